Context: an optimization exercise on an open-source flow, tuned for small area, a short achievable clock period and few clock cycles. The choices shown serve that exercise and are no tape-out recipe.
RTL that was checked went through simulation tests only; none was proved equivalent to the original.
Order is by start time. A run may have started before the one above it ended, and the first run may already hold edits.
The series may have gaps, and a smaller design here may also do less where the tests do not look.
Only the layout flow was run in runs 6 to 8, 10 and 12 to 18; the RTL was not checked for function there.
The clock cells of runs 30 and 31 come from the design's own scripts or RTL, not from TritonCTS.
The clock port is modelled as an ideal driver, which makes a skipped or thinned clock tree look cheaper than it is; a real chip needs a root buffer or a tree.
No activity file was given, so power comes from the tool's default toggle rates.

===== flow/design.v =====
module circle1(input logic clk, input logic rst_n, input logic [2:0] colour,
              input logic [7:0] centre_x, input logic [6:0] centre_y, input logic [7:0] radius,
              input logic start, 
              input logic [7:0] c_x2, input logic [7:0] c_x3,
              output logic done,
              output logic [7:0] vga_x, output logic [6:0] vga_y,
              output logic [2:0] vga_colour, output logic vga_plot);
logic [6:0] offset_y, next_offset_y;
logic [7:0] offset_x, next_offset_x;
logic signed [8:0] crit, next_crit;
logic [2:0] octant, next_octant;
logic [1:0] state;
logic [1:0] next_state;
logic [6:0] pixel_y;
logic [7:0] pixel_x;
logic signed [9:0] temp_x, temp_y;
logic onscreen;
always_ff @(posedge clk) begin
    if(!rst_n) begin
        state <= 2'b00;
    end
    else begin
        state <= next_state;
    end
end
always_ff @(posedge clk)begin
     if(!rst_n)begin
          offset_y <= 7'd0;
          offset_x <= 8'd0;
          crit <= 8'd0;
          octant <= 3'd0;
     end
     else begin
          offset_y <= next_offset_y;
          offset_x <= next_offset_x;
          crit <= next_crit;
          octant <= next_octant;
     end
end
always_comb begin
     next_state = state;
     vga_plot = 1'b0;
     done = 1'b0;
     next_offset_y = offset_y;
     next_offset_x = offset_x;
     next_crit = crit;
     vga_x = 8'd0;
     vga_y = 7'd0;
     vga_colour = 3'd0;
     next_octant = octant;
     temp_x = 10'd0;
     temp_y = 10'd0;
     onscreen = 1'b0;
     case(state)
     2'b00: begin
          if(start) begin
          next_offset_y = 7'd0;
          next_offset_x = radius;
          next_crit = 9'sd1 - radius;
          next_state = 2'b01;
          next_octant = 3'd0;
     end
     end
     2'b01: begin
          vga_colour = colour;
          case(octant)
          3'd0:  begin temp_x = centre_x + offset_x; temp_y = centre_y + offset_y;end
          3'd1:  begin temp_x = centre_x + offset_y; temp_y = centre_y + offset_x;end
          3'd2:  begin temp_x = centre_x - offset_x; temp_y = centre_y + offset_y;end
          3'd3:  begin temp_x = centre_x - offset_y; temp_y = centre_y + offset_x;end
          3'd4:  begin temp_x = centre_x - offset_x; temp_y = centre_y - offset_y;end
          3'd5:  begin temp_x = centre_x - offset_y; temp_y = centre_y - offset_x;end
          3'd6:  begin temp_x = centre_x + offset_x; temp_y = centre_y - offset_y;end
          3'd7:  begin temp_x = centre_x + offset_y; temp_y = centre_y - offset_x;end
          default: begin vga_x = 8'd0; vga_y = 7'd0; temp_x = 9'd0; temp_y = 9'd0; end
          endcase
          if ((temp_x >= 0) && (temp_x < 160) && (temp_y >= 0) && (temp_y < 120)) begin
               vga_x = temp_x[7:0];
               vga_y = temp_y[6:0];
               vga_plot  = 1'b1;
               onscreen = 1'b1;
             end
          else begin
               vga_plot  = 1'b0;
          end
          if(onscreen &&((c_x2<=vga_x)&&(c_x3>=vga_x)&&(vga_y<=centre_y)))begin
               vga_plot = 1'b1;
          end
          else begin 
               vga_plot = 1'b0;
          end
          if(octant == 3'd7)begin
               next_octant = 3'd0;
               next_state = 2'b10;
          end
          else begin
               next_octant = octant + 3'd1;
               next_state = 2'b01;
          end
     end
          2'b10: begin
               next_offset_y = offset_y + 7'd1;
               if(crit <= 9'sd0)begin
                    next_crit = crit + ((offset_y << 1) + 9'd1);
               end
               else begin
                    next_offset_x = offset_x - 9'd1;
                    next_crit = crit + ((offset_y - offset_x)<<1) + 9'd1;
               end
               if(next_offset_y >= next_offset_x)begin
                    next_state = 2'b11;
               end
               else begin
                    next_state = 2'b01;
               end
          end
          2'b11: begin
               done = 1'd1;
               vga_plot = 1'd0;
               if(!start)begin
                    next_state = 2'b00;
               end
          end
          default: next_state = 2'b00;
     endcase
end     
endmodule
module circle2(input logic clk, input logic rst_n, input logic [2:0] colour,
              input logic [7:0] centre_x, input logic [6:0] centre_y, input logic [7:0] radius,
              input logic start, 
              input logic [7:0] c_x1, input logic [7:0]c_x3,
              output logic done,
              output logic [7:0] vga_x, output logic [6:0] vga_y,
              output logic [2:0] vga_colour, output logic vga_plot);
logic [6:0] offset_y, next_offset_y;
logic [7:0] offset_x, next_offset_x;
logic signed [8:0] crit, next_crit;
logic [2:0] octant, next_octant;
logic [1:0] state;
logic [1:0] next_state;
logic [6:0] pixel_y;
logic [7:0] pixel_x;
logic signed [9:0] temp_x, temp_y;
logic onscreen;
always_ff @(posedge clk) begin
    if(!rst_n) begin
        state <= 2'b00;
    end
    else begin
        state <= next_state;
    end
end
always_ff @(posedge clk)begin
     if(!rst_n)begin
          offset_y <= 7'd0;
          offset_x <= 8'd0;
          crit <= 8'd0;
          octant <= 3'd0;
     end
     else begin
          offset_y <= next_offset_y;
          offset_x <= next_offset_x;
          crit <= next_crit;
          octant <= next_octant;
     end
end
always_comb begin
     next_state = state;
     vga_plot = 1'b0;
     done = 1'b0;
     next_offset_y = offset_y;
     next_offset_x = offset_x;
     next_crit = crit;
     vga_x = 8'd0;
     vga_y = 7'd0;
     vga_colour = 3'd0;
     next_octant = octant;
     temp_x = 10'd0;
     temp_y = 10'd0;
     onscreen = 1'b0;
     case(state)
     2'b00: begin
          if(start) begin
          next_offset_y = 7'd0;
          next_offset_x = radius;
          next_crit = 9'sd1 - radius;
          next_state = 2'b01;
          next_octant = 3'd0;
     end
     end
     2'b01: begin
          vga_colour = colour;
          case(octant)
          3'd0:  begin temp_x = centre_x + offset_x; temp_y = centre_y + offset_y;end
          3'd1:  begin temp_x = centre_x + offset_y; temp_y = centre_y + offset_x;end
          3'd2:  begin temp_x = centre_x - offset_x; temp_y = centre_y + offset_y;end
          3'd3:  begin temp_x = centre_x - offset_y; temp_y = centre_y + offset_x;end
          3'd4:  begin temp_x = centre_x - offset_x; temp_y = centre_y - offset_y;end
          3'd5:  begin temp_x = centre_x - offset_y; temp_y = centre_y - offset_x;end
          3'd6:  begin temp_x = centre_x + offset_x; temp_y = centre_y - offset_y;end
          3'd7:  begin temp_x = centre_x + offset_y; temp_y = centre_y - offset_x;end
          default: begin vga_x = 8'd0; vga_y = 7'd0; temp_x = 9'd0; temp_y = 9'd0; end
          endcase
          if ((temp_x >= 0) && (temp_x < 160) && (temp_y >= 0) && (temp_y < 120)) begin
               vga_x = temp_x[7:0];
               vga_y = temp_y[6:0];
               vga_plot  = 1'b1;
               onscreen = 1'b1;
             end
          else begin
               vga_plot  = 1'b0;
          end
          if(onscreen &&((c_x1>=vga_x)&&(c_x3<=vga_x)&&(vga_y<=centre_y)))begin
               vga_plot = 1'b1;
          end
          else begin 
               vga_plot = 1'b0;
          end
          if(octant == 3'd7)begin
               next_octant = 3'd0;
               next_state = 2'b10;
          end
          else begin
               next_octant = octant + 3'd1;
               next_state = 2'b01;
          end
     end
          2'b10: begin
               next_offset_y = offset_y + 7'd1;
               if(crit <= 9'sd0)begin
                    next_crit = crit + ((offset_y << 1) + 9'd1);
               end
               else begin
                    next_offset_x = offset_x - 9'd1;
                    next_crit = crit + ((offset_y - offset_x)<<1) + 9'd1;
               end
               if(next_offset_y >= next_offset_x)begin
                    next_state = 2'b11;
               end
               else begin
                    next_state = 2'b01;
               end
          end
          2'b11: begin
               done = 1'd1;
               vga_plot = 1'd0;
               if(!start)begin
                    next_state = 2'b00;
               end
          end
          default: next_state = 2'b00;
     endcase
end     
endmodule
module circle3(input logic clk, input logic rst_n, input logic [2:0] colour,
              input logic [7:0] centre_x, input logic [6:0] centre_y, input logic [7:0] radius,
              input logic start, 
              input logic [6:0] c_y1,
              input logic [7:0] c_x1, input logic [7:0] c_x2,
              output logic done,
              output logic [7:0] vga_x, output logic [6:0] vga_y,
              output logic [2:0] vga_colour, output logic vga_plot);
logic [6:0] offset_y, next_offset_y;
logic [7:0] offset_x, next_offset_x;
logic signed [8:0] crit, next_crit;
logic [2:0] octant, next_octant;
logic [1:0] state;
logic [1:0] next_state;
logic [6:0] pixel_y;
logic [7:0] pixel_x;
logic signed [9:0] temp_x, temp_y;
logic onscreen;
always_ff @(posedge clk) begin
    if(!rst_n) begin
        state <= 2'b00;
    end
    else begin
        state <= next_state;
    end
end
always_ff @(posedge clk)begin
     if(!rst_n)begin
          offset_y <= 7'd0;
          offset_x <= 8'd0;
          crit <= 8'd0;
          octant <= 3'd0;
     end
     else begin
          offset_y <= next_offset_y;
          offset_x <= next_offset_x;
          crit <= next_crit;
          octant <= next_octant;
     end
end
always_comb begin
     next_state = state;
     vga_plot = 1'b0;
     done = 1'b0;
     next_offset_y = offset_y;
     next_offset_x = offset_x;
     next_crit = crit;
     vga_x = 8'd0;
     vga_y = 7'd0;
     vga_colour = 3'd0;
     next_octant = octant;
     temp_x = 10'd0;
     temp_y = 10'd0;
     onscreen = 1'b0;
     case(state)
     2'b00: begin
          if(start) begin
          next_offset_y = 7'd0;
          next_offset_x = radius;
          next_crit = 9'sd1 - radius;
          next_state = 2'b01;
          next_octant = 3'd0;
     end
     end
     2'b01: begin
          vga_colour = colour;
          case(octant)
          3'd0:  begin temp_x = centre_x + offset_x; temp_y = centre_y + offset_y;end
          3'd1:  begin temp_x = centre_x + offset_y; temp_y = centre_y + offset_x;end
          3'd2:  begin temp_x = centre_x - offset_x; temp_y = centre_y + offset_y;end
          3'd3:  begin temp_x = centre_x - offset_y; temp_y = centre_y + offset_x;end
          3'd4:  begin temp_x = centre_x - offset_x; temp_y = centre_y - offset_y;end
          3'd5:  begin temp_x = centre_x - offset_y; temp_y = centre_y - offset_x;end
          3'd6:  begin temp_x = centre_x + offset_x; temp_y = centre_y - offset_y;end
          3'd7:  begin temp_x = centre_x + offset_y; temp_y = centre_y - offset_x;end
          default: begin vga_x = 8'd0; vga_y = 7'd0; temp_x = 9'd0; temp_y = 9'd0; end
          endcase
          if ((temp_x >= 0) && (temp_x < 160) && (temp_y >= 0) && (temp_y < 120)) begin
               vga_x = temp_x[7:0];
               vga_y = temp_y[6:0];
               vga_plot  = 1'b1;
               onscreen = 1'b1;
             end
          else begin
               vga_plot  = 1'b0;
          end
          if(onscreen &&((vga_y>=c_y1)&&(vga_x>=c_x2)&&(vga_x<=c_x1)))begin
               vga_plot = 1'b1;
          end
          else begin 
               vga_plot = 1'b0;
          end
          if(octant == 3'd7)begin
               next_octant = 3'd0;
               next_state = 2'b10;
          end
          else begin
               next_octant = octant + 3'd1;
               next_state = 2'b01;
          end
     end
          2'b10: begin
               next_offset_y = offset_y + 7'd1;
               if(crit <= 9'sd0)begin
                    next_crit = crit + ((offset_y << 1) + 9'd1);
               end
               else begin
                    next_offset_x = offset_x - 9'd1;
                    next_crit = crit + ((offset_y - offset_x)<<1) + 9'd1;
               end
               if(next_offset_y >= next_offset_x)begin
                    next_state = 2'b11;
               end
               else begin
                    next_state = 2'b01;
               end
          end
          2'b11: begin
               done = 1'd1;
               vga_plot = 1'd0;
               if(!start)begin
                    next_state = 2'b00;
               end
          end
          default: next_state = 2'b00;
     endcase
end     
endmodule
module reuleaux(input logic clk, input logic rst_n, input logic [2:0] colour,
                input logic [7:0] centre_x, input logic [6:0] centre_y, input logic [7:0] diameter,
                input logic start, output logic done,
                output logic [7:0] vga_x, output logic [6:0] vga_y,
                output logic [2:0] vga_colour, output logic vga_plot);
logic signed [7:0] c_x, c_x1, c_x2, c_x3;
logic signed [6:0] c_y, c_y1, c_y2, c_y3;
logic [7:0] c1_vga_x;
logic [6:0] c1_vga_y;
logic c1_vga_plot;
logic [7:0] c2_vga_x;
logic [6:0] c2_vga_y;
logic c2_vga_plot;
logic [7:0] c3_vga_x;
logic [6:0] c3_vga_y;
logic c3_vga_plot;
logic [15:0] temp_y1;
logic [15:0] temp_y2;
logic [15:0] temp_y3; 
logic[2:0] c1_vga_colour, c2_vga_colour, c3_vga_colour;
assign c_y1 = temp_y1[6:0];
assign c_y2 = temp_y2[6:0];
assign c_y3 = temp_y3[6:0];
always_comb begin
c_x = centre_x;
c_y = centre_y;
c_x1 = c_x + (diameter>>1);
temp_y1 = c_y + ((diameter * 10'd288)/ 10'd1000);
c_x2 = c_x - (diameter>>1);
temp_y2 = c_y + ((diameter * 10'd288)/ 10'd1000); 
c_x3 = c_x;
temp_y3 = c_y - ((diameter * 10'd577)/ 10'd1000); 
end
logic [1:0] state, next_state;
logic start1, start2, start3;
logic done1, done2, done3;
always_ff @(posedge clk) begin
    if(!rst_n) begin
        state <= 2'b00;
    end
    else begin
        state <= next_state;
    end
end
always_comb begin
     next_state = state;
     start1 = 1'b0;
     start2 = 1'b0;
     start3 = 1'b0;
     done = 1'b0;
case(state)
     2'b00: begin
          if(start)begin
               next_state = 2'b01; 
          end
     end
     2'b01: begin 
          start1 = 1'b1;
          if(done1)begin
               next_state = 2'b10;
               end
          end
     2'b10: begin
          start2 = 1'b1;
          if(done2)begin
               next_state = 2'b11;
          end
     end
     2'b11: begin
          start3 = 1'b1;
          if(done3) begin
               done = 1'b1;
               if(!start) begin
               next_state = 2'b00;
               end
          end     
     end
     default: next_state = 2'b00; 
endcase
end
assign vga_x = (state == 2'b01)? c1_vga_x: (state == 2'b10)? c2_vga_x: c3_vga_x;
assign vga_y = (state == 2'b01)? c1_vga_y: (state == 2'b10)? c2_vga_y: c3_vga_y;
assign vga_plot = (state == 2'b01)? c1_vga_plot: (state == 2'b10)? c2_vga_plot: c3_vga_plot;
assign vga_colour = (state == 2'b01) ? c1_vga_colour :(state == 2'b10) ? c2_vga_colour : c3_vga_colour;
circle1 cir1(
        .clk(clk), 
        .rst_n(rst_n), 
        .colour(colour),
        .centre_x(c_x1),
        .centre_y(c_y1), 
        .radius(diameter),
        .start(start1),
        .c_x2(c_x2),
        .c_x3(c_x3),
        .done(done1),
        .vga_x(c1_vga_x),
        .vga_y(c1_vga_y),
        .vga_colour(c1_vga_colour),
        .vga_plot(c1_vga_plot));
circle2 cir2(
        .clk(clk), 
        .rst_n(rst_n), 
        .colour(colour),
        .centre_x(c_x2),
        .centre_y(c_y2), 
        .radius(diameter),
        .start(start2),
        .c_x1(c_x1),
        .c_x3(c_x3),
        .done(done2),
        .vga_x(c2_vga_x),
        .vga_y(c2_vga_y),
        .vga_colour(c2_vga_colour),
        .vga_plot(c2_vga_plot));
circle3 cir3(
        .clk(clk), 
        .rst_n(rst_n), 
        .colour(colour),
        .centre_x(c_x3),
        .centre_y(c_y3), 
        .radius(diameter),
        .start(start3),
        .c_y1(c_y1),
        .c_x1(c_x1),
        .c_x2(c_x2),
        .done(done3),
        .vga_x(c3_vga_x),
        .vga_y(c3_vga_y),
        .vga_colour(c3_vga_colour),
        .vga_plot(c3_vga_plot));
endmodule

===== flow/run.sh =====
#!/bin/bash
# synth_recipe.tcl (not shown) runs the flow's synth.tcl, then flattens the netlist and writes it again
# the make line also repeats each setting of config.mk as NAME=value (left out here)
make -C /OpenROAD-flow-scripts/flow DESIGN_CONFIG=/design/flow/config.mk WORK_HOME=/design/flow/orfs CLKGATE_MAP_FILE= SYNTH_SCRIPT=/design/flow/synth_recipe.tcl finish

===== flow/config.mk =====
export PLATFORM = sky130hd
export DESIGN_NAME = reuleaux
export DESIGN_NICKNAME = reuleaux
export VERILOG_FILES = /design/flow/design.v
export SDC_FILE = /design/flow/constraint.sdc
export NUM_CORES = 4
export LEC_CHECK = 0
export CAP_MARGIN = 20
export CORE_MARGIN = 2
export CORE_UTILIZATION = 40
export SLEW_MARGIN = 20

===== flow/constraint.sdc =====
create_clock -name core_clock -period 20.0 [get_ports {clk}]
set_input_delay 4.0000 -clock core_clock [delete_from_list [all_inputs] [get_ports {clk}]]
set_output_delay 4.0000 -clock core_clock [all_outputs]
set_load 0.01 [all_outputs]

==> key figures, run 1 <==
Status
  – Status: complete, no violations

Clock network
  – Clock Tree Buf Depth: 2
  – TritonCTS clock tree: yes
  – Clock root cell: clkbuf_16
  – # H-tree levels: 3
  – TritonCTS Sinks: 89
  – Worst skew pair latency: 400 ps
  – Cts bufs inserted: 9
  – Clk slew on worst S/H paths: 70 ps

Timing
  – Final cycle utilization of the critical path: 0.971
  – Least-Margin Pin Slew: 1150 ps
  – Final setup viols: 0
  – Rel. slew slack: 0.228
  – Hold_ws: 513 ps
  – Clock Skews: 19.6 ps
  – Final hold vios: 0
  – Fmax: 51.5 MHz
  – Max-slew violations: 0
  – Min Tclk post-route: 19,410 ps
  – Final TNS setup: 0 ps

Route
  – Antenna Nets Post-Route: 0
  – DRT Pass-1 Iters: 7
  – Via count: 21,906
  – Iter 0 DRT Violations: 1,717
  – Routed wire length: 77.7 mm
  – Residual DRC: 0
  – DR vias/cell: 5.90
  – Avg WL per Cell: 20.9 µm

Worst setup path
  – CP endpoint kind: primary output
  – CP dominant cell by count: buf_4
  – Worst Path Arrival: 15,410 ps
  – Critical path peak fanout: 7
  – Crit path max-delay cell type: or4_1
  – CP required: 16,000 ps
  – Crit Path Category: in -> out
  – Slowest cell delay on critical path: 520 ps
  – Critical Path Start Type: input port

Pwr
  – Leak Pwr: 11.0 nW
  – VDD IR max: 0.0000729 V
  – Power per Cell Area: 156 mW/mm²

Yosys
  – Ys flop type: dfxtp_1
  – Synth async-reset ratio: 0
  – Cells after synthesis: 2,846
  – Ys Warns: 4
  – Number of synthesized flops with an enable pin: 0
  – Syn Area/Cell: 7.46 µm²
  – Flops & latches, synth: 89
  – Mapped cell area: 0.0212 mm²
  – Register area share after synthesis: 0.0839
  – Syn Nets: 3,303
  – Distinct cells, synth: 107

GRT
  – Vias in the first global route: 20,811
  – Largest net degree at the start of global routing: 75
  – Initial antenna violation count: 4
  – GR Overflow Total: 0
  – First-pass GRT wire length: 119 mm
  – GRT Total Usage: 0.278

Cells and area
  – Post-route cell area: 0.0247 mm²
  – Most common cell after layout, fill and taps aside: ha_1
  – Final net count: 3,478
  – Finished Layout Cells: 3,714
  – Number of fill cells: 5,201
  – Diode count: 0
  – Most frequent cells in the layout: ha_1, nor2_1, a21oi_1
  – Area Overhead vs Synth: 16.4%
  – Fin util: 0.470
  – Layout cells sized above 1: 0.126

Floorplan
  – Core area: 0.0526 mm²
  – Die H: 234 µm
  – I/O pin total: 49
  – Die W: 234 µm
  – Row cnt: 84
  – Initial Util: 0.404
  – Die ar.: 0.0550 mm²

Place
  – Placed insts: 3,683
  – HPWL Detailed: 61.8 mm
  – RePlAce Congestion: 0.959
  – DP Area: 0.0238 mm²
  – IO buf count: 48

Hold path
  – Hold WC Path Type: reg -> reg

Flow run
  – Max Cap Viol: 0
-- synthesized netlist by cell type, drive strengths merged (9+ instances only) --
cell type	number	area share
and2	21	0.0062
nor2b	66	0.019
xnor2	166	0.070
a31oi	17	0.0067
nand4	24	0.0071
o21ai	170	0.040
a21oi	229	0.054
nand3	47	0.011
mux2i	22	0.010
o22ai	29	0.0085
inv	196	0.035
nor2	301	0.053
nor3	65	0.015
and3	12	0.0035
a211o	10	0.0041
nand2b	53	0.016
a221oi	15	0.0062
buf	23	0.0063
o31ai	14	0.0062
o21bai	46	0.016
nand2	175	0.031
or3	10	0.0029
fa	37	0.035
or2	22	0.0065
ha	391	0.23
xor2	70	0.030
o21a	30	0.011
o221ai	17	0.0070
a21boi	23	0.0085
a21o	127	0.045
o211ai	37	0.014
o221a	9	0.0048
nor4	16	0.0047
a211oi	33	0.012
a22oi	25	0.0088
dfxtp	89	0.084
clkbuf	89	0.016
-- cells by family (layout without fill, tap and decap cells) --
family | count (synthesis) | after routing | share of synthesized area
flops | 89 | 89 | 0.0839
fa+ha+maj | 431 | 431 | 0.267
compound gates | 914 | 914 | 0.290
xor+xnor | 237 | 237 | 0.101
mux | 30 | 30 | 0.0153
buf+inv | 309 | 489 | 0.0569
simple gates | 836 | 836 | 0.186
-- routing by layer --
metal	wire, µm	global-route usage
met4	3920	0.141
met3	4660	0.0374
met2	34800	0.446
met1	34300	0.364
met5	49	0
-- stage by stage --
step | setup WS [ps] | total power, W
after global placement | -242 | 0.00340
after global routing | -55.0 | 0.00421
after detailed placement | -363 | 0.00348
final | 589 | 0.00386
after floorplan | 1440 | 0.00240
after CTS | 34.7 | 0.00372
-- area by class of cell --
cell class | instances | area, µm² | area share
multi-input cells | 2448 | 18800 | 0.759
clock buffers | 9 | 225 | 0.00911
well taps | 688 | 861 | 0.0348
repair buffers | 276 | 2260 | 0.0915
flip-flops and latches | 89 | 1780 | 0.0721
clock inverters | 7 | 96.3 | 0.00390
inverters | 197 | 739 | 0.0299
-- where the power goes --
part	total (W)	internal, W	switching (W)
clock network	0.000204	0.000101	0.000103
logic	0.00340	0.00153	0.00187
registers	0.000258	0.000205	0.0000530
-- flip-flops by register name, summed over array words and instances (netlist names), 3 cells and up --
register and cells:
cir3.octant 3, cir1.offset_x 8, cir1.octant 3, cir3.crit 9, cir2.offset_y 7, cir2.crit 9
cir2.offset_x 8, cir1.crit 9, cir1.offset_y 7, cir3.offset_y 7, cir3.offset_x 8, cir2.octant 3
-- critical path, delay by kind of cell --
family                     cells  cell delay (ps)
AOI/OAI and AO/OA             20             3380
and+or+nand+nor               18             2910
adders and majority gates      7             2080
buffers and inverters         11             1940
xor gates and xnor gates       4              660
muxes                          1              470
-- timing repair --
action / 4_1_cts / 5_1_grt
hold buffers: 0 / 0
cloned: 1 / 0
pin swaps: 5 / 34
gates resized for setup: 26 / 80
setup endpoints to repair: 1 / 1
setup buffers: 3 / 11
-- final timing paths --
kind / startpoint / end / slack (ps) / cells past startpoint
max: diameter[6] / vga_plot / 590 / 61
min: cir1.crit[8] / cir1.crit[8] / 510 / 2
max reg2reg: cir2.offset_y[0] / cir2.crit[8] / 15770 / 18
min reg2reg: cir1.crit[8] / cir1.crit[8] / 510 / 2
Testbench counts, summed over its fixed seeds: cycles 190,336.
==> run 2, diff against run 1 <==
==> flow/design.v (replaced) <==
module reuleaux(input logic clk, input logic rst_n, input logic [2:0] colour,
                input logic [7:0] centre_x, input logic [6:0] centre_y, input logic [7:0] diameter,
                input logic start, output logic done,
                output logic [7:0] vga_x, output logic [6:0] vga_y,
                output logic [2:0] vga_colour, output logic vga_plot);
function automatic logic [6:0] q1f(input logic [7:0] d);
  case (d)
    8'd0: q1f = 7'd0;
    8'd1: q1f = 7'd0;
    8'd2: q1f = 7'd0;
    8'd3: q1f = 7'd0;
    8'd4: q1f = 7'd1;
    8'd5: q1f = 7'd1;
    8'd6: q1f = 7'd1;
    8'd7: q1f = 7'd2;
    8'd8: q1f = 7'd2;
    8'd9: q1f = 7'd2;
    8'd10: q1f = 7'd2;
    8'd11: q1f = 7'd3;
    8'd12: q1f = 7'd3;
    8'd13: q1f = 7'd3;
    8'd14: q1f = 7'd4;
    8'd15: q1f = 7'd4;
    8'd16: q1f = 7'd4;
    8'd17: q1f = 7'd4;
    8'd18: q1f = 7'd5;
    8'd19: q1f = 7'd5;
    8'd20: q1f = 7'd5;
    8'd21: q1f = 7'd6;
    8'd22: q1f = 7'd6;
    8'd23: q1f = 7'd6;
    8'd24: q1f = 7'd6;
    8'd25: q1f = 7'd7;
    8'd26: q1f = 7'd7;
    8'd27: q1f = 7'd7;
    8'd28: q1f = 7'd8;
    8'd29: q1f = 7'd8;
    8'd30: q1f = 7'd8;
    8'd31: q1f = 7'd8;
    8'd32: q1f = 7'd9;
    8'd33: q1f = 7'd9;
    8'd34: q1f = 7'd9;
    8'd35: q1f = 7'd10;
    8'd36: q1f = 7'd10;
    8'd37: q1f = 7'd10;
    8'd38: q1f = 7'd10;
    8'd39: q1f = 7'd11;
    8'd40: q1f = 7'd11;
    8'd41: q1f = 7'd11;
    8'd42: q1f = 7'd12;
    8'd43: q1f = 7'd12;
    8'd44: q1f = 7'd12;
    8'd45: q1f = 7'd12;
    8'd46: q1f = 7'd13;
    8'd47: q1f = 7'd13;
    8'd48: q1f = 7'd13;
    8'd49: q1f = 7'd14;
    8'd50: q1f = 7'd14;
    8'd51: q1f = 7'd14;
    8'd52: q1f = 7'd14;
    8'd53: q1f = 7'd15;
    8'd54: q1f = 7'd15;
    8'd55: q1f = 7'd15;
    8'd56: q1f = 7'd16;
    8'd57: q1f = 7'd16;
    8'd58: q1f = 7'd16;
    8'd59: q1f = 7'd16;
    8'd60: q1f = 7'd17;
    8'd61: q1f = 7'd17;
    8'd62: q1f = 7'd17;
    8'd63: q1f = 7'd18;
    8'd64: q1f = 7'd18;
    8'd65: q1f = 7'd18;
    8'd66: q1f = 7'd19;
    8'd67: q1f = 7'd19;
    8'd68: q1f = 7'd19;
    8'd69: q1f = 7'd19;
    8'd70: q1f = 7'd20;
    8'd71: q1f = 7'd20;
    8'd72: q1f = 7'd20;
    8'd73: q1f = 7'd21;
    8'd74: q1f = 7'd21;
    8'd75: q1f = 7'd21;
    8'd76: q1f = 7'd21;
    8'd77: q1f = 7'd22;
    8'd78: q1f = 7'd22;
    8'd79: q1f = 7'd22;
    8'd80: q1f = 7'd23;
    8'd81: q1f = 7'd23;
    8'd82: q1f = 7'd23;
    8'd83: q1f = 7'd23;
    8'd84: q1f = 7'd24;
    8'd85: q1f = 7'd24;
    8'd86: q1f = 7'd24;
    8'd87: q1f = 7'd25;
    8'd88: q1f = 7'd25;
    8'd89: q1f = 7'd25;
    8'd90: q1f = 7'd25;
    8'd91: q1f = 7'd26;
    8'd92: q1f = 7'd26;
    8'd93: q1f = 7'd26;
    8'd94: q1f = 7'd27;
    8'd95: q1f = 7'd27;
    8'd96: q1f = 7'd27;
    8'd97: q1f = 7'd27;
    8'd98: q1f = 7'd28;
    8'd99: q1f = 7'd28;
    8'd100: q1f = 7'd28;
    8'd101: q1f = 7'd29;
    8'd102: q1f = 7'd29;
    8'd103: q1f = 7'd29;
    8'd104: q1f = 7'd29;
    8'd105: q1f = 7'd30;
    8'd106: q1f = 7'd30;
    8'd107: q1f = 7'd30;
    8'd108: q1f = 7'd31;
    8'd109: q1f = 7'd31;
    8'd110: q1f = 7'd31;
    8'd111: q1f = 7'd31;
    8'd112: q1f = 7'd32;
    8'd113: q1f = 7'd32;
    8'd114: q1f = 7'd32;
    8'd115: q1f = 7'd33;
    8'd116: q1f = 7'd33;
    8'd117: q1f = 7'd33;
    8'd118: q1f = 7'd33;
    8'd119: q1f = 7'd34;
    8'd120: q1f = 7'd34;
    8'd121: q1f = 7'd34;
    8'd122: q1f = 7'd35;
    8'd123: q1f = 7'd35;
    8'd124: q1f = 7'd35;
    8'd125: q1f = 7'd36;
    8'd126: q1f = 7'd36;
    8'd127: q1f = 7'd36;
    8'd128: q1f = 7'd36;
    8'd129: q1f = 7'd37;
    8'd130: q1f = 7'd37;
    8'd131: q1f = 7'd37;
    8'd132: q1f = 7'd38;
    8'd133: q1f = 7'd38;
    8'd134: q1f = 7'd38;
    8'd135: q1f = 7'd38;
    8'd136: q1f = 7'd39;
    8'd137: q1f = 7'd39;
    8'd138: q1f = 7'd39;
    8'd139: q1f = 7'd40;
    8'd140: q1f = 7'd40;
    8'd141: q1f = 7'd40;
    8'd142: q1f = 7'd40;
    8'd143: q1f = 7'd41;
    8'd144: q1f = 7'd41;
    8'd145: q1f = 7'd41;
    8'd146: q1f = 7'd42;
    8'd147: q1f = 7'd42;
    8'd148: q1f = 7'd42;
    8'd149: q1f = 7'd42;
    8'd150: q1f = 7'd43;
    8'd151: q1f = 7'd43;
    8'd152: q1f = 7'd43;
    8'd153: q1f = 7'd44;
    8'd154: q1f = 7'd44;
    8'd155: q1f = 7'd44;
    8'd156: q1f = 7'd44;
    8'd157: q1f = 7'd45;
    8'd158: q1f = 7'd45;
    8'd159: q1f = 7'd45;
    8'd160: q1f = 7'd46;
    8'd161: q1f = 7'd46;
    8'd162: q1f = 7'd46;
    8'd163: q1f = 7'd46;
    8'd164: q1f = 7'd47;
    8'd165: q1f = 7'd47;
    8'd166: q1f = 7'd47;
    8'd167: q1f = 7'd48;
    8'd168: q1f = 7'd48;
    8'd169: q1f = 7'd48;
    8'd170: q1f = 7'd48;
    8'd171: q1f = 7'd49;
    8'd172: q1f = 7'd49;
    8'd173: q1f = 7'd49;
    8'd174: q1f = 7'd50;
    8'd175: q1f = 7'd50;
    8'd176: q1f = 7'd50;
    8'd177: q1f = 7'd50;
    8'd178: q1f = 7'd51;
    8'd179: q1f = 7'd51;
    8'd180: q1f = 7'd51;
    8'd181: q1f = 7'd52;
    8'd182: q1f = 7'd52;
    8'd183: q1f = 7'd52;
    8'd184: q1f = 7'd52;
    8'd185: q1f = 7'd53;
    8'd186: q1f = 7'd53;
    8'd187: q1f = 7'd53;
    8'd188: q1f = 7'd54;
    8'd189: q1f = 7'd54;
    8'd190: q1f = 7'd54;
    8'd191: q1f = 7'd55;
    8'd192: q1f = 7'd55;
    8'd193: q1f = 7'd55;
    8'd194: q1f = 7'd55;
    8'd195: q1f = 7'd56;
    8'd196: q1f = 7'd56;
    8'd197: q1f = 7'd56;
    8'd198: q1f = 7'd57;
    8'd199: q1f = 7'd57;
    8'd200: q1f = 7'd57;
    8'd201: q1f = 7'd57;
    8'd202: q1f = 7'd58;
    8'd203: q1f = 7'd58;
    8'd204: q1f = 7'd58;
    8'd205: q1f = 7'd59;
    8'd206: q1f = 7'd59;
    8'd207: q1f = 7'd59;
    8'd208: q1f = 7'd59;
    8'd209: q1f = 7'd60;
    8'd210: q1f = 7'd60;
    8'd211: q1f = 7'd60;
    8'd212: q1f = 7'd61;
    8'd213: q1f = 7'd61;
    8'd214: q1f = 7'd61;
    8'd215: q1f = 7'd61;
    8'd216: q1f = 7'd62;
    8'd217: q1f = 7'd62;
    8'd218: q1f = 7'd62;
    8'd219: q1f = 7'd63;
    8'd220: q1f = 7'd63;
    8'd221: q1f = 7'd63;
    8'd222: q1f = 7'd63;
    8'd223: q1f = 7'd64;
    8'd224: q1f = 7'd64;
    8'd225: q1f = 7'd64;
    8'd226: q1f = 7'd65;
    8'd227: q1f = 7'd65;
    8'd228: q1f = 7'd0;
    8'd229: q1f = 7'd0;
    8'd230: q1f = 7'd0;
    8'd231: q1f = 7'd0;
    8'd232: q1f = 7'd1;
    8'd233: q1f = 7'd1;
    8'd234: q1f = 7'd1;
    8'd235: q1f = 7'd2;
    8'd236: q1f = 7'd2;
    8'd237: q1f = 7'd2;
    8'd238: q1f = 7'd3;
    8'd239: q1f = 7'd3;
    8'd240: q1f = 7'd3;
    8'd241: q1f = 7'd3;
    8'd242: q1f = 7'd4;
    8'd243: q1f = 7'd4;
    8'd244: q1f = 7'd4;
    8'd245: q1f = 7'd5;
    8'd246: q1f = 7'd5;
    8'd247: q1f = 7'd5;
    8'd248: q1f = 7'd5;
    8'd249: q1f = 7'd6;
    8'd250: q1f = 7'd6;
    8'd251: q1f = 7'd6;
    8'd252: q1f = 7'd7;
    8'd253: q1f = 7'd7;
    8'd254: q1f = 7'd7;
    8'd255: q1f = 7'd7;
    default: q1f = 7'd0;
  endcase
endfunction
function automatic logic [6:0] q3f(input logic [7:0] d);
  case (d)
    8'd0: q3f = 7'd0;
    8'd1: q3f = 7'd0;
    8'd2: q3f = 7'd1;
    8'd3: q3f = 7'd1;
    8'd4: q3f = 7'd2;
    8'd5: q3f = 7'd2;
    8'd6: q3f = 7'd3;
    8'd7: q3f = 7'd4;
    8'd8: q3f = 7'd4;
    8'd9: q3f = 7'd5;
    8'd10: q3f = 7'd5;
    8'd11: q3f = 7'd6;
    8'd12: q3f = 7'd6;
    8'd13: q3f = 7'd7;
    8'd14: q3f = 7'd8;
    8'd15: q3f = 7'd8;
    8'd16: q3f = 7'd9;
    8'd17: q3f = 7'd9;
    8'd18: q3f = 7'd10;
    8'd19: q3f = 7'd10;
    8'd20: q3f = 7'd11;
    8'd21: q3f = 7'd12;
    8'd22: q3f = 7'd12;
    8'd23: q3f = 7'd13;
    8'd24: q3f = 7'd13;
    8'd25: q3f = 7'd14;
    8'd26: q3f = 7'd15;
    8'd27: q3f = 7'd15;
    8'd28: q3f = 7'd16;
    8'd29: q3f = 7'd16;
    8'd30: q3f = 7'd17;
    8'd31: q3f = 7'd17;
    8'd32: q3f = 7'd18;
    8'd33: q3f = 7'd19;
    8'd34: q3f = 7'd19;
    8'd35: q3f = 7'd20;
    8'd36: q3f = 7'd20;
    8'd37: q3f = 7'd21;
    8'd38: q3f = 7'd21;
    8'd39: q3f = 7'd22;
    8'd40: q3f = 7'd23;
    8'd41: q3f = 7'd23;
    8'd42: q3f = 7'd24;
    8'd43: q3f = 7'd24;
    8'd44: q3f = 7'd25;
    8'd45: q3f = 7'd25;
    8'd46: q3f = 7'd26;
    8'd47: q3f = 7'd27;
    8'd48: q3f = 7'd27;
    8'd49: q3f = 7'd28;
    8'd50: q3f = 7'd28;
    8'd51: q3f = 7'd29;
    8'd52: q3f = 7'd30;
    8'd53: q3f = 7'd30;
    8'd54: q3f = 7'd31;
    8'd55: q3f = 7'd31;
    8'd56: q3f = 7'd32;
    8'd57: q3f = 7'd32;
    8'd58: q3f = 7'd33;
    8'd59: q3f = 7'd34;
    8'd60: q3f = 7'd34;
    8'd61: q3f = 7'd35;
    8'd62: q3f = 7'd35;
    8'd63: q3f = 7'd36;
    8'd64: q3f = 7'd36;
    8'd65: q3f = 7'd37;
    8'd66: q3f = 7'd38;
    8'd67: q3f = 7'd38;
    8'd68: q3f = 7'd39;
    8'd69: q3f = 7'd39;
    8'd70: q3f = 7'd40;
    8'd71: q3f = 7'd40;
    8'd72: q3f = 7'd41;
    8'd73: q3f = 7'd42;
    8'd74: q3f = 7'd42;
    8'd75: q3f = 7'd43;
    8'd76: q3f = 7'd43;
    8'd77: q3f = 7'd44;
    8'd78: q3f = 7'd45;
    8'd79: q3f = 7'd45;
    8'd80: q3f = 7'd46;
    8'd81: q3f = 7'd46;
    8'd82: q3f = 7'd47;
    8'd83: q3f = 7'd47;
    8'd84: q3f = 7'd48;
    8'd85: q3f = 7'd49;
    8'd86: q3f = 7'd49;
    8'd87: q3f = 7'd50;
    8'd88: q3f = 7'd50;
    8'd89: q3f = 7'd51;
    8'd90: q3f = 7'd51;
    8'd91: q3f = 7'd52;
    8'd92: q3f = 7'd53;
    8'd93: q3f = 7'd53;
    8'd94: q3f = 7'd54;
    8'd95: q3f = 7'd54;
    8'd96: q3f = 7'd55;
    8'd97: q3f = 7'd55;
    8'd98: q3f = 7'd56;
    8'd99: q3f = 7'd57;
    8'd100: q3f = 7'd57;
    8'd101: q3f = 7'd58;
    8'd102: q3f = 7'd58;
    8'd103: q3f = 7'd59;
    8'd104: q3f = 7'd60;
    8'd105: q3f = 7'd60;
    8'd106: q3f = 7'd61;
    8'd107: q3f = 7'd61;
    8'd108: q3f = 7'd62;
    8'd109: q3f = 7'd62;
    8'd110: q3f = 7'd63;
    8'd111: q3f = 7'd64;
    8'd112: q3f = 7'd64;
    8'd113: q3f = 7'd65;
    8'd114: q3f = 7'd0;
    8'd115: q3f = 7'd0;
    8'd116: q3f = 7'd1;
    8'd117: q3f = 7'd1;
    8'd118: q3f = 7'd2;
    8'd119: q3f = 7'd3;
    8'd120: q3f = 7'd3;
    8'd121: q3f = 7'd4;
    8'd122: q3f = 7'd4;
    8'd123: q3f = 7'd5;
    8'd124: q3f = 7'd6;
    8'd125: q3f = 7'd6;
    8'd126: q3f = 7'd7;
    8'd127: q3f = 7'd7;
    8'd128: q3f = 7'd8;
    8'd129: q3f = 7'd8;
    8'd130: q3f = 7'd9;
    8'd131: q3f = 7'd10;
    8'd132: q3f = 7'd10;
    8'd133: q3f = 7'd11;
    8'd134: q3f = 7'd11;
    8'd135: q3f = 7'd12;
    8'd136: q3f = 7'd12;
    8'd137: q3f = 7'd13;
    8'd138: q3f = 7'd14;
    8'd139: q3f = 7'd14;
    8'd140: q3f = 7'd15;
    8'd141: q3f = 7'd15;
    8'd142: q3f = 7'd16;
    8'd143: q3f = 7'd16;
    8'd144: q3f = 7'd17;
    8'd145: q3f = 7'd18;
    8'd146: q3f = 7'd18;
    8'd147: q3f = 7'd19;
    8'd148: q3f = 7'd19;
    8'd149: q3f = 7'd20;
    8'd150: q3f = 7'd21;
    8'd151: q3f = 7'd21;
    8'd152: q3f = 7'd22;
    8'd153: q3f = 7'd22;
    8'd154: q3f = 7'd23;
    8'd155: q3f = 7'd23;
    8'd156: q3f = 7'd24;
    8'd157: q3f = 7'd25;
    8'd158: q3f = 7'd25;
    8'd159: q3f = 7'd26;
    8'd160: q3f = 7'd26;
    8'd161: q3f = 7'd27;
    8'd162: q3f = 7'd27;
    8'd163: q3f = 7'd28;
    8'd164: q3f = 7'd29;
    8'd165: q3f = 7'd29;
    8'd166: q3f = 7'd30;
    8'd167: q3f = 7'd30;
    8'd168: q3f = 7'd31;
    8'd169: q3f = 7'd31;
    8'd170: q3f = 7'd32;
    8'd171: q3f = 7'd33;
    8'd172: q3f = 7'd33;
    8'd173: q3f = 7'd34;
    8'd174: q3f = 7'd34;
    8'd175: q3f = 7'd35;
    8'd176: q3f = 7'd36;
    8'd177: q3f = 7'd36;
    8'd178: q3f = 7'd37;
    8'd179: q3f = 7'd37;
    8'd180: q3f = 7'd38;
    8'd181: q3f = 7'd38;
    8'd182: q3f = 7'd39;
    8'd183: q3f = 7'd40;
    8'd184: q3f = 7'd40;
    8'd185: q3f = 7'd41;
    8'd186: q3f = 7'd41;
    8'd187: q3f = 7'd42;
    8'd188: q3f = 7'd42;
    8'd189: q3f = 7'd43;
    8'd190: q3f = 7'd44;
    8'd191: q3f = 7'd44;
    8'd192: q3f = 7'd45;
    8'd193: q3f = 7'd45;
    8'd194: q3f = 7'd46;
    8'd195: q3f = 7'd46;
    8'd196: q3f = 7'd47;
    8'd197: q3f = 7'd48;
    8'd198: q3f = 7'd48;
    8'd199: q3f = 7'd49;
    8'd200: q3f = 7'd49;
    8'd201: q3f = 7'd50;
    8'd202: q3f = 7'd51;
    8'd203: q3f = 7'd51;
    8'd204: q3f = 7'd52;
    8'd205: q3f = 7'd52;
    8'd206: q3f = 7'd53;
    8'd207: q3f = 7'd53;
    8'd208: q3f = 7'd54;
    8'd209: q3f = 7'd55;
    8'd210: q3f = 7'd55;
    8'd211: q3f = 7'd56;
    8'd212: q3f = 7'd56;
    8'd213: q3f = 7'd57;
    8'd214: q3f = 7'd57;
    8'd215: q3f = 7'd58;
    8'd216: q3f = 7'd59;
    8'd217: q3f = 7'd59;
    8'd218: q3f = 7'd60;
    8'd219: q3f = 7'd60;
    8'd220: q3f = 7'd61;
    8'd221: q3f = 7'd61;
    8'd222: q3f = 7'd62;
    8'd223: q3f = 7'd63;
    8'd224: q3f = 7'd63;
    8'd225: q3f = 7'd64;
    8'd226: q3f = 7'd64;
    8'd227: q3f = 7'd65;
    8'd228: q3f = 7'd0;
    8'd229: q3f = 7'd1;
    8'd230: q3f = 7'd1;
    8'd231: q3f = 7'd2;
    8'd232: q3f = 7'd2;
    8'd233: q3f = 7'd3;
    8'd234: q3f = 7'd3;
    8'd235: q3f = 7'd4;
    8'd236: q3f = 7'd5;
    8'd237: q3f = 7'd5;
    8'd238: q3f = 7'd6;
    8'd239: q3f = 7'd6;
    8'd240: q3f = 7'd7;
    8'd241: q3f = 7'd7;
    8'd242: q3f = 7'd8;
    8'd243: q3f = 7'd9;
    8'd244: q3f = 7'd9;
    8'd245: q3f = 7'd10;
    8'd246: q3f = 7'd10;
    8'd247: q3f = 7'd11;
    8'd248: q3f = 7'd12;
    8'd249: q3f = 7'd12;
    8'd250: q3f = 7'd13;
    8'd251: q3f = 7'd13;
    8'd252: q3f = 7'd14;
    8'd253: q3f = 7'd14;
    8'd254: q3f = 7'd15;
    8'd255: q3f = 7'd16;
    default: q3f = 7'd0;
  endcase
endfunction
function automatic logic [8:0] add8(input logic [7:0] a, input logic [7:0] b, input logic cin);
    logic c;
    logic [8:0] s;
    c = cin;
    for (int i = 0; i < 8; i++) begin
        s[i] = a[i] ^ b[i] ^ c;
        c    = (a[i] & b[i]) | (a[i] & c) | (b[i] & c);
    end
    s[8] = c;
    add8 = s;
endfunction
function automatic logic [8:0] sub8(input logic [7:0] a, input logic [7:0] b);
    sub8 = add8(a, ~b, 1'b1);
endfunction
function automatic logic ge8(input logic [7:0] a, input logic [7:0] b);
    logic c;
    c = 1'b1;
    for (int i = 0; i < 8; i++) c = (a[i] & ~b[i]) | (a[i] & c) | (~b[i] & c);
    ge8 = c;
endfunction
function automatic logic lt160(input logic [7:0] x);
    lt160 = !(x[7] && (x[6] || x[5]));
endfunction
localparam logic [1:0] S_IDLE = 2'd0, S_SETUP = 2'd1, S_RUN = 2'd2, S_DONE = 2'd3;
logic [1:0] st;
logic [7:0] cx_r, d_r;
logic [6:0] cy_r;
logic [7:0] x1r, x2r;             
logic       f1, f2;               
logic [6:0] y1r, y3r;             
logic [6:0] h;
logic [8:0] x1w, x2w;
assign h   = d_r[7:1];
assign x1w = add8(cx_r, {1'b0, h}, 1'b0);
assign x2w = sub8(cx_r, {1'b0, h});
logic f1_now;
assign f1_now = x2w[8];
always_ff @(posedge clk) begin
    cx_r       <= centre_x;
    cy_r       <= centre_y;
    d_r        <= diameter;
    vga_colour <= colour;
    x1r        <= x1w[7:0];
    x2r        <= x2w[7:0];
    f1         <= x2w[8];
    f2         <= !x1w[8];
    y1r        <= cy_r + q1f(d_r);
    y3r        <= cy_r - q3f(d_r);
end
logic [7:0] ox;
logic [6:0] oy;
logic [8:0] crit;
logic       wfin;                 
logic       dec;                  
logic [6:0] noy;
logic [7:0] nox;
logic [8:0] ncrit;
logic       ndec, nstop;
always_comb begin
    noy  = oy + 7'd1;
    ndec = !(crit[8] || crit == 9'd0);
    nox  = ndec ? ox - 8'd1 : ox;
    ncrit = crit + {1'b0, oy, 1'b1} - (ndec ? {ox, 1'b0} : 9'd0);
    nstop = {1'b0, noy} >= nox;
end
logic [7:0] oyx;
assign oyx = {1'b0, oy};
logic [7:0] h2;
assign h2 = {h, 1'b0};
function automatic logic [2:0] win(input logic [7:0] o, input logic [6:0] hh);
    logic ge_h, le_h, le_2h, wa, wb;
    logic [8:0] t1, t2;
    ge_h  = ge8(o, {1'b0, hh});
    le_h  = ge8({1'b0, hh}, o);
    le_2h = ge8({hh, 1'b0}, o);
    t1    = add8(o, {hh, 1'b0}, 1'b0);       
    t2    = add8(o, {1'b0, hh}, 1'b0);       
    wa    = ge_h & le_2h;
    wb    = t1[8] & (!t2[8] || t2[7:0] == 8'd0);
    win = {le_h, wb, wa};
endfunction
logic [10:0] ev;
always_comb begin
    logic [2:0] wx, wy;
    logic [8:0] s;
    logic a1x, a1y, a2x, a2y, a3px, a3py, a3mx, a3my;
    logic u_x, u_y, t_px, t_py, t_mx, t_my;
    wx = win(ox, h);
    wy = win(oyx, h);
    s   = f2 ? sub8(x1r, ox)  : add8(x1r, ox, 1'b0);
    a1x = f1 & (f2 ? wx[0] : wx[1]) & lt160(s[7:0]);
    s   = f2 ? sub8(x1r, oyx) : add8(x1r, oyx, 1'b0);
    a1y = f1 & (f2 ? wy[0] : wy[1]) & lt160(s[7:0]);
    s   = f1 ? add8(x2r, ox, 1'b0)  : sub8(x2r, ox);
    a2x = f2 & (f1 ? wx[0] : wx[1]) & lt160(s[7:0]);
    s   = f1 ? add8(x2r, oyx, 1'b0) : sub8(x2r, oyx);
    a2y = f2 & (f1 ? wy[0] : wy[1]) & lt160(s[7:0]);
    s    = add8(cx_r, ox, 1'b0);  a3px = f1 & f2 & wx[2] & lt160(s[7:0]);
    s    = add8(cx_r, oyx, 1'b0); a3py = f1 & f2 & wy[2] & lt160(s[7:0]);
    s    = sub8(cx_r, ox);        a3mx = f1 & f2 & wx[2] & lt160(s[7:0]);
    s    = sub8(cx_r, oyx);       a3my = f1 & f2 & wy[2] & lt160(s[7:0]);
    s   = sub8({1'b0, y1r}, oyx); u_y = s[8] & (s[6:0] < 7'd120);
    s   = sub8({1'b0, y1r}, ox);  u_x = s[8] & (s[6:0] < 7'd120);
    s    = add8({1'b0, y3r}, ox, 1'b0);  t_px = !s[8] & !s[7] & (s[6:0] < 7'd120) & ge8({1'b0, s[6:0]}, {1'b0, y1r});
    s    = add8({1'b0, y3r}, oyx, 1'b0); t_py = !s[8] & !s[7] & (s[6:0] < 7'd120) & ge8({1'b0, s[6:0]}, {1'b0, y1r});
    s    = sub8({1'b0, y3r}, ox);        t_mx = s[8] & (s[6:0] < 7'd120) & ge8({1'b0, s[6:0]}, {1'b0, y1r});
    s    = sub8({1'b0, y3r}, oyx);       t_my = s[8] & (s[6:0] < 7'd120) & ge8({1'b0, s[6:0]}, {1'b0, y1r});
    ev[0]  = a1x & u_y;     
    ev[1]  = a1y & u_x;     
    ev[2]  = a2x & u_y;     
    ev[3]  = a2y & u_x;     
    ev[4]  = a3py & t_px;   
    ev[5]  = a3mx & t_py;   
    ev[6]  = a3my & t_px;   
    ev[7]  = a3mx & t_my;   
    ev[8]  = a3my & t_mx;   
    ev[9]  = a3px & t_my;   
    ev[10] = a3py & t_mx;   
end
logic [10:0] mask, pick, rem;
assign pick = mask & (~mask + 11'd1);
assign rem  = mask & ~pick;
logic [7:0] pox;
logic [6:0] poy;
assign pox = ox + {7'd0, dec};
assign poy = oy - 7'd1;
logic selx1, selx2, xsub, swp, sely3, ysub;
assign selx1 = |pick[1:0];
assign selx2 = |pick[3:2];
assign xsub  = (selx1 & f2) | (selx2 & !f1) | pick[5] | pick[6] | pick[7] | pick[8];
assign swp   = pick[1] | pick[3] | pick[4] | pick[6] | pick[8] | pick[10];
assign sely3 = |pick[10:4];
assign ysub  = ~sely3 | pick[7] | pick[8] | pick[9] | pick[10];
logic [7:0] px_c, px_o;
logic [6:0] py_c, py_o;
logic [8:0] pxs, pys;
always_comb begin
    px_c = selx1 ? x1r : selx2 ? x2r : cx_r;
    px_o = swp ? {1'b0, poy} : pox;
    py_c = sely3 ? y3r : y1r;
    py_o = swp ? pox[6:0] : poy;
    pxs  = xsub ? sub8(px_c, px_o) : add8(px_c, px_o, 1'b0);
    pys  = ysub ? sub8({1'b0, py_c}, {1'b0, py_o}) : add8({1'b0, py_c}, {1'b0, py_o}, 1'b0);
end
logic load;
assign load = (rem == 11'd0) && !wfin;
always_ff @(posedge clk) begin
    vga_x <= pxs[7:0];
    vga_y <= pys[6:0];
    if (!rst_n) begin
        st       <= S_IDLE;
        done     <= 1'b0;
        vga_plot <= 1'b0;
        mask     <= 11'd0;
        wfin     <= 1'b1;
    end else begin
        case (st)
        S_IDLE: begin
            vga_plot <= 1'b0;
            mask     <= 11'd0;
            wfin     <= 1'b1;
            if (start) st <= S_SETUP;
        end
        S_SETUP: begin
            if (!f1_now && !d_r[7]) begin
                st   <= S_DONE;
                done <= 1'b1;
            end else begin
                st   <= S_RUN;
                wfin <= 1'b0;
            end
        end
        S_RUN: begin
            vga_plot <= |mask;
            if (load) begin
                mask <= ev;
                wfin <= nstop;
            end else begin
                mask <= rem;
            end
            if (wfin && mask == 11'd0) begin
                st   <= S_DONE;
                done <= 1'b1;
            end
        end
        S_DONE: begin
            vga_plot <= 1'b0;
            if (!start) begin
                st   <= S_IDLE;
                done <= 1'b0;
            end
        end
        endcase
    end
end
always_ff @(posedge clk) begin
    if (st == S_SETUP) begin
        ox   <= d_r;
        oy   <= 7'd0;
        crit <= 9'd1 - {1'b0, d_r};
    end else if (load) begin
        ox   <= nox;
        oy   <= noy;
        crit <= ncrit;
        dec  <= ndec;
    end
end
endmodule
==> key figures, run 2 <==
Status
  – Status: complete, no violations

Worst setup path
  – Worst Setup SP: diameter[1]
  – Critical Path Start Type: input port
  – Reg2reg path depth: 14 (-4)
  – Terminus of the critical flop-to-flop path: mask[0]
  – Top delay family on crit path: buffers and inverters
  – Worst Path Buf+Inv: 3 (-8)
  – CP endpoint kind: flip-flop
  – Stages on worst setup path: 10 (-84%)
  – Crit Path Category: in -> reg
  – Critical path peak fanout: 17 (+10)
  – CP required: 20,280 ps (+4280 ps)
  – Worst R2R Start: ox[0]
  – Worst Path Arrival: 7180 ps (-8230 ps)
  – Slowest cell delay on critical path: 720 ps (+200 ps)
  – Crit path max-delay cell type: clkdlybuf4s50_1
  – Worst path cell trace: clkdlybuf4s50_1 -> inv_1 -> ha_1 -> inv_1 -> ha_1 -> or2_2 -> mux4_2 -> mux4_2 -> nor2_1 -> a21oi_1
  – Reg2Reg Setup Slack: 14,560 ps (-1210 ps)

Yosys
  – Ys Warns: 1 (-3)
  – Flops & latches, synth: 127 (+43%)
  – Ys flop type: dfxtp_1
  – Top cell type's share of synthesized area: 0.167 (-0.0635)
  – Largest cells by area after synthesis: dfxtp_1, fa_1, ha_1, inv_1, edfxtp_1
  – Syn Area/Cell: 8.74 µm² (+17%)
  – Mapped cell area: 0.0131 mm² (-38%)
  – Top-count cell post-synth: inv_1
  – Post-synth top cells: inv_1, dfxtp_1, fa_1
  – Synth area leader: dfxtp_1
  – Synth async-reset ratio: 0 (unchanged)
  – Register area share after synthesis: 0.208 (+0.124)
  – Syn Nets: 1,721 (-48%)
  – Cells after synthesis: 1,496 (-47%)
  – Distinct cells, synth: 86 (-20%)
  – Number of synthesized flops with an enable pin: 18 (+18)

Route
  – Avg WL per Cell: 19.4 µm (-7.5%)
  – Iter 0 DRT Violations: 1,004 (-42%)
  – Residual DRC: 0 (unchanged)
  – DRT Pass-1 Iters: 5 (-2)
  – Routed wire length: 37.7 mm (-51%)
  – Antenna Nets Post-Route: 0 (unchanged)
  – DR vias/cell: 5.60 (-5.1%)
  – Via count: 10,909 (-50%)

Place
  – IO buf count: 48 (unchanged)
  – DP Worst Slack: 12,660 ps (+13,020 ps)
  – DP Area: 0.0139 mm² (-42%)
  – RePlAce Congestion: 0.895 (-6.7%)
  – HPWL Detailed: 27.9 mm (-55%)

Timing
  – Max-slew violations: 0 (unchanged)
  – Worst Setup Slack, final: 13,100 ps (+12,510 ps)
  – Clock Skews: 14.2 ps (-5.34 ps)
  – Final cycle utilization of the critical path: 0.345 (-0.626)
  – Least-Margin Pin Slew: 1040 ps (-107 ps)
  – Fmax: 145 MHz (+180%)
  – Rel. slew slack: 0.304 (+0.0758)
  – Final setup viols: 0 (unchanged)
  – Final hold vios: 0 (unchanged)
  – Unrepaired setup endpoints after global routing: no
  – Min Tclk post-route: 6900 ps (-12,510 ps)
  – Final TNS setup: 0 ps (unchanged)

Floorplan
  – I/O pin total: 49 (unchanged)
  – Die H: 185 µm (-21%)
  – Core area: 0.0324 mm² (-38%)
  – Die W: 185 µm (-21%)
  – Row cnt: 66 (-21%)
  – Initial Util: 0.404 (about the same)
  – Die ar.: 0.0342 mm² (-38%)

Pwr
  – VDD IR max: 0.0000624 V (-14%)
  – Leak Pwr: 5.96 nW (-46%)
  – Power per Cell Area: 136 mW/mm² (-13%)

Cells and area
  – Layout cells sized above 1: 0.0683 (-0.0579)
  – Area Overhead vs Synth: 11.3%
  – Final net count: 1,719 (-51%)
  – Post-route cell area: 0.0146 mm² (-41%)
  – Most frequent cells in the layout: inv_1, dfxtp_1, fa_1
  – Number of fill cells: 3,201 (-38%)
  – Sequential Area: 0.00272 mm² (+53%)
  – Diode count: 0 (unchanged)
  – Most common cell after layout, fill and taps aside: inv_1
  – Area taken by multi-input logic gates: 0.00932 mm² (-50%)

Clock network
  – Worst skew pair latency: 440 ps (+40 ps)
  – TritonCTS clock tree: yes
  – # H-tree levels: 4 (+1)
  – Hold_buf cts: 0 (unchanged)
  – TritonCTS Sinks: 127 (+43%)
  – Post-CTS Setup Bufs: 0 (-3)
  – PostCTS Resize Cnt: 0 (-100%)
  – Clock root cell: clkbuf_16
  – Cts bufs inserted: 17 (+8)
  – Clock Tree Buf Depth: 2 (unchanged)
  – Clk slew on worst S/H paths: 70 ps (about the same)

GRT
  – Largest net degree at the start of global routing: 70 (-6.7%)
  – GR Overflow Total: 0 (unchanged)
  – First-pass GRT wire length: 61.2 mm (-48%)
  – Vias in the first global route: 10,895 (-48%)
  – Initial antenna violation count: 0 (-4)
  – GRT Total Usage: 0.232 (-0.0455)

Flow run
  – Max Cap Viol: 0 (unchanged)

Hold path
  – Hold Startpoint: done
  – Hold WC Path Type: reg -> reg
## run 2: cell types whose count changed after synthesis, sizes merged, moves of 57 or more
cell / delta
a21o: -114
a21oi: -126
fa: +68
ha: -300
nand2: -86
nor2: -215
o21ai: -92
xnor2: -117
xor2: -57
## run 2: metal layers
layer | GRT usage | part of all wire | vias to the layer above
met4 | 0.0883 | 0.032 | 0
met2 | 0.378 | 0.46 | 370
li1 | - | - | 5215
met3 | 0.0309 | 0.056 | 74
met5 | 0 | 0 | -
met1 | 0.315 | 0.45 | 5250
## run 2: worst register-to-register path: cells and delay by family, from the launching register on
kind | cells | cell delay (ps)
adders and majority gates | 8 | 2960
AOI/OAI and AO/OA | 4 | 1180
DFF | 1 | 640
and+or+nand+nor | 2 | 580
## run 2: metrics by stage
step / hold WS (ps) / util / total power, W / instances
5_1_grt: 531 / 0.450 / 0.00217 / 1949
2_1_floorplan: 420 / - / 0.00129 / 1496
3_5_place_dp: 481 / 0.429 / 0.00161 / 1916
4_1_cts: 487 / 0.450 / 0.00198 / 1948
6_report: 479 / 0.450 / 0.00197 / 1949
3_3_place_gp: 463 / 0.429 / 0.00158 / 1916
## run 2: logic make-up after synthesis
kind of cell / after synthesis / share of synthesized area
buf+inv: 273 / 0.0796
compound gates: 370 / 0.185
flops: 127 / 0.208
simple gates: 354 / 0.134
xor+xnor: 63 / 0.0432
fa+ha+maj: 244 / 0.284
mux: 65 / 0.0656
## run 2: layout make-up
| type | instances | area share |
|---|---|---|
| multi-input cells | 1096 | 0.640 |
| inverters | 184 | 0.0474 |
| repair buffers | 68 | 0.0425 |
| well taps | 442 | 0.0380 |
| flip-flops and latches | 127 | 0.187 |
| clock inverters | 14 | 0.0157 |
| clock buffers | 18 | 0.0295 |
## run 2: worst min-delay path by stage
| stage | cells past startpoint | endpoint |
|---|---|---|
| final | 2 | done |
| after global routing | 2 | done |
| after CTS | 2 | done |
| after detailed placement | 2 | done |
| after global placement | 2 | done |
| after floorplan | 1 | y1r[0] |
## run 2: power by group
part,internal (W),leakage (nW),switching [W]
combinational,0.000506,4.56,0.000664
clock,0.000224,0.314,0.000134
sequential,0.000350,1.08,0.0000967
total,0.00108,5.96,0.000894
Testbench counts for the RTL of run 2, summed over its fixed seeds: cycles 14,870.
==> run 3, diff against run 2 <==
==> flow/design.v (replaced) <==
module reuleaux(input logic clk, input logic rst_n, input logic [2:0] colour,
                input logic [7:0] centre_x, input logic [6:0] centre_y, input logic [7:0] diameter,
                input logic start, output logic done,
                output logic [7:0] vga_x, output logic [6:0] vga_y,
                output logic [2:0] vga_colour, output logic vga_plot);
function automatic logic [6:0] q1f(input logic [7:0] d);
    q1f[0] = 256'hf1e3c70c78f1e3c78e1c3870e1c3870e1c78f1e3c78f1e3c70e1c3870e1c3870 >> d;
    q1f[1] = 256'hfe03f8007f01fc07f01fc07f01fc07f01f80fe03f80fe03f80fe03f80fe03f80 >> d;
    q1f[2] = 256'hfffc00007ffe0007ffe0007ffe0007ffe000fffc000fffc000fffc000fffc000 >> d;
    q1f[3] = 256'h000000007ffffff80000007ffffff8000000fffffff0000000fffffff0000000 >> d;
    q1f[4] = 256'h000000007fffffffffffff80000000000000ffffffffffffff00000000000000 >> d;
    q1f[5] = 256'h000000007fffffffffffffffffffffffffff0000000000000000000000000000 >> d;
    q1f[6] = 256'h0000000f80000000000000000000000000000000000000000000000000000000 >> d;
endfunction
function automatic logic [6:0] q3f(input logic [7:0] d);
    q3f[0] = 256'h4c9b3669b366cd93264c9b366cd93264c9b24c9b366cd93264c9b366cd93264c >> d;
    q3f[1] = 256'h70e3c781c3870e1c3870e3c78f1e3c78f1c070e3c78f1e3c78f1c3870e1c3870 >> d;
    q3f[2] = 256'h7f03f801fc07f01fc07f03f80fe03f80fe007f03f80fe03f80fe03f80fe03f80 >> d;
    q3f[3] = 256'h7ffc0001fff8001fff8003fff0003fff00007ffc000fffc000fffc000fffc000 >> d;
    q3f[4] = 256'h80000001ffffffe0000003ffffffc00000007ffffff0000000fffffff0000000 >> d;
    q3f[5] = 256'h00000001fffffffffffffc000000000000007fffffffffffff00000000000000 >> d;
    q3f[6] = 256'h0000000e00000000000000000000000000038000000000000000000000000000 >> d;
endfunction
function automatic logic [8:0] add8(input logic [7:0] a, input logic [7:0] b, input logic cin);
    logic c;
    logic [8:0] s;
    c = cin;
    for (int i = 0; i < 8; i++) begin
        s[i] = a[i] ^ b[i] ^ c;
        c    = (a[i] & b[i]) | (a[i] & c) | (b[i] & c);
    end
    s[8] = c;
    add8 = s;
endfunction
function automatic logic [8:0] sub8(input logic [7:0] a, input logic [7:0] b);
    sub8 = add8(a, ~b, 1'b1);
endfunction
function automatic logic ge8(input logic [7:0] a, input logic [7:0] b);
    logic c;
    c = 1'b1;
    for (int i = 0; i < 8; i++) c = (a[i] & ~b[i]) | (a[i] & c) | (~b[i] & c);
    ge8 = c;
endfunction
function automatic logic lt160(input logic [7:0] x);
    lt160 = !(x[7] && (x[6] || x[5]));
endfunction
localparam logic [1:0] S_IDLE = 2'd0, S_SETUP = 2'd1, S_RUN = 2'd2, S_DONE = 2'd3;
logic [1:0] st;
logic [7:0] cx_r, d_r;
logic [6:0] cy_r;
logic [7:0] x1r, x2r;             
logic       f1, f2;               
logic [6:0] y1r, y3r;             
logic [6:0] h;
logic [8:0] x1w, x2w;
assign h   = d_r[7:1];
assign x1w = add8(cx_r, {1'b0, h}, 1'b0);
assign x2w = sub8(cx_r, {1'b0, h});
logic f1_now;
assign f1_now = x2w[8];
always_ff @(posedge clk) begin
    cx_r       <= centre_x;
    cy_r       <= centre_y;
    d_r        <= diameter;
    vga_colour <= colour;
    x1r        <= x1w[7:0];
    x2r        <= x2w[7:0];
    f1         <= x2w[8];
    f2         <= !x1w[8];
    y1r        <= cy_r + q1f(d_r);
    y3r        <= cy_r - q3f(d_r);
end
logic [7:0] ox;
logic [6:0] oy;
logic [8:0] crit;
logic       ph;                   
logic       wfin;                 
logic       dec;                  
logic [6:0] noy;
logic [7:0] nox;
logic [8:0] ncrit;
logic       ndec, nstop;
always_comb begin
    noy  = oy + 7'd1;
    ndec = !(crit[8] || crit == 9'd0);
    nox  = ndec ? ox - 8'd1 : ox;
    ncrit = crit + {1'b0, oy, 1'b1} - (ndec ? {ox, 1'b0} : 9'd0);
    nstop = {1'b0, noy} >= nox;
end
logic [7:0] p, q;
assign p = ph ? {1'b0, oy} : ox;
assign q = ph ? ox : {1'b0, oy};
logic [5:0] ev;
logic       swp_need;             
always_comb begin
    logic [8:0] s, r;
    logic p_ge_h, p_le_h, p_le_2h, wa, wb, q_ge_h, q_le_h;
    logic a1, a2, a3p, a3m, u, tp, tm;
    r       = sub8(p, {1'b0, h});
    p_ge_h  = r[8];
    p_le_h  = !r[8] || r[7:0] == 8'd0;
    p_le_2h = ge8({h, 1'b0}, p);
    wa      = p_ge_h & p_le_2h;
    s       = add8(p, {h, 1'b0}, 1'b0);       
    r       = add8(p, {1'b0, h}, 1'b0);       
    wb      = s[8] & (!r[8] || r[7:0] == 8'd0);
    r       = sub8(q, {1'b0, h});
    q_ge_h  = r[8];
    q_le_h  = !r[8] || r[7:0] == 8'd0;
    s   = f2 ? sub8(x1r, p) : add8(x1r, p, 1'b0);
    a1  = f1 & (f2 ? wa : wb) & lt160(s[7:0]);
    s   = f1 ? add8(x2r, p, 1'b0) : sub8(x2r, p);
    a2  = f2 & (f1 ? wa : wb) & lt160(s[7:0]);
    s   = add8(cx_r, q, 1'b0); a3p = f1 & f2 & q_le_h & lt160(s[7:0]);
    s   = sub8(cx_r, q);       a3m = f1 & f2 & q_le_h & lt160(s[7:0]);
    s   = sub8({1'b0, y1r}, q); u = s[8] & (s[6:0] < 7'd120);
    s   = add8({1'b0, y3r}, p, 1'b0); tp = !s[8] & !s[7] & (s[6:0] < 7'd120) & ge8({1'b0, s[6:0]}, {1'b0, y1r});
    s   = sub8({1'b0, y3r}, p);       tm = s[8] & (s[6:0] < 7'd120) & ge8({1'b0, s[6:0]}, {1'b0, y1r});
    ev[0] = a1 & u;      
    ev[1] = a2 & u;      
    ev[2] = a3p & tp;    
    ev[3] = a3m & tp;    
    ev[4] = a3m & tm;    
    ev[5] = a3p & tm;    
    swp_need = q_ge_h | d_r[7] | p_le_h;
end
logic [5:0] mask, pick, rem;
logic       mph, madv;            
assign pick = mask & (~mask + 6'd1);
assign rem  = mask & ~pick;
logic [7:0] pox, pp, pq;
logic [6:0] poy;
assign pox = ox + {7'd0, madv & dec};
assign poy = oy - {6'd0, madv};
assign pp  = mph ? {1'b0, poy} : pox;
assign pq  = mph ? pox : {1'b0, poy};
logic a12, selx1, xsub, sely3, ysub;
assign a12   = |pick[1:0];
assign selx1 = pick[0];
assign xsub  = (pick[0] & f2) | (pick[1] & !f1) | pick[3] | pick[4];
assign sely3 = ~a12;
assign ysub  = a12 | pick[4] | pick[5];
logic [7:0] px_c, px_o, py_o;
logic [6:0] py_c;
logic [8:0] pxs, pys;
always_comb begin
    px_c = selx1 ? x1r : pick[1] ? x2r : cx_r;
    px_o = a12 ? pp : pq;
    py_c = sely3 ? y3r : y1r;
    py_o = a12 ? pq : pp;
    pxs  = xsub ? sub8(px_c, px_o) : add8(px_c, px_o, 1'b0);
    pys  = ysub ? sub8({1'b0, py_c}, py_o) : add8({1'b0, py_c}, py_o, 1'b0);
end
logic load, adv;
assign load = (rem == 6'd0) && !wfin;
assign adv  = ph || !swp_need;
always_ff @(posedge clk) begin
    vga_x <= pxs[7:0];
    vga_y <= pys[6:0];
    if (!rst_n) begin
        st       <= S_IDLE;
        done     <= 1'b0;
        vga_plot <= 1'b0;
        mask     <= 6'd0;
        wfin     <= 1'b1;
    end else begin
        case (st)
        S_IDLE: begin
            vga_plot <= 1'b0;
            mask     <= 6'd0;
            wfin     <= 1'b1;
            if (start) st <= S_SETUP;
        end
        S_SETUP: begin
            if (!f1_now && !d_r[7]) begin
                st   <= S_DONE;
                done <= 1'b1;
            end else begin
                st   <= S_RUN;
                wfin <= 1'b0;
            end
        end
        S_RUN: begin
            vga_plot <= |mask;
            if (load) begin
                mask <= ev;
                if (adv) wfin <= nstop;
            end else begin
                mask <= rem;
            end
            if (wfin && mask == 6'd0) begin
                st   <= S_DONE;
                done <= 1'b1;
            end
        end
        S_DONE: begin
            vga_plot <= 1'b0;
            if (!start) begin
                st   <= S_IDLE;
                done <= 1'b0;
            end
        end
        endcase
    end
end
always_ff @(posedge clk) begin
    if (st == S_SETUP) begin
        ox   <= d_r;
        oy   <= 7'd0;
        crit <= 9'd1 - {1'b0, d_r};
        ph   <= 1'b0;
    end else if (load) begin
        mph  <= ph;
        madv <= adv;
        if (adv) begin
            ox   <= nox;
            oy   <= noy;
            crit <= ncrit;
            dec  <= ndec;
            ph   <= 1'b0;
        end else begin
            ph   <= 1'b1;
        end
    end
end
endmodule
==> key figures, run 3 <==
Floorplan
  – Initial Util: 0.407 (+0.00285)
  – Core area: 0.0278 mm² (-14%)
  – Die ar.: 0.0296 mm² (-13%)
  – Row cnt: 61 (-7.6%)
  – Die H: 172 µm (-6.9%)
  – I/O pin total: 49 (unchanged)
  – Die W: 172 µm (-6.9%)

Worst setup path
  – Critical Path Start Type: flip-flop
  – Worst Path Arrival: 5940 ps (-1240 ps)
  – CP endpoint kind: flip-flop
  – Worst path cell trace: buf_4 -> clkinv_1 -> fa_1 -> fa_1 -> fa_1 -> fa_1 -> or4_1 -> o211a_1 -> o221ai_2 -> nand2_1
  – Slowest cell delay on critical path: 840 ps (+120 ps)
  – Crit path max-delay cell type: clkinv_1
  – CP dominant cell by count: fa_1
  – CP required: 19,940 ps (-340 ps)
  – Critical path peak fanout: 72 (+55)
  – Crit Path Category: reg -> reg
  – Worst Path Buf+Inv: 2 (-1)
  – Top delay family on crit path: adder cells

Yosys
  – Mapped cell area: 0.0113 mm² (-14%)
  – Syn Nets: 1,485 (-14%)
  – Flops & latches, synth: 111 (-13%)
  – Top cell type's share of synthesized area: 0.161 (-0.00568)
  – Post-synth top cells: inv_1, nand2_1, dfxtp_1
  – Top-count cell post-synth: inv_1
  – Register area share after synthesis: 0.214 (+0.00612)
  – Synth area leader: dfxtp_1
  – Number of synthesized flops with an enable pin: 20 (+2)
  – Largest cells by area after synthesis: dfxtp_1, fa_1, ha_1, edfxtp_1, inv_1
  – Syn Area/Cell: 8.81 µm² (+0.70%)
  – Cells after synthesis: 1,284 (-14%)
  – Synth async-reset ratio: 0 (unchanged)
  – Ys flop type: dfxtp_1
  – Distinct cells, synth: 86 (unchanged)
  – Ys Warns: 1 (unchanged)

Route
  – DR vias/cell: 5.61 (+0.15%)
  – Avg WL per Cell: 18.9 µm (-2.5%)
  – DRT Pass-1 Iters: 5 (unchanged)
  – Antenna Nets Post-Route: 0 (unchanged)
  – Iter 0 DRT Violations: 674 (-33%)
  – Residual DRC: 0 (unchanged)
  – Routed wire length: 31.5 mm (-17%)
  – Via count: 9,356 (-14%)

GRT
  – First-pass GRT wire length: 49.8 mm (-19%)
  – Initial antenna violation count: 0 (unchanged)
  – GR Overflow Total: 0 (unchanged)
  – Vias in the first global route: 8,859 (-19%)
  – GRT Total Usage: 0.219 (-0.0136)
  – Largest net degree at the start of global routing: 76 (+8.6%)

Timing
  – Clock Skews: 8.15 ps (-6.08 ps)
  – Least-Margin Pin Slew: 919 ps (-124 ps)
  – Max-slew violations: 0 (unchanged)
  – Unrepaired setup endpoints after global routing: no
  – Final setup viols: 0 (unchanged)
  – Fmax: 167 MHz (+15%)
  – Final hold vios: 0 (unchanged)
  – Final TNS setup: 0 ps (unchanged)
  – Rel. slew slack: 0.372 (+0.0676)
  – Final cycle utilization of the critical path: 0.300 (-0.0447)
  – Min Tclk post-route: 6000 ps (-894 ps)
  – Hold_ws: 496 ps (+16.8 ps)

Flow run
  – Max Cap Viol: 0 (unchanged)

Clock network
  – Cts bufs inserted: 9 (-8)
  – TritonCTS clock tree: yes
  – TritonCTS Sinks: 111 (-13%)
  – Worst skew pair latency: 370 ps (-70 ps)
  – Post-CTS Setup Bufs: 0 (unchanged)
  – Clk slew on worst S/H paths: 80 ps (about the same)
  – Hold_buf cts: 0 (unchanged)
  – Clock Tree Buf Depth: 2 (unchanged)
  – PostCTS Resize Cnt: 0 (unchanged)
  – Clock root cell: clkbuf_16
  – # H-tree levels: 3 (-1)

Place
  – HPWL Detailed: 23.7 mm (-15%)
  – Placed insts: 1,653 (-14%)
  – DP Area: 0.0120 mm² (-14%)
  – IO buf count: 48 (unchanged)
  – RePlAce Congestion: 0.939 (+5.0%)

Pwr
  – Power per Cell Area: 141 mW/mm² (+4.2%)
  – VDD IR max: 0.0000509 V (-18%)
  – Leak Pwr: 5.13 nW (-14%)

Cells and area
  – Largest register FFs: 9
  – Top reg by flops: crit
  – Final net count: 1,487 (-13%)
  – Post-route cell area: 0.0123 mm² (-15%)
  – Layout cells sized above 1: 0.0604 (-0.00793)
  – Finished Layout Cells: 1,669 (-14%)
  – Area Overhead vs Synth: 9.05%
  – Most common cell after layout, fill and taps aside: inv_1
  – Diode count: 0 (unchanged)
  – Most frequent cells in the layout: inv_1, nand2_1, fa_1

Hold path
  – Hold WC Path Type: reg -> reg

Status
  – Status: complete, no violations
-- run 3: cell types whose count changed in the layout (fill, tap and decap cells not counted), sizes merged, moves of 16 or more --
cell and delta:
dfxtp -18, a21oi -20, maj3 -37, fa -16, inv -40, o211ai -17
-- run 3: routing by layer --
metal	up-vias	global-route usage	wire length, µm
met1	4502	0.307	14400
met5	-	0	0
met4	0	0.0793	960
met2	350	0.343	14200
li1	4447	-	-
met3	57	0.0327	2010
-- run 3: worst register-to-register path, stage by stage (launching register included) --
cell,delay (ps)
dfxtp_2,320
buf_4,590
clkinv_1,860
fa_1,680
fa_1,390
fa_1,400
fa_1,440
or4_1,410
o211a_1,280
o221ai_2,540
nand2_1,650
-- run 3: worst paths after layout --
kind / slack (ps) / start / endpoint / depth (start not counted)
worst max register to register: 14000 / d_r[4] / ox[1] / 10
worst min register to register: 500 / cy_r[0] / y1r[0] / 1
worst min-delay path: 500 / cy_r[0] / y1r[0] / 1
worst max-delay path: 14000 / d_r[4] / ox[1] / 10
-- run 3: power by group --
group / leakage (nW) / total [W] / internal (W) / switching [W]
Combinational: 4.03 / 0.00116 / 0.000506 / 0.000659
Sequential: 0.950 / 0.000390 / 0.000315 / 0.0000749
Clock: 0.148 / 0.000188 / 0.0000950 / 0.0000930
-- run 3: layout make-up --
type / count / area, µm²
Clock inverter: 5 / 46.3
Clock buffer: 11 / 254
Tap cell: 378 / 473
Multi-Input combinational cell: 957 / 7990
Sequential cell: 111 / 2430
Inverter: 143 / 544
Timing Repair Buffer: 64 / 601
Fill cell: 2779 / 15500
-- run 3: logic make-up (layout without fill, tap and decap cells) --
logic type               after synthesis  after routing  share of synthesized area
AO/OA/AOI/OAI                        310            310                      0.178
XOR/XNOR                              65             65                     0.0552
adder cells (fa/ha/maj)              183            183                      0.260
buffers and inverters                216            223                     0.0807
flip-flops                           111            111                      0.214
multiplexers                          62             62                     0.0688
AND/OR/NAND/NOR                      337            337                      0.144
-- run 3: per-stage QoR --
| stage | util | worst slack, ps | power (W) |
|---|---|---|---|
| floorplan | - | 14950 | 0.00124 |
| global placement | 0.432 | 13790 | 0.00153 |
| detailed placement | 0.432 | 13640 | 0.00154 |
| CTS | 0.443 | 13620 | 0.00174 |
| global route | 0.444 | 13640 | 0.00192 |
| finish | 0.444 | 14000 | 0.00174 |
Testbench counts for the RTL of run 3, summed over its fixed seeds: cycles 15,574.
==> run 4, diff against run 3 <==
--- a/flow/config.mk
+++ b/flow/config.mk
@@ -5,6 +5,7 @@
 export SDC_FILE = /design/flow/constraint.sdc
 export NUM_CORES = 4
 export LEC_CHECK = 0
+export ABC_CLOCK_PERIOD_IN_PS = 4000
 export CAP_MARGIN = 20
 export CORE_MARGIN = 2
 export CORE_UTILIZATION = 40
==> key figures, run 4 <==
Floorplan
  – Die H: 172 µm (unchanged)
  – I/O pin total: 49 (unchanged)
  – Row cnt: 61 (unchanged)
  – Die ar.: 0.0296 mm² (unchanged)
  – Initial Util: 0.407 (unchanged)
  – Core area: 0.0278 mm² (unchanged)
  – Die W: 172 µm (unchanged)

Yosys
  – Syn Area/Cell: 8.81 µm² (unchanged)
  – Largest cells by area after synthesis: dfxtp_1, fa_1, ha_1, edfxtp_1, inv_1
  – Syn Nets: 1,485 (unchanged)
  – Register area share after synthesis: 0.214 (unchanged)
  – Flops & latches, synth: 111 (unchanged)
  – Post-synth top cells: inv_1, nand2_1, dfxtp_1
  – Number of synthesized flops with an enable pin: 20 (unchanged)
  – Top-count cell post-synth: inv_1
  – Top cell type's share of synthesized area: 0.161 (unchanged)
  – Synth area leader: dfxtp_1
  – Cells after synthesis: 1,284 (unchanged)
  – Synth async-reset ratio: 0 (unchanged)
  – Ys flop type: dfxtp_1
  – Ys Warns: 1 (unchanged)
  – Distinct cells, synth: 86 (unchanged)
  – Mapped cell area: 0.0113 mm² (unchanged)

Cells and area
  – Layout cells sized above 1: 0.0604 (unchanged)
  – Number of fill cells: 2,779 (unchanged)
  – Most common cell after layout, fill and taps aside: inv_1
  – Post-route cell area: 0.0123 mm² (unchanged)
  – Area Overhead vs Synth: 9.05% (unchanged)
  – Final net count: 1,487 (unchanged)
  – Finished Layout Cells: 1,669 (unchanged)
  – Top reg by flops: crit
  – Diode count: 0 (unchanged)
  – Most frequent cells in the layout: inv_1, nand2_1, fa_1
  – Largest register FFs: 9 (unchanged)

Timing
  – Hold_ws: 496 ps (unchanged)
  – Worst Setup Slack, final: 14,000 ps (unchanged)
  – Rel. slew slack: 0.372 (unchanged)
  – Least-Margin Pin Slew: 919 ps (unchanged)
  – Fmax: 167 MHz (unchanged)
  – Unrepaired setup endpoints after global routing: no
  – Final TNS setup: 0 ps (unchanged)
  – Final cycle utilization of the critical path: 0.300 (unchanged)
  – Final hold vios: 0 (unchanged)
  – Final setup viols: 0 (unchanged)
  – Min Tclk post-route: 6000 ps (unchanged)
  – Clock Skews: 8.15 ps (unchanged)
  – Max-slew violations: 0 (unchanged)

Route
  – DRT Pass-1 Iters: 5 (unchanged)
  – Met3 routed WL: 2.01 mm (unchanged)
  – Top Metal Used: met4
  – Residual DRC: 0 (unchanged)
  – Via count: 9,356 (unchanged)
  – Met2 routed WL: 14.2 mm (unchanged)
  – Iter 0 DRT Violations: 674 (unchanged)
  – DR vias/cell: 5.61 (unchanged)
  – Antenna Nets Post-Route: 0 (unchanged)
  – Avg WL per Cell: 18.9 µm (unchanged)
  – Metal-1 WL: 14.4 mm (unchanged)
  – Routed wire length: 31.5 mm (unchanged)

Clock network
  – Post-CTS Setup Bufs: 0 (unchanged)
  – # H-tree levels: 3 (unchanged)
  – Clk slew on worst S/H paths: 80 ps (about the same)
  – Clock root cell: clkbuf_16
  – TritonCTS clock tree: yes
  – Hold_buf cts: 0 (unchanged)
  – PostCTS Resize Cnt: 0 (unchanged)
  – Worst skew pair latency: 370 ps (about the same)
  – Cts bufs inserted: 9 (unchanged)
  – TritonCTS Sinks: 111 (unchanged)
  – Clock Tree Buf Depth: 2 (unchanged)

Hold path
  – Hold WC Path Type: reg -> reg

Worst setup path
  – Critical path peak fanout: 72 (unchanged)
  – Slowest cell delay on critical path: 840 ps (about the same)
  – CP endpoint kind: flip-flop
  – Crit Path Category: reg -> reg
  – Worst path cell trace: buf_4 -> clkinv_1 -> fa_1 -> fa_1 -> fa_1 -> fa_1 -> or4_1 -> o211a_1 -> o221ai_2 -> nand2_1
  – Critical Path Start Type: flip-flop
  – CP dominant cell by count: fa_1
  – Worst Path Arrival: 5940 ps (about the same)
  – CP required: 19,940 ps (about the same)
  – Crit path max-delay cell type: clkinv_1

Place
  – DP Worst Slack: 13,640 ps (unchanged)
  – HPWL Detailed: 23.7 mm (unchanged)
  – Placed insts: 1,653 (unchanged)
  – DP Area: 0.0120 mm² (unchanged)
  – RePlAce Congestion: 0.939 (unchanged)
  – IO buf count: 48 (unchanged)

Pwr
  – VDD IR max: 0.0000509 V (unchanged)
  – Leak Pwr: 5.13 nW (unchanged)
  – Power per Cell Area: 141 mW/mm² (unchanged)

GRT
  – GRT Total Usage: 0.219 (unchanged)
  – Initial antenna violation count: 0 (unchanged)
  – First-pass GRT wire length: 49.8 mm (unchanged)
  – GR Overflow Total: 0 (unchanged)
  – Largest net degree at the start of global routing: 76 (unchanged)
  – Vias in the first global route: 8,859 (unchanged)

Flow run
  – Max Cap Viol: 0 (unchanged)

Status
  – Status: complete, no violations
-- run 4: cell counts after synthesis --
No cell type changed its count.
-- run 4: path summary, 6_finish.rpt --
| check | start | to | slack, ps | depth (start not counted) |
|---|---|---|---|---|
| hold / removal | cy_r[0] | y1r[0] | 500 | 1 |
| hold reg to reg | cy_r[0] | y1r[0] | 500 | 1 |
| setup / recovery | d_r[4] | ox[1] | 14000 | 10 |
| setup reg to reg | d_r[4] | ox[1] | 14000 | 10 |
-- run 4: metal layers --
layer | vias up | track usage
met3 | 57 | 0.0327
met4 | 0 | 0.0793
met2 | 350 | 0.343
li1 | 4447 | -
met1 | 4502 | 0.307
met5 | - | 0
-- run 4: power by group --
part | switching (W) | internal (W) | total, W
Sequential | 0.0000749 | 0.000315 | 0.000390
Combinational | 0.000659 | 0.000506 | 0.00116
Clock | 0.0000930 | 0.0000950 | 0.000188
-- run 4: cells by family after synthesis --
group	after synthesis	synth area share
mux	62	0.0688
compound gates	310	0.178
flops	111	0.214
fa+ha+maj	183	0.260
simple gates	337	0.144
buf+inv	216	0.0807
xor+xnor	65	0.0552
-- run 4: cell type report --
type | instances | area [µm²] | area share
Inverter | 143 | 544 | 0.0441
Sequential cell | 111 | 2430 | 0.197
Clock buffer | 11 | 254 | 0.0206
Clock inverter | 5 | 46.3 | 0.00375
Timing Repair Buffer | 64 | 601 | 0.0487
Multi-Input combinational cell | 957 | 7990 | 0.648
Tap cell | 378 | 473 | 0.0384
-- run 4: per-stage QoR --
stage	total power, W	utilization
after floorplan	0.00124	-
after CTS	0.00174	0.443
after global placement	0.00153	0.432
final	0.00174	0.444
after detailed placement	0.00154	0.432
after global routing	0.00192	0.444
-- run 4: critical path, delay by kind of cell (launching register included) --
family	cells	cell delay (ps)
fa+ha+maj	4	1910
simple gates	2	1050
buf+inv	2	1430
compound gates	2	820
flops	1	320
==> run 5, diff against run 4 <==
==> flow/config.mk (replaced) <==
export PLATFORM = sky130hd
export DESIGN_NAME = reuleaux
export DESIGN_NICKNAME = reuleaux
export VERILOG_FILES = /design/flow/design.v
export SDC_FILE = /design/flow/constraint.sdc
export NUM_CORES = 4
export LEC_CHECK = 0
export CAP_MARGIN = 50
export CORE_MARGIN = 2
export CORE_UTILIZATION = 40
export SLEW_MARGIN = 70
==> key figures, run 5 <==
Yosys
  – Top cell type's share of synthesized area: 0.161 (unchanged)
  – Register area share after synthesis: 0.214 (unchanged)
  – Post-synth top cells: inv_1, nand2_1, dfxtp_1
  – Ys Warns: 1 (unchanged)
  – Synth async-reset ratio: 0 (unchanged)
  – Ys flop type: dfxtp_1
  – Cells after synthesis: 1,284 (unchanged)
  – Syn Nets: 1,485 (unchanged)
  – Number of synthesized flops with an enable pin: 20 (unchanged)
  – Top-count cell post-synth: inv_1
  – Mapped cell area: 0.0113 mm² (unchanged)
  – Distinct cells, synth: 86 (unchanged)
  – Syn Area/Cell: 8.81 µm² (unchanged)
  – Largest cells by area after synthesis: dfxtp_1, fa_1, ha_1, edfxtp_1, inv_1
  – Flops & latches, synth: 111 (unchanged)
  – Synth area leader: dfxtp_1

Clock network
  – Clock root cell: clkbuf_16
  – Hold_buf cts: 0 (unchanged)
  – PostCTS Resize Cnt: 0 (unchanged)
  – Clk slew on worst S/H paths: 80 ps (about the same)
  – Clock Tree Buf Depth: 2 (unchanged)
  – TritonCTS clock tree: yes
  – Worst skew pair latency: 360 ps (about the same)
  – TritonCTS Sinks: 111 (unchanged)
  – Post-CTS Setup Bufs: 0 (unchanged)
  – Cts bufs inserted: 9 (unchanged)
  – # H-tree levels: 3 (unchanged)

Floorplan
  – Die ar.: 0.0296 mm² (unchanged)
  – Initial Util: 0.407 (unchanged)
  – I/O pin total: 49 (unchanged)
  – Core area: 0.0278 mm² (unchanged)
  – Die W: 172 µm (unchanged)
  – Die H: 172 µm (unchanged)
  – Row cnt: 61 (unchanged)

Route
  – Residual DRC: 0 (unchanged)
  – DRT Pass-1 Iters: 7 (+2)
  – DR vias/cell: 5.60 (-0.15%)
  – Routed wire length: 31.5 mm (about the same)
  – Antenna Nets Post-Route: 0 (unchanged)
  – Avg WL per Cell: 18.7 µm (-0.77%)
  – Via count: 9,420 (+0.68%)
  – Iter 0 DRT Violations: 641 (-4.9%)

Worst setup path
  – Critical path peak fanout: 2 (-97%)
  – Worst path cell trace: clkdlybuf4s50_1
  – Top delay family on crit path: buffers and inverters
  – Critical Path Start Type: flip-flop
  – Slowest cell delay on critical path: 530 ps (-310 ps)
  – CP endpoint kind: primary output
  – Worst Path Buf+Inv: 1 (-1)
  – Crit path max-delay cell type: clkdlybuf4s50_1
  – Crit Path Category: reg -> out
  – Worst Path Arrival: 1230 ps (-4710 ps)
  – CP required: 16,000 ps (-3940 ps)

Timing
  – Max-slew violations: 0 (unchanged)
  – Final hold vios: 0 (unchanged)
  – Fmax: 191 MHz (+15%)
  – Final cycle utilization of the critical path: 0.261 (-0.0387)
  – Final TNS setup: 0 ps (unchanged)
  – Unrepaired setup endpoints after global routing: no
  – Final setup viols: 0 (unchanged)
  – Least-Margin Pin Slew: 434 ps (-485 ps)
  – Hold_ws: 502 ps (+6.27 ps)
  – Clock Skews: 12.0 ps (+3.80 ps)
  – Min Tclk post-route: 5230 ps (-775 ps)
  – Rel. slew slack: 0.709 (+0.337)

Cells and area
  – Most frequent cells in the layout: inv_1, nand2_1, fa_1
  – Post-route cell area: 0.0126 mm² (+2.5%)
  – Layout cells sized above 1: 0.100 (+0.0400)
  – Final net count: 1,501 (+0.94%)
  – Top reg by flops: crit
  – Most common cell after layout, fill and taps aside: inv_1
  – Diode count: 0 (unchanged)
  – Number of fill cells: 2,741 (-1.4%)
  – Largest register FFs: 9 (unchanged)
  – Area Overhead vs Synth: 11.8%

GRT
  – Largest net degree at the start of global routing: 76 (unchanged)
  – GR Overflow Total: 0 (unchanged)
  – Vias in the first global route: 9,125 (+3.0%)
  – Initial antenna violation count: 0 (unchanged)
  – First-pass GRT wire length: 50.1 mm (+0.66%)
  – GRT Total Usage: 0.219 (+0.000481)

Flow run
  – Max Cap Viol: 0 (unchanged)

Status
  – Status: complete, no violations

Pwr
  – Power per Cell Area: 141 mW/mm² (-0.21%)
  – VDD IR max: 0.0000603 V (+18%)
  – Leak Pwr: 5.22 nW (+1.8%)

Place
  – RePlAce Congestion: 0.939 (unchanged)
  – DP Area: 0.0123 mm² (+2.0%)
  – HPWL Detailed: 23.9 mm (+1.1%)
  – IO buf count: 48 (unchanged)

Hold path
  – Hold WC Path Type: reg -> reg
==> run 5: cell type report <==
type                            count  area (µm²)  share of cell area
Clock inverter                      6        53.8             0.00426
Inverter                          143         548              0.0433
Sequential cell                   111        2430               0.192
Clock buffer                       10         229              0.0181
Multi-Input combinational cell    957        8180               0.647
Tap cell                          378         473              0.0374
Timing Repair Buffer               78         733              0.0580
==> run 5: power breakdown <==
part | leakage (nW) | switching [W] | total (W) | internal (W)
Combinational | 4.13 | 0.000687 | 0.00122 | 0.000532
Clock | 0.141 | 0.0000924 | 0.000180 | 0.0000873
Sequential | 0.952 | 0.0000695 | 0.000384 | 0.000314
==> run 5: final timing paths <==
path / slack (ps) / end / startpoint / cells after the start
min reg2reg: 500 / y1r[0] / cy_r[0] / 1
max reg2reg: 15050 / ox[1] / ph / 15
max: 14770 / vga_plot / vga_plot / 1
min: 500 / y1r[0] / cy_r[0] / 1
==> run 5: stage by stage <==
stage / setup WS (ps) / power, W / cells / utilization
after floorplan: 14950 / 0.00124 / 1284 / -
after global placement: 13790 / 0.00153 / 1653 / 0.432
after CTS: 14690 / 0.00177 / 1680 / 0.451
after global routing: 14710 / 0.00196 / 1683 / 0.455
final: 14770 / 0.00178 / 1683 / 0.455
after detailed placement: 14310 / 0.00158 / 1664 / 0.441
==> run 5: logic make-up after synthesis <==
logic type / Yosys count / synth area share
simple gates: 337 / 0.144
mux: 62 / 0.0688
fa+ha+maj: 183 / 0.260
xor+xnor: 65 / 0.0552
compound gates: 310 / 0.178
buf+inv: 216 / 0.0807
flops: 111 / 0.214
==> run 5: layer usage <==
metal  vias up  routed length (µm)  GRT usage
li1       4498                   -          -
met1      4572               14400      0.306
met2       316               14500      0.353
met3        34                1860     0.0293
met4         0                 727     0.0694
met5         -                   0          0
==> run 6, diff against run 5 <==
--- a/flow/design.v
+++ b/flow/design.v
@@ -40,6 +40,16 @@
     c = 1'b1;
     for (int i = 0; i < 8; i++) c = (a[i] & ~b[i]) | (a[i] & c) | (~b[i] & c);
     ge8 = c;
+endfunction
+function automatic logic ge_sum(input logic [8:0] a, input logic [8:0] b, input logic [8:0] c,
+                                input logic cin);
+    logic [8:0] t, k;
+    logic cy;
+    t  = a ^ b ^ c;
+    k  = (a & b) | (a & c) | (b & c);
+    cy = (t[0] & cin);
+    for (int i = 1; i < 9; i++) cy = (t[i] & k[i-1]) | (t[i] & cy) | (k[i-1] & cy);
+    ge_sum = k[8] | cy;
 endfunction
 function automatic logic lt160(input logic [7:0] x);
     lt160 = !(x[7] && (x[6] || x[5]));
@@ -74,55 +84,62 @@
 logic [6:0] oy;
 logic [8:0] crit;
 logic       ph;                   
+logic       swp;                  
 logic       wfin;                 
 logic       dec;                  
 logic [6:0] noy;
 logic [7:0] nox;
 logic [8:0] ncrit;
-logic       ndec, nstop;
+logic       ndec, nstop, nswp;
 always_comb begin
+    logic [8:0] ca, cb;
+    logic sa, sb;
     noy  = oy + 7'd1;
     ndec = !(crit[8] || crit == 9'd0);
     nox  = ndec ? ox - 8'd1 : ox;
-    ncrit = crit + {1'b0, oy, 1'b1} - (ndec ? {ox, 1'b0} : 9'd0);
-    nstop = {1'b0, noy} >= nox;
+    ca   = crit + {1'b0, oy, 1'b1};
+    cb   = crit + {1'b0, oy, 1'b1} - {ox, 1'b0};
+    ncrit = ndec ? cb : ca;
+    sa   = ge8({1'b0, noy}, ox);
+    sb   = (ox != 8'd0) && ge_sum({2'b0, noy}, 9'd1, {1'b1, ~ox}, 1'b1);    
+    nstop = ndec ? sb : sa;
+    nswp = swp | d_r[7] | ge_sum({2'b0, oy}, 9'd1, {2'b11, ~h}, 1'b1)     
+               | ge_sum({2'b0, h}, 9'd1, {1'b1, ~ox}, 1'b1);               
 end
 logic [7:0] p, q;
 assign p = ph ? {1'b0, oy} : ox;
 assign q = ph ? ox : {1'b0, oy};
 logic [5:0] ev;
-logic       swp_need;             
 always_comb begin
-    logic [8:0] s, r;
-    logic p_ge_h, p_le_h, p_le_2h, wa, wb, q_ge_h, q_le_h;
+    logic [8:0] p9, q9, x1s, x2s, cxn, y1n, y3n;
+    logic wa, wb, win, q_le_h;
     logic a1, a2, a3p, a3m, u, tp, tm;
-    r       = sub8(p, {1'b0, h});
-    p_ge_h  = r[8];
-    p_le_h  = !r[8] || r[7:0] == 8'd0;
-    p_le_2h = ge8({h, 1'b0}, p);
-    wa      = p_ge_h & p_le_2h;
-    s       = add8(p, {h, 1'b0}, 1'b0);       
-    r       = add8(p, {1'b0, h}, 1'b0);       
-    wb      = s[8] & (!r[8] || r[7:0] == 8'd0);
-    r       = sub8(q, {1'b0, h});
-    q_ge_h  = r[8];
-    q_le_h  = !r[8] || r[7:0] == 8'd0;
-    s   = f2 ? sub8(x1r, p) : add8(x1r, p, 1'b0);
-    a1  = f1 & (f2 ? wa : wb) & lt160(s[7:0]);
-    s   = f1 ? add8(x2r, p, 1'b0) : sub8(x2r, p);
-    a2  = f2 & (f1 ? wa : wb) & lt160(s[7:0]);
-    s   = add8(cx_r, q, 1'b0); a3p = f1 & f2 & q_le_h & lt160(s[7:0]);
-    s   = sub8(cx_r, q);       a3m = f1 & f2 & q_le_h & lt160(s[7:0]);
-    s   = sub8({1'b0, y1r}, q); u = s[8] & (s[6:0] < 7'd120);
-    s   = add8({1'b0, y3r}, p, 1'b0); tp = !s[8] & !s[7] & (s[6:0] < 7'd120) & ge8({1'b0, s[6:0]}, {1'b0, y1r});
-    s   = sub8({1'b0, y3r}, p);       tm = s[8] & (s[6:0] < 7'd120) & ge8({1'b0, s[6:0]}, {1'b0, y1r});
+    p9  = {1'b0, p};
+    q9  = {1'b0, q};
+    wa  = ge8(p, {1'b0, h}) & ge8({h, 1'b0}, p);
+    wb  = ge_sum(p9, {1'b0, h, 1'b0}, 9'd256, 1'b0)                     
+        & !ge_sum(p9, {2'b0, h}, 9'd255, 1'b0);                         
+    q_le_h = ge8({1'b0, h}, q);
+    x1s = {f2, x1r ^ {8{f2}}};
+    a1  = f1 & (f2 ? wa : wb) & (f2 ^ !ge_sum(p9, x1s, f2 ? 9'd160 : 9'd352, 1'b0));
+    x2s = {!f1, x2r ^ {8{!f1}}};
+    a2  = f2 & (f1 ? wa : wb) & (!f1 ^ !ge_sum(p9, x2s, f1 ? 9'd352 : 9'd160, 1'b0));
+    cxn = {1'b1, ~cx_r};
+    a3p = f1 & f2 & q_le_h & !ge_sum(q9, {1'b0, cx_r}, 9'd352, 1'b0);
+    a3m = f1 & f2 & q_le_h &  ge_sum(q9, cxn, 9'd160, 1'b0);
+    y1n = {2'b11, ~y1r};
+    y3n = {2'b11, ~y3r};
+    u   = ge8({1'b0, y1r}, q) & ge_sum(q9, y1n, 9'd120, 1'b0);         
+    tp  = ge_sum(p9, {2'b0, y3r}, y1n, 1'b1)                            
+        & !ge_sum(p9, {2'b0, y3r}, 9'd392, 1'b0);                       
+    tm  = !ge_sum(p9, {2'b0, y1r}, y3n, 1'b0)                           
+        & ge_sum(p9, y3n, 9'd120, 1'b0);                                
     ev[0] = a1 & u;      
     ev[1] = a2 & u;      
     ev[2] = a3p & tp;    
     ev[3] = a3m & tp;    
     ev[4] = a3m & tm;    
     ev[5] = a3p & tm;    
-    swp_need = q_ge_h | d_r[7] | p_le_h;
 end
 logic [5:0] mask, pick, rem;
 logic       mph, madv;            
@@ -153,7 +170,7 @@
 end
 logic load, adv;
 assign load = (rem == 6'd0) && !wfin;
-assign adv  = ph || !swp_need;
+assign adv  = ph || !swp;
 always_ff @(posedge clk) begin
     vga_x <= pxs[7:0];
     vga_y <= pys[6:0];
@@ -209,6 +226,7 @@
         oy   <= 7'd0;
         crit <= 9'd1 - {1'b0, d_r};
         ph   <= 1'b0;
+        swp  <= d_r[7] || d_r[7:1] == 7'd0;
     end else if (load) begin
         mph  <= ph;
         madv <= adv;
@@ -217,6 +235,7 @@
             oy   <= noy;
             crit <= ncrit;
             dec  <= ndec;
+            swp  <= nswp;
             ph   <= 1'b0;
         end else begin
             ph   <= 1'b1;
--- a/flow/config.mk
+++ b/flow/config.mk
@@ -5,7 +5,7 @@
 export SDC_FILE = /design/flow/constraint.sdc
 export NUM_CORES = 4
 export LEC_CHECK = 0
-export CAP_MARGIN = 50
+export CAP_MARGIN = 20
 export CORE_MARGIN = 2
 export CORE_UTILIZATION = 40
-export SLEW_MARGIN = 70
+export SLEW_MARGIN = 20
==> key figures, run 6 <==
Status
  – Status: complete, no violations

Flow run
  – Max Cap Viol: 0 (unchanged)

Worst setup path
  – Worst path cell trace: clkdlybuf4s50_1 -> nand2_1 -> nor2_1 -> o311ai_0 -> a211oi_1 -> o311ai_0 -> nor2_1 -> a2bb2oi_1
  – Critical Path Start Type: input port
  – Terminus of the critical flop-to-flop path: vga_x[7]
  – Slowest cell delay on critical path: 660 ps (+130 ps)
  – Reg2Reg Setup Slack: 14,950 ps (-100 ps)
  – CP required: 20,310 ps (+4310 ps)
  – Reg2reg path depth: 14 (-1)
  – Worst R2R Start: mask[0]
  – Crit path max-delay cell type: clkdlybuf4s50_1
  – Critical path peak fanout: 8 (+6)
  – Worst Path Arrival: 5800 ps (+4570 ps)
  – CP endpoint kind: flip-flop
  – Crit Path Category: in -> reg

Yosys
  – Mapped cell area: 0.0119 mm² (+5.4%)
  – Largest cells by area after synthesis: ha_1, dfxtp_1, fa_1, edfxtp_1, o21ai_0
  – Ys flop type: dfxtp_1
  – Post-synth top cells: ha_1, nand2_1, inv_1
  – Top-count cell post-synth: ha_1
  – Distinct cells, synth: 75 (-13%)
  – Number of synthesized flops with an enable pin: 21 (+5.0%)
  – Cells after synthesis: 1,414 (+10%)
  – Flops & latches, synth: 112 (+0.90%)
  – Syn Area/Cell: 8.43 µm² (-4.3%)
  – Ys Warns: 1 (unchanged)
  – Register area share after synthesis: 0.206 (-0.00844)
  – Synth async-reset ratio: 0 (unchanged)
  – Synth area leader: ha_1
  – Top cell type's share of synthesized area: 0.177 (+0.0163)
  – Syn Nets: 1,664 (+12%)

Clock network
  – Hold_buf cts: 0 (unchanged)
  – PostCTS Resize Cnt: 0 (unchanged)
  – # H-tree levels: 3 (unchanged)
  – TritonCTS Sinks: 112 (+0.90%)
  – Clock root cell: clkbuf_16
  – Worst skew pair latency: 370 ps (about the same)
  – TritonCTS clock tree: yes
  – Clk slew on worst S/H paths: 90 ps (about the same)
  – Post-CTS Setup Bufs: 0 (unchanged)
  – Cts bufs inserted: 9 (unchanged)
  – Clock Tree Buf Depth: 2 (unchanged)

Route
  – Iter 0 DRT Violations: 686 (+7.0%)
  – Antenna Nets Post-Route: 0 (unchanged)
  – DRT Pass-1 Iters: 5 (-2)
  – Via count: 10,268 (+9.0%)
  – Routed wire length: 33.5 mm (+6.2%)
  – Avg WL per Cell: 18.4 µm (-1.6%)
  – DR vias/cell: 5.65 (+0.96%)
  – Residual DRC: 0 (unchanged)

Hold path
  – Hold Startpoint: cy_r[0]
  – Hold path cells: 1 (unchanged)
  – Hold WC Path Type: reg -> reg
  – Hold EP: y1r[0]

Timing
  – Clock Skews: 12.3 ps (+0.301 ps)
  – Final cycle utilization of the critical path: 0.275 (+0.0133)
  – Unrepaired setup endpoints after global routing: no
  – Least-Margin Pin Slew: 977 ps (+543 ps)
  – Max-slew violations: 0 (unchanged)
  – Final TNS setup: 0 ps (unchanged)
  – Final hold vios: 0 (unchanged)
  – Final setup viols: 0 (unchanged)
  – Fmax: 182 MHz (-4.8%)
  – Rel. slew slack: 0.348 (-0.361)
  – Min Tclk post-route: 5490 ps (+266 ps)

Cells and area
  – Final net count: 1,672 (+11%)
  – Post-route cell area: 0.0131 mm² (+3.7%)
  – Top reg by flops: crit
  – Layout cells sized above 1: 0.0441 (-0.0562)
  – Largest register FFs: 9 (unchanged)
  – Area Overhead vs Synth: 9.99%
  – Area taken by multi-input logic gates: 0.00872 mm² (+6.7%)
  – Sequential Area: 0.00246 mm² (+1.1%)
  – Diode count: 0 (unchanged)
  – Fin util: 0.445 (-0.0106)
  – Most frequent cells in the layout: ha_1, nand2_1, inv_1
  – Most common cell after layout, fill and taps aside: ha_1
  – Number of fill cells: 2,941 (+7.3%)

Floorplan
  – Row cnt: 63 (+3.3%)
  – Core area: 0.0295 mm² (+6.1%)
  – Die W: 177 µm (+2.6%)
  – Die H: 177 µm (+2.6%)
  – Initial Util: 0.404 (-0.00279)
  – Die ar.: 0.0312 mm² (+5.3%)
  – I/O pin total: 49 (unchanged)

GRT
  – First-pass GRT wire length: 53.6 mm (+7.0%)
  – GR Overflow Total: 0 (unchanged)
  – Initial antenna violation count: 0 (unchanged)
  – Largest net degree at the start of global routing: 82 (+7.9%)
  – Vias in the first global route: 9,878 (+8.3%)
  – GRT Total Usage: 0.220 (+0.000379)

Pwr
  – Power per Cell Area: 127 mW/mm² (-9.6%)
  – Leak Pwr: 5.60 nW (+7.3%)
  – VDD IR max: 0.0000598 V (-0.93%)
  – Total chip power: 0.00167 W (-6.3%)

Place
  – RePlAce Congestion: 0.928 (-1.2%)
  – HPWL Detailed: 24.8 mm (+3.7%)
  – DP Area: 0.0128 mm² (+4.2%)
  – IO buf count: 48 (unchanged)
-- run 6: through the flow --
stage / hold WS (ps) / setup slack (ps) / std cells
2_1_floorplan: 455 / 15060 / 1414
3_3_place_gp: 495 / 14170 / 1801
6_report: 531 / 14510 / 1817
3_5_place_dp: 510 / 14100 / 1801
4_1_cts: 525 / 14490 / 1817
5_1_grt: 560 / 14350 / 1817
-- run 6: worst max path at each step --
stage / start / endpoint / slack, ps / cells after the start
5_1_grt: rst_n / mask[1] / 14350 / 8
3_3_place_gp: rst_n / mask[1] / 14170 / 8
3_5_place_dp: rst_n / mask[1] / 14100 / 8
6_report: rst_n / mask[1] / 14510 / 8
4_1_cts: rst_n / mask[1] / 14490 / 8
2_1_floorplan: rst_n / mask[1] / 15060 / 7
-- run 6: power by group --
group	internal, W	total, W	switching (W)	leakage (nW)
registers	0.000312	0.000382	0.0000699	0.958
clock network	0.000103	0.000207	0.000104	0.157
logic	0.000463	0.00108	0.000619	4.49
total	0.000878	0.00167	0.000792	5.60
-- run 6: critical path: cells and delay by family --
family          cells  cell delay (ps)
compound gates      4              720
simple gates        3              410
buf+inv             1              660
-- run 6: final cells by class --
| type | instances | share of cell area |
|---|---|---|
| well taps | 390 | 0.0372 |
| flip-flops and latches | 112 | 0.188 |
| repair buffers | 70 | 0.0493 |
| clock buffers | 9 | 0.0172 |
| multi-input cells | 1107 | 0.666 |
| inverters | 122 | 0.0349 |
| clock inverters | 7 | 0.00812 |
-- run 6: layer usage --
layer  global-route usage  vias to the layer above  share of wire
met1                0.295                     4891           0.46
met2                0.365                      314           0.46
li1                     -                     5019              -
met4               0.0716                        0          0.027
met3               0.0282                       44          0.054
met5                    0                        -              0
-- run 6: logic make-up after synthesis --
kind of cell    after synthesis  synth area share
compound gates              389             0.208
mux                          55            0.0508
xor+xnor                     77            0.0566
buf+inv                     195            0.0620
fa+ha+maj                   253             0.292
simple gates                333             0.125
flops                       112             0.206
==> run 7, diff against run 6 <==
--- a/flow/config.mk
+++ b/flow/config.mk
@@ -5,6 +5,7 @@
 export SDC_FILE = /design/flow/constraint.sdc
 export NUM_CORES = 4
 export LEC_CHECK = 0
+export ABC_AREA = 1
 export CAP_MARGIN = 20
 export CORE_MARGIN = 2
 export CORE_UTILIZATION = 40
==> key figures, run 7 <==
Place
  – RePlAce Congestion: 0.934 (+0.64%)
  – HPWL Detailed: 27.3 mm (+9.8%)
  – IO buf count: 48 (unchanged)
  – DP Worst Slack: 14,690 ps (+587 ps)
  – Placed insts: 2,007 (+11%)

Route
  – Antenna Nets Post-Route: 0 (unchanged)
  – Avg WL per Cell: 17.7 µm (-3.7%)
  – Iter 0 DRT Violations: 1,032 (+50%)
  – Via count: 10,956 (+6.7%)
  – Residual DRC: 0 (unchanged)
  – DRT Pass-1 Iters: 6 (+1)
  – DR vias/cell: 5.41 (-4.2%)
  – Routed wire length: 35.9 mm (+7.2%)

Pwr
  – Reg power frac: 0.221 (-0.008)
  – Power share of the clock group: 0.115 (-0.009)
  – Sw Share: 0.503 (+0.0287)
  – VDD IR max: 0.0000562 V (-5.9%)
  – Leak Pwr: 6.23 nW (+11%)
  – Logic gate share of total power: 0.664 (+0.017)
  – NetSw: 0.000873 W (+10%)
  – Power per Cell Area: 134 mW/mm² (+5.1%)
  – Internal power: 0.000864 W (-1.7%)
  – Total chip power: 0.00174 W (+4.0%)

Hold path
  – Hold WC Path Type: reg -> reg
  – Hold EP: done
  – Hold path cells: 2 (+1)
  – Hold Startpoint: done

Cells and area
  – Layout cells sized above 1: 0.0390 (-0.00512)
  – Most common cell after layout, fill and taps aside: nand2_1
  – Finished Layout Cells: 2,024 (+11%)
  – Largest register FFs: 9 (unchanged)
  – Top reg by flops: crit
  – Area Overhead vs Synth: 10.2%
  – Most frequent cells in the layout: nand2_1, inv_1, ha_1
  – Diode count: 0 (unchanged)
  – Final net count: 1,885 (+13%)

GRT
  – Vias in the first global route: 10,703 (+8.4%)
  – GRT Total Usage: 0.240 (+0.0204)
  – GR Overflow Total: 0 (unchanged)
  – Initial antenna violation count: 0 (unchanged)
  – Largest net degree at the start of global routing: 38 (-54%)
  – First-pass GRT wire length: 57.8 mm (+7.8%)

Worst setup path
  – Worst R2R Start: mask[0]
  – Critical Path Start Type: flip-flop
  – CP required: 20,270 ps (-40 ps)
  – Critical path peak fanout: 37 (+29)
  – CP endpoint kind: flip-flop
  – Reg2Reg Setup Slack: 14,650 ps (-300 ps)
  – Terminus of the critical flop-to-flop path: vga_x[7]
  – Worst Path Arrival: 5620 ps (-180 ps)
  – Reg2reg path depth: 15 (+1)
  – Crit Path Category: reg -> reg

Timing
  – Max-slew violations: 0 (unchanged)
  – Final cycle utilization of the critical path: 0.267 (-0.00724)
  – Rel. slew slack: 0.333 (-0.0155)
  – Unrepaired setup endpoints after global routing: no
  – Final setup viols: 0 (unchanged)
  – Min Tclk post-route: 5350 ps (-145 ps)
  – Hold_ws: 444 ps (-87.1 ps)
  – Clock Skews: 15.4 ps (+3.13 ps)
  – Worst Setup Slack, final: 14,650 ps (+145 ps)
  – Final TNS setup: 0 ps (unchanged)
  – Fmax: 187 MHz (+2.7%)
  – Final hold vios: 0 (unchanged)
  – Least-Margin Pin Slew: 1000 ps (+22.9 ps)

Yosys
  – Ys flop type: dfxtp_1
  – Synth Area in XOR/XNOR: 0.0387 (-0.0179)
  – Number of synthesized flops with an enable pin: 21 (unchanged)
  – Register area share after synthesis: 0.208 (+0.00260)
  – Synth Area in Simple Gates: 0.192 (+0.0666)
  – Top cell type's share of synthesized area: 0.180 (+0.00225)
  – Post-synth top cells: nand2_1, inv_1, ha_1
  – Cells after synthesis: 1,603 (+13%)
  – Largest cells by area after synthesis: ha_1, dfxtp_1, nand2_1, fa_1, inv_1
  – Flops & latches, synth: 112 (unchanged)
  – Main combinational cell family by area after synthesis: adder cells
  – Synth area leader: ha_1
  – Synth async-reset ratio: 0 (unchanged)
  – Mux contribution to synthesized area: 0.00191 (-0.0489)
  – Top-count cell post-synth: nand2_1
  – Synth Area in Compound Gates: 0.198 (-0.0100)
  – Ys Warns: 1 (unchanged)
  – Distinct cells, synth: 63 (-16%)
  – Post-Synth Adder-Cell Area: 0.268 (-0.0240)
  – Mapped cell area: 0.0118 mm² (-1.2%)
  – Syn Nets: 1,853 (+11%)
  – Syn Area/Cell: 7.34 µm² (-13%)

Clock network
  – Clock Tree Buf Depth: 2 (unchanged)
  – Hold_buf cts: 0 (unchanged)
  – TritonCTS Sinks: 112 (unchanged)
  – Clk slew on worst S/H paths: 80 ps (about the same)
  – Post-CTS Setup Bufs: 0 (unchanged)
  – Clock root cell: clkbuf_16
  – PostCTS Resize Cnt: 0 (unchanged)
  – Worst skew pair latency: 380 ps (about the same)
  – # H-tree levels: 3 (unchanged)
  – Cts bufs inserted: 9 (unchanged)
  – TritonCTS clock tree: yes

Status
  – Status: complete, no violations

Floorplan
  – Die H: 176 µm (-0.61%)
  – Initial Util: 0.408 (+0.00357)
  – Die ar.: 0.0308 mm² (-1.2%)
  – Core area: 0.0289 mm² (-2.1%)
  – Die W: 176 µm (-0.61%)
  – Row cnt: 62 (-1.6%)
  – I/O pin total: 49 (unchanged)

Flow run
  – Max Cap Viol: 0 (unchanged)
==> run 7: changes by cell type in the layout (fill, tap and decap cells not counted), sizes merged, moves of 24 or more <==
cell   delta
inv     +115
nand3    +24
mux2i    -47
nand2   +234
maj3     -32
xnor2    -41
o21ai    +42
a21oi    -30
==> run 7: cells by family after synthesis <==
kind of cell | count (synthesis)
adder cells (fa/ha/maj) | 221
AND/OR/NAND/NOR | 555
XOR/XNOR | 52
multiplexers | 2
flip-flops | 112
buffers and inverters | 284
AO/OA/AOI/OAI | 377
==> run 7: worst max-delay path: stages, from the launching register on <==
cell      delay [ps]
dfxtp_1          570
clkinv_4         110
nand2_4          210
clkinv_1         690
o21ai_0          530
ha_1             210
inv_1             50
fa_1             380
fa_1             390
fa_1             410
fa_1             390
fa_1             390
fa_1             360
mux2_2           270
xor2_1           150
xnor2_1          130
==> run 7: power by group through the flow <==
stage	clock, W	combinational (W)	sequential, W
2_1_floorplan	0	0.000836	0.000368
3_3_place_gp	0	0.00112	0.000387
3_5_place_dp	0	0.00114	0.000388
4_1_cts	0.000203	0.00115	0.000383
5_1_grt	0.000213	0.00133	0.000393
6_report	0.000199	0.00115	0.000384
==> run 7: area by class of cell <==
cell class	instances	area (µm²)
fill	2954	15900
clock inverter	7	86.3
sequential	112	2450
clock buffer	9	225
inverter	240	906
tap	384	480
multi-input combinational	1207	8210
timing repair buffer	65	608
==> run 7: metal layers <==
layer  vias to the layer above  track usage  share of wire
li1                       5402            -              -
met1                      5086        0.306           0.43
met2                       390        0.409           0.47
met3                        78       0.0307          0.056
met4                         0        0.103          0.040
met5                         -            0              0
==> run 7: worst max path at each step <==
stage	start	end	slack, ps	depth (start not counted)
final	mask[0]	vga_x[7]	14650	15
after CTS	mask[0]	vga_x[7]	14670	15
after global placement	mask[0]	vga_x[7]	14770	15
after global routing	mask[0]	vga_x[7]	14260	15
after floorplan	start	done	15260	5
after detailed placement	mask[0]	vga_x[7]	14690	15
==> run 7: stage by stage <==
stage / utilization / cell area (µm²)
after global routing: 0.449 / 13000
final: 0.449 / 13000
after detailed placement: 0.438 / 12700
after CTS: 0.449 / 13000
after global placement: 0.438 / 12700
after floorplan: - / 11800
==> run 8, diff against run 7 <==
==> flow/flow/run.sh (new file) <==
#!/bin/bash
# The standard layout (standard.sh: standard synthesis, then ORFS to
# finish), with one change: the buffers that ORFS puts on every input and
# output port are sky130_fd_sc_hd__buf_2 instead of the resizer's default pick.
set -euo pipefail
export BUFFER_PORTS_ARGS="-buffer_cell sky130_fd_sc_hd__buf_2"
bash standard.sh > standard.log 2>&1
==> flow/standard.sh (new file) <==
#!/bin/bash
# synth_recipe.tcl (not shown) runs the flow's synth.tcl, then flattens the netlist and writes it again
# the make line also repeats each setting of config.mk as NAME=value (left out here)
make -C /OpenROAD-flow-scripts/flow DESIGN_CONFIG=/design/flow/config.mk WORK_HOME=/design/flow/orfs CLKGATE_MAP_FILE= SYNTH_SCRIPT=/design/flow/synth_recipe.tcl "${@:-finish}"
removed: flow/run.sh
==> key figures, run 8 <==
Worst setup path
  – Critical Path Start Type: flip-flop
  – Worst R2R Start: mask[0]
  – CP endpoint kind: flip-flop
  – Critical path peak fanout: 37 (unchanged)
  – Worst Path Arrival: 5570 ps (-50 ps)
  – Crit Path Category: reg -> reg
  – Worst Setup SP: mask[0]
  – CP required: 20,290 ps (+20 ps)

Yosys
  – Syn Area/Cell: 7.34 µm² (unchanged)
  – Synth async-reset ratio: 0 (unchanged)
  – Number of synthesized flops with an enable pin: 21 (unchanged)
  – Ys flop type: dfxtp_1
  – Syn Nets: 1,853 (unchanged)
  – Top cell type's share of synthesized area: 0.180 (unchanged)
  – Top-count cell post-synth: nand2_1
  – Mapped cell area: 0.0118 mm² (unchanged)
  – Ys Warns: 1 (unchanged)
  – Largest cells by area after synthesis: ha_1, dfxtp_1, nand2_1, fa_1, inv_1
  – Flops & latches, synth: 112 (unchanged)
  – Distinct cells, synth: 63 (unchanged)
  – Synth area leader: ha_1
  – Register area share after synthesis: 0.208 (unchanged)
  – Cells after synthesis: 1,603 (unchanged)
  – Post-synth top cells: nand2_1, inv_1, ha_1

Place
  – IO buf count: 48 (unchanged)
  – Placed insts: 2,004 (-0.15%)
  – RePlAce Congestion: 0.967 (+3.6%)
  – HPWL Detailed: 27.4 mm (+0.69%)

Timing
  – Final setup viols: 0 (unchanged)
  – Unrepaired setup endpoints after global routing: no
  – Min Tclk post-route: 5280 ps (-64.3 ps)
  – Final TNS setup: 0 ps (unchanged)
  – Fmax: 189 MHz (+1.2%)
  – Final cycle utilization of the critical path: 0.264 (-0.00321)
  – Rel. slew slack: 0.247 (-0.0853)
  – Final hold vios: 0 (unchanged)
  – Hold_ws: 444 ps (+0.223 ps)
  – Max-slew violations: 0 (unchanged)
  – Least-Margin Pin Slew: 1120 ps (+117 ps)
  – Clock Skews: 17.7 ps (+2.33 ps)

Floorplan
  – Die W: 176 µm (unchanged)
  – Row cnt: 62 (unchanged)
  – Core area: 0.0289 mm² (unchanged)
  – Die ar.: 0.0308 mm² (unchanged)
  – Die H: 176 µm (unchanged)
  – I/O pin total: 49 (unchanged)
  – Initial Util: 0.408 (unchanged)

Cells and area
  – Final net count: 1,881 (-0.21%)
  – Most common cell after layout, fill and taps aside: nand2_1
  – Area Overhead vs Synth: 8.09%
  – Fin util: 0.441 (-0.00876)
  – Top reg by flops: crit
  – Most frequent cells in the layout: nand2_1, inv_1, ha_1
  – Diode count: 0 (unchanged)
  – Largest register FFs: 9 (unchanged)
  – Finished Layout Cells: 2,020 (-0.20%)
  – Layout cells sized above 1: 0.0660 (+0.0270)

Route
  – Via count: 10,870 (-0.78%)
  – Residual DRC: 0 (unchanged)
  – Avg WL per Cell: 17.8 µm (+0.29%)
  – Iter 0 DRT Violations: 776 (-25%)
  – DR vias/cell: 5.38 (-0.59%)
  – Antenna Nets Post-Route: 0 (unchanged)
  – DRT Pass-1 Iters: 5 (-1)
  – Routed wire length: 35.9 mm (about the same)

Flow run
  – Max Cap Viol: 0 (unchanged)

GRT
  – First-pass GRT wire length: 56.8 mm (-1.7%)
  – Largest net degree at the start of global routing: 38 (unchanged)
  – Vias in the first global route: 10,466 (-2.2%)
  – GRT Total Usage: 0.239 (-0.000751)
  – Initial antenna violation count: 0 (unchanged)
  – GR Overflow Total: 0 (unchanged)

Clock network
  – Cts bufs inserted: 9 (unchanged)
  – PostCTS Resize Cnt: 0 (unchanged)
  – TritonCTS clock tree: yes
  – # H-tree levels: 3 (unchanged)
  – Hold_buf cts: 0 (unchanged)
  – Clock root cell: clkbuf_16
  – Clk slew on worst S/H paths: 90 ps (about the same)
  – TritonCTS Sinks: 112 (unchanged)
  – Clock Tree Buf Depth: 2 (unchanged)
  – Worst skew pair latency: 400 ps (+20 ps)
  – Post-CTS Setup Bufs: 0 (unchanged)

Pwr
  – Leak Pwr: 6.22 nW (-0.21%)
  – VDD IR max: 0.0000525 V (-6.6%)
  – Power per Cell Area: 135 mW/mm² (+1.1%)

Hold path
  – Hold Startpoint: done
  – Hold WC Path Type: reg -> reg

Status
  – Status: complete, no violations
[run 8: kinds of logic (layout without fill, tap and decap cells)]
kind of cell	after synthesis	count (layout)	synth area share
DFF	112	112	0.208
adders and majority gates	221	221	0.268
AOI/OAI and AO/OA	377	377	0.198
xor gates and xnor gates	52	52	0.0387
and+or+nand+nor	555	555	0.192
muxes	2	2	0.00191
buffers and inverters	284	317	0.0936
[run 8: through the flow]
stage	area [µm²]	power (W)	setup slack, ps
final	12700	0.00172	14720
after global routing	12700	0.00192	14330
after detailed placement	12400	0.00151	14720
after floorplan	11800	0.00120	15260
after global placement	12400	0.00149	14820
after CTS	12700	0.00173	14710
[run 8: where the power goes]
group / switching, W / internal, W / leakage (nW)
combinational: 0.000705 / 0.000425 / 5.11
clock: 0.000100 / 0.000108 / 0.156
sequential: 0.0000691 / 0.000314 / 0.957
total: 0.000874 / 0.000847 / 6.22
[run 8: area by class of cell]
class / count / area (µm²)
Timing Repair Buffer: 61 / 338
Inverter: 240 / 906
Sequential cell: 112 / 2450
Clock inverter: 6 / 78.8
Fill cell: 2994 / 16100
Multi-Input combinational cell: 1207 / 8210
Tap cell: 384 / 480
Clock buffer: 10 / 250
[run 8: final timing paths]
kind                            cells past startpoint  slack [ps]        to
worst max-delay path                               15       14720  vga_x[7]
worst min-delay path                                2         440      done
worst max register to register                     15       14720  vga_x[7]
worst min register to register                      2         440      done
[run 8: routing by layer]
metal,global-route usage,share of wire,vias to the layer above
li1,-,-,5395
met1,0.299,0.43,5002
met2,0.404,0.47,370
met3,0.0355,0.055,103
met4,0.117,0.047,0
met5,0,0,-
[run 8: worst max-delay path, stage by stage (launching register included)]
cell and delay, ps:
dfxtp_1 560, clkinv_4 110, nand2_4 200, clkinv_1 670, o21ai_0 510, ha_1 200, inv_1 50, fa_1 370
fa_1 400, fa_1 400, fa_1 400, fa_1 390, fa_1 360, mux2_2 270, xor2_1 150, xnor2_1 140
==> run 9, diff against run 8 <==
==> flow/design.v: back to that of run 3 <==
==> flow/run.sh (new file) <==
#!/bin/bash
# synth_recipe.tcl (not shown) runs the flow's synth.tcl, then flattens the netlist and writes it again
# the make line also repeats each setting of config.mk as NAME=value (left out here)
make -C /OpenROAD-flow-scripts/flow DESIGN_CONFIG=/design/flow/config.mk WORK_HOME=/design/flow/orfs CLKGATE_MAP_FILE= SYNTH_SCRIPT=/design/flow/synth_recipe.tcl finish
removed: flow/flow/run.sh
removed: flow/standard.sh
==> key figures, run 9 <==
Timing
  – Hold_ws: 448 ps (+3.78 ps)
  – Rel. slew slack: 0.235 (-0.0119)
  – Worst Setup Slack, final: 14,750 ps (+34.1 ps)
  – Max-slew violations: 0 (unchanged)
  – Fmax: 190 MHz (+0.65%)
  – Final TNS setup: 0 ps (unchanged)
  – Final hold vios: 0 (unchanged)
  – Least-Margin Pin Slew: 1130 ps (+17.6 ps)
  – Final cycle utilization of the critical path: 0.263 (-0.00171)
  – Final setup viols: 0 (unchanged)
  – Clock Skews: 18.6 ps (+0.867 ps)
  – Min Tclk post-route: 5250 ps (-34.1 ps)
  – Unrepaired setup endpoints after global routing: no

Pwr
  – VDD IR max: 0.0000606 V (+15%)
  – Reg power frac: 0.197 (-0.026)
  – Internal power: 0.000952 W (+12%)
  – NetSw: 0.00104 W (+19%)
  – Sw Share: 0.522 (+0.0142)
  – Total chip power: 0.00199 W (+16%)
  – Power per Cell Area: 168 mW/mm² (+24%)
  – Leak Pwr: 5.59 nW (-10%)
  – Power share of the clock group: 0.098 (-0.023)
  – Logic gate share of total power: 0.705 (+0.048)

Worst setup path
  – CP required: 16,000 ps (-4290 ps)
  – Critical Path Start Type: flip-flop
  – Crit Path Category: reg -> out
  – Worst Setup SP: vga_plot
  – CP endpoint kind: primary output
  – Slowest cell delay on critical path: 540 ps (-130 ps)
  – Critical path peak fanout: 2 (-95%)
  – Top delay family on crit path: buffers and inverters
  – Worst R2R Start: ph
  – Worst path cell trace: clkdlybuf4s50_1
  – Worst Path Buf+Inv: 1 (-2)
  – Worst Path Arrival: 1250 ps (-4320 ps)
  – Crit path max-delay cell type: clkdlybuf4s50_1

Cells and area
  – Area taken by multi-input logic gates: 0.00720 mm² (-12%)
  – Top reg by flops: crit
  – Layout cells sized above 1: 0.0398 (-0.0262)
  – Number of fill cells: 2,710 (-9.5%)
  – Area Overhead vs Synth: 9.97%
  – Sequential Area: 0.00242 mm² (-1.2%)
  – Final net count: 1,677 (-11%)
  – Largest register FFs: 9 (unchanged)
  – Most common cell after layout, fill and taps aside: nand2_1
  – Diode count: 0 (unchanged)
  – Most frequent cells in the layout: nand2_1, inv_1, o21ai_0

Clock network
  – TritonCTS Sinks: 111 (-0.89%)
  – PostCTS Resize Cnt: 0 (unchanged)
  – Post-CTS Setup Bufs: 0 (unchanged)
  – # H-tree levels: 3 (unchanged)
  – Hold_buf cts: 0 (unchanged)
  – Worst skew pair latency: 370 ps (-30 ps)
  – Clock root cell: clkbuf_16
  – Clk slew on worst S/H paths: 90 ps (about the same)
  – TritonCTS clock tree: yes
  – Clock Tree Buf Depth: 2 (unchanged)
  – Cts bufs inserted: 9 (unchanged)

Yosys
  – Synth area leader: dfxtp_1
  – Mapped cell area: 0.0108 mm² (-8.6%)
  – Top-count cell post-synth: nand2_1
  – Synth Area in XOR/XNOR: 0.0383 (-0.000447)
  – Flops & latches, synth: 111 (-0.89%)
  – Largest cells by area after synthesis: dfxtp_1, fa_1, nand2_1, ha_1, inv_1
  – Synth Area in Simple Gates: 0.194 (+0.00293)
  – Ys Warns: 1 (unchanged)
  – Syn Nets: 1,651 (-11%)
  – Synth async-reset ratio: 0 (unchanged)
  – Cells after synthesis: 1,450 (-9.5%)
  – Main combinational cell family by area after synthesis: adder cells
  – Mux contribution to synthesized area: 0.00105 (-0.000867)
  – Synth Area in Compound Gates: 0.174 (-0.0239)
  – Top cell type's share of synthesized area: 0.169 (-0.0104)
  – Register area share after synthesis: 0.225 (+0.0167)
  – Ys flop type: dfxtp_1
  – Distinct cells, synth: 55 (-13%)
  – Syn Area/Cell: 7.42 µm² (+1.1%)
  – Number of synthesized flops with an enable pin: 20 (-4.8%)
  – Post-synth top cells: nand2_1, inv_1, o21ai_0
  – Post-Synth Adder-Cell Area: 0.262 (-0.00606)

GRT
  – First-pass GRT wire length: 50.2 mm (-12%)
  – GR met3 Demand/Resource: 0.0226 (-0.0129)
  – Vias in the first global route: 9,405 (-10%)
  – Gr busiest metal: met2
  – Largest net degree at the start of global routing: 44 (+16%)
  – Initial antenna violation count: 0 (unchanged)
  – GR Overflow Total: 0 (unchanged)
  – GR Util met1: 0.300 (+0.000472)
  – GRT Total Usage: 0.227 (-0.0127)
  – Met2 Track Usage GR: 0.389 (-0.0147)

Route
  – DR vias/cell: 5.30 (-1.4%)
  – Via count: 9,664 (-11%)
  – DRT Pass-1 Iters: 6 (+1)
  – Avg WL per Cell: 17.3 µm (-2.7%)
  – Iter 0 DRT Violations: 955 (+23%)
  – Antenna Nets Post-Route: 0 (unchanged)
  – Routed wire length: 31.5 mm (-12%)
  – Residual DRC: 0 (unchanged)

Floorplan
  – Core area: 0.0267 mm² (-7.6%)
  – Die ar.: 0.0282 mm² (-8.4%)
  – Die W: 168 µm (-4.3%)
  – Die H: 168 µm (-4.3%)
  – Initial Util: 0.404 (-0.00403)
  – Row cnt: 60 (-3.2%)
  – I/O pin total: 49 (unchanged)

Status
  – Status: complete, no violations

Hold path
  – Hold WC Path Type: reg -> reg
  – Hold Startpoint: done

Place
  – RePlAce Congestion: 0.888 (-8.2%)
  – DP Worst Slack: 14,810 ps (+94.4 ps)
  – IO buf count: 48 (unchanged)
  – HPWL Detailed: 24.6 mm (-10%)

Flow run
  – Max Cap Viol: 0 (unchanged)
[run 9: path summary, 6_finish.rpt]
path	endpoint	slack [ps]	depth (start not counted)
worst max register to register	crit[6]	14820	18
worst max-delay path	vga_plot	14750	1
worst min register to register	done	450	2
worst min-delay path	done	450	2
[run 9: layout make-up]
cell class              instances  share of cell area
inverters                     240              0.0764
well taps                     341              0.0361
multi-input cells            1056               0.609
clock inverters                 7             0.00793
flip-flops and latches        111               0.205
repair buffers                 58              0.0470
clock buffers                   9              0.0190
[run 9: power groups by stage]
stage                     logic, W  registers [W]  clock network (W)
final                      0.00140       0.000392           0.000196
after detailed placement   0.00140       0.000396                  0
after global placement     0.00136       0.000394                  0
after CTS                  0.00141       0.000392           0.000199
after floorplan            0.00102       0.000382                  0
after global routing       0.00163       0.000400           0.000208
[run 9: kinds of logic (layout without fill, tap and decap cells)]
logic type	after synthesis	count (layout)
buf+inv	283	314
fa+ha+maj	172	172
mux	1	1
xor+xnor	47	47
simple gates	513	513
compound gates	323	323
flops	111	111
[run 9: metal layers]
layer	vias up	wire length (µm)
met1	4561	14000
met2	315	15200
met4	0	907
met3	53	1500
met5	-	0
li1	4735	-
[run 9: stage by stage]
| step | util | std cells | cell area, µm² |
|---|---|---|---|
| CTS | 0.444 | 1822 | 11800 |
| global placement | 0.432 | 1806 | 11500 |
| global route | 0.444 | 1822 | 11800 |
| floorplan | - | 1450 | 10800 |
| detailed placement | 0.432 | 1806 | 11500 |
| finish | 0.444 | 1822 | 11800 |
Testbench counts for the RTL of run 9, summed over its fixed seeds: cycles 15,574.
==> run 10, diff against run 9 <==
--- a/flow/design.v
+++ b/flow/design.v
@@ -40,6 +40,16 @@
     c = 1'b1;
     for (int i = 0; i < 8; i++) c = (a[i] & ~b[i]) | (a[i] & c) | (~b[i] & c);
     ge8 = c;
+endfunction
+function automatic logic ge_sum(input logic [8:0] a, input logic [8:0] b, input logic [8:0] c,
+                                input logic cin);
+    logic [8:0] t, k;
+    logic cy;
+    t  = a ^ b ^ c;
+    k  = (a & b) | (a & c) | (b & c);
+    cy = (t[0] & cin);
+    for (int i = 1; i < 9; i++) cy = (t[i] & k[i-1]) | (t[i] & cy) | (k[i-1] & cy);
+    ge_sum = k[8] | cy;
 endfunction
 function automatic logic lt160(input logic [7:0] x);
     lt160 = !(x[7] && (x[6] || x[5]));
@@ -74,38 +84,44 @@
 logic [6:0] oy;
 logic [8:0] crit;
 logic       ph;                   
+logic       swp;                  
 logic       wfin;                 
 logic       dec;                  
 logic [6:0] noy;
 logic [7:0] nox;
 logic [8:0] ncrit;
-logic       ndec, nstop;
+logic       ndec, nstop, nswp;
 always_comb begin
+    logic [8:0] ca, cb;
+    logic sa, sb;
     noy  = oy + 7'd1;
     ndec = !(crit[8] || crit == 9'd0);
     nox  = ndec ? ox - 8'd1 : ox;
-    ncrit = crit + {1'b0, oy, 1'b1} - (ndec ? {ox, 1'b0} : 9'd0);
-    nstop = {1'b0, noy} >= nox;
+    ca   = crit + {1'b0, oy, 1'b1};
+    cb   = crit + {1'b0, oy, 1'b1} - {ox, 1'b0};
+    ncrit = ndec ? cb : ca;
+    sa   = ge8({1'b0, noy}, ox);
+    sb   = (ox != 8'd0) && ge_sum({2'b0, noy}, 9'd1, {1'b1, ~ox}, 1'b1);    
+    nstop = ndec ? sb : sa;
+    nswp = swp | d_r[7] | ge_sum({2'b0, oy}, 9'd1, {2'b11, ~h}, 1'b1)     
+               | ge_sum({2'b0, h}, 9'd1, {1'b1, ~ox}, 1'b1);               
 end
 logic [7:0] p, q;
 assign p = ph ? {1'b0, oy} : ox;
 assign q = ph ? ox : {1'b0, oy};
 logic [5:0] ev;
-logic       swp_need;             
 always_comb begin
     logic [8:0] s, r;
-    logic p_ge_h, p_le_h, p_le_2h, wa, wb, q_ge_h, q_le_h;
+    logic p_ge_h, p_le_2h, wa, wb, q_le_h;
     logic a1, a2, a3p, a3m, u, tp, tm;
     r       = sub8(p, {1'b0, h});
     p_ge_h  = r[8];
-    p_le_h  = !r[8] || r[7:0] == 8'd0;
     p_le_2h = ge8({h, 1'b0}, p);
     wa      = p_ge_h & p_le_2h;
     s       = add8(p, {h, 1'b0}, 1'b0);       
     r       = add8(p, {1'b0, h}, 1'b0);       
     wb      = s[8] & (!r[8] || r[7:0] == 8'd0);
     r       = sub8(q, {1'b0, h});
-    q_ge_h  = r[8];
     q_le_h  = !r[8] || r[7:0] == 8'd0;
     s   = f2 ? sub8(x1r, p) : add8(x1r, p, 1'b0);
     a1  = f1 & (f2 ? wa : wb) & lt160(s[7:0]);
@@ -122,7 +138,6 @@
     ev[3] = a3m & tp;    
     ev[4] = a3m & tm;    
     ev[5] = a3p & tm;    
-    swp_need = q_ge_h | d_r[7] | p_le_h;
 end
 logic [5:0] mask, pick, rem;
 logic       mph, madv;            
@@ -148,12 +163,12 @@
     px_o = a12 ? pp : pq;
     py_c = sely3 ? y3r : y1r;
     py_o = a12 ? pq : pp;
-    pxs  = xsub ? sub8(px_c, px_o) : add8(px_c, px_o, 1'b0);
-    pys  = ysub ? sub8({1'b0, py_c}, py_o) : add8({1'b0, py_c}, py_o, 1'b0);
+    pxs  = {1'b0, px_c} + {1'b0, px_o ^ {8{xsub}}} + {8'd0, xsub};
+    pys  = {2'b0, py_c} + {1'b0, py_o ^ {8{ysub}}} + {8'd0, ysub};
 end
 logic load, adv;
 assign load = (rem == 6'd0) && !wfin;
-assign adv  = ph || !swp_need;
+assign adv  = ph || !swp;
 always_ff @(posedge clk) begin
     vga_x <= pxs[7:0];
     vga_y <= pys[6:0];
@@ -209,6 +224,7 @@
         oy   <= 7'd0;
         crit <= 9'd1 - {1'b0, d_r};
         ph   <= 1'b0;
+        swp  <= d_r[7] || d_r[7:1] == 7'd0;
     end else if (load) begin
         mph  <= ph;
         madv <= adv;
@@ -217,6 +233,7 @@
             oy   <= noy;
             crit <= ncrit;
             dec  <= ndec;
+            swp  <= nswp;
             ph   <= 1'b0;
         end else begin
             ph   <= 1'b1;
==> flow/flow/run.sh (new file) <==
#!/bin/bash
# The standard layout (standard.sh: standard synthesis, then ORFS to
# finish), with one change: the buffers that ORFS puts on every input and
# output port are sky130_fd_sc_hd__buf_2 instead of the resizer's default pick.
set -euo pipefail
export BUFFER_PORTS_ARGS="-buffer_cell sky130_fd_sc_hd__buf_2"
bash standard.sh > standard.log 2>&1
==> flow/standard.sh (new file) <==
#!/bin/bash
# synth_recipe.tcl (not shown) runs the flow's synth.tcl, then flattens the netlist and writes it again
# the make line also repeats each setting of config.mk as NAME=value (left out here)
make -C /OpenROAD-flow-scripts/flow DESIGN_CONFIG=/design/flow/config.mk WORK_HOME=/design/flow/orfs CLKGATE_MAP_FILE= SYNTH_SCRIPT=/design/flow/synth_recipe.tcl "${@:-finish}"
removed: flow/run.sh
==> key figures, run 10 <==
Status
  – Status: complete, no violations

Timing
  – Hold_ws: 454 ps (+5.78 ps)
  – Min Tclk post-route: 4850 ps (-403 ps)
  – Final cycle utilization of the critical path: 0.242 (-0.0201)
  – Fmax: 206 MHz (+8.3%)
  – Max-slew violations: 0 (unchanged)
  – Final setup viols: 0 (unchanged)
  – Clock Skews: 12.8 ps (-5.73 ps)
  – Unrepaired setup endpoints after global routing: no
  – Rel. slew slack: 0.316 (+0.0808)
  – Least-Margin Pin Slew: 1020 ps (-110 ps)
  – Final TNS setup: 0 ps (unchanged)
  – Final hold vios: 0 (unchanged)

Hold path
  – Hold WC Path Type: reg -> reg

Yosys
  – Synth area leader: dfxtp_1
  – Mapped cell area: 0.0111 mm² (+3.5%)
  – Cells after synthesis: 1,513 (+4.3%)
  – Syn Area/Cell: 7.36 µm² (-0.83%)
  – Largest cells by area after synthesis: dfxtp_1, ha_1, fa_1, nand2_1, inv_1
  – Post-synth top cells: nand2_1, inv_1, o21ai_0
  – Syn Nets: 1,714 (+3.8%)
  – Ys Warns: 1 (unchanged)
  – Ys flop type: dfxtp_1
  – Register area share after synthesis: 0.220 (-0.00487)
  – Distinct cells, synth: 58 (+5.5%)
  – Top cell type's share of synthesized area: 0.164 (-0.00569)
  – Top-count cell post-synth: nand2_1
  – Synth async-reset ratio: 0 (unchanged)
  – Number of synthesized flops with an enable pin: 21 (+5.0%)
  – Flops & latches, synth: 112 (+0.90%)

Clock network
  – Worst skew pair latency: 370 ps (about the same)
  – Clock Tree Buf Depth: 2 (unchanged)
  – # H-tree levels: 3 (unchanged)
  – Clock root cell: clkbuf_16
  – Hold_buf cts: 0 (unchanged)
  – TritonCTS clock tree: yes
  – Cts bufs inserted: 9 (unchanged)
  – Post-CTS Setup Bufs: 0 (unchanged)
  – PostCTS Resize Cnt: 0 (unchanged)
  – Clk slew on worst S/H paths: 80 ps (about the same)
  – TritonCTS Sinks: 112 (+0.90%)

Route
  – Routed wire length: 33.6 mm (+6.6%)
  – Avg WL per Cell: 17.5 µm (+0.86%)
  – Antenna Nets Post-Route: 0 (unchanged)
  – DRT Pass-1 Iters: 5 (-1)
  – Residual DRC: 0 (unchanged)
  – DR vias/cell: 5.32 (+0.35%)
  – Via count: 10,251 (+6.1%)
  – Iter 0 DRT Violations: 787 (-18%)

Cells and area
  – Area Overhead vs Synth: 8.33%
  – Top reg by flops: crit
  – Most frequent cells in the layout: nand2_1, inv_1, o21ai_0
  – Largest register FFs: 9 (unchanged)
  – Fin util: 0.437 (-0.00744)
  – Diode count: 0 (unchanged)
  – Number of fill cells: 2,857 (+5.4%)
  – Layout cells sized above 1: 0.0840 (+0.0441)
  – Final net count: 1,744 (+4.0%)
  – Most common cell after layout, fill and taps aside: nand2_1

GRT
  – Vias in the first global route: 9,684 (+3.0%)
  – Initial antenna violation count: 0 (unchanged)
  – First-pass GRT wire length: 52.8 mm (+5.2%)
  – Largest net degree at the start of global routing: 48 (+9.1%)
  – GR Overflow Total: 0 (unchanged)
  – GRT Total Usage: 0.236 (+0.00933)

Worst setup path
  – CP endpoint kind: primary output
  – Top delay family on crit path: flip-flops
  – Worst Path Buf+Inv: 1 (unchanged)
  – Critical Path Start Type: flip-flop
  – Slowest cell delay on critical path: 330 ps (-210 ps)
  – Worst Path Arrival: 850 ps (-400 ps)
  – Critical path peak fanout: 2 (unchanged)
  – Crit path max-delay cell type: dfxtp_1
  – Crit Path Category: reg -> out
  – Worst path cell trace: buf_2
  – CP required: 16,000 ps (about the same)

Floorplan
  – Die W: 171 µm (+1.7%)
  – Die H: 171 µm (+1.7%)
  – Initial Util: 0.403 (-0.000756)
  – I/O pin total: 49 (unchanged)
  – Core area: 0.0276 mm² (+3.7%)
  – Row cnt: 61 (+1.7%)
  – Die ar.: 0.0292 mm² (+3.4%)

Place
  – HPWL Detailed: 25.9 mm (+5.5%)
  – IO buf count: 48 (unchanged)
  – RePlAce Congestion: 0.913 (+2.8%)

Pwr
  – Power per Cell Area: 139 mW/mm² (-18%)
  – Leak Pwr: 5.69 nW (+1.8%)
  – VDD IR max: 0.0000595 V (-1.8%)

Flow run
  – Max Cap Viol: 0 (unchanged)
run 10: changes by cell type in the layout (fill, tap and decap cells not counted), moves of 17 or more:
| cell | delta |
|---|---|
| a21oi_1 | +22 |
| fa_1 | -31 |
| buf_2 | +48 |
| inv_1 | -17 |
| ha_1 | +31 |
| clkdlybuf4s50_1 | -48 |
| o22ai_1 | +17 |
run 10: final cells by class:
| class | count | area (µm²) | share of cell area |
|---|---|---|---|
| multi-input cells | 1130 | 7620 | 0.632 |
| repair buffers | 62 | 345 | 0.0286 |
| inverters | 228 | 858 | 0.0712 |
| flip-flops and latches | 112 | 2450 | 0.203 |
| clock buffers | 11 | 254 | 0.0211 |
| well taps | 378 | 473 | 0.0392 |
| clock inverters | 5 | 56.3 | 0.00467 |
run 10: path summary, 6_finish.rpt:
kind                               start       end  slack, ps  cells past startpoint
worst min register to register      done      done        450                      2
worst min-delay path                done      done        450                      2
worst max register to register    d_r[3]   mask[5]      15240                     17
worst max-delay path            vga_plot  vga_plot      15150                      1
run 10: where the power goes:
group / switching, W / leakage [nW] / internal (W) / total (W)
Combinational: 0.000696 / 4.58 / 0.000408 / 0.00110
Sequential: 0.0000612 / 0.957 / 0.000314 / 0.000376
Clock: 0.0000950 / 0.152 / 0.0000957 / 0.000191
run 10: per-stage QoR:
stage | power, W | area, µm² | instances | worst slack, ps
2_1_floorplan | 0.00119 | 11100 | 1513 | 15260
3_3_place_gp | 0.00146 | 11800 | 1910 | 15100
3_5_place_dp | 0.00148 | 11800 | 1910 | 15120
4_1_cts | 0.00168 | 12100 | 1926 | 15130
5_1_grt | 0.00186 | 12100 | 1926 | 14930
6_report | 0.00167 | 12100 | 1926 | 15150
run 10: cell families (layout without fill, tap and decap cells):
group	after synthesis	after routing	share of synthesized area
and+or+nand+nor	514	514	0.197
AOI/OAI and AO/OA	373	373	0.199
buffers and inverters	271	306	0.0952
adders and majority gates	173	173	0.233
DFF	112	112	0.220
xor gates and xnor gates	67	67	0.0527
muxes	3	3	0.00270
run 10: layer usage:
metal | GRT usage | part of all wire | vias up
li1 | - | - | 5093
met1 | 0.314 | 0.45 | 4776
met2 | 0.386 | 0.46 | 320
met3 | 0.0305 | 0.055 | 62
met4 | 0.0999 | 0.038 | 0
met5 | 0 | 0 | -
==> run 11, diff against run 10 <==
--- a/flow/design.v
+++ b/flow/design.v
@@ -84,13 +84,18 @@
 logic [6:0] oy;
 logic [8:0] crit;
 logic       ph;                   
+logic       swa;                  
+logic       swc;                  
 logic       swp;                  
 logic       wfin;                 
 logic       dec;                  
 logic [6:0] noy;
 logic [7:0] nox;
 logic [8:0] ncrit;
-logic       ndec, nstop, nswp;
+logic       ndec, nstop, nswa, nswc;
+logic [7:0] oyx;
+assign oyx = {1'b0, oy};
+assign swp = (swa & ge8({1'b0, y1r}, ox)) | swc;
 always_comb begin
     logic [8:0] ca, cb;
     logic sa, sb;
@@ -103,8 +108,9 @@
     sa   = ge8({1'b0, noy}, ox);
     sb   = (ox != 8'd0) && ge_sum({2'b0, noy}, 9'd1, {1'b1, ~ox}, 1'b1);    
     nstop = ndec ? sb : sa;
-    nswp = swp | d_r[7] | ge_sum({2'b0, oy}, 9'd1, {2'b11, ~h}, 1'b1)     
-               | ge_sum({2'b0, h}, 9'd1, {1'b1, ~ox}, 1'b1);               
+    if (!d_r[7] && h != 7'd0 && ge8(oyx, {1'b0, y1r}) && ge8(oyx, {1'b0, h})) nstop = 1'b1;
+    nswa = swa | d_r[7] | ge_sum({2'b0, oy}, 9'd1, {2'b11, ~h}, 1'b1);    
+    nswc = swc | ge_sum({2'b0, h}, 9'd1, {1'b1, ~ox}, 1'b1);             
 end
 logic [7:0] p, q;
 assign p = ph ? {1'b0, oy} : ox;
@@ -224,7 +230,8 @@
         oy   <= 7'd0;
         crit <= 9'd1 - {1'b0, d_r};
         ph   <= 1'b0;
-        swp  <= d_r[7] || d_r[7:1] == 7'd0;
+        swa  <= d_r[7] || d_r[7:1] == 7'd0;
+        swc  <= d_r[7:1] == 7'd0;
     end else if (load) begin
         mph  <= ph;
         madv <= adv;
@@ -233,7 +240,8 @@
             oy   <= noy;
             crit <= ncrit;
             dec  <= ndec;
-            swp  <= nswp;
+            swa  <= nswa;
+            swc  <= nswc;
             ph   <= 1'b0;
         end else begin
             ph   <= 1'b1;
==> key figures, run 11 <==
GRT
  – First-pass GRT wire length: 56.1 mm (+6.2%)
  – Largest net degree at the start of global routing: 46 (-4.2%)
  – Vias in the first global route: 10,318 (+6.5%)
  – GRT Total Usage: 0.247 (+0.0114)
  – Initial antenna violation count: 1 (+1)
  – GR Overflow Total: 0 (unchanged)

Floorplan
  – I/O pin total: 49 (unchanged)
  – Die ar.: 0.0296 mm² (+1.5%)
  – Row cnt: 61 (unchanged)
  – Core area: 0.0278 mm² (+0.55%)
  – Initial Util: 0.407 (+0.00405)
  – Die H: 172 µm (+0.76%)
  – Die W: 172 µm (+0.76%)

Clock network
  – TritonCTS clock tree: yes
  – Post-CTS Setup Bufs: 0 (unchanged)
  – Worst skew pair latency: 430 ps (+60 ps)
  – Clock Tree Buf Depth: 2 (unchanged)
  – TritonCTS Sinks: 113 (+0.89%)
  – Hold_buf cts: 0 (unchanged)
  – Clk slew on worst S/H paths: 60 ps (-20 ps)
  – Clock root cell: clkbuf_16
  – # H-tree levels: 4 (+1)
  – PostCTS Resize Cnt: 0 (unchanged)
  – Cts bufs inserted: 17 (+8)

Pwr
  – Leak Pwr: 5.94 nW (+4.4%)
  – VDD IR max: 0.0000614 V (+3.1%)
  – Power per Cell Area: 151 mW/mm² (+9.2%)
  – Total chip power: 0.00189 W (+13%)

Worst setup path
  – Worst R2R Start: ph
  – CP required: 16,000 ps (about the same)
  – Slowest cell delay on critical path: 330 ps (about the same)
  – CP endpoint kind: primary output
  – Critical Path Start Type: flip-flop
  – Worst Path Arrival: 900 ps (+50 ps)
  – Top delay family on crit path: flip-flops
  – Worst path cell trace: buf_2
  – Crit path max-delay cell type: dfxtp_1
  – Worst Setup SP: done
  – Stages on worst setup path: 1 (unchanged)
  – Worst Path Buf+Inv: 1 (unchanged)
  – Reg2reg path depth: 19 (+2)
  – Critical path peak fanout: 2 (unchanged)
  – Crit Path Category: reg -> out

Yosys
  – Post-synth top cells: nand2_1, inv_1, nor2_1
  – Main combinational cell family by area after synthesis: adder cells
  – Register area share after synthesis: 0.220 (-0.000732)
  – Cells after synthesis: 1,557 (+2.9%)
  – Syn Area/Cell: 7.26 µm² (-1.3%)
  – Mux contribution to synthesized area: 0.00266 (-0.0000415)
  – Distinct cells, synth: 59 (+1.7%)
  – Ys Warns: 1 (unchanged)
  – Synth Area in Compound Gates: 0.202 (+0.00269)
  – Top-count cell post-synth: nand2_1
  – Synth area leader: dfxtp_1
  – Top cell type's share of synthesized area: 0.161 (-0.00252)
  – Ys flop type: dfxtp_1
  – Largest cells by area after synthesis: dfxtp_1, ha_1, nand2_1, fa_1, inv_1
  – Synth Area in XOR/XNOR: 0.0473 (-0.00546)
  – Syn Nets: 1,757 (+2.5%)
  – Flops & latches, synth: 113 (+0.89%)
  – Post-Synth Adder-Cell Area: 0.228 (-0.00569)
  – Mapped cell area: 0.0113 mm² (+1.6%)
  – Synth Area in Simple Gates: 0.203 (+0.00671)
  – Number of synthesized flops with an enable pin: 22 (+4.8%)
  – Synth async-reset ratio: 0 (unchanged)

Cells and area
  – Area taken by multi-input logic gates: 0.00772 mm² (+1.3%)
  – Largest register FFs: 9 (unchanged)
  – Layout cells sized above 1: 0.0835 (-0.000490)
  – Most frequent cells in the layout: nand2_1, inv_1, nor2_1
  – Most common cell after layout, fill and taps aside: nand2_1
  – Area Overhead vs Synth: 10.6%
  – Number of fill cells: 2,866 (+0.32%)
  – Sequential Area: 0.00248 mm² (+1.2%)
  – Diode count: 0 (unchanged)
  – Finished Layout Cells: 1,983 (+3.0%)
  – Top reg by flops: crit
  – Final net count: 1,792 (+2.8%)
  – Fin util: 0.450 (+0.0135)

Route
  – Via count: 10,875 (+6.1%)
  – Avg WL per Cell: 17.9 µm (+2.4%)
  – Residual DRC: 0 (unchanged)
  – DRT Pass-1 Iters: 6 (+1)
  – Routed wire length: 35.5 mm (+5.4%)
  – Antenna Nets Post-Route: 0 (unchanged)
  – Iter 0 DRT Violations: 1,027 (+30%)
  – DR vias/cell: 5.48 (+3.0%)

Timing
  – Clock Skews: 16.7 ps (+3.84 ps)
  – Final TNS setup: 0 ps (unchanged)
  – Max-slew violations: 0 (unchanged)
  – Final setup viols: 0 (unchanged)
  – Rel. slew slack: 0.332 (+0.0152)
  – Final hold vios: 0 (unchanged)
  – Min Tclk post-route: 4900 ps (+55.9 ps)
  – Unrepaired setup endpoints after global routing: no
  – Final cycle utilization of the critical path: 0.245 (+0.00279)
  – Least-Margin Pin Slew: 992 ps (-32.2 ps)
  – Fmax: 204 MHz (-1.1%)

Place
  – IO buf count: 48 (unchanged)
  – HPWL Detailed: 27.1 mm (+4.5%)
  – Placed insts: 1,951 (+2.1%)
  – RePlAce Congestion: 0.953 (+4.5%)

Status
  – Status: complete, no violations

Hold path
  – Hold Startpoint: vga_plot
  – Hold path cells: 2 (unchanged)
  – Hold WC Path Type: reg -> reg

Flow run
  – Max Cap Viol: 0 (unchanged)
run 11: cell types whose count changed in the layout (fill, tap and decap cells not counted), moves of 5 or more:
cell / change
clkbuf_16: +10
inv_1: +9
nand2_1: +32
nand3_1: +12
o21ai_1: -5
run 11: path summary, 6_finish.rpt:
check / endpoint / slack [ps]
worst max-delay path: done / 15100
worst min-delay path: vga_plot / 450
worst max register to register: mask[5] / 15140
worst min register to register: vga_plot / 450
run 11: metal layers:
metal  GRT usage  wire, µm  part of all wire  vias up
met5           0         9           0.00025        -
met1       0.326     15600              0.44     5034
li1            -         -                 -     5277
met4      0.0986      1310             0.037        2
met2       0.408     16100              0.45      468
met3      0.0366      2410             0.068       94
run 11: power breakdown:
part           internal [W]  switching (W)  total (W)
logic              0.000441       0.000748    0.00119
registers          0.000322      0.0000671   0.000389
clock network      0.000196       0.000119   0.000314
total              0.000958       0.000933    0.00189
run 11: worst min-delay path: stages (launching register included):
cell     delay [ps]
dfxtp_1         310
nand2_1          50
a21oi_1          50
run 11: kinds of logic after synthesis:
kind of cell	count (synthesis)
multiplexers	3
adder cells (fa/ha/maj)	171
AND/OR/NAND/NOR	550
XOR/XNOR	61
AO/OA/AOI/OAI	377
flip-flops	113
buffers and inverters	282
run 11: final cells by class:
class,count,area share
Multi-Input combinational cell,1162,0.618
Sequential cell,113,0.199
Inverter,237,0.0714
Clock buffer,24,0.0420
Tap cell,378,0.0378
Timing Repair Buffer,61,0.0270
Clock inverter,8,0.00561
run 11: through the flow:
stage                     hold slack, ps  setup WS (ps)  area (µm²)
final                                454          15100       12500
after global routing                 475          14830       12500
after CTS                            462          15070       12500
after detailed placement             452          15160       11900
after global placement               444          15200       11900
after floorplan                      454          15380       11300
Testbench counts for the RTL of run 11, summed over its fixed seeds: cycles 14,429.
==> run 12, diff against run 11 <==
--- a/flow/design.v
+++ b/flow/design.v
@@ -3,23 +3,23 @@
                 input logic start, output logic done,
                 output logic [7:0] vga_x, output logic [6:0] vga_y,
                 output logic [2:0] vga_colour, output logic vga_plot);
-function automatic logic [6:0] q1f(input logic [7:0] d);
-    q1f[0] = 256'hf1e3c70c78f1e3c78e1c3870e1c3870e1c78f1e3c78f1e3c70e1c3870e1c3870 >> d;
-    q1f[1] = 256'hfe03f8007f01fc07f01fc07f01fc07f01f80fe03f80fe03f80fe03f80fe03f80 >> d;
-    q1f[2] = 256'hfffc00007ffe0007ffe0007ffe0007ffe000fffc000fffc000fffc000fffc000 >> d;
-    q1f[3] = 256'h000000007ffffff80000007ffffff8000000fffffff0000000fffffff0000000 >> d;
-    q1f[4] = 256'h000000007fffffffffffff80000000000000ffffffffffffff00000000000000 >> d;
-    q1f[5] = 256'h000000007fffffffffffffffffffffffffff0000000000000000000000000000 >> d;
-    q1f[6] = 256'h0000000f80000000000000000000000000000000000000000000000000000000 >> d;
-endfunction
-function automatic logic [6:0] q3f(input logic [7:0] d);
-    q3f[0] = 256'h4c9b3669b366cd93264c9b366cd93264c9b24c9b366cd93264c9b366cd93264c >> d;
-    q3f[1] = 256'h70e3c781c3870e1c3870e3c78f1e3c78f1c070e3c78f1e3c78f1c3870e1c3870 >> d;
-    q3f[2] = 256'h7f03f801fc07f01fc07f03f80fe03f80fe007f03f80fe03f80fe03f80fe03f80 >> d;
-    q3f[3] = 256'h7ffc0001fff8001fff8003fff0003fff00007ffc000fffc000fffc000fffc000 >> d;
-    q3f[4] = 256'h80000001ffffffe0000003ffffffc00000007ffffff0000000fffffff0000000 >> d;
-    q3f[5] = 256'h00000001fffffffffffffc000000000000007fffffffffffff00000000000000 >> d;
-    q3f[6] = 256'h0000000e00000000000000000000000000038000000000000000000000000000 >> d;
+function automatic logic [6:0] e1f(input logic [7:0] d);
+    e1f[0] = 256'h011337fc880113377eecc880113377feec880113377feecc80113377feecc880 >> d;
+    e1f[1] = 256'h011337f0000113377fffffffeecc880000000113377fffffffeecc8800000000 >> d;
+    e1f[2] = 256'h011337f0000113377ffffffffffffffffffffeecc88000000000000000000000 >> d;
+    e1f[3] = 256'hfeecc80ffffeecc8800000000000000000000000000000000000000000000000 >> d;
+    e1f[4] = 256'h0000000000000000000000000000000000000000000000000000000000000000 >> d;
+    e1f[5] = 256'h0000000000000000000000000000000000000000000000000000000000000000 >> d;
+    e1f[6] = 256'hfffffff000000000000000000000000000000000000000000000000000000000 >> d;
+endfunction
+function automatic logic [6:0] e3f(input logic [7:0] d);
+    e3f[0] = 256'h7fa8faa58055015f157f57fa5feafea8fa818057055f15fe57fa7faafea0ea80 >> d;
+    e3f[1] = 256'h8000000affaafea0ea80a800a00000000002ffa8faa0ea00a800800000000000 >> d;
+    e3f[2] = 256'h0000000000000000000000000000000000000000000000000000000000000000 >> d;
+    e3f[3] = 256'h0000000000000000000000000000000000000000000000000000000000000000 >> d;
+    e3f[4] = 256'h0000000000000000000000000000000000000000000000000000000000000000 >> d;
+    e3f[5] = 256'h0000000000000000000000000000000000000000000000000000000000000000 >> d;
+    e3f[6] = 256'h0000000ffffffffffffffffffffffffffffc0000000000000000000000000000 >> d;
 endfunction
 function automatic logic [8:0] add8(input logic [7:0] a, input logic [7:0] b, input logic cin);
     logic c;
@@ -77,8 +77,8 @@
     x2r        <= x2w[7:0];
     f1         <= x2w[8];
     f2         <= !x1w[8];
-    y1r        <= cy_r + q1f(d_r);
-    y3r        <= cy_r - q3f(d_r);
+    y1r        <= cy_r + {1'b0, d_r[7:2]} + e1f(d_r);
+    y3r        <= cy_r - d_r[7:1] - {3'b0, d_r[7:4]} - e3f(d_r);
 end
 logic [7:0] ox;
 logic [6:0] oy;
==> key figures, run 12 <==
Status
  – Status: complete, no violations

Route
  – Iter 0 DRT Violations: 801 (-22%)
  – Antenna Nets Post-Route: 0 (unchanged)
  – Avg WL per Cell: 18.2 µm (+1.8%)
  – DR vias/cell: 5.48 (-0.12%)
  – Residual DRC: 0 (unchanged)
  – Routed wire length: 32.8 mm (-7.6%)
  – DRT Pass-1 Iters: 6 (unchanged)
  – Via count: 9,854 (-9.4%)

Pwr
  – Power per Cell Area: 164 mW/mm² (+8.2%)
  – Leak Pwr: 5.58 nW (-6.1%)
  – VDD IR max: 0.0000802 V (+31%)
  – Total chip power: 0.00193 W (+2.0%)

Flow run
  – Max Cap Viol: 0 (unchanged)

Clock network
  – Worst skew pair latency: 430 ps (about the same)
  – # H-tree levels: 4 (unchanged)
  – Clk slew on worst S/H paths: 60 ps (about the same)
  – PostCTS Resize Cnt: 0 (unchanged)
  – Cts bufs inserted: 17 (unchanged)
  – Clock root cell: clkbuf_16
  – TritonCTS Sinks: 113 (unchanged)
  – Post-CTS Setup Bufs: 0 (unchanged)
  – TritonCTS clock tree: yes
  – Clock Tree Buf Depth: 2 (unchanged)
  – Hold_buf cts: 0 (unchanged)

GRT
  – GR Overflow Total: 0 (unchanged)
  – Vias in the first global route: 9,584 (-7.1%)
  – First-pass GRT wire length: 52.7 mm (-6.2%)
  – Initial antenna violation count: 0 (-1)
  – GRT Total Usage: 0.240 (-0.00764)
  – Largest net degree at the start of global routing: 44 (-4.3%)

Floorplan
  – Die H: 167 µm (-3.0%)
  – Die ar.: 0.0279 mm² (-6.0%)
  – Die W: 167 µm (-3.0%)
  – Initial Util: 0.407 (+0.000453)
  – Core area: 0.0261 mm² (-6.2%)
  – Row cnt: 59 (-3.3%)
  – I/O pin total: 49 (unchanged)

Worst setup path
  – Reg2Reg Setup Slack: 15,210 ps (+70 ps)
  – Worst Path Arrival: 880 ps (-20 ps)
  – Crit Path Category: reg -> out
  – Worst path cell trace: buf_2
  – Critical path peak fanout: 2 (unchanged)
  – Slowest cell delay on critical path: 330 ps (about the same)
  – Top delay family on crit path: flip-flops
  – Reg2reg path depth: 23 (+4)
  – Terminus of the critical flop-to-flop path: mask[1]
  – CP endpoint kind: primary output
  – Worst R2R Start: oy[0]
  – Crit path max-delay cell type: dfxtp_1
  – Worst Path Buf+Inv: 1 (unchanged)
  – CP required: 16,000 ps (about the same)
  – Critical Path Start Type: flip-flop

Place
  – DP Area: 0.0112 mm² (-6.0%)
  – Placed insts: 1,767 (-9.4%)
  – IO buf count: 48 (unchanged)
  – HPWL Detailed: 24.8 mm (-8.3%)
  – RePlAce Congestion: 0.948 (-0.59%)
  – DP Worst Slack: 14,920 ps (-234 ps)

Yosys
  – Mapped cell area: 0.0106 mm² (-6.1%)
  – Syn Area/Cell: 7.53 µm² (+3.7%)
  – Cells after synthesis: 1,410 (-9.4%)
  – Number of synthesized flops with an enable pin: 22 (unchanged)
  – Top cell type's share of synthesized area: 0.172 (+0.0105)
  – Ys Warns: 1 (unchanged)
  – Syn Nets: 1,606 (-8.6%)
  – Top-count cell post-synth: nand2_1
  – Synth async-reset ratio: 0 (unchanged)
  – Largest cells by area after synthesis: dfxtp_1, fa_1, ha_1, nand2_1, inv_1
  – Ys flop type: dfxtp_1
  – Post-synth top cells: nand2_1, inv_1, nor2_1
  – Flops & latches, synth: 113 (unchanged)
  – Distinct cells, synth: 56 (-5.1%)
  – Register area share after synthesis: 0.234 (+0.0143)
  – Synth area leader: dfxtp_1

Cells and area
  – Area Overhead vs Synth: 11.0%
  – Most frequent cells in the layout: nand2_1, inv_1, nor2_1
  – Diode count: 0 (unchanged)
  – Post-route cell area: 0.0118 mm² (-5.7%)
  – Top reg by flops: crit
  – Final net count: 1,647 (-8.1%)
  – Finished Layout Cells: 1,799 (-9.3%)
  – Largest register FFs: 9 (unchanged)
  – Most common cell after layout, fill and taps aside: nand2_1
  – Layout cells sized above 1: 0.0908 (+0.00736)

Timing
  – Max-slew violations: 0 (unchanged)
  – Final cycle utilization of the critical path: 0.244 (-0.00118)
  – Final hold vios: 0 (unchanged)
  – Worst Setup Slack, final: 15,120 ps (+23.6 ps)
  – Fmax: 205 MHz (+0.48%)
  – Rel. slew slack: 0.343 (+0.0119)
  – Clock Skews: 13.4 ps (-3.31 ps)
  – Final TNS setup: 0 ps (unchanged)
  – Min Tclk post-route: 4880 ps (-23.6 ps)
  – Final setup viols: 0 (unchanged)
  – Least-Margin Pin Slew: 983 ps (-9.65 ps)
  – Unrepaired setup endpoints after global routing: no

Hold path
  – Hold path cells: 2 (unchanged)
  – Hold Startpoint: done
  – Hold WC Path Type: reg -> reg
  – Hold EP: done
[run 12: cell types whose count changed in the layout (fill, tap and decap cells not counted), moves of 5 or more]
cell | previous run | this run
o22ai_1 | 45 | 36
inv_1 | 219 | 192
ha_1 | 113 | 99
o21ai_1 | 4 | 18
o211ai_1 | 14 | 9
nand3_1 | 55 | 43
fa_1 | 58 | 68
o21ai_0 | 112 | 94
a21oi_1 | 112 | 86
nand2_1 | 332 | 290
nor2_1 | 115 | 110
[run 12: how the worst max path moves through the flow]
| stage | slack (ps) | depth (start not counted) | from | endpoint |
|---|---|---|---|---|
| 2_1_floorplan | 15380 | 4 | start | st[0] |
| 3_3_place_gp | 15000 | 21 | ph | mask[1] |
| 3_5_place_dp | 14920 | 21 | ph | mask[1] |
| 4_1_cts | 14890 | 21 | ph | mask[1] |
| 5_1_grt | 14850 | 23 | oy[0] | mask[1] |
| 6_report | 15120 | 1 | vga_plot | vga_plot |
[run 12: cell type report]
cell class	count	area, µm²
Fill cell	2658	14300
Multi-Input combinational cell	1048	7180
Sequential cell	113	2480
Inverter	213	800
Clock buffer	18	439
Tap cell	335	419
Timing Repair Buffer	58	313
Clock inverter	14	153
[run 12: where the power goes]
part           total (W)  internal (W)  switching [W]
Clock           0.000316      0.000188       0.000127
Sequential      0.000417      0.000327      0.0000906
Combinational    0.00120      0.000452       0.000745
Total            0.00193      0.000967       0.000963
[run 12: cells by family (layout without fill, tap and decap cells)]
family / Yosys count / after routing / share of synthesized area
fa+ha+maj: 167 / 167 / 0.245
buf+inv: 249 / 303 / 0.0899
compound gates: 331 / 331 / 0.189
flops: 113 / 113 / 0.234
mux: 2 / 2 / 0.00189
simple gates: 484 / 484 / 0.187
xor+xnor: 64 / 64 / 0.0528
[run 12: layer usage]
layer | vias up | share of wire | GRT usage
met5 | - | 0 | 0
met4 | 0 | 0.020 | 0.0768
met3 | 57 | 0.071 | 0.0380
met2 | 408 | 0.46 | 0.400
met1 | 4601 | 0.44 | 0.319
li1 | 4788 | - | -
[run 12: stage by stage]
| step | hold slack (ps) | utilization |
|---|---|---|
| 3_3_place_gp | 452 | 0.429 |
| 3_5_place_dp | 459 | 0.430 |
| 5_1_grt | 488 | 0.452 |
| 6_report | 468 | 0.452 |
| 4_1_cts | 474 | 0.452 |
| 2_1_floorplan | 445 | - |
==> run 13, diff against run 12 <==
--- a/flow/design.v
+++ b/flow/design.v
@@ -117,21 +117,17 @@
 assign q = ph ? ox : {1'b0, oy};
 logic [5:0] ev;
 always_comb begin
-    logic [8:0] s, r;
-    logic p_ge_h, p_le_2h, wa, wb, q_le_h;
+    logic [8:0] s;
+    logic wa, wb, q_le_h;
     logic a1, a2, a3p, a3m, u, tp, tm;
-    r       = sub8(p, {1'b0, h});
-    p_ge_h  = r[8];
-    p_le_2h = ge8({h, 1'b0}, p);
-    wa      = p_ge_h & p_le_2h;
-    s       = add8(p, {h, 1'b0}, 1'b0);       
-    r       = add8(p, {1'b0, h}, 1'b0);       
-    wb      = s[8] & (!r[8] || r[7:0] == 8'd0);
-    r       = sub8(q, {1'b0, h});
-    q_le_h  = !r[8] || r[7:0] == 8'd0;
-    s   = f2 ? sub8(x1r, p) : add8(x1r, p, 1'b0);
+    logic [7:0] nh;
+    nh      = ~{1'b0, h} + 8'd1;                  
+    wa      = ge8(p, {1'b0, h}) & ge8({h, 1'b0}, p);
+    wb      = ge8(p, {nh[6:0], 1'b0}) & ge8(nh, p);
+    q_le_h  = ge8({1'b0, h}, q);
+    s   = add8(x1r, p ^ {8{f2}}, f2);
     a1  = f1 & (f2 ? wa : wb) & lt160(s[7:0]);
-    s   = f1 ? add8(x2r, p, 1'b0) : sub8(x2r, p);
+    s   = add8(x2r, p ^ {8{!f1}}, !f1);
     a2  = f2 & (f1 ? wa : wb) & lt160(s[7:0]);
     s   = add8(cx_r, q, 1'b0); a3p = f1 & f2 & q_le_h & lt160(s[7:0]);
     s   = sub8(cx_r, q);       a3m = f1 & f2 & q_le_h & lt160(s[7:0]);
==> key figures, run 13 <==
Hold path
  – Hold WC Path Type: reg -> reg

Route
  – Antenna Nets Post-Route: 0 (unchanged)
  – DR vias/cell: 5.40 (-1.3%)
  – Residual DRC: 0 (unchanged)
  – Iter 0 DRT Violations: 971 (+21%)
  – Via count: 9,712 (-1.4%)
  – Routed wire length: 31.3 mm (-4.4%)
  – Avg WL per Cell: 17.4 µm (-4.3%)
  – DRT Pass-1 Iters: 6 (unchanged)

Yosys
  – Flops & latches, synth: 113 (unchanged)
  – Top-count cell post-synth: nand2_1
  – Ys flop type: dfxtp_1
  – Syn Nets: 1,579 (-1.7%)
  – Largest cells by area after synthesis: dfxtp_1, nand2_1, fa_1, ha_1, inv_1
  – Cells after synthesis: 1,415 (+0.35%)
  – Synth async-reset ratio: 0 (unchanged)
  – Register area share after synthesis: 0.238 (+0.00392)
  – Post-synth top cells: nand2_1, inv_1, o21ai_0
  – Mapped cell area: 0.0104 mm² (-1.6%)
  – Distinct cells, synth: 60 (+7.1%)
  – Syn Area/Cell: 7.38 µm² (-2.0%)
  – Top cell type's share of synthesized area: 0.174 (+0.00288)
  – Number of synthesized flops with an enable pin: 22 (unchanged)
  – Ys Warns: 1 (unchanged)
  – Synth area leader: dfxtp_1

Cells and area
  – Area Overhead vs Synth: 10.5%
  – Final net count: 1,613 (-2.1%)
  – Diode count: 0 (unchanged)
  – Layout cells sized above 1: 0.101 (+0.00970)
  – Top reg by flops: crit
  – Most frequent cells in the layout: nand2_1, inv_1, o21ai_0
  – Fin util: 0.447 (-0.00557)
  – Largest register FFs: 9 (unchanged)
  – Most common cell after layout, fill and taps aside: nand2_1

GRT
  – GRT Total Usage: 0.237 (-0.00249)
  – First-pass GRT wire length: 49.5 mm (-6.0%)
  – Initial antenna violation count: 0 (unchanged)
  – Vias in the first global route: 9,165 (-4.4%)
  – GR met3 Demand/Resource: 0.0445 (+0.00643)
  – Largest net degree at the start of global routing: 40 (-9.1%)
  – GR Overflow Total: 0 (unchanged)
  – GR Util met1: 0.325 (+0.00638)
  – Gr busiest metal: met2
  – Met2 Track Usage GR: 0.377 (-0.0225)

Worst setup path
  – Worst Path Arrival: 880 ps (about the same)
  – Critical Path Start Type: flip-flop
  – Top delay family on crit path: flip-flops
  – Worst Path Buf+Inv: 1 (unchanged)
  – Worst path cell trace: buf_2
  – CP endpoint kind: primary output
  – Crit path max-delay cell type: dfxtp_1
  – Slowest cell delay on critical path: 330 ps (about the same)
  – CP required: 16,000 ps (about the same)
  – Crit Path Category: reg -> out
  – Critical path peak fanout: 2 (unchanged)

Pwr
  – Power per Cell Area: 165 mW/mm² (+1.0%)
  – VDD IR max: 0.0000802 V (about the same)
  – Leak Pwr: 5.47 nW (-1.9%)

Timing
  – Final cycle utilization of the critical path: 0.244 (about the same)
  – Final TNS setup: 0 ps (unchanged)
  – Fmax: 205 MHz (about the same)
  – Min Tclk post-route: 4880 ps (+0.600 ps)
  – Unrepaired setup endpoints after global routing: no
  – Least-Margin Pin Slew: 1070 ps (+87.4 ps)
  – Clock Skews: 12.0 ps (-1.42 ps)
  – Worst Setup Slack, final: 15,120 ps (-0.600 ps)
  – Final hold vios: 0 (unchanged)
  – Final setup viols: 0 (unchanged)
  – Max-slew violations: 0 (unchanged)
  – Rel. slew slack: 0.286 (-0.0577)

Place
  – HPWL Detailed: 23.3 mm (-6.1%)
  – DP Worst Slack: 15,160 ps (+239 ps)
  – RePlAce Congestion: 0.930 (-1.9%)
  – IO buf count: 48 (unchanged)

Floorplan
  – Die W: 166 µm (-0.81%)
  – Die ar.: 0.0274 mm² (-1.6%)
  – I/O pin total: 49 (unchanged)
  – Initial Util: 0.404 (-0.00329)
  – Die H: 166 µm (-0.81%)
  – Row cnt: 59 (unchanged)
  – Core area: 0.0258 mm² (-0.85%)

Clock network
  – Hold_buf cts: 0 (unchanged)
  – Clk slew on worst S/H paths: 60 ps (about the same)
  – TritonCTS Sinks: 113 (unchanged)
  – TritonCTS clock tree: yes
  – PostCTS Resize Cnt: 0 (unchanged)
  – # H-tree levels: 4 (unchanged)
  – Clock root cell: clkbuf_16
  – Post-CTS Setup Bufs: 0 (unchanged)
  – Clock Tree Buf Depth: 2 (unchanged)
  – Worst skew pair latency: 430 ps (about the same)
  – Cts bufs inserted: 17 (unchanged)

Flow run
  – Max Cap Viol: 0 (unchanged)

Status
  – Status: complete, no violations
run 13: logic make-up (layout without fill, tap and decap cells):
family / after synthesis / count (layout) / synth area share
buf+inv: 255 / 302 / 0.0973
mux: 2 / 2 / 0.00192
xor+xnor: 80 / 80 / 0.0671
flops: 113 / 113 / 0.238
fa+ha+maj: 135 / 135 / 0.199
simple gates: 488 / 488 / 0.198
compound gates: 342 / 342 / 0.199
run 13: through the flow:
stage,total power (W),std cells,hold WS (ps),cell area (µm²)
finish,0.00191,1797,457,11500
global route,0.00210,1797,490,11500
CTS,0.00190,1797,459,11500
detailed placement,0.00158,1765,449,11000
global placement,0.00155,1765,444,11000
floorplan,0.00129,1415,445,10400
run 13: final timing paths:
kind,from,end,slack [ps],cells after the start
max reg2reg,ph,mask[4],15120,18
min reg2reg,done,done,460,2
max,vga_plot,vga_plot,15120,1
min,done,done,460,2
run 13: where the power goes:
group	total (W)	internal (W)	switching [W]
combinational	0.00118	0.000446	0.000731
sequential	0.000419	0.000327	0.0000917
clock	0.000314	0.000196	0.000119
total	0.00191	0.000969	0.000941
run 13: area by class of cell:
type                       instances  area, µm²
clock buffer                      19        433
clock inverter                    13        158
fill                            2609      14300
inverter                         213        800
multi-input combinational       1047       6940
sequential                       113       2480
tap                              335        419
timing repair buffer              57        308
run 13: layer usage:
layer  wire length, µm  vias to the layer above
li1                  -                     4770
met1             14000                     4508
met2             14100                      376
met3              2440                       58
met4               735                        0
met5                 0                        -
==> run 14, diff against run 13 <==
--- a/flow/config.mk
+++ b/flow/config.mk
@@ -9,4 +9,6 @@
 export CAP_MARGIN = 20
 export CORE_MARGIN = 2
 export CORE_UTILIZATION = 40
+export CTS_CLUSTER_DIAMETER = 150
+export CTS_CLUSTER_SIZE = 30
 export SLEW_MARGIN = 20
==> key figures, run 14 <==
Status
  – Status: complete, no violations

Yosys
  – Mapped cell area: 0.0104 mm² (unchanged)
  – Syn Area/Cell: 7.38 µm² (unchanged)
  – Top-count cell post-synth: nand2_1
  – Largest cells by area after synthesis: dfxtp_1, nand2_1, fa_1, ha_1, inv_1
  – Ys flop type: dfxtp_1
  – Cells after synthesis: 1,415 (unchanged)
  – Top cell type's share of synthesized area: 0.174 (unchanged)
  – Ys Warns: 1 (unchanged)
  – Synth area leader: dfxtp_1
  – Flops & latches, synth: 113 (unchanged)
  – Post-synth top cells: nand2_1, inv_1, o21ai_0
  – Syn Nets: 1,579 (unchanged)
  – Synth async-reset ratio: 0 (unchanged)
  – Number of synthesized flops with an enable pin: 22 (unchanged)
  – Distinct cells, synth: 60 (unchanged)
  – Register area share after synthesis: 0.238 (unchanged)

Pwr
  – Leak Pwr: 5.47 nW (unchanged)
  – Total chip power: 0.00191 W (unchanged)
  – VDD IR max: 0.0000802 V (unchanged)
  – Power per Cell Area: 165 mW/mm² (unchanged)

Timing
  – Max-slew violations: 0 (unchanged)
  – Final cycle utilization of the critical path: 0.244 (unchanged)
  – Final TNS setup: 0 ps (unchanged)
  – Fmax: 205 MHz (unchanged)
  – Min Tclk post-route: 4880 ps (unchanged)
  – Hold_ws: 457 ps (unchanged)
  – Clock Skews: 12.0 ps (unchanged)
  – Unrepaired setup endpoints after global routing: no
  – Final setup viols: 0 (unchanged)
  – Least-Margin Pin Slew: 1070 ps (unchanged)
  – Final hold vios: 0 (unchanged)
  – Rel. slew slack: 0.286 (unchanged)

Floorplan
  – Die H: 166 µm (unchanged)
  – Initial Util: 0.404 (unchanged)
  – Row cnt: 59 (unchanged)
  – Die W: 166 µm (unchanged)
  – Core area: 0.0258 mm² (unchanged)
  – I/O pin total: 49 (unchanged)
  – Die ar.: 0.0274 mm² (unchanged)

Place
  – IO buf count: 48 (unchanged)
  – HPWL Detailed: 23.3 mm (unchanged)
  – RePlAce Congestion: 0.930 (unchanged)

GRT
  – Initial antenna violation count: 0 (unchanged)
  – Met2 Track Usage GR: 0.377 (unchanged)
  – GR Util met1: 0.325 (unchanged)
  – GR met3 Demand/Resource: 0.0445 (unchanged)
  – GRT Total Usage: 0.237 (unchanged)
  – Vias in the first global route: 9,165 (unchanged)
  – First-pass GRT wire length: 49.5 mm (unchanged)
  – Gr busiest metal: met2
  – GR Overflow Total: 0 (unchanged)
  – Largest net degree at the start of global routing: 40 (unchanged)

Worst setup path
  – Crit path max-delay cell type: dfxtp_1
  – Worst Path Buf+Inv: 1 (unchanged)
  – Crit Path Category: reg -> out
  – Slowest cell delay on critical path: 330 ps (about the same)
  – Worst Path Arrival: 880 ps (about the same)
  – Critical path peak fanout: 2 (unchanged)
  – Critical Path Start Type: flip-flop
  – CP endpoint kind: primary output
  – Worst path cell trace: buf_2
  – Top delay family on crit path: flip-flops
  – CP required: 16,000 ps (about the same)

Route
  – Via count: 9,712 (unchanged)
  – DRT Pass-1 Iters: 6 (unchanged)
  – Avg WL per Cell: 17.4 µm (unchanged)
  – Iter 0 DRT Violations: 971 (unchanged)
  – Residual DRC: 0 (unchanged)
  – Routed wire length: 31.3 mm (unchanged)
  – DR vias/cell: 5.40 (unchanged)
  – Antenna Nets Post-Route: 0 (unchanged)

Clock network
  – Clock root cell: clkbuf_16
  – TritonCTS Sinks: 113 (unchanged)
  – Post-CTS Setup Bufs: 0 (unchanged)
  – PostCTS Resize Cnt: 0 (unchanged)
  – Clk slew on worst S/H paths: 60 ps (about the same)
  – TritonCTS clock tree: yes
  – # H-tree levels: 4 (unchanged)
  – Worst skew pair latency: 430 ps (about the same)
  – Clock Tree Buf Depth: 2 (unchanged)
  – Hold_buf cts: 0 (unchanged)
  – Cts bufs inserted: 17 (unchanged)

Flow run
  – Max Cap Viol: 0 (unchanged)

Cells and area
  – Largest register FFs: 9 (unchanged)
  – Top reg by flops: crit
  – Area Overhead vs Synth: 10.5% (unchanged)
  – Final net count: 1,613 (unchanged)
  – Most frequent cells in the layout: nand2_1, inv_1, o21ai_0
  – Number of fill cells: 2,609 (unchanged)
  – Sequential Area: 0.00248 mm² (unchanged)
  – Most common cell after layout, fill and taps aside: nand2_1
  – Layout cells sized above 1: 0.101 (unchanged)
  – Area taken by multi-input logic gates: 0.00694 mm² (unchanged)
  – Diode count: 0 (unchanged)

Hold path
  – Hold WC Path Type: reg -> reg
[run 14: report_power, final]
part | leakage (nW) | switching (W) | internal, W
clock network | 0.281 | 0.000119 | 0.000196
logic | 4.22 | 0.000731 | 0.000446
registers | 0.968 | 0.0000917 | 0.000327
total | 5.47 | 0.000941 | 0.000969
[run 14: worst paths after layout]
kind	depth (start not counted)	from	to	slack (ps)
max	1	vga_plot	vga_plot	15120
min	2	done	done	460
max reg2reg	18	ph	mask[4]	15120
min reg2reg	2	done	done	460
[run 14: cell type report]
class / instances / share of cell area
tap: 335 / 0.0363
timing repair buffer: 57 / 0.0267
sequential: 113 / 0.215
clock buffer: 19 / 0.0375
multi-input combinational: 1047 / 0.602
clock inverter: 13 / 0.0137
inverter: 213 / 0.0693
[run 14: logic make-up (layout without fill, tap and decap cells)]
| family | after synthesis | after routing | synth area share |
|---|---|---|---|
| and+or+nand+nor | 488 | 488 | 0.198 |
| DFF | 113 | 113 | 0.238 |
| buffers and inverters | 255 | 302 | 0.0973 |
| muxes | 2 | 2 | 0.00192 |
| adders and majority gates | 135 | 135 | 0.199 |
| xor gates and xnor gates | 80 | 80 | 0.0671 |
| AOI/OAI and AO/OA | 342 | 342 | 0.199 |
[run 14: layer usage]
layer | up-vias | part of all wire
met5 | - | 0
met4 | 0 | 0.023
met3 | 58 | 0.078
met2 | 376 | 0.45
met1 | 4508 | 0.45
li1 | 4770 | -
[run 14: metrics by stage]
step | setup slack (ps) | cells | util | cell area [µm²]
3_5_place_dp | 15160 | 1765 | 0.424 | 11000
2_1_floorplan | 15360 | 1415 | - | 10400
5_1_grt | 14670 | 1797 | 0.447 | 11500
3_3_place_gp | 15180 | 1765 | 0.424 | 11000
6_report | 15120 | 1797 | 0.447 | 11500
4_1_cts | 15110 | 1797 | 0.447 | 11500
==> run 15, diff against run 14 <==
--- a/flow/design.v
+++ b/flow/design.v
@@ -97,20 +97,14 @@
 assign oyx = {1'b0, oy};
 assign swp = (swa & ge8({1'b0, y1r}, ox)) | swc;
 always_comb begin
-    logic [8:0] ca, cb;
-    logic sa, sb;
-    noy  = oy + 7'd1;
-    ndec = !(crit[8] || crit == 9'd0);
-    nox  = ndec ? ox - 8'd1 : ox;
-    ca   = crit + {1'b0, oy, 1'b1};
-    cb   = crit + {1'b0, oy, 1'b1} - {ox, 1'b0};
-    ncrit = ndec ? cb : ca;
-    sa   = ge8({1'b0, noy}, ox);
-    sb   = (ox != 8'd0) && ge_sum({2'b0, noy}, 9'd1, {1'b1, ~ox}, 1'b1);    
-    nstop = ndec ? sb : sa;
+    noy   = oy + 7'd1;
+    ndec  = !(crit[8] || crit == 9'd0);
+    nox   = ndec ? ox - 8'd1 : ox;
+    ncrit = crit + {1'b0, oy, 1'b1} - (ndec ? {ox, 1'b0} : 9'd0);
+    nstop = ge8({1'b0, noy}, nox);
     if (!d_r[7] && h != 7'd0 && ge8(oyx, {1'b0, y1r}) && ge8(oyx, {1'b0, h})) nstop = 1'b1;
-    nswa = swa | d_r[7] | ge_sum({2'b0, oy}, 9'd1, {2'b11, ~h}, 1'b1);    
-    nswc = swc | ge_sum({2'b0, h}, 9'd1, {1'b1, ~ox}, 1'b1);             
+    nswa = swa | d_r[7] | ge8({1'b0, noy}, {1'b0, h});
+    nswc = swc | ge8({1'b0, h}, nox);
 end
 logic [7:0] p, q;
 assign p = ph ? {1'b0, oy} : ox;
@@ -131,7 +125,7 @@
     a2  = f2 & (f1 ? wa : wb) & lt160(s[7:0]);
     s   = add8(cx_r, q, 1'b0); a3p = f1 & f2 & q_le_h & lt160(s[7:0]);
     s   = sub8(cx_r, q);       a3m = f1 & f2 & q_le_h & lt160(s[7:0]);
-    s   = sub8({1'b0, y1r}, q); u = s[8] & (s[6:0] < 7'd120);
+    u   = ge8({1'b0, y1r}, q) & (y1r[6:3] != 4'hf || q[7:3] != 5'd0 || q[2:0] > y1r[2:0]);
     s   = add8({1'b0, y3r}, p, 1'b0); tp = !s[8] & !s[7] & (s[6:0] < 7'd120) & ge8({1'b0, s[6:0]}, {1'b0, y1r});
     s   = sub8({1'b0, y3r}, p);       tm = s[8] & (s[6:0] < 7'd120) & ge8({1'b0, s[6:0]}, {1'b0, y1r});
     ev[0] = a1 & u;      
@@ -145,12 +139,10 @@
 logic       mph, madv;            
 assign pick = mask & (~mask + 6'd1);
 assign rem  = mask & ~pick;
-logic [7:0] pox, pp, pq;
+logic [7:0] pox;
 logic [6:0] poy;
 assign pox = ox + {7'd0, madv & dec};
 assign poy = oy - {6'd0, madv};
-assign pp  = mph ? {1'b0, poy} : pox;
-assign pq  = mph ? pox : {1'b0, poy};
 logic a12, selx1, xsub, sely3, ysub;
 assign a12   = |pick[1:0];
 assign selx1 = pick[0];
@@ -162,9 +154,9 @@
 logic [8:0] pxs, pys;
 always_comb begin
     px_c = selx1 ? x1r : pick[1] ? x2r : cx_r;
-    px_o = a12 ? pp : pq;
+    px_o = (a12 ^ mph) ? pox : {1'b0, poy};
     py_c = sely3 ? y3r : y1r;
-    py_o = a12 ? pq : pp;
+    py_o = (a12 ^ mph) ? {1'b0, poy} : pox;
     pxs  = {1'b0, px_c} + {1'b0, px_o ^ {8{xsub}}} + {8'd0, xsub};
     pys  = {2'b0, py_c} + {1'b0, py_o ^ {8{ysub}}} + {8'd0, ysub};
 end
--- a/flow/config.mk
+++ b/flow/config.mk
@@ -9,6 +9,4 @@
 export CAP_MARGIN = 20
 export CORE_MARGIN = 2
 export CORE_UTILIZATION = 40
-export CTS_CLUSTER_DIAMETER = 150
-export CTS_CLUSTER_SIZE = 30
 export SLEW_MARGIN = 20
==> key figures, run 15 <==
Worst setup path
  – Worst path cell trace: buf_2
  – Worst R2R Start: ph
  – Worst Path Buf+Inv: 1 (unchanged)
  – Crit Path Category: reg -> out
  – Slowest cell delay on critical path: 330 ps (about the same)
  – Reg2Reg Setup Slack: 15,370 ps (+250 ps)
  – Top delay family on crit path: flip-flops
  – Critical Path Start Type: flip-flop
  – CP required: 16,000 ps (about the same)
  – Critical path peak fanout: 2 (unchanged)
  – CP endpoint kind: primary output
  – Worst Path Arrival: 880 ps (about the same)
  – Worst Setup SP: done
  – Crit path max-delay cell type: dfxtp_1

Pwr
  – Power per Cell Area: 177 mW/mm² (+6.9%)
  – NetSw: 0.000993 W (+5.5%)
  – Sw Share: 0.499 (+0.00605)
  – VDD IR max: 0.0000650 V (-19%)
  – Total chip power: 0.00199 W (+4.2%)
  – Power share of the clock group: 0.159 (-0.005)
  – Leak Pwr: 5.56 nW (+1.6%)
  – Internal power: 0.000998 W (+3.0%)
  – Logic gate share of total power: 0.634 (+0.018)
  – Reg power frac: 0.207 (-0.012)

Clock network
  – Hold_buf cts: 0 (unchanged)
  – # H-tree levels: 4 (unchanged)
  – Cts bufs inserted: 17 (unchanged)
  – PostCTS Resize Cnt: 0 (unchanged)
  – TritonCTS Sinks: 113 (unchanged)
  – Clock root cell: clkbuf_16
  – Post-CTS Setup Bufs: 0 (unchanged)
  – Worst skew pair latency: 430 ps (about the same)
  – TritonCTS clock tree: yes
  – Clock Tree Buf Depth: 2 (unchanged)
  – Clk slew on worst S/H paths: 60 ps (about the same)

Cells and area
  – Number of fill cells: 2,522 (-3.3%)
  – Largest register FFs: 9 (unchanged)
  – Most common cell after layout, fill and taps aside: nand2_1
  – Most frequent cells in the layout: nand2_1, inv_1, o21ai_0
  – Post-route cell area: 0.0113 mm² (-2.5%)
  – Final net count: 1,612 (-0.062%)
  – Layout cells sized above 1: 0.0806 (-0.0199)
  – Top reg by flops: crit
  – Area Overhead vs Synth: 10.9%
  – Finished Layout Cells: 1,807 (+0.56%)

Timing
  – Rel. slew slack: 0.369 (+0.0836)
  – Final cycle utilization of the critical path: 0.244 (about the same)
  – Max-slew violations: 0 (unchanged)
  – Unrepaired setup endpoints after global routing: no
  – Fmax: 205 MHz (about the same)
  – Clock Skews: 14.2 ps (+2.23 ps)
  – Final setup viols: 0 (unchanged)
  – Min Tclk post-route: 4880 ps (+0.400 ps)
  – Final hold vios: 0 (unchanged)
  – Final TNS setup: 0 ps (unchanged)
  – Hold_ws: 448 ps (-8.88 ps)
  – Least-Margin Pin Slew: 946 ps (-124 ps)

Yosys
  – Ys Warns: 1 (unchanged)
  – Synth Area in XOR/XNOR: 0.0656 (-0.00152)
  – Syn Area/Cell: 7.10 µm² (-3.8%)
  – Synth async-reset ratio: 0 (unchanged)
  – Top-count cell post-synth: nand2_1
  – Distinct cells, synth: 54 (-10%)
  – Register area share after synthesis: 0.245 (+0.00686)
  – Main combinational cell family by area after synthesis: simple AND/OR/NAND/NOR gates
  – Syn Nets: 1,579 (unchanged)
  – Mux contribution to synthesized area: 0 (-0.00192)
  – Post-synth top cells: nand2_1, inv_1, o21ai_0
  – Synth area leader: dfxtp_1
  – Top cell type's share of synthesized area: 0.179 (+0.00503)
  – Flops & latches, synth: 113 (unchanged)
  – Largest cells by area after synthesis: dfxtp_1, nand2_1, fa_1, inv_1, ha_1
  – Synth Area in Simple Gates: 0.210 (+0.0125)
  – Post-Synth Adder-Cell Area: 0.188 (-0.0110)
  – Ys flop type: dfxtp_1
  – Cells after synthesis: 1,430 (+1.1%)
  – Synth Area in Compound Gates: 0.175 (-0.0240)
  – Mapped cell area: 0.0101 mm² (-2.8%)
  – Number of synthesized flops with an enable pin: 22 (unchanged)

Route
  – Met2 routed WL: 13.8 mm (-2.3%)
  – Routed wire length: 30.8 mm (-1.6%)
  – Top Metal Used: met4
  – Met3 routed WL: 2.35 mm (-3.6%)
  – Metal-1 WL: 13.9 mm (-1.1%)
  – Via count: 9,711 (-0.010%)
  – Residual DRC: 0 (unchanged)
  – DR vias/cell: 5.37 (-0.56%)
  – DRT Pass-1 Iters: 6 (unchanged)
  – Iter 0 DRT Violations: 880 (-9.4%)
  – Antenna Nets Post-Route: 0 (unchanged)
  – Avg WL per Cell: 17.1 µm (-2.1%)

Place
  – DP Area: 0.0106 mm² (-2.9%)
  – IO buf count: 48 (unchanged)
  – Placed insts: 1,774 (+0.51%)
  – RePlAce Congestion: 0.966 (+3.8%)
  – HPWL Detailed: 23.4 mm (+0.32%)

Floorplan
  – Core area: 0.0250 mm² (-3.1%)
  – Die ar.: 0.0267 mm² (-2.7%)
  – Row cnt: 58 (-1.7%)
  – Initial Util: 0.405 (+0.00123)
  – I/O pin total: 49 (unchanged)
  – Die H: 163 µm (-1.4%)
  – Die W: 163 µm (-1.4%)

GRT
  – Initial antenna violation count: 0 (unchanged)
  – Vias in the first global route: 9,239 (+0.81%)
  – GRT Total Usage: 0.240 (+0.00282)
  – GR Overflow Total: 0 (unchanged)
  – Largest net degree at the start of global routing: 34 (-15%)
  – First-pass GRT wire length: 49.5 mm (about the same)

Hold path
  – Hold WC Path Type: reg -> reg
  – Hold Startpoint: done

Flow run
  – Max Cap Viol: 0 (unchanged)

Status
  – Status: complete, no violations
run 15: changes by cell type in the layout (fill, tap and decap cells not counted), sizes merged, moves of 5 or more:
cell,before,now
nand4,9,15
ha,83,67
clkinv,5,15
a21oi,83,67
inv,214,245
o21bai,10,5
nand2,328,337
nor2,85,99
o211ai,15,3
a22oi,10,4
o22ai,45,55
run 15: final cells by class:
class,count,area (µm²),share of cell area
diodes,1,2.50,0.000222
clock buffers,19,464,0.0412
clock inverters,13,148,0.0131
inverters,251,942,0.0837
multi-input cells,1022,6490,0.576
flip-flops and latches,113,2480,0.221
well taps,330,413,0.0367
repair buffers,58,315,0.0280
run 15: metal layers:
metal  vias to the layer above  GRT usage
met3                        61     0.0389
met1                      4520      0.327
met5                         -          0
li1                       4717          -
met2                       413      0.384
met4                         0     0.0881
run 15: cells by family (layout without fill, tap and decap cells):
group	Yosys count	after routing
AO/OA/AOI/OAI	304	304
XOR/XNOR	76	76
adder cells (fa/ha/maj)	121	121
buffers and inverters	295	341
flip-flops	113	113
other	0	1
AND/OR/NAND/NOR	521	521
run 15: final timing paths:
path / to / cells after the start
setup reg to reg: mask[4] / 19
hold / removal: done / 2
hold reg to reg: done / 2
setup / recovery: done / 1
run 15: metrics by stage:
step	util	worst slack (ps)
3_5_place_dp	0.425	15100
5_1_grt	0.449	15080
3_3_place_gp	0.425	15110
6_report	0.449	15120
2_1_floorplan	-	15260
4_1_cts	0.449	15100
run 15: power by group through the flow:
stage	Sequential (W)	Clock [W]	Combinational, W
finish	0.000413	0.000316	0.00126
global route	0.000419	0.000329	0.00145
CTS	0.000410	0.000321	0.00125
detailed placement	0.000414	0	0.00124
global placement	0.000414	0	0.00123
floorplan	0.000388	0	0.000960
==> run 16, diff against run 15 <==
--- a/flow/design.v
+++ b/flow/design.v
@@ -128,16 +128,17 @@
     u   = ge8({1'b0, y1r}, q) & (y1r[6:3] != 4'hf || q[7:3] != 5'd0 || q[2:0] > y1r[2:0]);
     s   = add8({1'b0, y3r}, p, 1'b0); tp = !s[8] & !s[7] & (s[6:0] < 7'd120) & ge8({1'b0, s[6:0]}, {1'b0, y1r});
     s   = sub8({1'b0, y3r}, p);       tm = s[8] & (s[6:0] < 7'd120) & ge8({1'b0, s[6:0]}, {1'b0, y1r});
-    ev[0] = a1 & u;      
-    ev[1] = a2 & u;      
-    ev[2] = a3p & tp;    
-    ev[3] = a3m & tp;    
-    ev[4] = a3m & tm;    
-    ev[5] = a3p & tm;    
+    ev[0] = a1 & u;                             
+    ev[1] = a2 & u & !(f1 & f2 & p == {1'b0, h});   
+    ev[2] = a3p & tp;                           
+    ev[3] = a3m & tp & (q != 8'd0);             
+    ev[4] = a3m & tm & (q != 8'd0);             
+    ev[5] = a3p & tm;                           
 end
 logic [5:0] mask, pick, rem;
 logic       mph, madv;            
-assign pick = mask & (~mask + 6'd1);
+assign pick = {mask[5] & ~|mask[4:0], mask[4] & ~|mask[3:0], mask[3] & ~|mask[2:0],
+               mask[2] & ~|mask[1:0], mask[1] & ~mask[0], mask[0]};
 assign rem  = mask & ~pick;
 logic [7:0] pox;
 logic [6:0] poy;
==> key figures, run 16 <==
Status
  – Status: complete, no violations

Yosys
  – Mapped cell area: 0.0102 mm² (+0.92%)
  – Post-synth top cells: nand2_1, inv_1, o21ai_0
  – Flops & latches, synth: 113 (unchanged)
  – Largest cells by area after synthesis: dfxtp_1, nand2_1, fa_1, ha_1, inv_1
  – Top cell type's share of synthesized area: 0.178 (-0.00164)
  – Register area share after synthesis: 0.242 (-0.00224)
  – Number of synthesized flops with an enable pin: 22 (unchanged)
  – Synth area leader: dfxtp_1
  – Cells after synthesis: 1,391 (-2.7%)
  – Distinct cells, synth: 64 (+19%)
  – Syn Area/Cell: 7.36 µm² (+3.8%)
  – Synth async-reset ratio: 0 (unchanged)
  – Syn Nets: 1,549 (-1.9%)
  – Top-count cell post-synth: nand2_1
  – Ys Warns: 1 (unchanged)
  – Ys flop type: dfxtp_1

Route
  – Residual DRC: 0 (unchanged)
  – Routed wire length: 30.7 mm (-0.55%)
  – Antenna Nets Post-Route: 0 (unchanged)
  – Iter 0 DRT Violations: 882 (+0.23%)
  – DRT Pass-1 Iters: 5 (-1)
  – DR vias/cell: 5.35 (-0.49%)
  – Avg WL per Cell: 17.4 µm (+1.8%)
  – Via count: 9,444 (-2.7%)

Clock network
  – TritonCTS Sinks: 113 (unchanged)
  – Clk slew on worst S/H paths: 60 ps (about the same)
  – PostCTS Resize Cnt: 0 (unchanged)
  – Post-CTS Setup Bufs: 0 (unchanged)
  – Clock Tree Buf Depth: 2 (unchanged)
  – # H-tree levels: 4 (unchanged)
  – Hold_buf cts: 0 (unchanged)
  – TritonCTS clock tree: yes
  – Clock root cell: clkbuf_16
  – Cts bufs inserted: 17 (unchanged)
  – Worst skew pair latency: 430 ps (about the same)

Worst setup path
  – Worst Path Arrival: 880 ps (about the same)
  – Slowest cell delay on critical path: 320 ps (about the same)
  – Reg2reg path depth: 19 (unchanged)
  – Worst path cell trace: buf_2
  – Top delay family on crit path: flip-flops
  – CP endpoint kind: primary output
  – Worst Path Buf+Inv: 1 (unchanged)
  – Critical Path Start Type: flip-flop
  – Stages on worst setup path: 1 (unchanged)
  – Worst R2R Start: d_r[2]
  – Worst Setup SP: done
  – Critical path peak fanout: 2 (unchanged)
  – Crit Path Category: reg -> out
  – Crit path max-delay cell type: dfxtp_1
  – CP required: 16,000 ps (about the same)

Hold path
  – Hold WC Path Type: reg -> reg
  – Hold path cells: 2 (unchanged)
  – Hold Startpoint: done

Cells and area
  – Top reg by flops: crit
  – Final net count: 1,581 (-1.9%)
  – Largest register FFs: 9 (unchanged)
  – Fin util: 0.451 (+0.00163)
  – Diode count: 0 (-1)
  – Layout cells sized above 1: 0.105 (+0.0245)
  – Area Overhead vs Synth: 10.9% (about the same)
  – Most frequent cells in the layout: nand2_1, inv_1, o21ai_0
  – Most common cell after layout, fill and taps aside: nand2_1

Floorplan
  – Die W: 164 µm (+0.45%)
  – Die H: 164 µm (+0.45%)
  – I/O pin total: 49 (unchanged)
  – Row cnt: 58 (unchanged)
  – Initial Util: 0.407 (+0.00139)
  – Core area: 0.0252 mm² (+0.58%)
  – Die ar.: 0.0269 mm² (+0.90%)

Timing
  – Final setup viols: 0 (unchanged)
  – Max-slew violations: 0 (unchanged)
  – Rel. slew slack: 0.365 (-0.00441)
  – Final cycle utilization of the critical path: 0.244 (about the same)
  – Least-Margin Pin Slew: 951 ps (+5.31 ps)
  – Final hold vios: 0 (unchanged)
  – Fmax: 205 MHz (about the same)
  – Final TNS setup: 0 ps (unchanged)
  – Unrepaired setup endpoints after global routing: no
  – Min Tclk post-route: 4880 ps (-4.00 ps)
  – Clock Skews: 9.73 ps (-4.45 ps)
  – Worst Setup Slack, final: 15,120 ps (+4.00 ps)

Place
  – HPWL Detailed: 22.9 mm (-2.2%)
  – DP Worst Slack: 15,110 ps (+10.4 ps)
  – RePlAce Congestion: 0.943 (-2.4%)
  – IO buf count: 48 (unchanged)

GRT
  – First-pass GRT wire length: 48.5 mm (-1.9%)
  – GRT Total Usage: 0.236 (-0.00438)
  – GR Overflow Total: 0 (unchanged)
  – Initial antenna violation count: 0 (unchanged)
  – Vias in the first global route: 9,099 (-1.5%)
  – Largest net degree at the start of global routing: 32 (-5.9%)

Pwr
  – Leak Pwr: 5.45 nW (-1.9%)
  – VDD IR max: 0.0000735 V (+13%)
  – Power per Cell Area: 177 mW/mm² (about the same)

Flow run
  – Max Cap Viol: 0 (unchanged)
[run 16: path summary, 6_finish.rpt]
path | to | slack, ps
min | done | 460
max reg2reg | y3r[6] | 15590
min reg2reg | done | 460
max | done | 15120
[run 16: through the flow]
| step | power (W) | area (µm²) | hold WS [ps] | std cells |
|---|---|---|---|---|
| 5_1_grt | 0.00221 | 11400 | 482 | 1766 |
| 3_3_place_gp | 0.00165 | 10800 | 448 | 1734 |
| 2_1_floorplan | 0.00137 | 10200 | 409 | 1391 |
| 6_report | 0.00201 | 11400 | 459 | 1766 |
| 4_1_cts | 0.00200 | 11300 | 466 | 1766 |
| 3_5_place_dp | 0.00168 | 10800 | 457 | 1734 |
[run 16: logic make-up (layout without fill, tap and decap cells)]
logic type | Yosys count | count (layout) | synth area share
flops | 113 | 113 | 0.242
xor+xnor | 79 | 79 | 0.0683
fa+ha+maj | 131 | 131 | 0.198
compound gates | 309 | 309 | 0.183
simple gates | 489 | 489 | 0.204
buf+inv | 270 | 315 | 0.104
[run 16: area by class of cell]
type,instances,area [µm²]
Sequential cell,113,2480
Multi-Input combinational cell,1008,6710
Clock buffer,17,425
Clock inverter,15,173
Timing Repair Buffer,58,315
Fill cell,2520,13800
Inverter,225,845
Tap cell,330,413
[run 16: where the power goes]
part / switching [W] / internal, W
combinational: 0.000789 / 0.000484
sequential: 0.0000840 / 0.000335
clock: 0.000129 / 0.000187
[run 16: routing by layer]
layer,up-vias,wire length [µm],share of wire,track usage
li1,4654,-,-,-
met1,4404,14100,0.46,0.324
met2,337,13800,0.45,0.380
met3,49,2090,0.068,0.0394
met4,0,649,0.021,0.0702
met5,-,0,0,0
[run 16: worst reg2reg max path, stage by stage, from the launching register on]
cell       delay (ps)
dfxtp_1           940
nand2_1           150
inv_1             170
nand2_1           100
nor2_1            350
inv_1             110
a21oi_1           140
a2111oi_0          70
o22ai_1           160
a31oi_1            90
fa_1              510
inv_1              50
fa_1              400
fa_1              410
a21oi_1           170
o21bai_1          110
nand2_1            70
nand2_1            40
a21oi_1           150
xnor2_1           140
==> run 17, diff against run 16 <==
--- a/flow/design.v
+++ b/flow/design.v
@@ -128,17 +128,16 @@
     u   = ge8({1'b0, y1r}, q) & (y1r[6:3] != 4'hf || q[7:3] != 5'd0 || q[2:0] > y1r[2:0]);
     s   = add8({1'b0, y3r}, p, 1'b0); tp = !s[8] & !s[7] & (s[6:0] < 7'd120) & ge8({1'b0, s[6:0]}, {1'b0, y1r});
     s   = sub8({1'b0, y3r}, p);       tm = s[8] & (s[6:0] < 7'd120) & ge8({1'b0, s[6:0]}, {1'b0, y1r});
-    ev[0] = a1 & u;                             
-    ev[1] = a2 & u & !(f1 & f2 & p == {1'b0, h});   
-    ev[2] = a3p & tp;                           
-    ev[3] = a3m & tp & (q != 8'd0);             
-    ev[4] = a3m & tm & (q != 8'd0);             
-    ev[5] = a3p & tm;                           
+    ev[0] = a1 & u;      
+    ev[1] = a2 & u;      
+    ev[2] = a3p & tp;    
+    ev[3] = a3m & tp;    
+    ev[4] = a3m & tm;    
+    ev[5] = a3p & tm;    
 end
 logic [5:0] mask, pick, rem;
 logic       mph, madv;            
-assign pick = {mask[5] & ~|mask[4:0], mask[4] & ~|mask[3:0], mask[3] & ~|mask[2:0],
-               mask[2] & ~|mask[1:0], mask[1] & ~mask[0], mask[0]};
+assign pick = mask & (~mask + 6'd1);
 assign rem  = mask & ~pick;
 logic [7:0] pox;
 logic [6:0] poy;
--- a/flow/config.mk
+++ b/flow/config.mk
@@ -9,4 +9,5 @@
 export CAP_MARGIN = 20
 export CORE_MARGIN = 2
 export CORE_UTILIZATION = 40
+export CTS_BUF_LIST = sky130_fd_sc_hd__clkbuf_8
 export SLEW_MARGIN = 20
==> key figures, run 17 <==
Yosys
  – Cells after synthesis: 1,430 (+2.8%)
  – Number of synthesized flops with an enable pin: 22 (unchanged)
  – Synth Area in Simple Gates: 0.210 (+0.00669)
  – Syn Nets: 1,579 (+1.9%)
  – Post-synth top cells: nand2_1, inv_1, o21ai_0
  – Largest cells by area after synthesis: dfxtp_1, nand2_1, fa_1, inv_1, ha_1
  – Top-count cell post-synth: nand2_1
  – Ys flop type: dfxtp_1
  – Top cell type's share of synthesized area: 0.179 (+0.00164)
  – Synth area leader: dfxtp_1
  – Flops & latches, synth: 113 (unchanged)
  – Mux contribution to synthesized area: 0 (unchanged)
  – Synth Area in XOR/XNOR: 0.0656 (-0.00270)
  – Post-Synth Adder-Cell Area: 0.188 (-0.0102)
  – Synth Area in Compound Gates: 0.175 (-0.00829)
  – Main combinational cell family by area after synthesis: simple AND/OR/NAND/NOR gates
  – Ys Warns: 1 (unchanged)
  – Register area share after synthesis: 0.245 (+0.00224)
  – Distinct cells, synth: 54 (-16%)
  – Synth async-reset ratio: 0 (unchanged)
  – Syn Area/Cell: 7.10 µm² (-3.6%)
  – Mapped cell area: 0.0101 mm² (-0.92%)

Pwr
  – Sw Share: 0.514 (+0.0151)
  – Total chip power: 0.00191 W (-4.7%)
  – Leak Pwr: 5.47 nW (+0.32%)
  – Logic gate share of total power: 0.661 (+0.027)
  – Power share of the clock group: 0.124 (-0.033)
  – Internal power: 0.000930 W (-7.6%)
  – VDD IR max: 0.0000643 V (-13%)
  – Reg power frac: 0.215 (+0.006)
  – NetSw: 0.000983 W (-1.8%)
  – Power per Cell Area: 173 mW/mm² (-2.2%)

Floorplan
  – Initial Util: 0.405 (-0.00139)
  – Die ar.: 0.0267 mm² (-0.89%)
  – Die H: 163 µm (-0.45%)
  – I/O pin total: 49 (unchanged)
  – Core area: 0.0250 mm² (-0.58%)
  – Row cnt: 58 (unchanged)
  – Die W: 163 µm (-0.45%)

Timing
  – Unrepaired setup endpoints after global routing: no
  – Final hold vios: 0 (unchanged)
  – Rel. slew slack: 0.375 (+0.00977)
  – Min Tclk post-route: 4910 ps (+37.4 ps)
  – Fmax: 203 MHz (-0.76%)
  – Max-slew violations: 0 (unchanged)
  – Clock Skews: 14.4 ps (+4.71 ps)
  – Least-Margin Pin Slew: 938 ps (-13.4 ps)
  – Final setup viols: 0 (unchanged)
  – Final TNS setup: 0 ps (unchanged)
  – Final cycle utilization of the critical path: 0.246 (+0.00187)

Worst setup path
  – Worst Setup SP: done
  – Worst path cell trace: buf_2
  – Stages on worst setup path: 1 (unchanged)
  – CP required: 16,000 ps (about the same)
  – Crit path max-delay cell type: dfxtp_1
  – Reg2Reg Setup Slack: 15,360 ps (-230 ps)
  – Top delay family on crit path: flip-flops
  – Crit Path Category: reg -> out
  – Reg2reg path depth: 19 (unchanged)
  – Critical path peak fanout: 2 (unchanged)
  – Critical Path Start Type: flip-flop
  – CP endpoint kind: primary output
  – Worst Path Buf+Inv: 1 (unchanged)
  – Worst R2R Start: ph
  – Slowest cell delay on critical path: 340 ps (+20 ps)
  – Worst Path Arrival: 910 ps (+30 ps)

Cells and area
  – Area Overhead vs Synth: 9.01%
  – Layout cells sized above 1: 0.0806 (-0.0245)
  – Final net count: 1,612 (+2.0%)
  – Number of fill cells: 2,556 (+1.4%)
  – Largest register FFs: 9 (unchanged)
  – Area taken by multi-input logic gates: 0.00649 mm² (-3.3%)
  – Most frequent cells in the layout: nand2_1, inv_1, o21ai_0
  – Diode count: 0 (unchanged)
  – Post-route cell area: 0.0111 mm² (-2.6%)
  – Sequential Area: 0.00248 mm² (unchanged)
  – Top reg by flops: crit
  – Most common cell after layout, fill and taps aside: nand2_1

Route
  – Iter 0 DRT Violations: 809 (-8.3%)
  – Via count: 9,732 (+3.0%)
  – Avg WL per Cell: 17.1 µm (-1.7%)
  – Antenna Nets Post-Route: 0 (unchanged)
  – Residual DRC: 0 (unchanged)
  – DRT Pass-1 Iters: 5 (unchanged)
  – DR vias/cell: 5.39 (+0.77%)
  – Routed wire length: 30.8 mm (+0.57%)

Clock network
  – Clock Tree Buf Depth: 2 (unchanged)
  – Worst skew pair latency: 450 ps (+20 ps)
  – Post-CTS Setup Bufs: 0 (unchanged)
  – # H-tree levels: 4 (unchanged)
  – Clk slew on worst S/H paths: 80 ps (+20 ps)
  – PostCTS Resize Cnt: 0 (unchanged)
  – Clock root cell: clkbuf_8
  – Hold_buf cts: 0 (unchanged)
  – TritonCTS Sinks: 113 (unchanged)
  – TritonCTS clock tree: yes
  – Cts bufs inserted: 17 (unchanged)

Status
  – Status: complete, no violations

Hold path
  – Hold WC Path Type: reg -> reg
  – Hold Startpoint: done
  – Hold path cells: 2 (unchanged)

GRT
  – Vias in the first global route: 9,205 (+1.2%)
  – Largest net degree at the start of global routing: 34 (+6.3%)
  – First-pass GRT wire length: 49.3 mm (+1.6%)
  – GR Overflow Total: 0 (unchanged)
  – Initial antenna violation count: 0 (unchanged)
  – GRT Total Usage: 0.239 (+0.00290)

Place
  – DP Area: 0.0106 mm² (-1.0%)
  – HPWL Detailed: 23.4 mm (+2.3%)
  – RePlAce Congestion: 0.966 (+2.4%)
  – IO buf count: 48 (unchanged)

Flow run
  – Max Cap Viol: 0 (unchanged)
==> run 17: layout make-up <==
type	instances	share of cell area
clock buffers	18	0.0224
clock inverters	14	0.0161
inverters	251	0.0852
multi-input cells	1022	0.586
flip-flops and latches	113	0.224
well taps	330	0.0373
repair buffers	58	0.0285
==> run 17: cells by family (layout without fill, tap and decap cells) <==
family                     Yosys count  after routing
AOI/OAI and AO/OA                  304            304
xor gates and xnor gates            76             76
adders and majority gates          121            121
buffers and inverters              295            341
DFF                                113            113
and+or+nand+nor                    521            521
==> run 17: power groups by stage <==
| stage | clock network (W) | registers, W | logic [W] |
|---|---|---|---|
| floorplan | 0 | 0.000388 | 0.000960 |
| global placement | 0 | 0.000414 | 0.00123 |
| detailed placement | 0 | 0.000414 | 0.00124 |
| CTS | 0.000242 | 0.000410 | 0.00125 |
| global route | 0.000251 | 0.000418 | 0.00145 |
| finish | 0.000237 | 0.000412 | 0.00126 |
==> run 17: path summary, 6_finish.rpt <==
path,end
worst max-delay path,done
worst min-delay path,done
worst max register to register,mask[4]
worst min register to register,done
==> run 17: stage by stage <==
stage                     hold WS [ps]  setup WS (ps)  instances  utilization
after floorplan                    431          15260       1430            -
after global placement             419          15110       1774        0.425
after detailed placement           426          15100       1774        0.425
after CTS                          444          15060       1806        0.442
after global routing               448          15030       1806        0.442
final                              451          15090       1806        0.442
==> run 17: layer usage <==
layer  track usage  vias up  share of wire
li1              -     4714              -
met5             0        -              0
met2         0.385      452           0.45
met3        0.0424       61          0.084
met1         0.325     4505           0.44
met4        0.0724        0          0.023
==> run 18, diff against run 17 <==
--- a/flow/design.v
+++ b/flow/design.v
@@ -128,16 +128,17 @@
     u   = ge8({1'b0, y1r}, q) & (y1r[6:3] != 4'hf || q[7:3] != 5'd0 || q[2:0] > y1r[2:0]);
     s   = add8({1'b0, y3r}, p, 1'b0); tp = !s[8] & !s[7] & (s[6:0] < 7'd120) & ge8({1'b0, s[6:0]}, {1'b0, y1r});
     s   = sub8({1'b0, y3r}, p);       tm = s[8] & (s[6:0] < 7'd120) & ge8({1'b0, s[6:0]}, {1'b0, y1r});
-    ev[0] = a1 & u;      
-    ev[1] = a2 & u;      
-    ev[2] = a3p & tp;    
-    ev[3] = a3m & tp;    
-    ev[4] = a3m & tm;    
-    ev[5] = a3p & tm;    
+    ev[0] = a1 & u;                             
+    ev[1] = a2 & u & !(f1 & f2 & p == {1'b0, h});   
+    ev[2] = a3p & tp;                           
+    ev[3] = a3m & tp & (q != 8'd0);             
+    ev[4] = a3m & tm & (q != 8'd0);             
+    ev[5] = a3p & tm;                           
 end
 logic [5:0] mask, pick, rem;
 logic       mph, madv;            
-assign pick = mask & (~mask + 6'd1);
+assign pick = {mask[5] & ~|mask[4:0], mask[4] & ~|mask[3:0], mask[3] & ~|mask[2:0],
+               mask[2] & ~|mask[1:0], mask[1] & ~mask[0], mask[0]};
 assign rem  = mask & ~pick;
 logic [7:0] pox;
 logic [6:0] poy;
==> key figures, run 18 <==
Hold path
  – Hold Startpoint: done
  – Hold EP: done
  – Hold path cells: 2 (unchanged)
  – Hold WC Path Type: reg -> reg

Yosys
  – Ys flop type: dfxtp_1
  – Syn Nets: 1,549 (-1.9%)
  – Mapped cell area: 0.0102 mm² (+0.92%)
  – Ys Warns: 1 (unchanged)
  – Synth area leader: dfxtp_1
  – Number of synthesized flops with an enable pin: 22 (unchanged)
  – Register area share after synthesis: 0.242 (-0.00224)
  – Syn Area/Cell: 7.36 µm² (+3.8%)
  – Top cell type's share of synthesized area: 0.178 (-0.00164)
  – Post-synth top cells: nand2_1, inv_1, o21ai_0
  – Largest cells by area after synthesis: dfxtp_1, nand2_1, fa_1, ha_1, inv_1
  – Synth async-reset ratio: 0 (unchanged)
  – Cells after synthesis: 1,391 (-2.7%)
  – Distinct cells, synth: 64 (+19%)
  – Top-count cell post-synth: nand2_1
  – Flops & latches, synth: 113 (unchanged)

Worst setup path
  – Critical Path Start Type: flip-flop
  – Terminus of the critical flop-to-flop path: y3r[6]
  – Worst R2R Start: d_r[2]
  – Worst Path Arrival: 930 ps (+20 ps)
  – Critical path peak fanout: 2 (unchanged)
  – CP required: 16,000 ps (about the same)
  – Reg2reg path depth: 19 (unchanged)
  – Worst Path Buf+Inv: 1 (unchanged)
  – CP endpoint kind: primary output
  – Slowest cell delay on critical path: 330 ps (about the same)
  – Worst path cell trace: buf_2
  – Crit path max-delay cell type: dfxtp_1
  – Top delay family on crit path: flip-flops
  – Reg2Reg Setup Slack: 15,610 ps (+250 ps)
  – Crit Path Category: reg -> out
  – Stages on worst setup path: 1 (unchanged)

Route
  – DRT Pass-1 Iters: 5 (unchanged)
  – Avg WL per Cell: 17.2 µm (+0.79%)
  – Residual DRC: 0 (unchanged)
  – Via count: 9,436 (-3.0%)
  – Antenna Nets Post-Route: 0 (unchanged)
  – Routed wire length: 30.4 mm (-1.4%)
  – Iter 0 DRT Violations: 890 (+10%)
  – DR vias/cell: 5.34 (-0.90%)

Timing
  – Final setup viols: 0 (unchanged)
  – Final TNS setup: 0 ps (unchanged)
  – Final hold vios: 0 (unchanged)
  – Worst Setup Slack, final: 15,070 ps (-16.7 ps)
  – Clock Skews: 13.1 ps (-1.38 ps)
  – Unrepaired setup endpoints after global routing: no
  – Final cycle utilization of the critical path: 0.247 (+0.000835)
  – Rel. slew slack: 0.363 (-0.0116)
  – Max-slew violations: 0 (unchanged)
  – Least-Margin Pin Slew: 954 ps (+16.1 ps)
  – Fmax: 203 MHz (-0.34%)
  – Min Tclk post-route: 4930 ps (+16.7 ps)

Clock network
  – TritonCTS Sinks: 113 (unchanged)
  – Hold_buf cts: 0 (unchanged)
  – Clock root cell: clkbuf_8
  – # H-tree levels: 4 (unchanged)
  – Worst skew pair latency: 470 ps (+20 ps)
  – Clk slew on worst S/H paths: 80 ps (about the same)
  – TritonCTS clock tree: yes
  – PostCTS Resize Cnt: 0 (unchanged)
  – Post-CTS Setup Bufs: 0 (unchanged)
  – Clock Tree Buf Depth: 2 (unchanged)
  – Cts bufs inserted: 17 (unchanged)

Cells and area
  – Largest register FFs: 9 (unchanged)
  – Most common cell after layout, fill and taps aside: nand2_1
  – Top reg by flops: crit
  – Area Overhead vs Synth: 9.05% (about the same)
  – Fin util: 0.444 (+0.00168)
  – Final net count: 1,581 (-1.9%)
  – Post-route cell area: 0.0112 mm² (+0.96%)
  – Layout cells sized above 1: 0.105 (+0.0245)
  – Most frequent cells in the layout: nand2_1, inv_1, o21ai_0

Place
  – DP Worst Slack: 15,110 ps (+10.4 ps)
  – HPWL Detailed: 22.9 mm (-2.2%)
  – DP Area: 0.0108 mm² (+1.0%)
  – RePlAce Congestion: 0.943 (-2.4%)
  – IO buf count: 48 (unchanged)

Floorplan
  – Die H: 164 µm (+0.45%)
  – Row cnt: 58 (unchanged)
  – Die ar.: 0.0269 mm² (+0.90%)
  – Core area: 0.0252 mm² (+0.58%)
  – Initial Util: 0.407 (+0.00139)
  – Die W: 164 µm (+0.45%)
  – I/O pin total: 49 (unchanged)

Pwr
  – NetSw: 0.000989 W (+0.59%)
  – Leak Pwr: 5.37 nW (-1.9%)
  – Reg power frac: 0.218 (+0.003)
  – Logic gate share of total power: 0.661 (about the same)
  – Power per Cell Area: 172 mW/mm² (-0.50%)
  – Power share of the clock group: 0.121 (-0.003)
  – VDD IR max: 0.0000734 V (+14%)
  – Sw Share: 0.515 (+0.000679)
  – Internal power: 0.000933 W (+0.31%)

GRT
  – Initial antenna violation count: 1 (+1)
  – Vias in the first global route: 9,118 (-0.95%)
  – First-pass GRT wire length: 48.3 mm (-2.0%)
  – GRT Total Usage: 0.236 (-0.00309)
  – Largest net degree at the start of global routing: 32 (-5.9%)
  – GR Overflow Total: 0 (unchanged)

Flow run
  – Max Cap Viol: 0 (unchanged)

Status
  – Status: complete, no violations
-- run 18: changes by cell type after synthesis, sizes merged, moves of 9 or more --
cell | before | now
o22ai | 55 | 46
inv | 241 | 219
nand2 | 337 | 310
a21oi | 67 | 76
nor2 | 99 | 88
ha | 67 | 76
-- run 18: cells by family (layout without fill, tap and decap cells) --
kind of cell | Yosys count | in the layout | share of synthesized area
buffers and inverters | 270 | 315 | 0.104
AOI/OAI and AO/OA | 309 | 309 | 0.183
DFF | 113 | 113 | 0.242
xor gates and xnor gates | 79 | 79 | 0.0683
adders and majority gates | 131 | 131 | 0.198
other | 0 | 1 | 0
and+or+nand+nor | 489 | 489 | 0.204
-- run 18: power groups by stage --
stage	logic [W]	registers, W	clock network, W
final	0.00127	0.000419	0.000233
after detailed placement	0.00126	0.000419	0
after floorplan	0.000981	0.000387	0
after global routing	0.00146	0.000424	0.000247
after global placement	0.00123	0.000418	0
after CTS	0.00126	0.000414	0.000238
-- run 18: final cells by class --
class                   count  area [µm²]
inverters                 225         845
flip-flops and latches    113        2480
clock buffers              17         234
multi-input cells        1008        6710
clock inverters            15         173
fillers                  2550       14000
diodes                      1        2.50
repair buffers             58         315
well taps                 330         413
-- run 18: through the flow --
stage / cells / total power, W / hold slack, ps
2_1_floorplan: 1391 / 0.00137 / 409
3_3_place_gp: 1734 / 0.00165 / 448
3_5_place_dp: 1734 / 0.00168 / 457
4_1_cts: 1766 / 0.00192 / 470
5_1_grt: 1766 / 0.00213 / 486
6_report: 1767 / 0.00192 / 463
-- run 18: metal layers --
metal	GRT usage	share of wire	vias to the layer above	routed length [µm]
met5	0	0	-	0
met1	0.313	0.45	4385	13600
met2	0.375	0.45	356	13600
li1	-	-	4639	-
met4	0.0754	0.024	0	724
met3	0.0588	0.084	56	2550
-- run 18: how the worst max path moves through the flow --
stage            end  start  slack, ps
5_1_grt         done   done      15010
2_1_floorplan  st[0]  start      15310
3_5_place_dp   st[0]  start      15110
6_report        done   done      15070
3_3_place_gp   st[0]  start      15110
4_1_cts         done   done      15040
==> run 19, diff against run 18 <==
--- a/flow/design.v
+++ b/flow/design.v
@@ -85,26 +85,24 @@
 logic [8:0] crit;
 logic       ph;                   
 logic       swa;                  
-logic       swc;                  
 logic       swp;                  
 logic       wfin;                 
 logic       dec;                  
 logic [6:0] noy;
 logic [7:0] nox;
 logic [8:0] ncrit;
-logic       ndec, nstop, nswa, nswc;
+logic       ndec, nstop, nswa;
 logic [7:0] oyx;
 assign oyx = {1'b0, oy};
-assign swp = (swa & ge8({1'b0, y1r}, ox)) | swc;
+assign swp = (swa & ge8({1'b0, y1r}, ox)) | d_r[7] | (h == 7'd0);
 always_comb begin
     noy   = oy + 7'd1;
     ndec  = !(crit[8] || crit == 9'd0);
     nox   = ndec ? ox - 8'd1 : ox;
     ncrit = crit + {1'b0, oy, 1'b1} - (ndec ? {ox, 1'b0} : 9'd0);
     nstop = ge8({1'b0, noy}, nox);
-    if (!d_r[7] && h != 7'd0 && ge8(oyx, {1'b0, y1r}) && ge8(oyx, {1'b0, h})) nstop = 1'b1;
+    if (!d_r[7] && h != 7'd0 && swa && ge8(oyx, {1'b0, y1r})) nstop = 1'b1;
     nswa = swa | d_r[7] | ge8({1'b0, noy}, {1'b0, h});
-    nswc = swc | ge8({1'b0, h}, nox);
 end
 logic [7:0] p, q;
 assign p = ph ? {1'b0, oy} : ox;
@@ -220,7 +218,6 @@
         crit <= 9'd1 - {1'b0, d_r};
         ph   <= 1'b0;
         swa  <= d_r[7] || d_r[7:1] == 7'd0;
-        swc  <= d_r[7:1] == 7'd0;
     end else if (load) begin
         mph  <= ph;
         madv <= adv;
@@ -230,7 +227,6 @@
             crit <= ncrit;
             dec  <= ndec;
             swa  <= nswa;
-            swc  <= nswc;
             ph   <= 1'b0;
         end else begin
             ph   <= 1'b1;
--- a/flow/config.mk
+++ b/flow/config.mk
@@ -9,5 +9,4 @@
 export CAP_MARGIN = 20
 export CORE_MARGIN = 2
 export CORE_UTILIZATION = 40
-export CTS_BUF_LIST = sky130_fd_sc_hd__clkbuf_8
 export SLEW_MARGIN = 20
==> key figures, run 19 <==
Timing
  – Clock Skews: 14.5 ps (+1.48 ps)
  – Least-Margin Pin Slew: 987 ps (+33.2 ps)
  – Final hold vios: 0 (unchanged)
  – Final TNS setup: 0 ps (unchanged)
  – Unrepaired setup endpoints after global routing: no
  – Min Tclk post-route: 4830 ps (-95.9 ps)
  – Max-slew violations: 0 (unchanged)
  – Final setup viols: 0 (unchanged)
  – Final cycle utilization of the critical path: 0.242 (-0.00480)
  – Rel. slew slack: 0.339 (-0.0245)
  – Fmax: 207 MHz (+2.0%)

Yosys
  – Top cell type's share of synthesized area: 0.184 (+0.00634)
  – Top-count cell post-synth: nand2_1
  – Synth Area in Simple Gates: 0.187 (-0.0168)
  – Cells after synthesis: 1,344 (-3.4%)
  – Synth Area in XOR/XNOR: 0.0724 (+0.00408)
  – Register area share after synthesis: 0.248 (+0.00561)
  – Mux contribution to synthesized area: 0.00101 (+0.00101)
  – Ys flop type: dfxtp_1
  – Synth async-reset ratio: 0 (unchanged)
  – Post-synth top cells: nand2_1, inv_1, o21ai_0
  – Largest cells by area after synthesis: dfxtp_1, fa_1, nand2_1, ha_1, inv_1
  – Distinct cells, synth: 52 (-19%)
  – Main combinational cell family by area after synthesis: adder cells
  – Flops & latches, synth: 112 (-0.88%)
  – Post-Synth Adder-Cell Area: 0.205 (+0.00708)
  – Synth Area in Compound Gates: 0.182 (-0.000928)
  – Ys Warns: 1 (unchanged)
  – Number of synthesized flops with an enable pin: 21 (-4.5%)
  – Mapped cell area: 0.00989 mm² (-3.4%)
  – Syn Area/Cell: 7.36 µm² (about the same)
  – Syn Nets: 1,502 (-3.0%)
  – Synth area leader: dfxtp_1

GRT
  – Met2 Track Usage GR: 0.370 (-0.00560)
  – GR met3 Demand/Resource: 0.0331 (-0.0257)
  – Vias in the first global route: 8,553 (-6.2%)
  – GR Overflow Total: 0 (unchanged)
  – Initial antenna violation count: 0 (-1)
  – Largest net degree at the start of global routing: 31 (-3.1%)
  – Gr busiest metal: met2
  – GRT Total Usage: 0.224 (-0.0120)
  – First-pass GRT wire length: 45.5 mm (-5.7%)
  – GR Util met1: 0.308 (-0.00589)

Worst setup path
  – Worst Path Buf+Inv: 1 (unchanged)
  – CP required: 16,000 ps (about the same)
  – Worst Setup SP: done
  – Worst Path Arrival: 830 ps (-100 ps)
  – Worst path cell trace: buf_2
  – Crit path max-delay cell type: dfxtp_1
  – Critical path peak fanout: 2 (unchanged)
  – Top delay family on crit path: flip-flops
  – Crit Path Category: reg -> out
  – CP endpoint kind: primary output
  – Worst R2R Start: ph
  – Slowest cell delay on critical path: 340 ps (about the same)
  – Critical Path Start Type: flip-flop

Floorplan
  – Die W: 161 µm (-1.7%)
  – Die H: 161 µm (-1.7%)
  – Row cnt: 57 (-1.7%)
  – I/O pin total: 49 (unchanged)
  – Core area: 0.0243 mm² (-3.4%)
  – Die ar.: 0.0260 mm² (-3.4%)
  – Initial Util: 0.407 (about the same)

Pwr
  – Total chip power: 0.00178 W (-7.3%)
  – Internal power: 0.000874 W (-6.3%)
  – VDD IR max: 0.0000628 V (-14%)
  – NetSw: 0.000907 W (-8.3%)
  – Logic gate share of total power: 0.663 (+0.002)
  – Power per Cell Area: 165 mW/mm² (-3.9%)
  – Power share of the clock group: 0.106 (-0.015)
  – Leak Pwr: 5.18 nW (-3.5%)
  – Sw Share: 0.509 (-0.00544)
  – Reg power frac: 0.230 (+0.012)

Flow run
  – Max Cap Viol: 0 (unchanged)

Route
  – Antenna Nets Post-Route: 0 (unchanged)
  – Avg WL per Cell: 16.8 µm (-2.3%)
  – Via count: 9,073 (-3.8%)
  – DR vias/cell: 5.32 (-0.35%)
  – Routed wire length: 28.7 mm (-5.7%)
  – DRT Pass-1 Iters: 5 (unchanged)
  – Residual DRC: 0 (unchanged)
  – Iter 0 DRT Violations: 844 (-5.2%)

Cells and area
  – Number of fill cells: 2,514 (-1.4%)
  – Layout cells sized above 1: 0.0753 (-0.0298)
  – Largest register FFs: 9 (unchanged)
  – Area Overhead vs Synth: 8.91%
  – Top reg by flops: crit
  – Final net count: 1,534 (-3.0%)
  – Most common cell after layout, fill and taps aside: nand2_1
  – Fin util: 0.443 (-0.000687)
  – Most frequent cells in the layout: nand2_1, inv_1, o21ai_0
  – Diode count: 0 (-1)

Clock network
  – Post-CTS Setup Bufs: 0 (unchanged)
  – TritonCTS Sinks: 112 (-0.88%)
  – Worst skew pair latency: 370 ps (-100 ps)
  – Clock Tree Buf Depth: 2 (unchanged)
  – TritonCTS clock tree: yes
  – # H-tree levels: 3 (-1)
  – PostCTS Resize Cnt: 0 (unchanged)
  – Clk slew on worst S/H paths: 90 ps (about the same)
  – Hold_buf cts: 0 (unchanged)
  – Cts bufs inserted: 9 (-8)
  – Clock root cell: clkbuf_16

Hold path
  – Hold WC Path Type: reg -> reg
  – Hold Startpoint: done

Place
  – RePlAce Congestion: 0.923 (-2.1%)
  – IO buf count: 48 (unchanged)
  – HPWL Detailed: 22.1 mm (-3.4%)

Status
  – Status: complete, no violations
[run 19: cell types whose count changed after synthesis, sizes merged, moves of 4 or more]
cell	delta
a21oi	-7
buf	-5
clkbuf	-4
inv	+8
nand2	-40
nand3	-10
nor2	+5
o2111ai	+4
o21ai	+9
o22ai	-5
[run 19: logic make-up (layout without fill, tap and decap cells)]
group                      after synthesis  in the layout
and+or+nand+nor                        444            444
AOI/OAI and AO/OA                      305            305
buffers and inverters                  271            308
adders and majority gates              131            131
DFF                                    112            112
xor gates and xnor gates                80             80
muxes                                    1              1
[run 19: area by class of cell]
type / instances / area, µm² / share of cell area
multi-input cells: 961 / 6410 / 0.595
repair buffers: 57 / 315 / 0.0293
clock buffers: 9 / 225 / 0.0209
well taps: 324 / 405 / 0.0376
inverters: 235 / 882 / 0.0819
clock inverters: 7 / 81.3 / 0.00755
flip-flops and latches: 112 / 2450 / 0.228
[run 19: metrics by stage]
step           setup WS, ps  cells  instance area [µm²]  hold slack [ps]
2_1_floorplan         15310   1344                 9890              419
3_3_place_gp          15130   1688                10500              449
3_5_place_dp          15110   1688                10500              466
4_1_cts               15160   1704                10800              478
5_1_grt               15040   1705                10800              489
6_report              15170   1705                10800              480
[run 19: path summary, 6_finish.rpt]
kind                            endpoint  slack, ps  depth (start not counted)
worst max-delay path                done      15170                          1
worst min-delay path                done        480                          2
worst max register to register   mask[5]      15360                         20
worst min register to register      done        480                          2
[run 19: worst reg2reg max path, cell delays in order, from the launching register on]
cell and delay [ps]:
dfxtp_1 420, buf_8 210, o21ai_0 480, inv_1 230, ha_1 230, inv_1 60, fa_1 190, fa_1 180
inv_1 60, fa_1 380, fa_1 400, fa_1 400, fa_1 480, a22o_1 240, inv_1 50, nand2_1 40
o21ai_0 70, nand2_1 80, o21ai_0 180, nand2_1 70, a21oi_1 120
[run 19: per-layer routing]
| metal | wire (µm) | vias to the layer above | share of wire |
|---|---|---|---|
| met2 | 13100 | 385 | 0.46 |
| met3 | 1980 | 41 | 0.069 |
| met4 | 469 | 0 | 0.016 |
| met1 | 13100 | 4178 | 0.46 |
| met5 | 0 | - | 0 |
| li1 | - | 4469 | - |
[run 19: power groups by stage]
stage / Clock [W] / Sequential [W] / Combinational [W]
floorplan: 0 / 0.000380 / 0.000913
global placement: 0 / 0.000416 / 0.00115
detailed placement: 0 / 0.000418 / 0.00117
CTS: 0.000194 / 0.000412 / 0.00117
global route: 0.000199 / 0.000416 / 0.00135
finish: 0.000190 / 0.000410 / 0.00118
Testbench counts for the RTL of run 19, summed over its fixed seeds: cycles 14,257.
==> run 20, diff against run 19 <==
==> flow/flow/run.sh (replaced) <==
#!/bin/bash
# Own layout flow. Steps:
#  1. the standard synthesis (standard.sh synth), unchanged;
#  2. the combinational logic of that netlist re-mapped by ABC with a
#     stronger script (flow/resyn.tcl, flow/resyn.abc); every register stays
#     the same instance, with the same name and cell type;
#  3. the standard ORFS flow from floorplan to finish (standard.sh), with
#     sky130_fd_sc_hd__buf_2 as the buffer ORFS puts on every port.
# Each tool's output goes to a log file in this folder.
set -euo pipefail
here=$(pwd)
export BUFFER_PORTS_ARGS="-buffer_cell sky130_fd_sc_hd__buf_2"
bash standard.sh synth > "$here/standard_synth.log" 2>&1
R=$here/orfs/results/$FLOW_PLATFORM/reuleaux/base
L=$here/orfs/logs/$FLOW_PLATFORM/reuleaux/base
cp "$R/1_2_yosys.v" "$here/standard_1_2_yosys.v"
YOSYS=$FLOW_HOME/../tools/install/yosys/bin/yosys
[ -x "$YOSYS" ] || YOSYS=yosys
export RS_LIB=$FLOW_HOME/platforms/$FLOW_PLATFORM/lib/sky130_fd_sc_hd__tt_025C_1v80.lib
export RS_IN=$here/standard_1_2_yosys.v
export RS_OUT=$here/resyn_1_2_yosys.v
export RS_STAT=$here/resyn_stat.txt
export RS_ABC=$here/flow/resyn.abc
RS_DONT_USE="$(grep -o -- '-dont_use [A-Za-z0-9_]*' "$L/1_2_yosys.log" | awk '{print $2}' | sort -u | tr '\n' ' ')"
export RS_DONT_USE
"$YOSYS" -l "$here/resyn.log" -c "$here/flow/resyn.tcl" > /dev/null
cp "$RS_OUT" "$R/1_2_yosys.v"
rm -f "$R/1_synth.odb" "$R/1_synth.sdc"
bash standard.sh > "$here/standard_finish.log" 2>&1
==> flow/flow/resyn.abc (new file) <==
# ABC script used by resyn.tcl: deep AIG optimisation, then delay-aware
# mapping with area recovery and ABC's usual sizing (as in ORFS abc_speed).
strash
&get -n
&deepsyn -T 60
&nf
&put
buffer -c
topo
stime -c
upsize -c
dnsize -c
==> flow/flow/resyn.tcl (new file) <==
# Re-map the combinational logic of the standard synthesis netlist with a
# stronger ABC script. The registers are kept as they are (same instances,
# names and cell types); only the logic between registers and ports changes.
yosys -import
set lib $::env(RS_LIB)
read_liberty -ignore_miss_func $lib
blackbox sky130_fd_sc_hd__dfxtp_1 sky130_fd_sc_hd__edfxtp_1
read_verilog $::env(RS_IN)
hierarchy -top reuleaux
flatten
opt -purge
set du {}
foreach c $::env(RS_DONT_USE) { lappend du -dont_use $c }
abc -D 4000 -script $::env(RS_ABC) -liberty $lib {*}$du
opt_clean -purge
setundef -zero
hilomap -singleton -hicell sky130_fd_sc_hd__conb_1 HI -locell sky130_fd_sc_hd__conb_1 LO
insbuf -buf sky130_fd_sc_hd__buf_4 A X
splitnets
opt_clean -purge
yosys rename -enumerate -pattern rs_%_
blackbox sky130_fd_sc_hd__*
tee -o $::env(RS_STAT) stat -liberty $lib
write_verilog -noattr -noexpr -nohex -nodec $::env(RS_OUT)
==> key figures, run 20 <==
Timing
  – Final hold vios: 0 (unchanged)
  – Final setup viols: 0 (unchanged)
  – Min Tclk post-route: 4830 ps (-7.80 ps)
  – Fmax: 207 MHz (+0.16%)
  – Rel. slew slack: 0.423 (+0.0847)
  – Least-Margin Pin Slew: 841 ps (-146 ps)
  – Final TNS setup: 0 ps (unchanged)
  – Final cycle utilization of the critical path: 0.241 (-0.000390)
  – Hold_ws: 489 ps (+8.75 ps)
  – Unrepaired setup endpoints after global routing: no
  – Max-slew violations: 0 (unchanged)
  – Clock Skews: 10.5 ps (-4.04 ps)

GRT
  – Vias in the first global route: 7,575 (-11%)
  – GR Overflow Total: 0 (unchanged)
  – Initial antenna violation count: 0 (unchanged)
  – First-pass GRT wire length: 40.8 mm (-10%)
  – Largest net degree at the start of global routing: 37 (+19%)
  – GRT Total Usage: 0.219 (-0.00506)

Worst setup path
  – Crit path max-delay cell type: dfxtp_1
  – CP endpoint kind: primary output
  – Critical Path Start Type: flip-flop
  – Worst Setup SP: done
  – Crit Path Category: reg -> out
  – Worst R2R Start: mask[1]
  – Terminus of the critical flop-to-flop path: vga_x[7]
  – Critical path peak fanout: 2 (unchanged)
  – Worst Path Arrival: 830 ps (about the same)
  – Top delay family on crit path: flip-flops
  – Slowest cell delay on critical path: 340 ps (about the same)
  – Reg2Reg Setup Slack: 15,570 ps (+210 ps)
  – Reg2reg path depth: 12 (-40%)
  – Worst Path Buf+Inv: 1 (unchanged)
  – Worst path cell trace: buf_2
  – CP required: 16,000 ps (about the same)

Clock network
  – TritonCTS clock tree: yes
  – TritonCTS Sinks: 112 (unchanged)
  – Clk slew on worst S/H paths: 70 ps (-20 ps)
  – # H-tree levels: 3 (unchanged)
  – Clock Tree Buf Depth: 2 (unchanged)
  – Hold_buf cts: 0 (unchanged)
  – Worst skew pair latency: 360 ps (about the same)
  – Cts bufs inserted: 9 (unchanged)
  – Clock root cell: clkbuf_16
  – PostCTS Resize Cnt: 0 (unchanged)
  – Post-CTS Setup Bufs: 0 (unchanged)

Place
  – RePlAce Congestion: 0.914 (-1.0%)
  – HPWL Detailed: 18.8 mm (-15%)
  – IO buf count: 48 (unchanged)

Status
  – Status: complete, no violations

Hold path
  – Hold Startpoint: done
  – Hold EP: done
  – Hold WC Path Type: reg -> reg
  – Hold path cells: 2 (unchanged)

Cells and area
  – Most frequent cells in the layout: xnor2_1, nand2_1, nor2_1
  – Most common cell after layout, fill and taps aside: xnor2_1
  – Largest register FFs: 9 (unchanged)
  – Layout cells sized above 1: 0.112 (+0.0367)
  – Final net count: 1,149 (-25%)
  – Area Overhead vs Synth: 11.1%
  – Top reg by flops: crit
  – Diode count: 0 (unchanged)

Route
  – Residual DRC: 0 (unchanged)
  – Routed wire length: 25.2 mm (-12%)
  – Avg WL per Cell: 17.9 µm (+6.5%)
  – Via count: 8,057 (-11%)
  – DRT Pass-1 Iters: 5 (unchanged)
  – Iter 0 DRT Violations: 807 (-4.4%)
  – Antenna Nets Post-Route: 0 (unchanged)
  – DR vias/cell: 5.73 (+7.8%)

Yosys
  – Syn Area/Cell: 8.29 µm² (+13%)
  – Ys Warns: 1 (unchanged)
  – Cells after synthesis: 1,056 (-21%)
  – Mapped cell area: 0.00876 mm² (-11%)
  – Syn Nets: 1,085 (-28%)

Floorplan
  – Core area: 0.0217 mm² (-11%)
  – Row cnt: 54 (-5.3%)
  – Die W: 152 µm (-5.8%)
  – Die H: 152 µm (-5.8%)
  – Die ar.: 0.0231 mm² (-11%)
  – Initial Util: 0.404 (-0.00287)
  – I/O pin total: 49 (unchanged)

Pwr
  – VDD IR max: 0.0000611 V (-2.8%)
  – Leak Pwr: 3.67 nW (-29%)
  – Power per Cell Area: 137 mW/mm² (-17%)

Flow run
  – Max Cap Viol: 0 (unchanged)
[run 20: cell types whose count changed in the layout (fill, tap and decap cells not counted), sizes merged, moves of 23 or more]
| cell | before | now |
|---|---|---|
| xnor2 | 18 | 125 |
| fa | 53 | 0 |
| o22ai | 41 | 18 |
| mux2i | 1 | 42 |
| nand2 | 270 | 111 |
| o21ai | 134 | 81 |
| ha | 76 | 0 |
| nand3 | 46 | 15 |
| inv | 231 | 41 |
| maj3 | 2 | 62 |
[run 20: routing by layer]
metal | up-vias | global-route usage | share of wire
met3 | 41 | 0.0268 | 0.062
met2 | 303 | 0.354 | 0.45
li1 | 3924 | - | -
met4 | 0 | 0.0636 | 0.023
met5 | - | 0 | 0
met1 | 3789 | 0.306 | 0.46
[run 20: through the flow]
stage               setup WS, ps  utilization  cell area [µm²]  instances  power, W
CTS                        15160        0.449             9730       1405   0.00133
global placement           15380        0.435             9430       1389   0.00113
floorplan                  15580            -             8760       1056  0.000960
finish                     15170        0.449             9730       1405   0.00133
global route               15140        0.449             9730       1405   0.00144
detailed placement         15430        0.435             9430       1389   0.00114
[run 20: worst max-delay path by stage]
stage / endpoint / slack (ps) / cells after the start
2_1_floorplan: done / 15580 / 3
3_3_place_gp: done / 15380 / 4
3_5_place_dp: done / 15430 / 4
4_1_cts: done / 15160 / 1
5_1_grt: done / 15140 / 1
6_report: done / 15170 / 1
[run 20: area by class of cell]
cell class,count,area (µm²)
Fill cell,2167,12000
Sequential cell,112,2450
Clock buffer,10,239
Timing Repair Buffer,68,390
Tap cell,280,350
Inverter,39,146
Clock inverter,6,65.1
Multi-Input combinational cell,890,6090
[run 20: power by group]
group / total (W) / switching (W) / internal [W]
combinational: 0.000771 / 0.000425 / 0.000347
clock: 0.000186 / 0.0000849 / 0.000101
sequential: 0.000376 / 0.0000742 / 0.000302
total: 0.00133 / 0.000584 / 0.000749
==> run 21, diff against run 20 <==
==> flow/flow/resyn.abc (replaced) <==
# ABC script used by resyn.tcl: deep AIG optimisation, then delay-aware
# mapping with strong area recovery, and downsizing.
strash
&get -n
&deepsyn -T 60
&nf -R 1000
&put
topo
stime -c
dnsize -c
==> key figures, run 21 <==
Route
  – DRT Pass-1 Iters: 5 (unchanged)
  – Avg WL per Cell: 17.7 µm (-1.4%)
  – Routed wire length: 24.7 mm (-2.0%)
  – Iter 0 DRT Violations: 678 (-16%)
  – Via count: 7,928 (-1.6%)
  – Residual DRC: 0 (unchanged)
  – DR vias/cell: 5.68 (-1.0%)
  – Antenna Nets Post-Route: 0 (unchanged)

Worst setup path
  – CP required: 20,250 ps (+4250 ps)
  – Terminus of the critical flop-to-flop path: vga_x[7]
  – Reg2Reg Setup Slack: 14,840 ps (-730 ps)
  – Critical Path Start Type: flip-flop
  – Worst Path Buf+Inv: 0 (-1)
  – Reg2reg path depth: 12 (unchanged)
  – Worst path cell trace: nor2_1 -> xnor2_2 -> mux2i_1 -> mux2i_1 -> maj3_1 -> maj3_1 -> maj3_1 -> maj3_1 -> maj3_1 -> maj3_1 -> xnor2_1 -> xnor2_1
  – CP endpoint kind: flip-flop
  – Top delay family on crit path: adder cells
  – Critical path peak fanout: 19 (+17)
  – Worst Path Arrival: 5410 ps (+4580 ps)
  – Slowest cell delay on critical path: 820 ps (+480 ps)
  – Stages on worst setup path: 12 (+11)
  – CP dominant cell by count: maj3_1
  – Crit Path Category: reg -> reg
  – Crit path max-delay cell type: xnor2_2
  – Worst R2R Start: mask[0]

Timing
  – Fmax: 194 MHz (-6.5%)
  – Hold_ws: 500 ps (+11.0 ps)
  – Final setup viols: 0 (unchanged)
  – Max-slew violations: 0 (unchanged)
  – Unrepaired setup endpoints after global routing: no
  – Final TNS setup: 0 ps (unchanged)
  – Min Tclk post-route: 5160 ps (+334 ps)
  – Clock Skews: 13.3 ps (+2.77 ps)
  – Rel. slew slack: 0.292 (-0.131)
  – Final hold vios: 0 (unchanged)
  – Least-Margin Pin Slew: 1030 ps (+194 ps)
  – Final cycle utilization of the critical path: 0.258 (+0.0167)

Pwr
  – Power share of the clock group: 0.135 (-0.004)
  – VDD IR max: 0.0000489 V (-20%)
  – NetSw: 0.000569 W (-2.5%)
  – Logic gate share of total power: 0.575 (-0.004)
  – Total chip power: 0.00129 W (-3.3%)
  – Leak Pwr: 3.39 nW (-7.6%)
  – Internal power: 0.000720 W (-3.9%)
  – Sw Share: 0.441 (+0.00351)
  – Reg power frac: 0.290 (+0.008)
  – Power per Cell Area: 137 mW/mm² (-0.30%)

GRT
  – Initial antenna violation count: 0 (unchanged)
  – GRT Total Usage: 0.226 (+0.00739)
  – GR Overflow Total: 0 (unchanged)
  – Largest net degree at the start of global routing: 36 (-2.7%)
  – First-pass GRT wire length: 39.6 mm (-2.8%)
  – Vias in the first global route: 7,304 (-3.6%)

Floorplan
  – Row cnt: 53 (-1.9%)
  – I/O pin total: 49 (unchanged)
  – Die H: 149 µm (-1.9%)
  – Die W: 149 µm (-1.9%)
  – Core area: 0.0208 mm² (-4.0%)
  – Initial Util: 0.405 (+0.000808)
  – Die ar.: 0.0222 mm² (-3.7%)

Clock network
  – Hold_buf cts: 0 (unchanged)
  – Clk slew on worst S/H paths: 70 ps (about the same)
  – TritonCTS Sinks: 112 (unchanged)
  – Cts bufs inserted: 9 (unchanged)
  – # H-tree levels: 3 (unchanged)
  – Clock root cell: clkbuf_16
  – TritonCTS clock tree: yes
  – PostCTS Resize Cnt: 0 (unchanged)
  – Clock Tree Buf Depth: 2 (unchanged)
  – Post-CTS Setup Bufs: 0 (unchanged)
  – Worst skew pair latency: 370 ps (about the same)

Flow run
  – Max Cap Viol: 0 (unchanged)

Cells and area
  – Diode count: 0 (unchanged)
  – Final net count: 1,147 (-0.17%)
  – Finished Layout Cells: 1,397 (-0.57%)
  – Most common cell after layout, fill and taps aside: xnor2_1
  – Layout cells sized above 1: 0.0740 (-0.0380)
  – Largest register FFs: 9 (unchanged)
  – Top reg by flops: crit
  – Number of fill cells: 2,130 (-1.7%)
  – Area Overhead vs Synth: 12.0%
  – Most frequent cells in the layout: xnor2_1, nand2_1, nor2_1

Hold path
  – Hold path cells: 2 (unchanged)
  – Hold WC Path Type: reg -> reg
  – Hold Startpoint: done
  – Hold EP: done

Yosys
  – Ys Warns: 1 (unchanged)
  – Mapped cell area: 0.00843 mm² (-3.8%)
  – Syn Area/Cell: 8.10 µm² (-2.3%)
  – Syn Nets: 1,069 (-1.5%)
  – Cells after synthesis: 1,040 (-1.5%)

Place
  – RePlAce Congestion: 0.938 (+2.6%)
  – IO buf count: 48 (unchanged)
  – HPWL Detailed: 18.5 mm (-1.6%)
  – Placed insts: 1,382 (-0.50%)

Status
  – Status: complete, no violations
[run 21: power groups by stage]
| stage | registers [W] | logic (W) | clock network [W] |
|---|---|---|---|
| after CTS | 0.000373 | 0.000736 | 0.000181 |
| after detailed placement | 0.000378 | 0.000733 | 0 |
| after global routing | 0.000382 | 0.000821 | 0.000186 |
| after floorplan | 0.000367 | 0.000568 | 0 |
| final | 0.000374 | 0.000741 | 0.000174 |
| after global placement | 0.000378 | 0.000724 | 0 |
[run 21: worst max path at each step]
stage	slack [ps]	from	end
2_1_floorplan	14770	mask[0]	vga_x[7]
3_3_place_gp	14940	mask[0]	vga_x[7]
3_5_place_dp	14840	mask[0]	vga_x[7]
4_1_cts	14840	mask[0]	vga_x[7]
5_1_grt	14380	d_r[2]	y3r[6]
6_report	14840	mask[0]	vga_x[7]
[run 21: final cells by class]
cell class | instances | area [µm²] | share of cell area
repair buffers | 67 | 383 | 0.0406
flip-flops and latches | 112 | 2450 | 0.260
inverters | 41 | 154 | 0.0163
clock inverters | 5 | 40.0 | 0.00424
well taps | 275 | 344 | 0.0365
clock buffers | 10 | 239 | 0.0253
multi-input cells | 887 | 5830 | 0.617
[run 21: through the flow]
stage	worst slack [ps]	utilization	cell area, µm²
2_1_floorplan	14770	-	8430
3_3_place_gp	14940	0.440	9160
3_5_place_dp	14840	0.440	9160
4_1_cts	14840	0.453	9440
5_1_grt	14380	0.453	9440
6_report	14840	0.453	9440
[run 21: routing by layer]
metal / vias up / part of all wire / track usage
met5: - / 0 / 0
met4: 0 / 0.030 / 0.0810
met3: 51 / 0.056 / 0.0300
met2: 313 / 0.45 / 0.361
met1: 3694 / 0.47 / 0.313
li1: 3870 / - / -
[run 21: worst min-delay path: stages (launching register included)]
cell	delay (ps)
dfxtp_1	320
nor2_1	100
nor2_1	40
==> run 22, diff against run 21 <==
==> flow/flow/resyn.abc (replaced) <==
# ABC script used by resyn.tcl: deep AIG optimisation, then delay-aware
# mapping with area recovery and ABC's usual sizing (as in ORFS abc_speed).
strash
&get -n
&deepsyn -T 60
&nf
&put
buffer -c
topo
stime -c
upsize -c
dnsize -c
--- a/flow/config.mk
+++ b/flow/config.mk
@@ -9,4 +9,5 @@
 export CAP_MARGIN = 20
 export CORE_MARGIN = 2
 export CORE_UTILIZATION = 40
+export CTS_BUF_LIST = sky130_fd_sc_hd__clkbuf_8 sky130_fd_sc_hd__clkbuf_16
 export SLEW_MARGIN = 20
==> key figures, run 22 <==
Status
  – Status: complete, no violations

Timing
  – Fmax: 207 MHz (+6.9%)
  – Unrepaired setup endpoints after global routing: no
  – Least-Margin Pin Slew: 841 ps (-194 ps)
  – Max-slew violations: 0 (unchanged)
  – Min Tclk post-route: 4830 ps (-334 ps)
  – Final setup viols: 0 (unchanged)
  – Final cycle utilization of the critical path: 0.241 (-0.0167)
  – Rel. slew slack: 0.423 (+0.131)
  – Final TNS setup: 0 ps (unchanged)
  – Clock Skews: 10.5 ps (-2.77 ps)
  – Final hold vios: 0 (unchanged)

Route
  – DRT Pass-1 Iters: 5 (unchanged)
  – Routed wire length: 25.2 mm (+2.0%)
  – Antenna Nets Post-Route: 0 (unchanged)
  – Avg WL per Cell: 17.9 µm (+1.4%)
  – Via count: 8,057 (+1.6%)
  – Iter 0 DRT Violations: 807 (+19%)
  – DR vias/cell: 5.73 (+1.0%)
  – Residual DRC: 0 (unchanged)

Pwr
  – Total chip power: 0.00133 W (+3.4%)
  – VDD IR max: 0.0000611 V (+25%)
  – Power per Cell Area: 137 mW/mm² (+0.30%)
  – Leak Pwr: 3.67 nW (+8.2%)

Worst setup path
  – Crit Path Category: reg -> out
  – Worst Path Buf+Inv: 1 (+1)
  – Worst Path Arrival: 830 ps (-4580 ps)
  – Critical Path Start Type: flip-flop
  – CP endpoint kind: primary output
  – Top delay family on crit path: flip-flops
  – CP required: 16,000 ps (-4250 ps)
  – Crit path max-delay cell type: dfxtp_1
  – Worst path cell trace: buf_2
  – Slowest cell delay on critical path: 340 ps (-480 ps)
  – Critical path peak fanout: 2 (-17)

Yosys
  – Cells after synthesis: 1,056 (+1.5%)
  – Syn Area/Cell: 8.29 µm² (+2.4%)
  – Syn Nets: 1,085 (+1.5%)
  – Mapped cell area: 0.00876 mm² (+4.0%)
  – Ys Warns: 1 (unchanged)

Place
  – RePlAce Congestion: 0.914 (-2.5%)
  – DP Area: 0.00943 mm² (+2.9%)
  – Placed insts: 1,389 (+0.51%)
  – IO buf count: 48 (unchanged)
  – HPWL Detailed: 18.8 mm (+1.6%)

Hold path
  – Hold WC Path Type: reg -> reg

Floorplan
  – Initial Util: 0.404 (-0.000808)
  – Die ar.: 0.0231 mm² (+3.8%)
  – I/O pin total: 49 (unchanged)
  – Row cnt: 54 (+1.9%)
  – Die W: 152 µm (+1.9%)
  – Die H: 152 µm (+1.9%)
  – Core area: 0.0217 mm² (+4.2%)

Clock network
  – Clock Tree Buf Depth: 2 (unchanged)
  – # H-tree levels: 3 (unchanged)
  – Worst skew pair latency: 360 ps (about the same)
  – TritonCTS Sinks: 112 (unchanged)
  – PostCTS Resize Cnt: 0 (unchanged)
  – Post-CTS Setup Bufs: 0 (unchanged)
  – TritonCTS clock tree: yes
  – Hold_buf cts: 0 (unchanged)
  – Cts bufs inserted: 9 (unchanged)
  – Clock root cell: clkbuf_16
  – Clk slew on worst S/H paths: 70 ps (about the same)

Cells and area
  – Area Overhead vs Synth: 11.1%
  – Number of fill cells: 2,167 (+1.7%)
  – Layout cells sized above 1: 0.112 (+0.0380)
  – Final net count: 1,149 (+0.17%)
  – Largest register FFs: 9 (unchanged)
  – Post-route cell area: 0.00973 mm² (+3.1%)
  – Fin util: 0.449 (-0.00460)
  – Diode count: 0 (unchanged)
  – Top reg by flops: crit
  – Finished Layout Cells: 1,405 (+0.57%)
  – Most frequent cells in the layout: xnor2_1, nand2_1, nor2_1
  – Most common cell after layout, fill and taps aside: xnor2_1

GRT
  – Vias in the first global route: 7,575 (+3.7%)
  – GRT Total Usage: 0.219 (-0.00739)
  – GR Overflow Total: 0 (unchanged)
  – First-pass GRT wire length: 40.8 mm (+2.9%)
  – Initial antenna violation count: 0 (unchanged)
  – Largest net degree at the start of global routing: 37 (+2.8%)

Flow run
  – Max Cap Viol: 0 (unchanged)
run 22: worst paths after layout:
check,startpoint,endpoint,slack [ps],cells after the start
worst max-delay path,done,done,15170,1
worst min-delay path,done,done,490,2
worst max register to register,mask[1],vga_x[7],15570,12
worst min register to register,done,done,490,2
run 22: routing by layer:
layer | global-route usage | routed length, µm
met1 | 0.306 | 11600
met2 | 0.354 | 11400
met3 | 0.0268 | 1560
met4 | 0.0636 | 569
met5 | 0 | 0
run 22: tightest hold or removal path: cells and delay by family (launching register included):
family           cells  cell delay, ps
DFF                  1             340
and+or+nand+nor      2             120
run 22: per-stage QoR:
step | setup WS, ps | hold slack [ps]
2_1_floorplan | 15580 | 469
5_1_grt | 15140 | 530
3_3_place_gp | 15380 | 473
3_5_place_dp | 15430 | 473
4_1_cts | 15160 | 490
6_report | 15170 | 489
run 22: final cells by class:
type,instances,area [µm²],share of cell area
Sequential cell,112,2450,0.252
Inverter,39,146,0.0150
Clock buffer,10,239,0.0246
Clock inverter,6,65.1,0.00669
Tap cell,280,350,0.0360
Timing Repair Buffer,68,390,0.0401
Multi-Input combinational cell,890,6090,0.626
run 22: where the power goes:
| group | switching [W] | internal, W | total, W |
|---|---|---|---|
| sequential | 0.0000742 | 0.000302 | 0.000376 |
| clock | 0.0000849 | 0.000101 | 0.000186 |
| combinational | 0.000425 | 0.000347 | 0.000771 |
==> run 23, diff against run 22 <==
==> flow/flow/resyn.abc (replaced) <==
# ABC script used by resyn.tcl: deep AIG optimisation, choice computation,
# area-oriented mapping, then ABC's usual buffering and sizing against the
# delay target (as at the end of ORFS abc_speed).
strash
&get -n
&deepsyn -T 60
&put
dch -f
amap
buffer -c
topo
stime -c
upsize -c
dnsize -c
--- a/flow/config.mk
+++ b/flow/config.mk
@@ -9,5 +9,4 @@
 export CAP_MARGIN = 20
 export CORE_MARGIN = 2
 export CORE_UTILIZATION = 40
-export CTS_BUF_LIST = sky130_fd_sc_hd__clkbuf_8 sky130_fd_sc_hd__clkbuf_16
 export SLEW_MARGIN = 20
==> key figures, run 23 <==
GRT
  – First-pass GRT wire length: 44.1 mm (+8.2%)
  – Vias in the first global route: 8,057 (+6.4%)
  – Initial antenna violation count: 0 (unchanged)
  – Met2 Track Usage GR: 0.411 (+0.0566)
  – Largest net degree at the start of global routing: 27 (-27%)
  – GR Util met1: 0.365 (+0.0584)
  – GR Overflow Total: 0 (unchanged)
  – GRT Total Usage: 0.258 (+0.0394)
  – Gr busiest metal: met2
  – GR met3 Demand/Resource: 0.0302 (+0.00344)

Pwr
  – Reg power frac: 0.299 (+0.017)
  – Power per Cell Area: 124 mW/mm² (-9.2%)
  – Leak Pwr: 3.65 nW (-0.60%)
  – Internal power: 0.000604 W (-19%)
  – Logic gate share of total power: 0.538 (-0.041)
  – NetSw: 0.000531 W (-9.1%)
  – Power share of the clock group: 0.164 (+0.025)
  – VDD IR max: 0.0000638 V (+4.4%)
  – Sw Share: 0.468 (+0.0298)

Hold path
  – Hold WC Path Type: reg -> reg
  – Hold Startpoint: done
  – Hold path cells: 2 (unchanged)
  – Hold EP: done

Cells and area
  – Most frequent cells in the layout: nor2_1, nand2_1, o21ai_0
  – Diode count: 0 (unchanged)
  – Largest register FFs: 9 (unchanged)
  – Fin util: 0.451 (+0.00206)
  – Most common cell after layout, fill and taps aside: nor2_1
  – Number of fill cells: 2,122 (-2.1%)
  – Layout cells sized above 1: 0.0961 (-0.0159)
  – Final net count: 1,314 (+14%)
  – Area Overhead vs Synth: 10.9%
  – Top reg by flops: crit

Route
  – Iter 0 DRT Violations: 997 (+24%)
  – DR vias/cell: 5.84 (+1.9%)
  – Routed wire length: 28.0 mm (+11%)
  – Residual DRC: 0 (unchanged)
  – DRT Pass-1 Iters: 8 (+3)
  – Antenna Nets Post-Route: 0 (unchanged)
  – Avg WL per Cell: 17.9 µm (about the same)
  – Via count: 9,116 (+13%)

Floorplan
  – I/O pin total: 49 (unchanged)
  – Die H: 147 µm (-3.0%)
  – Die ar.: 0.0217 mm² (-5.9%)
  – Core area: 0.0202 mm² (-6.7%)
  – Initial Util: 0.407 (+0.00274)
  – Die W: 147 µm (-3.0%)
  – Row cnt: 52 (-3.7%)

Status
  – Status: complete, no violations

Place
  – RePlAce Congestion: 0.941 (+3.0%)
  – IO buf count: 48 (unchanged)
  – HPWL Detailed: 21.3 mm (+13%)

Timing
  – Unrepaired setup endpoints after global routing: no
  – Least-Margin Pin Slew: 1020 ps (+178 ps)
  – Rel. slew slack: 0.321 (-0.103)
  – Clock Skews: 7.97 ps (-2.54 ps)
  – Final setup viols: 0 (unchanged)
  – Min Tclk post-route: 5080 ps (+252 ps)
  – Final TNS setup: 0 ps (unchanged)
  – Final hold vios: 0 (unchanged)
  – Fmax: 197 MHz (-5.0%)
  – Final cycle utilization of the critical path: 0.254 (+0.0126)
  – Max-slew violations: 0 (unchanged)

Clock network
  – PostCTS Resize Cnt: 0 (unchanged)
  – Hold_buf cts: 0 (unchanged)
  – Clock Tree Buf Depth: 2 (unchanged)
  – # H-tree levels: 3 (unchanged)
  – Post-CTS Setup Bufs: 0 (unchanged)
  – Worst skew pair latency: 370 ps (about the same)
  – TritonCTS clock tree: yes
  – Clk slew on worst S/H paths: 80 ps (about the same)
  – Cts bufs inserted: 9 (unchanged)
  – Clock root cell: clkbuf_16
  – TritonCTS Sinks: 112 (unchanged)

Worst setup path
  – Critical path peak fanout: 20 (+18)
  – Worst Path Buf+Inv: 1 (unchanged)
  – CP dominant cell by count: nand2_1
  – Worst Path Arrival: 5380 ps (+4550 ps)
  – Worst Setup SP: d_r[5]
  – Crit Path Category: reg -> reg
  – Crit path max-delay cell type: dfxtp_1
  – CP required: 20,300 ps (+4300 ps)
  – Reg2Reg Setup Slack: 14,920 ps (-650 ps)
  – CP endpoint kind: flip-flop
  – Reg2reg path depth: 28 (+16)
  – Terminus of the critical flop-to-flop path: y3r[6]
  – Top delay family on crit path: simple AND/OR/NAND/NOR gates
  – Worst R2R Start: d_r[5]
  – Slowest cell delay on critical path: 810 ps (+470 ps)
  – Critical Path Start Type: flip-flop

Yosys
  – Cells after synthesis: 1,233 (+17%)
  – Mapped cell area: 0.00823 mm² (-6.1%)
  – Syn Area/Cell: 6.67 µm² (-20%)
  – Ys Warns: 1 (unchanged)
  – Syn Nets: 1,262 (+16%)

Flow run
  – Max Cap Viol: 0 (unchanged)
-- run 23: metrics by stage --
| step | hold WS (ps) | cell area, µm² | power, W | worst slack (ps) | cells |
|---|---|---|---|---|---|
| after CTS | 491 | 9120 | 0.00113 | 14980 | 1560 |
| after global routing | 519 | 9120 | 0.00123 | 14310 | 1560 |
| after detailed placement | 469 | 8830 | 0.000940 | 15010 | 1544 |
| after floorplan | 425 | 8230 | 0.000786 | 15460 | 1233 |
| after global placement | 464 | 8830 | 0.000933 | 15170 | 1544 |
| final | 492 | 9120 | 0.00113 | 14920 | 1560 |
-- run 23: worst max-delay path by stage --
stage                          end  slack, ps  depth (start not counted)
final                       y3r[6]      14920                         28
after CTS                   y3r[6]      14980                         28
after global placement      y3r[6]      15170                         28
after global routing      vga_x[7]      14310                         27
after detailed placement    y3r[6]      15010                         28
after floorplan               wfin      15460                          3
-- run 23: cell type report --
type	instances	area, µm²	area share
multi-input combinational	961	5160	0.566
sequential	112	2450	0.269
inverter	140	536	0.0587
timing repair buffer	61	338	0.0370
tap	270	338	0.0370
clock buffer	9	225	0.0247
clock inverter	7	67.6	0.00741
-- run 23: power by group through the flow --
stage | clock network, W | registers [W] | logic, W
final | 0.000186 | 0.000339 | 0.000610
after global routing | 0.000196 | 0.000346 | 0.000690
after CTS | 0.000189 | 0.000337 | 0.000600
after detailed placement | 0 | 0.000343 | 0.000598
after global placement | 0 | 0.000343 | 0.000591
after floorplan | 0 | 0.000334 | 0.000452
-- run 23: metal layers --
metal	up-vias	routed length, µm
li1	4614	-
met1	4052	12700
met2	407	12500
met3	43	2170
met4	0	664
met5	-	0
-- run 23: worst reg2reg max path, delay by kind of cell, from the launching register on --
family,cells,cell delay [ps]
simple gates,15,1930
flops,1,810
xor+xnor,1,200
compound gates,11,1480
buf+inv,1,590
==> run 24, diff against run 23 <==
--- a/flow/config.mk
+++ b/flow/config.mk
@@ -9,4 +9,5 @@
 export CAP_MARGIN = 20
 export CORE_MARGIN = 2
 export CORE_UTILIZATION = 40
+export CTS_BUF_LIST = sky130_fd_sc_hd__clkbuf_8
 export SLEW_MARGIN = 20
==> key figures, run 24 <==
Yosys
  – Ys Warns: 1 (unchanged)
  – Syn Area/Cell: 6.67 µm² (unchanged)
  – Syn Nets: 1,262 (unchanged)
  – Mapped cell area: 0.00823 mm² (unchanged)
  – Cells after synthesis: 1,233 (unchanged)

Route
  – Routed wire length: 28.0 mm (about the same)
  – DRT Pass-1 Iters: 6 (-2)
  – DR vias/cell: 5.88 (+0.56%)
  – Antenna Nets Post-Route: 0 (unchanged)
  – Avg WL per Cell: 17.9 µm (about the same)
  – Iter 0 DRT Violations: 922 (-7.5%)
  – Via count: 9,167 (+0.56%)
  – Residual DRC: 0 (unchanged)

Clock network
  – Worst skew pair latency: 410 ps (+40 ps)
  – Clock root cell: clkbuf_8
  – Post-CTS Setup Bufs: 0 (unchanged)
  – Hold_buf cts: 0 (unchanged)
  – Clk slew on worst S/H paths: 120 ps (+40 ps)
  – TritonCTS clock tree: yes
  – PostCTS Resize Cnt: 0 (unchanged)
  – TritonCTS Sinks: 112 (unchanged)
  – Cts bufs inserted: 9 (unchanged)
  – # H-tree levels: 3 (unchanged)
  – Clock Tree Buf Depth: 2 (unchanged)

Worst setup path
  – Worst Setup SP: d_r[5]
  – CP dominant cell by count: nand2_1
  – Crit path max-delay cell type: dfxtp_1
  – Slowest cell delay on critical path: 840 ps (+30 ps)
  – Worst Path Arrival: 5470 ps (+90 ps)
  – CP endpoint kind: flip-flop
  – Worst R2R Start: d_r[5]
  – CP required: 20,340 ps (+40 ps)
  – Crit Path Category: reg -> reg
  – Critical Path Start Type: flip-flop
  – Critical path peak fanout: 20 (unchanged)

Floorplan
  – Die W: 147 µm (unchanged)
  – Core area: 0.0202 mm² (unchanged)
  – I/O pin total: 49 (unchanged)
  – Row cnt: 52 (unchanged)
  – Die H: 147 µm (unchanged)
  – Initial Util: 0.407 (unchanged)
  – Die ar.: 0.0217 mm² (unchanged)

Timing
  – Least-Margin Pin Slew: 1020 ps (-0.295 ps)
  – Max-slew violations: 0 (unchanged)
  – Min Tclk post-route: 5130 ps (+49.9 ps)
  – Clock Skews: 11.8 ps (+3.83 ps)
  – Fmax: 195 MHz (-0.97%)
  – Final hold vios: 0 (unchanged)
  – Final cycle utilization of the critical path: 0.256 (+0.00249)
  – Final setup viols: 0 (unchanged)
  – Rel. slew slack: 0.321 (about the same)
  – Hold_ws: 500 ps (+8.11 ps)
  – Unrepaired setup endpoints after global routing: no
  – Final TNS setup: 0 ps (unchanged)

Cells and area
  – Most common cell after layout, fill and taps aside: nor2_1
  – Area Overhead vs Synth: 9.64%
  – Post-route cell area: 0.00902 mm² (-1.1%)
  – Final net count: 1,314 (unchanged)
  – Largest register FFs: 9 (unchanged)
  – Most frequent cells in the layout: nor2_1, nand2_1, o21ai_0
  – Number of fill cells: 2,139 (+0.80%)
  – Top reg by flops: crit
  – Diode count: 0 (unchanged)
  – Layout cells sized above 1: 0.0961 (unchanged)

Status
  – Status: complete, no violations

Place
  – RePlAce Congestion: 0.941 (unchanged)
  – IO buf count: 48 (unchanged)
  – DP Area: 0.00883 mm² (unchanged)
  – HPWL Detailed: 21.3 mm (unchanged)

GRT
  – Largest net degree at the start of global routing: 27 (unchanged)
  – Initial antenna violation count: 0 (unchanged)
  – GRT Total Usage: 0.257 (-0.000853)
  – GR Overflow Total: 0 (unchanged)
  – Vias in the first global route: 8,082 (+0.31%)
  – First-pass GRT wire length: 44.0 mm (-0.31%)

Pwr
  – VDD IR max: 0.0000516 V (-19%)
  – Leak Pwr: 3.60 nW (-1.3%)
  – Power per Cell Area: 121 mW/mm² (-2.9%)

Hold path
  – Hold Startpoint: done
  – Hold WC Path Type: reg -> reg

Flow run
  – Max Cap Viol: 0 (unchanged)
-- run 24: final cells by class --
| type | count | area, µm² | share of cell area |
|---|---|---|---|
| clock inverters | 7 | 67.6 | 0.00749 |
| clock buffers | 9 | 124 | 0.0137 |
| flip-flops and latches | 112 | 2450 | 0.272 |
| multi-input cells | 961 | 5160 | 0.573 |
| well taps | 270 | 338 | 0.0375 |
| inverters | 140 | 536 | 0.0594 |
| repair buffers | 61 | 338 | 0.0375 |
-- run 24: routing by layer --
| metal | up-vias | GRT usage | part of all wire |
|---|---|---|---|
| li1 | 4598 | - | - |
| met1 | 4126 | 0.361 | 0.46 |
| met2 | 388 | 0.407 | 0.44 |
| met3 | 55 | 0.0318 | 0.071 |
| met4 | 0 | 0.0918 | 0.030 |
| met5 | - | 0 | 0 |
-- run 24: worst paths after layout --
kind	end	slack, ps	depth (start not counted)
worst max register to register	y3r[6]	14870	28
worst max-delay path	y3r[6]	14870	28
worst min-delay path	done	500	2
worst min register to register	done	500	2
-- run 24: report_power, final --
| group | total (W) | switching [W] | internal, W |
|---|---|---|---|
| clock | 0.000140 | 0.0000907 | 0.0000494 |
| combinational | 0.000610 | 0.000384 | 0.000227 |
| sequential | 0.000339 | 0.0000504 | 0.000288 |
-- run 24: through the flow --
step | std cells | utilization | setup WS, ps | total power [W]
6_report | 1560 | 0.446 | 14870 | 0.00109
5_1_grt | 1560 | 0.446 | 14300 | 0.00119
4_1_cts | 1560 | 0.446 | 14960 | 0.00108
3_5_place_dp | 1544 | 0.436 | 15010 | 0.000940
3_3_place_gp | 1544 | 0.436 | 15170 | 0.000933
2_1_floorplan | 1233 | - | 15460 | 0.000786
-- run 24: worst max-delay path: cells and delay by family, from the launching register on --
kind	cells	cell delay (ps)
compound gates	11	1460
xor+xnor	1	200
buf+inv	1	590
simple gates	15	1940
flops	1	840
==> run 25, diff against run 24 <==
==> flow/flow/resyn.abc (replaced) <==
# ABC script used by resyn.tcl: deep AIG optimisation, then delay-aware
# mapping (delay relaxed by 40% for area recovery) and ABC's usual sizing.
strash
&get -n
&deepsyn -T 60
&nf -R 40
&put
buffer -c
topo
stime -c
upsize -c
dnsize -c
--- a/flow/config.mk
+++ b/flow/config.mk
@@ -9,5 +9,4 @@
 export CAP_MARGIN = 20
 export CORE_MARGIN = 2
 export CORE_UTILIZATION = 40
-export CTS_BUF_LIST = sky130_fd_sc_hd__clkbuf_8
 export SLEW_MARGIN = 20
==> key figures, run 25 <==
Pwr
  – Leak Pwr: 3.63 nW (+0.78%)
  – Power per Cell Area: 137 mW/mm² (+14%)
  – Total chip power: 0.00131 W (+21%)
  – VDD IR max: 0.0000526 V (+2.1%)

Route
  – DRT Pass-1 Iters: 5 (-1)
  – Via count: 7,886 (-14%)
  – Routed wire length: 24.7 mm (-12%)
  – DR vias/cell: 5.64 (-4.0%)
  – Avg WL per Cell: 17.7 µm (-1.4%)
  – Iter 0 DRT Violations: 656 (-29%)
  – Residual DRC: 0 (unchanged)
  – Antenna Nets Post-Route: 0 (unchanged)

Floorplan
  – Core area: 0.0212 mm² (+4.5%)
  – Row cnt: 53 (+1.9%)
  – Die W: 151 µm (+2.5%)
  – Die H: 151 µm (+2.5%)
  – I/O pin total: 49 (unchanged)
  – Initial Util: 0.409 (+0.00232)
  – Die ar.: 0.0228 mm² (+5.0%)

Clock network
  – Clock Tree Buf Depth: 2 (unchanged)
  – Clk slew on worst S/H paths: 80 ps (-40 ps)
  – Cts bufs inserted: 9 (unchanged)
  – TritonCTS Sinks: 112 (unchanged)
  – # H-tree levels: 3 (unchanged)
  – Post-CTS Setup Bufs: 0 (unchanged)
  – PostCTS Resize Cnt: 0 (unchanged)
  – TritonCTS clock tree: yes
  – Clock root cell: clkbuf_16
  – Hold_buf cts: 0 (unchanged)
  – Worst skew pair latency: 360 ps (-50 ps)

Timing
  – Max-slew violations: 0 (unchanged)
  – Least-Margin Pin Slew: 1080 ps (+63.6 ps)
  – Rel. slew slack: 0.258 (-0.0631)
  – Final hold vios: 0 (unchanged)
  – Unrepaired setup endpoints after global routing: no
  – Final cycle utilization of the critical path: 0.251 (-0.00543)
  – Final TNS setup: 0 ps (unchanged)
  – Fmax: 199 MHz (+2.2%)
  – Final setup viols: 0 (unchanged)
  – Clock Skews: 7.65 ps (-4.14 ps)
  – Hold_ws: 467 ps (-32.4 ps)
  – Min Tclk post-route: 5020 ps (-109 ps)

Place
  – RePlAce Congestion: 0.973 (+3.4%)
  – IO buf count: 48 (unchanged)
  – HPWL Detailed: 18.5 mm (-13%)

GRT
  – Initial antenna violation count: 0 (unchanged)
  – GR Overflow Total: 0 (unchanged)
  – Vias in the first global route: 7,347 (-9.1%)
  – First-pass GRT wire length: 40.0 mm (-9.1%)
  – GRT Total Usage: 0.226 (-0.0312)
  – Largest net degree at the start of global routing: 36 (+33%)

Worst setup path
  – Worst Path Arrival: 5320 ps (-150 ps)
  – Crit Path Category: reg -> reg
  – Critical Path Start Type: flip-flop
  – CP endpoint kind: flip-flop
  – CP required: 20,300 ps (-40 ps)
  – Critical path peak fanout: 22 (+10%)

Cells and area
  – Final net count: 1,147 (-13%)
  – Most common cell after layout, fill and taps aside: xnor2_1
  – Largest register FFs: 9 (unchanged)
  – Most frequent cells in the layout: xnor2_1, nand2_1, nor2_1
  – Layout cells sized above 1: 0.102 (+0.00628)
  – Diode count: 0 (unchanged)
  – Area Overhead vs Synth: 10.9%
  – Top reg by flops: crit
  – Fin util: 0.453 (+0.00765)

Yosys
  – Syn Nets: 1,088 (-14%)
  – Ys Warns: 1 (unchanged)
  – Syn Area/Cell: 8.17 µm² (+22%)
  – Mapped cell area: 0.00865 mm² (+5.1%)
  – Cells after synthesis: 1,059 (-14%)

Flow run
  – Max Cap Viol: 0 (unchanged)

Hold path
  – Hold WC Path Type: reg -> reg

Status
  – Status: complete, no violations
-- run 25: cell types whose count changed in the layout (fill, tap and decap cells not counted), sizes merged, moves of 47 or more --
cell / delta
inv: -92
xor2: +65
nor2: -138
maj3: +64
a21oi: -47
xnor2: +125
o21ai: -64
o22ai: -97
-- run 25: power breakdown --
part | switching [W] | internal (W) | total, W
Clock | 0.0000906 | 0.000100 | 0.000191
Sequential | 0.0000771 | 0.000302 | 0.000379
Combinational | 0.000414 | 0.000331 | 0.000745
Total | 0.000581 | 0.000734 | 0.00131
-- run 25: worst max-delay path, stage by stage, from the launching register on --
cell and delay, ps:
dfxtp_1 1030, mux2i_1 980, xor2_1 390, o21ai_0 230, nor2_1 120, a21oi_1 80
maj3_1 400, maj3_1 410, xnor2_1 270, nor4_1 90, a2111oi_0 330, o21ai_0 200
o21ai_0 210, a22oi_1 100, nor2b_1 140
-- run 25: final cells by class --
class                   instances  area [µm²]
repair buffers                 65         368
fillers                      2165       11600
well taps                     275         344
inverters                      41         154
clock inverters                 7        85.1
flip-flops and latches        112        2450
clock buffers                   9         225
multi-input cells             889        5960
-- run 25: worst paths after layout --
path | from | end | slack, ps | depth (start not counted)
max | ph | mask[2] | 14980 | 14
min | done | done | 470 | 2
max reg2reg | ph | mask[2] | 14980 | 14
min reg2reg | done | done | 470 | 2
-- run 25: metal layers --
layer	part of all wire	vias up	track usage
met1	0.47	3697	0.318
met5	0	-	0
met2	0.45	284	0.359
met3	0.057	37	0.0334
li1	-	3868	-
met4	0.022	0	0.0640
-- run 25: per-stage QoR --
stage / instance area (µm²) / instances / worst slack [ps]
floorplan: 8650 / 1059 / 15580
global placement: 9280 / 1382 / 15330
detailed placement: 9280 / 1382 / 15150
CTS: 9590 / 1398 / 15100
global route: 9590 / 1398 / 14560
finish: 9590 / 1398 / 14980
==> run 26, diff against run 25 <==
==> flow/flow/resyn.abc (replaced) <==
# ABC script used by resyn.tcl: deep AIG optimisation, then delay-aware
# mapping (delay relaxed by 15% for area recovery) and ABC's usual sizing.
strash
&get -n
&deepsyn -T 60
&nf -R 15
&put
buffer -c
topo
stime -c
upsize -c
dnsize -c
==> key figures, run 26 <==
GRT
  – GR Overflow Total: 0 (unchanged)
  – Largest net degree at the start of global routing: 35 (-2.8%)
  – First-pass GRT wire length: 39.3 mm (-1.7%)
  – GRT Total Usage: 0.221 (-0.00484)
  – Initial antenna violation count: 0 (unchanged)
  – Vias in the first global route: 7,339 (-0.11%)

Cells and area
  – Area taken by multi-input logic gates: 0.00603 mm² (+1.0%)
  – Top reg by flops: crit
  – Sequential Area: 0.00245 mm² (about the same)
  – Area Overhead vs Synth: 10.7%
  – Most frequent cells in the layout: xnor2_1, nand2_1, nor2_1
  – Number of fill cells: 2,173 (+0.37%)
  – Final net count: 1,148 (+0.087%)
  – Layout cells sized above 1: 0.113 (+0.0106)
  – Diode count: 0 (unchanged)
  – Largest register FFs: 9 (unchanged)
  – Most common cell after layout, fill and taps aside: xnor2_1

Timing
  – Clock Skews: 9.24 ps (+1.59 ps)
  – Unrepaired setup endpoints after global routing: no
  – Final setup viols: 0 (unchanged)
  – Min Tclk post-route: 4830 ps (-193 ps)
  – Max-slew violations: 0 (unchanged)
  – Rel. slew slack: 0.279 (+0.0209)
  – Final TNS setup: 0 ps (unchanged)
  – Final hold vios: 0 (unchanged)
  – Final cycle utilization of the critical path: 0.241 (-0.00967)
  – Fmax: 207 MHz (+4.0%)
  – Least-Margin Pin Slew: 1050 ps (-30.4 ps)

Pwr
  – Total chip power: 0.00132 W (+0.30%)
  – Power per Cell Area: 137 mW/mm² (-0.27%)
  – Leak Pwr: 3.63 nW (about the same)
  – VDD IR max: 0.0000538 V (+2.1%)

Yosys
  – Ys Warns: 1 (unchanged)
  – Cells after synthesis: 1,060 (+0.094%)
  – Mapped cell area: 0.00871 mm² (+0.71%)
  – Syn Area/Cell: 8.22 µm² (+0.61%)
  – Syn Nets: 1,089 (+0.092%)

Worst setup path
  – Critical Path Start Type: flip-flop
  – Crit Path Category: reg -> out
  – Worst Path Arrival: 830 ps (-4490 ps)
  – CP endpoint kind: primary output
  – Worst path cell trace: buf_2
  – Crit path max-delay cell type: dfxtp_1
  – CP required: 16,000 ps (-4300 ps)
  – Worst Setup SP: vga_plot
  – Worst R2R Start: mask[0]
  – Top delay family on crit path: flip-flops
  – Critical path peak fanout: 2 (-91%)
  – Slowest cell delay on critical path: 340 ps (-690 ps)
  – Worst Path Buf+Inv: 1 (+1)

Floorplan
  – Initial Util: 0.410 (+0.00161)
  – Die W: 152 µm (+0.34%)
  – Die ar.: 0.0230 mm² (+0.69%)
  – Core area: 0.0212 mm² (+0.31%)
  – I/O pin total: 49 (unchanged)
  – Row cnt: 53 (unchanged)
  – Die H: 152 µm (+0.34%)

Clock network
  – # H-tree levels: 3 (unchanged)
  – Clock Tree Buf Depth: 2 (unchanged)
  – Clock root cell: clkbuf_16
  – Clk slew on worst S/H paths: 80 ps (about the same)
  – Hold_buf cts: 0 (unchanged)
  – Post-CTS Setup Bufs: 0 (unchanged)
  – Cts bufs inserted: 9 (unchanged)
  – Worst skew pair latency: 370 ps (about the same)
  – TritonCTS Sinks: 112 (unchanged)
  – PostCTS Resize Cnt: 0 (unchanged)
  – TritonCTS clock tree: yes

Place
  – HPWL Detailed: 18.5 mm (about the same)
  – RePlAce Congestion: 0.941 (-3.3%)
  – IO buf count: 48 (unchanged)

Flow run
  – Max Cap Viol: 0 (unchanged)

Route
  – Avg WL per Cell: 17.7 µm (about the same)
  – Via count: 7,894 (+0.10%)
  – Antenna Nets Post-Route: 0 (unchanged)
  – Residual DRC: 0 (unchanged)
  – DR vias/cell: 5.64 (about the same)
  – Routed wire length: 24.7 mm (about the same)
  – DRT Pass-1 Iters: 5 (unchanged)
  – Iter 0 DRT Violations: 650 (-0.91%)

Hold path
  – Hold WC Path Type: reg -> reg
  – Hold Startpoint: done

Status
  – Status: complete, no violations
[run 26: through the flow]
step / std cells / hold WS (ps) / area (µm²) / worst slack [ps] / util
floorplan: 1060 / 469 / 8710 / 15580 / -
global placement: 1383 / 467 / 9340 / 15400 / 0.440
detailed placement: 1383 / 465 / 9340 / 15240 / 0.440
CTS: 1399 / 479 / 9650 / 15140 / 0.455
global route: 1399 / 534 / 9650 / 14980 / 0.455
finish: 1399 / 479 / 9650 / 15170 / 0.455
[run 26: power by group]
group	leakage, nW	switching [W]	internal (W)
clock network	0.151	0.0000956	0.0000902
registers	0.959	0.0000764	0.000302
logic	2.52	0.000420	0.000335
[run 26: area by class of cell]
cell class	count	share of cell area
clock buffer	9	0.0233
sequential	112	0.254
inverter	39	0.0152
tap	275	0.0357
multi-input combinational	892	0.625
timing repair buffer	65	0.0381
clock inverter	7	0.00869
[run 26: worst paths after layout]
path | end | cells past startpoint | slack [ps]
setup / recovery | vga_plot | 1 | 15170
hold / removal | done | 2 | 480
setup reg to reg | vga_x[7] | 12 | 15310
hold reg to reg | done | 2 | 480
[run 26: routing by layer]
metal	routed length, µm	up-vias	part of all wire	global-route usage
met5	0	-	0	0
met4	429	0	0.017	0.0630
met3	1660	36	0.067	0.0347
met2	10900	269	0.44	0.347
met1	11700	3698	0.47	0.314
li1	-	3891	-	-
==> run 27, diff against run 26 <==
--- a/flow/config.mk
+++ b/flow/config.mk
@@ -8,5 +8,6 @@
 export ABC_AREA = 1
 export CAP_MARGIN = 20
 export CORE_MARGIN = 2
-export CORE_UTILIZATION = 40
+export CORE_UTILIZATION = 65
+export PLACE_DENSITY = 0.75
 export SLEW_MARGIN = 20
==> key figures, run 27 <==
Status
  – Status: complete, no violations

Floorplan
  – Die H: 120 µm (-21%)
  – Row cnt: 42 (-21%)
  – Core area: 0.0132 mm² (-38%)
  – I/O pin total: 49 (unchanged)
  – Initial Util: 0.660 (+0.250)
  – Die W: 120 µm (-21%)
  – Die ar.: 0.0143 mm² (-38%)

GRT
  – GRT Total Usage: 0.324 (+0.103)
  – First-pass GRT wire length: 36.8 mm (-6.5%)
  – GR Overflow Total: 0 (unchanged)
  – Largest net degree at the start of global routing: 35 (unchanged)
  – Initial antenna violation count: 0 (unchanged)
  – Vias in the first global route: 7,118 (-3.0%)

Clock network
  – Worst skew pair latency: 370 ps (about the same)
  – Clk slew on worst S/H paths: 80 ps (about the same)
  – Clock Tree Buf Depth: 2 (unchanged)
  – Cts bufs inserted: 9 (unchanged)
  – Hold_buf cts: 0 (unchanged)
  – Post-CTS Setup Bufs: 0 (unchanged)
  – TritonCTS Sinks: 112 (unchanged)
  – # H-tree levels: 3 (unchanged)
  – PostCTS Resize Cnt: 0 (unchanged)
  – TritonCTS clock tree: yes
  – Clock root cell: clkbuf_16

Worst setup path
  – Worst path cell trace: mux2i_1 -> xor2_1 -> o21ai_0 -> nor2_1 -> or3_1 -> o21ai_0 -> maj3_1 -> xnor2_1 -> nor4_1 -> a2111oi_0 -> o21ai_0 -> o21ai_0 -> a22oi_1 -> nor2b_1
  – Reg2Reg Setup Slack: 15,130 ps (-180 ps)
  – Worst R2R Start: ph
  – Crit path max-delay cell type: dfxtp_1
  – CP endpoint kind: flip-flop
  – Worst Setup SP: ph
  – Terminus of the critical flop-to-flop path: mask[2]
  – Slowest cell delay on critical path: 1030 ps (+690 ps)
  – Critical path peak fanout: 22 (+20)
  – CP dominant cell by count: o21ai_0
  – Capture point of the worst path: mask[2]
  – CP required: 20,300 ps (+4300 ps)
  – Worst Path Arrival: 5170 ps (+4340 ps)
  – Critical Path Start Type: flip-flop
  – Reg2reg path depth: 14 (+2)
  – Crit Path Category: reg -> reg

Cells and area
  – Number of fill cells: 1,108 (-49%)
  – Largest register FFs: 9 (unchanged)
  – Top reg by flops: crit
  – Area taken by multi-input logic gates: 0.00603 mm² (unchanged)
  – Fin util: 0.721 (+0.267)
  – Most frequent cells in the layout: xnor2_1, nand2_1, nor2_1
  – Sequential Area: 0.00245 mm² (about the same)
  – Final net count: 1,146 (-0.17%)
  – Layout cells sized above 1: 0.111 (-0.00247)
  – Most common cell after layout, fill and taps aside: xnor2_1
  – Area Overhead vs Synth: 9.24%
  – Diode count: 0 (unchanged)

Timing
  – Unrepaired setup endpoints after global routing: no
  – Rel. slew slack: 0.256 (-0.0225)
  – Clock Skews: 10.2 ps (+0.927 ps)
  – Fmax: 205 MHz (-0.83%)
  – Final TNS setup: 0 ps (unchanged)
  – Min Tclk post-route: 4870 ps (+40.3 ps)
  – Final hold vios: 0 (unchanged)
  – Final setup viols: 0 (unchanged)
  – Least-Margin Pin Slew: 1080 ps (+32.9 ps)
  – Max-slew violations: 0 (unchanged)
  – Final cycle utilization of the critical path: 0.243 (+0.00202)

Route
  – Iter 0 DRT Violations: 969 (+49%)
  – Residual DRC: 0 (unchanged)
  – Via count: 8,031 (+1.7%)
  – Antenna Nets Post-Route: 0 (unchanged)
  – DR vias/cell: 6.19 (+9.7%)
  – DRT Pass-1 Iters: 6 (+1)
  – Routed wire length: 23.0 mm (-7.2%)
  – Avg WL per Cell: 17.7 µm (about the same)

Pwr
  – Power per Cell Area: 138 mW/mm² (+0.62%)
  – Reg power frac: 0.288 (about the same)
  – VDD IR max: 0.0000582 V (+8.3%)
  – Sw Share: 0.445 (-0.00355)
  – Leak Pwr: 3.62 nW (-0.27%)
  – Logic gate share of total power: 0.567 (-0.005)
  – Power share of the clock group: 0.144 (+0.003)
  – Internal power: 0.000726 W (-0.11%)
  – NetSw: 0.000583 W (-1.5%)
  – Total chip power: 0.00131 W (-0.75%)

Place
  – HPWL Detailed: 17.0 mm (-8.3%)
  – IO buf count: 48 (unchanged)
  – RePlAce Congestion: 1.01 (+7.2%)

Yosys
  – Syn Nets: 1,089 (unchanged)
  – Syn Area/Cell: 8.22 µm² (unchanged)
  – Mapped cell area: 0.00871 mm² (unchanged)
  – Cells after synthesis: 1,060 (unchanged)
  – Ys Warns: 1 (unchanged)

Hold path
  – Hold Startpoint: done
  – Hold WC Path Type: reg -> reg

Flow run
  – Max Cap Viol: 0 (unchanged)
[run 27: layer usage]
metal	track usage	vias up	wire length, µm
li1	-	3883	-
met1	0.457	3738	10200
met5	0	-	0
met2	0.509	360	10300
met3	0.0404	50	1870
met4	0.122	0	603
[run 27: final cells by class]
class                   count  share of cell area
multi-input cells         892               0.633
flip-flops and latches    112               0.258
repair buffers             63              0.0371
clock buffers               9              0.0237
well taps                 176              0.0231
inverters                  39              0.0154
clock inverters             7             0.00973
[run 27: worst min path at each step]
stage / to / slack, ps / cells past startpoint
final: done / 480 / 2
after detailed placement: done / 460 / 2
after global placement: done / 460 / 2
after global routing: done / 540 / 2
after floorplan: f2 / 470 / 1
after CTS: done / 480 / 2
[run 27: power by group through the flow]
stage	Clock (W)	Combinational, W	Sequential, W
after floorplan	0	0.000584	0.000368
after global placement	0	0.000715	0.000379
after detailed placement	0	0.000730	0.000380
after CTS	0.000192	0.000734	0.000375
after global routing	0.000200	0.000821	0.000384
final	0.000189	0.000743	0.000377
[run 27: stage by stage]
| step | setup slack [ps] | hold WS, ps | instances | cell area (µm²) |
|---|---|---|---|---|
| 2_1_floorplan | 15580 | 469 | 1060 | 8710 |
| 3_3_place_gp | 15430 | 457 | 1282 | 9200 |
| 3_5_place_dp | 15310 | 463 | 1282 | 9200 |
| 4_1_cts | 15160 | 482 | 1298 | 9520 |
| 5_1_grt | 14790 | 543 | 1298 | 9520 |
| 6_report | 15130 | 484 | 1298 | 9520 |
[run 27: critical path: cells and delay by family, from the launching register on]
kind            cells  cell delay (ps)
mux                 1              980
flops               1             1030
simple gates        4              600
xor+xnor            2              490
fa+ha+maj           1              270
compound gates      6             1410
==> run 28, diff against run 27 <==
==> flow/flow/resyn.abc (replaced) <==
# ABC script used by resyn.tcl: deep AIG optimisation, then delay-aware
# mapping (delay relaxed by 25% for area recovery) and ABC's usual sizing.
strash
&get -n
&deepsyn -T 60
&nf -R 25
&put
buffer -c
topo
stime -c
upsize -c
dnsize -c
--- a/flow/config.mk
+++ b/flow/config.mk
@@ -8,6 +8,5 @@
 export ABC_AREA = 1
 export CAP_MARGIN = 20
 export CORE_MARGIN = 2
-export CORE_UTILIZATION = 65
-export PLACE_DENSITY = 0.75
+export CORE_UTILIZATION = 40
 export SLEW_MARGIN = 20
==> key figures, run 28 <==
Cells and area
  – Most common cell after layout, fill and taps aside: xnor2_1
  – Area taken by multi-input logic gates: 0.00597 mm² (-0.87%)
  – Layout cells sized above 1: 0.105 (-0.00502)
  – Final net count: 1,152 (+0.52%)
  – Sequential Area: 0.00245 mm² (unchanged)
  – Largest register FFs: 9 (unchanged)
  – Area Overhead vs Synth: 11.1%
  – Finished Layout Cells: 1,403 (+8.1%)
  – Diode count: 0 (unchanged)
  – Most frequent cells in the layout: xnor2_1, nand2_1, nor2_1
  – Number of fill cells: 2,086 (+88%)
  – Top reg by flops: crit
  – Post-route cell area: 0.00963 mm² (+1.2%)

Timing
  – Final cycle utilization of the critical path: 0.241 (-0.00220)
  – Unrepaired setup endpoints after global routing: no
  – Min Tclk post-route: 4820 ps (-44.0 ps)
  – Fmax: 207 MHz (+0.91%)
  – Max-slew violations: 0 (unchanged)
  – Final TNS setup: 0 ps (unchanged)
  – Rel. slew slack: 0.346 (+0.0894)
  – Least-Margin Pin Slew: 977 ps (-108 ps)
  – Final hold vios: 0 (unchanged)
  – Worst Setup Slack, final: 15,180 ps (+44.0 ps)
  – Clock Skews: 10.1 ps (-0.0528 ps)
  – Final setup viols: 0 (unchanged)

Route
  – Via count: 7,871 (-2.0%)
  – DRT Pass-1 Iters: 8 (+2)
  – Iter 0 DRT Violations: 694 (-28%)
  – Met3 routed WL: 1.55 mm (-17%)
  – Avg WL per Cell: 17.1 µm (-3.2%)
  – Antenna Nets Post-Route: 0 (unchanged)
  – Met2 routed WL: 10.6 mm (+3.5%)
  – Top Metal Used: met4
  – Routed wire length: 24.0 mm (+4.6%)
  – DR vias/cell: 5.61 (-9.3%)
  – Residual DRC: 0 (unchanged)
  – Metal-1 WL: 11.5 mm (+12%)

Floorplan
  – Die ar.: 0.0229 mm² (+59%)
  – Die H: 151 µm (+26%)
  – I/O pin total: 49 (unchanged)
  – Die W: 151 µm (+26%)
  – Core area: 0.0212 mm² (+60%)
  – Initial Util: 0.410 (-0.251)
  – Row cnt: 53 (+26%)

Worst setup path
  – Top delay family on crit path: flip-flops
  – Crit path max-delay cell type: dfxtp_1
  – Worst Path Buf+Inv: 1 (+1)
  – Critical path peak fanout: 2 (-91%)
  – Critical Path Start Type: flip-flop
  – Crit Path Category: reg -> out
  – CP required: 16,000 ps (-4300 ps)
  – CP endpoint kind: primary output
  – Slowest cell delay on critical path: 330 ps (-700 ps)
  – Worst path cell trace: buf_2
  – Worst Path Arrival: 820 ps (-4350 ps)

Yosys
  – Cells after synthesis: 1,062 (+0.19%)
  – Syn Nets: 1,091 (+0.18%)
  – Ys Warns: 1 (unchanged)
  – Mapped cell area: 0.00866 mm² (-0.55%)
  – Syn Area/Cell: 8.16 µm² (-0.73%)

Pwr
  – Leak Pwr: 3.66 nW (+1.1%)
  – Power per Cell Area: 136 mW/mm² (-1.4%)
  – VDD IR max: 0.0000634 V (+9.0%)
  – Total chip power: 0.00131 W (-0.28%)

Hold path
  – Hold WC Path Type: reg -> reg

Place
  – DP Area: 0.00931 mm² (+1.3%)
  – DP Worst Slack: 15,410 ps (+102 ps)
  – IO buf count: 48 (unchanged)
  – HPWL Detailed: 18.1 mm (+6.6%)
  – RePlAce Congestion: 0.910 (-9.8%)
  – Placed insts: 1,387 (+8.2%)

Clock network
  – PostCTS Resize Cnt: 0 (unchanged)
  – # H-tree levels: 3 (unchanged)
  – Hold_buf cts: 0 (unchanged)
  – TritonCTS Sinks: 112 (unchanged)
  – Post-CTS Setup Bufs: 0 (unchanged)
  – Clk slew on worst S/H paths: 70 ps (about the same)
  – Clock root cell: clkbuf_16
  – Worst skew pair latency: 360 ps (about the same)
  – TritonCTS clock tree: yes
  – Cts bufs inserted: 9 (unchanged)
  – Clock Tree Buf Depth: 2 (unchanged)

GRT
  – Vias in the first global route: 7,125 (+0.098%)
  – GR Overflow Total: 0 (unchanged)
  – Largest net degree at the start of global routing: 35 (unchanged)
  – Initial antenna violation count: 0 (unchanged)
  – First-pass GRT wire length: 38.3 mm (+4.3%)
  – GRT Total Usage: 0.216 (-0.109)

Status
  – Status: complete, no violations

Flow run
  – Max Cap Viol: 0 (unchanged)
[run 28: metal layers]
| layer | vias up | track usage |
|---|---|---|
| met3 | 40 | 0.0413 |
| met1 | 3631 | 0.303 |
| met5 | - | 0 |
| met4 | 0 | 0.0509 |
| met2 | 296 | 0.343 |
| li1 | 3904 | - |
[run 28: power by group]
group / leakage [nW] / switching (W) / internal, W
clock: 0.155 / 0.0000859 / 0.0000999
combinational: 2.55 / 0.000418 / 0.000333
sequential: 0.958 / 0.0000665 / 0.000302
total: 3.66 / 0.000571 / 0.000735
[run 28: area by class of cell]
| type | instances | share of cell area |
|---|---|---|
| timing repair buffer | 68 | 0.0406 |
| inverter | 42 | 0.0164 |
| sequential | 112 | 0.255 |
| clock inverter | 4 | 0.00312 |
| multi-input combinational | 890 | 0.621 |
| tap | 275 | 0.0357 |
| clock buffer | 12 | 0.0289 |
[run 28: path summary, 6_finish.rpt]
path | from | to | slack, ps | cells past startpoint
worst max register to register | mask[0] | vga_x[7] | 15490 | 13
worst min-delay path | done | done | 480 | 2
worst min register to register | done | done | 480 | 2
worst max-delay path | vga_plot | vga_plot | 15180 | 1
[run 28: per-stage QoR]
| step | util | hold slack (ps) |
|---|---|---|
| floorplan | - | 469 |
| global placement | 0.440 | 469 |
| detailed placement | 0.440 | 472 |
| CTS | 0.455 | 491 |
| global route | 0.455 | 505 |
| finish | 0.455 | 482 |
==> run 29, diff against run 28 <==
==> flow/flow/resyn.abc (replaced) <==
# ABC script used by resyn.tcl: deep AIG optimisation, then delay-aware
# mapping (delay relaxed by 30% for area recovery) and ABC's usual sizing.
strash
&get -n
&deepsyn -T 60
&nf -R 30
&put
buffer -c
topo
stime -c
upsize -c
dnsize -c
==> key figures, run 29 <==
Cells and area
  – Post-route cell area: 0.00957 mm² (-0.57%)
  – Layout cells sized above 1: 0.0954 (-0.0101)
  – Largest register FFs: 9 (unchanged)
  – Area Overhead vs Synth: 11.0% (about the same)
  – Most common cell after layout, fill and taps aside: xnor2_1
  – Number of fill cells: 2,130 (+2.1%)
  – Diode count: 0 (unchanged)
  – Final net count: 1,146 (-0.52%)
  – Most frequent cells in the layout: xnor2_1, nand2_1, nor2_1
  – Fin util: 0.454 (-0.00118)
  – Area taken by multi-input logic gates: 0.00595 mm² (-0.40%)
  – Sequential Area: 0.00245 mm² (unchanged)
  – Top reg by flops: crit

Clock network
  – Clk slew on worst S/H paths: 90 ps (+20 ps)
  – Cts bufs inserted: 9 (unchanged)
  – Clock root cell: clkbuf_16
  – Worst skew pair latency: 380 ps (+20 ps)
  – # H-tree levels: 3 (unchanged)
  – Post-CTS Setup Bufs: 0 (unchanged)
  – Hold_buf cts: 0 (unchanged)
  – PostCTS Resize Cnt: 0 (unchanged)
  – TritonCTS clock tree: yes
  – TritonCTS Sinks: 112 (unchanged)
  – Clock Tree Buf Depth: 2 (unchanged)

Worst setup path
  – CP endpoint kind: flip-flop
  – CP required: 20,300 ps (+4300 ps)
  – Critical path peak fanout: 22 (+20)
  – Crit Path Category: reg -> reg
  – Worst Path Arrival: 5370 ps (+4550 ps)
  – Critical Path Start Type: flip-flop

Timing
  – Final setup viols: 0 (unchanged)
  – Min Tclk post-route: 5070 ps (+245 ps)
  – Final hold vios: 0 (unchanged)
  – Final cycle utilization of the critical path: 0.253 (+0.0123)
  – Max-slew violations: 0 (unchanged)
  – Rel. slew slack: 0.264 (-0.0820)
  – Clock Skews: 17.6 ps (+7.52 ps)
  – Final TNS setup: 0 ps (unchanged)
  – Worst Setup Slack, final: 14,930 ps (-245 ps)
  – Least-Margin Pin Slew: 1070 ps (+97.0 ps)
  – Fmax: 197 MHz (-4.8%)
  – Unrepaired setup endpoints after global routing: no

GRT
  – GRT Total Usage: 0.223 (+0.00768)
  – GR Overflow Total: 0 (unchanged)
  – First-pass GRT wire length: 39.5 mm (+2.9%)
  – Initial antenna violation count: 0 (unchanged)
  – Vias in the first global route: 7,231 (+1.5%)
  – Largest net degree at the start of global routing: 36 (+2.9%)

Floorplan
  – Die W: 151 µm (-0.24%)
  – Die H: 151 µm (-0.24%)
  – Initial Util: 0.409 (-0.000730)
  – Row cnt: 53 (unchanged)
  – Core area: 0.0211 mm² (-0.31%)
  – I/O pin total: 49 (unchanged)
  – Die ar.: 0.0227 mm² (-0.48%)

Yosys
  – Syn Area/Cell: 8.15 µm² (-0.11%)
  – Syn Nets: 1,087 (-0.37%)
  – Ys Warns: 1 (unchanged)
  – Cells after synthesis: 1,058 (-0.38%)
  – Mapped cell area: 0.00862 mm² (-0.49%)

Pwr
  – Reg power frac: 0.287 (+0.005)
  – NetSw: 0.000592 W (+3.8%)
  – Sw Share: 0.450 (+0.0124)
  – Power per Cell Area: 138 mW/mm² (+1.5%)
  – Leak Pwr: 3.60 nW (-1.6%)
  – Internal power: 0.000725 W (-1.3%)
  – Power share of the clock group: 0.145 (+0.003)
  – Total chip power: 0.00132 W (+0.90%)
  – Logic gate share of total power: 0.568 (-0.008)
  – VDD IR max: 0.0000548 V (-14%)

Place
  – DP Area: 0.00926 mm² (-0.62%)
  – RePlAce Congestion: 0.964 (+5.9%)
  – DP Worst Slack: 15,070 ps (-341 ps)
  – HPWL Detailed: 18.5 mm (+2.1%)
  – IO buf count: 48 (unchanged)

Route
  – DR vias/cell: 5.75 (+2.4%)
  – Residual DRC: 0 (unchanged)
  – DRT Pass-1 Iters: 6 (-2)
  – Via count: 8,026 (+2.0%)
  – Iter 0 DRT Violations: 818 (+18%)
  – Routed wire length: 24.9 mm (+3.7%)
  – Avg WL per Cell: 17.8 µm (+4.2%)
  – Antenna Nets Post-Route: 0 (unchanged)

Hold path
  – Hold WC Path Type: reg -> reg

Status
  – Status: complete, no violations

Flow run
  – Max Cap Viol: 0 (unchanged)
[run 29: worst paths after layout]
path	startpoint	end	slack (ps)	cells past startpoint
max	ph	mask[2]	14930	13
max reg2reg	ph	mask[2]	14930	13
min reg2reg	done	done	480	2
min	done	done	480	2
[run 29: final cells by class]
type | instances | area share
Clock buffer | 9 | 0.0235
Clock inverter | 7 | 0.00928
Inverter | 40 | 0.0157
Multi-Input combinational cell | 890 | 0.622
Sequential cell | 112 | 0.256
Tap cell | 275 | 0.0360
Timing Repair Buffer | 64 | 0.0377
[run 29: power groups by stage]
stage / clock, W / combinational [W] / sequential [W]
2_1_floorplan: 0 / 0.000581 / 0.000367
3_3_place_gp: 0 / 0.000730 / 0.000382
3_5_place_dp: 0 / 0.000740 / 0.000381
4_1_cts: 0.000197 / 0.000743 / 0.000376
5_1_grt: 0.000204 / 0.000833 / 0.000386
6_report: 0.000191 / 0.000748 / 0.000378
[run 29: worst max-delay path: stages, from the launching register on]
cell	delay, ps
dfxtp_1	1010
mux2i_1	940
xor2_1	400
o21ai_0	230
nor2_1	130
a21oi_1	80
maj3_1	400
maj3_1	400
maj3_1	370
a2111oi_0	400
o21ai_0	220
o21ai_0	220
a22oi_1	90
nor2b_1	120
[run 29: per-layer routing]
layer  wire [µm]  track usage
met1       11600        0.320
met2       11000        0.347
met3        1860       0.0355
met4         531       0.0659
met5           0            0
[run 29: stage by stage]
step                hold slack (ps)  std cells
floorplan                       469       1058
global placement                462       1381
detailed placement              470       1381
CTS                             488       1397
global route                    555       1397
finish                          484       1397
==> run 30, diff against run 29 <==
--- a/flow/flow/run.sh
+++ b/flow/flow/run.sh
@@ -4,8 +4,11 @@
 #  2. the combinational logic of that netlist re-mapped by ABC with a
 #     stronger script (flow/resyn.tcl, flow/resyn.abc); every register stays
 #     the same instance, with the same name and cell type;
-#  3. the standard ORFS flow from floorplan to finish (standard.sh), with
-#     sky130_fd_sc_hd__buf_2 as the buffer ORFS puts on every port.
+#  3. the standard ORFS flow from floorplan to placement (standard.sh place),
+#     with sky130_fd_sc_hd__buf_2 as the buffer ORFS puts on every port;
+#  4. a one-level clock tree of four clkbuf_16 (flow/cts.tcl) in place of
+#     ORFS's CTS step;
+#  5. the standard ORFS flow from global routing to finish (standard.sh).
 # Each tool's output goes to a log file in this folder.
 set -euo pipefail
 here=$(pwd)
@@ -26,4 +29,8 @@
 "$YOSYS" -l "$here/resyn.log" -c "$here/flow/resyn.tcl" > /dev/null
 cp "$RS_OUT" "$R/1_2_yosys.v"
 rm -f "$R/1_synth.odb" "$R/1_synth.sdc"
+bash standard.sh place > "$here/standard_place.log" 2>&1
+OPENROAD=openroad
+command -v openroad > /dev/null || OPENROAD=$FLOW_HOME/../tools/install/OpenROAD/bin/openroad
+CTS_RESULTS=$R "$OPENROAD" -no_init -exit "$here/flow/cts.tcl" > "$here/cts.log" 2>&1
 bash standard.sh > "$here/standard_finish.log" 2>&1
==> flow/flow/cts.tcl (new file) <==
# Clock tree for this small design, in place of ORFS's CTS step: the clock
# port drives four sky130_fd_sc_hd__clkbuf_16, one per quarter of the
# flip-flops (split by x, then by y), each placed at the centre of its
# flip-flops. Every flip-flop's clock goes through exactly one buffer, so
# all clock arrivals match; nothing else in the design is changed.
# Reads the placed design (3_place), writes 4_1_cts.odb and 4_cts.sdc as
# ORFS's CTS step would.
set plat $::env(FLOW_HOME)/platforms/$::env(FLOW_PLATFORM)
set R $::env(CTS_RESULTS)
read_lef $plat/lef/sky130_fd_sc_hd.tlef
read_lef $plat/lef/sky130_fd_sc_hd_merged.lef
read_liberty $plat/lib/sky130_fd_sc_hd__tt_025C_1v80.lib
read_db $R/3_place.odb
read_sdc $R/3_place.sdc

set block [ord::get_db_block]
set clknet [$block findNet clk]
set master [[ord::get_db] findMaster sky130_fd_sc_hd__clkbuf_16]
set sinks {}
foreach it [$clknet getITerms] {
  set loc [[$it getInst] getLocation]
  lappend sinks [list $it [lindex $loc 0] [lindex $loc 1]]
}
puts "clock sinks: [llength $sinks]"
set byx [lsort -integer -index 1 $sinks]
set half [expr {[llength $byx] / 2}]
set quarters {}
foreach g [list [lrange $byx 0 [expr {$half - 1}]] [lrange $byx $half end]] {
  set byy [lsort -integer -index 2 $g]
  set h [expr {[llength $byy] / 2}]
  lappend quarters [lrange $byy 0 [expr {$h - 1}]] [lrange $byy $h end]
}
set i 0
foreach g $quarters {
  set sx 0
  set sy 0
  foreach s $g {
    set sx [expr {$sx + [lindex $s 1]}]
    set sy [expr {$sy + [lindex $s 2]}]
  }
  set n [llength $g]
  set inst [odb::dbInst_create $block $master "clkbuf_q${i}_clk"]
  $inst setLocation [expr {$sx / $n}] [expr {$sy / $n}]
  $inst setPlacementStatus PLACED
  set net [odb::dbNet_create $block "clknet_q${i}_clk"]
  $net setSigType CLOCK
  foreach s $g {
    set it [lindex $s 0]
    $it disconnect
    $it connect $net
  }
  [$inst findITerm X] connect $net
  [$inst findITerm A] connect $clknet
  puts "clkbuf_q${i}_clk drives $n flip-flops"
  incr i
}
detailed_placement
check_placement -verbose
set_propagated_clock [all_clocks]
source $plat/setRC.tcl
estimate_parasitics -placement
report_clock_skew
write_db $R/4_1_cts.odb
write_sdc -no_timestamp $R/4_cts.sdc
==> flow/flow/resyn.abc (replaced) <==
# ABC script used by resyn.tcl: deep AIG optimisation, then delay-aware
# mapping (delay relaxed by 15% for area recovery) and ABC's usual sizing.
strash
&get -n
&deepsyn -T 60
&nf -R 15
&put
buffer -c
topo
stime -c
upsize -c
dnsize -c
==> key figures, run 30 <==
Yosys
  – Cells after synthesis: 1,060 (+0.19%)
  – Mapped cell area: 0.00871 mm² (+1.0%)
  – Syn Area/Cell: 8.22 µm² (+0.85%)
  – Syn Nets: 1,089 (+0.18%)
  – Ys Warns: 1 (unchanged)

Pwr
  – Power per Cell Area: 130 mW/mm² (-5.6%)
  – Leak Pwr: 3.53 nW (-2.1%)
  – VDD IR max: 0.0000502 V (-8.4%)

Floorplan
  – Initial Util: 0.410 (+0.00169)
  – Die H: 152 µm (+0.51%)
  – Row cnt: 53 (unchanged)
  – I/O pin total: 49 (unchanged)
  – Die W: 152 µm (+0.51%)
  – Core area: 0.0212 mm² (+0.63%)
  – Die ar.: 0.0230 mm² (+1.0%)

Worst setup path
  – Terminus of the critical flop-to-flop path: vga_x[7]
  – CP required: 20,060 ps (-240 ps)
  – CP endpoint kind: flip-flop
  – Crit Path Category: reg -> reg
  – Reg2reg path depth: 12 (-1)
  – Critical Path Start Type: flip-flop
  – Worst R2R Start: mask[0]
  – Worst Path Arrival: 4750 ps (-620 ps)
  – Critical path peak fanout: 19 (-14%)
  – Reg2Reg Setup Slack: 15,310 ps (+380 ps)

Timing
  – Max-slew violations: 0 (unchanged)
  – Final TNS setup: 0 ps (unchanged)
  – Unrepaired setup endpoints after global routing: no
  – Clock Skews: 13.7 ps (-3.95 ps)
  – Final cycle utilization of the critical path: 0.235 (-0.0188)
  – Fmax: 213 MHz (+8.0%)
  – Min Tclk post-route: 4690 ps (-375 ps)
  – Final setup viols: 0 (unchanged)
  – Hold_ws: 485 ps (+0.419 ps)
  – Final hold vios: 0 (unchanged)
  – Rel. slew slack: 0.289 (+0.0253)
  – Least-Margin Pin Slew: 1040 ps (-36.9 ps)

Cells and area
  – Layout cells sized above 1: 0.103 (+0.00805)
  – Largest register FFs: 9 (unchanged)
  – Area Overhead vs Synth: 8.35%
  – Most frequent cells in the layout: xnor2_1, nand2_1, nor2_1
  – Top reg by flops: crit
  – Most common cell after layout, fill and taps aside: xnor2_1
  – Diode count: 0 (unchanged)
  – Final net count: 1,143 (-0.26%)

GRT
  – First-pass GRT wire length: 39.0 mm (-1.2%)
  – GR Overflow Total: 0 (unchanged)
  – Vias in the first global route: 7,238 (+0.097%)
  – Initial antenna violation count: 0 (unchanged)
  – Largest net degree at the start of global routing: 35 (-2.8%)
  – GRT Total Usage: 0.213 (-0.0106)

Status
  – Status: complete, no violations

Route
  – Avg WL per Cell: 17.7 µm (-0.74%)
  – DRT Pass-1 Iters: 7 (+1)
  – Routed wire length: 24.6 mm (-1.4%)
  – Residual DRC: 0 (unchanged)
  – Via count: 7,816 (-2.6%)
  – DR vias/cell: 5.64 (-1.9%)
  – Antenna Nets Post-Route: 0 (unchanged)
  – Iter 0 DRT Violations: 591 (-28%)

Hold path
  – Hold path cells: 2 (unchanged)
  – Hold WC Path Type: reg -> reg
  – Hold EP: done
  – Hold Startpoint: done

Place
  – IO buf count: 48 (unchanged)
  – HPWL Detailed: 18.5 mm (+0.23%)
  – RePlAce Congestion: 0.941 (-2.3%)

Flow run
  – Max Cap Viol: 0 (unchanged)

Clock network
  – Clk slew on worst S/H paths: 100 ps (about the same)
  – Worst skew pair latency: 170 ps (-210 ps)
run 30: stage by stage:
stage	area, µm²	power [W]	util	worst slack [ps]	instances
after detailed placement	9340	0.00113	0.440	15240	1383
after global routing	9440	0.00133	0.445	14980	1387
final	9440	0.00123	0.445	15310	1387
after global placement	9340	0.00111	0.440	15400	1383
after floorplan	8710	0.000951	-	15580	1060
run 30: how the worst max path moves through the flow:
stage            start       end  slack, ps  cells past startpoint
2_1_floorplan    start      done      15580                      3
3_3_place_gp     start      done      15400                      4
3_5_place_dp        ph   mask[2]      15240                     14
5_1_grt             ph   mask[2]      14980                     14
6_report       mask[0]  vga_x[7]      15310                     12
run 30: per-layer routing:
metal,GRT usage,vias up,wire length (µm)
met5,0,-,0
met4,0.0319,0,398
met3,0.0171,35,1470
met2,0.344,252,10800
met1,0.316,3658,11900
li1,-,3871,-
run 30: worst max-delay path, stage by stage (launching register included):
cell and delay, ps:
dfxtp_1 820, nor2_8 140, xnor2_2 800, mux2i_1 390
mux2i_1 170, maj3_2 350, maj3_2 330, maj3_2 330
maj3_2 340, maj3_2 330, maj3_2 320, xnor2_1 140
xnor2_1 120
run 30: where the power goes:
group / leakage, nW / internal, W / switching (W)
clock network: 0.0493 / 0.0000370 / 0.0000555
registers: 0.959 / 0.000302 / 0.0000764
logic: 2.52 / 0.000335 / 0.000420
run 30: layout make-up:
type,instances,area (µm²)
buffer,4,100
fill,2191,11800
inverter,39,146
multi-input combinational,892,6030
sequential,112,2450
tap,275,344
timing repair buffer,65,368
==> run 31, diff against run 30 <==
==> flow/flow/resyn.abc (replaced) <==
# ABC script used by resyn.tcl: deep AIG optimisation, then delay-aware
# mapping with area recovery and ABC's usual sizing (as in ORFS abc_speed).
strash
&get -n
&deepsyn -T 60
&nf
&put
buffer -c
topo
stime -c
upsize -c
dnsize -c
==> key figures, run 31 <==
Status
  – Status: complete, no violations

Route
  – Iter 0 DRT Violations: 748 (+27%)
  – Avg WL per Cell: 17.9 µm (+1.2%)
  – DR vias/cell: 5.73 (+1.7%)
  – Routed wire length: 24.9 mm (+1.6%)
  – Residual DRC: 0 (unchanged)
  – Antenna Nets Post-Route: 0 (unchanged)
  – DRT Pass-1 Iters: 5 (-2)
  – Via count: 7,981 (+2.1%)

Timing
  – Rel. slew slack: 0.370 (+0.0816)
  – Clock Skews: 19.8 ps (+6.16 ps)
  – Min Tclk post-route: 4640 ps (-56.8 ps)
  – Final cycle utilization of the critical path: 0.232 (-0.00284)
  – Fmax: 216 MHz (+1.2%)
  – Max-slew violations: 0 (unchanged)
  – Worst Setup Slack, final: 15,360 ps (+56.8 ps)
  – Final TNS setup: 0 ps (unchanged)
  – Hold_ws: 490 ps (+5.17 ps)
  – Unrepaired setup endpoints after global routing: no
  – Least-Margin Pin Slew: 918 ps (-119 ps)
  – Final setup viols: 0 (unchanged)
  – Final hold vios: 0 (unchanged)

Place
  – IO buf count: 48 (unchanged)
  – Placed insts: 1,389 (+0.43%)
  – DP Worst Slack: 15,430 ps (+188 ps)
  – RePlAce Congestion: 0.914 (-2.9%)
  – HPWL Detailed: 18.8 mm (+1.8%)

Worst setup path
  – Crit path max-delay cell type: dfxtp_1
  – Worst path cell trace: buf_2
  – Critical Path Start Type: flip-flop
  – CP required: 16,000 ps (-4060 ps)
  – Top delay family on crit path: flip-flops
  – Slowest cell delay on critical path: 340 ps (-480 ps)
  – Crit Path Category: reg -> out
  – Worst Path Arrival: 640 ps (-4110 ps)
  – Worst Path Buf+Inv: 1 (+1)
  – CP endpoint kind: primary output
  – Critical path peak fanout: 2 (-17)

Pwr
  – Reg power frac: 0.303 (-0.005)
  – Power per Cell Area: 130 mW/mm² (+0.25%)
  – NetSw: 0.000556 W (+0.59%)
  – Internal power: 0.000685 W (+1.7%)
  – Logic gate share of total power: 0.621 (+0.005)
  – VDD IR max: 0.0000495 V (-1.5%)
  – Leak Pwr: 3.57 nW (+1.3%)
  – Sw Share: 0.448 (-0.00277)
  – Power share of the clock group: 0.076 (about the same)

Cells and area
  – Fin util: 0.439 (-0.00544)
  – Top reg by flops: crit
  – Number of fill cells: 2,188 (-0.14%)
  – Most frequent cells in the layout: xnor2_1, nand2_1, nor2_1
  – Most common cell after layout, fill and taps aside: xnor2_1
  – Largest register FFs: 9 (unchanged)
  – Finished Layout Cells: 1,393 (+0.43%)
  – Diode count: 0 (unchanged)
  – Layout cells sized above 1: 0.102 (-0.000991)
  – Final net count: 1,144 (+0.087%)
  – Area Overhead vs Synth: 8.79%

Yosys
  – Mapped cell area: 0.00876 mm² (+0.55%)
  – Cells after synthesis: 1,056 (-0.38%)
  – Syn Area/Cell: 8.29 µm² (+0.93%)
  – Ys Warns: 1 (unchanged)
  – Syn Nets: 1,085 (-0.37%)

Floorplan
  – Core area: 0.0217 mm² (+2.2%)
  – Die ar.: 0.0231 mm² (+0.53%)
  – Row cnt: 54 (+1.9%)
  – Initial Util: 0.404 (-0.00666)
  – Die W: 152 µm (+0.26%)
  – I/O pin total: 49 (unchanged)
  – Die H: 152 µm (+0.26%)

GRT
  – GR Overflow Total: 0 (unchanged)
  – Vias in the first global route: 7,497 (+3.6%)
  – Initial antenna violation count: 0 (unchanged)
  – Largest net degree at the start of global routing: 37 (+5.7%)
  – First-pass GRT wire length: 40.6 mm (+4.1%)
  – GRT Total Usage: 0.211 (-0.00164)

Hold path
  – Hold WC Path Type: reg -> reg

Clock network
  – Worst skew pair latency: 180 ps (about the same)
  – Clk slew on worst S/H paths: 100 ps (about the same)

Flow run
  – Max Cap Viol: 0 (unchanged)
==> run 31: power by group through the flow <==
stage / combinational, W / sequential [W] / clock (W)
floorplan: 0.000591 / 0.000368 / 0
global placement: 0.000753 / 0.000379 / 0
detailed placement: 0.000762 / 0.000379 / 0
global route: 0.000854 / 0.000383 / 0.000105
finish: 0.000771 / 0.000376 / 0.0000942
==> run 31: final timing paths <==
check             startpoint        to  slack (ps)  cells after the start
setup / recovery        done      done       15360                      1
hold / removal          done      done         490                      2
setup reg to reg     mask[1]  vga_x[7]       15560                     12
hold reg to reg         done      done         490                      2
==> run 31: stage by stage <==
step	total power (W)	cell area [µm²]
global route	0.00134	9530
detailed placement	0.00114	9430
global placement	0.00113	9430
finish	0.00124	9530
floorplan	0.000960	8760
==> run 31: layer usage <==
layer / share of wire / wire (µm) / global-route usage
met1: 0.47 / 11800 / 0.308
met2: 0.45 / 11300 / 0.347
met3: 0.052 / 1300 / 0.0131
met4: 0.023 / 568 / 0.0409
met5: 0 / 0 / 0
==> run 31: cell type report <==
| class | count | area, µm² | share of cell area |
|---|---|---|---|
| plain buffers | 4 | 100 | 0.0105 |
| well taps | 280 | 350 | 0.0368 |
| repair buffers | 68 | 390 | 0.0410 |
| flip-flops and latches | 112 | 2450 | 0.257 |
| inverters | 39 | 146 | 0.0154 |
| multi-input cells | 890 | 6090 | 0.639 |
==> run 31: worst register-to-register path: stages, from the launching register on <==
cell,delay [ps]
dfxtp_1,800
nor2_8,130
xnor2_4,580
mux2i_2,370
mux2i_1,160
maj3_2,380
maj3_2,340
maj3_2,330
maj3_2,330
maj3_2,330
maj3_2,330
xnor2_2,140
xnor2_1,120

## port drivers added, routing unchanged
The flow's constraints put no driver on any port. The routed layouts listed below were extracted and timed again, unchanged, in two steps.
Step 1, drivers: a clkbuf_16 drives clk and a buf_2 each remaining input, both assumed.
Step 2 adds t to the input delays and takes it off the output delays; t is the mean of the earliest and latest rising clock arrival at the registers after step 1. Input paths then give back, and output paths get back, about the clock's delay inside the block.
a / b / c = no drivers / after step 1 / after step 2; a / b = the first two.
run | shift t [ns] | setup WS [ns] | worst setup path after step 2 | worst data-port slew with drivers (ns) | pins driven straight from the clock port
run 1 | 0.444 | 0.589 / 0.540 / 0.540 | input to output | 0.05 | 1
run 2 | 0.485 | 13.104 / 13.132 / 12.646 | input to register | 0.03 | 1
run 3 | 0.405 | 13.998 / 13.998 / 13.998 | register to register | 0.06 | 1
run 4 | 0.405 | 13.998 / 13.998 / 13.998 | register to register | 0.06 | 1
run 5 | 0.399 | 14.773 / 14.731 / 14.517 | input to register | 0.06 | 1
run 6 | 0.416 | 14.507 / 14.530 / 14.114 | input to register | 0.03 | 1
run 7 | 0.423 | 14.651 / 14.651 / 14.651 | register to register | 0.04 | 1
run 8 | 0.435 | 14.716 / 14.716 / 14.716 | register to register | 0.04 | 1
run 9 | 0.407 | 14.750 / 14.705 / 14.814 | input to register | 0.04 | 1
run 10 | 0.416 | 15.153 / 15.103 / 15.096 | input to register | 0.03 | 1
run 11 | 0.466 | 15.097 / 15.054 / 15.141 | register to register | 0.03 | 1
run 12 | 0.469 | 15.120 / 15.073 / 15.140 | input to register | 0.03 | 1
run 13 | 0.472 | 15.120 / 15.073 / 15.121 | register to register | 0.04 | 1
run 14 | 0.472 | 15.120 / 15.073 / 15.121 | register to register | 0.04 | 1
run 15 | 0.470 | 15.119 / 15.071 / 15.105 | input to register | 0.03 | 1
run 16 | 0.473 | 15.123 / 15.075 / 15.107 | input to register | 0.03 | 1
run 17 | 0.484 | 15.086 / 15.045 / 15.118 | input to register | 0.03 | 1
run 18 | 0.510 | 15.069 / 15.025 / 15.111 | input to register | 0.03 | 1
run 19 | 0.411 | 15.165 / 15.117 / 15.095 | input to register | 0.03 | 1
run 20 | 0.402 | 15.173 / 15.129 / 15.408 | input to register | 0.03 | 1
run 21 | 0.404 | 14.839 / 14.839 / 14.839 | register to register | 0.04 | 1
run 22 | 0.402 | 15.173 / 15.129 / 15.408 | input to register | 0.03 | 1
run 23 | 0.417 | 14.921 / 14.921 / 14.921 | register to register | 0.03 | 1
run 24 | 0.447 | 14.871 / 14.871 / 14.871 | register to register | 0.03 | 1
run 25 | 0.408 | 14.979 / 14.979 / 14.979 | register to register | 0.03 | 1
run 26 | 0.408 | 15.173 / 15.127 / 15.312 | register to register | 0.03 | 1
run 27 | 0.406 | 15.133 / 15.127 / 15.133 | register to register | 0.03 | 1
run 28 | 0.401 | 15.177 / 15.131 / 15.422 | input to register | 0.03 | 1
run 29 | 0.410 | 14.931 / 14.931 / 14.931 | register to register | 0.03 | 1
run 30 | 0.266 | 15.307 / 15.260 / 15.307 | register to register | 0.03 | 4
run 31 | 0.271 | 15.363 / 15.261 / 15.415 | input to register | 0.03 | 4
After both steps setup and hold are still met in every run listed. The setup slack of run 2, which loses most, moves by +0.028 ns with the drivers and by -0.458 ns with both steps.
